What follows belongs to an exercise in optimizing a design on an open flow for small area and a short achievable clock period; a production flow would make more cautious choices.
Where RTL was checked, it was by simulation tests only, not by an equivalence proof against the original.
Runs are listed by start time; runs that overlapped did not see each other's results, and the first one shown may already differ from the original design.
The series may have gaps, and a smaller design here may also do less where the tests do not look.
Function not checked in runs 3 to 9, 18 to 28, 31 and 35: the RTL went through the layout flow alone.
Power and IR drop assume default switching activity.

File: config.mk
export PLATFORM = sky130hd
export DESIGN_NAME = mult_top
export DESIGN_NICKNAME = mult_top
export VERILOG_FILES = /design/flow/design.v
export SDC_FILE = /design/flow/constraint.sdc
export NUM_CORES = 4
export LEC_CHECK = 0
export CAP_MARGIN = 20
export CORE_MARGIN = 2
export CORE_UTILIZATION = 40
export SLEW_MARGIN = 20
File: constraint.sdc
create_clock -name core_clock -period 7.0 [get_ports {clk}]
set_input_delay 1.4000 -clock core_clock [delete_from_list [all_inputs] [get_ports {clk}]]
set_output_delay 1.4000 -clock core_clock [all_outputs]
set_load 0.01 [all_outputs]
File: design.v
`timescale 1ns / 1ps
module ALM10_SOA(
    input [15:0] x,
    input [15:0] y,
    output [31:0] p
    );
	wire [15:0] x_abs;
	wire [15:0] y_abs;
	assign x_abs = x ^ {16{x[15]}};
	assign y_abs = y ^ {16{y[15]}};
	wire [15:0] kx;
	wire zero_x;
	wire [3:0] code_x;
	LOD16 LODx (
		.data_i(x_abs),
		.zero_o(zero_x),
		.data_o(kx)
	 ); 
	PriorityEncoder_16 PEx (
		.data_i(kx),
		.code_o(code_x)
	 ); 
	wire [15:0] ky;
	wire zero_y;
	wire [3:0] code_y;
	LOD16 LODy (
		.data_i(y_abs),
		.zero_o(zero_y),
		.data_o(ky)
	 ); 
	PriorityEncoder_16 PEy (
			.data_i(ky),
			.code_o(code_y)
		 ); 
	wire [3:0] code_x_inv;
	wire [6:0] barrel_x;
	assign code_x_inv = ~code_x;
	Barrel16L BShiftx (
		.data_i(x_abs),
		.shift_i(code_x_inv),
		.data_o(barrel_x)
 	 ); 
	wire [3:0] code_y_inv;
	wire [6:0] barrel_y;
	assign code_y_inv = ~code_y;
	Barrel16L BShifty (
		.data_i(y_abs),
		.shift_i(code_y_inv),
		.data_o(barrel_y)
 	 );
	wire [9:0] op1;
	wire [9:0] op2;
	wire [19:0] L;
	wire c_in;
	assign op1 = {1'b0,code_x,barrel_x[5:1]};
	assign op2 = {1'b0,code_y,barrel_y[5:1]};
	assign c_in = barrel_x[0] & barrel_y[0];
	assign L[19:10] = op1 + op2 + c_in;
	assign L[9:0] = {10{1'b1}};
	wire [31:0] tmp_out; 
	AntiLog anti_log(
		.data_i(L),
		.data_o(tmp_out)
	);
	wire prod_sign; 
	wire [31:0] tmp_sign;
	assign prod_sign = x[15] ^ y[15];
	assign tmp_sign = {32{prod_sign}} ^ tmp_out;
	wire not_zero;
	assign not_zero = (~zero_x | x[15] | x[0]) & (~zero_y | y[15] | y[0]);
	assign p = not_zero ? tmp_sign : 32'b0;
endmodule
module AntiLog(
	input [19:0] data_i,
	output [31:0] data_o
	);
	wire [31:0] l1_in;
	wire [31:0] l1_out;
	wire [4:0] k_enc;
	wire [4:0] k_enc_inc;
	assign l1_in = {16'b0,1'b1,data_i[14:0]};
	assign k_enc = {1'b0,data_i[18:15]};
	carry_lookahead_inc inc_inst(
     .i_add1(k_enc),
     .o_result(k_enc_inc)
     );	
	Barrel32L L1shift (
		.data_i(l1_in),
		.shift_i(k_enc_inc),
		.data_o(l1_out)
 	 );
	wire [15:0] r_in;
	wire [15:0] r_out;
	wire [3:0] enc;
	assign enc = ~data_i[18:15];
	assign r_in = {1'b1,data_i[14:0]};
	Barrel16R Rshift (
		.data_i(r_in),
		.shift_i(enc),
		.data_o(r_out)
 	 );
	wire lr;
	wire [15:0] out_msb;
	assign lr = data_i[19];
	assign out_msb = {16{lr}} & l1_out[31:16];
	wire [15:0] out_lsb;
	assign out_lsb = lr ? l1_out[15:0] : r_out;
	assign data_o = {out_msb,out_lsb};
endmodule
module PriorityEncoder_16_old(
    input [15:0] data_i,
    output reg [3:0] code_o
    );
	always @*
		case (data_i)
         16'b0000000000000001 : code_o = 4'b0000;
         16'b0000000000000010 : code_o = 4'b0001;
         16'b0000000000000100 : code_o = 4'b0010;
         16'b0000000000001000 : code_o = 4'b0011;
         16'b0000000000010000 : code_o = 4'b0100;
         16'b0000000000100000 : code_o = 4'b0101;
         16'b0000000001000000 : code_o = 4'b0110;
         16'b0000000010000000 : code_o = 4'b0111;
         16'b0000000100000000 : code_o = 4'b1000;
         16'b0000001000000000 : code_o = 4'b1001;
         16'b0000010000000000 : code_o = 4'b1010;
         16'b0000100000000000 : code_o = 4'b1011;
         16'b0001000000000000 : code_o = 4'b1100;
         16'b0010000000000000 : code_o = 4'b1101;
         16'b0100000000000000 : code_o = 4'b1110;
         16'b1000000000000000 : code_o = 4'b1111;
			default     : code_o = 4'b0000;
		endcase
endmodule
module PriorityEncoder_16(
    input [15:0] data_i,
    output [3:0] code_o
    );
    wire [7:0] tmp0;
    assign tmp0 = {data_i[15],data_i[13],data_i[11],data_i[9],data_i[7],data_i[5],data_i[3],data_i[1]};
    OR_tree code0(tmp0,code_o[0]);
    wire [7:0] tmp1;
    assign tmp1 = {data_i[15],data_i[14],data_i[11],data_i[10],data_i[7],data_i[6],data_i[3],data_i[2]};
    OR_tree code1(tmp1,code_o[1]);
    wire [7:0] tmp2;
    assign tmp2 = {data_i[15],data_i[14],data_i[13],data_i[12],data_i[7],data_i[6],data_i[5],data_i[4]};
    OR_tree code2(tmp2,code_o[2]);
    wire [7:0] tmp3;
    assign tmp3 = {data_i[15],data_i[14],data_i[13],data_i[12],data_i[11],data_i[10],data_i[9],data_i[8]};
    OR_tree code3(tmp3,code_o[3]);
endmodule
module OR_tree(
    input [7:0] data_i,
    output data_o
    );
    wire [3:0] tmp1;
    wire [1:0] tmp2;
    assign tmp1 = data_i[3:0] | data_i[7:4];
    assign tmp2 = tmp1[1:0] | tmp1[3:2];
    assign data_o = tmp2[0] | tmp2[1];
endmodule
module LOD4(
    input [3:0] data_i,
    output [3:0] data_o
    );
	 wire mux0;
	 wire mux1;
	 wire mux2;
	 assign mux2 = (data_i[3]==1) ? 1'b0 : 1'b1;
	 assign mux1 = (data_i[2]==1) ? 1'b0 : mux2;
	 assign mux0 = (data_i[1]==1) ? 1'b0 : mux1;
	 assign data_o[3] = data_i[3];
	 assign data_o[2] =(mux2 & data_i[2]);
	 assign data_o[1] =(mux1 & data_i[1]);
	 assign data_o[0] =(mux0 & data_i[0]);
endmodule
module Muxes2in1Array4(
    input [3:0] data_i,
    input select_i,
    output [3:0] data_o
    );
	assign data_o[3] = select_i ? data_i[3] : 1'b0;
	assign data_o[2] = select_i ? data_i[2] : 1'b0;
	assign data_o[1] = select_i ? data_i[1] : 1'b0;
	assign data_o[0] = select_i ? data_i[0] : 1'b0;
endmodule
module LOD16(
    input [15:0] data_i,
    output zero_o,
    output [15:0] data_o
    );
	 wire [15:0] z;
	 wire [3:0] select;
	 wire [3:0] zdet;
	 assign zdet[3] = data_i[15] | data_i[14] | data_i[13] | data_i[12];
	 assign zdet[2] = data_i[11] | data_i[10] | data_i[9] | data_i[8];
	 assign zdet[1] = data_i[7] | data_i[6] | data_i[5] | data_i[4];
	 assign zdet[0] = data_i[3] | data_i[2] | data_i[1] | data_i[0];
	 assign zero_o = ~(zdet[3] | zdet[2] | zdet[1] | zdet[0]);
	 LOD4 lod4_3 (
		.data_i(data_i[15:12]), 
		.data_o(z[15:12])
	 );
	 LOD4 lod4_2 (
		.data_i(data_i[11:8]), 
		.data_o(z[11:8])
	 );
	 LOD4 lod4_1 (
		.data_i(data_i[7:4]), 
		.data_o(z[7:4])
	 );
	 LOD4 lod4_0 (
		.data_i(data_i[3:0]), 
		.data_o(z[3:0])
	 );
	 LOD4 lod4_middle (
		.data_i(zdet), 
		.data_o(select)
	 );
	 Muxes2in1Array4 Inst_MUX214_3 (
		.data_i(z[15:12]), 
		.select_i(select[3]), 
		.data_o(data_o[15:12])
    );
	 Muxes2in1Array4 Inst_MUX214_2 (
		.data_i(z[11:8]), 
		.select_i(select[2]), 
		.data_o(data_o[11:8])
    );
	 Muxes2in1Array4 Inst_MUX214_1 (
		.data_i(z[7:4]), 
		.select_i(select[1]), 
		.data_o(data_o[7:4])
    );
	 Muxes2in1Array4 Inst_MUX214_0 (
		.data_i(z[3:0]), 
		.select_i(select[0]), 
		.data_o(data_o[3:0])
    );
endmodule
module Barrel16L(
    input [15:0] data_i,
    input [3:0] shift_i,
    output [6:0] data_o
    );
   reg [15:0] tmp;
   always @*
      case (shift_i)
         4'b0000: tmp = data_i;
         4'b0001: tmp = data_i << 1;
         4'b0010: tmp = data_i << 2;
         4'b0011: tmp = data_i << 3;
         4'b0100: tmp = data_i << 4;
         4'b0101: tmp = data_i << 5;
         4'b0110: tmp = data_i << 6;
         4'b0111: tmp = data_i << 7;
         4'b1000: tmp = data_i << 8;
         4'b1001: tmp = data_i << 9;
         4'b1010: tmp = data_i << 10;
         4'b1011: tmp = data_i << 11;
         4'b1100: tmp = data_i << 12;
         4'b1101: tmp = data_i << 13;
         4'b1110: tmp = data_i << 14;
         default: tmp = data_i << 15;
      endcase
	assign data_o = tmp[15:9];
endmodule
module Barrel16R(
    input [15:0] data_i,
    input [3:0] shift_i,
    output reg [15:0] data_o
    );
   always @*
      case (shift_i)
         4'b0000: data_o = data_i;
         4'b0001: data_o = data_i >> 1;
         4'b0010: data_o = data_i >> 2;
         4'b0011: data_o = data_i >> 3;
         4'b0100: data_o = data_i >> 4;
         4'b0101: data_o = data_i >> 5;
         4'b0110: data_o = data_i >> 6;
         4'b0111: data_o = data_i >> 7;
         4'b1000: data_o = data_i >> 8;
         4'b1001: data_o = data_i >> 9;
         4'b1010: data_o = data_i >> 10;
         4'b1011: data_o = data_i >> 11;
         4'b1100: data_o = data_i >> 12;
         4'b1101: data_o = data_i >> 13;
         4'b1110: data_o = data_i >> 14;
         default: data_o = data_i >> 15;
      endcase
endmodule
module Barrel32L(
    input [31:0] data_i,
    input [4:0] shift_i,
    output reg [31:0] data_o
    );
   always @*
      case (shift_i)
         5'b00000: data_o = data_i;
         5'b00001: data_o = data_i << 1;
         5'b00010: data_o = data_i << 2;
         5'b00011: data_o = data_i << 3;
         5'b00100: data_o = data_i << 4;
         5'b00101: data_o = data_i << 5;
         5'b00110: data_o = data_i << 6;
         5'b00111: data_o = data_i << 7;
         5'b01000: data_o = data_i << 8;
         5'b01001: data_o = data_i << 9;
         5'b01010: data_o = data_i << 10;
         5'b01011: data_o = data_i << 11;
         5'b01100: data_o = data_i << 12;
         5'b01101: data_o = data_i << 13;
         5'b01110: data_o = data_i << 14;
	     5'b01111: data_o = data_i << 15;
         default:  data_o = data_i << 16;
      endcase
endmodule
module FAd(a,b,c,cy,sm);
	input a,b,c;
	output cy,sm;
	wire x,y,z;
	xor x1(x,a,b);
	xor x2(sm,x,c);
	and a1(y,a,b);
	and a2(z,x,c);
	or o1(cy,y,z);
endmodule
module carry_lookahead_inc
  (
   input [4:0] i_add1,
   output [4:0]  o_result
   );
  wire [5:0]     w_C;
  wire [4:0]   w_SUM;
  genvar  ii;
  generate 
    for (ii=0; ii<5; ii=ii+1) 
      begin: once_told
         assign w_SUM[ii] = i_add1[ii] ^ w_C[ii];
      end
  endgenerate
  genvar jj;
  generate
    for (jj=0; jj<5; jj=jj+1) 
      begin : someone
        assign w_C[jj+1] = (i_add1[jj] & w_C[jj]);
      end
  endgenerate
  assign w_C[0] = 1'b1;  
  assign o_result = w_SUM;    
endmodule  
`timescale 1ns / 10ps
module mult_top(
    input clk,
    input  [15:0] x,
    input  [15:0] y,
    output reg [31:0] p_out
    );
    wire [31:0] P_vec;
    reg [15:0] X_vec;
    reg [15:0] Y_vec;
    ALM10_SOA mult(X_vec,Y_vec,P_vec); 
    always @(posedge clk) 
    begin
        p_out <= P_vec;
        X_vec <= x;
        Y_vec <= y;
    end
endmodule
File: run.sh
#!/bin/bash
# synth_recipe.tcl (not shown) runs the flow's synth.tcl, then flattens the netlist and writes it again
# the make line also repeats each setting of config.mk as NAME=value (left out here)
make -C /OpenROAD-flow-scripts/flow DESIGN_CONFIG=/design/flow/config.mk WORK_HOME=/design/flow/orfs CLKGATE_MAP_FILE= SYNTH_SCRIPT=/design/flow/synth_recipe.tcl finish
==> results.py, run 1 <==
metrics = {
    "timing": {
        "holdWs_ps": 978,
        "final_max_slew_viol_count": 0,
        "worst_pin_slew_ps": 923,
        "min_period_ps": 6630,
        "finalSetupTns_ps": 0,
        "finalSetupViolCount": 0,
        "clock_skew_ps": 8.70,
        "clock.fmax_mhz": 151,
        "slew_headroom_pct": 37.8,
        "grt_setup_unrepaired": "no",
        "min_period_over_period_pct": 94.7,
        "final_hold_viol_count": 0,
    },
    "final_layout": {
        "syn_to_final_growth_pct": 19.0,
        "multi_input_area_um2": 5290,
        "area.sequential_um2": 1290,
        "diodes": 0,
        "nNetsFinal": 1046,
        "stdcell_count": 1233,
        "fillers": 1679,
        "layout-drive-gt1-share_pct": 14.6,
    },
    "worst_hold_path": {
        "min_from": "X_vec[1]",
        "holdPathStages": 4,
        "min_to": "p_out[18]",
        "hold_path_class": "reg2reg",
    },
    "critical_path": {
        "worst_path_most_repeated_cell": "nor2_1",
        "crit_required_ps": 7200,
        "crit_family": "compound AO/OA/AOI/OAI gates",
        "rr_endpoint": "p_out[14]",
        "path_class": "reg2reg",
        "cp-end-kind": "register",
        "crit_arrival_ps": 6830,
        "critPathLaunchType": "register",
        "cp_slowest_cell": "or4_4",
        "cp_max_fo": 22,
        "cpPeakStageDelay_ps": 580,
        "worst-r2r-setup-slack_ps": 370,
        "r2r_start": "X_vec[15]",
        "cp_num_buf_inv": 4,
        "ff2ff_path_depth": 27,
    },
    "clock_tree": {
        "cts-htree-levels": 3,
        "clkSlewWorstSetupHoldPaths_ps": 60,
        "clk_latency_ps": 350,
        "ctsHoldBuffers": 0,
        "cts_max_path_buffers": 2,
        "cts_num_sinks": 64,
        "clock-root-buffer": "clkbuf_16",
        "cts_tree": "built",
        "cts_buffers": 9,
    },
    "place": {
        "gp_congestion": 0.961,
        "hpwl_mm": 17.2,
        "dp.cells": 1217,
        "portBuffers": 64,
    },
    "synth": {
        "synth_edf_count": 0,
        "syn_area_um2": 7030,
        "synth_area_per_cell_um2": 7.32,
        "synthArstFlopShare_pct": 0,
        "yosys_register_bits": 64,
        "synth_most_common_cell": "nor2_1",
        "synth_area_leaders": "dfxtp_1 (18%), mux2i_1 (6.7%), a21oi_1 (4.9%), nor2_1 (4.9%), nand2_1 (4.6%)",
        "synthDistinctLibCells": 97,
        "yosysSeqAreaShare_pct": 18.2,
        "ys_top_cells_by_count": "nor2_1 (91), nand2_1 (86), clkbuf_1 (70), a21oi_1 (69), dfxtp_1 (64)",
        "synth-warning-count": 4,
        "synth_flop_cell": "dfxtp_1",
        "post-synth-top-area-cell": "dfxtp_1",
        "synth_top_area_share_pct": 18.2,
        "syn_inst": 960,
    },
    "pwr": {
        "power.leakage_nw": 3.13,
        "power_density_nw_per_um2": 299,
        "ir_worst_vdd_v": 0.000211,
    },
    "detailed_routing": {
        "viasPerCell": 6.38,
        "drtPass1Iterations": 7,
        "wirelength_mm": 23.4,
        "drcViolationCount": 0,
        "drtAntennaViolNets": 0,
        "avgRoutedWirePerCell_um": 19.0,
        "drt_first_iter_violations": 859,
        "vias": 7870,
    },
    "grt": {
        "overflow": 0,
        "antenna_found_initial": 0,
        "first_global_vias": 6980,
        "grt_pass1_wl_mm": 37.6,
        "grt_max_degree": 37,
        "grt.total_usage_pct": 25.1,
    },
    "flow_run": {
        "maxCapViolCount": 0,
    },
    "die": {
        "io_pins": 65,
        "core_region_area_um2": 17200,
        "placement_rows": 48,
        "die_width_um": 137,
        "die_h_um": 137,
        "start_util_pct": 40.8,
        "die-area_um2": 18600,
    },
    "status": {
        "status": "timing/DRC/antenna clean",
    },
}
-- worst max path at each step --
stage | from | cells past startpoint | endpoint
2_1_floorplan | Y_vec[7] | 34 | p_out[14]
3_3_place_gp | X_vec[15] | 30 | p_out[14]
3_5_place_dp | X_vec[15] | 31 | p_out[14]
4_1_cts | X_vec[15] | 30 | p_out[14]
5_1_grt | Y_vec[15] | 30 | p_out[14]
6_report | X_vec[15] | 27 | p_out[14]
-- layout make-up --
class	count	share of cell area, %
clock buffer	10	2.86
clock inverter	6	0.524
inverter	23	1.06
multi-input combinational	776	63.3
sequential	64	15.4
tap	225	3.37
timing repair buffer	129	13.5
-- report_power, final --
part | internal [mW] | switching, mW
clock network | 0.250 | 0.185
registers | 0.462 | 0.0408
logic | 0.652 | 0.911
-- cells in the final DEF, fill, tap and decap left out, types with 10 or more instances in the layout --
cell type / netlist / layout
nor2_1: 91 / 90
nor2b_1: 10 / 10
o21ai_0: 59 / 57
a31oi_1: 23 / 23
nand3_1: 23 / 23
o22ai_1: 17 / 16
o221ai_1: 15 / 15
or3_1: 11 / 11
o211ai_1: 17 / 17
xor2_1: 18 / 18
clkdlybuf4s50_1: 0 / 64
mux2i_1: 47 / 47
a21oi_1: 69 / 68
a211oi_1: 17 / 15
and2_1: 10 / 10
a221oi_1: 21 / 20
xnor2_1: 12 / 12
a221o_1: 15 / 15
nor3_1: 22 / 22
dfxtp_1: 64 / 62
buf_4: 1 / 64
nand2_1: 86 / 86
inv_1: 18 / 18
nand2b_1: 11 / 11
-- kinds of logic after synthesis --
logic type	share of synthesized area (%)
DFF	18.2
buffers and inverters	7.37
muxes	7.90
and+or+nand+nor	21.9
adders and majority gates	1.99
AOI/OAI and AO/OA	38.2
xor gates and xnor gates	4.40
-- sequential cells by signal, indices dropped and copies added (netlist names) --
register,cells
p_out,32
Y_vec,16
X_vec,16
-- through the flow --
step	utilization (%)	instance area [um2]	power [mW]	setup WS [ps]
6_report	48.5	8360	2.50	368
5_1_grt	48.5	8360	2.66	39.5
4_1_cts	48.1	8300	2.47	180
3_5_place_dp	46.5	8020	2.02	199
3_3_place_gp	46.5	8020	2.03	298
2_1_floorplan	-	7030	1.53	28.7
-- tightest hold or removal path, delay by kind of cell (launching register included) --
family	cells	cell delay (ps)
flops	1	350
simple gates	1	100
compound gates	1	90
buf+inv	2	400
-- routing by layer --
| metal | track usage [%] | wire, um | share of wire [%] | vias to the layer above |
|---|---|---|---|---|
| met1 | 37.2 | 10900 | 47 | 3665 |
| met3 | 2.52 | 1700 | 7.2 | 32 |
| met2 | 37.8 | 10300 | 44 | 406 |
| met5 | 0 | 0 | 0 | - |
| met4 | 8.04 | 475 | 2.0 | 0 |
| li1 | - | - | - | 3767 |
-- timing repair --
item	in CTS	in global routing
hold endpoints to repair	0	0
buffers inserted	0	0
setup endpoints to repair	0	16
gates resized for setup	0	17
==> inputs of run 2 (changes only) <==
==> design.v (replaced) <==
`timescale 1ns / 1ps
module ALM10_SOA_log(
    input  [15:0] x,
    input  [15:0] y,
    output [9:0]  s,
    output        sgn,
    output        nz
    );
    wire [15:0] xa = x ^ {16{x[15]}};
    wire [15:0] ya = y ^ {16{y[15]}};
    wire [3:0] kx, ky;
    wire [5:0] fx, fy;
    ALM10_SOA_lod lodx(.a(xa[14:0]), .k(kx), .f(fx));
    ALM10_SOA_lod lody(.a(ya[14:0]), .k(ky), .f(fy));
    assign s   = {1'b0, kx, fx[5:1]} + {1'b0, ky, fy[5:1]} + (fx[0] & fy[0]);
    assign sgn = x[15] ^ y[15];
    assign nz  = (|x) & (|y);
endmodule
module ALM10_SOA_lod(
    input  [14:0] a,
    output reg [3:0] k,
    output [5:0] f
    );
    integer i;
    always @* begin
        k = 4'd0;
        for (i = 1; i < 15; i = i + 1)
            if (a[i]) k = i;
    end
    wire [20:0] ext = {a, 6'b0};
    wire [20:0] sh  = ext << (4'd14 - k);
    assign f = sh[19:14];
endmodule
module ALM10_SOA_antilog(
    input  [9:0]  s,
    input         sgn,
    input         nz,
    output [31:0] p
    );
    wire [15:0] m = {1'b1, s[4:0], 10'b1111111111};
    wire [46:0] sh = {31'b0, m} << s[9:5];
    wire [31:0] o = sh[46:15];
    assign p = nz ? (o ^ {32{sgn}}) : 32'b0;
endmodule
module ALM10_SOA(
    input [15:0] x,
    input [15:0] y,
    output [31:0] p
    );
    wire [9:0] s;
    wire sgn, nz;
    ALM10_SOA_log     lg(.x(x), .y(y), .s(s), .sgn(sgn), .nz(nz));
    ALM10_SOA_antilog al(.s(s), .sgn(sgn), .nz(nz), .p(p));
endmodule
`timescale 1ns / 10ps
module mult_top(
    input clk,
    input  [15:0] x,
    input  [15:0] y,
    output [31:0] p_out
    );
    wire [9:0] s;
    wire sgn, nz;
    reg  [9:0] s1, s2;
    reg  sgn1, sgn2, nz1, nz2;
    ALM10_SOA_log lg(.x(x), .y(y), .s(s), .sgn(sgn), .nz(nz));
    always @(posedge clk) begin
        s1 <= s;   sgn1 <= sgn;   nz1 <= nz;
        s2 <= s1;  sgn2 <= sgn1;  nz2 <= nz1;
    end
    ALM10_SOA_antilog al(.s(s2), .sgn(sgn2), .nz(nz2), .p(p_out));
endmodule
==> run 2 against run 1 <==
Area after synthesis decreased by 41%. Final cell count decreased by 39%. Die area decreased by 40%. Non-clock buffer count decreased by 52. Setup slack improved by 570 ps. Critical endpoint is now s1[8]. Synthesized cell count decreased by 39%. First-iteration DRC count decreased by 54%. Via count decreased by 45%. Largest cell class unchanged. Flip-flop and latch count decreased by 40.
==> results.py, run 2 <==
metrics = {
    "timing": {
        "slew_headroom_pct": 50.4,
        "worst_pin_slew_ps": 743,
        "clock.fmax_mhz": 165,
        "final_max_slew_viol_count": 0,
        "finalSetupViolCount": 0,
        "final_hold_viol_count": 0,
        "grt_setup_unrepaired": "no",
        "min_period_over_period_pct": 86.6,
        "min_period_ps": 6070,
        "clock_skew_ps": 0.952,
        "finalSetupTns_ps": 0,
    },
    "critical_path": {
        "critPathLaunchType": "input pin",
        "cp_max_fo": 23,
        "path_class": "in2reg",
        "crit_required_ps": 7190,
        "crit_arrival_ps": 6250,
        "cp-end-kind": "register",
    },
    "clock_tree": {
        "clock-root-buffer": "clkbuf_8",
        "clkSlewWorstSetupHoldPaths_ps": 70,
        "clk_latency_ps": 250,
        "cts_num_sinks": 24,
        "ctsHoldBuffers": 0,
        "cts_max_path_buffers": 2,
        "cts_tree": "built",
        "cts-resized-gates": 0,
        "cts_buffers": 3,
        "cts-htree-levels": 1,
        "cts_setup_buffers": 0,
    },
    "place": {
        "hpwl_mm": 8.79,
        "portBuffers": 64,
        "gp_congestion": 0.964,
    },
    "synth": {
        "synth_fa_ha_area_share_pct": 4.22,
        "yosysSeqAreaShare_pct": 11.6,
        "yosys_register_bits": 24,
        "synthDistinctLibCells": 74,
        "synth_area_leaders": "dfxtp_1 (12%), mux2i_1 (9.4%), xnor2_1 (8.9%), o21ai_0 (4.6%), nor2_1 (4.3%)",
        "synth_most_common_cell": "nor2_1",
        "synth-simple-area-share_pct": 24.9,
        "synth_area_per_cell_um2": 7.05,
        "synthMuxAreaShare_pct": 11.7,
        "synthXorXnorAreaFrac_pct": 12.4,
        "synth_top_area_share_pct": 11.6,
        "synthArstFlopShare_pct": 0,
        "synth_edf_count": 0,
        "synth_flop_cell": "dfxtp_1",
        "synth-warning-count": 2,
        "syn_area_um2": 4150,
        "post-synth-top-area-cell": "dfxtp_1",
        "synth_top_family_by_area": "compound AO/OA/AOI/OAI gates",
        "synth_compound_area_share_pct": 27.4,
        "syn_inst": 588,
        "ys_top_cells_by_count": "nor2_1 (48), nand2_1 (46), xnor2_1 (42), mux2i_1 (39), o21ai_0 (38)",
    },
    "die": {
        "die-area_um2": 11200,
        "io_pins": 65,
        "start_util_pct": 40.7,
        "die_h_um": 106,
        "die_width_um": 106,
        "placement_rows": 37,
        "core_region_area_um2": 10200,
    },
    "pwr": {
        "power.leakage_nw": 1.94,
        "ir_worst_vdd_v": 0.000158,
        "p_clk_share_pct": 5.5,
        "p_int_uw": 737,
        "power.switching_uw": 594,
        "p_comb_share_pct": 75.3,
        "swShare_pct": 44.6,
        "power_density_nw_per_um2": 273,
        "p_seq_share_pct": 19.3,
    },
    "final_layout": {
        "diodes": 0,
        "fillers": 1058,
        "final_common_cell": "clkdlybuf4s50_1",
        "layout_common_cells": "clkdlybuf4s50_1 (64), nor2_1 (48), nand2_1 (46)",
        "layout-drive-gt1-share_pct": 6.03,
        "area.sequential_um2": 480,
        "syn_to_final_growth_pct": 17.4,
        "nNetsFinal": 661,
        "fin_util_pct": 47.8,
        "multi_input_area_um2": 3340,
        "reg.largest.list": "s1: 10 flops, s2: 10 flops",
    },
    "grt": {
        "overflow": 0,
        "grt_pass1_wl_mm": 18.6,
        "antenna_found_initial": 0,
        "first_global_vias": 3810,
        "grt.total_usage_pct": 19.6,
        "grt_max_degree": 37,
    },
    "detailed_routing": {
        "drtPass1Iterations": 5,
        "drtAntennaViolNets": 0,
        "drcViolationCount": 0,
        "viasPerCell": 5.76,
        "drt_first_iter_violations": 398,
        "vias": 4322,
        "avgRoutedWirePerCell_um": 14.9,
        "wirelength_mm": 11.2,
    },
    "worst_hold_path": {
        "hold_path_class": "reg2reg",
    },
    "status": {
        "status": "timing/DRC/antenna clean",
    },
    "flow_run": {
        "maxCapViolCount": 0,
    },
}
[run 2: cell types whose count changed in the layout (fill, tap and decap cells not counted), moves of 19 or more]
cell	previous run	this run
nor2_1	90	48
dfxtp_1	62	24
a31oi_1	23	3
o21ai_0	57	38
nand2_1	86	46
xnor2_1	12	42
a21oi_1	68	31
buf_4	64	13
[run 2: final cells by class]
cell class                 count  share of cell area, %
timing repair buffer          77                   15.2
sequential                    24                   9.87
inverter                      25                   1.93
clock buffer                   3                  0.848
multi-input combinational    485                   68.7
tap                          136                   3.50
[run 2: logic make-up after synthesis]
| kind of cell | after synthesis |
|---|---|
| AND/OR/NAND/NOR | 208 |
| AO/OA/AOI/OAI | 162 |
| XOR/XNOR | 58 |
| buffers and inverters | 79 |
| flip-flops | 24 |
| adder cells (fa/ha/maj) | 13 |
| multiplexers | 44 |
[run 2: path summary, 6_finish.rpt]
check	depth (start not counted)	to	slack (ps)	start
min	0	s2[0]	330	s1[0]
max reg2reg	0	s2[3]	6600	s1[3]
min reg2reg	0	s2[0]	330	s1[0]
max	26	s1[8]	930	x[15]
[run 2: metrics by stage]
| step | setup slack [ps] | total power, mW | std cells | instance area, um2 | hold WS, ps |
|---|---|---|---|---|---|
| 2_1_floorplan | 1020 | 0.916 | 588 | 4150 | 310 |
| 3_3_place_gp | 736 | 1.26 | 747 | 4830 | 310 |
| 3_5_place_dp | 703 | 1.26 | 747 | 4830 | 312 |
| 4_1_cts | 955 | 1.34 | 750 | 4870 | 329 |
| 5_1_grt | 539 | 1.46 | 750 | 4870 | 332 |
| 6_report | 935 | 1.33 | 750 | 4870 | 327 |
[run 2: worst max-delay path, cell delays in order]
cell	delay, ps
clkdlybuf4s50_1	500
buf_4	280
nand2_1	110
o32ai_1	280
a21oi_1	100
o2111ai_2	250
inv_2	110
ha_1	220
xor2_2	340
buf_4	270
mux2i_1	240
xnor2_1	70
o21ai_0	240
o221ai_1	220
fa_1	440
inv_1	90
fa_1	200
a21oi_1	70
nor2_1	80
nor2_1	60
inv_1	50
a21oi_1	50
o21ai_0	70
o21ai_0	170
o21ai_1	190
xor2_1	140
[run 2: power groups by stage]
stage                     registers (mW)  logic (mW)  clock network (mW)
after detailed placement           0.259        1.00                   0
after CTS                          0.256        1.01              0.0764
final                              0.256        1.00              0.0729
after floorplan                    0.211       0.705                   0
after global placement             0.257        1.00                   0
after global routing               0.267        1.11              0.0826
[run 2: layer usage]
metal / wire length (um) / global-route usage (%) / up-vias
li1: - / - / 2160
met1: 5100 / 27.5 / 1999
met2: 5230 / 32.6 / 149
met3: 644 / 1.73 / 14
met4: 193 / 4.51 / 0
met5: 0 / 0 / -
==> inputs of run 3 (changes only) <==
==> design.v (replaced) <==
`timescale 1ns / 1ps
module ALM10_SOA_lod(
    input  [14:0] a,
    output reg [3:0] k,
    output [5:0] f
    );
    integer i;
    always @* begin
        k = 4'd0;
        for (i = 1; i < 15; i = i + 1)
            if (a[i]) k = i;
    end
    wire [20:0] ext = {a, 6'b0};
    wire [20:0] sh  = ext << (4'd14 - k);
    assign f = sh[19:14];
endmodule
module ALM10_SOA_log(
    input  [15:0] x,
    input  [15:0] y,
    output [8:0]  lx,
    output [8:0]  ly,
    output        c,
    output        sgn,
    output        nz
    );
    wire [15:0] xa = x ^ {16{x[15]}};
    wire [15:0] ya = y ^ {16{y[15]}};
    wire [3:0] kx, ky;
    wire [5:0] fx, fy;
    ALM10_SOA_lod lodx(.a(xa[14:0]), .k(kx), .f(fx));
    ALM10_SOA_lod lody(.a(ya[14:0]), .k(ky), .f(fy));
    assign lx  = {kx, fx[5:1]};
    assign ly  = {ky, fy[5:1]};
    assign c   = fx[0] & fy[0];
    assign sgn = x[15] ^ y[15];
    assign nz  = (|x) & (|y);
endmodule
module ALM10_SOA_add(
    input  [8:0] lx,
    input  [8:0] ly,
    input        c,
    output [9:0] s
    );
    assign s = lx + ly + c;
endmodule
module ALM10_SOA_antilog(
    input  [9:0]  s,
    input         sgn,
    input         nz,
    output [31:0] p
    );
    wire [15:0] m = {1'b1, s[4:0], 10'b1111111111};
    wire [46:0] sh = {31'b0, m} << s[9:5];
    wire [31:0] o = sh[46:15];
    assign p = nz ? (o ^ {32{sgn}}) : 32'b0;
endmodule
module ALM10_SOA(
    input [15:0] x,
    input [15:0] y,
    output [31:0] p
    );
    wire [8:0] lx, ly;
    wire [9:0] s;
    wire c, sgn, nz;
    ALM10_SOA_log     lg(.x(x), .y(y), .lx(lx), .ly(ly), .c(c), .sgn(sgn), .nz(nz));
    ALM10_SOA_add     ad(.lx(lx), .ly(ly), .c(c), .s(s));
    ALM10_SOA_antilog al(.s(s), .sgn(sgn), .nz(nz), .p(p));
endmodule
`timescale 1ns / 10ps
module mult_top(
    input clk,
    input  [15:0] x,
    input  [15:0] y,
    output [31:0] p_out
    );
    wire [8:0] lx, ly;
    wire [9:0] s;
    wire c, sgn, nz;
    reg  [8:0] lx1, ly1;
    reg  c1, sgn1, nz1, sgn2, nz2;
    reg  [9:0] s2;
    ALM10_SOA_log lg(.x(x), .y(y), .lx(lx), .ly(ly), .c(c), .sgn(sgn), .nz(nz));
    ALM10_SOA_add ad(.lx(lx1), .ly(ly1), .c(c1), .s(s));
    always @(posedge clk) begin
        lx1 <= lx;  ly1 <= ly;  c1 <= c;  sgn1 <= sgn;  nz1 <= nz;
        s2 <= s;    sgn2 <= sgn1;  nz2 <= nz1;
    end
    ALM10_SOA_antilog al(.s(s2), .sgn(sgn2), .nz(nz2), .p(p_out));
endmodule
--- a/config.mk
+++ b/config.mk
@@ -8,4 +8,5 @@
 export CAP_MARGIN = 20
 export CORE_MARGIN = 2
 export CORE_UTILIZATION = 40
+export SETUP_SLACK_MARGIN = 3.0
 export SLEW_MARGIN = 20
==> run 3 against run 2 <==
Die area up 11%. Global-route usage up 0.69 points. Sequential power up 17%. Clock power rose to 2.8 times the previous value. Highest routed layer unchanged.
==> results.py, run 3 <==
metrics = {
    "detailed_routing": {
        "drtPass1Iterations": 5,
        "viasPerCell": 5.82,
        "vias": 4862,
        "drt_first_iter_violations": 364,
        "drtAntennaViolNets": 0,
        "avgRoutedWirePerCell_um": 15.8,
        "wirelength_mm": 13.2,
        "drcViolationCount": 0,
    },
    "critical_path": {
        "r2r_start": "ly1[0]",
        "crit_start": "s2[6]",
        "crit_family": "compound AO/OA/AOI/OAI gates",
        "cp_slowest_cell": "clkdlybuf4s50_1",
        "critPathLaunchType": "register",
        "path_class": "reg2out",
        "crit_end": "p_out[25]",
        "cpPeakStageDelay_ps": 600,
        "worst-r2r-setup-slack_ps": 4820,
        "cp_max_fo": 13,
        "crit_chain": "nor2b_1 > a211oi_1 > a21oi_1 > mux2i_2 > or3_1 > a21boi_0 > clkdlybuf4s50_1",
        "crit_arrival_ps": 2550,
        "crit_required_ps": 5600,
        "rr_endpoint": "s2[8]",
        "cp_num_buf_inv": 1,
        "cp-end-kind": "primary output",
        "critical_path_cell_count": 7,
        "ff2ff_path_depth": 12,
    },
    "final_layout": {
        "syn_to_final_growth_pct": 24.3,
        "stdcell_count": 835,
        "largest_reg_flops": 10,
        "multi_input_area_um2": 3830,
        "layout-drive-gt1-share_pct": 13.6,
        "fin_util_pct": 50.7,
        "area.sequential_um2": 674,
        "reg.largest.list": "s2: 10 flops, lx1: 9 flops, ly1: 9 flops",
        "final_common_cell": "nand2_1",
        "fillers": 1146,
        "nNetsFinal": 736,
        "layout_common_cells": "nand2_1 (56), nor2_1 (49), clkdlybuf4s50_1 (42)",
        "diodes": 0,
        "largest_register": "s2",
    },
    "synth": {
        "synth_area_per_cell_um2": 7.04,
        "ys_top_cells_by_count": "nand2_1 (56), nor2_1 (53), a21oi_1 (40), o21ai_0 (37)",
        "yosysSeqAreaShare_pct": 14.3,
        "synth_area_leaders": "dfxtp_1 (14%), mux2i_1 (7.8%), xnor2_1 (6.8%), nand2_1 (4.6%), a21oi_1 (4.3%)",
        "synthDistinctLibCells": 78,
        "post-synth-top-area-cell": "dfxtp_1",
        "yosys_register_bits": 33,
        "synth_edf_count": 0,
        "synth_flop_cell": "dfxtp_1",
        "syn_area_um2": 4620,
        "synth_top_area_share_pct": 14.3,
        "synth_most_common_cell": "nand2_1",
        "synth-warning-count": 2,
        "syn_inst": 656,
        "synthArstFlopShare_pct": 0,
    },
    "die": {
        "io_pins": 65,
        "die_width_um": 111,
        "placement_rows": 39,
        "core_region_area_um2": 11300,
        "die-area_um2": 12400,
        "start_util_pct": 40.8,
        "die_h_um": 111,
    },
    "status": {
        "status": "timing/DRC/antenna clean",
    },
    "timing": {
        "holdWs_ps": 324,
        "final_hold_viol_count": 0,
        "finalSetupTns_ps": 0,
        "final_max_slew_viol_count": 0,
        "worst_pin_slew_ps": 714,
        "min_period_over_period_pct": 56.4,
        "grt_setup_unrepaired": "yes",
        "min_period_ps": 3950,
        "finalSetupViolCount": 0,
        "clock.fmax_mhz": 253,
        "slew_headroom_pct": 52.3,
        "clock_skew_ps": 3.96,
    },
    "grt": {
        "antenna_found_initial": 0,
        "grt_pass1_wl_mm": 21.5,
        "grt_max_degree": 39,
        "overflow": 0,
        "first_global_vias": 4426,
        "grt.total_usage_pct": 20.3,
    },
    "pwr": {
        "power.leakage_nw": 2.24,
        "power_density_nw_per_um2": 265,
        "ir_worst_vdd_v": 0.000170,
    },
    "clock_tree": {
        "cts_buffers": 5,
        "cts-htree-levels": 2,
        "cts_num_sinks": 33,
        "clkSlewWorstSetupHoldPaths_ps": 50,
        "clock-root-buffer": "clkbuf_16",
        "cts_max_path_buffers": 2,
        "clk_latency_ps": 270,
        "ctsHoldBuffers": 0,
        "cts_tree": "built",
    },
    "place": {
        "dp.cells": 808,
        "portBuffers": 64,
        "hpwl_mm": 9.91,
        "gp_congestion": 0.916,
    },
    "flow_run": {
        "maxCapViolCount": 0,
    },
    "worst_hold_path": {
        "hold_path_class": "reg2reg",
        "min_from": "nz1",
    },
}
## run 3: layout make-up
| cell class | count | area share [%] |
|---|---|---|
| Inverter | 24 | 1.77 |
| Multi-Input combinational cell | 542 | 66.8 |
| Sequential cell | 33 | 11.8 |
| Timing Repair Buffer | 85 | 14.1 |
| Clock buffer | 5 | 2.18 |
| Tap cell | 143 | 3.12 |
| Clock inverter | 3 | 0.305 |
## run 3: stage by stage
stage	setup WS (ps)	power [mW]	area, um2
after global placement	1810	1.22	5210
after global routing	2970	1.64	5740
after detailed placement	1630	1.24	5210
final	3050	1.52	5740
after CTS	2980	1.48	5490
after floorplan	3180	0.905	4620
## run 3: repair_timing
action | 4_1_cts | 5_1_grt
buffers inserted | 7 | 12
resized for setup | 40 | 55
endpoints found under the setup margin | 43 | 31
pin swaps | 2 | 11
cloned | 0 | 0
## run 3: worst min path at each step
stage,end,depth (start not counted)
finish,nz2,0
detailed placement,nz2,0
floorplan,nz2,0
global placement,sgn2,0
CTS,nz2,0
global route,sgn2,0
## run 3: metal layers
metal,wire (um),track usage (%)
met5,0,0
met4,288,6.09
met3,574,1.80
met2,6520,35.9
met1,5810,26.3
## run 3: logic make-up (layout without fill, tap and decap cells)
logic type / after synthesis / count (layout) / synth area share, %
simple gates: 239 / 239 / 25.8
fa+ha+maj: 12 / 12 / 3.58
mux: 46 / 46 / 10.2
compound gates: 194 / 194 / 28.9
xor+xnor: 51 / 51 / 10.0
flops: 33 / 33 / 14.3
buf+inv: 81 / 117 / 7.21
## run 3: power by group
| group | switching [mW] | internal [mW] |
|---|---|---|
| Sequential | 0.0614 | 0.239 |
| Combinational | 0.507 | 0.509 |
| Clock | 0.0727 | 0.130 |
| Total | 0.641 | 0.878 |
==> inputs of run 4 (changes only) <==
--- a/config.mk
+++ b/config.mk
@@ -8,5 +8,4 @@
 export CAP_MARGIN = 20
 export CORE_MARGIN = 2
 export CORE_UTILIZATION = 40
-export SETUP_SLACK_MARGIN = 3.0
 export SLEW_MARGIN = 20
==> run 4 against run 3 <==
Worst hold slack about the same. Die area did not move. Area after synthesis is the same. Maximum frequency down 23%. Combinational power is about 10% lower. Sequential share of layout area grew 0.59 points. Core utilization shrank 3.4 points. Final cell count decreased by 2.3%. Routed wire length is 3.6% lower. Synthesized cell count is the same. Critical path depth grew 3.
==> results.py, run 4 <==
metrics = {
    "detailed_routing": {
        "drcViolationCount": 0,
        "avgRoutedWirePerCell_um": 15.6,
        "wirelength_mm": 12.7,
        "drtPass1Iterations": 5,
        "viasPerCell": 5.81,
        "drtAntennaViolNets": 0,
        "vias": 4745,
        "drt_first_iter_violations": 350,
    },
    "synth": {
        "ys_top_cells_by_count": "nand2_1 (56), nor2_1 (53), a21oi_1 (40), o21ai_0 (37)",
        "synth_area_per_cell_um2": 7.04,
        "syn_area_um2": 4620,
        "synth-simple-area-share_pct": 25.8,
        "syn_inst": 656,
        "synth_flop_cell": "dfxtp_1",
        "yosysSeqAreaShare_pct": 14.3,
        "post-synth-top-area-cell": "dfxtp_1",
        "synth_most_common_cell": "nand2_1",
        "synth_edf_count": 0,
        "synth-warning-count": 2,
        "synthArstFlopShare_pct": 0,
        "synth_top_family_by_area": "compound AO/OA/AOI/OAI gates",
        "synthXorXnorAreaFrac_pct": 10.0,
        "synth_fa_ha_area_share_pct": 3.58,
        "synth_area_leaders": "dfxtp_1 (14%), mux2i_1 (7.8%), xnor2_1 (6.8%), nand2_1 (4.6%), a21oi_1 (4.3%)",
        "synthDistinctLibCells": 78,
        "yosys_register_bits": 33,
        "synth_compound_area_share_pct": 28.9,
        "synthMuxAreaShare_pct": 10.2,
        "synth_top_area_share_pct": 14.3,
    },
    "die": {
        "die-area_um2": 12400,
        "start_util_pct": 40.8,
        "io_pins": 65,
        "die_width_um": 111,
        "die_h_um": 111,
        "core_region_area_um2": 11300,
        "placement_rows": 39,
    },
    "final_layout": {
        "reg.largest.list": "s2: 10 flops, lx1: 9 flops, ly1: 9 flops",
        "syn_to_final_growth_pct": 15.9,
        "nNetsFinal": 717,
        "largest_register": "s2",
        "diodes": 0,
        "fillers": 1181,
        "final_common_cell": "clkdlybuf4s50_1",
        "largest_reg_flops": 10,
        "layout-drive-gt1-share_pct": 4.46,
        "layout_common_cells": "clkdlybuf4s50_1 (64), nand2_1 (56), nor2_1 (53)",
    },
    "timing": {
        "grt_setup_unrepaired": "no",
        "setup_slack_ps": 1850,
        "final_hold_viol_count": 0,
        "finalSetupTns_ps": 0,
        "min_period_over_period_pct": 73.5,
        "slew_headroom_pct": 35.6,
        "clock.fmax_mhz": 194,
        "clock_skew_ps": 4.04,
        "min_period_ps": 5150,
        "worst_pin_slew_ps": 940,
        "finalSetupViolCount": 0,
        "final_max_slew_viol_count": 0,
    },
    "critical_path": {
        "crit_start": "y[15]",
        "r2r_start": "ly1[0]",
        "path_class": "in2reg",
        "worst-r2r-setup-slack_ps": 4820,
        "cp-end-kind": "register",
        "cp_max_fo": 25,
        "crit_required_ps": 7200,
        "crit_end": "c1",
        "crit_arrival_ps": 5340,
        "rr_endpoint": "s2[8]",
        "ff2ff_path_depth": 12,
        "critPathLaunchType": "input pin",
    },
    "worst_hold_path": {
        "holdPathStages": 0,
        "hold_path_class": "reg2reg",
    },
    "clock_tree": {
        "cts-resized-gates": 0,
        "cts_tree": "built",
        "cts_num_sinks": 33,
        "clk_latency_ps": 270,
        "clock-root-buffer": "clkbuf_16",
        "cts-htree-levels": 2,
        "clkSlewWorstSetupHoldPaths_ps": 50,
        "cts_buffers": 5,
        "ctsHoldBuffers": 0,
        "cts_max_path_buffers": 2,
        "cts_setup_buffers": 0,
    },
    "grt": {
        "first_global_vias": 4369,
        "grt.total_usage_pct": 20.0,
        "grt.busiest_layer": "met2",
        "use_met2_pct": 35.2,
        "grt_use_met1_pct": 25.8,
        "overflow": 0,
        "grt_max_degree": 39,
        "antenna_found_initial": 0,
        "grt_pass1_wl_mm": 21.2,
        "grt_use_met3_pct": 2.07,
    },
    "place": {
        "hpwl_mm": 9.91,
        "portBuffers": 64,
        "pre_cts_slack_ps": 1630,
        "gp_congestion": 0.916,
    },
    "flow_run": {
        "maxCapViolCount": 0,
    },
    "pwr": {
        "power.leakage_nw": 2.01,
        "ir_worst_vdd_v": 0.000178,
        "power_density_nw_per_um2": 267,
    },
    "status": {
        "status": "timing/DRC/antenna clean",
    },
}
==> run 4: cell types whose count changed in the layout (fill, tap and decap cells not counted), sizes merged <==
cell           change
buf               -19
clkbuf             -4
clkdlybuf4s15      -1
clkdlybuf4s50     +22
clkinv             +2
clkinvlp           -3
dlygate4sd2        -4
dlymetal6s2s      -13
inv                +1
==> run 4: where the power goes <==
part / switching, mW / internal [mW]
Clock: 0.0725 / 0.130
Sequential: 0.0759 / 0.234
Combinational: 0.457 / 0.459
Total: 0.606 / 0.823
==> run 4: per-layer routing <==
metal / wire [um] / part of all wire (%)
met3: 683 / 5.4
met5: 0 / 0
met1: 5570 / 44
met2: 6190 / 49
met4: 275 / 2.2
==> run 4: cells by family after synthesis <==
family,Yosys count
flip-flops,33
adder cells (fa/ha/maj),12
XOR/XNOR,51
buffers and inverters,81
AO/OA/AOI/OAI,194
multiplexers,46
AND/OR/NAND/NOR,239
==> run 4: worst min-delay path by stage <==
stage | start | to | slack, ps
after floorplan | nz1 | nz2 | 310
after global placement | sgn1 | sgn2 | 310
after detailed placement | nz1 | nz2 | 310
after CTS | nz1 | nz2 | 320
after global routing | sgn1 | sgn2 | 330
final | nz1 | nz2 | 320
==> run 4: critical path, stage by stage <==
cell,delay (ps)
clkdlybuf4s50_1,1110
inv_2,400
ha_1,640
a21oi_1,290
o21ai_1,220
a31oi_1,580
a211oi_1,150
o22ai_1,250
a22oi_1,160
nor3_1,150
==> run 4: cell type report <==
class	count	area [um2]	share of cell area, %
flip-flops and latches	33	661	12.3
well taps	143	179	3.34
clock buffers	5	125	2.34
repair buffers	66	656	12.3
inverters	24	90.1	1.68
clock inverters	3	17.5	0.327
multi-input cells	542	3620	67.7
==> run 4: stage by stage <==
step	area, um2	cells	hold WS [ps]	utilization (%)	power (mW)
detailed placement	5210	808	312	46.0	1.24
CTS	5350	816	324	47.3	1.44
global placement	5210	808	311	46.0	1.22
finish	5350	816	324	47.3	1.43
global route	5350	816	330	47.3	1.55
floorplan	4620	656	310	-	0.905
==> inputs of run 5 (changes only) <==
--- a/config.mk
+++ b/config.mk
@@ -8,4 +8,5 @@
 export CAP_MARGIN = 20
 export CORE_MARGIN = 2
 export CORE_UTILIZATION = 40
+export SETUP_SLACK_MARGIN = 4.0
 export SLEW_MARGIN = 20
==> run 5 against run 4 <==
Still clean on timing, DRC and antenna. Area after synthesis unchanged. Synthesized cell count unchanged. Clock skew shrank 2.5 ps. Register-to-register slack lost 30 ps.
==> results.py, run 5 <==
metrics = {
    "status": {
        "status": "timing/DRC/antenna clean",
    },
    "clock_tree": {
        "cts_tree": "built",
        "clkSlewWorstSetupHoldPaths_ps": 50,
        "cts_max_path_buffers": 2,
        "cts-htree-levels": 2,
        "clk_latency_ps": 270,
        "clock-root-buffer": "clkbuf_16",
        "cts_num_sinks": 33,
        "cts_buffers": 5,
    },
    "timing": {
        "min_period_ps": 3710,
        "min_period_over_period_pct": 53.1,
        "final_max_slew_viol_count": 0,
        "slew_headroom_pct": 48.4,
        "finalSetupTns_ps": 0,
        "final_hold_viol_count": 0,
        "finalSetupViolCount": 0,
        "clock.fmax_mhz": 269,
        "holdWs_ps": 336,
        "grt_setup_unrepaired": "yes",
        "clock_skew_ps": 1.54,
        "worst_pin_slew_ps": 772,
    },
    "synth": {
        "post-synth-top-area-cell": "dfxtp_1",
        "synthArstFlopShare_pct": 0,
        "synth_edf_count": 0,
        "synth_area_per_cell_um2": 7.04,
        "synth_area_leaders": "dfxtp_1 (14%), mux2i_1 (7.8%), xnor2_1 (6.8%), nand2_1 (4.6%), a21oi_1 (4.3%)",
        "syn_inst": 656,
        "synth_most_common_cell": "nand2_1",
        "ys_top_cells_by_count": "nand2_1 (56), nor2_1 (53), a21oi_1 (40), o21ai_0 (37)",
        "synth_flop_cell": "dfxtp_1",
        "syn_area_um2": 4620,
        "yosysSeqAreaShare_pct": 14.3,
        "synth_top_area_share_pct": 14.3,
        "synthDistinctLibCells": 78,
        "synth-warning-count": 2,
        "yosys_register_bits": 33,
    },
    "flow_run": {
        "maxCapViolCount": 0,
    },
    "final_layout": {
        "syn_to_final_growth_pct": 60.1,
        "nNetsFinal": 826,
        "final_common_cell": "buf_4",
        "reg.largest.list": "s2: 10 flops, lx1: 9 flops, ly1: 9 flops",
        "diodes": 0,
        "fillers": 913,
        "layout-drive-gt1-share_pct": 44.8,
        "layout_common_cells": "buf_4 (75), nand2_1 (45), nor2_1 (39)",
        "largest_register": "s2",
        "largest_reg_flops": 10,
    },
    "detailed_routing": {
        "vias": 5471,
        "drtPass1Iterations": 5,
        "wirelength_mm": 16.5,
        "viasPerCell": 5.91,
        "drcViolationCount": 0,
        "avgRoutedWirePerCell_um": 17.8,
        "drtAntennaViolNets": 0,
        "drt_first_iter_violations": 477,
    },
    "grt": {
        "first_global_vias": 5090,
        "overflow": 0,
        "antenna_found_initial": 0,
        "grt_max_degree": 39,
        "grt_pass1_wl_mm": 24.5,
        "grt.total_usage_pct": 23.1,
    },
    "critical_path": {
        "crit_start": "s2[6]",
        "critPathLaunchType": "register",
        "r2r_start": "c1",
        "cp-end-kind": "primary output",
        "cp_max_fo": 6,
        "path_class": "reg2out",
        "crit_arrival_ps": 2310,
        "crit_required_ps": 5600,
    },
    "die": {
        "placement_rows": 39,
        "die_h_um": 111,
        "start_util_pct": 40.8,
        "die-area_um2": 12400,
        "io_pins": 65,
        "die_width_um": 111,
        "core_region_area_um2": 11300,
    },
    "worst_hold_path": {
        "hold_path_class": "reg2reg",
        "min_from": "nz1",
    },
    "pwr": {
        "power.leakage_nw": 2.93,
        "power_density_nw_per_um2": 298,
        "ir_worst_vdd_v": 0.000225,
    },
    "place": {
        "hpwl_mm": 9.85,
        "portBuffers": 64,
        "gp_congestion": 0.920,
    },
}
-- run 5: cell counts after synthesis --
Identical to the previous run, type by type.
-- run 5: final cells by class --
class                   instances  area [um2]  area share, %
well taps                     143         179           2.42
inverters                      24         111           1.51
multi-input cells             542        4630           62.6
clock inverters                 1        5.00         0.0677
clock buffers                   7         153           2.07
repair buffers                175        1630           22.1
flip-flops and latches         33         683           9.24
-- run 5: per-layer routing --
metal  wire (um)  GRT usage (%)  vias up  share of wire, %
met5           0              0        -                 0
met4         514           7.82        0               3.1
met3         760           3.10       44               4.6
met2        8470           42.6      210                51
met1        6730           27.6     2599                41
li1            -              -     2618                 -
-- run 5: per-stage QoR --
stage	power, mW	cell area [um2]	setup WS, ps	utilization [%]	instances
after detailed placement	1.26	5370	2070	47.5	808
after floorplan	0.949	4900	3310	-	656
final	2.20	7390	3290	65.3	925
after global routing	2.33	7390	3140	65.3	925
after CTS	1.89	6940	3410	61.3	903
after global placement	1.25	5370	2120	47.5	808
-- run 5: critical path: stages, from the launching register on --
cell	delay (ps)
dfxtp_4	390
buf_12	160
buf_12	130
buf_4	140
o41ai_1	600
o21ai_2	150
xnor2_1	210
and2_1	140
buf_2	130
-- run 5: path summary, 6_finish.rpt --
| check | slack (ps) | end | cells past startpoint |
|---|---|---|---|
| worst max-delay path | 3290 | p_out[1] | 8 |
| worst min-delay path | 340 | nz2 | 0 |
| worst min register to register | 340 | nz2 | 0 |
| worst max register to register | 4790 | s2[8] | 12 |
-- run 5: cell families after synthesis --
kind of cell             after synthesis  share of synthesized area, %
AND/OR/NAND/NOR                      239                          25.8
AO/OA/AOI/OAI                        194                          28.9
buffers and inverters                 81                          7.21
XOR/XNOR                              51                          10.0
multiplexers                          46                          10.2
flip-flops                            33                          14.3
adder cells (fa/ha/maj)               12                          3.58
-- run 5: timing repair --
| action | in CTS | in global routing |
|---|---|---|
| hold buffers | 0 | 0 |
| endpoints found under the setup margin | 51 | 43 |
| gates cloned | 3 | 1 |
| buffers inserted | 84 | 21 |
| pin swaps | 76 | 50 |
| resized for setup | 417 | 91 |
-- run 5: power breakdown --
part	leakage [nW]	switching, mW	internal, mW
Sequential	0.277	0.0756	0.242
Combinational	2.57	0.801	0.864
Clock	0.0799	0.0696	0.150
==> inputs of run 6 (changes only) <==
--- a/config.mk
+++ b/config.mk
@@ -8,5 +8,5 @@
 export CAP_MARGIN = 20
 export CORE_MARGIN = 2
 export CORE_UTILIZATION = 40
-export SETUP_SLACK_MARGIN = 4.0
+export SETUP_SLACK_MARGIN = 3.5
 export SLEW_MARGIN = 20
==> run 6 against run 5 <==
Synthesized cell count unchanged. Design area is 10% lower. Routed wire length decreased by 10%. Highest routed layer unchanged.
==> results.py, run 6 <==
metrics = {
    "final_layout": {
        "multi_input_area_um2": 4470,
        "fin_util_pct": 58.4,
        "stdcell_count": 877,
        "fin_area_um2": 6620,
        "layout_common_cells": "nand2_1 (50), buf_4 (48), nor2_1 (43)",
        "area.sequential_um2": 682,
        "syn_to_final_growth_pct": 43.3,
        "nNetsFinal": 778,
        "reg.largest.list": "s2: 10 flops, lx1: 9 flops, ly1: 9 flops",
        "largest_reg_flops": 10,
        "diodes": 0,
        "layout-drive-gt1-share_pct": 35.4,
        "final_common_cell": "nand2_1",
        "largest_register": "s2",
        "fillers": 1029,
    },
    "grt": {
        "first_global_vias": 4849,
        "antenna_found_initial": 0,
        "grt_max_degree": 39,
        "overflow": 0,
        "grt.total_usage_pct": 22.1,
        "grt_pass1_wl_mm": 23.4,
    },
    "synth": {
        "synth_top_area_share_pct": 14.3,
        "yosysSeqAreaShare_pct": 14.3,
        "synth_most_common_cell": "nand2_1",
        "synth_area_per_cell_um2": 7.04,
        "yosys_register_bits": 33,
        "syn_area_um2": 4620,
        "post-synth-top-area-cell": "dfxtp_1",
        "synth_area_leaders": "dfxtp_1 (14%), mux2i_1 (7.8%), xnor2_1 (6.8%), nand2_1 (4.6%), a21oi_1 (4.3%)",
        "synth-warning-count": 2,
        "synthArstFlopShare_pct": 0,
        "synth_edf_count": 0,
        "syn_inst": 656,
        "ys_top_cells_by_count": "nand2_1 (56), nor2_1 (53), a21oi_1 (40), o21ai_0 (37)",
        "synth_flop_cell": "dfxtp_1",
        "synthDistinctLibCells": 78,
    },
    "detailed_routing": {
        "avgRoutedWirePerCell_um": 16.9,
        "drtPass1Iterations": 4,
        "vias": 5192,
        "drtAntennaViolNets": 0,
        "drcViolationCount": 0,
        "wirelength_mm": 14.8,
        "drt_first_iter_violations": 284,
        "viasPerCell": 5.92,
    },
    "worst_hold_path": {
        "holdPathStages": 0,
        "hold_path_class": "reg2reg",
    },
    "critical_path": {
        "crit_chain": "nor2b_2 > a211oi_4 > a21oi_2 > buf_6 > mux2i_4 > buf_4 > or3_1 > a21boi_1 > dlygate4sd2_1",
        "cp_slowest_cell": "dfxtp_2",
        "ff2ff_path_depth": 12,
        "cpPeakStageDelay_ps": 380,
        "critPathLaunchType": "register",
        "path_class": "reg2out",
        "crit_arrival_ps": 2180,
        "cp_max_fo": 3,
        "cp-end-kind": "primary output",
        "crit_required_ps": 5600,
    },
    "clock_tree": {
        "cts-htree-levels": 2,
        "cts_num_sinks": 33,
        "cts_max_path_buffers": 2,
        "clk_latency_ps": 270,
        "clock-root-buffer": "clkbuf_16",
        "cts_tree": "built",
        "clkSlewWorstSetupHoldPaths_ps": 50,
        "cts_buffers": 5,
        "ctsHoldBuffers": 0,
    },
    "die": {
        "io_pins": 65,
        "placement_rows": 39,
        "start_util_pct": 40.8,
        "die-area_um2": 12400,
        "die_width_um": 111,
        "core_region_area_um2": 11300,
        "die_h_um": 111,
    },
    "timing": {
        "grt_setup_unrepaired": "yes",
        "setup_slack_ps": 3420,
        "finalSetupTns_ps": 0,
        "final_hold_viol_count": 0,
        "worst_pin_slew_ps": 732,
        "slew_headroom_pct": 51.2,
        "min_period_over_period_pct": 51.1,
        "final_max_slew_viol_count": 0,
        "finalSetupViolCount": 0,
        "clock.fmax_mhz": 279,
        "min_period_ps": 3580,
        "clock_skew_ps": 1.55,
    },
    "status": {
        "status": "timing/DRC/antenna clean",
    },
    "flow_run": {
        "maxCapViolCount": 0,
    },
    "place": {
        "gp_congestion": 0.946,
        "pre_cts_slack_ps": 1720,
        "placed_area_um2": 5260,
        "hpwl_mm": 9.79,
        "portBuffers": 64,
        "dp.cells": 808,
    },
    "pwr": {
        "power_density_nw_per_um2": 280,
        "ir_worst_vdd_v": 0.000237,
        "power.leakage_nw": 2.54,
    },
}
[run 6: cell counts after synthesis]
Identical to the previous run, type by type.
[run 6: repair_timing]
action                     CTS  global route
gates cloned                 1             0
hold endpoints to repair     0             0
resized for setup          237           164
pin swaps                   31            36
setup endpoints to repair   47            37
setup buffers               40            20
[run 6: cells by family after synthesis]
logic type      synth area share (%)
compound gates                  28.9
xor+xnor                        10.0
fa+ha+maj                       3.58
buf+inv                         7.21
flops                           14.3
mux                             10.2
simple gates                    25.8
[run 6: layout make-up]
type | count | share of cell area [%]
Clock buffer | 5 | 1.89
Clock inverter | 3 | 0.265
Tap cell | 143 | 2.70
Inverter | 24 | 1.59
Timing Repair Buffer | 126 | 15.6
Sequential cell | 33 | 10.3
Multi-Input combinational cell | 543 | 67.6
[run 6: through the flow]
| step | hold slack [ps] | power, mW |
|---|---|---|
| finish | 324 | 1.85 |
| global route | 341 | 1.97 |
| floorplan | 310 | 0.911 |
| global placement | 312 | 1.23 |
| detailed placement | 312 | 1.24 |
| CTS | 324 | 1.64 |
[run 6: worst max-delay path: cells and delay by family (launching register included)]
kind / cells / cell delay, ps
compound gates: 3 / 360
mux: 1 / 80
buf+inv: 3 / 570
flops: 1 / 380
simple gates: 2 / 520
[run 6: worst paths after layout]
path | slack (ps) | endpoint | start
worst max-delay path | 3420 | p_out[25] | s2[2]
worst min-delay path | 320 | nz2 | nz1
worst max register to register | 4810 | s2[8] | ly1[0]
worst min register to register | 320 | nz2 | nz1
[run 6: per-layer routing]
metal / wire [um] / global-route usage (%) / up-vias / part of all wire [%]
met5: 0 / 0 / - / 0
met4: 448 / 7.49 / 0 / 3.0
met2: 7530 / 40.0 / 181 / 51
li1: - / - / 2528 / -
met3: 636 / 1.91 / 40 / 4.3
met1: 6210 / 27.6 / 2443 / 42
[run 6: power breakdown]
group	switching, mW	internal [mW]	total [mW]
combinational	0.673	0.663	1.34
clock	0.0723	0.130	0.202
sequential	0.0731	0.242	0.315
total	0.819	1.03	1.85
==> inputs of run 7 (changes only) <==
--- a/design.v
+++ b/design.v
@@ -1,18 +1,74 @@
 `timescale 1ns / 1ps
+module c_xor2 (input a, input b, output y); assign y = a ^ b; endmodule
+module c_nor3 (input a, input b, input c, output y); assign y = ~(a | b | c); endmodule
+module c_nor4 (input a, input b, input c, input d, output y); assign y = ~(a | b | c | d); endmodule
+module c_mux4 (input a0, input a1, input a2, input a3, input s0, input s1, output y);
+    assign y = s1 ? (s0 ? a3 : a2) : (s0 ? a1 : a0);
+endmodule
+module c_ao4 (input a0, input a1, input a2, input a3,
+              input s0, input s1, input s2, input s3, output y);
+    assign y = (a0 & s0) | (a1 & s1) | (a2 & s2) | (a3 & s3);
+endmodule
+module c_ao3 (input a0, input a1, input a2, input s0, input s1, input s2, output y);
+    assign y = (a0 & s0) | (a1 & s1) | (a2 & s2);
+endmodule
+module c_ao2 (input a0, input a1, input s0, input s1, output y);
+    assign y = (a0 & s0) | (a1 & s1);
+endmodule
+module ALM10_SOA_lod4(input [3:0] b, output [1:0] p);
+    assign p[1] = b[3] | b[2];
+    assign p[0] = b[3] | (~b[2] & b[1]);
+endmodule
+module ALM10_SOA_grp(input z3, input z2, input z1,
+                     output s3, output s2, output s1, output s0, output [1:0] g);
+    assign s3 = ~z3;
+    assign s2 = z3 & ~z2;
+    assign s1 = z3 & z2 & ~z1;
+    assign s0 = z3 & z2 & z1;
+    assign g[1] = ~(z3 & z2);
+    assign g[0] = ~z3 | (z2 & ~z1);
+endmodule
 module ALM10_SOA_lod(
-    input  [14:0] a,
-    output reg [3:0] k,
-    output [5:0] f
+    input  [15:0] x,
+    output [3:0]  k,
+    output [5:0]  f,
+    output        xz
     );
-    integer i;
-    always @* begin
-        k = 4'd0;
-        for (i = 1; i < 15; i = i + 1)
-            if (a[i]) k = i;
-    end
-    wire [20:0] ext = {a, 6'b0};
-    wire [20:0] sh  = ext << (4'd14 - k);
-    assign f = sh[19:14];
+    wire sg = x[15];
+    wire [14:0] a;
+    genvar i;
+    generate for (i = 0; i < 15; i = i + 1) begin : abs
+        c_xor2 u(.a(x[i]), .b(sg), .y(a[i]));
+    end endgenerate
+    wire z3, z2, z1, z0;
+    c_nor3 uz3(.a(a[14]), .b(a[13]), .c(a[12]), .y(z3));
+    c_nor4 uz2(.a(a[11]), .b(a[10]), .c(a[9]), .d(a[8]), .y(z2));
+    c_nor4 uz1(.a(a[7]),  .b(a[6]),  .c(a[5]), .d(a[4]), .y(z1));
+    c_nor4 uz0(.a(a[3]),  .b(a[2]),  .c(a[1]), .d(a[0]), .y(z0));
+    wire s3, s2, s1, s0;
+    ALM10_SOA_grp ug(.z3(z3), .z2(z2), .z1(z1), .s3(s3), .s2(s2), .s1(s1), .s0(s0), .g(k[3:2]));
+    assign xz = ~sg & s0 & z0;
+    wire [10:1] w;
+    c_ao3 uw10(.a0(a[11]), .a1(a[7]), .a2(a[3]), .s0(s2), .s1(s1), .s2(s0), .y(w[10]));
+    c_ao4 uw9 (.a0(a[14]), .a1(a[10]), .a2(a[6]), .a3(a[2]), .s0(s3), .s1(s2), .s2(s1), .s3(s0), .y(w[9]));
+    c_ao4 uw8 (.a0(a[13]), .a1(a[9]),  .a2(a[5]), .a3(a[1]), .s0(s3), .s1(s2), .s2(s1), .s3(s0), .y(w[8]));
+    c_ao4 uw7 (.a0(a[12]), .a1(a[8]),  .a2(a[4]), .a3(a[0]), .s0(s3), .s1(s2), .s2(s1), .s3(s0), .y(w[7]));
+    c_ao3 uw6 (.a0(a[11]), .a1(a[7]), .a2(a[3]), .s0(s3), .s1(s2), .s2(s1), .y(w[6]));
+    c_ao3 uw5 (.a0(a[10]), .a1(a[6]), .a2(a[2]), .s0(s3), .s1(s2), .s2(s1), .y(w[5]));
+    c_ao3 uw4 (.a0(a[9]),  .a1(a[5]), .a2(a[1]), .s0(s3), .s1(s2), .s2(s1), .y(w[4]));
+    c_ao3 uw3 (.a0(a[8]),  .a1(a[4]), .a2(a[0]), .s0(s3), .s1(s2), .s2(s1), .y(w[3]));
+    c_ao2 uw2 (.a0(a[7]), .a1(a[3]), .s0(s3), .s1(s2), .y(w[2]));
+    c_ao2 uw1 (.a0(a[6]), .a1(a[2]), .s0(s3), .s1(s2), .y(w[1]));
+    wire [1:0] p3, p2, p1, p0;
+    ALM10_SOA_lod4 ul3(.b({1'b0, a[14:12]}), .p(p3));
+    ALM10_SOA_lod4 ul2(.b(a[11:8]), .p(p2));
+    ALM10_SOA_lod4 ul1(.b(a[7:4]),  .p(p1));
+    ALM10_SOA_lod4 ul0(.b(a[3:0]),  .p(p0));
+    c_ao4 up1(.a0(p3[1]), .a1(p2[1]), .a2(p1[1]), .a3(p0[1]), .s0(s3), .s1(s2), .s2(s1), .s3(s0), .y(k[1]));
+    c_ao4 up0(.a0(p3[0]), .a1(p2[0]), .a2(p1[0]), .a3(p0[0]), .s0(s3), .s1(s2), .s2(s1), .s3(s0), .y(k[0]));
+    generate for (i = 0; i < 6; i = i + 1) begin : fr
+        c_mux4 u(.a0(w[1+i]), .a1(w[2+i]), .a2(w[3+i]), .a3(w[4+i]), .s0(k[0]), .s1(k[1]), .y(f[i]));
+    end endgenerate
 endmodule
 module ALM10_SOA_log(
     input  [15:0] x,
@@ -23,17 +79,16 @@
     output        sgn,
     output        nz
     );
-    wire [15:0] xa = x ^ {16{x[15]}};
-    wire [15:0] ya = y ^ {16{y[15]}};
     wire [3:0] kx, ky;
     wire [5:0] fx, fy;
-    ALM10_SOA_lod lodx(.a(xa[14:0]), .k(kx), .f(fx));
-    ALM10_SOA_lod lody(.a(ya[14:0]), .k(ky), .f(fy));
+    wire xz, yz;
+    ALM10_SOA_lod lodx(.x(x), .k(kx), .f(fx), .xz(xz));
+    ALM10_SOA_lod lody(.x(y), .k(ky), .f(fy), .xz(yz));
     assign lx  = {kx, fx[5:1]};
     assign ly  = {ky, fy[5:1]};
     assign c   = fx[0] & fy[0];
     assign sgn = x[15] ^ y[15];
-    assign nz  = (|x) & (|y);
+    assign nz  = ~(xz | yz);
 endmodule
 module ALM10_SOA_add(
     input  [8:0] lx,
@@ -43,16 +98,51 @@
     );
     assign s = lx + ly + c;
 endmodule
+module ALM10_SOA_dec8(input [2:0] a, input en, output [7:0] h);
+    assign h = en ? (8'b1 << a) : 8'b0;
+endmodule
+module ALM10_SOA_fine(
+    input [1:0] b,
+    input [4:0] t,
+    output g00, g10, g20, g30,
+    output g01, g11, g21, g31,
+    output g32, g14, g24, g34
+    );
+    assign g00 = b == 2'd0 ? 1'b1 : b == 2'd1 ? t[4] : b == 2'd2 ? t[3] : t[2];
+    assign g10 = b == 2'd0 ? 1'b0 : b == 2'd1 ? 1'b1 : b == 2'd2 ? t[4] : t[3];
+    assign g20 = b == 2'd3 ? t[4] : (b == 2'd2);
+    assign g30 = b == 2'd3;
+    assign g01 = b == 2'd0 ? t[1] : b == 2'd1 ? t[0] : 1'b1;
+    assign g11 = b == 2'd0 ? t[2] : b == 2'd1 ? t[1] : b == 2'd2 ? t[0] : 1'b1;
+    assign g21 = b == 2'd0 ? t[3] : b == 2'd1 ? t[2] : b == 2'd2 ? t[1] : t[0];
+    assign g31 = b == 2'd0 ? t[4] : b == 2'd1 ? t[3] : b == 2'd2 ? t[2] : t[1];
+    assign g32 = b == 2'd0 ? t[0] : 1'b1;
+    assign g14 = b == 2'd0;
+    assign g24 = ~b[1];
+    assign g34 = ~(b[1] & b[0]);
+endmodule
 module ALM10_SOA_antilog(
     input  [9:0]  s,
     input         sgn,
     input         nz,
     output [31:0] p
     );
-    wire [15:0] m = {1'b1, s[4:0], 10'b1111111111};
-    wire [46:0] sh = {31'b0, m} << s[9:5];
-    wire [31:0] o = sh[46:15];
-    assign p = nz ? (o ^ {32{sgn}}) : 32'b0;
+    wire [11:0] h;                        
+    ALM10_SOA_dec8 ud(.a(s[9:7]), .en(nz), .h(h[7:0]));
+    assign h[11:8] = 4'b0;
+    wire g00, g10, g20, g30, g01, g11, g21, g31, g32, g14, g24, g34;
+    ALM10_SOA_fine uf(.b(s[6:5]), .t(s[4:0]),
+        .g00(g00), .g10(g10), .g20(g20), .g30(g30),
+        .g01(g01), .g11(g11), .g21(g21), .g31(g31),
+        .g32(g32), .g14(g14), .g24(g24), .g34(g34));
+    wire sn = sgn & nz;
+    genvar q;
+    generate for (q = 0; q < 8; q = q + 1) begin : ob
+        assign p[4*q]   = ((h[q] & g00) | (h[q+1] & g01) | h[q+2] | h[q+3]) ^ sn;
+        assign p[4*q+1] = ((h[q] & g10) | (h[q+1] & g11) | h[q+2] | h[q+3] | (h[q+4] & g14)) ^ sn;
+        assign p[4*q+2] = ((h[q] & g20) | (h[q+1] & g21) | h[q+2] | h[q+3] | (h[q+4] & g24)) ^ sn;
+        assign p[4*q+3] = ((h[q] & g30) | (h[q+1] & g31) | (h[q+2] & g32) | h[q+3] | (h[q+4] & g34)) ^ sn;
+    end endgenerate
 endmodule
 module ALM10_SOA(
     input [15:0] x,
--- a/config.mk
+++ b/config.mk
@@ -8,5 +8,6 @@
 export CAP_MARGIN = 20
 export CORE_MARGIN = 2
 export CORE_UTILIZATION = 40
-export SETUP_SLACK_MARGIN = 3.5
+export SETUP_SLACK_MARGIN = 3.0
 export SLEW_MARGIN = 20
+export SYNTH_HIERARCHICAL = 1
==> run 7 against run 6 <==
Synthesized cell count fell by 43%. Final cell count fell by 38%. Global-route usage fell by 5.1 points. Area after synthesis fell by 29%. Design area fell by 38%. Critical path type is now in2reg. Critical endpoint is now c1. Largest power group unchanged.
==> results.py, run 7 <==
metrics = {
    "status": {
        "status": "timing/DRC/antenna clean",
    },
    "timing": {
        "slew_headroom_pct": 55.7,
        "grt_setup_unrepaired": "yes",
        "clock.fmax_mhz": 256,
        "worst_pin_slew_ps": 647,
        "clock_skew_ps": 2.90,
        "final_hold_viol_count": 0,
        "min_period_over_period_pct": 55.9,
        "holdWs_ps": 329,
        "finalSetupTns_ps": 0,
        "min_period_ps": 3910,
        "finalSetupViolCount": 0,
        "final_max_slew_viol_count": 0,
    },
    "final_layout": {
        "area.sequential_um2": 663,
        "layout-drive-gt1-share_pct": 13.3,
        "layout_common_cells": "clkdlybuf4s50_1 (62), xor2_1 (48), nand2_1 (41)",
        "reg.largest.list": "s2: 10 flops, lx1: 9 flops, ly1: 9 flops",
        "multi_input_area_um2": 2440,
        "final_common_cell": "clkdlybuf4s50_1",
        "nNetsFinal": 477,
        "largest_reg_flops": 10,
        "diodes": 0,
        "syn_to_final_growth_pct": 24.2,
        "fillers": 793,
        "largest_register": "s2",
    },
    "synth": {
        "post-synth-top-area-cell": "dfxtp_1",
        "synth_area_leaders": "dfxtp_1 (20%), xor2_1 (13%), mux4_2 (8.2%), a22oi_1 (7.5%), xnor2_1 (5.9%)",
        "ys_top_cells_by_count": "xor2_1 (48), nand2_1 (43), a22oi_1 (33), dfxtp_1 (33), inv_1 (33)",
        "synth_edf_count": 0,
        "synth_area_per_cell_um2": 8.72,
        "syn_area_um2": 3290,
        "syn_inst": 377,
        "synth_top_area_share_pct": 20.1,
        "synthDistinctLibCells": 47,
        "synth_flop_cell": "dfxtp_1",
        "synthArstFlopShare_pct": 0,
        "synth_most_common_cell": "xor2_1",
        "yosys_register_bits": 33,
        "synth-warning-count": 7,
        "yosysSeqAreaShare_pct": 20.1,
    },
    "clock_tree": {
        "cts_max_path_buffers": 2,
        "cts_buffers": 5,
        "clock-root-buffer": "clkbuf_8",
        "ctsHoldBuffers": 0,
        "cts_num_sinks": 33,
        "cts_tree": "built",
        "cts_setup_buffers": 0,
        "cts-htree-levels": 2,
        "clk_latency_ps": 280,
        "clkSlewWorstSetupHoldPaths_ps": 70,
    },
    "detailed_routing": {
        "avgRoutedWirePerCell_um": 14.0,
        "wirelength_mm": 7.58,
        "drtAntennaViolNets": 0,
        "viasPerCell": 5.49,
        "drtPass1Iterations": 8,
        "drt_first_iter_violations": 237,
        "drcViolationCount": 0,
        "vias": 2963,
    },
    "flow_run": {
        "maxCapViolCount": 0,
    },
    "critical_path": {
        "cp-end-kind": "register",
        "cp_max_fo": 17,
        "crit_arrival_ps": 4090,
        "path_class": "in2reg",
        "crit_required_ps": 7180,
        "critPathLaunchType": "input pin",
    },
    "die": {
        "placement_rows": 33,
        "die_h_um": 94.6,
        "die-area_um2": 8950,
        "start_util_pct": 40.6,
        "core_region_area_um2": 8090,
        "die_width_um": 94.6,
        "io_pins": 65,
    },
    "grt": {
        "antenna_found_initial": 0,
        "first_global_vias": 2598,
        "grt_max_degree": 33,
        "overflow": 0,
        "grt.total_usage_pct": 17.0,
        "grt_pass1_wl_mm": 12.4,
    },
    "place": {
        "gp_congestion": 0.930,
        "hpwl_mm": 6.04,
        "portBuffers": 64,
    },
    "pwr": {
        "power_density_nw_per_um2": 380,
        "ir_worst_vdd_v": 0.000163,
        "power.leakage_nw": 1.67,
    },
    "worst_hold_path": {
        "hold_path_class": "reg2reg",
    },
}
[run 7: cell type report]
type | instances | share of cell area, %
clock buffer | 6 | 1.78
clock inverter | 2 | 0.245
sequential | 33 | 16.3
inverter | 33 | 3.04
timing repair buffer | 65 | 15.8
tap | 105 | 3.22
multi-input combinational | 296 | 59.7
[run 7: kinds of logic (layout without fill, tap and decap cells)]
group,after synthesis,in the layout,share of synthesized area (%)
fa+ha+maj,10,10,4.27
mux,18,18,10.1
compound gates,87,87,21.0
other cells,2,4,0.229
flops,33,33,20.1
simple gates,107,107,18.8
xor+xnor,70,70,18.7
buf+inv,50,106,6.89
[run 7: power by group]
part	switching, mW	leakage [nW]	internal (mW)
clock	0.0664	0.0450	0.0688
sequential	0.0489	0.276	0.245
combinational	0.561	1.35	0.562
[run 7: what timing repair did]
action	4_1_cts	5_1_grt
pin swaps	0	0
gates resized for setup	12	10
endpoints found under the setup margin	22	32
[run 7: per-module statistics from Yosys (local to each module, per instance), excerpt]
| module | times used | cells | flip-flops and latches |
|---|---|---|---|
| ALM10_SOA_dec8 | 1 | 8 | 0 |
| ALM10_SOA_fine | 1 | 23 | 0 |
| c_xor2 | 30 | 1 | 0 |
| c_nor3 | 2 | 1 | 0 |
| ALM10_SOA_lod | 2 | 2 | 0 |
| c_ao3 | 8 | 2 | 0 |
| ALM10_SOA_log | 1 | 3 | 0 |
| ALM10_SOA_add | 1 | 49 | 0 |
| mult_top | 1 | 33 | 33 |
| c_ao4 | 10 | 3 | 0 |
[run 7: path summary, 6_finish.rpt]
check	startpoint	to	slack (ps)	cells after the start
worst min-delay path	nz1	nz2	330	0
worst min register to register	nz1	nz2	330	0
worst max register to register	c1	s2[8]	5040	8
worst max-delay path	x[15]	c1	3090	9
[run 7: per-stage QoR]
stage | util (%) | power, mW | instances | worst slack, ps | instance area [um2]
6_report | 50.4 | 1.55 | 540 | 3090 | 4080
5_1_grt | 50.4 | 1.67 | 540 | 2840 | 4080
4_1_cts | 50.3 | 1.55 | 540 | 2970 | 4070
3_5_place_dp | 49.1 | 1.41 | 532 | 1930 | 3970
3_3_place_gp | 49.1 | 1.40 | 532 | 2020 | 3970
2_1_floorplan | - | 1.02 | 379 | 3390 | 3290
[run 7: routing by layer]
metal	track usage (%)	up-vias	share of wire (%)
met4	4.23	0	1.3
met2	31.8	136	52
li1	-	1476	-
met1	20.6	1340	40
met5	0	-	0
met3	2.08	11	6.6
[run 7: critical path, stage by stage]
cell             delay (ps)
clkdlybuf4s18_2         390
xor2_1                  300
nor4_2                  460
nand2_1                 140
nor2_2                  290
a22oi_1                 170
nand2_2                 220
mux4_2                  540
and2_1                  170
==> inputs of run 8 (changes only) <==
--- a/design.v
+++ b/design.v
@@ -18,6 +18,10 @@
 module ALM10_SOA_lod4(input [3:0] b, output [1:0] p);
     assign p[1] = b[3] | b[2];
     assign p[0] = b[3] | (~b[2] & b[1]);
+endmodule
+module ALM10_SOA_lod3(input [2:0] b, output [1:0] p);
+    assign p[1] = b[2];
+    assign p[0] = ~b[2] & b[1];
 endmodule
 module ALM10_SOA_grp(input z3, input z2, input z1,
                      output s3, output s2, output s1, output s0, output [1:0] g);
@@ -60,7 +64,7 @@
     c_ao2 uw2 (.a0(a[7]), .a1(a[3]), .s0(s3), .s1(s2), .y(w[2]));
     c_ao2 uw1 (.a0(a[6]), .a1(a[2]), .s0(s3), .s1(s2), .y(w[1]));
     wire [1:0] p3, p2, p1, p0;
-    ALM10_SOA_lod4 ul3(.b({1'b0, a[14:12]}), .p(p3));
+    ALM10_SOA_lod3 ul3(.b(a[14:12]), .p(p3));
     ALM10_SOA_lod4 ul2(.b(a[11:8]), .p(p2));
     ALM10_SOA_lod4 ul1(.b(a[7:4]),  .p(p1));
     ALM10_SOA_lod4 ul0(.b(a[3:0]),  .p(p0));
@@ -121,27 +125,37 @@
     assign g24 = ~b[1];
     assign g34 = ~(b[1] & b[0]);
 endmodule
-module ALM10_SOA_antilog(
+module ALM10_SOA_expand(
     input  [9:0]  s,
     input         sgn,
     input         nz,
+    output [7:0]  h,
+    output [11:0] g,
+    output        sn
+    );
+    ALM10_SOA_dec8 ud(.a(s[9:7]), .en(nz), .h(h));
+    ALM10_SOA_fine uf(.b(s[6:5]), .t(s[4:0]),
+        .g00(g[0]), .g10(g[1]), .g20(g[2]), .g30(g[3]),
+        .g01(g[4]), .g11(g[5]), .g21(g[6]), .g31(g[7]),
+        .g32(g[8]), .g14(g[9]), .g24(g[10]), .g34(g[11]));
+    assign sn = sgn & nz;
+endmodule
+module ALM10_SOA_out(
+    input  [7:0]  h,
+    input  [11:0] g,
+    input         sn,
     output [31:0] p
     );
-    wire [11:0] h;                        
-    ALM10_SOA_dec8 ud(.a(s[9:7]), .en(nz), .h(h[7:0]));
-    assign h[11:8] = 4'b0;
-    wire g00, g10, g20, g30, g01, g11, g21, g31, g32, g14, g24, g34;
-    ALM10_SOA_fine uf(.b(s[6:5]), .t(s[4:0]),
-        .g00(g00), .g10(g10), .g20(g20), .g30(g30),
-        .g01(g01), .g11(g11), .g21(g21), .g31(g31),
-        .g32(g32), .g14(g14), .g24(g24), .g34(g34));
-    wire sn = sgn & nz;
+    wire [11:0] hh = {4'b0, h};
+    wire g00 = g[0], g10 = g[1], g20 = g[2], g30 = g[3];
+    wire g01 = g[4], g11 = g[5], g21 = g[6], g31 = g[7];
+    wire g32 = g[8], g14 = g[9], g24 = g[10], g34 = g[11];
     genvar q;
     generate for (q = 0; q < 8; q = q + 1) begin : ob
-        assign p[4*q]   = ((h[q] & g00) | (h[q+1] & g01) | h[q+2] | h[q+3]) ^ sn;
-        assign p[4*q+1] = ((h[q] & g10) | (h[q+1] & g11) | h[q+2] | h[q+3] | (h[q+4] & g14)) ^ sn;
-        assign p[4*q+2] = ((h[q] & g20) | (h[q+1] & g21) | h[q+2] | h[q+3] | (h[q+4] & g24)) ^ sn;
-        assign p[4*q+3] = ((h[q] & g30) | (h[q+1] & g31) | (h[q+2] & g32) | h[q+3] | (h[q+4] & g34)) ^ sn;
+        assign p[4*q]   = ((hh[q] & g00) | (hh[q+1] & g01) | hh[q+2] | hh[q+3]) ^ sn;
+        assign p[4*q+1] = ((hh[q] & g10) | (hh[q+1] & g11) | hh[q+2] | hh[q+3] | (hh[q+4] & g14)) ^ sn;
+        assign p[4*q+2] = ((hh[q] & g20) | (hh[q+1] & g21) | hh[q+2] | hh[q+3] | (hh[q+4] & g24)) ^ sn;
+        assign p[4*q+3] = ((hh[q] & g30) | (hh[q+1] & g31) | (hh[q+2] & g32) | hh[q+3] | (hh[q+4] & g34)) ^ sn;
     end endgenerate
 endmodule
 module ALM10_SOA(
@@ -154,7 +168,11 @@
     wire c, sgn, nz;
     ALM10_SOA_log     lg(.x(x), .y(y), .lx(lx), .ly(ly), .c(c), .sgn(sgn), .nz(nz));
     ALM10_SOA_add     ad(.lx(lx), .ly(ly), .c(c), .s(s));
-    ALM10_SOA_antilog al(.s(s), .sgn(sgn), .nz(nz), .p(p));
+    wire [7:0] h;
+    wire [11:0] g;
+    wire sn;
+    ALM10_SOA_expand  ex(.s(s), .sgn(sgn), .nz(nz), .h(h), .g(g), .sn(sn));
+    ALM10_SOA_out     ou(.h(h), .g(g), .sn(sn), .p(p));
 endmodule
 `timescale 1ns / 10ps
 module mult_top(
@@ -164,16 +182,22 @@
     output [31:0] p_out
     );
     wire [8:0] lx, ly;
-    wire [9:0] s;
     wire c, sgn, nz;
     reg  [8:0] lx1, ly1;
-    reg  c1, sgn1, nz1, sgn2, nz2;
-    reg  [9:0] s2;
+    reg  c1, sgn1, nz1;
     ALM10_SOA_log lg(.x(x), .y(y), .lx(lx), .ly(ly), .c(c), .sgn(sgn), .nz(nz));
-    ALM10_SOA_add ad(.lx(lx1), .ly(ly1), .c(c1), .s(s));
+    wire [9:0] s;
+    wire [7:0] h;
+    wire [11:0] g;
+    wire sn;
+    reg  [7:0] h2;
+    reg  [11:0] g2;
+    reg  sn2;
+    ALM10_SOA_add    ad(.lx(lx1), .ly(ly1), .c(c1), .s(s));
+    ALM10_SOA_expand ex(.s(s), .sgn(sgn1), .nz(nz1), .h(h), .g(g), .sn(sn));
     always @(posedge clk) begin
         lx1 <= lx;  ly1 <= ly;  c1 <= c;  sgn1 <= sgn;  nz1 <= nz;
-        s2 <= s;    sgn2 <= sgn1;  nz2 <= nz1;
+        h2 <= h;    g2 <= g;    sn2 <= sn;
     end
-    ALM10_SOA_antilog al(.s(s2), .sgn(sgn2), .nz(nz2), .p(p_out));
-endmodule
+    ALM10_SOA_out ou(.h(h2), .g(g2), .sn(sn2), .p(p_out));
+endmodule
==> run 8 against run 7 <==
Global-route usage fell by 0.85 points. Final cell count is 0.56% higher. Maximum frequency up 2.6%. Largest power group unchanged. Flip-flop and latch count is 9 higher. Clock power increased by 6%.
==> results.py, run 8 <==
metrics = {
    "synth": {
        "synth_flop_cell": "dfxtp_1",
        "post-synth-top-area-cell": "dfxtp_1",
        "synth_area_leaders": "dfxtp_1 (24%), xor2_1 (13%), mux4_2 (7.7%), a22oi_1 (7.1%), xnor2_1 (5.0%)",
        "yosys_register_bits": 42,
        "yosysSeqAreaShare_pct": 24.1,
        "ys_top_cells_by_count": "xor2_1 (50), dfxtp_1 (42), nand2_1 (42), a22oi_1 (33), inv_1 (31)",
        "synth_top_area_share_pct": 24.1,
        "synth-warning-count": 7,
        "synth_area_per_cell_um2": 9.11,
        "syn_area_um2": 3490,
        "synthArstFlopShare_pct": 0,
        "synth_edf_count": 0,
        "syn_inst": 383,
        "synth_most_common_cell": "xor2_1",
        "synthDistinctLibCells": 46,
    },
    "timing": {
        "slew_headroom_pct": 35.4,
        "worst_pin_slew_ps": 962,
        "finalSetupViolCount": 0,
        "holdWs_ps": 434,
        "min_period_ps": 3810,
        "clock_skew_ps": 4.40,
        "min_period_over_period_pct": 54.5,
        "grt_setup_unrepaired": "no",
        "clock.fmax_mhz": 262,
        "finalSetupTns_ps": 0,
        "final_max_slew_viol_count": 0,
        "final_hold_viol_count": 0,
        "setup_slack_ps": 3190,
    },
    "critical_path": {
        "cp_num_buf_inv": 1,
        "worst-r2r-setup-slack_ps": 4250,
        "crit_arrival_ps": 4000,
        "path_class": "in2reg",
        "cpPeakStageDelay_ps": 520,
        "cp_slowest_cell": "mux4_2",
        "critPathLaunchType": "input pin",
        "cp_max_fo": 9,
        "crit_required_ps": 7190,
        "crit_family": "simple AND/OR/NAND/NOR gates",
        "crit_chain": "clkdlybuf4s50_1 > xor2_1 > nor4_4 > nand2_1 > nor2_2 > a22oi_1 > nand2_2 > mux4_2 > and2_1",
        "cp-end-kind": "register",
    },
    "grt": {
        "overflow": 0,
        "grt_max_degree": 33,
        "grt.total_usage_pct": 16.2,
        "antenna_found_initial": 0,
        "first_global_vias": 2716,
        "grt_pass1_wl_mm": 12.8,
    },
    "die": {
        "die-area_um2": 9490,
        "die_width_um": 97.4,
        "io_pins": 65,
        "placement_rows": 34,
        "core_region_area_um2": 8590,
        "start_util_pct": 40.6,
        "die_h_um": 97.4,
    },
    "detailed_routing": {
        "drtPass1Iterations": 6,
        "wirelength_mm": 7.81,
        "avgRoutedWirePerCell_um": 14.4,
        "drcViolationCount": 0,
        "vias": 3001,
        "drt_first_iter_violations": 183,
        "viasPerCell": 5.53,
        "drtAntennaViolNets": 0,
    },
    "place": {
        "dp.cells": 536,
        "hpwl_mm": 6.12,
        "portBuffers": 64,
        "pre_cts_slack_ps": 1920,
        "gp_congestion": 0.835,
        "placed_area_um2": 4150,
    },
    "clock_tree": {
        "cts_buffers": 5,
        "cts_num_sinks": 42,
        "cts-htree-levels": 2,
        "cts_tree": "built",
        "clkSlewWorstSetupHoldPaths_ps": 70,
        "clk_latency_ps": 290,
        "clock-root-buffer": "clkbuf_8",
        "ctsHoldBuffers": 0,
        "cts_max_path_buffers": 2,
    },
    "final_layout": {
        "fin_util_pct": 49.6,
        "largest_register": "g2",
        "fin_area_um2": 4260,
        "layout_common_cells": "clkdlybuf4s50_1 (62), xor2_1 (50), dfxtp_1 (42)",
        "fillers": 847,
        "final_common_cell": "clkdlybuf4s50_1",
        "largest_reg_flops": 12,
        "diodes": 0,
        "layout-drive-gt1-share_pct": 12.6,
        "syn_to_final_growth_pct": 22.1,
        "nNetsFinal": 478,
        "stdcell_count": 543,
        "reg.largest.list": "g2: 12 flops, lx1: 9 flops, ly1: 9 flops",
    },
    "pwr": {
        "p_comb_share_pct": 64.4,
        "p_total_mw": 1.66,
        "power.leakage_nw": 1.74,
        "power_density_nw_per_um2": 390,
        "p_int_uw": 957,
        "p_seq_share_pct": 27.0,
        "p_clk_share_pct": 8.6,
        "power.switching_uw": 705,
        "ir_worst_vdd_v": 0.000157,
        "swShare_pct": 42.4,
    },
    "status": {
        "status": "timing/DRC/antenna clean",
    },
    "flow_run": {
        "maxCapViolCount": 0,
    },
    "worst_hold_path": {
        "hold_path_class": "reg2reg",
    },
}
## run 8: cell families after synthesis
kind of cell | after synthesis | synth area share, %
XOR/XNOR | 70 | 17.6
flip-flops | 42 | 24.1
AND/OR/NAND/NOR | 107 | 18.2
multiplexers | 18 | 9.47
buffers and inverters | 51 | 6.96
AO/OA/AOI/OAI | 85 | 19.7
adder cells (fa/ha/maj) | 10 | 4.02
## run 8: timing repair
| action | in CTS | in global routing |
|---|---|---|
| endpoints found under the setup margin | 15 | 7 |
| buffers inserted | 0 | 0 |
| resized for setup | 13 | 8 |
## run 8: final cells by class
type	count	area (um2)	area share, %
Sequential cell	42	841	19.7
Clock inverter	2	10.0	0.235
Multi-Input combinational cell	290	2450	57.5
Inverter	31	116	2.73
Timing Repair Buffer	65	641	15.0
Tap cell	108	135	3.17
Clock buffer	5	68.8	1.62
## run 8: path summary, 6_finish.rpt
| check | to | start | depth (start not counted) |
|---|---|---|---|
| max reg2reg | g2[7] | c1 | 10 |
| max | c1 | x[10] | 9 |
| min | sn2 | sgn1 | 1 |
| min reg2reg | sn2 | sgn1 | 1 |
## run 8: power groups by stage
| stage | registers (mW) | logic (mW) | clock network (mW) |
|---|---|---|---|
| global route | 0.462 | 1.17 | 0.162 |
| CTS | 0.448 | 1.08 | 0.149 |
| detailed placement | 0.454 | 1.07 | 0 |
| finish | 0.449 | 1.07 | 0.143 |
| global placement | 0.452 | 1.06 | 0 |
| floorplan | 0.363 | 0.786 | 0 |
## run 8: Yosys stat by module, one instance, submodules excluded, excerpt
module / area (um2) / flops+latches
ALM10_SOA_add: 375 / 0
ALM10_SOA_lod: 8.76 / 0
ALM10_SOA_lod4: 17.5 / 0
c_ao2: 8.76 / 0
c_ao3: 13.8 / 0
c_ao4: 18.8 / 0
c_nor3: 10.0 / 0
c_nor4: 12.5 / 0
c_xor2: 8.76 / 0
## run 8: per-layer routing
layer | vias to the layer above | GRT usage [%] | wire length (um)
li1 | 1488 | - | -
met1 | 1363 | 18.7 | 3090
met2 | 133 | 29.4 | 4050
met3 | 17 | 2.45 | 456
met4 | 0 | 7.05 | 209
met5 | - | 0 | 0
==> inputs of run 9 (changes only) <==
==> flow/run.sh (new file) <==
#!/bin/bash
# The standard layout, with plain buffers (not delay cells) on the ports.
set -euo pipefail
bash standard.sh BUFFER_PORTS_ARGS="-buffer_cell sky130_fd_sc_hd__buf_2" finish > flow_make.log 2>&1
==> standard.sh (new file) <==
#!/bin/bash
# synth_recipe.tcl (not shown) runs the flow's synth.tcl, then flattens the netlist and writes it again
# the make line also repeats each setting of config.mk as NAME=value (left out here)
make -C /OpenROAD-flow-scripts/flow DESIGN_CONFIG=/design/flow/config.mk WORK_HOME=/design/flow/orfs CLKGATE_MAP_FILE= SYNTH_SCRIPT=/design/flow/synth_recipe.tcl "${@:-finish}"
removed: run.sh
==> run 9 against run 8 <==
Maximum frequency up 0.63%. Clock skew about the same. Die area did not move. Critical path depth did not move. Highest routed layer unchanged. Combinational power down 14%. Synthesized cell count unchanged. Flip-flop and latch count did not move. Sequential share of layout area is 1.3 points higher. Non-clock buffer count is the same.
==> results.py, run 9 <==
metrics = {
    "timing": {
        "min_period_ps": 3790,
        "worst_pin_slew_ps": 1010,
        "setup_slack_ps": 3210,
        "finalSetupViolCount": 0,
        "clock.fmax_mhz": 264,
        "min_period_over_period_pct": 54.1,
        "finalSetupTns_ps": 0,
        "grt_setup_unrepaired": "no",
        "final_max_slew_viol_count": 0,
        "clock_skew_ps": 4.84,
        "final_hold_viol_count": 0,
        "slew_headroom_pct": 32.4,
    },
    "synth": {
        "ys_top_cells_by_count": "xor2_1 (50), dfxtp_1 (42), nand2_1 (42), a22oi_1 (33), inv_1 (31)",
        "syn_area_um2": 3490,
        "yosys_register_bits": 42,
        "synth-warning-count": 7,
        "synth_area_leaders": "dfxtp_1 (24%), xor2_1 (13%), mux4_2 (7.7%), a22oi_1 (7.1%), xnor2_1 (5.0%)",
        "synth_edf_count": 0,
        "synthDistinctLibCells": 46,
        "synth_area_per_cell_um2": 9.11,
        "yosysSeqAreaShare_pct": 24.1,
        "syn_inst": 383,
        "post-synth-top-area-cell": "dfxtp_1",
        "synth_most_common_cell": "xor2_1",
        "synth_top_area_share_pct": 24.1,
        "synth_flop_cell": "dfxtp_1",
        "synthArstFlopShare_pct": 0,
    },
    "die": {
        "die_h_um": 97.4,
        "io_pins": 65,
        "start_util_pct": 40.6,
        "die-area_um2": 9490,
        "die_width_um": 97.4,
        "placement_rows": 34,
        "core_region_area_um2": 8590,
    },
    "critical_path": {
        "cp_max_fo": 17,
        "critPathLaunchType": "input pin",
        "ff2ff_path_depth": 10,
        "crit_required_ps": 7180,
        "crit_arrival_ps": 3970,
        "path_class": "in2reg",
        "r2r_start": "c1",
        "cp-end-kind": "register",
        "rr_endpoint": "g2[7]",
        "worst-r2r-setup-slack_ps": 4240,
    },
    "detailed_routing": {
        "drcViolationCount": 0,
        "avgRoutedWirePerCell_um": 13.8,
        "drtAntennaViolNets": 0,
        "wirelength_mm": 7.50,
        "drtPass1Iterations": 6,
        "viasPerCell": 5.49,
        "vias": 2987,
        "drt_first_iter_violations": 150,
    },
    "clock_tree": {
        "cts_max_path_buffers": 2,
        "ctsHoldBuffers": 0,
        "clkSlewWorstSetupHoldPaths_ps": 80,
        "clock-root-buffer": "clkbuf_8",
        "clk_latency_ps": 280,
        "cts_num_sinks": 42,
        "cts-htree-levels": 2,
        "cts_buffers": 5,
        "cts_tree": "built",
    },
    "final_layout": {
        "fin_area_um2": 4000,
        "layout-drive-gt1-share_pct": 27.1,
        "largest_register": "g2",
        "final_common_cell": "buf_2",
        "diodes": 0,
        "syn_to_final_growth_pct": 14.6,
        "layout_common_cells": "buf_2 (63), xor2_1 (50), dfxtp_1 (42)",
        "reg.largest.list": "g2: 12 flops, lx1: 9 flops, ly1: 9 flops",
        "largest_reg_flops": 12,
        "nNetsFinal": 478,
        "fillers": 873,
    },
    "pwr": {
        "p_int_uw": 901,
        "p_clk_share_pct": 14.4,
        "power.switching_uw": 691,
        "swShare_pct": 43.4,
        "power.leakage_nw": 1.77,
        "p_comb_share_pct": 57.8,
        "power_density_nw_per_um2": 398,
        "p_seq_share_pct": 27.8,
        "ir_worst_vdd_v": 0.000127,
    },
    "grt": {
        "grt.total_usage_pct": 15.8,
        "antenna_found_initial": 0,
        "first_global_vias": 2754,
        "grt_max_degree": 33,
        "grt_pass1_wl_mm": 12.8,
        "overflow": 0,
    },
    "place": {
        "portBuffers": 64,
        "pre_cts_slack_ps": 2640,
        "hpwl_mm": 5.92,
        "gp_congestion": 0.937,
        "placed_area_um2": 3830,
    },
    "status": {
        "status": "timing/DRC/antenna clean",
    },
    "worst_hold_path": {
        "hold_path_class": "reg2reg",
        "holdPathStages": 1,
        "min_from": "sgn1",
        "min_to": "sn2",
    },
    "flow_run": {
        "maxCapViolCount": 0,
    },
}
-- run 9: cell counts after synthesis --
No cell type changed its count.
-- run 9: timing repair --
| action | CTS | global route |
|---|---|---|
| setup endpoints to repair | 1 | 9 |
| buffers inserted | 0 | 0 |
| resized for setup | 3 | 6 |
-- run 9: per-layer routing --
layer / GRT usage, % / share of wire, % / vias to the layer above
met5: 0 / 0 / -
met4: 4.38 / 1.4 / 0
met3: 2.52 / 4.9 / 10
met2: 28.2 / 51 / 99
met1: 19.7 / 42 / 1386
li1: - / - / 1492
-- run 9: area by class of cell --
type	instances	area, um2	area share, %
Inverter	31	116	2.91
Tap cell	108	135	3.38
Timing Repair Buffer	65	330	8.26
Multi-Input combinational cell	290	2430	60.9
Clock buffer	6	82.6	2.06
Sequential cell	42	841	21.0
Clock inverter	2	60.1	1.50
-- run 9: cells by family after synthesis --
family / share of synthesized area (%)
and+or+nand+nor: 18.2
AOI/OAI and AO/OA: 19.7
xor gates and xnor gates: 17.6
buffers and inverters: 6.96
DFF: 24.1
muxes: 9.47
adders and majority gates: 4.02
-- run 9: critical path: stages --
cell and delay [ps]:
buf_2 350, xor2_1 250, nor4_4 440, nand2_1 130
nor2_2 300, a22oi_1 170, nand2_2 230, mux4_2 520
and2_1 170
-- run 9: how the worst max path moves through the flow --
stage / endpoint / from / slack, ps
floorplan: c1 / x[15] / 3360
global placement: c1 / y[15] / 2770
detailed placement: c1 / x[15] / 2640
CTS: c1 / y[15] / 3010
global route: c1 / x[15] / 3000
finish: c1 / x[15] / 3210
-- run 9: per-module statistics from Yosys (local to each module, per instance), a selection --
module / area [um2] / flip-flops and latches / times used / cells
ALM10_SOA_expand: 6.26 / 0 / 1 / 1
ALM10_SOA_dec8: 95.1 / 0 / 1 / 8
c_nor3: 10.0 / 0 / 2 / 1
ALM10_SOA_grp: 31.3 / 0 / 2 / 7
ALM10_SOA_lod: 8.76 / 0 / 2 / 1
c_ao3: 13.8 / 0 / 8 / 2
c_ao4: 18.8 / 0 / 10 / 3
c_mux4: 22.5 / 0 / 12 / 1
ALM10_SOA_fine: 155 / 0 / 1 / 23
c_xor2: 8.76 / 0 / 30 / 1
ALM10_SOA_out: 810 / 0 / 1 / 119
ALM10_SOA_log: 18.8 / 0 / 1 / 3
ALM10_SOA_lod4: 17.5 / 0 / 6 / 3
ALM10_SOA_add: 375 / 0 / 1 / 49
ALM10_SOA_lod3: 21.3 / 0 / 2 / 2
c_nor4: 12.5 / 0 / 6 / 1
-- run 9: power by group through the flow --
stage               Clock [mW]  Sequential, mW  Combinational (mW)
detailed placement           0           0.448               0.926
global placement             0           0.448               0.911
global route             0.245           0.456                1.02
finish                   0.229           0.443               0.921
CTS                      0.234           0.443               0.930
floorplan                    0           0.363               0.786
-- run 9: through the flow --
step                util [%]  cells  hold slack, ps  power, mW
floorplan                  -    383             412       1.15
global placement        44.5    536             419       1.36
detailed placement      44.5    536             424       1.37
CTS                     46.3    544             441       1.61
global route            46.5    544             467       1.73
finish                  46.5    544             438       1.59
==> inputs of run 10 (changes only) <==
==> design.v (replaced) <==
`timescale 1ns / 1ps
module c_xor2 (input a, input b, output y); assign y = a ^ b; endmodule
module c_nor2 (input a, input b, output y); assign y = ~(a | b); endmodule
module c_nand2 (input a, input b, output y); assign y = ~(a & b); endmodule
module c_nor3 (input a, input b, input c, output y); assign y = ~(a | b | c); endmodule
module c_mux4 (input a0, input a1, input a2, input a3, input s0, input s1, output y);
    assign y = s1 ? (s0 ? a3 : a2) : (s0 ? a1 : a0);
endmodule
module c_ao4 (input a0, input a1, input a2, input a3,
              input s0, input s1, input s2, input s3, output y);
    assign y = (a0 & s0) | (a1 & s1) | (a2 & s2) | (a3 & s3);
endmodule
module c_ao3 (input a0, input a1, input a2, input s0, input s1, input s2, output y);
    assign y = (a0 & s0) | (a1 & s1) | (a2 & s2);
endmodule
module c_ao2 (input a0, input a1, input s0, input s1, output y);
    assign y = (a0 & s0) | (a1 & s1);
endmodule
module ALM10_SOA_grp(input n3, input n2, input n1,
                     output s3, output s2, output s1, output s0, output [1:0] g);
    assign s3 = n3;
    assign s2 = ~n3 & n2;
    assign s1 = ~n3 & ~n2 & n1;
    assign s0 = ~n3 & ~n2 & ~n1;
    assign g[1] = n3 | n2;
    assign g[0] = n3 | (~n2 & n1);
endmodule
module ALM10_SOA_win(
    input  [15:0] x,
    output [1:0]  g,
    output [10:1] w,
    output        xz
    );
    wire sg = x[15];
    wire [14:0] a;
    genvar i;
    generate for (i = 0; i < 15; i = i + 1) begin : abs
        c_xor2 u(.a(x[i]), .b(sg), .y(a[i]));
    end endgenerate
    wire n3, n2, n1, z0;
    wire [5:0] o;
    c_nor2 uo0(.a(a[11]), .b(a[10]), .y(o[0]));
    c_nor2 uo1(.a(a[9]),  .b(a[8]),  .y(o[1]));
    c_nor2 uo2(.a(a[7]),  .b(a[6]),  .y(o[2]));
    c_nor2 uo3(.a(a[5]),  .b(a[4]),  .y(o[3]));
    c_nor2 uo4(.a(a[13]), .b(a[12]), .y(o[4]));
    c_nor2 uo5(.a(a[3]),  .b(a[2]),  .y(o[5]));
    c_nand2 un2(.a(o[0]), .b(o[1]), .y(n2));
    c_nand2 un1(.a(o[2]), .b(o[3]), .y(n1));
    wire a14n;
    c_nor2 un3a(.a(a[14]), .b(a[14]), .y(a14n));
    c_nand2 un3(.a(o[4]), .b(a14n), .y(n3));
    c_nor3 uz0(.a(a[1]), .b(a[0]), .c(~o[5]), .y(z0));
    wire s3, s2, s1, s0;
    ALM10_SOA_grp ug(.n3(n3), .n2(n2), .n1(n1), .s3(s3), .s2(s2), .s1(s1), .s0(s0), .g(g));
    assign xz = ~sg & s0 & z0;
    c_ao3 uw10(.a0(a[11]), .a1(a[7]), .a2(a[3]), .s0(s2), .s1(s1), .s2(s0), .y(w[10]));
    c_ao4 uw9 (.a0(a[14]), .a1(a[10]), .a2(a[6]), .a3(a[2]), .s0(s3), .s1(s2), .s2(s1), .s3(s0), .y(w[9]));
    c_ao4 uw8 (.a0(a[13]), .a1(a[9]),  .a2(a[5]), .a3(a[1]), .s0(s3), .s1(s2), .s2(s1), .s3(s0), .y(w[8]));
    c_ao4 uw7 (.a0(a[12]), .a1(a[8]),  .a2(a[4]), .a3(a[0]), .s0(s3), .s1(s2), .s2(s1), .s3(s0), .y(w[7]));
    c_ao3 uw6 (.a0(a[11]), .a1(a[7]), .a2(a[3]), .s0(s3), .s1(s2), .s2(s1), .y(w[6]));
    c_ao3 uw5 (.a0(a[10]), .a1(a[6]), .a2(a[2]), .s0(s3), .s1(s2), .s2(s1), .y(w[5]));
    c_ao3 uw4 (.a0(a[9]),  .a1(a[5]), .a2(a[1]), .s0(s3), .s1(s2), .s2(s1), .y(w[4]));
    c_ao3 uw3 (.a0(a[8]),  .a1(a[4]), .a2(a[0]), .s0(s3), .s1(s2), .s2(s1), .y(w[3]));
    c_ao2 uw2 (.a0(a[7]), .a1(a[3]), .s0(s3), .s1(s2), .y(w[2]));
    c_ao2 uw1 (.a0(a[6]), .a1(a[2]), .s0(s3), .s1(s2), .y(w[1]));
endmodule
module ALM10_SOA_norm(
    input  [1:0]  g,
    input  [10:1] w,
    output [3:0]  k,
    output [5:0]  f
    );
    wire [1:0] p;
    assign p[1] = w[10] | w[9];
    assign p[0] = w[10] | (~w[9] & w[8]);
    assign k = {g, p};
    genvar i;
    generate for (i = 0; i < 6; i = i + 1) begin : fr
        c_mux4 u(.a0(w[1+i]), .a1(w[2+i]), .a2(w[3+i]), .a3(w[4+i]), .s0(p[0]), .s1(p[1]), .y(f[i]));
    end endgenerate
endmodule
module ALM10_SOA_add(
    input  [8:0] lx,
    input  [8:0] ly,
    input        c,
    output [9:0] s
    );
    assign s = lx + ly + c;
endmodule
module ALM10_SOA_dec8(input [2:0] a, input en, output [7:0] h);
    assign h = en ? (8'b1 << a) : 8'b0;
endmodule
module ALM10_SOA_fine(
    input [1:0] b,
    input [4:0] t,
    output g00, g10, g20, g30,
    output g01, g11, g21, g31,
    output g32, g14, g24, g34
    );
    assign g00 = b == 2'd0 ? 1'b1 : b == 2'd1 ? t[4] : b == 2'd2 ? t[3] : t[2];
    assign g10 = b == 2'd0 ? 1'b0 : b == 2'd1 ? 1'b1 : b == 2'd2 ? t[4] : t[3];
    assign g20 = b == 2'd3 ? t[4] : (b == 2'd2);
    assign g30 = b == 2'd3;
    assign g01 = b == 2'd0 ? t[1] : b == 2'd1 ? t[0] : 1'b1;
    assign g11 = b == 2'd0 ? t[2] : b == 2'd1 ? t[1] : b == 2'd2 ? t[0] : 1'b1;
    assign g21 = b == 2'd0 ? t[3] : b == 2'd1 ? t[2] : b == 2'd2 ? t[1] : t[0];
    assign g31 = b == 2'd0 ? t[4] : b == 2'd1 ? t[3] : b == 2'd2 ? t[2] : t[1];
    assign g32 = b == 2'd0 ? t[0] : 1'b1;
    assign g14 = b == 2'd0;
    assign g24 = ~b[1];
    assign g34 = ~(b[1] & b[0]);
endmodule
module ALM10_SOA_expand(
    input  [9:0]  s,
    input         sgn,
    input         nz,
    output [7:0]  h,
    output [11:0] g,
    output        sn
    );
    ALM10_SOA_dec8 ud(.a(s[9:7]), .en(nz), .h(h));
    ALM10_SOA_fine uf(.b(s[6:5]), .t(s[4:0]),
        .g00(g[0]), .g10(g[1]), .g20(g[2]), .g30(g[3]),
        .g01(g[4]), .g11(g[5]), .g21(g[6]), .g31(g[7]),
        .g32(g[8]), .g14(g[9]), .g24(g[10]), .g34(g[11]));
    assign sn = sgn & nz;
endmodule
module ALM10_SOA_out(
    input  [7:0]  h,
    input  [11:0] g,
    input         sn,
    output [31:0] p
    );
    wire [11:0] hh = {4'b0, h};
    wire g00 = g[0], g10 = g[1], g20 = g[2], g30 = g[3];
    wire g01 = g[4], g11 = g[5], g21 = g[6], g31 = g[7];
    wire g32 = g[8], g14 = g[9], g24 = g[10], g34 = g[11];
    genvar q;
    generate for (q = 0; q < 8; q = q + 1) begin : ob
        assign p[4*q]   = ((hh[q] & g00) | (hh[q+1] & g01) | hh[q+2] | hh[q+3]) ^ sn;
        assign p[4*q+1] = ((hh[q] & g10) | (hh[q+1] & g11) | hh[q+2] | hh[q+3] | (hh[q+4] & g14)) ^ sn;
        assign p[4*q+2] = ((hh[q] & g20) | (hh[q+1] & g21) | hh[q+2] | hh[q+3] | (hh[q+4] & g24)) ^ sn;
        assign p[4*q+3] = ((hh[q] & g30) | (hh[q+1] & g31) | (hh[q+2] & g32) | hh[q+3] | (hh[q+4] & g34)) ^ sn;
    end endgenerate
endmodule
module ALM10_SOA_mid(
    input  [1:0]  gx,
    input  [10:1] wx,
    input  [1:0]  gy,
    input  [10:1] wy,
    input         sgn,
    input         nz,
    output [7:0]  h,
    output [11:0] g,
    output        sn
    );
    wire [3:0] kx, ky;
    wire [5:0] fx, fy;
    ALM10_SOA_norm nx(.g(gx), .w(wx), .k(kx), .f(fx));
    ALM10_SOA_norm ny(.g(gy), .w(wy), .k(ky), .f(fy));
    wire [9:0] s;
    ALM10_SOA_add ad(.lx({kx, fx[5:1]}), .ly({ky, fy[5:1]}), .c(fx[0] & fy[0]), .s(s));
    ALM10_SOA_expand ex(.s(s), .sgn(sgn), .nz(nz), .h(h), .g(g), .sn(sn));
endmodule
module ALM10_SOA(
    input [15:0] x,
    input [15:0] y,
    output [31:0] p
    );
    wire [1:0] gx, gy;
    wire [10:1] wx, wy;
    wire xz, yz;
    ALM10_SOA_win ux(.x(x), .g(gx), .w(wx), .xz(xz));
    ALM10_SOA_win uy(.x(y), .g(gy), .w(wy), .xz(yz));
    wire [7:0] h;
    wire [11:0] g;
    wire sn;
    ALM10_SOA_mid um(.gx(gx), .wx(wx), .gy(gy), .wy(wy), .sgn(x[15] ^ y[15]), .nz(~(xz | yz)),
                     .h(h), .g(g), .sn(sn));
    ALM10_SOA_out uo(.h(h), .g(g), .sn(sn), .p(p));
endmodule
`timescale 1ns / 10ps
module mult_top(
    input clk,
    input  [15:0] x,
    input  [15:0] y,
    output [31:0] p_out
    );
    wire [1:0] gx, gy;
    wire [10:1] wx, wy;
    wire xz, yz;
    reg  [1:0] gx1, gy1;
    reg  [10:1] wx1, wy1;
    reg  sgn1, nz1;
    ALM10_SOA_win ux(.x(x), .g(gx), .w(wx), .xz(xz));
    ALM10_SOA_win uy(.x(y), .g(gy), .w(wy), .xz(yz));
    wire [7:0] h;
    wire [11:0] g;
    wire sn;
    reg  [7:0] h2;
    reg  [11:0] g2;
    reg  sn2;
    ALM10_SOA_mid um(.gx(gx1), .wx(wx1), .gy(gy1), .wy(wy1), .sgn(sgn1), .nz(nz1),
                     .h(h), .g(g), .sn(sn));
    always @(posedge clk) begin
        gx1 <= gx;  wx1 <= wx;  gy1 <= gy;  wy1 <= wy;
        sgn1 <= x[15] ^ y[15];  nz1 <= ~(xz | yz);
        h2 <= h;    g2 <= g;    sn2 <= sn;
    end
    ALM10_SOA_out uo(.h(h2), .g(g2), .sn(sn2), .p(p_out));
endmodule
==> run.sh (new file) <==
#!/bin/bash
# synth_recipe.tcl (not shown) runs the flow's synth.tcl, then flattens the netlist and writes it again
# the make line also repeats each setting of config.mk as NAME=value (left out here)
make -C /OpenROAD-flow-scripts/flow DESIGN_CONFIG=/design/flow/config.mk WORK_HOME=/design/flow/orfs CLKGATE_MAP_FILE= SYNTH_SCRIPT=/design/flow/synth_recipe.tcl finish
removed: flow/run.sh
removed: standard.sh
==> run 10 against run 9 <==
Critical path type unchanged. Routed wire length about the same. Design area increased by 5.7%. Via count decreased by 2.0%. Non-clock buffer count unchanged. Critical endpoint is now wy1[10]. Clock power decreased by about 20%. Still clean on timing, DRC and antenna. Worst hold slack improved by 52 ps. Flip-flop and latch count increased by 5. Synthesized cell count increased by 0.78%. Clock-buffer cell count unchanged. First-iteration DRC count increased by 17%. Sequential power increased by 3%. Clock skew increased by 2.3 ps.
==> results.py, run 10 <==
metrics = {
    "final_layout": {
        "reg.largest.list": "g2: 12 flops, wx1: 10 flops, wy1: 10 flops",
        "layout-drive-gt1-share_pct": 9.68,
        "diodes": 0,
        "syn_to_final_growth_pct": 20.8,
        "fin_util_pct": 49.2,
        "final_common_cell": "clkdlybuf4s50_1",
        "largest_reg_flops": 12,
        "largest_register": "g2",
        "nNetsFinal": 477,
        "layout_common_cells": "clkdlybuf4s50_1 (64), xor2_1 (50), dfxtp_1 (47)",
    },
    "grt": {
        "antenna_found_initial": 0,
        "overflow": 0,
        "grt.total_usage_pct": 15.9,
        "grt_max_degree": 33,
        "grt_pass1_wl_mm": 12.6,
        "first_global_vias": 2733,
    },
    "critical_path": {
        "crit_chain": "clkdlybuf4s50_1 > xor2_1 > nor2_1 > nand2_1 > nor2_1 > a222oi_1 > inv_1",
        "crit_arrival_ps": 3870,
        "path_class": "in2reg",
        "cp_max_fo": 17,
        "ff2ff_path_depth": 14,
        "critPathLaunchType": "input pin",
        "cp-end-kind": "register",
        "worst_path_most_repeated_cell": "nor2_1",
        "cpPeakStageDelay_ps": 990,
        "crit_required_ps": 7240,
        "cp_slowest_cell": "clkdlybuf4s50_1",
        "worst-r2r-setup-slack_ps": 3410,
    },
    "die": {
        "core_region_area_um2": 8590,
        "io_pins": 65,
        "placement_rows": 34,
        "die_h_um": 97.5,
        "die_width_um": 97.5,
        "start_util_pct": 40.7,
        "die-area_um2": 9510,
    },
    "synth": {
        "synth_top_area_share_pct": 26.9,
        "yosys_register_bits": 47,
        "syn_inst": 386,
        "synth-warning-count": 7,
        "synthArstFlopShare_pct": 0,
        "synth_flop_cell": "dfxtp_1",
        "synthDistinctLibCells": 43,
        "synth_most_common_cell": "xor2_1",
        "synth_area_per_cell_um2": 9.07,
        "synth_area_leaders": "dfxtp_1 (27%), xor2_1 (13%), mux4_2 (7.7%), a22oi_1 (5.4%), xnor2_1 (5.0%)",
        "synth_edf_count": 0,
        "ys_top_cells_by_count": "xor2_1 (50), dfxtp_1 (47), nand2_1 (42), inv_1 (31)",
        "syn_area_um2": 3500,
        "post-synth-top-area-cell": "dfxtp_1",
        "yosysSeqAreaShare_pct": 26.9,
    },
    "clock_tree": {
        "cts_setup_buffers": 0,
        "cts_num_sinks": 47,
        "cts-resized-gates": 0,
        "ctsHoldBuffers": 0,
        "cts_tree": "built",
        "clk_latency_ps": 290,
        "cts_max_path_buffers": 2,
        "clkSlewWorstSetupHoldPaths_ps": 80,
        "clock-root-buffer": "clkbuf_8",
        "cts-htree-levels": 2,
        "cts_buffers": 5,
    },
    "detailed_routing": {
        "avgRoutedWirePerCell_um": 13.8,
        "drcViolationCount": 0,
        "viasPerCell": 5.40,
        "drt_first_iter_violations": 176,
        "drtPass1Iterations": 6,
        "wirelength_mm": 7.50,
        "vias": 2926,
        "drtAntennaViolNets": 0,
    },
    "flow_run": {
        "maxCapViolCount": 0,
    },
    "timing": {
        "finalSetupViolCount": 0,
        "grt_setup_unrepaired": "no",
        "finalSetupTns_ps": 0,
        "final_max_slew_viol_count": 0,
        "clock.fmax_mhz": 276,
        "min_period_ps": 3620,
        "slew_headroom_pct": 36.5,
        "clock_skew_ps": 7.11,
        "worst_pin_slew_ps": 946,
        "min_period_over_period_pct": 51.8,
        "final_hold_viol_count": 0,
    },
    "pwr": {
        "power.switching_uw": 641,
        "swShare_pct": 40.3,
        "p_comb_share_pct": 59.9,
        "power_density_nw_per_um2": 376,
        "p_seq_share_pct": 28.6,
        "power.leakage_nw": 1.79,
        "ir_worst_vdd_v": 0.000130,
        "p_clk_share_pct": 11.5,
        "p_int_uw": 949,
    },
    "status": {
        "status": "timing/DRC/antenna clean",
    },
    "worst_hold_path": {
        "holdPathStages": 1,
        "hold_path_class": "reg2reg",
    },
    "place": {
        "gp_congestion": 0.959,
        "hpwl_mm": 5.96,
        "portBuffers": 64,
    },
}
## run 10: cell types whose count changed after synthesis, sizes merged, moves of 4 or more
cell   previous run  this run
nor4              6         0
buf              18        22
a22oi            33        25
nor2             13        29
dfxtp            42        47
## run 10: cell type report
type | instances | area, um2
inverters | 31 | 116
clock inverters | 1 | 30.0
fillers | 830 | 4360
flip-flops and latches | 47 | 941
multi-input cells | 284 | 2290
repair buffers | 65 | 648
well taps | 108 | 135
clock buffers | 6 | 72.6
## run 10: through the flow
stage	total power, mW	worst slack [ps]	hold slack, ps	instances	instance area, um2
after floorplan	1.08	3900	412	386	3500
after global placement	1.41	3110	456	535	4130
after detailed placement	1.42	3110	475	535	4130
after CTS	1.60	3390	489	542	4230
after global routing	1.72	3130	502	542	4230
final	1.59	3380	490	542	4230
## run 10: worst max-delay path, delay by kind of cell
family	cells	cell delay (ps)
simple gates	3	970
xor+xnor	1	200
compound gates	1	230
buf+inv	2	1070
## run 10: kinds of logic (layout without fill, tap and decap cells)
kind of cell / count (synthesis) / count (layout) / synth area share [%]
simple gates: 111 / 111 / 16.6
mux: 18 / 18 / 9.44
compound gates: 75 / 75 / 17.8
fa+ha+maj: 10 / 10 / 4.00
buf+inv: 55 / 103 / 7.79
xor+xnor: 70 / 70 / 17.5
flops: 47 / 47 / 26.9
## run 10: path summary, 6_finish.rpt
kind              startpoint       to
setup / recovery       y[15]  wy1[10]
hold / removal          sgn1      sn2
setup reg to reg      wy1[9]    g2[7]
hold reg to reg         sgn1      sn2
## run 10: Yosys stat by module, one instance, submodules excluded, excerpt
module            times used  flip-flops and latches  cell area [um2]
c_xor2                    30                       0             8.76
ALM10_SOA_norm             2                       0             32.5
ALM10_SOA_out              1                       0              810
mult_top                   1                      47              953
c_ao4                      6                       0             18.8
ALM10_SOA_expand           1                       0             6.26
c_mux4                    12                       0             22.5
c_nand2                    6                       0             3.75
## run 10: per-layer routing
metal	GRT usage [%]	vias to the layer above	wire length [um]
li1	-	1460	-
met1	17.9	1316	3020
met2	29.5	131	3850
met3	2.95	19	414
met4	6.30	0	215
met5	0	-	0
## run 10: power by group through the flow
stage / Combinational, mW / Sequential, mW / Clock, mW
final: 0.951 / 0.455 / 0.183
after CTS: 0.963 / 0.451 / 0.189
after global placement: 0.951 / 0.455 / 0
after global routing: 1.05 / 0.464 / 0.201
after floorplan: 0.702 / 0.379 / 0
after detailed placement: 0.958 / 0.458 / 0
==> inputs of run 11 (changes only) <==
==> flow/run.sh (new file) <==
#!/bin/bash
# The standard layout, with plain buffers (not delay cells) on the ports.
set -euo pipefail
bash standard.sh BUFFER_PORTS_ARGS="-buffer_cell sky130_fd_sc_hd__buf_2" finish > flow_make.log 2>&1
==> standard.sh (new file) <==
#!/bin/bash
# synth_recipe.tcl (not shown) runs the flow's synth.tcl, then flattens the netlist and writes it again
# the make line also repeats each setting of config.mk as NAME=value (left out here)
make -C /OpenROAD-flow-scripts/flow DESIGN_CONFIG=/design/flow/config.mk WORK_HOME=/design/flow/orfs CLKGATE_MAP_FILE= SYNTH_SCRIPT=/design/flow/synth_recipe.tcl "${@:-finish}"
--- a/config.mk
+++ b/config.mk
@@ -8,6 +8,6 @@
 export CAP_MARGIN = 20
 export CORE_MARGIN = 2
 export CORE_UTILIZATION = 40
-export SETUP_SLACK_MARGIN = 3.0
+export SETUP_SLACK_MARGIN = 3.5
 export SLEW_MARGIN = 20
 export SYNTH_HIERARCHICAL = 1
removed: run.sh
==> run 11 against run 10 <==
Total power is 8.8% lower. Via count down 1.7%. Sequential share of layout area grew 1.6 points. Design area shrank 6.8%. Critical path depth rose by 6. Setup slack improved by 380 ps. Core utilization decreased by 3.4 points. Non-clock buffer count increased by 2. First-iteration DRC count fell by 6.8%. Clock skew is 3.1 ps lower. Critical path type is now reg2reg. Critical endpoint is now h2[1]. Largest cell class unchanged. Largest power group unchanged.
==> results.py, run 11 <==
metrics = {
    "status": {
        "status": "timing/DRC/antenna clean",
    },
    "detailed_routing": {
        "drcViolationCount": 0,
        "wirelength_mm": 7.09,
        "drtPass1Iterations": 5,
        "vias": 2876,
        "viasPerCell": 5.28,
        "drt_first_iter_violations": 164,
        "avgRoutedWirePerCell_um": 13.0,
        "drtAntennaViolNets": 0,
    },
    "clock_tree": {
        "ctsHoldBuffers": 0,
        "cts_buffers": 5,
        "cts-htree-levels": 2,
        "clkSlewWorstSetupHoldPaths_ps": 80,
        "cts_num_sinks": 47,
        "clk_latency_ps": 290,
        "cts_tree": "built",
        "clock-root-buffer": "clkbuf_8",
        "cts_max_path_buffers": 2,
    },
    "timing": {
        "min_period_over_period_pct": 46.3,
        "min_period_ps": 3240,
        "slew_headroom_pct": 54.0,
        "final_max_slew_viol_count": 0,
        "finalSetupViolCount": 0,
        "final_hold_viol_count": 0,
        "clock.fmax_mhz": 309,
        "finalSetupTns_ps": 0,
        "worst_pin_slew_ps": 683,
        "clock_skew_ps": 3.98,
        "grt_setup_unrepaired": "no",
    },
    "synth": {
        "synth-simple-area-share_pct": 16.6,
        "synth_area_leaders": "dfxtp_1 (27%), xor2_1 (13%), mux4_2 (7.7%), a22oi_1 (5.4%), xnor2_1 (5.0%)",
        "yosys_register_bits": 47,
        "post-synth-top-area-cell": "dfxtp_1",
        "ys_top_cells_by_count": "xor2_1 (50), dfxtp_1 (47), nand2_1 (42), inv_1 (31)",
        "synthDistinctLibCells": 43,
        "synth_edf_count": 0,
        "yosysSeqAreaShare_pct": 26.9,
        "synth-warning-count": 7,
        "synth_flop_cell": "dfxtp_1",
        "synth_most_common_cell": "xor2_1",
        "synthXorXnorAreaFrac_pct": 17.5,
        "syn_area_um2": 3500,
        "synthMuxAreaShare_pct": 9.44,
        "synth_top_area_share_pct": 26.9,
        "synth_compound_area_share_pct": 17.8,
        "synth_top_family_by_area": "compound AO/OA/AOI/OAI gates",
        "syn_inst": 386,
        "synthArstFlopShare_pct": 0,
        "synth_fa_ha_area_share_pct": 4.00,
        "synth_area_per_cell_um2": 9.07,
    },
    "die": {
        "placement_rows": 34,
        "core_region_area_um2": 8590,
        "start_util_pct": 40.7,
        "die_h_um": 97.5,
        "die-area_um2": 9510,
        "die_width_um": 97.5,
        "io_pins": 65,
    },
    "final_layout": {
        "reg.largest.list": "g2: 12 flops, wx1: 10 flops, wy1: 10 flops",
        "largest_reg_flops": 12,
        "nNetsFinal": 479,
        "final_common_cell": "buf_2",
        "diodes": 0,
        "layout-drive-gt1-share_pct": 25.9,
        "fin_area_um2": 3940,
        "fin_util_pct": 45.9,
        "layout_common_cells": "buf_2 (64), xor2_1 (49), dfxtp_1 (47)",
        "largest_register": "g2",
        "syn_to_final_growth_pct": 12.6,
    },
    "critical_path": {
        "worst-r2r-setup-slack_ps": 3760,
        "critPathLaunchType": "register",
        "crit_family": "adder cells",
        "worst_path_most_repeated_cell": "inv_1",
        "cp_num_buf_inv": 3,
        "rr_endpoint": "h2[1]",
        "r2r_start": "wy1[9]",
        "cp_slowest_cell": "fa_1",
        "cpPeakStageDelay_ps": 460,
        "critical_path_cell_count": 13,
        "crit_arrival_ps": 3430,
        "cp_max_fo": 8,
        "ff2ff_path_depth": 13,
        "crit_required_ps": 7190,
        "cp-end-kind": "register",
        "crit_chain": "inv_1 > a21o_1 > mux4_2 > and2_1 > inv_1 > fa_1 > fa_1 > inv_1 > a21oi_4 > o21ai_2 > o41a_1 > xor2_2 > and4bb_2",
        "path_class": "reg2reg",
    },
    "grt": {
        "overflow": 0,
        "grt_max_degree": 33,
        "first_global_vias": 2663,
        "antenna_found_initial": 0,
        "grt.total_usage_pct": 15.0,
        "grt_pass1_wl_mm": 12.2,
    },
    "pwr": {
        "power.leakage_nw": 1.81,
        "ir_worst_vdd_v": 0.000125,
        "power_density_nw_per_um2": 368,
    },
    "worst_hold_path": {
        "hold_path_class": "reg2reg",
        "holdPathStages": 1,
        "min_from": "sgn1",
        "min_to": "sn2",
    },
    "place": {
        "placed_area_um2": 3810,
        "gp_congestion": 0.911,
        "portBuffers": 64,
        "hpwl_mm": 5.58,
    },
    "flow_run": {
        "maxCapViolCount": 0,
    },
}
-- run 11: cell families (layout without fill, tap and decap cells) --
logic type,after synthesis,count (layout)
multiplexers,18,18
AO/OA/AOI/OAI,75,75
flip-flops,47,47
XOR/XNOR,70,70
AND/OR/NAND/NOR,111,111
buffers and inverters,55,106
adder cells (fa/ha/maj),10,10
-- run 11: how the worst max path moves through the flow --
stage / to / from / slack, ps
2_1_floorplan: h2[1] / wx1[9] / 3900
3_3_place_gp: g2[7] / wx1[9] / 3570
3_5_place_dp: g2[7] / wx1[9] / 3500
4_1_cts: g2[0] / wx1[9] / 3580
5_1_grt: h2[1] / wy1[9] / 3510
6_report: h2[1] / wy1[9] / 3760
-- run 11: worst reg2reg max path, stage by stage, from the launching register on --
cell and delay (ps):
dfxtp_1 340, inv_1 40, a21o_1 270, mux4_2 370, and2_1 120, inv_1 60, fa_1 470, fa_1 420
inv_1 110, a21oi_4 60, o21ai_2 150, o41a_1 180, xor2_2 280, and4bb_2 270
-- run 11: metrics by stage --
| step | std cells | hold slack, ps | setup slack, ps | power (mW) |
|---|---|---|---|---|
| floorplan | 386 | 412 | 3900 | 1.08 |
| global placement | 535 | 420 | 3570 | 1.26 |
| detailed placement | 535 | 423 | 3500 | 1.28 |
| CTS | 543 | 443 | 3580 | 1.45 |
| global route | 545 | 468 | 3510 | 1.58 |
| finish | 545 | 437 | 3760 | 1.45 |
-- run 11: layout make-up --
class                   instances  area (um2)
inverters                      31         116
fillers                       885        4650
clock inverters                 1        8.76
multi-input cells             284        2310
well taps                     108         135
clock buffers                   7        86.3
flip-flops and latches         47         941
repair buffers                 67         343
-- run 11: metal layers --
metal  GRT usage, %  share of wire [%]  vias up
li1               -                  -     1463
met1           19.1                 44     1305
met2           25.9                 50      102
met3           2.73                5.9        6
met4           4.59                1.0        0
met5              0                  0        -
-- run 11: per-module statistics from Yosys, one instance, submodules excluded, excerpt --
module,flops+latches,cell area (um2),times used
ALM10_SOA_out,0,810,1
c_ao2,0,8.76,4
ALM10_SOA_add,0,375,1
ALM10_SOA_dec8,0,95.1,1
ALM10_SOA_mid,0,6.26,1
ALM10_SOA_expand,0,6.26,1
ALM10_SOA_win,0,12.5,2
c_nor2,0,3.75,14
c_ao3,0,13.8,10
mult_top,47,953,1
c_nand2,0,3.75,6
c_ao4,0,18.8,6
c_nor3,0,10.0,2
ALM10_SOA_grp,0,47.5,2
-- run 11: where the power goes --
part / switching, mW / internal [mW] / leakage (nW)
Combinational: 0.427 / 0.403 / 1.37
Sequential: 0.123 / 0.332 / 0.392
Clock: 0.0841 / 0.0809 / 0.0484
-- run 11: timing repair --
| item | in CTS | in global routing |
|---|---|---|
| hold endpoints to repair | 0 | 0 |
| gates resized for setup | 1 | 3 |
| endpoints found under the setup margin | 2 | 15 |
| pin swaps | 0 | 1 |
| setup buffers | 0 | 2 |
==> inputs of run 12 (changes only) <==
--- a/design.v
+++ b/design.v
@@ -2,6 +2,10 @@
 module c_xor2 (input a, input b, output y); assign y = a ^ b; endmodule
 module c_nor2 (input a, input b, output y); assign y = ~(a | b); endmodule
 module c_nand2 (input a, input b, output y); assign y = ~(a & b); endmodule
+module c_inv (input a, output y); assign y = ~a; endmodule
+module c_xnor2 (input a, input b, output y); assign y = ~(a ^ b); endmodule
+module c_a21oi (input a1, input a2, input b1, output y); assign y = ~((a1 & a2) | b1); endmodule
+module c_o21ai (input a1, input a2, input b1, output y); assign y = ~((a1 | a2) & b1); endmodule
 module c_nor3 (input a, input b, input c, output y); assign y = ~(a | b | c); endmodule
 module c_mux4 (input a0, input a1, input a2, input a3, input s0, input s1, output y);
     assign y = s1 ? (s0 ? a3 : a2) : (s0 ? a1 : a0);
@@ -48,7 +52,7 @@
     c_nand2 un2(.a(o[0]), .b(o[1]), .y(n2));
     c_nand2 un1(.a(o[2]), .b(o[3]), .y(n1));
     wire a14n;
-    c_nor2 un3a(.a(a[14]), .b(a[14]), .y(a14n));
+    c_inv un3a(.a(a[14]), .y(a14n));
     c_nand2 un3(.a(o[4]), .b(a14n), .y(n3));
     c_nor3 uz0(.a(a[1]), .b(a[0]), .c(~o[5]), .y(z0));
     wire s3, s2, s1, s0;
@@ -83,13 +87,148 @@
 module ALM10_SOA_add(
     input  [8:0] lx,
     input  [8:0] ly,
-    input        c,
+    input        fx0,
+    input        fy0,
     output [9:0] s
     );
-    assign s = lx + ly + c;
+    wire g0_0;
+    c_nand2 u1(.a(fx0), .b(fy0), .y(g0_0));
+    wire g0_1;
+    c_nand2 u2(.a(lx[0]), .b(ly[0]), .y(g0_1));
+    wire t0_1;
+    c_nor2 u3(.a(lx[0]), .b(ly[0]), .y(t0_1));
+    wire p_1;
+    c_xor2 u4(.a(lx[0]), .b(ly[0]), .y(p_1));
+    wire g0_2;
+    c_nand2 u5(.a(lx[1]), .b(ly[1]), .y(g0_2));
+    wire t0_2;
+    c_nor2 u6(.a(lx[1]), .b(ly[1]), .y(t0_2));
+    wire p_2;
+    c_xor2 u7(.a(lx[1]), .b(ly[1]), .y(p_2));
+    wire g0_3;
+    c_nand2 u8(.a(lx[2]), .b(ly[2]), .y(g0_3));
+    wire t0_3;
+    c_nor2 u9(.a(lx[2]), .b(ly[2]), .y(t0_3));
+    wire p_3;
+    c_xor2 u10(.a(lx[2]), .b(ly[2]), .y(p_3));
+    wire g0_4;
+    c_nand2 u11(.a(lx[3]), .b(ly[3]), .y(g0_4));
+    wire t0_4;
+    c_nor2 u12(.a(lx[3]), .b(ly[3]), .y(t0_4));
+    wire p_4;
+    c_xor2 u13(.a(lx[3]), .b(ly[3]), .y(p_4));
+    wire g0_5;
+    c_nand2 u14(.a(lx[4]), .b(ly[4]), .y(g0_5));
+    wire t0_5;
+    c_nor2 u15(.a(lx[4]), .b(ly[4]), .y(t0_5));
+    wire p_5;
+    c_xor2 u16(.a(lx[4]), .b(ly[4]), .y(p_5));
+    wire g0_6;
+    c_nand2 u17(.a(lx[5]), .b(ly[5]), .y(g0_6));
+    wire t0_6;
+    c_nor2 u18(.a(lx[5]), .b(ly[5]), .y(t0_6));
+    wire p_6;
+    c_xor2 u19(.a(lx[5]), .b(ly[5]), .y(p_6));
+    wire g0_7;
+    c_nand2 u20(.a(lx[6]), .b(ly[6]), .y(g0_7));
+    wire t0_7;
+    c_nor2 u21(.a(lx[6]), .b(ly[6]), .y(t0_7));
+    wire p_7;
+    c_xor2 u22(.a(lx[6]), .b(ly[6]), .y(p_7));
+    wire g0_8;
+    c_nand2 u23(.a(lx[7]), .b(ly[7]), .y(g0_8));
+    wire t0_8;
+    c_nor2 u24(.a(lx[7]), .b(ly[7]), .y(t0_8));
+    wire p_8;
+    c_xor2 u25(.a(lx[7]), .b(ly[7]), .y(p_8));
+    wire g0_9;
+    c_nand2 u26(.a(lx[8]), .b(ly[8]), .y(g0_9));
+    wire t0_9;
+    c_nor2 u27(.a(lx[8]), .b(ly[8]), .y(t0_9));
+    wire p_9;
+    c_xor2 u28(.a(lx[8]), .b(ly[8]), .y(p_9));
+    wire g1_1;
+    c_o21ai u29(.a1(t0_1), .a2(g0_0), .b1(g0_1), .y(g1_1));
+    wire g1_3;
+    c_o21ai u30(.a1(t0_3), .a2(g0_2), .b1(g0_3), .y(g1_3));
+    wire t1_3;
+    c_nor2 u31(.a(t0_3), .b(t0_2), .y(t1_3));
+    wire g1_5;
+    c_o21ai u32(.a1(t0_5), .a2(g0_4), .b1(g0_5), .y(g1_5));
+    wire t1_5;
+    c_nor2 u33(.a(t0_5), .b(t0_4), .y(t1_5));
+    wire g1_7;
+    c_o21ai u34(.a1(t0_7), .a2(g0_6), .b1(g0_7), .y(g1_7));
+    wire t1_7;
+    c_nor2 u35(.a(t0_7), .b(t0_6), .y(t1_7));
+    wire g1_9;
+    c_o21ai u36(.a1(t0_9), .a2(g0_8), .b1(g0_9), .y(g1_9));
+    wire t1_9;
+    c_nor2 u37(.a(t0_9), .b(t0_8), .y(t1_9));
+    wire g1_1_i;
+    c_inv u38(.a(g1_1), .y(g1_1_i));
+    wire g2_2;
+    c_o21ai u39(.a1(t0_2), .a2(g1_1_i), .b1(g0_2), .y(g2_2));
+    wire g2_3;
+    c_a21oi u40(.a1(t1_3), .a2(g1_1), .b1(g1_3), .y(g2_3));
+    wire g1_5_i;
+    c_inv u41(.a(g1_5), .y(g1_5_i));
+    wire g2_6;
+    c_o21ai u42(.a1(t0_6), .a2(g1_5_i), .b1(g0_6), .y(g2_6));
+    wire t1_5_i;
+    c_inv u43(.a(t1_5), .y(t1_5_i));
+    wire t2_6;
+    c_nor2 u44(.a(t0_6), .b(t1_5_i), .y(t2_6));
+    wire g2_7;
+    c_a21oi u45(.a1(t1_7), .a2(g1_5), .b1(g1_7), .y(g2_7));
+    wire t2_7;
+    c_nand2 u46(.a(t1_7), .b(t1_5), .y(t2_7));
+    wire g3_4;
+    c_o21ai u47(.a1(t0_4), .a2(g2_3), .b1(g0_4), .y(g3_4));
+    wire g2_3_i;
+    c_inv u48(.a(g2_3), .y(g2_3_i));
+    wire g3_5;
+    c_a21oi u49(.a1(t1_5), .a2(g2_3_i), .b1(g1_5), .y(g3_5));
+    wire g3_6;
+    c_a21oi u50(.a1(t2_6), .a2(g2_3_i), .b1(g2_6), .y(g3_6));
+    wire g3_7;
+    c_o21ai u51(.a1(t2_7), .a2(g2_3), .b1(g2_7), .y(g3_7));
+    wire g3_7_i;
+    c_inv u52(.a(g3_7), .y(g3_7_i));
+    wire g4_8;
+    c_o21ai u53(.a1(t0_8), .a2(g3_7_i), .b1(g0_8), .y(g4_8));
+    wire g4_9;
+    c_a21oi u54(.a1(t1_9), .a2(g3_7), .b1(g1_9), .y(g4_9));
+    c_xnor2 u55(.a(p_1), .b(g0_0), .y(s[0]));
+    c_xor2 u56(.a(p_2), .b(g1_1), .y(s[1]));
+    c_xor2 u57(.a(p_3), .b(g2_2), .y(s[2]));
+    c_xnor2 u58(.a(p_4), .b(g2_3), .y(s[3]));
+    c_xor2 u59(.a(p_5), .b(g3_4), .y(s[4]));
+    c_xnor2 u60(.a(p_6), .b(g3_5), .y(s[5]));
+    c_xnor2 u61(.a(p_7), .b(g3_6), .y(s[6]));
+    c_xor2 u62(.a(p_8), .b(g3_7), .y(s[7]));
+    c_xor2 u63(.a(p_9), .b(g4_8), .y(s[8]));
+    wire g4_9_i;
+    c_inv u64(.a(g4_9), .y(g4_9_i));
+    assign s[9] = g4_9_i;
 endmodule
 module ALM10_SOA_dec8(input [2:0] a, input en, output [7:0] h);
-    assign h = en ? (8'b1 << a) : 8'b0;
+    wire [2:0] an;
+    c_inv ui0(.a(a[0]), .y(an[0]));
+    c_inv ui1(.a(a[1]), .y(an[1]));
+    c_inv ui2(.a(a[2]), .y(an[2]));
+    wire [3:0] pn;
+    wire [1:0] qn;
+    c_nand2 up0(.a(an[1]), .b(an[0]), .y(pn[0]));
+    c_nand2 up1(.a(an[1]), .b(a[0]),  .y(pn[1]));
+    c_nand2 up2(.a(a[1]),  .b(an[0]), .y(pn[2]));
+    c_nand2 up3(.a(a[1]),  .b(a[0]),  .y(pn[3]));
+    c_nand2 uq0(.a(en), .b(an[2]), .y(qn[0]));
+    c_nand2 uq1(.a(en), .b(a[2]),  .y(qn[1]));
+    genvar i;
+    generate for (i = 0; i < 8; i = i + 1) begin : o
+        c_nor2 u(.a(pn[i % 4]), .b(qn[i / 4]), .y(h[i]));
+    end endgenerate
 endmodule
 module ALM10_SOA_fine(
     input [1:0] b,
@@ -160,7 +299,7 @@
     ALM10_SOA_norm nx(.g(gx), .w(wx), .k(kx), .f(fx));
     ALM10_SOA_norm ny(.g(gy), .w(wy), .k(ky), .f(fy));
     wire [9:0] s;
-    ALM10_SOA_add ad(.lx({kx, fx[5:1]}), .ly({ky, fy[5:1]}), .c(fx[0] & fy[0]), .s(s));
+    ALM10_SOA_add ad(.lx({kx, fx[5:1]}), .ly({ky, fy[5:1]}), .fx0(fx[0]), .fy0(fy[0]), .s(s));
     ALM10_SOA_expand ex(.s(s), .sgn(sgn), .nz(nz), .h(h), .g(g), .sn(sn));
 endmodule
 module ALM10_SOA(
--- a/config.mk
+++ b/config.mk
@@ -8,6 +8,6 @@
 export CAP_MARGIN = 20
 export CORE_MARGIN = 2
 export CORE_UTILIZATION = 40
-export SETUP_SLACK_MARGIN = 3.5
+export SETUP_SLACK_MARGIN = 4.0
 export SLEW_MARGIN = 20
 export SYNTH_HIERARCHICAL = 1
==> run 12 against run 11 <==
Still clean on timing, DRC and antenna. Synthesized cell count increased by 6.2%. Worst hold slack improved by 83 ps. Combinational power increased by 4.9%. Design area decreased by 0.64%. Clock skew increased by 4.4 ps. Register-to-register slack improved by 480 ps. Routed wire length increased by 5.0%. Area after synthesis decreased by 1.1%. Highest routed layer unchanged.
==> results.py, run 12 <==
metrics = {
    "final_layout": {
        "fin_area_um2": 3920,
        "nNetsFinal": 489,
        "largest_register": "g2",
        "final_common_cell": "buf_2",
        "diodes": 0,
        "reg.largest.list": "g2: 12 flops, wx1: 10 flops, wy1: 10 flops",
        "stdcell_count": 562,
        "fillers": 849,
        "fin_util_pct": 47.2,
        "largest_reg_flops": 12,
        "syn_to_final_growth_pct": 13.1,
        "layout-drive-gt1-share_pct": 25.4,
        "layout_common_cells": "buf_2 (63), xor2_1 (62), nand2_1 (56)",
    },
    "timing": {
        "finalSetupViolCount": 0,
        "setup_slack_ps": 4080,
        "clock.fmax_mhz": 342,
        "final_hold_viol_count": 0,
        "clock_skew_ps": 8.40,
        "min_period_ps": 2920,
        "min_period_over_period_pct": 41.8,
        "holdWs_ps": 520,
        "grt_setup_unrepaired": "no",
        "slew_headroom_pct": 61.4,
        "final_max_slew_viol_count": 0,
        "worst_pin_slew_ps": 576,
        "finalSetupTns_ps": 0,
    },
    "place": {
        "gp_congestion": 0.916,
        "portBuffers": 64,
        "pre_cts_slack_ps": 3830,
        "hpwl_mm": 5.86,
        "placed_area_um2": 3750,
        "dp.cells": 554,
    },
    "status": {
        "status": "timing/DRC/antenna clean",
    },
    "detailed_routing": {
        "avgRoutedWirePerCell_um": 13.2,
        "vias": 2941,
        "viasPerCell": 5.23,
        "drcViolationCount": 0,
        "drtPass1Iterations": 5,
        "wirelength_mm": 7.44,
        "drt_first_iter_violations": 162,
        "drtAntennaViolNets": 0,
    },
    "synth": {
        "synth_area_leaders": "dfxtp_1 (27%), xor2_1 (16%), mux4_2 (7.8%), nand2_1 (6.1%), a22oi_1 (5.4%)",
        "synthXorXnorAreaFrac_pct": 20.5,
        "synthDistinctLibCells": 29,
        "yosysSeqAreaShare_pct": 27.2,
        "synth_flop_cell": "dfxtp_1",
        "synth_compound_area_share_pct": 18.4,
        "synth_top_family_by_area": "XOR/XNOR gates",
        "ys_top_cells_by_count": "xor2_1 (62), nand2_1 (56), dfxtp_1 (47), nor2_1 (42), inv_1 (33)",
        "synthMuxAreaShare_pct": 9.54,
        "post-synth-top-area-cell": "dfxtp_1",
        "synth_most_common_cell": "xor2_1",
        "syn_area_um2": 3460,
        "synth_top_area_share_pct": 27.2,
        "synthArstFlopShare_pct": 0,
        "synth_fa_ha_area_share_pct": 0,
        "synth-warning-count": 7,
        "yosys_register_bits": 47,
        "syn_inst": 410,
        "synth_area_per_cell_um2": 8.44,
        "synth-simple-area-share_pct": 16.1,
        "synth_edf_count": 0,
    },
    "grt": {
        "use_met2_pct": 27.5,
        "overflow": 0,
        "grt_pass1_wl_mm": 12.5,
        "grt.busiest_layer": "met2",
        "grt_max_degree": 33,
        "antenna_found_initial": 0,
        "grt_use_met3_pct": 2.46,
        "grt_use_met1_pct": 19.1,
        "first_global_vias": 2726,
        "grt.total_usage_pct": 15.6,
    },
    "die": {
        "die_width_um": 97.0,
        "start_util_pct": 41.7,
        "die-area_um2": 9420,
        "die_h_um": 97.0,
        "core_region_area_um2": 8300,
        "placement_rows": 33,
        "io_pins": 65,
    },
    "clock_tree": {
        "cts_buffers": 5,
        "cts_max_path_buffers": 2,
        "cts_setup_buffers": 0,
        "cts-htree-levels": 2,
        "clock-root-buffer": "clkbuf_8",
        "clk_latency_ps": 300,
        "cts_tree": "built",
        "cts_num_sinks": 47,
        "clkSlewWorstSetupHoldPaths_ps": 90,
        "ctsHoldBuffers": 0,
    },
    "critical_path": {
        "cp_num_buf_inv": 1,
        "cp_max_fo": 15,
        "path_class": "reg2out",
        "crit_family": "flip-flops",
        "critPathLaunchType": "register",
        "crit_required_ps": 5600,
        "r2r_start": "wx1[9]",
        "cp_slowest_cell": "dfxtp_4",
        "crit_arrival_ps": 1520,
        "crit_start": "h2[6]",
        "cpPeakStageDelay_ps": 410,
        "crit_chain": "a222oi_1 > nand2_1 > xor2_1 > buf_2",
        "cp-end-kind": "primary output",
    },
    "pwr": {
        "power_density_nw_per_um2": 392,
        "p_total_mw": 1.54,
        "ir_worst_vdd_v": 0.000113,
        "power.leakage_nw": 1.82,
    },
    "flow_run": {
        "maxCapViolCount": 0,
    },
    "worst_hold_path": {
        "min_from": "sgn1",
        "hold_path_class": "reg2reg",
    },
}
[run 12: worst reg2reg max path: cells and delay by family (launching register included)]
| family | cells | cell delay [ps] |
|---|---|---|
| AND/OR/NAND/NOR | 2 | 250 |
| XOR/XNOR | 1 | 270 |
| buffers and inverters | 2 | 190 |
| AO/OA/AOI/OAI | 3 | 610 |
| flip-flops | 1 | 330 |
| multiplexers | 3 | 990 |
[run 12: timing repair]
| item | 4_1_cts | 5_1_grt |
|---|---|---|
| setup endpoints to repair | 23 | 30 |
| gates resized for setup | 6 | 11 |
| cloned | 0 | 0 |
| pin swaps | 0 | 1 |
[run 12: per-module statistics from Yosys (local to each module, per instance), a selection]
module | cells inside | copies in the design | area (um2)
c_o21ai | 1 | 10 | 5.00
c_nand2 | 1 | 23 | 3.75
c_nor3 | 1 | 2 | 10.0
c_xor2 | 1 | 44 | 8.76
c_xnor2 | 1 | 4 | 8.76
c_ao4 | 3 | 6 | 18.8
ALM10_SOA_norm | 5 | 2 | 32.5
c_ao3 | 2 | 10 | 13.8
c_a21oi | 1 | 5 | 8.76
[run 12: layer usage]
metal	routed length, um	part of all wire (%)	up-vias
li1	-	-	1497
met1	3120	42	1305
met2	3750	50	122
met3	388	5.2	17
met4	176	2.4	0
met5	0	0	-
[run 12: kinds of logic (layout without fill, tap and decap cells)]
logic type,after synthesis,in the layout
DFF,47,47
muxes,18,18
buffers and inverters,58,105
AOI/OAI and AO/OA,79,79
and+or+nand+nor,127,127
xor gates and xnor gates,81,81
[run 12: path summary, 6_finish.rpt]
| path | end | slack, ps | cells after the start |
|---|---|---|---|
| worst max-delay path | p_out[11] | 4080 | 4 |
| worst min-delay path | sn2 | 520 | 1 |
| worst max register to register | g2[7] | 4240 | 11 |
| worst min register to register | sn2 | 520 | 1 |
[run 12: final cells by class]
class,count,area [um2],share of cell area [%]
Inverter,33,124,3.16
Multi-Input combinational cell,305,2270,57.9
Sequential cell,47,956,24.4
Tap cell,105,131,3.36
Clock inverter,3,43.8,1.12
Timing Repair Buffer,64,323,8.25
Clock buffer,5,68.8,1.76
[run 12: power breakdown]
part           switching (mW)  leakage, nW  internal (mW)  total [mW]
Sequential              0.133        0.394          0.341       0.474
Clock                  0.0852       0.0581          0.106       0.191
Combinational           0.469         1.37          0.402       0.871
==> inputs of run 13 (changes only) <==
==> design.v: back to that of run 10 <==
==> run 13 against run 12 <==
Still clean. Total power up 2.8%. Via count up 1.8%. Critical path depth up 9. Maximum frequency down 1.4%. Routed wire length up 1.9%. Sequential share of layout area down 1.5 points. Synthesized cell count down 5.9%. Clock power down 3%. Sequential power down 3%. Largest power group unchanged.
==> results.py, run 13 <==
metrics = {
    "clock_tree": {
        "cts_tree": "built",
        "clock-root-buffer": "clkbuf_8",
        "clk_latency_ps": 300,
        "clkSlewWorstSetupHoldPaths_ps": 80,
        "cts_num_sinks": 47,
        "cts-htree-levels": 2,
        "cts_buffers": 5,
        "cts_max_path_buffers": 2,
    },
    "critical_path": {
        "crit_start": "wx1[9]",
        "path_class": "reg2reg",
        "crit_required_ps": 7180,
        "crit_chain": "inv_2 > a21o_4 > buf_6 > mux4_2 > ha_4 > nor2b_1 > o21ai_0 > nand2b_1 > a31oi_2 > xnor2_2 > buf_4 > buf_4 > or3_1",
        "r2r_start": "wx1[9]",
        "rr_endpoint": "g2[8]",
        "critical_path_cell_count": 13,
        "ff2ff_path_depth": 13,
        "crit_family": "compound AO/OA/AOI/OAI gates",
        "critPathLaunchType": "register",
        "cp_slowest_cell": "mux4_2",
        "cp_max_fo": 6,
        "cp-end-kind": "register",
        "worst-r2r-setup-slack_ps": 4040,
        "crit_arrival_ps": 3150,
        "crit_end": "g2[8]",
        "worst_path_most_repeated_cell": "buf_4",
        "cpPeakStageDelay_ps": 470,
        "cp_num_buf_inv": 4,
    },
    "synth": {
        "yosysSeqAreaShare_pct": 26.9,
        "post-synth-top-area-cell": "dfxtp_1",
        "yosys_register_bits": 47,
        "synth_flop_cell": "dfxtp_1",
        "synthArstFlopShare_pct": 0,
        "syn_inst": 386,
        "synth_area_per_cell_um2": 9.07,
        "synth_edf_count": 0,
        "synth-warning-count": 7,
        "synthDistinctLibCells": 43,
        "ys_top_cells_by_count": "xor2_1 (50), dfxtp_1 (47), nand2_1 (42), inv_1 (31)",
        "syn_area_um2": 3500,
        "synth_top_area_share_pct": 26.9,
        "synth_area_leaders": "dfxtp_1 (27%), xor2_1 (13%), mux4_2 (7.7%), a22oi_1 (5.4%), xnor2_1 (5.0%)",
        "synth_most_common_cell": "xor2_1",
    },
    "final_layout": {
        "final_common_cell": "buf_2",
        "largest_reg_flops": 12,
        "fin_util_pct": 48.4,
        "stdcell_count": 559,
        "layout-drive-gt1-share_pct": 33.7,
        "largest_register": "g2",
        "fin_area_um2": 4160,
        "multi_input_area_um2": 2390,
        "area.sequential_um2": 953,
        "diodes": 0,
        "syn_to_final_growth_pct": 18.9,
        "layout_common_cells": "buf_2 (62), xor2_1 (49), nand2_1 (40)",
        "nNetsFinal": 494,
        "fillers": 850,
        "reg.largest.list": "g2: 12 flops, wx1: 10 flops, wy1: 10 flops",
    },
    "timing": {
        "clock.fmax_mhz": 337,
        "finalSetupTns_ps": 0,
        "finalSetupViolCount": 0,
        "holdWs_ps": 438,
        "clock_skew_ps": 2.10,
        "min_period_ps": 2960,
        "worst_pin_slew_ps": 633,
        "setup_slack_ps": 4040,
        "grt_setup_unrepaired": "yes",
        "slew_headroom_pct": 57.6,
        "final_hold_viol_count": 0,
        "min_period_over_period_pct": 42.3,
        "final_max_slew_viol_count": 0,
    },
    "grt": {
        "antenna_found_initial": 0,
        "grt_pass1_wl_mm": 12.4,
        "overflow": 0,
        "grt_max_degree": 33,
        "first_global_vias": 2666,
        "grt.total_usage_pct": 15.6,
    },
    "pwr": {
        "power_density_nw_per_um2": 379,
        "p_total_mw": 1.58,
        "ir_worst_vdd_v": 0.000115,
        "power.leakage_nw": 1.89,
    },
    "die": {
        "io_pins": 65,
        "die_width_um": 97.5,
        "placement_rows": 34,
        "start_util_pct": 40.7,
        "die-area_um2": 9510,
        "die_h_um": 97.5,
        "core_region_area_um2": 8590,
    },
    "worst_hold_path": {
        "hold_path_class": "reg2reg",
        "min_from": "sgn1",
    },
    "detailed_routing": {
        "drtAntennaViolNets": 0,
        "drtPass1Iterations": 6,
        "wirelength_mm": 7.58,
        "drcViolationCount": 0,
        "avgRoutedWirePerCell_um": 13.6,
        "vias": 2993,
        "viasPerCell": 5.35,
        "drt_first_iter_violations": 114,
    },
    "place": {
        "placed_area_um2": 3830,
        "gp_congestion": 0.887,
        "hpwl_mm": 5.82,
        "portBuffers": 64,
        "pre_cts_slack_ps": 3570,
        "dp.cells": 535,
    },
    "status": {
        "status": "timing/DRC/antenna clean",
    },
    "flow_run": {
        "maxCapViolCount": 0,
    },
}
-- run 13: final cells by class --
type,count,share of cell area [%]
multi-input cells,284,57.3
flip-flops and latches,47,22.9
repair buffers,82,11.2
well taps,108,3.25
inverters,31,2.80
clock buffers,6,1.74
clock inverters,1,0.722
-- run 13: how the worst min path moves through the flow --
stage / endpoint / slack [ps] / cells after the start
final: sn2 / 440 / 1
after global routing: sn2 / 470 / 1
after detailed placement: sn2 / 420 / 1
after floorplan: sn2 / 410 / 1
after CTS: sn2 / 440 / 1
after global placement: sn2 / 420 / 1
-- run 13: cells by family after synthesis --
kind of cell | Yosys count | share of synthesized area [%]
simple gates | 111 | 16.6
mux | 18 | 9.44
buf+inv | 55 | 7.79
flops | 47 | 26.9
xor+xnor | 70 | 17.5
compound gates | 75 | 17.8
fa+ha+maj | 10 | 4.00
-- run 13: layer usage --
layer / GRT usage (%) / part of all wire, % / up-vias
met2: 27.2 / 51 / 112
met5: 0 / 0 / -
met4: 5.88 / 2.6 / 0
li1: - / - / 1495
met1: 18.8 / 40 / 1370
met3: 3.24 / 5.7 / 16
-- run 13: power by group --
part | switching (mW) | total [mW] | internal (mW)
clock | 0.0814 | 0.186 | 0.105
combinational | 0.465 | 0.935 | 0.471
sequential | 0.122 | 0.458 | 0.336
total | 0.668 | 1.58 | 0.911
-- run 13: worst reg2reg max path: cells and delay by family, from the launching register on --
family	cells	cell delay, ps
AO/OA/AOI/OAI	3	610
XOR/XNOR	1	100
adder cells (fa/ha/maj)	1	250
buffers and inverters	4	480
flip-flops	1	350
multiplexers	1	470
AND/OR/NAND/NOR	3	590
-- run 13: what timing repair did --
action | in CTS | in global routing
setup endpoints to repair | 32 | 43
buffers inserted | 7 | 10
resized for setup | 18 | 15
hold buffers | 0 | 0
pin swaps | 9 | 10
-- run 13: Yosys stat by module, one instance, submodules excluded, a selection --
module / flip-flops and latches / cells inside
ALM10_SOA_add: 0 / 49
ALM10_SOA_dec8: 0 / 8
ALM10_SOA_expand: 0 / 1
ALM10_SOA_grp: 0 / 8
ALM10_SOA_mid: 0 / 1
ALM10_SOA_out: 0 / 119
ALM10_SOA_win: 0 / 2
c_mux4: 0 / 1
c_nor3: 0 / 1
==> inputs of run 14 (changes only) <==
==> design.v: back to that of run 12 <==
--- a/config.mk
+++ b/config.mk
@@ -8,6 +8,6 @@
 export CAP_MARGIN = 20
 export CORE_MARGIN = 2
 export CORE_UTILIZATION = 40
-export SETUP_SLACK_MARGIN = 4.0
+export SETUP_SLACK_MARGIN = 4.3
 export SLEW_MARGIN = 20
 export SYNTH_HIERARCHICAL = 1
==> run 14 against run 13 <==
Core utilization up 7.9 points. Largest cell class unchanged. Flip-flop and latch count unchanged. Maximum frequency up 3.1%. Design area up 12%. Largest power group unchanged. First-iteration DRC count up 39%. Worst hold slack better by 83 ps. Die area down 1.0%. Routed wire length up 16%. Setup slack better by 89 ps. Critical endpoint is now p_out[18]. Sequential share of layout area down 1.7 points. Via count up 8.4%.
==> results.py, run 14 <==
metrics = {
    "status": {
        "status": "timing/DRC/antenna clean",
    },
    "synth": {
        "syn_area_um2": 3460,
        "synth-warning-count": 7,
        "synth_flop_cell": "dfxtp_1",
        "synthArstFlopShare_pct": 0,
        "synth_most_common_cell": "xor2_1",
        "synth_edf_count": 0,
        "ys_top_cells_by_count": "xor2_1 (62), nand2_1 (56), dfxtp_1 (47), nor2_1 (42), inv_1 (33)",
        "synth_top_area_share_pct": 27.2,
        "yosysSeqAreaShare_pct": 27.2,
        "post-synth-top-area-cell": "dfxtp_1",
        "synth_area_per_cell_um2": 8.44,
        "synth_area_leaders": "dfxtp_1 (27%), xor2_1 (16%), mux4_2 (7.8%), nand2_1 (6.1%), a22oi_1 (5.4%)",
        "syn_inst": 410,
        "synthDistinctLibCells": 29,
        "yosys_register_bits": 47,
    },
    "timing": {
        "finalSetupTns_ps": 0,
        "slew_headroom_pct": 54.7,
        "finalSetupViolCount": 0,
        "clock_skew_ps": 7.53,
        "final_hold_viol_count": 0,
        "final_max_slew_viol_count": 0,
        "holdWs_ps": 521,
        "clock.fmax_mhz": 348,
        "min_period_ps": 2870,
        "setup_slack_ps": 4130,
        "min_period_over_period_pct": 41.1,
        "grt_setup_unrepaired": "yes",
        "worst_pin_slew_ps": 677,
    },
    "worst_hold_path": {
        "hold_path_class": "reg2reg",
        "holdPathStages": 1,
        "min_to": "sn2",
        "min_from": "sgn1",
    },
    "final_layout": {
        "fin_util_pct": 56.3,
        "syn_to_final_growth_pct": 34.9,
        "layout-drive-gt1-share_pct": 43.3,
        "reg.largest.list": "g2: 12 flops, wx1: 10 flops, wy1: 10 flops",
        "fillers": 754,
        "fin_area_um2": 4670,
        "largest_register": "g2",
        "diodes": 0,
        "nNetsFinal": 533,
        "largest_reg_flops": 12,
        "stdcell_count": 606,
        "layout_common_cells": "xor2_1 (62), buf_2 (62), nand2_1 (51)",
    },
    "die": {
        "io_pins": 65,
        "start_util_pct": 41.7,
        "core_region_area_um2": 8300,
        "die_width_um": 97.0,
        "placement_rows": 33,
        "die-area_um2": 9420,
        "die_h_um": 97.0,
    },
    "place": {
        "gp_congestion": 0.916,
        "hpwl_mm": 5.86,
        "pre_cts_slack_ps": 3830,
        "dp.cells": 554,
        "portBuffers": 64,
        "placed_area_um2": 3750,
    },
    "pwr": {
        "p_total_mw": 1.86,
        "power.leakage_nw": 2.15,
        "ir_worst_vdd_v": 0.000138,
        "power_density_nw_per_um2": 398,
    },
    "grt": {
        "grt.total_usage_pct": 17.7,
        "grt_max_degree": 18,
        "first_global_vias": 2964,
        "antenna_found_initial": 0,
        "overflow": 0,
        "grt_pass1_wl_mm": 14.1,
    },
    "flow_run": {
        "maxCapViolCount": 0,
    },
    "clock_tree": {
        "cts_num_sinks": 47,
        "cts_max_path_buffers": 2,
        "clock-root-buffer": "clkbuf_8",
        "clkSlewWorstSetupHoldPaths_ps": 90,
        "cts_buffers": 5,
        "cts_tree": "built",
        "clk_latency_ps": 300,
        "cts-htree-levels": 2,
    },
    "detailed_routing": {
        "drcViolationCount": 0,
        "wirelength_mm": 8.82,
        "drtPass1Iterations": 5,
        "drt_first_iter_violations": 158,
        "avgRoutedWirePerCell_um": 14.5,
        "vias": 3245,
        "viasPerCell": 5.35,
        "drtAntennaViolNets": 0,
    },
    "critical_path": {
        "cp-end-kind": "primary output",
        "r2r_start": "wx1[9]",
        "cp_max_fo": 5,
        "critPathLaunchType": "register",
        "crit_required_ps": 5600,
        "worst-r2r-setup-slack_ps": 4370,
        "rr_endpoint": "g2[7]",
        "path_class": "reg2out",
        "ff2ff_path_depth": 11,
        "crit_arrival_ps": 1470,
        "crit_start": "h2[7]",
    },
}
-- run 14: layer usage --
metal	up-vias	track usage [%]	wire, um
met1	1525	20.6	3470
met5	-	0	0
met2	110	33.7	4790
li1	1597	-	-
met4	0	5.31	140
met3	13	2.24	417
-- run 14: layout make-up --
type                            instances  area (um2)  share of cell area (%)
Clock inverter                          3        43.8                   0.937
Multi-Input combinational cell        306        2590                    55.5
Timing Repair Buffer                  107         717                    15.3
Clock buffer                            5        68.8                    1.47
Inverter                               33         124                    2.65
Tap cell                              105         131                    2.81
Sequential cell                        47         992                    21.2
-- run 14: worst max-delay path by stage --
stage / to / cells after the start / slack (ps)
2_1_floorplan: g2[6] / 12 / 4340
3_3_place_gp: wx1[10] / 7 / 3840
3_5_place_dp: wx1[10] / 7 / 3830
4_1_cts: p_out[17] / 4 / 4150
5_1_grt: p_out[15] / 4 / 4060
6_report: p_out[18] / 4 / 4130
-- run 14: worst max-delay path, cell delays in order, from the launching register on --
cell	delay [ps]
dfxtp_4	370
or2_4	290
a221oi_4	200
xnor2_1	160
buf_2	160
-- run 14: what timing repair did --
item,CTS,global route
gates cloned,0,1
setup endpoints to repair,73,60
hold buffers,0,0
setup buffers,28,15
gates resized for setup,73,43
pin swaps,30,28
-- run 14: cell families after synthesis --
| logic type | after synthesis | share of synthesized area [%] |
|---|---|---|
| DFF | 47 | 27.2 |
| and+or+nand+nor | 127 | 16.1 |
| muxes | 18 | 9.54 |
| buffers and inverters | 58 | 8.31 |
| xor gates and xnor gates | 81 | 20.5 |
| AOI/OAI and AO/OA | 79 | 18.4 |
-- run 14: where the power goes --
part / switching, mW / internal (mW) / leakage (nW)
clock network: 0.0865 / 0.106 / 0.0581
logic: 0.620 / 0.575 / 1.69
registers: 0.123 / 0.348 / 0.398
-- run 14: per-module statistics from Yosys, one instance, submodules excluded, a selection --
module          area [um2]  flops+latches  copies in the design  cells inside
ALM10_SOA_fine         155              0                     1            23
ALM10_SOA_grp         47.5              0                     2             8
c_ao4                 18.8              0                     6             3
ALM10_SOA_win         12.5              0                     2             2
c_nor3                10.0              0                     2             1
c_xor2                8.76              0                    44             1
c_inv                 3.75              0                    11             1
==> inputs of run 15 (changes only) <==
--- a/config.mk
+++ b/config.mk
@@ -8,6 +8,6 @@
 export CAP_MARGIN = 20
 export CORE_MARGIN = 2
 export CORE_UTILIZATION = 40
-export SETUP_SLACK_MARGIN = 4.3
+export SETUP_SLACK_MARGIN = 4.6
 export SLEW_MARGIN = 20
 export SYNTH_HIERARCHICAL = 1
==> run 15 against run 14 <==
Still clean on timing, DRC and antenna. Flip-flop and latch count unchanged. Die area did not move. Sequential power increased by 0.8%. Critical path depth unchanged. Clock-buffer cell count did not move. Sequential share of layout area shrank 3.2 points. Design area rose by 19%. Setup slack got worse by 23 ps. Final cell count is 4.3% higher. First-iteration DRC count rose by 5.7%. Non-clock buffer count up 26.
==> results.py, run 15 <==
metrics = {
    "detailed_routing": {
        "drtAntennaViolNets": 0,
        "wirelength_mm": 9.92,
        "drcViolationCount": 0,
        "vias": 3382,
        "drt_first_iter_violations": 167,
        "avgRoutedWirePerCell_um": 15.7,
        "drtPass1Iterations": 6,
        "viasPerCell": 5.35,
    },
    "timing": {
        "final_hold_viol_count": 0,
        "min_period_ps": 2900,
        "min_period_over_period_pct": 41.4,
        "finalSetupViolCount": 0,
        "worst_pin_slew_ps": 699,
        "finalSetupTns_ps": 0,
        "clock_skew_ps": 5.67,
        "final_max_slew_viol_count": 0,
        "clock.fmax_mhz": 345,
        "slew_headroom_pct": 53.3,
        "grt_setup_unrepaired": "yes",
    },
    "synth": {
        "synth_most_common_cell": "xor2_1",
        "ys_top_cells_by_count": "xor2_1 (62), nand2_1 (56), dfxtp_1 (47), nor2_1 (42), inv_1 (33)",
        "synth_edf_count": 0,
        "synth_flop_cell": "dfxtp_1",
        "synthArstFlopShare_pct": 0,
        "post-synth-top-area-cell": "dfxtp_1",
        "synth-warning-count": 7,
        "yosysSeqAreaShare_pct": 27.2,
        "yosys_register_bits": 47,
        "syn_inst": 410,
        "synthDistinctLibCells": 29,
        "synth_area_leaders": "dfxtp_1 (27%), xor2_1 (16%), mux4_2 (7.8%), nand2_1 (6.1%), a22oi_1 (5.4%)",
        "synth_top_area_share_pct": 27.2,
        "syn_area_um2": 3460,
        "synth_area_per_cell_um2": 8.44,
    },
    "final_layout": {
        "nNetsFinal": 559,
        "largest_reg_flops": 12,
        "final_common_cell": "buf_2",
        "layout-drive-gt1-share_pct": 56.7,
        "syn_to_final_growth_pct": 60.4,
        "diodes": 0,
        "layout_common_cells": "buf_2 (60), buf_4 (46), nand2_1 (44)",
        "reg.largest.list": "g2: 12 flops, wx1: 10 flops, wy1: 10 flops",
        "largest_register": "g2",
    },
    "status": {
        "status": "timing/DRC/antenna clean",
    },
    "grt": {
        "overflow": 0,
        "grt_pass1_wl_mm": 14.2,
        "grt.total_usage_pct": 18.0,
        "antenna_found_initial": 0,
        "grt_max_degree": 18,
        "first_global_vias": 3004,
    },
    "critical_path": {
        "cpPeakStageDelay_ps": 380,
        "cp_slowest_cell": "dfxtp_4",
        "cp_num_buf_inv": 1,
        "cp-end-kind": "primary output",
        "crit_required_ps": 5600,
        "crit_arrival_ps": 1500,
        "crit_chain": "or2_4 > a221oi_2 > xnor2_1 > buf_2",
        "cp_max_fo": 6,
        "crit_family": "flip-flops",
        "critPathLaunchType": "register",
        "path_class": "reg2out",
    },
    "worst_hold_path": {
        "hold_path_class": "reg2reg",
    },
    "clock_tree": {
        "cts-htree-levels": 2,
        "cts_num_sinks": 47,
        "cts_buffers": 5,
        "cts_max_path_buffers": 2,
        "clk_latency_ps": 300,
        "clkSlewWorstSetupHoldPaths_ps": 90,
        "ctsHoldBuffers": 0,
        "clock-root-buffer": "clkbuf_8",
        "cts_tree": "built",
    },
    "die": {
        "io_pins": 65,
        "die_width_um": 97.0,
        "core_region_area_um2": 8300,
        "die-area_um2": 9420,
        "die_h_um": 97.0,
        "placement_rows": 33,
        "start_util_pct": 41.7,
    },
    "place": {
        "hpwl_mm": 5.61,
        "portBuffers": 64,
        "gp_congestion": 0.824,
    },
    "pwr": {
        "ir_worst_vdd_v": 0.000146,
        "power.leakage_nw": 2.42,
        "power_density_nw_per_um2": 378,
        "p_total_mw": 2.10,
    },
    "flow_run": {
        "maxCapViolCount": 0,
    },
}
## run 15: cell counts after synthesis
Identical to the previous run, type by type.
## run 15: timing repair
action	CTS	global route
buffers inserted	35	29
pin swaps	43	77
gates cloned	3	3
endpoints found under the setup margin	75	70
gates resized for setup	104	90
## run 15: Yosys stat by module, one instance, submodules excluded, a selection
module            cells  flip-flops and latches
ALM10_SOA_win         2                       0
ALM10_SOA_norm        5                       0
c_xnor2               1                       0
c_ao4                 3                       0
c_o21ai               1                       0
c_inv                 1                       0
c_nand2               1                       0
c_ao2                 1                       0
ALM10_SOA_fine       23                       0
ALM10_SOA_out       119                       0
ALM10_SOA_expand      1                       0
## run 15: power by group
part	internal (mW)	switching (mW)	total, mW	leakage, nW
Sequential	0.351	0.125	0.475	0.399
Clock	0.108	0.0928	0.200	0.0548
Combinational	0.712	0.708	1.42	1.97
Total	1.17	0.926	2.10	2.42
## run 15: cell type report
cell class	count	area, um2
multi-input combinational	306	3070
fill	615	2750
inverter	33	124
clock buffer	5	68.8
sequential	47	1000
tap	105	131
timing repair buffer	133	1110
clock inverter	3	46.3
## run 15: per-layer routing
metal  vias up  wire length (um)  track usage (%)
li1       1638                 -                -
met1      1610              3750             21.9
met2       120              5560             33.5
met3        14               451             2.24
met4         0               157             4.23
met5         -                 0                0
## run 15: through the flow
step,setup slack [ps],instance area (um2),utilization [%],instances,hold slack (ps)
floorplan,4550,3550,-,410,412
global placement,3940,3820,46.1,554,484
detailed placement,3840,3820,46.1,554,477
CTS,4160,4790,57.7,600,502
global route,4030,5550,66.9,632,527
finish,4100,5550,66.9,632,519
## run 15: cell families (layout without fill, tap and decap cells)
family | Yosys count | in the layout | synth area share, %
AND/OR/NAND/NOR | 127 | 127 | 16.1
XOR/XNOR | 81 | 82 | 20.5
AO/OA/AOI/OAI | 79 | 79 | 18.4
buffers and inverters | 58 | 174 | 8.31
flip-flops | 47 | 47 | 27.2
multiplexers | 18 | 18 | 9.54
## run 15: path summary, 6_finish.rpt
path,start,to,slack [ps],cells past startpoint
max,h2[7],p_out[17],4100,4
min,sgn1,sn2,520,1
max reg2reg,wy1[9],g2[6],4400,11
min reg2reg,sgn1,sn2,520,1
==> inputs of run 16 (changes only) <==
--- a/config.mk
+++ b/config.mk
@@ -7,7 +7,7 @@
 export LEC_CHECK = 0
 export CAP_MARGIN = 20
 export CORE_MARGIN = 2
-export CORE_UTILIZATION = 40
-export SETUP_SLACK_MARGIN = 4.6
+export CORE_UTILIZATION = 60
+export SETUP_SLACK_MARGIN = 4.0
 export SLEW_MARGIN = 20
 export SYNTH_HIERARCHICAL = 1
==> run 16 against run 15 <==
Clock power increased by 14%. Global-route usage up 5.3 points. Non-clock buffer count shrank 68. Core utilization rose by 3.4 points.
==> results.py, run 16 <==
metrics = {
    "synth": {
        "synth_most_common_cell": "xor2_1",
        "ys_top_cells_by_count": "xor2_1 (62), nand2_1 (56), dfxtp_1 (47), nor2_1 (42), inv_1 (33)",
        "synth_edf_count": 0,
        "synthDistinctLibCells": 29,
        "syn_inst": 410,
        "synth_flop_cell": "dfxtp_1",
        "synth_area_leaders": "dfxtp_1 (27%), xor2_1 (16%), mux4_2 (7.8%), nand2_1 (6.1%), a22oi_1 (5.4%)",
        "post-synth-top-area-cell": "dfxtp_1",
        "yosysSeqAreaShare_pct": 27.2,
        "synth_top_area_share_pct": 27.2,
        "yosys_register_bits": 47,
        "synth-warning-count": 7,
        "synthArstFlopShare_pct": 0,
        "syn_area_um2": 3460,
        "synth_area_per_cell_um2": 8.44,
    },
    "critical_path": {
        "crit_start": "h2[7]",
        "path_class": "reg2out",
        "critPathLaunchType": "register",
        "r2r_start": "wy1[8]",
        "cpPeakStageDelay_ps": 420,
        "cp-end-kind": "primary output",
        "crit_family": "flip-flops",
        "crit_chain": "or2_4 > a221oi_2 > xnor2_1 > buf_2",
        "cp_max_fo": 17,
        "cp_slowest_cell": "dfxtp_2",
        "cp_num_buf_inv": 1,
        "crit_required_ps": 5600,
        "crit_arrival_ps": 1550,
    },
    "pwr": {
        "power_density_nw_per_um2": 405,
        "ir_worst_vdd_v": 0.000239,
        "power.leakage_nw": 1.83,
    },
    "timing": {
        "finalSetupTns_ps": 0,
        "grt_setup_unrepaired": "yes",
        "worst_pin_slew_ps": 589,
        "clock.fmax_mhz": 339,
        "final_max_slew_viol_count": 0,
        "finalSetupViolCount": 0,
        "clock_skew_ps": 7.42,
        "slew_headroom_pct": 60.6,
        "final_hold_viol_count": 0,
        "min_period_ps": 2950,
        "setup_slack_ps": 4050,
        "min_period_over_period_pct": 42.1,
    },
    "final_layout": {
        "final_common_cell": "buf_2",
        "largest_reg_flops": 12,
        "area.sequential_um2": 953,
        "largest_register": "g2",
        "layout-drive-gt1-share_pct": 26.0,
        "multi_input_area_um2": 2260,
        "diodes": 0,
        "fillers": 465,
        "reg.largest.list": "g2: 12 flops, wx1: 10 flops, wy1: 10 flops",
        "nNetsFinal": 490,
        "syn_to_final_growth_pct": 12.5,
        "layout_common_cells": "buf_2 (64), xor2_1 (62), nand2_1 (55)",
    },
    "detailed_routing": {
        "drtAntennaViolNets": 0,
        "drtPass1Iterations": 10,
        "drt_first_iter_violations": 163,
        "wirelength_mm": 7.18,
        "drcViolationCount": 0,
        "viasPerCell": 5.58,
        "vias": 2960,
        "avgRoutedWirePerCell_um": 13.6,
    },
    "grt": {
        "grt_pass1_wl_mm": 11.9,
        "grt.total_usage_pct": 23.2,
        "overflow": 0,
        "grt_max_degree": 33,
        "first_global_vias": 2643,
        "antenna_found_initial": 0,
    },
    "clock_tree": {
        "cts_buffers": 5,
        "clkSlewWorstSetupHoldPaths_ps": 90,
        "clock-root-buffer": "clkbuf_8",
        "cts-htree-levels": 2,
        "cts_num_sinks": 47,
        "cts_max_path_buffers": 2,
        "cts_tree": "built",
        "cts_setup_buffers": 0,
        "clk_latency_ps": 300,
    },
    "die": {
        "io_pins": 65,
        "core_region_area_um2": 5540,
        "die_h_um": 80.0,
        "die-area_um2": 6390,
        "die_width_um": 80.0,
        "placement_rows": 27,
        "start_util_pct": 62.5,
    },
    "place": {
        "gp_congestion": 0.884,
        "portBuffers": 64,
        "hpwl_mm": 5.61,
        "pre_cts_slack_ps": 3820,
    },
    "worst_hold_path": {
        "min_from": "sgn1",
        "hold_path_class": "reg2reg",
    },
    "status": {
        "status": "timing/DRC/antenna clean",
    },
    "flow_run": {
        "maxCapViolCount": 0,
    },
}
[run 16: cell count changes in the layout (fill, tap and decap cells not counted), moves of 14 or more]
cell | previous run | this run
buf_4 | 46 | 1
xor2_1 | 39 | 62
a22oi_1 | 6 | 25
a22oi_2 | 19 | 0
nor2_1 | 25 | 41
nor2_4 | 14 | 0
[run 16: final timing paths]
kind               endpoint  slack (ps)  cells past startpoint
setup / recovery  p_out[17]        4050                      4
hold / removal          sn2         490                      1
setup reg to reg      g2[6]        4190                     10
hold reg to reg         sn2         490                      1
[run 16: per-module statistics from Yosys, one instance, submodules excluded, excerpt]
module / flip-flops and latches / cells inside / cell area [um2] / copies in the design
mult_top: 47 / 49 / 953 / 1
ALM10_SOA_out: 0 / 119 / 810 / 1
ALM10_SOA_grp: 0 / 8 / 47.5 / 2
ALM10_SOA_norm: 0 / 5 / 32.5 / 2
ALM10_SOA_win: 0 / 2 / 12.5 / 2
c_nor3: 0 / 1 / 10.0 / 2
c_a21oi: 0 / 1 / 8.76 / 5
ALM10_SOA_add: 0 / 1 / 7.51 / 1
c_nor2: 0 / 1 / 3.75 / 34
[run 16: final cells by class]
type                       instances  share of cell area [%]
multi-input combinational        305                    58.1
sequential                        47                    24.5
timing repair buffer              65                    8.42
inverter                          33                    3.18
tap                               72                    2.31
clock buffer                       5                    1.77
clock inverter                     3                    1.74
[run 16: through the flow]
stage	area [um2]	total power [mW]	util, %	hold WS [ps]	instances
5_1_grt	3890	1.70	70.3	498	530
2_1_floorplan	3460	1.13	-	412	410
3_3_place_gp	3720	1.32	67.1	467	522
4_1_cts	3860	1.57	69.8	494	530
6_report	3890	1.58	70.3	490	530
3_5_place_dp	3720	1.33	67.1	473	522
[run 16: layer usage]
| layer | global-route usage, % | routed length [um] | vias up |
|---|---|---|---|
| met3 | 4.41 | 364 | 12 |
| met4 | 8.47 | 145 | 0 |
| li1 | - | - | 1494 |
| met1 | 27.3 | 2950 | 1359 |
| met5 | 0 | 0 | - |
| met2 | 41.8 | 3720 | 95 |
[run 16: logic make-up (layout without fill, tap and decap cells)]
kind of cell / Yosys count / count (layout) / share of synthesized area (%)
XOR/XNOR: 81 / 81 / 20.5
AND/OR/NAND/NOR: 127 / 127 / 16.1
AO/OA/AOI/OAI: 79 / 79 / 18.4
multiplexers: 18 / 18 / 9.54
flip-flops: 47 / 47 / 27.2
buffers and inverters: 58 / 106 / 8.31
[run 16: report_power, final]
group | total (mW) | internal (mW) | switching [mW]
logic | 0.884 | 0.401 | 0.482
registers | 0.466 | 0.341 | 0.125
clock network | 0.229 | 0.142 | 0.0864
[run 16: repair_timing]
action | 4_1_cts | 5_1_grt
setup endpoints to repair | 16 | 33
resized for setup | 5 | 11
pin swaps | 0 | 2
hold buffers | 0 | 0
==> inputs of run 17 (changes only) <==
==> flow/run.sh (replaced) <==
#!/bin/bash
# The standard layout, with plain buffers (not delay cells) on the ports.
set -euo pipefail
bash standard.sh BUFFER_PORTS_ARGS="-buffer_cell sky130_fd_sc_hd__buf_1" RECOVER_POWER=100 finish > flow_make.log 2>&1
--- a/config.mk
+++ b/config.mk
@@ -7,7 +7,7 @@
 export LEC_CHECK = 0
 export CAP_MARGIN = 20
 export CORE_MARGIN = 2
-export CORE_UTILIZATION = 60
+export CORE_UTILIZATION = 40
 export SETUP_SLACK_MARGIN = 4.0
 export SLEW_MARGIN = 20
 export SYNTH_HIERARCHICAL = 1
==> run 17 against run 16 <==
Now fails the layout checks on max-capacitance violations, max-slew violations. Non-clock buffer count is the same. Via count fell by 1.7%. Clock power is 19% lower. Clock skew about the same. Design area is 2.8% lower. First-iteration DRC count decreased by 18%. Critical path type unchanged. Largest cell class unchanged. Largest power group unchanged.
==> results.py, run 17 <==
metrics = {
    "timing": {
        "finalSetupTns_ps": 0,
        "min_period_ps": 3570,
        "clock.fmax_mhz": 280,
        "min_period_over_period_pct": 51.0,
        "finalSetupViolCount": 0,
        "final_hold_viol_count": 0,
        "worst_pin_slew_ps": 1640,
        "grt_setup_unrepaired": "no",
        "clock_skew_ps": 7.87,
        "final_max_slew_viol_count": 33,
        "slew_headroom_pct": -9.79,
    },
    "die": {
        "die_h_um": 97.0,
        "die-area_um2": 9420,
        "io_pins": 65,
        "placement_rows": 33,
        "die_width_um": 97.0,
        "start_util_pct": 41.7,
        "core_region_area_um2": 8300,
    },
    "grt": {
        "grt_pass1_wl_mm": 11.9,
        "first_global_vias": 2631,
        "antenna_found_initial": 0,
        "overflow": 0,
        "grt.total_usage_pct": 14.9,
        "grt_max_degree": 33,
    },
    "synth": {
        "synth_top_area_share_pct": 27.2,
        "ys_top_cells_by_count": "xor2_1 (62), nand2_1 (56), dfxtp_1 (47), nor2_1 (42), inv_1 (33)",
        "yosysSeqAreaShare_pct": 27.2,
        "synth_most_common_cell": "xor2_1",
        "synth_edf_count": 0,
        "synthArstFlopShare_pct": 0,
        "syn_inst": 410,
        "yosys_register_bits": 47,
        "syn_area_um2": 3460,
        "synth_flop_cell": "dfxtp_1",
        "synth_area_per_cell_um2": 8.44,
        "synth-warning-count": 7,
        "post-synth-top-area-cell": "dfxtp_1",
        "synth_area_leaders": "dfxtp_1 (27%), xor2_1 (16%), mux4_2 (7.8%), nand2_1 (6.1%), a22oi_1 (5.4%)",
        "synthDistinctLibCells": 29,
    },
    "pwr": {
        "ir_worst_vdd_v": 0.000156,
        "power_density_nw_per_um2": 392,
        "power.leakage_nw": 1.63,
    },
    "clock_tree": {
        "ctsHoldBuffers": 0,
        "cts_num_sinks": 47,
        "clk_latency_ps": 290,
        "cts_buffers": 5,
        "clock-root-buffer": "clkbuf_8",
        "clkSlewWorstSetupHoldPaths_ps": 80,
        "cts-htree-levels": 2,
        "cts_tree": "built",
        "cts_max_path_buffers": 2,
    },
    "critical_path": {
        "critPathLaunchType": "register",
        "cp_slowest_cell": "dfxtp_1",
        "path_class": "reg2out",
        "cp-end-kind": "primary output",
        "cp_max_fo": 32,
        "cpPeakStageDelay_ps": 1430,
        "worst-r2r-setup-slack_ps": 3620,
        "crit_required_ps": 5600,
        "crit_arrival_ps": 2170,
        "crit_chain": "xnor2_1 > buf_1",
    },
    "final_layout": {
        "syn_to_final_growth_pct": 9.29,
        "layout_common_cells": "xor2_1 (62), buf_1 (62), nand2_1 (56)",
        "reg.largest.list": "g2: 12 flops, wx1: 10 flops, wy1: 10 flops",
        "largest_reg_flops": 12,
        "layout-drive-gt1-share_pct": 9.19,
        "diodes": 0,
        "largest_register": "g2",
        "nNetsFinal": 490,
        "fin_util_pct": 45.6,
    },
    "detailed_routing": {
        "avgRoutedWirePerCell_um": 12.7,
        "drt_first_iter_violations": 134,
        "viasPerCell": 5.18,
        "vias": 2911,
        "wirelength_mm": 7.15,
        "drtPass1Iterations": 5,
        "route.met3.wl_um": 412,
        "drcViolationCount": 0,
        "wl_met2_mm": 3.44,
        "drtAntennaViolNets": 0,
        "wl_met1_mm": 3.21,
        "maxUsedRoutingLayer": "met4",
    },
    "status": {
        "status": "failed layout checks",
        "so.violations": "max-capacitance violations, max-slew violations",
    },
    "place": {
        "hpwl_mm": 5.59,
        "portBuffers": 64,
        "gp_congestion": 0.826,
    },
    "worst_hold_path": {
        "hold_path_class": "reg2reg",
    },
    "flow_run": {
        "maxCapViolCount": 1,
    },
}
[run 17: final timing paths]
check	startpoint	endpoint	depth (start not counted)
hold / removal	sgn1	sn2	1
hold reg to reg	sgn1	sn2	1
setup / recovery	sn2	p_out[27]	2
setup reg to reg	wy1[9]	g2[0]	11
[run 17: critical path, delay by kind of cell (launching register included)]
kind / cells / cell delay, ps
flip-flops: 1 / 1430
XOR/XNOR: 1 / 240
buffers and inverters: 1 / 200
[run 17: Yosys stat by module, one instance, submodules excluded, a selection]
module | flip-flops and latches | area, um2 | copies in the design | cells inside
ALM10_SOA_grp | 0 | 47.5 | 2 | 8
mult_top | 47 | 953 | 1 | 49
c_xnor2 | 0 | 8.76 | 4 | 1
c_o21ai | 0 | 5.00 | 10 | 1
c_inv | 0 | 3.75 | 11 | 1
c_ao3 | 0 | 13.8 | 10 | 2
ALM10_SOA_expand | 0 | 6.26 | 1 | 1
ALM10_SOA_norm | 0 | 32.5 | 2 | 5
ALM10_SOA_add | 0 | 7.51 | 1 | 1
ALM10_SOA_win | 0 | 12.5 | 2 | 2
c_nand2 | 0 | 3.75 | 23 | 1
c_nor3 | 0 | 10.0 | 2 | 1
c_xor2 | 0 | 8.76 | 44 | 1
[run 17: final cells by class]
class | count | area [um2]
clock buffer | 6 | 72.6
sequential | 47 | 953
fill | 877 | 4520
timing repair buffer | 65 | 248
multi-input combinational | 305 | 2220
clock inverter | 1 | 30.0
inverter | 33 | 124
tap | 105 | 131
[run 17: stage by stage]
| stage | area [um2] | power (mW) | hold WS [ps] | std cells | setup WS [ps] |
|---|---|---|---|---|---|
| global placement | 3670 | 1.29 | 483 | 554 | 3510 |
| finish | 3780 | 1.48 | 522 | 562 | 3430 |
| detailed placement | 3670 | 1.30 | 478 | 554 | 3440 |
| floorplan | 3460 | 1.13 | 412 | 410 | 4340 |
| CTS | 3810 | 1.49 | 506 | 561 | 4030 |
| global route | 3780 | 1.62 | 559 | 562 | 3270 |
[run 17: power breakdown]
part / total [mW] / internal, mW / switching [mW]
registers: 0.466 / 0.340 / 0.126
logic: 0.831 / 0.368 / 0.462
clock network: 0.186 / 0.105 / 0.0813
total: 1.48 / 0.813 / 0.670
[run 17: cell families (layout without fill, tap and decap cells)]
group | after synthesis | count (layout) | synth area share [%]
muxes | 18 | 18 | 9.54
AOI/OAI and AO/OA | 79 | 79 | 18.4
xor gates and xnor gates | 81 | 81 | 20.5
buffers and inverters | 58 | 105 | 8.31
and+or+nand+nor | 127 | 127 | 16.1
DFF | 47 | 47 | 27.2
[run 17: layer usage]
layer  track usage (%)  vias up
met5                 0        -
met4              4.44        0
met3              3.11        5
met2              25.1       99
met1              19.2     1311
li1                  -     1496
[run 17: what timing repair did]
action                     in CTS  in global routing
setup buffers                   0                  1
setup endpoints to repair      46                 37
pin swaps                       0                  2
resized for setup              12                 18
==> inputs of run 18 (changes only) <==
--- a/design.v
+++ b/design.v
@@ -6,6 +6,15 @@
 module c_xnor2 (input a, input b, output y); assign y = ~(a ^ b); endmodule
 module c_a21oi (input a1, input a2, input b1, output y); assign y = ~((a1 & a2) | b1); endmodule
 module c_o21ai (input a1, input a2, input b1, output y); assign y = ~((a1 | a2) & b1); endmodule
+module c_a22oi (input a1, input a2, input b1, input b2, output y);
+    assign y = ~((a1 & a2) | (b1 & b2));
+endmodule
+module c_a221oi (input a1, input a2, input b1, input b2, input c1, output y);
+    assign y = ~((a1 & a2) | (b1 & b2) | c1);
+endmodule
+module c_a222oi (input a1, input a2, input b1, input b2, input c1, input c2, output y);
+    assign y = ~((a1 & a2) | (b1 & b2) | (c1 & c2));
+endmodule
 module c_nor3 (input a, input b, input c, output y); assign y = ~(a | b | c); endmodule
 module c_mux4 (input a0, input a1, input a2, input a3, input s0, input s1, output y);
     assign y = s1 ? (s0 ? a3 : a2) : (s0 ? a1 : a0);
@@ -271,17 +280,161 @@
     input         sn,
     output [31:0] p
     );
-    wire [11:0] hh = {4'b0, h};
     wire g00 = g[0], g10 = g[1], g20 = g[2], g30 = g[3];
     wire g01 = g[4], g11 = g[5], g21 = g[6], g31 = g[7];
     wire g32 = g[8], g14 = g[9], g24 = g[10], g34 = g[11];
-    genvar q;
-    generate for (q = 0; q < 8; q = q + 1) begin : ob
-        assign p[4*q]   = ((hh[q] & g00) | (hh[q+1] & g01) | hh[q+2] | hh[q+3]) ^ sn;
-        assign p[4*q+1] = ((hh[q] & g10) | (hh[q+1] & g11) | hh[q+2] | hh[q+3] | (hh[q+4] & g14)) ^ sn;
-        assign p[4*q+2] = ((hh[q] & g20) | (hh[q+1] & g21) | hh[q+2] | hh[q+3] | (hh[q+4] & g24)) ^ sn;
-        assign p[4*q+3] = ((hh[q] & g30) | (hh[q+1] & g31) | (hh[q+2] & g32) | hh[q+3] | (hh[q+4] & g34)) ^ sn;
-    end endgenerate
+    wire hpn0;
+    c_nor2 u1(.a(h[2]), .b(h[3]), .y(hpn0));
+    wire hp0;
+    c_inv u2(.a(hpn0), .y(hp0));
+    wire on0;
+    c_a221oi u3(.a1(h[0]), .a2(g00), .b1(h[1]), .b2(g01), .c1(hp0), .y(on0));
+    c_xnor2 u4(.a(on0), .b(sn), .y(p[0]));
+    wire oa1;
+    c_a222oi u5(.a1(h[0]), .a2(g10), .b1(h[1]), .b2(g11), .c1(h[4]), .c2(g14), .y(oa1));
+    wire o1;
+    c_nand2 u6(.a(oa1), .b(hpn0), .y(o1));
+    c_xor2 u7(.a(o1), .b(sn), .y(p[1]));
+    wire oa2;
+    c_a222oi u8(.a1(h[0]), .a2(g20), .b1(h[1]), .b2(g21), .c1(h[4]), .c2(g24), .y(oa2));
+    wire o2;
+    c_nand2 u9(.a(oa2), .b(hpn0), .y(o2));
+    c_xor2 u10(.a(o2), .b(sn), .y(p[2]));
+    wire oa3;
+    c_a222oi u11(.a1(h[0]), .a2(g30), .b1(h[1]), .b2(g31), .c1(h[2]), .c2(g32), .y(oa3));
+    wire ob3;
+    c_a21oi u12(.a1(h[4]), .a2(g34), .b1(h[3]), .y(ob3));
+    wire o3;
+    c_nand2 u13(.a(oa3), .b(ob3), .y(o3));
+    c_xor2 u14(.a(o3), .b(sn), .y(p[3]));
+    wire hpn1;
+    c_nor2 u15(.a(h[3]), .b(h[4]), .y(hpn1));
+    wire hp1;
+    c_inv u16(.a(hpn1), .y(hp1));
+    wire on4;
+    c_a221oi u17(.a1(h[1]), .a2(g00), .b1(h[2]), .b2(g01), .c1(hp1), .y(on4));
+    c_xnor2 u18(.a(on4), .b(sn), .y(p[4]));
+    wire oa5;
+    c_a222oi u19(.a1(h[1]), .a2(g10), .b1(h[2]), .b2(g11), .c1(h[5]), .c2(g14), .y(oa5));
+    wire o5;
+    c_nand2 u20(.a(oa5), .b(hpn1), .y(o5));
+    c_xor2 u21(.a(o5), .b(sn), .y(p[5]));
+    wire oa6;
+    c_a222oi u22(.a1(h[1]), .a2(g20), .b1(h[2]), .b2(g21), .c1(h[5]), .c2(g24), .y(oa6));
+    wire o6;
+    c_nand2 u23(.a(oa6), .b(hpn1), .y(o6));
+    c_xor2 u24(.a(o6), .b(sn), .y(p[6]));
+    wire oa7;
+    c_a222oi u25(.a1(h[1]), .a2(g30), .b1(h[2]), .b2(g31), .c1(h[3]), .c2(g32), .y(oa7));
+    wire ob7;
+    c_a21oi u26(.a1(h[5]), .a2(g34), .b1(h[4]), .y(ob7));
+    wire o7;
+    c_nand2 u27(.a(oa7), .b(ob7), .y(o7));
+    c_xor2 u28(.a(o7), .b(sn), .y(p[7]));
+    wire hpn2;
+    c_nor2 u29(.a(h[4]), .b(h[5]), .y(hpn2));
+    wire hp2;
+    c_inv u30(.a(hpn2), .y(hp2));
+    wire on8;
+    c_a221oi u31(.a1(h[2]), .a2(g00), .b1(h[3]), .b2(g01), .c1(hp2), .y(on8));
+    c_xnor2 u32(.a(on8), .b(sn), .y(p[8]));
+    wire oa9;
+    c_a222oi u33(.a1(h[2]), .a2(g10), .b1(h[3]), .b2(g11), .c1(h[6]), .c2(g14), .y(oa9));
+    wire o9;
+    c_nand2 u34(.a(oa9), .b(hpn2), .y(o9));
+    c_xor2 u35(.a(o9), .b(sn), .y(p[9]));
+    wire oa10;
+    c_a222oi u36(.a1(h[2]), .a2(g20), .b1(h[3]), .b2(g21), .c1(h[6]), .c2(g24), .y(oa10));
+    wire o10;
+    c_nand2 u37(.a(oa10), .b(hpn2), .y(o10));
+    c_xor2 u38(.a(o10), .b(sn), .y(p[10]));
+    wire oa11;
+    c_a222oi u39(.a1(h[2]), .a2(g30), .b1(h[3]), .b2(g31), .c1(h[4]), .c2(g32), .y(oa11));
+    wire ob11;
+    c_a21oi u40(.a1(h[6]), .a2(g34), .b1(h[5]), .y(ob11));
+    wire o11;
+    c_nand2 u41(.a(oa11), .b(ob11), .y(o11));
+    c_xor2 u42(.a(o11), .b(sn), .y(p[11]));
+    wire hpn3;
+    c_nor2 u43(.a(h[5]), .b(h[6]), .y(hpn3));
+    wire hp3;
+    c_inv u44(.a(hpn3), .y(hp3));
+    wire on12;
+    c_a221oi u45(.a1(h[3]), .a2(g00), .b1(h[4]), .b2(g01), .c1(hp3), .y(on12));
+    c_xnor2 u46(.a(on12), .b(sn), .y(p[12]));
+    wire oa13;
+    c_a222oi u47(.a1(h[3]), .a2(g10), .b1(h[4]), .b2(g11), .c1(h[7]), .c2(g14), .y(oa13));
+    wire o13;
+    c_nand2 u48(.a(oa13), .b(hpn3), .y(o13));
+    c_xor2 u49(.a(o13), .b(sn), .y(p[13]));
+    wire oa14;
+    c_a222oi u50(.a1(h[3]), .a2(g20), .b1(h[4]), .b2(g21), .c1(h[7]), .c2(g24), .y(oa14));
+    wire o14;
+    c_nand2 u51(.a(oa14), .b(hpn3), .y(o14));
+    c_xor2 u52(.a(o14), .b(sn), .y(p[14]));
+    wire oa15;
+    c_a222oi u53(.a1(h[3]), .a2(g30), .b1(h[4]), .b2(g31), .c1(h[5]), .c2(g32), .y(oa15));
+    wire ob15;
+    c_a21oi u54(.a1(h[7]), .a2(g34), .b1(h[6]), .y(ob15));
+    wire o15;
+    c_nand2 u55(.a(oa15), .b(ob15), .y(o15));
+    c_xor2 u56(.a(o15), .b(sn), .y(p[15]));
+    wire hpn4;
+    c_nor2 u57(.a(h[6]), .b(h[7]), .y(hpn4));
+    wire hp4;
+    c_inv u58(.a(hpn4), .y(hp4));
+    wire on16;
+    c_a221oi u59(.a1(h[4]), .a2(g00), .b1(h[5]), .b2(g01), .c1(hp4), .y(on16));
+    c_xnor2 u60(.a(on16), .b(sn), .y(p[16]));
+    wire on17;
+    c_a221oi u61(.a1(h[4]), .a2(g10), .b1(h[5]), .b2(g11), .c1(hp4), .y(on17));
+    c_xnor2 u62(.a(on17), .b(sn), .y(p[17]));
+    wire on18;
+    c_a221oi u63(.a1(h[4]), .a2(g20), .b1(h[5]), .b2(g21), .c1(hp4), .y(on18));
+    c_xnor2 u64(.a(on18), .b(sn), .y(p[18]));
+    wire oa19;
+    c_a222oi u65(.a1(h[4]), .a2(g30), .b1(h[5]), .b2(g31), .c1(h[6]), .c2(g32), .y(oa19));
+    wire hn7;
+    c_inv u66(.a(h[7]), .y(hn7));
+    wire o19;
+    c_nand2 u67(.a(oa19), .b(hn7), .y(o19));
+    c_xor2 u68(.a(o19), .b(sn), .y(p[19]));
+    wire on20;
+    c_a221oi u69(.a1(h[5]), .a2(g00), .b1(h[6]), .b2(g01), .c1(h[7]), .y(on20));
+    c_xnor2 u70(.a(on20), .b(sn), .y(p[20]));
+    wire on21;
+    c_a221oi u71(.a1(h[5]), .a2(g10), .b1(h[6]), .b2(g11), .c1(h[7]), .y(on21));
+    c_xnor2 u72(.a(on21), .b(sn), .y(p[21]));
+    wire on22;
+    c_a221oi u73(.a1(h[5]), .a2(g20), .b1(h[6]), .b2(g21), .c1(h[7]), .y(on22));
+    c_xnor2 u74(.a(on22), .b(sn), .y(p[22]));
+    wire oa23;
+    c_a222oi u75(.a1(h[5]), .a2(g30), .b1(h[6]), .b2(g31), .c1(h[7]), .c2(g32), .y(oa23));
+    c_xnor2 u76(.a(oa23), .b(sn), .y(p[23]));
+    wire on24;
+    c_a22oi u77(.a1(h[6]), .a2(g00), .b1(h[7]), .b2(g01), .y(on24));
+    c_xnor2 u78(.a(on24), .b(sn), .y(p[24]));
+    wire on25;
+    c_a22oi u79(.a1(h[6]), .a2(g10), .b1(h[7]), .b2(g11), .y(on25));
+    c_xnor2 u80(.a(on25), .b(sn), .y(p[25]));
+    wire on26;
+    c_a22oi u81(.a1(h[6]), .a2(g20), .b1(h[7]), .b2(g21), .y(on26));
+    c_xnor2 u82(.a(on26), .b(sn), .y(p[26]));
+    wire on27;
+    c_a22oi u83(.a1(h[6]), .a2(g30), .b1(h[7]), .b2(g31), .y(on27));
+    c_xnor2 u84(.a(on27), .b(sn), .y(p[27]));
+    wire on28;
+    c_nand2 u85(.a(h[7]), .b(g00), .y(on28));
+    c_xnor2 u86(.a(on28), .b(sn), .y(p[28]));
+    wire on29;
+    c_nand2 u87(.a(h[7]), .b(g10), .y(on29));
+    c_xnor2 u88(.a(on29), .b(sn), .y(p[29]));
+    wire on30;
+    c_nand2 u89(.a(h[7]), .b(g20), .y(on30));
+    c_xnor2 u90(.a(on30), .b(sn), .y(p[30]));
+    wire on31;
+    c_nand2 u91(.a(h[7]), .b(g30), .y(on31));
+    c_xnor2 u92(.a(on31), .b(sn), .y(p[31]));
 endmodule
 module ALM10_SOA_mid(
     input  [1:0]  gx,
==> flow/run.sh (replaced) <==
#!/bin/bash
# The standard layout, with plain buffers (not delay cells) on the ports.
set -euo pipefail
bash standard.sh BUFFER_PORTS_ARGS="-buffer_cell sky130_fd_sc_hd__buf_1" ABC_LOAD_IN_FF=1 finish > flow_make.log 2>&1
==> run 18 against run 17 <==
Now clean on timing, DRC and antenna. Clock power is 9% higher. Sequential power shrank 4%. Area after synthesis down 5.5%. Worst hold slack got worse by 38 ps. Global-route usage grew 1.2 points. Non-clock buffer count rose by 1. Clock skew shrank 3.6 ps. Design area increased by 1.8%. Final cell count shrank 2.1%. Die area decreased by 5.3%. Routed wire length shrank 0.48%. Setup slack improved by 660 ps. Largest cell class unchanged.
==> results.py, run 18 <==
metrics = {
    "grt": {
        "grt.total_usage_pct": 16.1,
        "grt_max_degree": 33,
        "overflow": 0,
        "first_global_vias": 2602,
        "grt_pass1_wl_mm": 11.7,
        "antenna_found_initial": 0,
    },
    "critical_path": {
        "cp_max_fo": 15,
        "critPathLaunchType": "register",
        "crit_start": "h2[5]",
        "crit_required_ps": 5600,
        "r2r_start": "wy1[8]",
        "cp-end-kind": "primary output",
        "ff2ff_path_depth": 10,
        "path_class": "reg2out",
        "crit_arrival_ps": 1510,
    },
    "die": {
        "start_util_pct": 41.9,
        "io_pins": 65,
        "core_region_area_um2": 7810,
        "die_h_um": 94.4,
        "die_width_um": 94.4,
        "placement_rows": 32,
        "die-area_um2": 8920,
    },
    "synth": {
        "synth-warning-count": 7,
        "yosys_register_bits": 47,
        "synth_area_leaders": "dfxtp_1 (29%), xor2_1 (16%), mux4_2 (8.3%), a222oi_1 (7.3%), xnor2_1 (6.2%)",
        "synth_flop_cell": "dfxtp_1",
        "ys_top_cells_by_count": "xor2_1 (58), nand2_1 (48), dfxtp_1 (47), nor2_1 (47), inv_1 (39)",
        "synthArstFlopShare_pct": 0,
        "syn_inst": 383,
        "synth_top_area_share_pct": 28.8,
        "synth_edf_count": 0,
        "syn_area_um2": 3270,
        "synthDistinctLibCells": 24,
        "yosysSeqAreaShare_pct": 28.8,
        "synth_area_per_cell_um2": 8.54,
        "synth_most_common_cell": "xor2_1",
        "post-synth-top-area-cell": "dfxtp_1",
    },
    "final_layout": {
        "multi_input_area_um2": 2230,
        "fin_util_pct": 49.3,
        "largest_reg_flops": 12,
        "largest_register": "g2",
        "layout-drive-gt1-share_pct": 12.5,
        "nNetsFinal": 480,
        "final_common_cell": "buf_1",
        "area.sequential_um2": 960,
        "layout_common_cells": "buf_1 (60), xor2_1 (58), nand2_1 (48)",
        "reg.largest.list": "g2: 12 flops, wx1: 10 flops, wy1: 10 flops",
        "diodes": 0,
        "fillers": 786,
        "syn_to_final_growth_pct": 17.7,
    },
    "flow_run": {
        "maxCapViolCount": 0,
    },
    "timing": {
        "grt_setup_unrepaired": "yes",
        "worst_pin_slew_ps": 552,
        "min_period_over_period_pct": 41.6,
        "finalSetupTns_ps": 0,
        "clock.fmax_mhz": 344,
        "finalSetupViolCount": 0,
        "final_hold_viol_count": 0,
        "min_period_ps": 2910,
        "slew_headroom_pct": 63.0,
        "clock_skew_ps": 4.24,
        "final_max_slew_viol_count": 0,
    },
    "clock_tree": {
        "cts_buffers": 5,
        "clk_latency_ps": 290,
        "cts_max_path_buffers": 2,
        "clock-root-buffer": "clkbuf_8",
        "cts-htree-levels": 2,
        "cts_tree": "built",
        "cts_num_sinks": 47,
        "clkSlewWorstSetupHoldPaths_ps": 80,
    },
    "detailed_routing": {
        "viasPerCell": 5.36,
        "drcViolationCount": 0,
        "wirelength_mm": 7.11,
        "vias": 2946,
        "drtPass1Iterations": 8,
        "drtAntennaViolNets": 0,
        "drt_first_iter_violations": 235,
        "avgRoutedWirePerCell_um": 12.9,
    },
    "worst_hold_path": {
        "hold_path_class": "reg2reg",
        "holdPathStages": 1,
        "min_from": "sgn1",
    },
    "status": {
        "status": "timing/DRC/antenna clean",
    },
    "place": {
        "gp_congestion": 0.895,
        "hpwl_mm": 5.43,
        "portBuffers": 64,
    },
    "pwr": {
        "ir_worst_vdd_v": 0.000121,
        "power.leakage_nw": 1.67,
        "power_density_nw_per_um2": 398,
    },
}
## run 18: cell types whose count changed after synthesis, sizes merged, moves of 6 or more
cell    before  now
buf         23    9
nand3       12    0
a222oi      15   24
a22oi       25   16
nand2       56   48
inv         33   39
## run 18: area by class of cell
cell class	count	share of cell area, %
repair buffers	66	6.89
clock buffers	6	2.14
multi-input cells	288	57.9
clock inverters	2	1.01
inverters	39	3.80
flip-flops and latches	47	24.9
well taps	102	3.31
## run 18: per-module statistics from Yosys (local to each module, per instance), a selection
module          flops+latches  cells inside  cell area (um2)  times used
ALM10_SOA_norm              0             5             32.5           2
ALM10_SOA_win               0             2             12.5           2
c_a221oi                    0             1             8.76          10
c_a222oi                    0             1             10.0          14
c_a22oi                     0             1             7.51           4
c_xnor2                     0             1             8.76          23
c_xor2                      0             1             8.76          57
mult_top                   47            49              953           1
## run 18: metrics by stage
stage | setup WS, ps | power [mW] | hold WS [ps] | instance area, um2 | cells
global placement | 3290 | 1.26 | 450 | 3570 | 541
CTS | 3990 | 1.49 | 493 | 3740 | 549
detailed placement | 3260 | 1.27 | 471 | 3570 | 541
global route | 3960 | 1.67 | 527 | 3850 | 550
floorplan | 4090 | 1.08 | 413 | 3270 | 383
finish | 4090 | 1.53 | 483 | 3850 | 550
## run 18: kinds of logic (layout without fill, tap and decap cells)
kind of cell | after synthesis | count (layout) | synth area share (%)
buf+inv | 48 | 113 | 6.77
flops | 47 | 47 | 28.8
compound gates | 82 | 82 | 19.3
mux | 18 | 18 | 10.1
simple gates | 107 | 107 | 13.3
xor+xnor | 81 | 81 | 21.7
## run 18: worst paths after layout
kind	slack [ps]	end
max	4090	p_out[8]
min	480	sn2
max reg2reg	4230	g2[6]
min reg2reg	480	sn2
## run 18: power breakdown
group	internal [mW]	total, mW	switching [mW]
clock network	0.117	0.203	0.0862
logic	0.390	0.884	0.494
registers	0.338	0.447	0.109
## run 18: repair_timing
item,in CTS,in global routing
buffers inserted,0,1
pin swaps,0,4
endpoints found under the hold margin,0,0
resized for setup,23,30
hold buffers,0,0
setup endpoints to repair,39,46
## run 18: worst max-delay path, stage by stage (launching register included)
cell      delay [ps]
dfxtp_2          420
nor2_2           210
inv_1             70
a221oi_2         190
xnor2_1          150
buf_1            170
## run 18: routing by layer
metal  wire length (um)  track usage, %
met3                452            2.15
met5                  0               0
met2               3330            27.1
met1               3110            20.2
met4                219            7.97
==> inputs of run 19 (changes only) <==
--- a/config.mk
+++ b/config.mk
@@ -8,6 +8,6 @@
 export CAP_MARGIN = 20
 export CORE_MARGIN = 2
 export CORE_UTILIZATION = 40
-export SETUP_SLACK_MARGIN = 4.0
+export SETUP_SLACK_MARGIN = 4.2
 export SLEW_MARGIN = 20
 export SYNTH_HIERARCHICAL = 1
==> run 19 against run 18 <==
Still clean. Flip-flop and latch count did not move. Die area stayed put. Global-route usage increased by 0.46 points. Final cell count rose by 4.7%. Core utilization up 4.7 points. Clock skew up 1.7 ps. Total power is 9.3% higher. Synthesized cell count unchanged. Sequential share of layout area down 1.7 points. Area after synthesis unchanged. Largest cell class unchanged. Largest power group unchanged.
==> results.py, run 19 <==
metrics = {
    "critical_path": {
        "cp_slowest_cell": "dfxtp_4",
        "path_class": "reg2out",
        "rr_endpoint": "g2[8]",
        "crit_arrival_ps": 1490,
        "cp_max_fo": 8,
        "worst-r2r-setup-slack_ps": 4310,
        "cp-end-kind": "primary output",
        "crit_required_ps": 5600,
        "ff2ff_path_depth": 12,
        "crit_chain": "buf_4 > nor2_4 > inv_1 > a221oi_2 > xnor2_1 > buf_2",
        "critPathLaunchType": "register",
        "cpPeakStageDelay_ps": 390,
        "r2r_start": "wy1[9]",
    },
    "final_layout": {
        "fin_area_um2": 4220,
        "layout_common_cells": "xor2_1 (57), nand2_1 (46), inv_1 (38)",
        "stdcell_count": 576,
        "largest_register": "g2",
        "nNetsFinal": 506,
        "reg.largest.list": "g2: 12 flops, wx1: 10 flops, wy1: 10 flops",
        "syn_to_final_growth_pct": 29.0,
        "multi_input_area_um2": 2350,
        "largest_reg_flops": 12,
        "area.sequential_um2": 981,
        "final_common_cell": "xor2_1",
        "fillers": 750,
        "diodes": 0,
        "layout-drive-gt1-share_pct": 26.8,
    },
    "synth": {
        "synthXorXnorAreaFrac_pct": 21.7,
        "synth-simple-area-share_pct": 13.3,
        "synth_top_family_by_area": "XOR/XNOR gates",
        "synth-warning-count": 7,
        "ys_top_cells_by_count": "xor2_1 (58), nand2_1 (48), dfxtp_1 (47), nor2_1 (47), inv_1 (39)",
        "synth_area_leaders": "dfxtp_1 (29%), xor2_1 (16%), mux4_2 (8.3%), a222oi_1 (7.3%), xnor2_1 (6.2%)",
        "syn_area_um2": 3270,
        "yosys_register_bits": 47,
        "synth_most_common_cell": "xor2_1",
        "synth_compound_area_share_pct": 19.3,
        "syn_inst": 383,
        "synth_area_per_cell_um2": 8.54,
        "synthArstFlopShare_pct": 0,
        "synth_top_area_share_pct": 28.8,
        "synthDistinctLibCells": 24,
        "post-synth-top-area-cell": "dfxtp_1",
        "synthMuxAreaShare_pct": 10.1,
        "synth_flop_cell": "dfxtp_1",
        "yosysSeqAreaShare_pct": 28.8,
        "synth_fa_ha_area_share_pct": 0,
        "synth_edf_count": 0,
    },
    "clock_tree": {
        "clkSlewWorstSetupHoldPaths_ps": 80,
        "clock-root-buffer": "clkbuf_8",
        "clk_latency_ps": 300,
        "cts_max_path_buffers": 2,
        "cts-htree-levels": 2,
        "cts_tree": "built",
        "cts_num_sinks": 47,
        "ctsHoldBuffers": 0,
        "cts_buffers": 5,
    },
    "detailed_routing": {
        "drtPass1Iterations": 6,
        "wirelength_mm": 7.82,
        "drt_first_iter_violations": 205,
        "avgRoutedWirePerCell_um": 13.6,
        "drtAntennaViolNets": 0,
        "viasPerCell": 5.36,
        "drcViolationCount": 0,
        "vias": 3089,
    },
    "timing": {
        "worst_pin_slew_ps": 507,
        "holdWs_ps": 473,
        "slew_headroom_pct": 66.1,
        "finalSetupViolCount": 0,
        "min_period_over_period_pct": 41.3,
        "final_max_slew_viol_count": 0,
        "clock_skew_ps": 5.98,
        "finalSetupTns_ps": 0,
        "grt_setup_unrepaired": "yes",
        "final_hold_viol_count": 0,
        "clock.fmax_mhz": 346,
        "min_period_ps": 2890,
    },
    "place": {
        "hpwl_mm": 5.38,
        "gp_congestion": 0.888,
        "portBuffers": 64,
        "placed_area_um2": 3570,
        "dp.cells": 540,
    },
    "worst_hold_path": {
        "min_from": "sgn1",
        "min_to": "sn2",
        "holdPathStages": 1,
        "hold_path_class": "reg2reg",
    },
    "flow_run": {
        "maxCapViolCount": 0,
    },
    "grt": {
        "grt_pass1_wl_mm": 12.1,
        "grt_max_degree": 33,
        "overflow": 0,
        "grt.total_usage_pct": 16.6,
        "antenna_found_initial": 0,
        "first_global_vias": 2685,
    },
    "pwr": {
        "ir_worst_vdd_v": 0.000124,
        "power.leakage_nw": 1.90,
        "power_density_nw_per_um2": 397,
    },
    "die": {
        "io_pins": 65,
        "core_region_area_um2": 7810,
        "die_h_um": 94.4,
        "die_width_um": 94.4,
        "die-area_um2": 8920,
        "start_util_pct": 41.9,
        "placement_rows": 32,
    },
    "status": {
        "status": "timing/DRC/antenna clean",
    },
}
==> run 19: through the flow <==
| step | util (%) | setup slack (ps) | power [mW] |
|---|---|---|---|
| after floorplan | - | 4290 | 1.08 |
| after global placement | 45.7 | 3300 | 1.25 |
| after detailed placement | 45.7 | 3260 | 1.27 |
| after CTS | 50.2 | 4100 | 1.55 |
| after global routing | 54.1 | 4000 | 1.81 |
| final | 54.1 | 4110 | 1.68 |
==> run 19: how the worst max path moves through the flow <==
stage | from | end
4_1_cts | h2[4] | p_out[15]
2_1_floorplan | wy1[9] | g2[6]
5_1_grt | h2[4] | p_out[14]
3_3_place_gp | y[15] | wy1[8]
3_5_place_dp | y[15] | wy1[7]
6_report | h2[4] | p_out[8]
==> run 19: cell families after synthesis <==
kind of cell    Yosys count
mux                      18
flops                    47
simple gates            107
xor+xnor                 81
compound gates           82
buf+inv                  48
==> run 19: layout make-up <==
type	instances	share of cell area, %
clock buffers	5	1.63
inverters	39	3.47
well taps	102	3.02
multi-input cells	289	55.8
repair buffers	91	12.4
flip-flops and latches	47	23.2
clock inverters	3	0.445
==> run 19: per-module statistics from Yosys (local to each module, per instance), excerpt <==
module          area [um2]  cells
ALM10_SOA_add         7.51      1
c_nor2                3.75      1
mult_top               953     49
ALM10_SOA_win         12.5      2
c_a22oi               7.51      1
c_nand2               3.75      1
ALM10_SOA_fine         155     23
ALM10_SOA_grp         40.0      8
c_xor2                8.76      1
c_ao3                 13.8      2
c_ao4                 18.8      3
==> run 19: where the power goes <==
part           leakage, nW  switching, mW  internal [mW]  total, mW
logic                 1.45          0.550          0.509       1.06
clock network       0.0483         0.0847         0.0702      0.155
registers            0.398          0.119          0.344      0.464
total                 1.90          0.754          0.923       1.68
==> run 19: layer usage <==
layer / vias up / global-route usage (%) / wire (um)
li1: 1533 / - / -
met1: 1419 / 20.3 / 3210
met2: 129 / 29.2 / 3980
met3: 8 / 3.11 / 520
met4: 0 / 5.56 / 110
met5: - / 0 / 0
==> run 19: what timing repair did <==
item | in CTS | in global routing
pin swaps | 17 | 27
gates resized for setup | 82 | 34
cloned | 1 | 0
endpoints found under the setup margin | 75 | 66
setup buffers | 8 | 19
==> run 19: worst max-delay path: cells and delay by family, from the launching register on <==
family                 cells  cell delay, ps
flip-flops                 1             390
buffers and inverters      3             350
AO/OA/AOI/OAI              1             200
XOR/XNOR                   1             150
AND/OR/NAND/NOR            1             100
==> inputs of run 20 (changes only) <==
--- a/config.mk
+++ b/config.mk
@@ -8,6 +8,6 @@
 export CAP_MARGIN = 20
 export CORE_MARGIN = 2
 export CORE_UTILIZATION = 40
-export SETUP_SLACK_MARGIN = 4.2
+export SETUP_SLACK_MARGIN = 3.8
 export SLEW_MARGIN = 20
 export SYNTH_HIERARCHICAL = 1
==> run 20 against run 19 <==
Maximum frequency is 8.2% lower. Critical path depth fell by 1. Synthesized cell count unchanged. Setup slack worse by 260 ps. First-iteration DRC count rose by 4.9%. Core utilization fell by 6.0 points. Area after synthesis did not move. Largest cell class unchanged.
==> results.py, run 20 <==
metrics = {
    "synth": {
        "synthDistinctLibCells": 24,
        "synth-warning-count": 7,
        "synth_compound_area_share_pct": 19.3,
        "synth_most_common_cell": "xor2_1",
        "post-synth-top-area-cell": "dfxtp_1",
        "synth_top_area_share_pct": 28.8,
        "syn_area_um2": 3270,
        "syn_inst": 383,
        "synth_area_per_cell_um2": 8.54,
        "yosys_register_bits": 47,
        "ys_top_cells_by_count": "xor2_1 (58), nand2_1 (48), dfxtp_1 (47), nor2_1 (47), inv_1 (39)",
        "synthXorXnorAreaFrac_pct": 21.7,
        "synth_top_family_by_area": "XOR/XNOR gates",
        "synthMuxAreaShare_pct": 10.1,
        "synth_fa_ha_area_share_pct": 0,
        "synthArstFlopShare_pct": 0,
        "synth-simple-area-share_pct": 13.3,
        "yosysSeqAreaShare_pct": 28.8,
        "synth_flop_cell": "dfxtp_1",
        "synth_edf_count": 0,
        "synth_area_leaders": "dfxtp_1 (29%), xor2_1 (16%), mux4_2 (8.3%), a222oi_1 (7.3%), xnor2_1 (6.2%)",
    },
    "pwr": {
        "p_seq_share_pct": 30.0,
        "power.switching_uw": 662,
        "p_total_mw": 1.48,
        "p_int_uw": 814,
        "ir_worst_vdd_v": 0.000118,
        "power_density_nw_per_um2": 394,
        "p_comb_share_pct": 56.3,
        "power.leakage_nw": 1.63,
        "swShare_pct": 44.8,
        "p_clk_share_pct": 13.8,
    },
    "worst_hold_path": {
        "holdPathStages": 1,
        "hold_path_class": "reg2reg",
        "min_to": "sn2",
        "min_from": "sgn1",
    },
    "die": {
        "die-area_um2": 8920,
        "placement_rows": 32,
        "io_pins": 65,
        "die_h_um": 94.4,
        "core_region_area_um2": 7810,
        "die_width_um": 94.4,
        "start_util_pct": 41.9,
    },
    "timing": {
        "min_period_ps": 3150,
        "final_hold_viol_count": 0,
        "clock.fmax_mhz": 317,
        "finalSetupTns_ps": 0,
        "holdWs_ps": 483,
        "grt_setup_unrepaired": "yes",
        "finalSetupViolCount": 0,
        "min_period_over_period_pct": 45.0,
        "final_max_slew_viol_count": 0,
        "clock_skew_ps": 4.43,
        "slew_headroom_pct": 53.0,
        "worst_pin_slew_ps": 701,
    },
    "detailed_routing": {
        "viasPerCell": 5.37,
        "drtPass1Iterations": 6,
        "drcViolationCount": 0,
        "drtAntennaViolNets": 0,
        "drt_first_iter_violations": 215,
        "vias": 2948,
        "avgRoutedWirePerCell_um": 12.8,
        "wirelength_mm": 7.00,
    },
    "place": {
        "portBuffers": 64,
        "hpwl_mm": 5.43,
        "gp_congestion": 0.895,
    },
    "clock_tree": {
        "clock-root-buffer": "clkbuf_8",
        "clkSlewWorstSetupHoldPaths_ps": 80,
        "cts_max_path_buffers": 2,
        "cts_tree": "built",
        "cts_buffers": 5,
        "cts_num_sinks": 47,
        "cts-htree-levels": 2,
        "clk_latency_ps": 290,
        "cts_setup_buffers": 0,
        "ctsHoldBuffers": 0,
    },
    "critical_path": {
        "critPathLaunchType": "register",
        "cp-end-kind": "primary output",
        "r2r_start": "wx1[9]",
        "worst-r2r-setup-slack_ps": 4080,
        "rr_endpoint": "g2[6]",
        "cp_max_fo": 15,
        "path_class": "reg2out",
        "ff2ff_path_depth": 10,
        "crit_required_ps": 5600,
        "crit_arrival_ps": 1750,
    },
    "status": {
        "status": "timing/DRC/antenna clean",
    },
    "final_layout": {
        "largest_reg_flops": 12,
        "layout-drive-gt1-share_pct": 7.83,
        "largest_register": "g2",
        "reg.largest.list": "g2: 12 flops, wx1: 10 flops, wy1: 10 flops",
        "final_common_cell": "buf_1",
        "diodes": 0,
        "syn_to_final_growth_pct": 14.6,
        "layout_common_cells": "buf_1 (62), xor2_1 (58), nand2_1 (48)",
        "nNetsFinal": 479,
    },
    "grt": {
        "antenna_found_initial": 0,
        "overflow": 0,
        "first_global_vias": 2599,
        "grt.total_usage_pct": 16.1,
        "grt_pass1_wl_mm": 11.7,
        "grt_max_degree": 33,
    },
    "flow_run": {
        "maxCapViolCount": 0,
    },
}
-- run 20: timing repair --
action	in CTS	in global routing
resized for setup	6	14
endpoints found under the setup margin	23	32
endpoints found under the hold margin	0	0
cloned	0	0
-- run 20: routing by layer --
metal	track usage [%]	up-vias	part of all wire, %
met3	2.15	12	6.9
met5	0	-	0
li1	-	1480	-
met1	20.1	1318	43
met2	27.3	138	47
met4	7.85	0	2.7
-- run 20: Yosys stat by module, one instance, submodules excluded, a selection --
module	flip-flops and latches	copies in the design
c_inv	0	17
c_ao3	0	10
mult_top	47	1
ALM10_SOA_win	0	2
c_a222oi	0	14
c_mux4	0	12
c_nand2	0	40
ALM10_SOA_fine	0	1
-- run 20: cells by family (layout without fill, tap and decap cells) --
logic type / count (synthesis) / in the layout
buffers and inverters: 48 / 112
AOI/OAI and AO/OA: 82 / 82
xor gates and xnor gates: 81 / 81
DFF: 47 / 47
muxes: 18 / 18
and+or+nand+nor: 107 / 107
-- run 20: worst max-delay path by stage --
stage / startpoint / end / slack [ps] / depth (start not counted)
finish: h2[4] / p_out[4] / 3850 / 5
global route: h2[4] / p_out[4] / 3780 / 5
CTS: wx1[9] / g2[6] / 3820 / 11
detailed placement: y[15] / wy1[7] / 3260 / 8
global placement: y[15] / wy1[4] / 3290 / 8
floorplan: sn2 / p_out[10] / 4090 / 1
-- run 20: layout make-up --
| cell class | count | area (um2) |
|---|---|---|
| Sequential cell | 47 | 943 |
| Fill cell | 794 | 4060 |
| Inverter | 39 | 146 |
| Multi-Input combinational cell | 288 | 2150 |
| Clock inverter | 2 | 38.8 |
| Tap cell | 102 | 128 |
| Timing Repair Buffer | 65 | 262 |
| Clock buffer | 6 | 82.6 |
-- run 20: metrics by stage --
stage / cell area [um2] / setup WS, ps / utilization, % / instances
after floorplan: 3270 / 4090 / - / 383
after global placement: 3570 / 3290 / 45.8 / 541
after detailed placement: 3570 / 3260 / 45.8 / 541
after CTS: 3720 / 3820 / 47.6 / 549
after global routing: 3750 / 3780 / 48.0 / 549
final: 3750 / 3850 / 48.0 / 549
-- run 20: critical path, cell delays in order, from the launching register on --
cell and delay (ps):
dfxtp_1 480, nor2_1 280, inv_1 60, a221oi_1 310, xnor2_1 160, buf_1 170
-- run 20: power by group through the flow --
stage          Sequential, mW  Combinational [mW]  Clock [mW]
6_report                0.442               0.831       0.203
5_1_grt                 0.457               0.935       0.221
4_1_cts                 0.438               0.831       0.210
3_5_place_dp            0.445               0.822           0
3_3_place_gp            0.443               0.812           0
2_1_floorplan           0.419               0.662           0
==> inputs of run 21 (changes only) <==
--- a/design.v
+++ b/design.v
@@ -15,6 +15,10 @@
 module c_a222oi (input a1, input a2, input b1, input b2, input c1, input c2, output y);
     assign y = ~((a1 & a2) | (b1 & b2) | (c1 & c2));
 endmodule
+module c_a211oi (input a1, input a2, input b1, input c1, output y);
+    assign y = ~((a1 & a2) | b1 | c1);
+endmodule
+module c_or2 (input a, input b, output y); assign y = a | b; endmodule
 module c_nor3 (input a, input b, input c, output y); assign y = ~(a | b | c); endmodule
 module c_mux4 (input a0, input a1, input a2, input a3, input s0, input s1, output y);
     assign y = s1 ? (s0 ? a3 : a2) : (s0 ? a1 : a0);
@@ -29,15 +33,6 @@
 module c_ao2 (input a0, input a1, input s0, input s1, output y);
     assign y = (a0 & s0) | (a1 & s1);
 endmodule
-module ALM10_SOA_grp(input n3, input n2, input n1,
-                     output s3, output s2, output s1, output s0, output [1:0] g);
-    assign s3 = n3;
-    assign s2 = ~n3 & n2;
-    assign s1 = ~n3 & ~n2 & n1;
-    assign s0 = ~n3 & ~n2 & ~n1;
-    assign g[1] = n3 | n2;
-    assign g[0] = n3 | (~n2 & n1);
-endmodule
 module ALM10_SOA_win(
     input  [15:0] x,
     output [1:0]  g,
@@ -50,7 +45,7 @@
     generate for (i = 0; i < 15; i = i + 1) begin : abs
         c_xor2 u(.a(x[i]), .b(sg), .y(a[i]));
     end endgenerate
-    wire n3, n2, n1, z0;
+    wire n2, n1, z0;
     wire [5:0] o;
     c_nor2 uo0(.a(a[11]), .b(a[10]), .y(o[0]));
     c_nor2 uo1(.a(a[9]),  .b(a[8]),  .y(o[1]));
@@ -62,10 +57,14 @@
     c_nand2 un1(.a(o[2]), .b(o[3]), .y(n1));
     wire a14n;
     c_inv un3a(.a(a[14]), .y(a14n));
-    c_nand2 un3(.a(o[4]), .b(a14n), .y(n3));
     c_nor3 uz0(.a(a[1]), .b(a[0]), .c(~o[5]), .y(z0));
     wire s3, s2, s1, s0;
-    ALM10_SOA_grp ug(.n3(n3), .n2(n2), .n1(n1), .s3(s3), .s2(s2), .s1(s1), .s0(s0), .g(g));
+    c_nand2 us3(.a(o[4]), .b(a14n), .y(s3));
+    c_a21oi us2(.a1(o[0]), .a2(o[1]), .b1(s3), .y(s2));
+    c_a211oi us1(.a1(o[2]), .a2(o[3]), .b1(s3), .c1(n2), .y(s1));
+    c_nor3 us0(.a(s3), .b(n2), .c(n1), .y(s0));
+    c_or2 ug1(.a(s3), .b(n2), .y(g[1]));
+    c_or2 ug0(.a(s3), .b(s1), .y(g[0]));
     assign xz = ~sg & s0 & z0;
     c_ao3 uw10(.a0(a[11]), .a1(a[7]), .a2(a[3]), .s0(s2), .s1(s1), .s2(s0), .y(w[10]));
     c_ao4 uw9 (.a0(a[14]), .a1(a[10]), .a2(a[6]), .a3(a[2]), .s0(s3), .s1(s2), .s2(s1), .s3(s0), .y(w[9]));
@@ -88,11 +87,20 @@
     assign p[1] = w[10] | w[9];
     assign p[0] = w[10] | (~w[9] & w[8]);
     assign k = {g, p};
+    wire [3:0] ph;                       
+    ALM10_SOA_oh4 uo(.w(w[10:8]), .ph(ph));
     genvar i;
     generate for (i = 0; i < 6; i = i + 1) begin : fr
-        c_mux4 u(.a0(w[1+i]), .a1(w[2+i]), .a2(w[3+i]), .a3(w[4+i]), .s0(p[0]), .s1(p[1]), .y(f[i]));
+        c_ao4 u(.a0(w[1+i]), .a1(w[2+i]), .a2(w[3+i]), .a3(w[4+i]),
+                .s0(ph[0]), .s1(ph[1]), .s2(ph[2]), .s3(ph[3]), .y(f[i]));
     end endgenerate
 endmodule
+module ALM10_SOA_oh4(input [10:8] w, output [3:0] ph);
+    assign ph[3] = w[10];
+    assign ph[2] = ~w[10] & w[9];
+    assign ph[1] = ~w[10] & ~w[9] & w[8];
+    assign ph[0] = ~w[10] & ~w[9] & ~w[8];
+endmodule
 module ALM10_SOA_add(
     input  [8:0] lx,
     input  [8:0] ly,
--- a/config.mk
+++ b/config.mk
@@ -8,6 +8,6 @@
 export CAP_MARGIN = 20
 export CORE_MARGIN = 2
 export CORE_UTILIZATION = 40
-export SETUP_SLACK_MARGIN = 3.8
+export SETUP_SLACK_MARGIN = 4.2
 export SLEW_MARGIN = 20
 export SYNTH_HIERARCHICAL = 1
==> run 21 against run 20 <==
Clock-buffer cell count up 2. Die area fell by 0.36%. Flip-flop and latch count unchanged. Via count is 11% higher. Critical path depth is the same. Sequential share of layout area shrank 1.8 points. Area after synthesis fell by 0.38%. Worst hold slack got worse by 49 ps. Final cell count grew 9.8%. Core utilization grew 6.3 points. Largest power group unchanged.
==> results.py, run 21 <==
metrics = {
    "timing": {
        "grt_setup_unrepaired": "yes",
        "final_hold_viol_count": 0,
        "finalSetupViolCount": 0,
        "slew_headroom_pct": 70.9,
        "clock_skew_ps": 1.90,
        "worst_pin_slew_ps": 436,
        "finalSetupTns_ps": 0,
        "final_max_slew_viol_count": 0,
        "min_period_ps": 2920,
        "clock.fmax_mhz": 342,
        "setup_slack_ps": 4080,
        "min_period_over_period_pct": 41.7,
    },
    "die": {
        "core_region_area_um2": 7810,
        "die_h_um": 94.3,
        "die_width_um": 94.3,
        "io_pins": 65,
        "placement_rows": 32,
        "start_util_pct": 41.7,
        "die-area_um2": 8890,
    },
    "grt": {
        "grt_use_met1_pct": 20.2,
        "use_met2_pct": 30.5,
        "first_global_vias": 2868,
        "antenna_found_initial": 0,
        "grt.total_usage_pct": 17.0,
        "grt_use_met3_pct": 2.49,
        "overflow": 0,
        "grt_max_degree": 33,
        "grt.busiest_layer": "met2",
        "grt_pass1_wl_mm": 12.5,
    },
    "flow_run": {
        "maxCapViolCount": 0,
    },
    "synth": {
        "yosysSeqAreaShare_pct": 28.9,
        "post-synth-top-area-cell": "dfxtp_1",
        "synth_flop_cell": "dfxtp_1",
        "synthArstFlopShare_pct": 0,
        "ys_top_cells_by_count": "nand2_1 (60), xor2_1 (58), dfxtp_1 (47), nor2_1 (41), a22oi_1 (40)",
        "yosys_register_bits": 47,
        "synth_area_per_cell_um2": 7.97,
        "synth_edf_count": 0,
        "synth_area_leaders": "dfxtp_1 (29%), xor2_1 (16%), a22oi_1 (9.2%), a222oi_1 (7.4%), nand2_1 (6.9%)",
        "synth-warning-count": 7,
        "syn_area_um2": 3260,
        "synth_top_area_share_pct": 28.9,
        "synthDistinctLibCells": 24,
        "synth_most_common_cell": "nand2_1",
        "syn_inst": 409,
    },
    "critical_path": {
        "worst-r2r-setup-slack_ps": 4460,
        "cp-end-kind": "primary output",
        "ff2ff_path_depth": 12,
        "r2r_start": "wy1[9]",
        "critPathLaunchType": "register",
        "cp_max_fo": 6,
        "crit_arrival_ps": 1520,
        "rr_endpoint": "g2[8]",
        "crit_end": "p_out[3]",
        "path_class": "reg2out",
        "crit_required_ps": 5600,
        "crit_start": "h2[2]",
    },
    "clock_tree": {
        "ctsHoldBuffers": 0,
        "clkSlewWorstSetupHoldPaths_ps": 70,
        "cts_tree": "built",
        "clock-root-buffer": "clkbuf_8",
        "cts_max_path_buffers": 2,
        "cts_buffers": 5,
        "clk_latency_ps": 280,
        "cts-htree-levels": 2,
        "cts_num_sinks": 47,
    },
    "place": {
        "portBuffers": 64,
        "gp_congestion": 0.911,
        "hpwl_mm": 5.44,
        "pre_cts_slack_ps": 3100,
    },
    "final_layout": {
        "area.sequential_um2": 990,
        "largest_register": "g2",
        "largest_reg_flops": 12,
        "reg.largest.list": "g2: 12 flops, wx1: 10 flops, wy1: 10 flops",
        "layout-drive-gt1-share_pct": 24.0,
        "nNetsFinal": 533,
        "syn_to_final_growth_pct": 30.1,
        "diodes": 0,
        "final_common_cell": "nand2_1",
        "fillers": 733,
        "multi_input_area_um2": 2370,
        "layout_common_cells": "nand2_1 (57), xor2_1 (54), a22oi_1 (40)",
    },
    "detailed_routing": {
        "drcViolationCount": 0,
        "avgRoutedWirePerCell_um": 13.2,
        "drtPass1Iterations": 6,
        "wirelength_mm": 7.96,
        "vias": 3283,
        "drtAntennaViolNets": 0,
        "viasPerCell": 5.44,
        "drt_first_iter_violations": 228,
    },
    "pwr": {
        "ir_worst_vdd_v": 0.000100,
        "p_total_mw": 1.53,
        "power.leakage_nw": 1.92,
        "power_density_nw_per_um2": 362,
    },
    "worst_hold_path": {
        "hold_path_class": "reg2reg",
    },
    "status": {
        "status": "timing/DRC/antenna clean",
    },
}
[run 21: cell count changes in the layout (fill, tap and decap cells not counted), sizes merged, moves of 3 or more]
cell,delta
mux4,-12
buf,+22
nor3,+4
nand2,+12
nor2,-6
a22oi,+24
a211oi,+3
clkbuf,+9
inv,-5
[run 21: timing repair]
action | CTS | global route
gates resized for setup | 77 | 43
cloned | 1 | 0
pin swaps | 10 | 21
endpoints found under the setup margin | 77 | 62
setup buffers | 9 | 19
[run 21: stage by stage]
stage	hold WS [ps]	instances	util (%)	instance area [um2]
3_3_place_gp	418	566	45.5	3550
6_report	435	603	54.3	4240
4_1_cts	438	584	50.7	3960
3_5_place_dp	420	566	45.5	3550
2_1_floorplan	413	409	-	3260
5_1_grt	465	603	54.3	4240
[run 21: report_power, final]
part	switching, mW	total, mW	internal (mW)
Sequential	0.122	0.466	0.344
Combinational	0.480	0.903	0.423
Clock	0.0757	0.166	0.0899
Total	0.677	1.53	0.857
[run 21: cell type report]
type	count	share of cell area, %
Tap cell	102	3.01
Multi-Input combinational cell	319	56.0
Sequential cell	47	23.3
Clock buffer	8	2.36
Inverter	35	3.10
Timing Repair Buffer	92	12.2
[run 21: cells by family (layout without fill, tap and decap cells)]
family / count (synthesis) / in the layout / share of synthesized area, %
muxes: 6 / 6 / 1.84
buffers and inverters: 44 / 135 / 6.33
xor gates and xnor gates: 81 / 81 / 21.8
AOI/OAI and AO/OA: 108 / 109 / 25.3
DFF: 47 / 47 / 28.9
and+or+nand+nor: 123 / 123 / 15.9
[run 21: how the worst min path moves through the flow]
stage | cells after the start | startpoint | endpoint
final | 1 | sgn1 | sn2
after global routing | 1 | sgn1 | sn2
after global placement | 1 | sgn1 | sn2
after CTS | 1 | sgn1 | sn2
after detailed placement | 1 | sgn1 | sn2
after floorplan | 1 | sgn1 | sn2
[run 21: layer usage]
| layer | routed length [um] | share of wire, % |
|---|---|---|
| met5 | 0 | 0 |
| met3 | 446 | 5.6 |
| met2 | 4020 | 50 |
| met4 | 185 | 2.3 |
| met1 | 3310 | 42 |
[run 21: Yosys stat by module, one instance, submodules excluded, excerpt]
module,times used,cells inside,cell area (um2)
ALM10_SOA_add,1,1,7.51
ALM10_SOA_fine,1,23,155
c_a21oi,11,1,5.00
c_a222oi,14,1,10.0
c_ao4,18,3,18.8
c_nor2,39,1,3.75
c_o21ai,10,1,5.00
c_xor2,57,1,8.76
mult_top,1,49,953
[run 21: critical path, cell delays in order (launching register included)]
cell      delay (ps)
dfxtp_4          370
buf_6            140
a222oi_1         320
nand2_1          120
xor2_1           150
buf_2            140
==> inputs of run 22 (changes only) <==
--- a/config.mk
+++ b/config.mk
@@ -8,6 +8,6 @@
 export CAP_MARGIN = 20
 export CORE_MARGIN = 2
 export CORE_UTILIZATION = 40
-export SETUP_SLACK_MARGIN = 4.2
+export SETUP_SLACK_MARGIN = 4.0
 export SLEW_MARGIN = 20
 export SYNTH_HIERARCHICAL = 1
==> run 22 against run 21 <==
Synthesized cell count stayed put. Clock-buffer cell count fell by 3. Clock skew rose by 5.7 ps. Register-to-register slack got worse by 220 ps. Core utilization down 5.1 points. Routed wire length fell by 8.6%. Sequential share of layout area is 1.6 points higher. Design area fell by 9.3%. Worst hold slack improved by 29 ps. Critical path depth fell by 1. Final cell count down 4.5%. Largest power group unchanged. Highest routed layer unchanged.
==> results.py, run 22 <==
metrics = {
    "status": {
        "status": "timing/DRC/antenna clean",
    },
    "pwr": {
        "p_comb_share_pct": 56.2,
        "power.leakage_nw": 1.64,
        "power.switching_uw": 647,
        "p_clk_share_pct": 11.1,
        "ir_worst_vdd_v": 0.000111,
        "p_total_mw": 1.39,
        "p_int_uw": 743,
        "p_seq_share_pct": 32.7,
        "swShare_pct": 46.5,
        "power_density_nw_per_um2": 362,
    },
    "worst_hold_path": {
        "min_to": "sn2",
        "min_from": "sgn1",
        "hold_path_class": "reg2reg",
        "holdPathStages": 1,
    },
    "timing": {
        "final_hold_viol_count": 0,
        "min_period_ps": 2910,
        "final_max_slew_viol_count": 0,
        "grt_setup_unrepaired": "yes",
        "min_period_over_period_pct": 41.6,
        "worst_pin_slew_ps": 478,
        "clock_skew_ps": 7.55,
        "clock.fmax_mhz": 343,
        "slew_headroom_pct": 68.2,
        "finalSetupViolCount": 0,
        "finalSetupTns_ps": 0,
        "holdWs_ps": 464,
    },
    "grt": {
        "first_global_vias": 2757,
        "grt_pass1_wl_mm": 11.9,
        "overflow": 0,
        "antenna_found_initial": 0,
        "grt.total_usage_pct": 16.3,
        "grt_max_degree": 33,
    },
    "final_layout": {
        "diodes": 0,
        "layout_common_cells": "buf_1 (60), xor2_1 (58), nand2_1 (58)",
        "reg.largest.list": "g2: 12 flops, wx1: 10 flops, wy1: 10 flops",
        "nNetsFinal": 506,
        "final_common_cell": "buf_1",
        "syn_to_final_growth_pct": 17.9,
        "layout-drive-gt1-share_pct": 9.70,
        "largest_reg_flops": 12,
        "fin_util_pct": 49.2,
        "largest_register": "g2",
        "fillers": 807,
    },
    "place": {
        "portBuffers": 64,
        "gp_congestion": 0.848,
        "hpwl_mm": 5.43,
    },
    "synth": {
        "synth_top_area_share_pct": 28.9,
        "ys_top_cells_by_count": "nand2_1 (60), xor2_1 (58), dfxtp_1 (47), nor2_1 (41), a22oi_1 (40)",
        "syn_area_um2": 3260,
        "yosys_register_bits": 47,
        "synth_area_leaders": "dfxtp_1 (29%), xor2_1 (16%), a22oi_1 (9.2%), a222oi_1 (7.4%), nand2_1 (6.9%)",
        "synth_flop_cell": "dfxtp_1",
        "synth_area_per_cell_um2": 7.97,
        "synth-warning-count": 7,
        "synth_most_common_cell": "nand2_1",
        "synthDistinctLibCells": 24,
        "synth_edf_count": 0,
        "synthArstFlopShare_pct": 0,
        "post-synth-top-area-cell": "dfxtp_1",
        "syn_inst": 409,
        "yosysSeqAreaShare_pct": 28.9,
    },
    "die": {
        "die_width_um": 94.3,
        "io_pins": 65,
        "die_h_um": 94.3,
        "placement_rows": 32,
        "die-area_um2": 8890,
        "start_util_pct": 41.7,
        "core_region_area_um2": 7810,
    },
    "flow_run": {
        "maxCapViolCount": 0,
    },
    "detailed_routing": {
        "wirelength_mm": 7.28,
        "drt_first_iter_violations": 232,
        "viasPerCell": 5.39,
        "drtPass1Iterations": 7,
        "drcViolationCount": 0,
        "avgRoutedWirePerCell_um": 12.6,
        "drtAntennaViolNets": 0,
        "vias": 3107,
    },
    "critical_path": {
        "r2r_start": "wy1[9]",
        "cpPeakStageDelay_ps": 420,
        "crit_required_ps": 5600,
        "cp_max_fo": 8,
        "critPathLaunchType": "register",
        "cp-end-kind": "primary output",
        "critical_path_cell_count": 4,
        "path_class": "reg2out",
        "cp_num_buf_inv": 1,
        "crit_chain": "a222oi_1 > nand2_1 > xor2_1 > buf_1",
        "rr_endpoint": "g2[6]",
        "cp_slowest_cell": "dfxtp_1",
        "worst-r2r-setup-slack_ps": 4240,
        "crit_family": "flip-flops",
        "ff2ff_path_depth": 11,
        "crit_arrival_ps": 1510,
    },
    "clock_tree": {
        "cts_num_sinks": 47,
        "clk_latency_ps": 300,
        "clock-root-buffer": "clkbuf_8",
        "cts_buffers": 5,
        "cts-htree-levels": 2,
        "cts_max_path_buffers": 2,
        "cts_setup_buffers": 0,
        "clkSlewWorstSetupHoldPaths_ps": 90,
        "cts_tree": "built",
    },
}
-- run 22: changes by cell type in the layout (fill, tap and decap cells not counted), moves of 3 or more --
cell	change
nor2_4	-3
a221oi_2	-7
xor2_2	-4
buf_4	-24
dfxtp_1	+8
xor2_1	+4
clkbuf_2	-5
dfxtp_4	-8
buf_1	+23
a221oi_1	+7
buf_2	-17
-- run 22: power groups by stage --
stage	Combinational, mW	Sequential (mW)	Clock (mW)
final	0.781	0.455	0.154
after global routing	0.883	0.470	0.169
after CTS	0.761	0.444	0.158
after detailed placement	0.750	0.447	0
after global placement	0.742	0.446	0
after floorplan	0.600	0.420	0
-- run 22: final cells by class --
cell class / count / area (um2) / area share (%)
timing repair buffer: 65 / 259 / 6.74
clock inverter: 3 / 20.0 / 0.521
clock buffer: 5 / 68.8 / 1.79
inverter: 35 / 131 / 3.42
tap: 102 / 128 / 3.32
sequential: 47 / 960 / 25.0
multi-input combinational: 319 / 2280 / 59.2
-- run 22: timing repair --
item | 4_1_cts | 5_1_grt
resized for setup | 25 | 26
pin swaps | 0 | 5
hold buffers | 0 | 0
endpoints found under the setup margin | 41 | 56
gates cloned | 0 | 1
-- run 22: Yosys stat by module, one instance, submodules excluded, excerpt --
module,flip-flops and latches,area [um2],times used
c_inv,0,3.75,17
c_ao3,0,13.8,10
c_a221oi,0,8.76,10
ALM10_SOA_expand,0,6.26,1
c_a22oi,0,7.51,4
c_a222oi,0,10.0,14
c_xnor2,0,8.76,23
c_or2,0,6.26,4
ALM10_SOA_fine,0,155,1
-- run 22: layer usage --
metal	global-route usage (%)	up-vias	share of wire, %
met1	19.0	1385	43
met5	0	-	0
met3	2.97	9	6.4
met4	7.00	0	1.7
met2	29.2	131	49
li1	-	1582	-
-- run 22: logic make-up after synthesis --
group,Yosys count,synth area share [%]
AND/OR/NAND/NOR,123,15.9
AO/OA/AOI/OAI,108,25.3
flip-flops,47,28.9
multiplexers,6,1.84
buffers and inverters,44,6.33
XOR/XNOR,81,21.8
-- run 22: worst reg2reg max path, cell delays in order (launching register included) --
cell and delay (ps):
dfxtp_1 390, nor2b_2 230, a22oi_1 190, nand2_1 150, nor2_1 180, nor2_1 60
a21oi_1 330, inv_1 110, a21oi_1 330, xnor2_4 240, mux2i_1 320, mux2i_1 110
-- run 22: how the worst max path moves through the flow --
stage	start	to	slack [ps]
4_1_cts	x[15]	nz1	4000
3_3_place_gp	y[15]	wy1[8]	3220
6_report	h2[1]	p_out[5]	4090
5_1_grt	h2[7]	p_out[16]	3960
2_1_floorplan	sn2	p_out[10]	4090
3_5_place_dp	x[15]	wx1[8]	3080
-- run 22: stage by stage --
step | instance area [um2] | worst slack, ps | instances
2_1_floorplan | 3260 | 4090 | 409
3_3_place_gp | 3560 | 3220 | 567
3_5_place_dp | 3560 | 3080 | 567
4_1_cts | 3740 | 4000 | 575
5_1_grt | 3840 | 3960 | 576
6_report | 3840 | 4090 | 576
==> inputs of run 23 (changes only) <==
--- a/config.mk
+++ b/config.mk
@@ -8,6 +8,8 @@
 export CAP_MARGIN = 20
 export CORE_MARGIN = 2
 export CORE_UTILIZATION = 40
+export CTS_CLUSTER_DIAMETER = 80
+export CTS_CLUSTER_SIZE = 24
 export SETUP_SLACK_MARGIN = 4.0
 export SLEW_MARGIN = 20
 export SYNTH_HIERARCHICAL = 1
==> run 23 against run 22 <==
Routed wire length is the same. Setup slack is the same. Critical path depth is the same. Total power is the same. Area after synthesis is the same. Critical path type unchanged. Largest cell class unchanged.
==> results.py, run 23 <==
metrics = {
    "pwr": {
        "power.leakage_nw": 1.64,
        "ir_worst_vdd_v": 0.000111,
        "swShare_pct": 46.5,
        "p_seq_share_pct": 32.7,
        "power_density_nw_per_um2": 362,
        "p_clk_share_pct": 11.1,
        "p_comb_share_pct": 56.2,
        "p_int_uw": 743,
        "power.switching_uw": 647,
    },
    "final_layout": {
        "layout_common_cells": "buf_1 (60), xor2_1 (58), nand2_1 (58)",
        "largest_register": "g2",
        "fin_util_pct": 49.2,
        "syn_to_final_growth_pct": 17.9,
        "fillers": 807,
        "diodes": 0,
        "nNetsFinal": 506,
        "layout-drive-gt1-share_pct": 9.70,
        "largest_reg_flops": 12,
        "area.sequential_um2": 960,
        "reg.largest.list": "g2: 12 flops, wx1: 10 flops, wy1: 10 flops",
        "multi_input_area_um2": 2280,
        "stdcell_count": 576,
        "final_common_cell": "buf_1",
    },
    "clock_tree": {
        "cts-htree-levels": 2,
        "cts_setup_buffers": 0,
        "clk_latency_ps": 300,
        "ctsHoldBuffers": 0,
        "cts_buffers": 5,
        "cts_num_sinks": 47,
        "cts_tree": "built",
        "clkSlewWorstSetupHoldPaths_ps": 90,
        "clock-root-buffer": "clkbuf_8",
        "cts_max_path_buffers": 2,
    },
    "die": {
        "core_region_area_um2": 7810,
        "die_width_um": 94.3,
        "die_h_um": 94.3,
        "placement_rows": 32,
        "io_pins": 65,
        "start_util_pct": 41.7,
        "die-area_um2": 8890,
    },
    "timing": {
        "grt_setup_unrepaired": "yes",
        "final_hold_viol_count": 0,
        "min_period_over_period_pct": 41.6,
        "setup_slack_ps": 4090,
        "finalSetupTns_ps": 0,
        "final_max_slew_viol_count": 0,
        "worst_pin_slew_ps": 478,
        "slew_headroom_pct": 68.2,
        "clock.fmax_mhz": 343,
        "finalSetupViolCount": 0,
        "clock_skew_ps": 7.55,
        "min_period_ps": 2910,
    },
    "synth": {
        "synth_area_per_cell_um2": 7.97,
        "synth_edf_count": 0,
        "synth_top_area_share_pct": 28.9,
        "synth-warning-count": 7,
        "synth_most_common_cell": "nand2_1",
        "synthArstFlopShare_pct": 0,
        "synthDistinctLibCells": 24,
        "ys_top_cells_by_count": "nand2_1 (60), xor2_1 (58), dfxtp_1 (47), nor2_1 (41), a22oi_1 (40)",
        "synth_flop_cell": "dfxtp_1",
        "yosysSeqAreaShare_pct": 28.9,
        "syn_inst": 409,
        "post-synth-top-area-cell": "dfxtp_1",
        "synth_area_leaders": "dfxtp_1 (29%), xor2_1 (16%), a22oi_1 (9.2%), a222oi_1 (7.4%), nand2_1 (6.9%)",
        "yosys_register_bits": 47,
        "syn_area_um2": 3260,
    },
    "status": {
        "status": "timing/DRC/antenna clean",
    },
    "place": {
        "pre_cts_slack_ps": 3080,
        "gp_congestion": 0.848,
        "hpwl_mm": 5.43,
        "portBuffers": 64,
        "dp.cells": 567,
    },
    "grt": {
        "grt.total_usage_pct": 16.3,
        "overflow": 0,
        "first_global_vias": 2757,
        "antenna_found_initial": 0,
        "grt_max_degree": 33,
        "grt_pass1_wl_mm": 11.9,
    },
    "detailed_routing": {
        "drtPass1Iterations": 7,
        "wirelength_mm": 7.28,
        "avgRoutedWirePerCell_um": 12.6,
        "drt_first_iter_violations": 232,
        "viasPerCell": 5.39,
        "drcViolationCount": 0,
        "vias": 3107,
        "drtAntennaViolNets": 0,
    },
    "flow_run": {
        "maxCapViolCount": 0,
    },
    "critical_path": {
        "critPathLaunchType": "register",
        "crit_required_ps": 5600,
        "crit_arrival_ps": 1510,
        "cp_slowest_cell": "dfxtp_1",
        "crit_chain": "a222oi_1 > nand2_1 > xor2_1 > buf_1",
        "cp_max_fo": 8,
        "crit_family": "flip-flops",
        "cp-end-kind": "primary output",
        "path_class": "reg2out",
        "cp_num_buf_inv": 1,
        "cpPeakStageDelay_ps": 420,
    },
    "worst_hold_path": {
        "hold_path_class": "reg2reg",
    },
}
## run 23: cell counts after synthesis
Identical to the previous run, type by type.
## run 23: power groups by stage
| stage | logic, mW | registers, mW | clock network [mW] |
|---|---|---|---|
| after floorplan | 0.600 | 0.420 | 0 |
| after global placement | 0.742 | 0.446 | 0 |
| after detailed placement | 0.750 | 0.447 | 0 |
| after CTS | 0.761 | 0.444 | 0.158 |
| after global routing | 0.883 | 0.470 | 0.169 |
| final | 0.781 | 0.455 | 0.154 |
## run 23: final timing paths
kind               start  endpoint  slack [ps]  cells past startpoint
hold / removal      sgn1       sn2         460                      1
setup / recovery   h2[1]  p_out[5]        4090                      4
hold reg to reg     sgn1       sn2         460                      1
setup reg to reg  wy1[9]     g2[6]        4240                     11
## run 23: kinds of logic (layout without fill, tap and decap cells)
family | after synthesis | in the layout | synth area share, %
simple gates | 123 | 123 | 15.9
xor+xnor | 81 | 81 | 21.8
flops | 47 | 47 | 28.9
mux | 6 | 6 | 1.84
buf+inv | 44 | 108 | 6.33
compound gates | 108 | 109 | 25.3
## run 23: Yosys stat by module (local to each module, per instance), excerpt
module            flip-flops and latches  cell area (um2)
ALM10_SOA_expand                       0             6.26
c_a211oi                               0             7.51
c_ao2                                  0             8.76
c_ao4                                  0             18.8
c_inv                                  0             3.75
c_nor2                                 0             3.75
c_nor3                                 0             5.00
c_xnor2                                0             8.76
## run 23: cell type report
cell class	count	area share, %
multi-input combinational	319	59.2
sequential	47	25.0
timing repair buffer	65	6.74
inverter	35	3.42
tap	102	3.32
clock buffer	5	1.79
clock inverter	3	0.521
## run 23: metal layers
layer	part of all wire, %	routed length, um	global-route usage, %
met5	0	0	0
met4	1.7	125	7.00
met3	6.4	469	2.97
met2	49	3560	29.2
met1	43	3130	19.0
## run 23: what timing repair did
item | 4_1_cts | 5_1_grt
endpoints found under the setup margin | 41 | 56
hold endpoints to repair | 0 | 0
pin swaps | 0 | 5
cloned | 0 | 1
resized for setup | 25 | 26
## run 23: metrics by stage
step | cell area, um2 | total power, mW | hold slack, ps
after floorplan | 3260 | 1.02 | 413
after global placement | 3560 | 1.19 | 442
after detailed placement | 3560 | 1.20 | 444
after CTS | 3740 | 1.36 | 470
after global routing | 3840 | 1.52 | 494
final | 3840 | 1.39 | 464
==> inputs of run 24 (changes only) <==
==> design.v: back to that of run 18 <==
==> run 24 against run 23 <==
Still clean on timing, DRC and antenna. Register-to-register slack about the same. Maximum frequency rose by 0.21%. Non-clock buffer count is 1 higher. Combinational power up 13%. Global-route usage is 0.23 points lower. Final cell count shrank 4.5%. Clock-buffer cell count grew 1. Total power up 10%. Core utilization up 0.096 points. First-iteration DRC count rose by 1.3%. Sequential share of layout area hardly changed. Critical path type unchanged.
==> results.py, run 24 <==
metrics = {
    "status": {
        "status": "timing/DRC/antenna clean",
    },
    "place": {
        "dp.cells": 541,
        "hpwl_mm": 5.43,
        "placed_area_um2": 3570,
        "gp_congestion": 0.895,
        "pre_cts_slack_ps": 3260,
        "portBuffers": 64,
    },
    "synth": {
        "synth_most_common_cell": "xor2_1",
        "synth_top_family_by_area": "XOR/XNOR gates",
        "synthXorXnorAreaFrac_pct": 21.7,
        "synthMuxAreaShare_pct": 10.1,
        "yosys_register_bits": 47,
        "yosysSeqAreaShare_pct": 28.8,
        "synth_area_leaders": "dfxtp_1 (29%), xor2_1 (16%), mux4_2 (8.3%), a222oi_1 (7.3%), xnor2_1 (6.2%)",
        "synth_edf_count": 0,
        "synth_top_area_share_pct": 28.8,
        "synth-simple-area-share_pct": 13.3,
        "post-synth-top-area-cell": "dfxtp_1",
        "synth_flop_cell": "dfxtp_1",
        "synthArstFlopShare_pct": 0,
        "synth_compound_area_share_pct": 19.3,
        "synthDistinctLibCells": 24,
        "synth_area_per_cell_um2": 8.54,
        "syn_area_um2": 3270,
        "syn_inst": 383,
        "synth-warning-count": 7,
        "ys_top_cells_by_count": "xor2_1 (58), nand2_1 (48), dfxtp_1 (47), nor2_1 (47), inv_1 (39)",
        "synth_fa_ha_area_share_pct": 0,
    },
    "pwr": {
        "p_total_mw": 1.53,
        "power.leakage_nw": 1.67,
        "swShare_pct": 44.9,
        "p_int_uw": 845,
        "p_comb_share_pct": 57.6,
        "ir_worst_vdd_v": 0.000121,
        "p_seq_share_pct": 29.1,
        "p_clk_share_pct": 13.3,
        "power_density_nw_per_um2": 398,
        "power.switching_uw": 689,
    },
    "die": {
        "io_pins": 65,
        "die-area_um2": 8920,
        "placement_rows": 32,
        "die_h_um": 94.4,
        "die_width_um": 94.4,
        "start_util_pct": 41.9,
        "core_region_area_um2": 7810,
    },
    "timing": {
        "finalSetupViolCount": 0,
        "min_period_ps": 2910,
        "clock.fmax_mhz": 344,
        "worst_pin_slew_ps": 552,
        "final_max_slew_viol_count": 0,
        "setup_slack_ps": 4090,
        "min_period_over_period_pct": 41.6,
        "finalSetupTns_ps": 0,
        "final_hold_viol_count": 0,
        "holdWs_ps": 483,
        "clock_skew_ps": 4.24,
        "grt_setup_unrepaired": "yes",
        "slew_headroom_pct": 63.0,
    },
    "final_layout": {
        "layout_common_cells": "buf_1 (60), xor2_1 (58), nand2_1 (48)",
        "area.sequential_um2": 960,
        "fin_area_um2": 3850,
        "multi_input_area_um2": 2230,
        "largest_reg_flops": 12,
        "fillers": 786,
        "reg.largest.list": "g2: 12 flops, wx1: 10 flops, wy1: 10 flops",
        "fin_util_pct": 49.3,
        "final_common_cell": "buf_1",
        "layout-drive-gt1-share_pct": 12.5,
        "diodes": 0,
        "largest_register": "g2",
        "stdcell_count": 550,
        "syn_to_final_growth_pct": 17.7,
        "nNetsFinal": 480,
    },
    "clock_tree": {
        "cts_tree": "built",
        "clock-root-buffer": "clkbuf_8",
        "clk_latency_ps": 290,
        "cts-htree-levels": 2,
        "cts_num_sinks": 47,
        "clkSlewWorstSetupHoldPaths_ps": 80,
        "cts_buffers": 5,
        "cts_max_path_buffers": 2,
    },
    "grt": {
        "grt_pass1_wl_mm": 11.7,
        "grt.total_usage_pct": 16.1,
        "first_global_vias": 2602,
        "grt_max_degree": 33,
        "overflow": 0,
        "antenna_found_initial": 0,
    },
    "detailed_routing": {
        "avgRoutedWirePerCell_um": 12.9,
        "vias": 2946,
        "viasPerCell": 5.36,
        "drtPass1Iterations": 8,
        "drcViolationCount": 0,
        "drtAntennaViolNets": 0,
        "wirelength_mm": 7.11,
        "drt_first_iter_violations": 235,
    },
    "critical_path": {
        "critPathLaunchType": "register",
        "crit_required_ps": 5600,
        "cp-end-kind": "primary output",
        "worst-r2r-setup-slack_ps": 4230,
        "path_class": "reg2out",
        "crit_arrival_ps": 1510,
        "cp_max_fo": 15,
    },
    "flow_run": {
        "maxCapViolCount": 0,
    },
    "worst_hold_path": {
        "hold_path_class": "reg2reg",
    },
}
==> run 24: cell types whose count changed after synthesis, sizes merged <==
| cell | previous run | this run |
|---|---|---|
| a211oi | 2 | 0 |
| mux4 | 0 | 12 |
| nor3b | 4 | 2 |
| a21oi | 16 | 14 |
| nor2b | 2 | 0 |
| nor2 | 41 | 47 |
| nand2 | 60 | 48 |
| a22oi | 40 | 16 |
| a21o | 2 | 4 |
| or2 | 6 | 4 |
| nor3 | 6 | 2 |
| inv | 35 | 39 |
==> run 24: modules after synthesis (local to each module, per instance), a selection <==
module | flip-flops and latches | cell area [um2]
ALM10_SOA_expand | 0 | 6.26
c_nor2 | 0 | 3.75
c_a221oi | 0 | 8.76
c_nor3 | 0 | 5.00
c_ao2 | 0 | 8.76
c_xnor2 | 0 | 8.76
ALM10_SOA_add | 0 | 7.51
==> run 24: area by class of cell <==
type	instances	share of cell area, %
flip-flops and latches	47	24.9
repair buffers	66	6.89
clock inverters	2	1.01
clock buffers	6	2.14
multi-input cells	288	57.9
well taps	102	3.31
inverters	39	3.80
==> run 24: metal layers <==
layer,vias to the layer above,GRT usage [%],share of wire [%]
met5,-,0,0
met2,126,27.1,47
met4,0,7.97,3.1
li1,1486,-,-
met1,1319,20.2,44
met3,15,2.15,6.4
==> run 24: timing repair <==
| item | CTS | global route |
|---|---|---|
| hold endpoints to repair | 0 | 0 |
| endpoints found under the setup margin | 39 | 46 |
| resized for setup | 23 | 30 |
| pin swaps | 0 | 4 |
| buffers inserted | 0 | 1 |
| hold buffers | 0 | 0 |
==> run 24: kinds of logic after synthesis <==
| group | Yosys count |
|---|---|
| buffers and inverters | 48 |
| AOI/OAI and AO/OA | 82 |
| muxes | 18 |
| xor gates and xnor gates | 81 |
| DFF | 47 |
| and+or+nand+nor | 107 |
==> run 24: critical path, stage by stage, from the launching register on <==
cell and delay, ps:
dfxtp_2 420, nor2_2 210, inv_1 70, a221oi_2 190, xnor2_1 150, buf_1 170
==> run 24: worst paths after layout <==
check,endpoint,cells past startpoint,from
max,p_out[8],5,h2[5]
min,sn2,1,sgn1
max reg2reg,g2[6],10,wy1[8]
min reg2reg,sn2,1,sgn1
==> run 24: power by group through the flow <==
stage                     Combinational, mW  Clock, mW  Sequential, mW
after floorplan                       0.662          0           0.419
after global placement                0.812          0           0.443
after detailed placement              0.822          0           0.445
after CTS                             0.836      0.210           0.442
after global routing                  0.987      0.221           0.463
final                                 0.884      0.203           0.447
==> inputs of run 25 (changes only) <==
--- a/design.v
+++ b/design.v
@@ -15,6 +15,10 @@
 module c_a222oi (input a1, input a2, input b1, input b2, input c1, input c2, output y);
     assign y = ~((a1 & a2) | (b1 & b2) | (c1 & c2));
 endmodule
+module c_a211oi (input a1, input a2, input b1, input c1, output y);
+    assign y = ~((a1 & a2) | b1 | c1);
+endmodule
+module c_or2 (input a, input b, output y); assign y = a | b; endmodule
 module c_nor3 (input a, input b, input c, output y); assign y = ~(a | b | c); endmodule
 module c_mux4 (input a0, input a1, input a2, input a3, input s0, input s1, output y);
     assign y = s1 ? (s0 ? a3 : a2) : (s0 ? a1 : a0);
@@ -29,15 +33,6 @@
 module c_ao2 (input a0, input a1, input s0, input s1, output y);
     assign y = (a0 & s0) | (a1 & s1);
 endmodule
-module ALM10_SOA_grp(input n3, input n2, input n1,
-                     output s3, output s2, output s1, output s0, output [1:0] g);
-    assign s3 = n3;
-    assign s2 = ~n3 & n2;
-    assign s1 = ~n3 & ~n2 & n1;
-    assign s0 = ~n3 & ~n2 & ~n1;
-    assign g[1] = n3 | n2;
-    assign g[0] = n3 | (~n2 & n1);
-endmodule
 module ALM10_SOA_win(
     input  [15:0] x,
     output [1:0]  g,
@@ -50,7 +45,7 @@
     generate for (i = 0; i < 15; i = i + 1) begin : abs
         c_xor2 u(.a(x[i]), .b(sg), .y(a[i]));
     end endgenerate
-    wire n3, n2, n1, z0;
+    wire n2, n1, z0;
     wire [5:0] o;
     c_nor2 uo0(.a(a[11]), .b(a[10]), .y(o[0]));
     c_nor2 uo1(.a(a[9]),  .b(a[8]),  .y(o[1]));
@@ -62,10 +57,14 @@
     c_nand2 un1(.a(o[2]), .b(o[3]), .y(n1));
     wire a14n;
     c_inv un3a(.a(a[14]), .y(a14n));
-    c_nand2 un3(.a(o[4]), .b(a14n), .y(n3));
     c_nor3 uz0(.a(a[1]), .b(a[0]), .c(~o[5]), .y(z0));
     wire s3, s2, s1, s0;
-    ALM10_SOA_grp ug(.n3(n3), .n2(n2), .n1(n1), .s3(s3), .s2(s2), .s1(s1), .s0(s0), .g(g));
+    c_nand2 us3(.a(o[4]), .b(a14n), .y(s3));
+    c_a21oi us2(.a1(o[0]), .a2(o[1]), .b1(s3), .y(s2));
+    c_a211oi us1(.a1(o[2]), .a2(o[3]), .b1(s3), .c1(n2), .y(s1));
+    c_nor3 us0(.a(s3), .b(n2), .c(n1), .y(s0));
+    c_or2 ug1(.a(s3), .b(n2), .y(g[1]));
+    c_or2 ug0(.a(s3), .b(s1), .y(g[0]));
     assign xz = ~sg & s0 & z0;
     c_ao3 uw10(.a0(a[11]), .a1(a[7]), .a2(a[3]), .s0(s2), .s1(s1), .s2(s0), .y(w[10]));
     c_ao4 uw9 (.a0(a[14]), .a1(a[10]), .a2(a[6]), .a3(a[2]), .s0(s3), .s1(s2), .s2(s1), .s3(s0), .y(w[9]));
@@ -88,11 +87,20 @@
     assign p[1] = w[10] | w[9];
     assign p[0] = w[10] | (~w[9] & w[8]);
     assign k = {g, p};
+    wire [3:0] ph;                       
+    ALM10_SOA_oh4 uo(.w(w[10:8]), .ph(ph));
     genvar i;
     generate for (i = 0; i < 6; i = i + 1) begin : fr
-        c_mux4 u(.a0(w[1+i]), .a1(w[2+i]), .a2(w[3+i]), .a3(w[4+i]), .s0(p[0]), .s1(p[1]), .y(f[i]));
+        c_ao4 u(.a0(w[1+i]), .a1(w[2+i]), .a2(w[3+i]), .a3(w[4+i]),
+                .s0(ph[0]), .s1(ph[1]), .s2(ph[2]), .s3(ph[3]), .y(f[i]));
     end endgenerate
 endmodule
+module ALM10_SOA_oh4(input [10:8] w, output [3:0] ph);
+    assign ph[3] = w[10];
+    assign ph[2] = ~w[10] & w[9];
+    assign ph[1] = ~w[10] & ~w[9] & w[8];
+    assign ph[0] = ~w[10] & ~w[9] & ~w[8];
+endmodule
 module ALM10_SOA_add(
     input  [8:0] lx,
     input  [8:0] ly,
@@ -291,150 +299,170 @@
     c_a221oi u3(.a1(h[0]), .a2(g00), .b1(h[1]), .b2(g01), .c1(hp0), .y(on0));
     c_xnor2 u4(.a(on0), .b(sn), .y(p[0]));
     wire oa1;
-    c_a222oi u5(.a1(h[0]), .a2(g10), .b1(h[1]), .b2(g11), .c1(h[4]), .c2(g14), .y(oa1));
+    c_a22oi u5(.a1(h[0]), .a2(g10), .b1(h[1]), .b2(g11), .y(oa1));
+    wire ob1;
+    c_a21oi u6(.a1(h[4]), .a2(g14), .b1(hp0), .y(ob1));
     wire o1;
-    c_nand2 u6(.a(oa1), .b(hpn0), .y(o1));
-    c_xor2 u7(.a(o1), .b(sn), .y(p[1]));
+    c_nand2 u7(.a(oa1), .b(ob1), .y(o1));
+    c_xor2 u8(.a(o1), .b(sn), .y(p[1]));
     wire oa2;
-    c_a222oi u8(.a1(h[0]), .a2(g20), .b1(h[1]), .b2(g21), .c1(h[4]), .c2(g24), .y(oa2));
+    c_a22oi u9(.a1(h[0]), .a2(g20), .b1(h[1]), .b2(g21), .y(oa2));
+    wire ob2;
+    c_a21oi u10(.a1(h[4]), .a2(g24), .b1(hp0), .y(ob2));
     wire o2;
-    c_nand2 u9(.a(oa2), .b(hpn0), .y(o2));
-    c_xor2 u10(.a(o2), .b(sn), .y(p[2]));
+    c_nand2 u11(.a(oa2), .b(ob2), .y(o2));
+    c_xor2 u12(.a(o2), .b(sn), .y(p[2]));
     wire oa3;
-    c_a222oi u11(.a1(h[0]), .a2(g30), .b1(h[1]), .b2(g31), .c1(h[2]), .c2(g32), .y(oa3));
+    c_a22oi u13(.a1(h[0]), .a2(g30), .b1(h[1]), .b2(g31), .y(oa3));
     wire ob3;
-    c_a21oi u12(.a1(h[4]), .a2(g34), .b1(h[3]), .y(ob3));
+    c_a221oi u14(.a1(h[2]), .a2(g32), .b1(h[4]), .b2(g34), .c1(h[3]), .y(ob3));
     wire o3;
-    c_nand2 u13(.a(oa3), .b(ob3), .y(o3));
-    c_xor2 u14(.a(o3), .b(sn), .y(p[3]));
+    c_nand2 u15(.a(oa3), .b(ob3), .y(o3));
+    c_xor2 u16(.a(o3), .b(sn), .y(p[3]));
     wire hpn1;
-    c_nor2 u15(.a(h[3]), .b(h[4]), .y(hpn1));
+    c_nor2 u17(.a(h[3]), .b(h[4]), .y(hpn1));
     wire hp1;
-    c_inv u16(.a(hpn1), .y(hp1));
+    c_inv u18(.a(hpn1), .y(hp1));
     wire on4;
-    c_a221oi u17(.a1(h[1]), .a2(g00), .b1(h[2]), .b2(g01), .c1(hp1), .y(on4));
-    c_xnor2 u18(.a(on4), .b(sn), .y(p[4]));
+    c_a221oi u19(.a1(h[1]), .a2(g00), .b1(h[2]), .b2(g01), .c1(hp1), .y(on4));
+    c_xnor2 u20(.a(on4), .b(sn), .y(p[4]));
     wire oa5;
-    c_a222oi u19(.a1(h[1]), .a2(g10), .b1(h[2]), .b2(g11), .c1(h[5]), .c2(g14), .y(oa5));
+    c_a22oi u21(.a1(h[1]), .a2(g10), .b1(h[2]), .b2(g11), .y(oa5));
+    wire ob5;
+    c_a21oi u22(.a1(h[5]), .a2(g14), .b1(hp1), .y(ob5));
     wire o5;
-    c_nand2 u20(.a(oa5), .b(hpn1), .y(o5));
-    c_xor2 u21(.a(o5), .b(sn), .y(p[5]));
+    c_nand2 u23(.a(oa5), .b(ob5), .y(o5));
+    c_xor2 u24(.a(o5), .b(sn), .y(p[5]));
     wire oa6;
-    c_a222oi u22(.a1(h[1]), .a2(g20), .b1(h[2]), .b2(g21), .c1(h[5]), .c2(g24), .y(oa6));
+    c_a22oi u25(.a1(h[1]), .a2(g20), .b1(h[2]), .b2(g21), .y(oa6));
+    wire ob6;
+    c_a21oi u26(.a1(h[5]), .a2(g24), .b1(hp1), .y(ob6));
     wire o6;
-    c_nand2 u23(.a(oa6), .b(hpn1), .y(o6));
-    c_xor2 u24(.a(o6), .b(sn), .y(p[6]));
+    c_nand2 u27(.a(oa6), .b(ob6), .y(o6));
+    c_xor2 u28(.a(o6), .b(sn), .y(p[6]));
     wire oa7;
-    c_a222oi u25(.a1(h[1]), .a2(g30), .b1(h[2]), .b2(g31), .c1(h[3]), .c2(g32), .y(oa7));
+    c_a22oi u29(.a1(h[1]), .a2(g30), .b1(h[2]), .b2(g31), .y(oa7));
     wire ob7;
-    c_a21oi u26(.a1(h[5]), .a2(g34), .b1(h[4]), .y(ob7));
+    c_a221oi u30(.a1(h[3]), .a2(g32), .b1(h[5]), .b2(g34), .c1(h[4]), .y(ob7));
     wire o7;
-    c_nand2 u27(.a(oa7), .b(ob7), .y(o7));
-    c_xor2 u28(.a(o7), .b(sn), .y(p[7]));
+    c_nand2 u31(.a(oa7), .b(ob7), .y(o7));
+    c_xor2 u32(.a(o7), .b(sn), .y(p[7]));
     wire hpn2;
-    c_nor2 u29(.a(h[4]), .b(h[5]), .y(hpn2));
+    c_nor2 u33(.a(h[4]), .b(h[5]), .y(hpn2));
     wire hp2;
-    c_inv u30(.a(hpn2), .y(hp2));
+    c_inv u34(.a(hpn2), .y(hp2));
     wire on8;
-    c_a221oi u31(.a1(h[2]), .a2(g00), .b1(h[3]), .b2(g01), .c1(hp2), .y(on8));
-    c_xnor2 u32(.a(on8), .b(sn), .y(p[8]));
+    c_a221oi u35(.a1(h[2]), .a2(g00), .b1(h[3]), .b2(g01), .c1(hp2), .y(on8));
+    c_xnor2 u36(.a(on8), .b(sn), .y(p[8]));
     wire oa9;
-    c_a222oi u33(.a1(h[2]), .a2(g10), .b1(h[3]), .b2(g11), .c1(h[6]), .c2(g14), .y(oa9));
+    c_a22oi u37(.a1(h[2]), .a2(g10), .b1(h[3]), .b2(g11), .y(oa9));
+    wire ob9;
+    c_a21oi u38(.a1(h[6]), .a2(g14), .b1(hp2), .y(ob9));
     wire o9;
-    c_nand2 u34(.a(oa9), .b(hpn2), .y(o9));
-    c_xor2 u35(.a(o9), .b(sn), .y(p[9]));
+    c_nand2 u39(.a(oa9), .b(ob9), .y(o9));
+    c_xor2 u40(.a(o9), .b(sn), .y(p[9]));
     wire oa10;
-    c_a222oi u36(.a1(h[2]), .a2(g20), .b1(h[3]), .b2(g21), .c1(h[6]), .c2(g24), .y(oa10));
+    c_a22oi u41(.a1(h[2]), .a2(g20), .b1(h[3]), .b2(g21), .y(oa10));
+    wire ob10;
+    c_a21oi u42(.a1(h[6]), .a2(g24), .b1(hp2), .y(ob10));
     wire o10;
-    c_nand2 u37(.a(oa10), .b(hpn2), .y(o10));
-    c_xor2 u38(.a(o10), .b(sn), .y(p[10]));
+    c_nand2 u43(.a(oa10), .b(ob10), .y(o10));
+    c_xor2 u44(.a(o10), .b(sn), .y(p[10]));
     wire oa11;
-    c_a222oi u39(.a1(h[2]), .a2(g30), .b1(h[3]), .b2(g31), .c1(h[4]), .c2(g32), .y(oa11));
+    c_a22oi u45(.a1(h[2]), .a2(g30), .b1(h[3]), .b2(g31), .y(oa11));
     wire ob11;
-    c_a21oi u40(.a1(h[6]), .a2(g34), .b1(h[5]), .y(ob11));
+    c_a221oi u46(.a1(h[4]), .a2(g32), .b1(h[6]), .b2(g34), .c1(h[5]), .y(ob11));
     wire o11;
-    c_nand2 u41(.a(oa11), .b(ob11), .y(o11));
-    c_xor2 u42(.a(o11), .b(sn), .y(p[11]));
+    c_nand2 u47(.a(oa11), .b(ob11), .y(o11));
+    c_xor2 u48(.a(o11), .b(sn), .y(p[11]));
     wire hpn3;
-    c_nor2 u43(.a(h[5]), .b(h[6]), .y(hpn3));
+    c_nor2 u49(.a(h[5]), .b(h[6]), .y(hpn3));
     wire hp3;
-    c_inv u44(.a(hpn3), .y(hp3));
+    c_inv u50(.a(hpn3), .y(hp3));
     wire on12;
-    c_a221oi u45(.a1(h[3]), .a2(g00), .b1(h[4]), .b2(g01), .c1(hp3), .y(on12));
-    c_xnor2 u46(.a(on12), .b(sn), .y(p[12]));
+    c_a221oi u51(.a1(h[3]), .a2(g00), .b1(h[4]), .b2(g01), .c1(hp3), .y(on12));
+    c_xnor2 u52(.a(on12), .b(sn), .y(p[12]));
     wire oa13;
-    c_a222oi u47(.a1(h[3]), .a2(g10), .b1(h[4]), .b2(g11), .c1(h[7]), .c2(g14), .y(oa13));
+    c_a22oi u53(.a1(h[3]), .a2(g10), .b1(h[4]), .b2(g11), .y(oa13));
+    wire ob13;
+    c_a21oi u54(.a1(h[7]), .a2(g14), .b1(hp3), .y(ob13));
     wire o13;
-    c_nand2 u48(.a(oa13), .b(hpn3), .y(o13));
-    c_xor2 u49(.a(o13), .b(sn), .y(p[13]));
+    c_nand2 u55(.a(oa13), .b(ob13), .y(o13));
+    c_xor2 u56(.a(o13), .b(sn), .y(p[13]));
     wire oa14;
-    c_a222oi u50(.a1(h[3]), .a2(g20), .b1(h[4]), .b2(g21), .c1(h[7]), .c2(g24), .y(oa14));
+    c_a22oi u57(.a1(h[3]), .a2(g20), .b1(h[4]), .b2(g21), .y(oa14));
+    wire ob14;
+    c_a21oi u58(.a1(h[7]), .a2(g24), .b1(hp3), .y(ob14));
     wire o14;
-    c_nand2 u51(.a(oa14), .b(hpn3), .y(o14));
-    c_xor2 u52(.a(o14), .b(sn), .y(p[14]));
+    c_nand2 u59(.a(oa14), .b(ob14), .y(o14));
+    c_xor2 u60(.a(o14), .b(sn), .y(p[14]));
     wire oa15;
-    c_a222oi u53(.a1(h[3]), .a2(g30), .b1(h[4]), .b2(g31), .c1(h[5]), .c2(g32), .y(oa15));
+    c_a22oi u61(.a1(h[3]), .a2(g30), .b1(h[4]), .b2(g31), .y(oa15));
     wire ob15;
-    c_a21oi u54(.a1(h[7]), .a2(g34), .b1(h[6]), .y(ob15));
+    c_a221oi u62(.a1(h[5]), .a2(g32), .b1(h[7]), .b2(g34), .c1(h[6]), .y(ob15));
     wire o15;
-    c_nand2 u55(.a(oa15), .b(ob15), .y(o15));
-    c_xor2 u56(.a(o15), .b(sn), .y(p[15]));
+    c_nand2 u63(.a(oa15), .b(ob15), .y(o15));
+    c_xor2 u64(.a(o15), .b(sn), .y(p[15]));
     wire hpn4;
-    c_nor2 u57(.a(h[6]), .b(h[7]), .y(hpn4));
+    c_nor2 u65(.a(h[6]), .b(h[7]), .y(hpn4));
     wire hp4;
-    c_inv u58(.a(hpn4), .y(hp4));
+    c_inv u66(.a(hpn4), .y(hp4));
     wire on16;
-    c_a221oi u59(.a1(h[4]), .a2(g00), .b1(h[5]), .b2(g01), .c1(hp4), .y(on16));
-    c_xnor2 u60(.a(on16), .b(sn), .y(p[16]));
+    c_a221oi u67(.a1(h[4]), .a2(g00), .b1(h[5]), .b2(g01), .c1(hp4), .y(on16));
+    c_xnor2 u68(.a(on16), .b(sn), .y(p[16]));
     wire on17;
-    c_a221oi u61(.a1(h[4]), .a2(g10), .b1(h[5]), .b2(g11), .c1(hp4), .y(on17));
-    c_xnor2 u62(.a(on17), .b(sn), .y(p[17]));
+    c_a221oi u69(.a1(h[4]), .a2(g10), .b1(h[5]), .b2(g11), .c1(hp4), .y(on17));
+    c_xnor2 u70(.a(on17), .b(sn), .y(p[17]));
     wire on18;
-    c_a221oi u63(.a1(h[4]), .a2(g20), .b1(h[5]), .b2(g21), .c1(hp4), .y(on18));
-    c_xnor2 u64(.a(on18), .b(sn), .y(p[18]));
+    c_a221oi u71(.a1(h[4]), .a2(g20), .b1(h[5]), .b2(g21), .c1(hp4), .y(on18));
+    c_xnor2 u72(.a(on18), .b(sn), .y(p[18]));
     wire oa19;
-    c_a222oi u65(.a1(h[4]), .a2(g30), .b1(h[5]), .b2(g31), .c1(h[6]), .c2(g32), .y(oa19));
-    wire hn7;
-    c_inv u66(.a(h[7]), .y(hn7));
+    c_a22oi u73(.a1(h[4]), .a2(g30), .b1(h[5]), .b2(g31), .y(oa19));
+    wire ob19;
+    c_a21oi u74(.a1(h[6]), .a2(g32), .b1(h[7]), .y(ob19));
     wire o19;
-    c_nand2 u67(.a(oa19), .b(hn7), .y(o19));
-    c_xor2 u68(.a(o19), .b(sn), .y(p[19]));
+    c_nand2 u75(.a(oa19), .b(ob19), .y(o19));
+    c_xor2 u76(.a(o19), .b(sn), .y(p[19]));
     wire on20;
-    c_a221oi u69(.a1(h[5]), .a2(g00), .b1(h[6]), .b2(g01), .c1(h[7]), .y(on20));
-    c_xnor2 u70(.a(on20), .b(sn), .y(p[20]));
+    c_a221oi u77(.a1(h[5]), .a2(g00), .b1(h[6]), .b2(g01), .c1(h[7]), .y(on20));
+    c_xnor2 u78(.a(on20), .b(sn), .y(p[20]));
     wire on21;
-    c_a221oi u71(.a1(h[5]), .a2(g10), .b1(h[6]), .b2(g11), .c1(h[7]), .y(on21));
-    c_xnor2 u72(.a(on21), .b(sn), .y(p[21]));
+    c_a221oi u79(.a1(h[5]), .a2(g10), .b1(h[6]), .b2(g11), .c1(h[7]), .y(on21));
+    c_xnor2 u80(.a(on21), .b(sn), .y(p[21]));
     wire on22;
-    c_a221oi u73(.a1(h[5]), .a2(g20), .b1(h[6]), .b2(g21), .c1(h[7]), .y(on22));
-    c_xnor2 u74(.a(on22), .b(sn), .y(p[22]));
+    c_a221oi u81(.a1(h[5]), .a2(g20), .b1(h[6]), .b2(g21), .c1(h[7]), .y(on22));
+    c_xnor2 u82(.a(on22), .b(sn), .y(p[22]));
     wire oa23;
-    c_a222oi u75(.a1(h[5]), .a2(g30), .b1(h[6]), .b2(g31), .c1(h[7]), .c2(g32), .y(oa23));
-    c_xnor2 u76(.a(oa23), .b(sn), .y(p[23]));
+    c_a22oi u83(.a1(h[5]), .a2(g30), .b1(h[6]), .b2(g31), .y(oa23));
+    wire ob23;
+    c_nand2 u84(.a(h[7]), .b(g32), .y(ob23));
+    wire o23;
+    c_nand2 u85(.a(oa23), .b(ob23), .y(o23));
+    c_xor2 u86(.a(o23), .b(sn), .y(p[23]));
     wire on24;
-    c_a22oi u77(.a1(h[6]), .a2(g00), .b1(h[7]), .b2(g01), .y(on24));
-    c_xnor2 u78(.a(on24), .b(sn), .y(p[24]));
+    c_a22oi u87(.a1(h[6]), .a2(g00), .b1(h[7]), .b2(g01), .y(on24));
+    c_xnor2 u88(.a(on24), .b(sn), .y(p[24]));
     wire on25;
-    c_a22oi u79(.a1(h[6]), .a2(g10), .b1(h[7]), .b2(g11), .y(on25));
-    c_xnor2 u80(.a(on25), .b(sn), .y(p[25]));
+    c_a22oi u89(.a1(h[6]), .a2(g10), .b1(h[7]), .b2(g11), .y(on25));
+    c_xnor2 u90(.a(on25), .b(sn), .y(p[25]));
     wire on26;
-    c_a22oi u81(.a1(h[6]), .a2(g20), .b1(h[7]), .b2(g21), .y(on26));
-    c_xnor2 u82(.a(on26), .b(sn), .y(p[26]));
+    c_a22oi u91(.a1(h[6]), .a2(g20), .b1(h[7]), .b2(g21), .y(on26));
+    c_xnor2 u92(.a(on26), .b(sn), .y(p[26]));
     wire on27;
-    c_a22oi u83(.a1(h[6]), .a2(g30), .b1(h[7]), .b2(g31), .y(on27));
-    c_xnor2 u84(.a(on27), .b(sn), .y(p[27]));
+    c_a22oi u93(.a1(h[6]), .a2(g30), .b1(h[7]), .b2(g31), .y(on27));
+    c_xnor2 u94(.a(on27), .b(sn), .y(p[27]));
     wire on28;
-    c_nand2 u85(.a(h[7]), .b(g00), .y(on28));
-    c_xnor2 u86(.a(on28), .b(sn), .y(p[28]));
+    c_nand2 u95(.a(h[7]), .b(g00), .y(on28));
+    c_xnor2 u96(.a(on28), .b(sn), .y(p[28]));
     wire on29;
-    c_nand2 u87(.a(h[7]), .b(g10), .y(on29));
-    c_xnor2 u88(.a(on29), .b(sn), .y(p[29]));
+    c_nand2 u97(.a(h[7]), .b(g10), .y(on29));
+    c_xnor2 u98(.a(on29), .b(sn), .y(p[29]));
     wire on30;
-    c_nand2 u89(.a(h[7]), .b(g20), .y(on30));
-    c_xnor2 u90(.a(on30), .b(sn), .y(p[30]));
+    c_nand2 u99(.a(h[7]), .b(g20), .y(on30));
+    c_xnor2 u100(.a(on30), .b(sn), .y(p[30]));
     wire on31;
-    c_nand2 u91(.a(h[7]), .b(g30), .y(on31));
-    c_xnor2 u92(.a(on31), .b(sn), .y(p[31]));
+    c_nand2 u101(.a(h[7]), .b(g30), .y(on31));
+    c_xnor2 u102(.a(on31), .b(sn), .y(p[31]));
 endmodule
 module ALM10_SOA_mid(
     input  [1:0]  gx,
--- a/config.mk
+++ b/config.mk
@@ -8,8 +8,6 @@
 export CAP_MARGIN = 20
 export CORE_MARGIN = 2
 export CORE_UTILIZATION = 40
-export CTS_CLUSTER_DIAMETER = 80
-export CTS_CLUSTER_SIZE = 24
-export SETUP_SLACK_MARGIN = 4.0
+export SETUP_SLACK_MARGIN = 4.2
 export SLEW_MARGIN = 20
 export SYNTH_HIERARCHICAL = 1
==> run 25 against run 24 <==
Area after synthesis increased by 0.50%. Design area rose by 12%. Via count grew 12%. Clock-buffer cell count unchanged. Critical path type unchanged. Die area up 0.48%. Combinational power grew 8.0%. Core utilization grew 4.0 points. Sequential share of layout area fell by 2.2 points. First-iteration DRC count fell by 28%. Clock power shrank 22%. Worst hold slack lost 0.81 ps. Maximum frequency rose by 2.2%.
==> results.py, run 25 <==
metrics = {
    "timing": {
        "setup_slack_ps": 4150,
        "final_hold_viol_count": 0,
        "finalSetupTns_ps": 0,
        "final_max_slew_viol_count": 0,
        "finalSetupViolCount": 0,
        "min_period_over_period_pct": 40.7,
        "min_period_ps": 2850,
        "slew_headroom_pct": 72.0,
        "grt_setup_unrepaired": "yes",
        "clock_skew_ps": 5.03,
        "clock.fmax_mhz": 351,
        "worst_pin_slew_ps": 420,
    },
    "place": {
        "hpwl_mm": 5.54,
        "placed_area_um2": 3590,
        "portBuffers": 64,
        "gp_congestion": 0.855,
        "pre_cts_slack_ps": 3060,
    },
    "detailed_routing": {
        "drtAntennaViolNets": 0,
        "wirelength_mm": 8.19,
        "vias": 3293,
        "drt_first_iter_violations": 169,
        "drtPass1Iterations": 7,
        "drcViolationCount": 0,
        "viasPerCell": 5.33,
        "avgRoutedWirePerCell_um": 13.3,
    },
    "pwr": {
        "p_total_mw": 1.57,
        "ir_worst_vdd_v": 0.000125,
        "power_density_nw_per_um2": 365,
        "power.leakage_nw": 1.93,
    },
    "synth": {
        "synthDistinctLibCells": 24,
        "syn_inst": 419,
        "yosysSeqAreaShare_pct": 28.6,
        "synth_area_per_cell_um2": 7.85,
        "synth_area_leaders": "dfxtp_1 (29%), xor2_1 (16%), a22oi_1 (12%), nand2_1 (7.1%), xnor2_1 (5.9%)",
        "synthArstFlopShare_pct": 0,
        "synth_most_common_cell": "nand2_1",
        "ys_top_cells_by_count": "nand2_1 (62), xor2_1 (59), a22oi_1 (54), dfxtp_1 (47), nor2_1 (41)",
        "synth_flop_cell": "dfxtp_1",
        "syn_area_um2": 3290,
        "post-synth-top-area-cell": "dfxtp_1",
        "yosys_register_bits": 47,
        "synth_top_area_share_pct": 28.6,
        "synth-warning-count": 7,
        "synth_edf_count": 0,
    },
    "critical_path": {
        "cp_slowest_cell": "dfxtp_4",
        "cp_max_fo": 6,
        "path_class": "reg2out",
        "crit_family": "flip-flops",
        "cpPeakStageDelay_ps": 380,
        "crit_required_ps": 5600,
        "r2r_start": "wy1[8]",
        "critPathLaunchType": "register",
        "cp-end-kind": "primary output",
        "crit_start": "h2[2]",
        "crit_chain": "buf_2 > a221oi_2 > xnor2_1 > clkbuf_2",
        "crit_arrival_ps": 1450,
        "cp_num_buf_inv": 2,
    },
    "clock_tree": {
        "cts_num_sinks": 47,
        "ctsHoldBuffers": 0,
        "clock-root-buffer": "clkbuf_8",
        "clk_latency_ps": 300,
        "cts-htree-levels": 2,
        "cts_buffers": 5,
        "cts_max_path_buffers": 2,
        "clkSlewWorstSetupHoldPaths_ps": 80,
        "cts_tree": "built",
    },
    "final_layout": {
        "final_common_cell": "nand2_1",
        "syn_to_final_growth_pct": 31.2,
        "layout_common_cells": "nand2_1 (60), xor2_1 (55), a22oi_1 (45)",
        "fin_util_pct": 53.3,
        "nNetsFinal": 545,
        "largest_register": "g2",
        "reg.largest.list": "g2: 12 flops, wx1: 10 flops, wy1: 10 flops",
        "largest_reg_flops": 12,
        "diodes": 0,
        "layout-drive-gt1-share_pct": 25.1,
        "fin_area_um2": 4310,
    },
    "worst_hold_path": {
        "min_from": "sgn1",
        "hold_path_class": "reg2reg",
    },
    "die": {
        "die-area_um2": 8960,
        "die_h_um": 94.7,
        "start_util_pct": 40.6,
        "io_pins": 65,
        "core_region_area_um2": 8090,
        "placement_rows": 33,
        "die_width_um": 94.7,
    },
    "grt": {
        "grt.total_usage_pct": 16.7,
        "grt_pass1_wl_mm": 12.3,
        "first_global_vias": 2822,
        "grt_use_met3_pct": 2.31,
        "use_met2_pct": 30.9,
        "antenna_found_initial": 0,
        "grt_use_met1_pct": 19.3,
        "grt_max_degree": 33,
        "overflow": 0,
        "grt.busiest_layer": "met2",
    },
    "flow_run": {
        "maxCapViolCount": 0,
    },
    "status": {
        "status": "timing/DRC/antenna clean",
    },
}
[run 25: cell count changes after synthesis, sizes merged, moves of 2 or more]
cell / change
a21oi: +7
a222oi: -14
nor2b: +2
a221oi: +4
nor2: -6
nand2: +14
a22oi: +38
a21o: -2
or2: +2
mux4: -12
nor3b: +2
a211oi: +2
nor3: +4
inv: -5
[run 25: worst paths after layout]
| path | depth (start not counted) | slack, ps | to |
|---|---|---|---|
| max | 4 | 4150 | p_out[4] |
| min | 1 | 480 | sn2 |
| max reg2reg | 13 | 4420 | g2[8] |
| min reg2reg | 1 | 480 | sn2 |
[run 25: metal layers]
metal  wire, um  vias up
met1       3460     1469
li1           -     1659
met2       3980      146
met5          0        -
met3        488       19
met4        258        0
[run 25: what timing repair did]
item | CTS | global route
buffers inserted | 17 | 14
pin swaps | 3 | 8
resized for setup | 58 | 73
setup endpoints to repair | 76 | 64
[run 25: report_power, final]
group / switching [mW] / internal [mW] / leakage, nW / total, mW
clock: 0.0876 / 0.0716 / 0.0418 / 0.159
combinational: 0.506 / 0.449 / 1.49 / 0.955
sequential: 0.119 / 0.341 / 0.398 / 0.460
total: 0.713 / 0.862 / 1.93 / 1.57
[run 25: final cells by class]
type | count | area [um2]
Clock buffer | 6 | 72.6
Tap cell | 105 | 131
Clock inverter | 2 | 16.3
Timing Repair Buffer | 95 | 553
Inverter | 34 | 128
Fill cell | 789 | 3780
Sequential cell | 47 | 978
Multi-Input combinational cell | 329 | 2430
[run 25: metrics by stage]
stage          hold WS [ps]  std cells
2_1_floorplan           413        419
3_3_place_gp            473        579
3_5_place_dp            457        579
4_1_cts                 482        604
5_1_grt                 480        618
6_report                483        618
[run 25: worst reg2reg max path, delay by kind of cell (launching register included)]
kind                      cells  cell delay (ps)
and+or+nand+nor               4              840
AOI/OAI and AO/OA             4              620
buffers and inverters         4              540
xor gates and xnor gates      1               80
DFF                           1              380
[run 25: Yosys stat by module, one instance, submodules excluded, a selection]
module	cell area (um2)	flops+latches
ALM10_SOA_add	7.51	0
ALM10_SOA_fine	155	0
ALM10_SOA_norm	32.5	0
ALM10_SOA_oh4	26.3	0
ALM10_SOA_win	12.5	0
c_a211oi	7.51	0
c_ao4	18.8	0
c_nand2	3.75	0
c_nor2	3.75	0
c_or2	6.26	0
c_xnor2	8.76	0
[run 25: kinds of logic after synthesis]
logic type	after synthesis	synth area share (%)
compound gates	117	25.8
buf+inv	43	6.16
mux	6	1.83
xor+xnor	81	21.6
flops	47	28.6
simple gates	125	16.0
==> inputs of run 26 (changes only) <==
--- a/config.mk
+++ b/config.mk
@@ -8,6 +8,6 @@
 export CAP_MARGIN = 20
 export CORE_MARGIN = 2
 export CORE_UTILIZATION = 40
-export SETUP_SLACK_MARGIN = 4.2
+export SETUP_SLACK_MARGIN = 4.4
 export SLEW_MARGIN = 20
 export SYNTH_HIERARCHICAL = 1
==> run 26 against run 25 <==
Final cell count up 1.6%. Via count up 3.0%. Combinational power up 6%. Maximum frequency down 0.71%. Clock power about the same. Still clean. Non-clock buffer count up 10. Synthesized cell count unchanged. Design area up 7.0%.
==> results.py, run 26 <==
metrics = {
    "status": {
        "status": "timing/DRC/antenna clean",
    },
    "clock_tree": {
        "cts-htree-levels": 2,
        "clkSlewWorstSetupHoldPaths_ps": 80,
        "cts_buffers": 5,
        "cts_max_path_buffers": 2,
        "clock-root-buffer": "clkbuf_8",
        "cts_num_sinks": 47,
        "cts_tree": "built",
        "clk_latency_ps": 300,
    },
    "final_layout": {
        "diodes": 0,
        "area.sequential_um2": 991,
        "multi_input_area_um2": 2620,
        "nNetsFinal": 555,
        "fin_util_pct": 57.0,
        "reg.largest.list": "g2: 12 flops, wx1: 10 flops, wy1: 10 flops",
        "fin_area_um2": 4610,
        "final_common_cell": "nand2_1",
        "largest_register": "g2",
        "fillers": 750,
        "syn_to_final_growth_pct": 40.3,
        "layout_common_cells": "nand2_1 (54), xor2_1 (48), a22oi_1 (45)",
        "stdcell_count": 628,
        "layout-drive-gt1-share_pct": 32.9,
        "largest_reg_flops": 12,
    },
    "grt": {
        "antenna_found_initial": 0,
        "grt_pass1_wl_mm": 13.0,
        "grt.total_usage_pct": 17.6,
        "first_global_vias": 2861,
        "grt_max_degree": 18,
        "overflow": 0,
    },
    "synth": {
        "synth_most_common_cell": "nand2_1",
        "ys_top_cells_by_count": "nand2_1 (62), xor2_1 (59), a22oi_1 (54), dfxtp_1 (47), nor2_1 (41)",
        "synth_flop_cell": "dfxtp_1",
        "syn_area_um2": 3290,
        "post-synth-top-area-cell": "dfxtp_1",
        "synth-warning-count": 7,
        "yosysSeqAreaShare_pct": 28.6,
        "synth_area_per_cell_um2": 7.85,
        "synth_fa_ha_area_share_pct": 0,
        "syn_inst": 419,
        "synth_top_family_by_area": "compound AO/OA/AOI/OAI gates",
        "synth_edf_count": 0,
        "synthDistinctLibCells": 24,
        "synth_area_leaders": "dfxtp_1 (29%), xor2_1 (16%), a22oi_1 (12%), nand2_1 (7.1%), xnor2_1 (5.9%)",
        "synthArstFlopShare_pct": 0,
        "yosys_register_bits": 47,
        "synth-simple-area-share_pct": 16.0,
        "synth_top_area_share_pct": 28.6,
        "synthXorXnorAreaFrac_pct": 21.6,
        "synth_compound_area_share_pct": 25.8,
        "synthMuxAreaShare_pct": 1.83,
    },
    "place": {
        "placed_area_um2": 3600,
        "dp.cells": 579,
        "pre_cts_slack_ps": 3320,
        "hpwl_mm": 5.49,
        "gp_congestion": 0.839,
        "portBuffers": 64,
    },
    "critical_path": {
        "path_class": "reg2out",
        "cp_max_fo": 5,
        "cp-end-kind": "primary output",
        "crit_chain": "buf_6 > nor2_4 > inv_2 > a221oi_2 > xnor2_1 > buf_2",
        "crit_end": "p_out[4]",
        "crit_required_ps": 5600,
        "rr_endpoint": "g2[8]",
        "crit_start": "h2[3]",
        "r2r_start": "wy1[9]",
        "cp_slowest_cell": "dfxtp_4",
        "ff2ff_path_depth": 12,
        "crit_arrival_ps": 1470,
        "worst-r2r-setup-slack_ps": 4510,
        "critPathLaunchType": "register",
        "cpPeakStageDelay_ps": 380,
    },
    "die": {
        "die_h_um": 94.7,
        "core_region_area_um2": 8090,
        "start_util_pct": 40.6,
        "die-area_um2": 8960,
        "io_pins": 65,
        "placement_rows": 33,
        "die_width_um": 94.7,
    },
    "timing": {
        "min_period_ps": 2870,
        "final_max_slew_viol_count": 0,
        "clock.fmax_mhz": 349,
        "slew_headroom_pct": 70.9,
        "clock_skew_ps": 4.37,
        "finalSetupTns_ps": 0,
        "worst_pin_slew_ps": 436,
        "finalSetupViolCount": 0,
        "holdWs_ps": 477,
        "final_hold_viol_count": 0,
        "setup_slack_ps": 4130,
        "grt_setup_unrepaired": "yes",
        "min_period_over_period_pct": 41.0,
    },
    "pwr": {
        "p_comb_share_pct": 61.3,
        "p_int_uw": 891,
        "p_total_mw": 1.64,
        "ir_worst_vdd_v": 0.000129,
        "power.leakage_nw": 2.03,
        "swShare_pct": 45.8,
        "power.switching_uw": 751,
        "p_clk_share_pct": 9.7,
        "p_seq_share_pct": 29.0,
        "power_density_nw_per_um2": 356,
    },
    "detailed_routing": {
        "viasPerCell": 5.40,
        "wirelength_mm": 8.52,
        "vias": 3391,
        "avgRoutedWirePerCell_um": 13.6,
        "drtAntennaViolNets": 0,
        "drt_first_iter_violations": 183,
        "drtPass1Iterations": 5,
        "drcViolationCount": 0,
    },
    "worst_hold_path": {
        "hold_path_class": "reg2reg",
    },
    "flow_run": {
        "maxCapViolCount": 0,
    },
}
==> run 26: cell counts after synthesis <==
No cell type changed its count.
==> run 26: metal layers <==
layer	share of wire (%)	routed length, um	vias to the layer above	GRT usage (%)
met5	0	0	-	0
met4	2.2	185	0	4.83
met3	6.6	558	21	2.47
met2	51	4340	159	32.0
met1	40	3440	1534	21.7
li1	-	-	1677	-
==> run 26: layout make-up <==
| class | count | share of cell area [%] |
|---|---|---|
| clock buffer | 5 | 1.49 |
| clock inverter | 3 | 0.407 |
| inverter | 34 | 2.77 |
| multi-input combinational | 329 | 56.7 |
| sequential | 47 | 21.5 |
| tap | 105 | 2.85 |
| timing repair buffer | 105 | 14.3 |
==> run 26: cells by family after synthesis <==
family                 count (synthesis)
buffers and inverters                 43
multiplexers                           6
flip-flops                            47
XOR/XNOR                              81
AO/OA/AOI/OAI                        117
AND/OR/NAND/NOR                      125
==> run 26: worst min path at each step <==
stage                     endpoint  slack [ps]  start  cells after the start
after global placement         sn2         470   sgn1                      1
after floorplan                sn2         410   sgn1                      1
final                          sn2         480   sgn1                      1
after CTS                      sn2         490   sgn1                      1
after global routing           sn2         490   sgn1                      1
after detailed placement       sn2         460   sgn1                      1
==> run 26: power by group through the flow <==
| stage | Combinational [mW] | Sequential, mW | Clock [mW] |
|---|---|---|---|
| after global placement | 0.735 | 0.452 | 0 |
| after global routing | 1.11 | 0.486 | 0.177 |
| final | 1.01 | 0.477 | 0.159 |
| after CTS | 0.886 | 0.454 | 0.166 |
| after detailed placement | 0.744 | 0.454 | 0 |
| after floorplan | 0.601 | 0.421 | 0 |
==> run 26: critical path: cells and delay by family (launching register included) <==
kind,cells,cell delay (ps)
buffers and inverters,3,320
XOR/XNOR,1,140
flip-flops,1,380
AO/OA/AOI/OAI,1,230
AND/OR/NAND/NOR,1,90
==> run 26: repair_timing <==
action / in CTS / in global routing
buffers inserted: 18 / 23
pin swaps: 5 / 23
endpoints found under the setup margin: 77 / 65
hold buffers: 0 / 0
resized for setup: 100 / 75
==> run 26: modules after synthesis (local to each module, per instance), a selection <==
module / cell area (um2) / copies in the design / flip-flops and latches / cells
c_inv: 3.75 / 16 / 0 / 1
c_a221oi: 8.76 / 14 / 0 / 1
c_ao3: 13.8 / 10 / 0 / 2
ALM10_SOA_fine: 155 / 1 / 0 / 23
c_nor2: 3.75 / 39 / 0 / 1
c_nor3: 5.00 / 4 / 0 / 1
c_xor2: 8.76 / 58 / 0 / 1
mult_top: 953 / 1 / 47 / 49
c_a21oi: 5.00 / 16 / 0 / 1
==> inputs of run 27 (changes only) <==
--- a/config.mk
+++ b/config.mk
@@ -8,6 +8,6 @@
 export CAP_MARGIN = 20
 export CORE_MARGIN = 2
 export CORE_UTILIZATION = 40
-export SETUP_SLACK_MARGIN = 4.4
+export SETUP_SLACK_MARGIN = 4.0
 export SLEW_MARGIN = 20
 export SYNTH_HIERARCHICAL = 1
==> run 27 against run 26 <==
Routed wire length down 14%. Global-route usage decreased by 1.7 points. Total power down 14%. Synthesized cell count did not move. Design area is 16% lower. Critical path depth unchanged. Worst hold slack worse by 4.8 ps. Clock-buffer cell count is 1 higher. Flip-flop and latch count unchanged. Largest cell class unchanged. Register-to-register slack worse by 240 ps. Non-clock buffer count fell by 37. Core utilization decreased by 9.1 points. Critical endpoint is now p_out[1].
==> results.py, run 27 <==
metrics = {
    "critical_path": {
        "r2r_start": "wy1[8]",
        "worst-r2r-setup-slack_ps": 4270,
        "crit_arrival_ps": 1530,
        "cp_slowest_cell": "dfxtp_1",
        "ff2ff_path_depth": 12,
        "crit_end": "p_out[1]",
        "critPathLaunchType": "register",
        "cp_max_fo": 10,
        "rr_endpoint": "g2[7]",
        "crit_start": "h2[2]",
        "cp-end-kind": "primary output",
        "crit_chain": "nor2_1 > inv_1 > a21oi_1 > nand2_1 > xor2_1 > buf_1",
        "path_class": "reg2out",
        "cpPeakStageDelay_ps": 570,
        "crit_required_ps": 5600,
    },
    "clock_tree": {
        "cts_max_path_buffers": 2,
        "cts_buffers": 5,
        "ctsHoldBuffers": 0,
        "clk_latency_ps": 290,
        "clock-root-buffer": "clkbuf_8",
        "cts_tree": "built",
        "cts-htree-levels": 2,
        "cts_num_sinks": 47,
        "clkSlewWorstSetupHoldPaths_ps": 80,
    },
    "synth": {
        "syn_inst": 419,
        "synth-simple-area-share_pct": 16.0,
        "synth_edf_count": 0,
        "synth_area_per_cell_um2": 7.85,
        "synthDistinctLibCells": 24,
        "synthXorXnorAreaFrac_pct": 21.6,
        "synthMuxAreaShare_pct": 1.83,
        "synth_top_family_by_area": "compound AO/OA/AOI/OAI gates",
        "post-synth-top-area-cell": "dfxtp_1",
        "synth_most_common_cell": "nand2_1",
        "synth-warning-count": 7,
        "synth_area_leaders": "dfxtp_1 (29%), xor2_1 (16%), a22oi_1 (12%), nand2_1 (7.1%), xnor2_1 (5.9%)",
        "synthArstFlopShare_pct": 0,
        "yosys_register_bits": 47,
        "synth_fa_ha_area_share_pct": 0,
        "synth_flop_cell": "dfxtp_1",
        "yosysSeqAreaShare_pct": 28.6,
        "ys_top_cells_by_count": "nand2_1 (62), xor2_1 (59), a22oi_1 (54), dfxtp_1 (47), nor2_1 (41)",
        "syn_area_um2": 3290,
        "synth_top_area_share_pct": 28.6,
        "synth_compound_area_share_pct": 25.8,
    },
    "final_layout": {
        "syn_to_final_growth_pct": 17.9,
        "nNetsFinal": 519,
        "largest_reg_flops": 12,
        "diodes": 0,
        "layout_common_cells": "buf_1 (62), nand2_1 (60), xor2_1 (59)",
        "fin_util_pct": 47.9,
        "final_common_cell": "buf_1",
        "reg.largest.list": "g2: 12 flops, wx1: 10 flops, wy1: 10 flops",
        "stdcell_count": 592,
        "largest_register": "g2",
        "layout-drive-gt1-share_pct": 8.83,
        "fin_area_um2": 3880,
    },
    "pwr": {
        "p_clk_share_pct": 11.9,
        "swShare_pct": 46.3,
        "p_seq_share_pct": 32.1,
        "p_int_uw": 756,
        "power.leakage_nw": 1.67,
        "power_density_nw_per_um2": 363,
        "p_comb_share_pct": 56.0,
        "power.switching_uw": 651,
        "ir_worst_vdd_v": 0.000102,
    },
    "detailed_routing": {
        "viasPerCell": 5.30,
        "vias": 3136,
        "avgRoutedWirePerCell_um": 12.4,
        "wirelength_mm": 7.36,
        "drtAntennaViolNets": 0,
        "drtPass1Iterations": 5,
        "drcViolationCount": 0,
        "drt_first_iter_violations": 134,
    },
    "timing": {
        "clock.fmax_mhz": 341,
        "finalSetupTns_ps": 0,
        "slew_headroom_pct": 69.4,
        "min_period_over_period_pct": 41.9,
        "setup_slack_ps": 4070,
        "finalSetupViolCount": 0,
        "final_hold_viol_count": 0,
        "grt_setup_unrepaired": "yes",
        "min_period_ps": 2930,
        "clock_skew_ps": 2.63,
        "worst_pin_slew_ps": 459,
        "final_max_slew_viol_count": 0,
    },
    "grt": {
        "antenna_found_initial": 0,
        "grt_pass1_wl_mm": 11.8,
        "grt_max_degree": 33,
        "grt.total_usage_pct": 16.0,
        "overflow": 0,
        "first_global_vias": 2738,
    },
    "place": {
        "portBuffers": 64,
        "dp.cells": 580,
        "placed_area_um2": 3590,
        "pre_cts_slack_ps": 3060,
        "gp_congestion": 0.878,
        "hpwl_mm": 5.56,
    },
    "die": {
        "start_util_pct": 40.6,
        "core_region_area_um2": 8090,
        "die_h_um": 94.7,
        "io_pins": 65,
        "placement_rows": 33,
        "die_width_um": 94.7,
        "die-area_um2": 8960,
    },
    "worst_hold_path": {
        "hold_path_class": "reg2reg",
    },
    "flow_run": {
        "maxCapViolCount": 0,
    },
    "status": {
        "status": "timing/DRC/antenna clean",
    },
}
-- run 27: cell count changes in the layout (fill, tap and decap cells not counted), moves of 11 or more --
cell / previous run / this run
buf_1: 33 / 62
buf_2: 28 / 2
buf_4: 30 / 4
dfxtp_1: 27 / 39
xor2_1: 48 / 59
-- run 27: layout make-up --
cell class                      count  area (um2)
Fill cell                         827        4220
Multi-Input combinational cell    330        2290
Sequential cell                    47         956
Timing Repair Buffer               68         273
Tap cell                          105         131
Inverter                           34         128
Clock buffer                        6        82.6
Clock inverter                      2        13.8
-- run 27: through the flow --
stage	total power [mW]	hold slack, ps
4_1_cts	1.38	482
3_3_place_gp	1.18	473
2_1_floorplan	1.02	413
5_1_grt	1.53	499
3_5_place_dp	1.20	464
6_report	1.41	473
-- run 27: what timing repair did --
action / CTS / global route
buffers inserted: 0 / 3
setup endpoints to repair: 43 / 55
resized for setup: 19 / 25
pin swaps: 0 / 3
cloned: 0 / 1
-- run 27: cells by family (layout without fill, tap and decap cells) --
family          after synthesis  count (layout)
simple gates                125             125
compound gates              117             118
buf+inv                      43             110
mux                           6               6
flops                        47              47
xor+xnor                     81              81
-- run 27: power by group through the flow --
| stage | sequential, mW | clock, mW | combinational, mW |
|---|---|---|---|
| finish | 0.451 | 0.167 | 0.788 |
| global placement | 0.444 | 0 | 0.741 |
| global route | 0.464 | 0.181 | 0.889 |
| CTS | 0.442 | 0.171 | 0.764 |
| detailed placement | 0.447 | 0 | 0.753 |
| floorplan | 0.421 | 0 | 0.599 |
-- run 27: worst min-delay path by stage --
stage / start / endpoint / slack (ps) / depth (start not counted)
after floorplan: sgn1 / sn2 / 410 / 1
after global placement: sgn1 / sn2 / 470 / 1
after detailed placement: sgn1 / sn2 / 460 / 1
after CTS: sgn1 / sn2 / 480 / 1
after global routing: sgn1 / sn2 / 500 / 1
final: sgn1 / sn2 / 470 / 1
-- run 27: per-module statistics from Yosys (local to each module, per instance), excerpt --
| module | cells | times used |
|---|---|---|
| c_o21ai | 1 | 10 |
| c_a22oi | 1 | 18 |
| ALM10_SOA_fine | 23 | 1 |
| c_ao2 | 1 | 4 |
| ALM10_SOA_add | 1 | 1 |
| c_a211oi | 1 | 2 |
| ALM10_SOA_expand | 1 | 1 |
| c_ao4 | 3 | 18 |
| c_nand2 | 1 | 42 |
| c_nor3 | 1 | 4 |
| ALM10_SOA_win | 2 | 2 |
| ALM10_SOA_norm | 5 | 2 |
| mult_top | 49 | 1 |
-- run 27: critical path: cells and delay by family (launching register included) --
family                 cells  cell delay (ps)
AND/OR/NAND/NOR            2              170
buffers and inverters      2              290
flip-flops                 1              570
XOR/XNOR                   1              160
AO/OA/AOI/OAI              1               50
-- run 27: metal layers --
| metal | routed length [um] | GRT usage [%] |
|---|---|---|
| met1 | 3280 | 19.3 |
| met2 | 3570 | 29.0 |
| met3 | 393 | 1.92 |
| met4 | 113 | 5.56 |
| met5 | 0 | 0 |
==> inputs of run 28 (changes only) <==
--- a/design.v
+++ b/design.v
@@ -28,7 +28,10 @@
     assign y = (a0 & s0) | (a1 & s1) | (a2 & s2) | (a3 & s3);
 endmodule
 module c_ao3 (input a0, input a1, input a2, input s0, input s1, input s2, output y);
-    assign y = (a0 & s0) | (a1 & s1) | (a2 & s2);
+    wire n01, n2;
+    c_a22oi u0(.a1(a0), .a2(s0), .b1(a1), .b2(s1), .y(n01));
+    c_nand2 u1(.a(a2), .b(s2), .y(n2));
+    c_nand2 u2(.a(n01), .b(n2), .y(y));
 endmodule
 module c_ao2 (input a0, input a1, input s0, input s1, output y);
     assign y = (a0 & s0) | (a1 & s1);
==> run 28 against run 27 <==
Still clean on timing, DRC and antenna. Area after synthesis grew 0.38%. Setup slack lost 7.3 ps. Via count is essentially flat. Clock-buffer cell count shrank 1. Global-route usage grew 0.65 points. Sequential power grew 3%. Core utilization grew 0.74 points. Die area grew 0.37%. Total power grew 2.1%. Critical path type unchanged. Largest cell class unchanged.
==> results.py, run 28 <==
metrics = {
    "status": {
        "status": "timing/DRC/antenna clean",
    },
    "die": {
        "core_region_area_um2": 8090,
        "start_util_pct": 40.8,
        "io_pins": 65,
        "placement_rows": 33,
        "die_width_um": 94.8,
        "die-area_um2": 8990,
        "die_h_um": 94.8,
    },
    "synth": {
        "yosys_register_bits": 47,
        "synth_top_family_by_area": "compound AO/OA/AOI/OAI gates",
        "synth_top_area_share_pct": 28.5,
        "synthArstFlopShare_pct": 0,
        "post-synth-top-area-cell": "dfxtp_1",
        "synth_area_per_cell_um2": 7.69,
        "synthDistinctLibCells": 23,
        "synth-warning-count": 7,
        "synth_edf_count": 0,
        "syn_area_um2": 3300,
        "synthXorXnorAreaFrac_pct": 21.5,
        "syn_inst": 429,
        "synth_area_leaders": "dfxtp_1 (29%), xor2_1 (16%), a22oi_1 (15%), nand2_1 (9.3%), xnor2_1 (5.8%)",
        "synthMuxAreaShare_pct": 1.82,
        "synth-simple-area-share_pct": 18.2,
        "synth_flop_cell": "dfxtp_1",
        "synth_compound_area_share_pct": 24.9,
        "yosysSeqAreaShare_pct": 28.5,
        "synth_fa_ha_area_share_pct": 0,
        "ys_top_cells_by_count": "nand2_1 (82), a22oi_1 (64), xor2_1 (59), dfxtp_1 (47), nor2_1 (41)",
        "synth_most_common_cell": "nand2_1",
    },
    "place": {
        "portBuffers": 64,
        "placed_area_um2": 3600,
        "gp_congestion": 0.864,
        "hpwl_mm": 5.74,
        "pre_cts_slack_ps": 3110,
    },
    "clock_tree": {
        "cts_tree": "built",
        "clkSlewWorstSetupHoldPaths_ps": 90,
        "cts_max_path_buffers": 2,
        "cts_num_sinks": 47,
        "clock-root-buffer": "clkbuf_8",
        "clk_latency_ps": 300,
        "cts-htree-levels": 2,
        "cts_buffers": 5,
    },
    "detailed_routing": {
        "drcViolationCount": 0,
        "vias": 3138,
        "drt_first_iter_violations": 141,
        "drtPass1Iterations": 5,
        "drtAntennaViolNets": 0,
        "avgRoutedWirePerCell_um": 12.4,
        "viasPerCell": 5.22,
        "wirelength_mm": 7.43,
    },
    "timing": {
        "min_period_over_period_pct": 42.0,
        "finalSetupTns_ps": 0,
        "worst_pin_slew_ps": 488,
        "finalSetupViolCount": 0,
        "clock.fmax_mhz": 340,
        "holdWs_ps": 489,
        "final_hold_viol_count": 0,
        "min_period_ps": 2940,
        "slew_headroom_pct": 67.4,
        "grt_setup_unrepaired": "yes",
        "clock_skew_ps": 6.24,
        "final_max_slew_viol_count": 0,
        "setup_slack_ps": 4060,
    },
    "final_layout": {
        "layout_common_cells": "nand2_1 (80), a22oi_1 (64), buf_1 (61)",
        "fin_area_um2": 3940,
        "final_common_cell": "nand2_1",
        "largest_register": "g2",
        "diodes": 0,
        "nNetsFinal": 528,
        "fillers": 842,
        "fin_util_pct": 48.6,
        "largest_reg_flops": 12,
        "reg.largest.list": "g2: 12 flops, wx1: 10 flops, wy1: 10 flops",
        "syn_to_final_growth_pct": 19.3,
        "layout-drive-gt1-share_pct": 8.87,
    },
    "pwr": {
        "power.leakage_nw": 1.68,
        "swShare_pct": 46.0,
        "p_seq_share_pct": 32.3,
        "p_comb_share_pct": 54.2,
        "ir_worst_vdd_v": 0.000118,
        "p_int_uw": 775,
        "power_density_nw_per_um2": 365,
        "p_clk_share_pct": 13.5,
        "power.switching_uw": 662,
    },
    "worst_hold_path": {
        "min_to": "sn2",
        "min_from": "sgn1",
        "holdPathStages": 1,
        "hold_path_class": "reg2reg",
    },
    "critical_path": {
        "worst-r2r-setup-slack_ps": 4220,
        "r2r_start": "wx1[10]",
        "crit_arrival_ps": 1540,
        "cp-end-kind": "primary output",
        "rr_endpoint": "g2[7]",
        "critPathLaunchType": "register",
        "crit_required_ps": 5600,
        "ff2ff_path_depth": 11,
        "cp_max_fo": 17,
        "path_class": "reg2out",
    },
    "grt": {
        "overflow": 0,
        "grt_max_degree": 33,
        "first_global_vias": 2807,
        "grt_pass1_wl_mm": 12.4,
        "grt.total_usage_pct": 16.6,
        "antenna_found_initial": 0,
    },
    "flow_run": {
        "maxCapViolCount": 0,
    },
}
[run 28: changes by cell type after synthesis]
cell / before / now
a22oi_1: 54 / 64
nand2_1: 62 / 82
inv_1: 34 / 24
a222oi_1: 10 / 0
[run 28: worst max-delay path by stage]
stage	startpoint	slack [ps]	depth (start not counted)	to
after CTS	x[15]	4000	7	wx1[9]
after global placement	x[15]	3270	7	wx1[9]
after floorplan	sn2	4090	1	p_out[10]
after global routing	wx1[10]	3940	11	g2[6]
final	h2[7]	4060	5	p_out[18]
after detailed placement	y[15]	3110	7	wy1[9]
[run 28: kinds of logic after synthesis]
family / Yosys count
compound gates: 117
xor+xnor: 81
buf+inv: 33
flops: 47
mux: 6
simple gates: 145
[run 28: final cells by class]
class                           instances  area (um2)  share of cell area, %
Sequential cell                        47         961                   24.4
Clock buffer                            5        68.8                   1.75
Inverter                               24        90.1                   2.29
Multi-Input combinational cell        350        2370                   60.2
Clock inverter                          3        47.5                   1.21
Tap cell                              105         131                   3.34
Timing Repair Buffer                   67         267                   6.77
[run 28: power by group through the flow]
stage          Combinational [mW]  Clock, mW  Sequential, mW
2_1_floorplan               0.599          0           0.421
3_3_place_gp                0.733          0           0.456
3_5_place_dp                0.750          0           0.457
4_1_cts                     0.765      0.199           0.453
5_1_grt                     0.879      0.214           0.477
6_report                    0.778      0.194           0.465
[run 28: critical path, stage by stage, from the launching register on]
cell	delay, ps
dfxtp_4	410
nor2_1	110
inv_1	90
a221oi_1	300
xnor2_1	160
buf_1	170
[run 28: Yosys stat by module (local to each module, per instance), excerpt]
module,flops+latches,cells inside,times used
c_ao4,0,3,18
ALM10_SOA_norm,0,5,2
c_ao2,0,1,4
c_or2,0,1,4
c_o21ai,0,1,10
c_nor3,0,1,4
ALM10_SOA_oh4,0,4,2
mult_top,47,49,1
c_a211oi,0,1,2
c_nor2,0,1,39
c_a22oi,0,1,28
ALM10_SOA_add,0,1,1
ALM10_SOA_win,0,2,2
[run 28: what timing repair did]
| action | CTS | global route |
|---|---|---|
| buffers inserted | 0 | 3 |
| endpoints found under the hold margin | 0 | 0 |
| pin swaps | 0 | 3 |
| hold buffers | 0 | 0 |
| gates cloned | 0 | 1 |
| gates resized for setup | 21 | 31 |
| setup endpoints to repair | 48 | 58 |
[run 28: metrics by stage]
step | power, mW | std cells
5_1_grt | 1.57 | 601
6_report | 1.44 | 601
2_1_floorplan | 1.02 | 429
3_5_place_dp | 1.21 | 589
4_1_cts | 1.42 | 597
3_3_place_gp | 1.19 | 589
[run 28: per-layer routing]
layer / GRT usage, % / routed length (um) / part of all wire, %
met5: 0 / 0 / 0
met4: 4.83 / 48 / 0.65
met3: 2.55 / 417 / 5.6
met2: 30.1 / 3790 / 51
met1: 20.2 / 3170 / 43
==> inputs of run 29 (changes only) <==
==> design.v: back to that of run 12 <==
==> flow/run.sh (replaced) <==
#!/bin/bash
# The standard layout, with plain buffers (not delay cells) on the ports.
set -euo pipefail
bash standard.sh BUFFER_PORTS_ARGS="-buffer_cell sky130_fd_sc_hd__buf_1" finish > flow_make.log 2>&1
==> run 29 against run 28 <==
Maximum frequency increased by 1.3%. Combinational power increased by 11%. Total power increased by 5.4%. Area after synthesis increased by 4.9%. Clock power decreased by 5%. Design area decreased by 2.0%. Global-route usage decreased by 1.7 points. Via count decreased by 6.7%. Clock skew increased by 1.8 ps. Sequential power about the same. Die area increased by 4.7%. Largest power group unchanged.
==> results.py, run 29 <==
metrics = {
    "grt": {
        "grt.total_usage_pct": 14.9,
        "antenna_found_initial": 0,
        "grt_max_degree": 33,
        "grt_pass1_wl_mm": 11.9,
        "first_global_vias": 2631,
        "overflow": 0,
    },
    "critical_path": {
        "crit_family": "flip-flops",
        "cp-end-kind": "primary output",
        "crit_required_ps": 5600,
        "critPathLaunchType": "register",
        "cp_num_buf_inv": 1,
        "cp_slowest_cell": "dfxtp_2",
        "crit_chain": "or2_4 > a221oi_2 > xnor2_1 > buf_1",
        "path_class": "reg2out",
        "rr_endpoint": "g2[0]",
        "ff2ff_path_depth": 11,
        "worst-r2r-setup-slack_ps": 4240,
        "r2r_start": "wy1[9]",
        "crit_arrival_ps": 1500,
        "cpPeakStageDelay_ps": 410,
        "cp_max_fo": 17,
    },
    "worst_hold_path": {
        "min_from": "sgn1",
        "hold_path_class": "reg2reg",
        "holdPathStages": 1,
        "min_to": "sn2",
    },
    "timing": {
        "final_max_slew_viol_count": 0,
        "clock_skew_ps": 8.05,
        "grt_setup_unrepaired": "no",
        "clock.fmax_mhz": 345,
        "min_period_over_period_pct": 41.4,
        "finalSetupTns_ps": 0,
        "slew_headroom_pct": 66.2,
        "worst_pin_slew_ps": 506,
        "min_period_ps": 2900,
        "finalSetupViolCount": 0,
        "final_hold_viol_count": 0,
    },
    "synth": {
        "ys_top_cells_by_count": "xor2_1 (62), nand2_1 (56), dfxtp_1 (47), nor2_1 (42), inv_1 (33)",
        "synthArstFlopShare_pct": 0,
        "synthDistinctLibCells": 29,
        "synth_flop_cell": "dfxtp_1",
        "synth_area_per_cell_um2": 8.44,
        "syn_area_um2": 3460,
        "synth_top_area_share_pct": 27.2,
        "synth_area_leaders": "dfxtp_1 (27%), xor2_1 (16%), mux4_2 (7.8%), nand2_1 (6.1%), a22oi_1 (5.4%)",
        "syn_inst": 410,
        "synth_edf_count": 0,
        "yosys_register_bits": 47,
        "post-synth-top-area-cell": "dfxtp_1",
        "yosysSeqAreaShare_pct": 27.2,
        "synth_most_common_cell": "xor2_1",
        "synth-warning-count": 7,
    },
    "detailed_routing": {
        "drcViolationCount": 0,
        "drtAntennaViolNets": 0,
        "drtPass1Iterations": 6,
        "viasPerCell": 5.21,
        "wirelength_mm": 7.14,
        "avgRoutedWirePerCell_um": 12.7,
        "drt_first_iter_violations": 170,
        "vias": 2928,
    },
    "clock_tree": {
        "clk_latency_ps": 290,
        "cts_num_sinks": 47,
        "cts_buffers": 5,
        "clock-root-buffer": "clkbuf_8",
        "cts_tree": "built",
        "cts-htree-levels": 2,
        "ctsHoldBuffers": 0,
        "cts_max_path_buffers": 2,
        "clkSlewWorstSetupHoldPaths_ps": 80,
    },
    "die": {
        "placement_rows": 33,
        "die-area_um2": 9420,
        "io_pins": 65,
        "die_h_um": 97.0,
        "die_width_um": 97.0,
        "core_region_area_um2": 8300,
        "start_util_pct": 41.7,
    },
    "pwr": {
        "power.leakage_nw": 1.65,
        "ir_worst_vdd_v": 0.000169,
        "p_total_mw": 1.51,
        "power_density_nw_per_um2": 393,
    },
    "final_layout": {
        "diodes": 0,
        "layout_common_cells": "xor2_1 (62), buf_1 (62), nand2_1 (55)",
        "nNetsFinal": 490,
        "multi_input_area_um2": 2290,
        "syn_to_final_growth_pct": 11.4,
        "fillers": 860,
        "reg.largest.list": "g2: 12 flops, wx1: 10 flops, wy1: 10 flops",
        "largest_register": "g2",
        "layout-drive-gt1-share_pct": 12.7,
        "area.sequential_um2": 957,
        "largest_reg_flops": 12,
    },
    "place": {
        "portBuffers": 64,
        "hpwl_mm": 5.59,
        "gp_congestion": 0.826,
    },
    "status": {
        "status": "timing/DRC/antenna clean",
    },
    "flow_run": {
        "maxCapViolCount": 0,
    },
}
run 29: cell types whose count changed in the layout (fill, tap and decap cells not counted), moves of 5 or more:
cell	before	now
nand3_1	0	12
a21oi_2	0	5
or2_0	6	0
nand2_1	80	55
nor2_2	0	5
inv_1	24	33
a22oi_1	64	25
mux4_2	0	12
a222oi_1	0	15
a221oi_1	11	0
a21oi_1	19	10
run 29: repair_timing:
item	4_1_cts	5_1_grt
gates resized for setup	12	18
setup endpoints to repair	46	37
buffers inserted	0	1
pin swaps	0	2
run 29: cells by family after synthesis:
family / Yosys count / synth area share (%)
xor gates and xnor gates: 81 / 20.5
AOI/OAI and AO/OA: 79 / 18.4
and+or+nand+nor: 127 / 16.1
buffers and inverters: 58 / 8.31
DFF: 47 / 27.2
muxes: 18 / 9.54
run 29: where the power goes:
group | total (mW) | switching [mW] | internal (mW)
clock | 0.185 | 0.0807 | 0.105
combinational | 0.862 | 0.476 | 0.386
sequential | 0.467 | 0.127 | 0.340
run 29: worst max-delay path by stage:
stage | startpoint | endpoint | cells past startpoint
global placement | x[15] | wx1[8] | 8
floorplan | wy1[9] | g2[6] | 12
global route | h2[7] | p_out[17] | 4
CTS | x[15] | wx1[3] | 8
finish | h2[7] | p_out[18] | 4
detailed placement | x[15] | wx1[8] | 8
run 29: metrics by stage:
step / utilization [%] / hold slack (ps) / std cells / setup slack, ps / area, um2
6_report: 46.5 / 502 / 562 / 4100 / 3860
5_1_grt: 46.5 / 533 / 562 / 4000 / 3860
4_1_cts: 45.9 / 506 / 561 / 4030 / 3810
3_5_place_dp: 44.2 / 478 / 554 / 3440 / 3670
3_3_place_gp: 44.2 / 483 / 554 / 3510 / 3670
2_1_floorplan: - / 412 / 410 / 4340 / 3460
run 29: area by class of cell:
type | instances | area share (%)
Inverter | 33 | 3.21
Multi-Input combinational cell | 305 | 59.4
Tap cell | 105 | 3.41
Clock inverter | 1 | 0.779
Sequential cell | 47 | 24.8
Timing Repair Buffer | 65 | 6.49
Clock buffer | 6 | 1.88
run 29: metal layers:
metal  GRT usage [%]  wire length (um)  vias to the layer above
li1                -                 -                     1499
met1            19.2              3180                     1317
met2            25.1              3440                      107
met3            3.11               445                        5
met4            4.44                83                        0
met5               0                 0                        -
run 29: per-module statistics from Yosys (local to each module, per instance), excerpt:
module,times used,flip-flops and latches
ALM10_SOA_out,1,0
ALM10_SOA_grp,2,0
ALM10_SOA_win,2,0
c_xor2,44,0
c_ao2,4,0
c_xnor2,4,0
c_nand2,23,0
c_inv,11,0
c_nor2,34,0
==> inputs of run 30 (changes only) <==
==> flow/run.sh (replaced) <==
#!/bin/bash
# The standard layout, with plain buffers (not delay cells) on the ports.
set -euo pipefail
bash standard.sh BUFFER_PORTS_ARGS="-buffer_cell sky130_fd_sc_hd__buf_1" CTS_ARGS="-sink_clustering_enable -repair_clock_nets -sink_clustering_size 50 -sink_clustering_max_diameter 400 -dont_use_dummy_load" finish > flow_make.log 2>&1
==> run 30 against run 29 <==
Still clean on timing, DRC and antenna. Final cell count shrank 0.36%. Register-to-register slack is essentially flat. Synthesized cell count is the same. Clock power shrank 24%. Die area is the same. Clock skew grew 5.6 ps. Combinational power is essentially flat. Critical endpoint is now p_out[17].
==> results.py, run 30 <==
metrics = {
    "status": {
        "status": "timing/DRC/antenna clean",
    },
    "die": {
        "io_pins": 65,
        "die-area_um2": 9420,
        "core_region_area_um2": 8300,
        "die_width_um": 97.0,
        "start_util_pct": 41.7,
        "placement_rows": 33,
        "die_h_um": 97.0,
    },
    "synth": {
        "synth_most_common_cell": "xor2_1",
        "syn_area_um2": 3460,
        "synth_area_per_cell_um2": 8.44,
        "synth_area_leaders": "dfxtp_1 (27%), xor2_1 (16%), mux4_2 (7.8%), nand2_1 (6.1%), a22oi_1 (5.4%)",
        "syn_inst": 410,
        "yosys_register_bits": 47,
        "synth-warning-count": 7,
        "synth-simple-area-share_pct": 16.1,
        "synthArstFlopShare_pct": 0,
        "synth_top_family_by_area": "XOR/XNOR gates",
        "synth_flop_cell": "dfxtp_1",
        "post-synth-top-area-cell": "dfxtp_1",
        "yosysSeqAreaShare_pct": 27.2,
        "synth_top_area_share_pct": 27.2,
        "synth_edf_count": 0,
        "ys_top_cells_by_count": "xor2_1 (62), nand2_1 (56), dfxtp_1 (47), nor2_1 (42), inv_1 (33)",
        "synthMuxAreaShare_pct": 9.54,
        "synth_compound_area_share_pct": 18.4,
        "synth_fa_ha_area_share_pct": 0,
        "synthXorXnorAreaFrac_pct": 20.5,
        "synthDistinctLibCells": 29,
    },
    "critical_path": {
        "crit_required_ps": 5600,
        "crit_arrival_ps": 1500,
        "cp_max_fo": 17,
        "cp-end-kind": "primary output",
        "r2r_start": "wy1[9]",
        "critPathLaunchType": "register",
        "ff2ff_path_depth": 11,
        "crit_start": "h2[7]",
        "path_class": "reg2out",
    },
    "detailed_routing": {
        "viasPerCell": 5.21,
        "avgRoutedWirePerCell_um": 12.8,
        "vias": 2919,
        "drt_first_iter_violations": 161,
        "wirelength_mm": 7.16,
        "drtAntennaViolNets": 0,
        "drtPass1Iterations": 7,
        "drcViolationCount": 0,
    },
    "clock_tree": {
        "clkSlewWorstSetupHoldPaths_ps": 80,
        "clk_latency_ps": 290,
        "cts_num_sinks": 47,
        "cts_buffers": 5,
        "cts-htree-levels": 2,
        "cts_tree": "built",
        "clock-root-buffer": "clkbuf_8",
        "cts_max_path_buffers": 2,
    },
    "pwr": {
        "ir_worst_vdd_v": 0.000137,
        "power.leakage_nw": 1.63,
        "power_density_nw_per_um2": 385,
        "p_total_mw": 1.47,
    },
    "final_layout": {
        "stdcell_count": 560,
        "nNetsFinal": 490,
        "layout-drive-gt1-share_pct": 12.5,
        "diodes": 0,
        "largest_register": "g2",
        "fin_util_pct": 46.1,
        "reg.largest.list": "g2: 12 flops, wx1: 10 flops, wy1: 10 flops",
        "fillers": 866,
        "largest_reg_flops": 12,
        "syn_to_final_growth_pct": 10.4,
        "layout_common_cells": "xor2_1 (62), buf_1 (62), nand2_1 (55)",
    },
    "worst_hold_path": {
        "hold_path_class": "reg2reg",
        "holdPathStages": 1,
        "min_from": "sgn1",
    },
    "timing": {
        "min_period_ps": 2900,
        "final_max_slew_viol_count": 0,
        "min_period_over_period_pct": 41.4,
        "clock_skew_ps": 13.7,
        "worst_pin_slew_ps": 503,
        "finalSetupViolCount": 0,
        "final_hold_viol_count": 0,
        "finalSetupTns_ps": 0,
        "clock.fmax_mhz": 345,
        "grt_setup_unrepaired": "no",
        "slew_headroom_pct": 66.4,
    },
    "grt": {
        "first_global_vias": 2641,
        "antenna_found_initial": 0,
        "grt.total_usage_pct": 14.9,
        "overflow": 0,
        "grt_pass1_wl_mm": 11.9,
        "grt_max_degree": 33,
    },
    "place": {
        "dp.cells": 554,
        "portBuffers": 64,
        "hpwl_mm": 5.59,
        "gp_congestion": 0.826,
    },
    "flow_run": {
        "maxCapViolCount": 0,
    },
}
## run 30: cell counts after synthesis
Identical to the previous run, type by type.
## run 30: cell families (layout without fill, tap and decap cells)
group | Yosys count | in the layout
buffers and inverters | 58 | 103
flip-flops | 47 | 47
XOR/XNOR | 81 | 81
AO/OA/AOI/OAI | 79 | 79
AND/OR/NAND/NOR | 127 | 127
multiplexers | 18 | 18
## run 30: timing repair
action	4_1_cts	5_1_grt
pin swaps	0	2
resized for setup	12	18
endpoints found under the setup margin	43	37
buffers inserted	0	1
hold buffers	0	0
## run 30: metrics by stage
stage	hold WS (ps)	worst slack, ps	cell area, um2
floorplan	412	4340	3460
finish	512	4100	3820
global placement	483	3510	3670
detailed placement	478	3440	3670
CTS	517	4030	3770
global route	544	4000	3820
## run 30: report_power, final
| group | switching, mW | leakage (nW) | internal, mW | total (mW) |
|---|---|---|---|---|
| clock | 0.0767 | 0.0359 | 0.0644 | 0.141 |
| sequential | 0.126 | 0.395 | 0.340 | 0.467 |
| combinational | 0.478 | 1.20 | 0.386 | 0.864 |
| total | 0.681 | 1.63 | 0.791 | 1.47 |
## run 30: worst max-delay path: stages, from the launching register on
cell      delay, ps
dfxtp_2         420
or2_4           280
a221oi_2        200
xnor2_1         150
buf_1           170
## run 30: layer usage
layer / global-route usage (%) / up-vias / wire length, um
met5: 0 / - / 0
met4: 4.44 / 0 / 55
met3: 3.11 / 4 / 409
met2: 25.2 / 110 / 3490
met1: 19.2 / 1309 / 3210
li1: - / 1496 / -
## run 30: per-module statistics from Yosys, one instance, submodules excluded, a selection
module | cells | copies in the design | flops+latches
ALM10_SOA_norm | 5 | 2 | 0
c_mux4 | 1 | 12 | 0
c_ao3 | 2 | 10 | 0
c_nor3 | 1 | 2 | 0
c_xor2 | 1 | 44 | 0
c_o21ai | 1 | 10 | 0
## run 30: final cells by class
| class | instances | area, um2 | area share (%) |
|---|---|---|---|
| clock buffers | 5 | 68.8 | 1.80 |
| inverters | 33 | 124 | 3.24 |
| flip-flops and latches | 47 | 957 | 25.0 |
| well taps | 105 | 131 | 3.44 |
| multi-input cells | 305 | 2290 | 59.9 |
| repair buffers | 65 | 250 | 6.55 |
## run 30: path summary, 6_finish.rpt
kind                     to  slack [ps]
setup / recovery  p_out[17]        4100
hold reg to reg         sn2         510
setup reg to reg      g2[0]        4230
hold / removal          sn2         510
==> inputs of run 31 (changes only) <==
==> design.v: back to that of run 18 <==
==> flow/run.sh (replaced) <==
#!/bin/bash
# The standard layout, with plain buffers (not delay cells) on the ports.
set -euo pipefail
bash standard.sh BUFFER_PORTS_ARGS="-buffer_cell sky130_fd_sc_hd__buf_1" CTS_ARGS="-sink_clustering_enable -repair_clock_nets -dont_use_dummy_load" finish > flow_make.log 2>&1
==> run 31 against run 30 <==
First-iteration DRC count rose by 53%. Design area is 3.8% higher. Highest routed layer unchanged. Non-clock buffer count is 8 higher. Total power increased by 5.2%. Via count grew 1.7%. Largest power group unchanged. Worst hold slack lost 17 ps. Core utilization increased by 2.0 points. Combinational power up 8.4%. Global-route usage increased by 0.74 points.
==> results.py, run 31 <==
metrics = {
    "die": {
        "die_width_um": 96.4,
        "io_pins": 65,
        "die-area_um2": 9290,
        "placement_rows": 33,
        "die_h_um": 96.4,
        "start_util_pct": 41.3,
        "core_region_area_um2": 8260,
    },
    "timing": {
        "clock_skew_ps": 21.1,
        "min_period_over_period_pct": 41.7,
        "grt_setup_unrepaired": "yes",
        "final_max_slew_viol_count": 0,
        "worst_pin_slew_ps": 488,
        "finalSetupViolCount": 0,
        "slew_headroom_pct": 67.5,
        "finalSetupTns_ps": 0,
        "final_hold_viol_count": 0,
        "clock.fmax_mhz": 343,
        "min_period_ps": 2920,
    },
    "flow_run": {
        "maxCapViolCount": 0,
    },
    "clock_tree": {
        "ctsHoldBuffers": 0,
        "cts_tree": "built",
        "clock-root-buffer": "clkbuf_8",
        "cts-htree-levels": 2,
        "cts_buffers": 5,
        "cts_num_sinks": 47,
        "clk_latency_ps": 290,
        "clkSlewWorstSetupHoldPaths_ps": 80,
        "cts_max_path_buffers": 2,
    },
    "synth": {
        "syn_area_um2": 3410,
        "synthArstFlopShare_pct": 0,
        "synth_top_area_share_pct": 27.6,
        "post-synth-top-area-cell": "dfxtp_1",
        "synth_most_common_cell": "xor2_1",
        "yosys_register_bits": 47,
        "synth_flop_cell": "dfxtp_1",
        "synth_area_leaders": "dfxtp_1 (28%), xor2_1 (15%), mux4_2 (7.9%), a222oi_1 (7.0%), xnor2_1 (5.9%)",
        "syn_inst": 383,
        "synth-warning-count": 7,
        "synth_area_per_cell_um2": 8.91,
        "synth_edf_count": 0,
        "ys_top_cells_by_count": "xor2_1 (58), nand2_1 (48), dfxtp_1 (47), nor2_1 (43), inv_1 (39)",
        "synthDistinctLibCells": 27,
        "yosysSeqAreaShare_pct": 27.6,
    },
    "critical_path": {
        "crit_required_ps": 5600,
        "crit_arrival_ps": 1520,
        "rr_endpoint": "g2[6]",
        "crit_end": "p_out[5]",
        "ff2ff_path_depth": 11,
        "critPathLaunchType": "register",
        "worst-r2r-setup-slack_ps": 4210,
        "cp-end-kind": "primary output",
        "path_class": "reg2out",
        "crit_start": "h2[5]",
        "cp_max_fo": 15,
        "r2r_start": "wy1[9]",
    },
    "final_layout": {
        "fillers": 824,
        "layout-drive-gt1-share_pct": 19.5,
        "layout_common_cells": "xor2_1 (58), buf_1 (55), nand2_1 (46)",
        "multi_input_area_um2": 2320,
        "final_common_cell": "xor2_1",
        "largest_register": "g2",
        "syn_to_final_growth_pct": 16.2,
        "nNetsFinal": 487,
        "diodes": 0,
        "reg.largest.list": "g2: 12 flops, wx1: 10 flops, wy1: 10 flops",
        "largest_reg_flops": 12,
        "area.sequential_um2": 965,
    },
    "pwr": {
        "power.leakage_nw": 1.72,
        "power_density_nw_per_um2": 390,
        "ir_worst_vdd_v": 0.000117,
        "p_total_mw": 1.55,
    },
    "place": {
        "portBuffers": 64,
        "hpwl_mm": 5.50,
        "gp_congestion": 0.853,
    },
    "detailed_routing": {
        "drtPass1Iterations": 8,
        "drcViolationCount": 0,
        "drtAntennaViolNets": 0,
        "wirelength_mm": 7.10,
        "drt_first_iter_violations": 246,
        "viasPerCell": 5.33,
        "vias": 2969,
        "avgRoutedWirePerCell_um": 12.7,
    },
    "worst_hold_path": {
        "hold_path_class": "reg2reg",
        "holdPathStages": 1,
    },
    "grt": {
        "grt_max_degree": 33,
        "grt_pass1_wl_mm": 11.8,
        "antenna_found_initial": 0,
        "grt.total_usage_pct": 15.6,
        "overflow": 0,
        "first_global_vias": 2626,
    },
    "status": {
        "status": "timing/DRC/antenna clean",
    },
}
## run 31: critical path: stages (launching register included)
cell	delay [ps]
dfxtp_4	420
a222oi_1	360
nand2_1	130
xor2_1	160
clkbuf_2	160
## run 31: cell type report
type	count	share of cell area [%]
sequential	47	24.3
clock buffer	5	1.73
multi-input combinational	288	58.5
tap	105	3.31
inverter	39	3.69
timing repair buffer	73	8.42
## run 31: modules after synthesis, one instance, submodules excluded, excerpt
module | copies in the design | flops+latches | cells inside
c_o21ai | 10 | 0 | 1
c_a22oi | 4 | 0 | 1
mult_top | 1 | 47 | 49
c_inv | 17 | 0 | 1
c_ao4 | 6 | 0 | 3
c_ao3 | 10 | 0 | 2
c_a21oi | 9 | 0 | 1
c_xnor2 | 23 | 0 | 1
c_a221oi | 10 | 0 | 1
ALM10_SOA_win | 2 | 0 | 2
ALM10_SOA_grp | 2 | 0 | 8
c_nor3 | 2 | 0 | 1
ALM10_SOA_fine | 1 | 0 | 23
c_mux4 | 12 | 0 | 1
## run 31: logic make-up after synthesis
kind of cell / Yosys count / share of synthesized area, %
AND/OR/NAND/NOR: 107 / 13.5
AO/OA/AOI/OAI: 82 / 22.0
XOR/XNOR: 81 / 20.8
buffers and inverters: 48 / 6.49
flip-flops: 47 / 27.6
multiplexers: 18 / 9.68
## run 31: through the flow
| stage | setup slack [ps] | util [%] | instances | hold slack (ps) | cell area (um2) |
|---|---|---|---|---|---|
| global route | 3990 | 48.0 | 557 | 527 | 3970 |
| floorplan | 4090 | - | 383 | 412 | 3410 |
| detailed placement | 3380 | 44.9 | 543 | 478 | 3710 |
| global placement | 3400 | 44.9 | 543 | 498 | 3710 |
| CTS | 3980 | 46.2 | 548 | 505 | 3810 |
| finish | 4080 | 48.0 | 557 | 495 | 3970 |
## run 31: timing repair
item,CTS,global route
setup endpoints to repair,57,50
gates resized for setup,16,30
pin swaps,0,6
buffers inserted,0,9
## run 31: power by group
part / internal, mW / leakage [nW] / switching (mW)
clock: 0.0642 / 0.0359 / 0.0709
combinational: 0.437 / 1.29 / 0.499
sequential: 0.343 / 0.396 / 0.134
## run 31: layer usage
metal	GRT usage (%)	up-vias	part of all wire [%]
met5	0	-	0
met4	4.69	0	1.8
met3	2.72	9	7.2
met2	27.2	127	48
met1	19.8	1342	43
li1	-	1491	-
## run 31: worst min-delay path by stage
stage,from,end
3_5_place_dp,sgn1,sn2
4_1_cts,sgn1,sn2
3_3_place_gp,sgn1,sn2
2_1_floorplan,sgn1,sn2
6_report,sgn1,sn2
5_1_grt,sgn1,sn2
==> inputs of run 32 (changes only) <==
--- a/design.v
+++ b/design.v
@@ -6,15 +6,6 @@
 module c_xnor2 (input a, input b, output y); assign y = ~(a ^ b); endmodule
 module c_a21oi (input a1, input a2, input b1, output y); assign y = ~((a1 & a2) | b1); endmodule
 module c_o21ai (input a1, input a2, input b1, output y); assign y = ~((a1 | a2) & b1); endmodule
-module c_a22oi (input a1, input a2, input b1, input b2, output y);
-    assign y = ~((a1 & a2) | (b1 & b2));
-endmodule
-module c_a221oi (input a1, input a2, input b1, input b2, input c1, output y);
-    assign y = ~((a1 & a2) | (b1 & b2) | c1);
-endmodule
-module c_a222oi (input a1, input a2, input b1, input b2, input c1, input c2, output y);
-    assign y = ~((a1 & a2) | (b1 & b2) | (c1 & c2));
-endmodule
 module c_nor3 (input a, input b, input c, output y); assign y = ~(a | b | c); endmodule
 module c_mux4 (input a0, input a1, input a2, input a3, input s0, input s1, output y);
     assign y = s1 ? (s0 ? a3 : a2) : (s0 ? a1 : a0);
@@ -280,161 +271,22 @@
     input         sn,
     output [31:0] p
     );
+    wire [11:0] hh = {4'b0, h};
     wire g00 = g[0], g10 = g[1], g20 = g[2], g30 = g[3];
     wire g01 = g[4], g11 = g[5], g21 = g[6], g31 = g[7];
     wire g32 = g[8], g14 = g[9], g24 = g[10], g34 = g[11];
-    wire hpn0;
-    c_nor2 u1(.a(h[2]), .b(h[3]), .y(hpn0));
-    wire hp0;
-    c_inv u2(.a(hpn0), .y(hp0));
-    wire on0;
-    c_a221oi u3(.a1(h[0]), .a2(g00), .b1(h[1]), .b2(g01), .c1(hp0), .y(on0));
-    c_xnor2 u4(.a(on0), .b(sn), .y(p[0]));
-    wire oa1;
-    c_a222oi u5(.a1(h[0]), .a2(g10), .b1(h[1]), .b2(g11), .c1(h[4]), .c2(g14), .y(oa1));
-    wire o1;
-    c_nand2 u6(.a(oa1), .b(hpn0), .y(o1));
-    c_xor2 u7(.a(o1), .b(sn), .y(p[1]));
-    wire oa2;
-    c_a222oi u8(.a1(h[0]), .a2(g20), .b1(h[1]), .b2(g21), .c1(h[4]), .c2(g24), .y(oa2));
-    wire o2;
-    c_nand2 u9(.a(oa2), .b(hpn0), .y(o2));
-    c_xor2 u10(.a(o2), .b(sn), .y(p[2]));
-    wire oa3;
-    c_a222oi u11(.a1(h[0]), .a2(g30), .b1(h[1]), .b2(g31), .c1(h[2]), .c2(g32), .y(oa3));
-    wire ob3;
-    c_a21oi u12(.a1(h[4]), .a2(g34), .b1(h[3]), .y(ob3));
-    wire o3;
-    c_nand2 u13(.a(oa3), .b(ob3), .y(o3));
-    c_xor2 u14(.a(o3), .b(sn), .y(p[3]));
-    wire hpn1;
-    c_nor2 u15(.a(h[3]), .b(h[4]), .y(hpn1));
-    wire hp1;
-    c_inv u16(.a(hpn1), .y(hp1));
-    wire on4;
-    c_a221oi u17(.a1(h[1]), .a2(g00), .b1(h[2]), .b2(g01), .c1(hp1), .y(on4));
-    c_xnor2 u18(.a(on4), .b(sn), .y(p[4]));
-    wire oa5;
-    c_a222oi u19(.a1(h[1]), .a2(g10), .b1(h[2]), .b2(g11), .c1(h[5]), .c2(g14), .y(oa5));
-    wire o5;
-    c_nand2 u20(.a(oa5), .b(hpn1), .y(o5));
-    c_xor2 u21(.a(o5), .b(sn), .y(p[5]));
-    wire oa6;
-    c_a222oi u22(.a1(h[1]), .a2(g20), .b1(h[2]), .b2(g21), .c1(h[5]), .c2(g24), .y(oa6));
-    wire o6;
-    c_nand2 u23(.a(oa6), .b(hpn1), .y(o6));
-    c_xor2 u24(.a(o6), .b(sn), .y(p[6]));
-    wire oa7;
-    c_a222oi u25(.a1(h[1]), .a2(g30), .b1(h[2]), .b2(g31), .c1(h[3]), .c2(g32), .y(oa7));
-    wire ob7;
-    c_a21oi u26(.a1(h[5]), .a2(g34), .b1(h[4]), .y(ob7));
-    wire o7;
-    c_nand2 u27(.a(oa7), .b(ob7), .y(o7));
-    c_xor2 u28(.a(o7), .b(sn), .y(p[7]));
-    wire hpn2;
-    c_nor2 u29(.a(h[4]), .b(h[5]), .y(hpn2));
-    wire hp2;
-    c_inv u30(.a(hpn2), .y(hp2));
-    wire on8;
-    c_a221oi u31(.a1(h[2]), .a2(g00), .b1(h[3]), .b2(g01), .c1(hp2), .y(on8));
-    c_xnor2 u32(.a(on8), .b(sn), .y(p[8]));
-    wire oa9;
-    c_a222oi u33(.a1(h[2]), .a2(g10), .b1(h[3]), .b2(g11), .c1(h[6]), .c2(g14), .y(oa9));
-    wire o9;
-    c_nand2 u34(.a(oa9), .b(hpn2), .y(o9));
-    c_xor2 u35(.a(o9), .b(sn), .y(p[9]));
-    wire oa10;
-    c_a222oi u36(.a1(h[2]), .a2(g20), .b1(h[3]), .b2(g21), .c1(h[6]), .c2(g24), .y(oa10));
-    wire o10;
-    c_nand2 u37(.a(oa10), .b(hpn2), .y(o10));
-    c_xor2 u38(.a(o10), .b(sn), .y(p[10]));
-    wire oa11;
-    c_a222oi u39(.a1(h[2]), .a2(g30), .b1(h[3]), .b2(g31), .c1(h[4]), .c2(g32), .y(oa11));
-    wire ob11;
-    c_a21oi u40(.a1(h[6]), .a2(g34), .b1(h[5]), .y(ob11));
-    wire o11;
-    c_nand2 u41(.a(oa11), .b(ob11), .y(o11));
-    c_xor2 u42(.a(o11), .b(sn), .y(p[11]));
-    wire hpn3;
-    c_nor2 u43(.a(h[5]), .b(h[6]), .y(hpn3));
-    wire hp3;
-    c_inv u44(.a(hpn3), .y(hp3));
-    wire on12;
-    c_a221oi u45(.a1(h[3]), .a2(g00), .b1(h[4]), .b2(g01), .c1(hp3), .y(on12));
-    c_xnor2 u46(.a(on12), .b(sn), .y(p[12]));
-    wire oa13;
-    c_a222oi u47(.a1(h[3]), .a2(g10), .b1(h[4]), .b2(g11), .c1(h[7]), .c2(g14), .y(oa13));
-    wire o13;
-    c_nand2 u48(.a(oa13), .b(hpn3), .y(o13));
-    c_xor2 u49(.a(o13), .b(sn), .y(p[13]));
-    wire oa14;
-    c_a222oi u50(.a1(h[3]), .a2(g20), .b1(h[4]), .b2(g21), .c1(h[7]), .c2(g24), .y(oa14));
-    wire o14;
-    c_nand2 u51(.a(oa14), .b(hpn3), .y(o14));
-    c_xor2 u52(.a(o14), .b(sn), .y(p[14]));
-    wire oa15;
-    c_a222oi u53(.a1(h[3]), .a2(g30), .b1(h[4]), .b2(g31), .c1(h[5]), .c2(g32), .y(oa15));
-    wire ob15;
-    c_a21oi u54(.a1(h[7]), .a2(g34), .b1(h[6]), .y(ob15));
-    wire o15;
-    c_nand2 u55(.a(oa15), .b(ob15), .y(o15));
-    c_xor2 u56(.a(o15), .b(sn), .y(p[15]));
-    wire hpn4;
-    c_nor2 u57(.a(h[6]), .b(h[7]), .y(hpn4));
-    wire hp4;
-    c_inv u58(.a(hpn4), .y(hp4));
-    wire on16;
-    c_a221oi u59(.a1(h[4]), .a2(g00), .b1(h[5]), .b2(g01), .c1(hp4), .y(on16));
-    c_xnor2 u60(.a(on16), .b(sn), .y(p[16]));
-    wire on17;
-    c_a221oi u61(.a1(h[4]), .a2(g10), .b1(h[5]), .b2(g11), .c1(hp4), .y(on17));
-    c_xnor2 u62(.a(on17), .b(sn), .y(p[17]));
-    wire on18;
-    c_a221oi u63(.a1(h[4]), .a2(g20), .b1(h[5]), .b2(g21), .c1(hp4), .y(on18));
-    c_xnor2 u64(.a(on18), .b(sn), .y(p[18]));
-    wire oa19;
-    c_a222oi u65(.a1(h[4]), .a2(g30), .b1(h[5]), .b2(g31), .c1(h[6]), .c2(g32), .y(oa19));
-    wire hn7;
-    c_inv u66(.a(h[7]), .y(hn7));
-    wire o19;
-    c_nand2 u67(.a(oa19), .b(hn7), .y(o19));
-    c_xor2 u68(.a(o19), .b(sn), .y(p[19]));
-    wire on20;
-    c_a221oi u69(.a1(h[5]), .a2(g00), .b1(h[6]), .b2(g01), .c1(h[7]), .y(on20));
-    c_xnor2 u70(.a(on20), .b(sn), .y(p[20]));
-    wire on21;
-    c_a221oi u71(.a1(h[5]), .a2(g10), .b1(h[6]), .b2(g11), .c1(h[7]), .y(on21));
-    c_xnor2 u72(.a(on21), .b(sn), .y(p[21]));
-    wire on22;
-    c_a221oi u73(.a1(h[5]), .a2(g20), .b1(h[6]), .b2(g21), .c1(h[7]), .y(on22));
-    c_xnor2 u74(.a(on22), .b(sn), .y(p[22]));
-    wire oa23;
-    c_a222oi u75(.a1(h[5]), .a2(g30), .b1(h[6]), .b2(g31), .c1(h[7]), .c2(g32), .y(oa23));
-    c_xnor2 u76(.a(oa23), .b(sn), .y(p[23]));
-    wire on24;
-    c_a22oi u77(.a1(h[6]), .a2(g00), .b1(h[7]), .b2(g01), .y(on24));
-    c_xnor2 u78(.a(on24), .b(sn), .y(p[24]));
-    wire on25;
-    c_a22oi u79(.a1(h[6]), .a2(g10), .b1(h[7]), .b2(g11), .y(on25));
-    c_xnor2 u80(.a(on25), .b(sn), .y(p[25]));
-    wire on26;
-    c_a22oi u81(.a1(h[6]), .a2(g20), .b1(h[7]), .b2(g21), .y(on26));
-    c_xnor2 u82(.a(on26), .b(sn), .y(p[26]));
-    wire on27;
-    c_a22oi u83(.a1(h[6]), .a2(g30), .b1(h[7]), .b2(g31), .y(on27));
-    c_xnor2 u84(.a(on27), .b(sn), .y(p[27]));
-    wire on28;
-    c_nand2 u85(.a(h[7]), .b(g00), .y(on28));
-    c_xnor2 u86(.a(on28), .b(sn), .y(p[28]));
-    wire on29;
-    c_nand2 u87(.a(h[7]), .b(g10), .y(on29));
-    c_xnor2 u88(.a(on29), .b(sn), .y(p[29]));
-    wire on30;
-    c_nand2 u89(.a(h[7]), .b(g20), .y(on30));
-    c_xnor2 u90(.a(on30), .b(sn), .y(p[30]));
-    wire on31;
-    c_nand2 u91(.a(h[7]), .b(g30), .y(on31));
-    c_xnor2 u92(.a(on31), .b(sn), .y(p[31]));
+    genvar q;
+    generate for (q = 0; q < 8; q = q + 1) begin : ob
+        assign p[4*q]   = ((hh[q] & g00) | (hh[q+1] & g01) | hh[q+2] | hh[q+3]) ^ sn;
+        assign p[4*q+1] = ((hh[q] & g10) | (hh[q+1] & g11) | hh[q+2] | hh[q+3] | (hh[q+4] & g14)) ^ sn;
+        if (q < 7) begin : lo
+            assign p[4*q+2] = ((hh[q] & g20) | (hh[q+1] & g21) | hh[q+2] | hh[q+3] | (hh[q+4] & g24)) ^ sn;
+            assign p[4*q+3] = ((hh[q] & g30) | (hh[q+1] & g31) | (hh[q+2] & g32) | hh[q+3] | (hh[q+4] & g34)) ^ sn;
+        end else begin : hi
+            assign p[30] = sn;
+            assign p[31] = sn;
+        end
+    end endgenerate
 endmodule
 module ALM10_SOA_mid(
     input  [1:0]  gx,
--- a/config.mk
+++ b/config.mk
@@ -8,6 +8,6 @@
 export CAP_MARGIN = 20
 export CORE_MARGIN = 2
 export CORE_UTILIZATION = 40
-export SETUP_SLACK_MARGIN = 4.0
+export SETUP_SLACK_MARGIN = 4.1
 export SLEW_MARGIN = 20
 export SYNTH_HIERARCHICAL = 1
==> run 32 against run 31 <==
Still clean. Sequential share of layout area up 0.37 points. Core utilization decreased by 0.35 points. Register-to-register slack hardly changed. Critical path depth unchanged. Critical endpoint is now p_out[11].
==> results.py, run 32 <==
metrics = {
    "status": {
        "status": "timing/DRC/antenna clean",
    },
    "synth": {
        "syn_area_um2": 3430,
        "synth_top_area_share_pct": 27.4,
        "synth-warning-count": 7,
        "post-synth-top-area-cell": "dfxtp_1",
        "yosysSeqAreaShare_pct": 27.4,
        "synth_edf_count": 0,
        "synthArstFlopShare_pct": 0,
        "yosys_register_bits": 47,
        "synth_flop_cell": "dfxtp_1",
        "synthDistinctLibCells": 29,
        "syn_inst": 405,
        "synth_most_common_cell": "xor2_1",
        "ys_top_cells_by_count": "xor2_1 (62), nand2_1 (54), dfxtp_1 (47), nor2_1 (42), inv_1 (33)",
        "synth_area_per_cell_um2": 8.47,
        "synth_area_leaders": "dfxtp_1 (27%), xor2_1 (16%), mux4_2 (7.9%), nand2_1 (5.9%), a22oi_1 (5.5%)",
    },
    "timing": {
        "grt_setup_unrepaired": "yes",
        "final_hold_viol_count": 0,
        "finalSetupViolCount": 0,
        "min_period_ps": 2860,
        "clock.fmax_mhz": 350,
        "min_period_over_period_pct": 40.9,
        "finalSetupTns_ps": 0,
        "final_max_slew_viol_count": 0,
        "slew_headroom_pct": 60.0,
        "holdWs_ps": 499,
        "clock_skew_ps": 18.5,
        "worst_pin_slew_ps": 598,
    },
    "die": {
        "io_pins": 65,
        "die_width_um": 96.6,
        "die_h_um": 96.6,
        "start_util_pct": 41.5,
        "core_region_area_um2": 8260,
        "placement_rows": 33,
        "die-area_um2": 9330,
    },
    "critical_path": {
        "crit_arrival_ps": 1460,
        "crit_required_ps": 5600,
        "path_class": "reg2out",
        "cp-end-kind": "primary output",
        "critPathLaunchType": "register",
        "cp_max_fo": 10,
    },
    "grt": {
        "overflow": 0,
        "use_met2_pct": 26.0,
        "antenna_found_initial": 0,
        "grt.busiest_layer": "met2",
        "grt.total_usage_pct": 14.9,
        "grt_pass1_wl_mm": 11.9,
        "first_global_vias": 2654,
        "grt_use_met3_pct": 2.53,
        "grt_max_degree": 33,
        "grt_use_met1_pct": 18.9,
    },
    "clock_tree": {
        "clk_latency_ps": 300,
        "cts_max_path_buffers": 2,
        "clock-root-buffer": "clkbuf_8",
        "clkSlewWorstSetupHoldPaths_ps": 80,
        "cts-htree-levels": 2,
        "cts_tree": "built",
        "cts_buffers": 5,
        "cts_num_sinks": 47,
    },
    "detailed_routing": {
        "drt_first_iter_violations": 172,
        "wirelength_mm": 7.25,
        "drtPass1Iterations": 7,
        "viasPerCell": 5.23,
        "drtAntennaViolNets": 0,
        "vias": 2959,
        "avgRoutedWirePerCell_um": 12.8,
        "drcViolationCount": 0,
    },
    "final_layout": {
        "fin_util_pct": 47.7,
        "reg.largest.list": "g2: 12 flops, wx1: 10 flops, wy1: 10 flops",
        "largest_reg_flops": 12,
        "final_common_cell": "xor2_1",
        "syn_to_final_growth_pct": 14.8,
        "layout-drive-gt1-share_pct": 17.1,
        "layout_common_cells": "xor2_1 (62), buf_1 (54), nand2_1 (53)",
        "largest_register": "g2",
        "nNetsFinal": 496,
        "diodes": 0,
    },
    "pwr": {
        "power_density_nw_per_um2": 389,
        "power.leakage_nw": 1.70,
        "ir_worst_vdd_v": 0.000127,
    },
    "place": {
        "portBuffers": 64,
        "gp_congestion": 0.911,
        "hpwl_mm": 5.54,
    },
    "worst_hold_path": {
        "hold_path_class": "reg2reg",
    },
    "flow_run": {
        "maxCapViolCount": 0,
    },
}
run 32: changes by cell type after synthesis, moves of 5 or more:
cell / change
nand2_1: +6
a21oi_1: +5
a22oi_1: +13
nand3_1: +12
a222oi_1: -9
inv_1: -6
buf_2: +9
xnor2_1: -6
run 32: power breakdown:
part	switching (mW)	internal, mW
registers	0.103	0.343
clock network	0.0765	0.0644
logic	0.525	0.421
total	0.704	0.829
run 32: worst max-delay path, stage by stage (launching register included):
cell and delay [ps]:
dfxtp_4 390, a222oi_1 350, nand2_1 130, xor2_1 150, buf_2 160
run 32: through the flow:
step                instance area (um2)  setup slack, ps  total power, mW  instances
floorplan                          3430             4340             1.11        405
global placement                   3650             3540             1.27        550
CTS                                3780             4110             1.46        558
global route                       3940             4040             1.65        566
detailed placement                 3650             3440             1.29        550
finish                             3940             4140             1.53        566
run 32: per-module statistics from Yosys, one instance, submodules excluded, excerpt:
| module | flip-flops and latches | cells inside |
|---|---|---|
| c_nor2 | 0 | 1 |
| c_xor2 | 0 | 1 |
| ALM10_SOA_expand | 0 | 1 |
| c_nor3 | 0 | 1 |
| c_mux4 | 0 | 1 |
| ALM10_SOA_out | 0 | 114 |
| c_o21ai | 0 | 1 |
| c_xnor2 | 0 | 1 |
run 32: final timing paths:
kind / from / depth (start not counted) / to / slack, ps
worst max-delay path: h2[3] / 4 / p_out[11] / 4140
worst min-delay path: sgn1 / 1 / sn2 / 500
worst max register to register: wy1[9] / 11 / g2[0] / 4210
worst min register to register: sgn1 / 1 / sn2 / 500
run 32: final cells by class:
| cell class | count | area, um2 |
|---|---|---|
| fill | 821 | 4320 |
| inverter | 33 | 124 |
| multi-input combinational | 301 | 2290 |
| sequential | 47 | 972 |
| timing repair buffer | 75 | 350 |
| tap | 105 | 131 |
| clock buffer | 5 | 68.8 |
run 32: per-layer routing:
layer / part of all wire [%] / up-vias
met5: 0 / -
met4: 0.88 / 0
met3: 5.8 / 5
met2: 49 / 108
met1: 44 / 1345
li1: - / 1501
run 32: repair_timing:
item                                   4_1_cts  5_1_grt
endpoints found under the hold margin        0        0
resized for setup                           24       30
setup endpoints to repair                   62       42
buffers inserted                             3        8
hold buffers                                 0        0
pin swaps                                    0        9
run 32: cell families after synthesis:
group	share of synthesized area, %
simple gates	16.0
compound gates	18.6
xor+xnor	20.2
buf+inv	8.21
flops	27.4
mux	9.63
==> inputs of run 33 (changes only) <==
--- a/config.mk
+++ b/config.mk
@@ -8,6 +8,6 @@
 export CAP_MARGIN = 20
 export CORE_MARGIN = 2
 export CORE_UTILIZATION = 40
-export SETUP_SLACK_MARGIN = 4.1
+export SETUP_SLACK_MARGIN = 4.0
 export SLEW_MARGIN = 20
 export SYNTH_HIERARCHICAL = 1
==> run 33 against run 32 <==
Routed wire length shrank 3.4%. Still clean on timing, DRC and antenna. Clock skew barely moved. Setup slack worse by 69 ps. Highest routed layer unchanged. Clock power barely moved. Global-route usage down 0.11 points. Largest power group unchanged. Critical path type unchanged. Worst hold slack barely moved. Combinational power shrank 12%. First-iteration DRC count fell by 10%. Via count is 2.1% lower.
==> results.py, run 33 <==
metrics = {
    "final_layout": {
        "final_common_cell": "xor2_1",
        "syn_to_final_growth_pct": 10.0,
        "fin_util_pct": 45.7,
        "layout_common_cells": "xor2_1 (62), buf_1 (60), nand2_1 (53)",
        "reg.largest.list": "g2: 12 flops, wx1: 10 flops, wy1: 10 flops",
        "largest_register": "g2",
        "diodes": 0,
        "layout-drive-gt1-share_pct": 12.0,
        "largest_reg_flops": 12,
        "nNetsFinal": 485,
    },
    "timing": {
        "clock.fmax_mhz": 341,
        "min_period_ps": 2930,
        "slew_headroom_pct": 61.6,
        "final_hold_viol_count": 0,
        "min_period_over_period_pct": 41.8,
        "final_max_slew_viol_count": 0,
        "worst_pin_slew_ps": 573,
        "finalSetupViolCount": 0,
        "grt_setup_unrepaired": "no",
        "finalSetupTns_ps": 0,
        "clock_skew_ps": 18.5,
    },
    "synth": {
        "yosys_register_bits": 47,
        "yosysSeqAreaShare_pct": 27.4,
        "ys_top_cells_by_count": "xor2_1 (62), nand2_1 (54), dfxtp_1 (47), nor2_1 (42), inv_1 (33)",
        "synthDistinctLibCells": 29,
        "synth_area_per_cell_um2": 8.47,
        "synthArstFlopShare_pct": 0,
        "synth-warning-count": 7,
        "syn_area_um2": 3430,
        "synth_area_leaders": "dfxtp_1 (27%), xor2_1 (16%), mux4_2 (7.9%), nand2_1 (5.9%), a22oi_1 (5.5%)",
        "synth_edf_count": 0,
        "post-synth-top-area-cell": "dfxtp_1",
        "synth_flop_cell": "dfxtp_1",
        "synth_most_common_cell": "xor2_1",
        "syn_inst": 405,
        "synth_top_area_share_pct": 27.4,
    },
    "critical_path": {
        "r2r_start": "wx1[9]",
        "crit_required_ps": 5600,
        "crit_arrival_ps": 1530,
        "rr_endpoint": "g2[6]",
        "ff2ff_path_depth": 11,
        "path_class": "reg2out",
        "cp-end-kind": "primary output",
        "critPathLaunchType": "register",
        "cp_max_fo": 15,
        "worst-r2r-setup-slack_ps": 4150,
    },
    "die": {
        "core_region_area_um2": 8260,
        "die_h_um": 96.6,
        "start_util_pct": 41.5,
        "die-area_um2": 9330,
        "io_pins": 65,
        "placement_rows": 33,
        "die_width_um": 96.6,
    },
    "grt": {
        "grt.total_usage_pct": 14.8,
        "overflow": 0,
        "grt_max_degree": 33,
        "grt_pass1_wl_mm": 11.8,
        "antenna_found_initial": 0,
        "first_global_vias": 2630,
    },
    "detailed_routing": {
        "drtAntennaViolNets": 0,
        "avgRoutedWirePerCell_um": 12.6,
        "drcViolationCount": 0,
        "viasPerCell": 5.22,
        "vias": 2896,
        "drtPass1Iterations": 7,
        "drt_first_iter_violations": 154,
        "wirelength_mm": 7.01,
    },
    "place": {
        "portBuffers": 64,
        "gp_congestion": 0.911,
        "hpwl_mm": 5.54,
    },
    "clock_tree": {
        "cts_tree": "built",
        "cts_setup_buffers": 0,
        "cts_buffers": 5,
        "cts_max_path_buffers": 2,
        "clkSlewWorstSetupHoldPaths_ps": 80,
        "clock-root-buffer": "clkbuf_8",
        "cts-htree-levels": 2,
        "clk_latency_ps": 290,
        "cts_num_sinks": 47,
    },
    "worst_hold_path": {
        "min_to": "sn2",
        "min_from": "sgn1",
        "holdPathStages": 1,
        "hold_path_class": "reg2reg",
    },
    "pwr": {
        "power_density_nw_per_um2": 382,
        "ir_worst_vdd_v": 0.000123,
        "power.leakage_nw": 1.62,
    },
    "flow_run": {
        "maxCapViolCount": 0,
    },
    "status": {
        "status": "timing/DRC/antenna clean",
    },
}
[run 33: cell counts after synthesis]
No cell type changed its count.
[run 33: where the power goes]
| group | internal, mW | leakage [nW] | switching (mW) |
|---|---|---|---|
| Clock | 0.0644 | 0.0359 | 0.0753 |
| Combinational | 0.365 | 1.19 | 0.470 |
| Sequential | 0.342 | 0.395 | 0.124 |
[run 33: how the worst max path moves through the flow]
| stage | start | to | slack, ps |
|---|---|---|---|
| floorplan | wy1[9] | g2[6] | 4340 |
| global placement | y[15] | nz1 | 3540 |
| detailed placement | y[15] | wy1[10] | 3440 |
| CTS | h2[6] | p_out[17] | 4020 |
| global route | wx1[8] | g2[6] | 3980 |
| finish | h2[6] | p_out[17] | 4070 |
[run 33: cell families after synthesis]
logic type / after synthesis / synth area share [%]
mux: 18 / 9.63
simple gates: 125 / 16.0
compound gates: 79 / 18.6
xor+xnor: 79 / 20.2
flops: 47 / 27.4
buf+inv: 57 / 8.21
[run 33: layout make-up]
class / instances / area [um2]
fillers: 840 / 4480
multi-input cells: 301 / 2240
flip-flops and latches: 47 / 961
repair buffers: 64 / 245
well taps: 105 / 131
inverters: 33 / 124
clock buffers: 5 / 68.8
[run 33: critical path, stage by stage (launching register included)]
cell and delay (ps):
dfxtp_4 410, or2_4 280, a221oi_2 230, xnor2_1 160, clkbuf_2 150
[run 33: Yosys stat by module, one instance, submodules excluded, a selection]
module	flip-flops and latches	area, um2
c_mux4	0	22.5
c_a21oi	0	8.76
ALM10_SOA_out	0	778
ALM10_SOA_fine	0	155
c_xor2	0	8.76
c_o21ai	0	5.00
c_nor3	0	10.0
ALM10_SOA_grp	0	47.5
c_ao2	0	8.76
c_inv	0	3.75
ALM10_SOA_norm	0	32.5
ALM10_SOA_win	0	12.5
c_nor2	0	3.75
c_nand2	0	3.75
c_xnor2	0	8.76
ALM10_SOA_expand	0	6.26
[run 33: through the flow]
| step | setup slack, ps | area, um2 | power, mW | instances | hold slack [ps] |
|---|---|---|---|---|---|
| after floorplan | 4340 | 3430 | 1.11 | 405 | 412 |
| after global placement | 3540 | 3650 | 1.27 | 550 | 474 |
| after detailed placement | 3440 | 3650 | 1.29 | 550 | 470 |
| after CTS | 4020 | 3750 | 1.44 | 555 | 500 |
| after global routing | 3980 | 3770 | 1.56 | 555 | 531 |
| final | 4070 | 3770 | 1.44 | 555 | 499 |
[run 33: what timing repair did]
action / CTS / global route
endpoints found under the setup margin: 46 / 34
resized for setup: 12 / 17
pin swaps: 0 / 1
hold buffers: 0 / 0
[run 33: metal layers]
layer	vias to the layer above	track usage, %	routed length [um]
li1	1480	-	-
met1	1311	18.8	3140
met2	100	25.7	3400
met3	5	2.53	393
met4	0	4.12	64
met5	-	0	0
==> inputs of run 34 (changes only) <==
==> flow/run.sh (replaced) <==
#!/bin/bash
# The standard layout, with plain buffers (not delay cells) on the ports.
set -euo pipefail
bash standard.sh BUFFER_PORTS_ARGS="-buffer_cell sky130_fd_sc_hd__buf_1" ABC_LOAD_IN_FF=1 CTS_ARGS="-sink_clustering_enable -repair_clock_nets -dont_use_dummy_load" finish > flow_make.log 2>&1
==> run 34 against run 33 <==
Still clean on timing, DRC and antenna. Die area is 1.3% lower. Sequential share of layout area hardly changed. Via count is 1.5% lower. Register-to-register slack better by 80 ps. Clock power hardly changed. Global-route usage is 0.61 points higher. Synthesized cell count stayed put. Maximum frequency is 0.81% higher. Setup slack better by 24 ps. Final cell count stayed put. Critical endpoint is now p_out[18]. Largest cell class unchanged.
==> results.py, run 34 <==
metrics = {
    "die": {
        "placement_rows": 33,
        "io_pins": 65,
        "die-area_um2": 9210,
        "core_region_area_um2": 8220,
        "die_h_um": 96.0,
        "die_width_um": 96.0,
        "start_util_pct": 41.2,
    },
    "synth": {
        "synth_area_leaders": "dfxtp_1 (28%), xor2_1 (16%), mux4_2 (8.0%), nand2_1 (6.0%), a22oi_1 (5.5%)",
        "yosys_register_bits": 47,
        "synth_most_common_cell": "xor2_1",
        "synth_area_per_cell_um2": 8.35,
        "yosysSeqAreaShare_pct": 27.8,
        "synth_top_area_share_pct": 27.8,
        "syn_area_um2": 3380,
        "post-synth-top-area-cell": "dfxtp_1",
        "syn_inst": 405,
        "ys_top_cells_by_count": "xor2_1 (62), nand2_1 (54), dfxtp_1 (47), nor2_1 (46), inv_1 (33)",
        "synth_edf_count": 0,
        "synthArstFlopShare_pct": 0,
        "synth-warning-count": 7,
        "synth_flop_cell": "dfxtp_1",
        "synthDistinctLibCells": 28,
    },
    "grt": {
        "overflow": 0,
        "antenna_found_initial": 0,
        "grt_max_degree": 33,
        "first_global_vias": 2542,
        "grt.total_usage_pct": 15.4,
        "grt_pass1_wl_mm": 11.5,
    },
    "critical_path": {
        "cp-end-kind": "primary output",
        "crit_required_ps": 5600,
        "crit_start": "h2[6]",
        "cp_max_fo": 15,
        "path_class": "reg2out",
        "r2r_start": "wy1[8]",
        "critPathLaunchType": "register",
        "crit_arrival_ps": 1510,
    },
    "final_layout": {
        "layout_common_cells": "xor2_1 (62), buf_1 (59), nand2_1 (53)",
        "nNetsFinal": 485,
        "fillers": 839,
        "syn_to_final_growth_pct": 11.6,
        "fin_area_um2": 3780,
        "final_common_cell": "xor2_1",
        "layout-drive-gt1-share_pct": 10.2,
        "largest_register": "g2",
        "largest_reg_flops": 12,
        "reg.largest.list": "g2: 12 flops, wx1: 10 flops, wy1: 10 flops",
        "diodes": 0,
    },
    "timing": {
        "grt_setup_unrepaired": "yes",
        "finalSetupTns_ps": 0,
        "worst_pin_slew_ps": 623,
        "final_max_slew_viol_count": 0,
        "min_period_ps": 2910,
        "final_hold_viol_count": 0,
        "min_period_over_period_pct": 41.5,
        "clock.fmax_mhz": 344,
        "finalSetupViolCount": 0,
        "slew_headroom_pct": 58.3,
        "clock_skew_ps": 16.8,
        "holdWs_ps": 504,
    },
    "clock_tree": {
        "cts_tree": "built",
        "cts_num_sinks": 47,
        "cts_buffers": 5,
        "ctsHoldBuffers": 0,
        "clock-root-buffer": "clkbuf_8",
        "clk_latency_ps": 290,
        "cts_max_path_buffers": 2,
        "clkSlewWorstSetupHoldPaths_ps": 80,
        "cts-htree-levels": 2,
    },
    "place": {
        "gp_congestion": 0.852,
        "hpwl_mm": 5.29,
        "placed_area_um2": 3600,
        "portBuffers": 64,
    },
    "detailed_routing": {
        "drtAntennaViolNets": 0,
        "avgRoutedWirePerCell_um": 12.2,
        "wirelength_mm": 6.76,
        "drcViolationCount": 0,
        "drt_first_iter_violations": 174,
        "drtPass1Iterations": 5,
        "viasPerCell": 5.14,
        "vias": 2854,
    },
    "pwr": {
        "ir_worst_vdd_v": 0.000113,
        "power_density_nw_per_um2": 383,
        "power.leakage_nw": 1.63,
    },
    "worst_hold_path": {
        "min_from": "sgn1",
        "hold_path_class": "reg2reg",
    },
    "flow_run": {
        "maxCapViolCount": 0,
    },
    "status": {
        "status": "timing/DRC/antenna clean",
    },
}
[run 34: where the power goes]
group,switching [mW],internal [mW],leakage (nW)
sequential,0.120,0.341,0.395
clock,0.0770,0.0644,0.0359
combinational,0.469,0.376,1.20
total,0.666,0.781,1.63
[run 34: modules after synthesis (local to each module, per instance), excerpt]
module / copies in the design / area [um2] / flops+latches / cells inside
c_inv: 11 / 3.75 / 0 / 1
c_o21ai: 10 / 5.00 / 0 / 1
c_xnor2: 4 / 8.76 / 0 / 1
c_nor3: 2 / 5.00 / 0 / 1
c_ao4: 6 / 18.8 / 0 / 3
c_xor2: 44 / 8.76 / 0 / 1
ALM10_SOA_grp: 2 / 40.0 / 0 / 8
ALM10_SOA_expand: 1 / 6.26 / 0 / 1
c_a21oi: 5 / 5.00 / 0 / 1
[run 34: worst max-delay path: stages (launching register included)]
cell and delay (ps):
dfxtp_4 410, or2_4 280, a221oi_2 200, xnor2_1 150, buf_1 160
[run 34: final cells by class]
cell class                      instances  area (um2)  share of cell area, %
Clock buffer                            5        68.8                   1.82
Inverter                               33         124                   3.28
Multi-Input combinational cell        301        2240                   59.3
Sequential cell                        47         963                   25.5
Tap cell                              105         131                   3.48
Timing Repair Buffer                   64         251                   6.66
[run 34: worst paths after layout]
path               endpoint  slack [ps]  cells after the start
setup / recovery  p_out[18]        4090                      4
hold / removal          sn2         500                      1
setup reg to reg      g2[0]        4230                     10
hold reg to reg         sn2         500                      1
[run 34: logic make-up (layout without fill, tap and decap cells)]
| logic type | count (synthesis) | count (layout) | synth area share, % |
|---|---|---|---|
| AOI/OAI and AO/OA | 79 | 79 | 18.3 |
| xor gates and xnor gates | 79 | 79 | 20.5 |
| buffers and inverters | 57 | 102 | 8.21 |
| DFF | 47 | 47 | 27.8 |
| muxes | 18 | 18 | 9.76 |
| and+or+nand+nor | 125 | 125 | 15.5 |
[run 34: repair_timing]
| action | in CTS | in global routing |
|---|---|---|
| buffers inserted | 0 | 0 |
| gates cloned | 0 | 0 |
| endpoints found under the hold margin | 0 | 0 |
| pin swaps | 0 | 4 |
| resized for setup | 17 | 25 |
| endpoints found under the setup margin | 48 | 43 |
[run 34: through the flow]
stage	total power, mW	std cells	util [%]	setup WS, ps
after floorplan	1.10	405	-	4290
after global placement	1.26	550	43.8	3340
after detailed placement	1.27	550	43.8	3270
after CTS	1.42	555	45.2	3980
after global routing	1.59	555	46.0	3980
final	1.45	555	46.0	4090
[run 34: layer usage]
metal,global-route usage [%],up-vias,routed length [um]
li1,-,1485,-
met1,20.0,1268,3110
met4,2.86,0,55
met2,27.2,97,3230
met3,2.35,4,363
met5,0,-,0
==> inputs of run 35 (changes only) <==
--- a/design.v
+++ b/design.v
@@ -6,10 +6,11 @@
 module c_xnor2 (input a, input b, output y); assign y = ~(a ^ b); endmodule
 module c_a21oi (input a1, input a2, input b1, output y); assign y = ~((a1 & a2) | b1); endmodule
 module c_o21ai (input a1, input a2, input b1, output y); assign y = ~((a1 | a2) & b1); endmodule
-module c_nor3 (input a, input b, input c, output y); assign y = ~(a | b | c); endmodule
-module c_mux4 (input a0, input a1, input a2, input a3, input s0, input s1, output y);
-    assign y = s1 ? (s0 ? a3 : a2) : (s0 ? a1 : a0);
+module c_a211oi (input a1, input a2, input b1, input c1, output y);
+    assign y = ~((a1 & a2) | b1 | c1);
 endmodule
+module c_or2 (input a, input b, output y); assign y = a | b; endmodule
+module c_nor3 (input a, input b, input c, output y); assign y = ~(a | b | c); endmodule
 module c_ao4 (input a0, input a1, input a2, input a3,
               input s0, input s1, input s2, input s3, output y);
     assign y = (a0 & s0) | (a1 & s1) | (a2 & s2) | (a3 & s3);
@@ -20,15 +21,6 @@
 module c_ao2 (input a0, input a1, input s0, input s1, output y);
     assign y = (a0 & s0) | (a1 & s1);
 endmodule
-module ALM10_SOA_grp(input n3, input n2, input n1,
-                     output s3, output s2, output s1, output s0, output [1:0] g);
-    assign s3 = n3;
-    assign s2 = ~n3 & n2;
-    assign s1 = ~n3 & ~n2 & n1;
-    assign s0 = ~n3 & ~n2 & ~n1;
-    assign g[1] = n3 | n2;
-    assign g[0] = n3 | (~n2 & n1);
-endmodule
 module ALM10_SOA_win(
     input  [15:0] x,
     output [1:0]  g,
@@ -41,7 +33,7 @@
     generate for (i = 0; i < 15; i = i + 1) begin : abs
         c_xor2 u(.a(x[i]), .b(sg), .y(a[i]));
     end endgenerate
-    wire n3, n2, n1, z0;
+    wire n2, n1, z0;
     wire [5:0] o;
     c_nor2 uo0(.a(a[11]), .b(a[10]), .y(o[0]));
     c_nor2 uo1(.a(a[9]),  .b(a[8]),  .y(o[1]));
@@ -53,10 +45,14 @@
     c_nand2 un1(.a(o[2]), .b(o[3]), .y(n1));
     wire a14n;
     c_inv un3a(.a(a[14]), .y(a14n));
-    c_nand2 un3(.a(o[4]), .b(a14n), .y(n3));
     c_nor3 uz0(.a(a[1]), .b(a[0]), .c(~o[5]), .y(z0));
     wire s3, s2, s1, s0;
-    ALM10_SOA_grp ug(.n3(n3), .n2(n2), .n1(n1), .s3(s3), .s2(s2), .s1(s1), .s0(s0), .g(g));
+    c_nand2 us3(.a(o[4]), .b(a14n), .y(s3));
+    c_a21oi us2(.a1(o[0]), .a2(o[1]), .b1(s3), .y(s2));
+    c_a211oi us1(.a1(o[2]), .a2(o[3]), .b1(s3), .c1(n2), .y(s1));
+    c_nor3 us0(.a(s3), .b(n2), .c(n1), .y(s0));
+    c_or2 ug1(.a(s3), .b(n2), .y(g[1]));
+    c_or2 ug0(.a(s3), .b(s1), .y(g[0]));
     assign xz = ~sg & s0 & z0;
     c_ao3 uw10(.a0(a[11]), .a1(a[7]), .a2(a[3]), .s0(s2), .s1(s1), .s2(s0), .y(w[10]));
     c_ao4 uw9 (.a0(a[14]), .a1(a[10]), .a2(a[6]), .a3(a[2]), .s0(s3), .s1(s2), .s2(s1), .s3(s0), .y(w[9]));
@@ -79,11 +75,20 @@
     assign p[1] = w[10] | w[9];
     assign p[0] = w[10] | (~w[9] & w[8]);
     assign k = {g, p};
+    wire [3:0] ph;                       
+    ALM10_SOA_oh4 uo(.w(w[10:8]), .ph(ph));
     genvar i;
     generate for (i = 0; i < 6; i = i + 1) begin : fr
-        c_mux4 u(.a0(w[1+i]), .a1(w[2+i]), .a2(w[3+i]), .a3(w[4+i]), .s0(p[0]), .s1(p[1]), .y(f[i]));
+        c_ao4 u(.a0(w[1+i]), .a1(w[2+i]), .a2(w[3+i]), .a3(w[4+i]),
+                .s0(ph[0]), .s1(ph[1]), .s2(ph[2]), .s3(ph[3]), .y(f[i]));
     end endgenerate
 endmodule
+module ALM10_SOA_oh4(input [10:8] w, output [3:0] ph);
+    assign ph[3] = w[10];
+    assign ph[2] = ~w[10] & w[9];
+    assign ph[1] = ~w[10] & ~w[9] & w[8];
+    assign ph[0] = ~w[10] & ~w[9] & ~w[8];
+endmodule
 module ALM10_SOA_add(
     input  [8:0] lx,
     input  [8:0] ly,
==> run 35 against run 34 <==
Still clean on timing, DRC and antenna. Combinational power decreased by 8.4%. Highest routed layer unchanged. Sequential share of layout area shrank 0.59 points. Clock power about the same.
==> results.py, run 35 <==
metrics = {
    "timing": {
        "grt_setup_unrepaired": "yes",
        "slew_headroom_pct": 69.7,
        "min_period_ps": 2910,
        "final_max_slew_viol_count": 0,
        "finalSetupViolCount": 0,
        "holdWs_ps": 488,
        "min_period_over_period_pct": 41.6,
        "final_hold_viol_count": 0,
        "clock_skew_ps": 8.57,
        "clock.fmax_mhz": 344,
        "worst_pin_slew_ps": 455,
        "setup_slack_ps": 4090,
        "finalSetupTns_ps": 0,
    },
    "detailed_routing": {
        "vias": 3168,
        "wirelength_mm": 7.26,
        "viasPerCell": 5.43,
        "drtAntennaViolNets": 0,
        "drcViolationCount": 0,
        "drtPass1Iterations": 9,
        "avgRoutedWirePerCell_um": 12.5,
        "drt_first_iter_violations": 211,
    },
    "status": {
        "status": "timing/DRC/antenna clean",
    },
    "critical_path": {
        "critPathLaunchType": "input pin",
        "cp_num_buf_inv": 2,
        "crit_chain": "clkdlybuf4s18_2 > xor2_1 > nor2_1 > nand2_1 > a211oi_4 > a222oi_1 > inv_1",
        "cpPeakStageDelay_ps": 410,
        "cp_slowest_cell": "a211oi_4",
        "crit_family": "compound AO/OA/AOI/OAI gates",
        "crit_required_ps": 7230,
        "cp-end-kind": "register",
        "path_class": "in2reg",
        "cp_max_fo": 17,
        "crit_arrival_ps": 3140,
    },
    "die": {
        "die_h_um": 95.8,
        "core_region_area_um2": 8180,
        "die_width_um": 95.8,
        "die-area_um2": 9180,
        "placement_rows": 33,
        "io_pins": 65,
        "start_util_pct": 41.2,
    },
    "synth": {
        "post-synth-top-area-cell": "dfxtp_1",
        "synth-warning-count": 7,
        "synthDistinctLibCells": 28,
        "synth_area_leaders": "dfxtp_1 (28%), xor2_1 (16%), a22oi_1 (11%), nand2_1 (7.3%), a222oi_1 (4.5%)",
        "synth_area_per_cell_um2": 7.82,
        "syn_area_um2": 3370,
        "yosys_register_bits": 47,
        "ys_top_cells_by_count": "nand2_1 (66), xor2_1 (62), a22oi_1 (49), dfxtp_1 (47), nor2_1 (40)",
        "yosysSeqAreaShare_pct": 27.9,
        "syn_inst": 431,
        "synth_top_area_share_pct": 27.9,
        "synthArstFlopShare_pct": 0,
        "synth_most_common_cell": "nand2_1",
        "synth_edf_count": 0,
        "synth_flop_cell": "dfxtp_1",
    },
    "place": {
        "placed_area_um2": 3600,
        "dp.cells": 577,
        "gp_congestion": 0.847,
        "hpwl_mm": 5.66,
        "pre_cts_slack_ps": 3140,
        "portBuffers": 64,
    },
    "pwr": {
        "power.leakage_nw": 1.64,
        "swShare_pct": 46.7,
        "p_total_mw": 1.38,
        "p_clk_share_pct": 10.1,
        "ir_worst_vdd_v": 0.0000970,
        "p_comb_share_pct": 56.2,
        "p_seq_share_pct": 33.7,
        "power_density_nw_per_um2": 359,
        "p_int_uw": 733,
        "power.switching_uw": 643,
    },
    "final_layout": {
        "layout-drive-gt1-share_pct": 8.37,
        "syn_to_final_growth_pct": 13.7,
        "stdcell_count": 583,
        "final_common_cell": "nand2_1",
        "largest_register": "g2",
        "diodes": 0,
        "largest_reg_flops": 12,
        "nNetsFinal": 513,
        "fin_util_pct": 46.9,
        "reg.largest.list": "g2: 12 flops, wx1: 10 flops, wy1: 10 flops",
        "fin_area_um2": 3830,
        "layout_common_cells": "nand2_1 (64), xor2_1 (62), buf_1 (61)",
    },
    "grt": {
        "grt_pass1_wl_mm": 12.2,
        "overflow": 0,
        "antenna_found_initial": 0,
        "grt_max_degree": 33,
        "grt.total_usage_pct": 16.4,
        "first_global_vias": 2744,
    },
    "clock_tree": {
        "clk_latency_ps": 290,
        "clkSlewWorstSetupHoldPaths_ps": 80,
        "cts_num_sinks": 47,
        "cts_tree": "built",
        "ctsHoldBuffers": 0,
        "cts_max_path_buffers": 2,
        "clock-root-buffer": "clkbuf_8",
        "cts-htree-levels": 2,
        "cts_buffers": 5,
    },
    "flow_run": {
        "maxCapViolCount": 0,
    },
    "worst_hold_path": {
        "hold_path_class": "reg2reg",
    },
}
[run 35: what timing repair did]
item | 4_1_cts | 5_1_grt
setup endpoints to repair | 46 | 45
buffers inserted | 0 | 0
gates resized for setup | 17 | 24
pin swaps | 0 | 2
cloned | 0 | 1
[run 35: routing by layer]
metal  share of wire [%]  track usage [%]  wire, um  vias up
met5                   0                0         0        -
met4                 2.2             4.40       158        0
met3                 6.6             2.66       482       13
met2                  48             29.5      3500      153
met1                  43             20.1      3120     1407
li1                    -                -         -     1595
[run 35: logic make-up (layout without fill, tap and decap cells)]
| logic type | after synthesis | after routing | synth area share [%] |
|---|---|---|---|
| multiplexers | 6 | 6 | 1.78 |
| XOR/XNOR | 79 | 79 | 20.5 |
| AO/OA/AOI/OAI | 105 | 106 | 24.0 |
| buffers and inverters | 53 | 99 | 7.79 |
| AND/OR/NAND/NOR | 141 | 141 | 18.0 |
| flip-flops | 47 | 47 | 27.9 |
[run 35: area by class of cell]
| type | count | area (um2) |
|---|---|---|
| Timing Repair Buffer | 65 | 256 |
| Inverter | 29 | 109 |
| Multi-Input combinational cell | 332 | 2310 |
| Sequential cell | 47 | 955 |
| Clock buffer | 5 | 68.8 |
| Tap cell | 105 | 131 |
| Fill cell | 852 | 4340 |
[run 35: path summary, 6_finish.rpt]
check / startpoint / end / slack [ps] / depth (start not counted)
worst max-delay path: y[15] / wy1[3] / 4090 / 7
worst min-delay path: sgn1 / sn2 / 490 / 1
worst max register to register: wx1[9] / h2[1] / 4240 / 13
worst min register to register: sgn1 / sn2 / 490 / 1
[run 35: power groups by stage]
stage               clock (mW)  sequential [mW]  combinational [mW]
finish                   0.139            0.464               0.773
CTS                      0.146            0.458               0.761
floorplan                    0            0.395               0.645
global placement             0            0.461               0.736
detailed placement           0            0.463               0.747
global route             0.157            0.475               0.879
[run 35: modules after synthesis (local to each module, per instance), excerpt]
module	flip-flops and latches	cell area [um2]	cells
mult_top	47	953	49
ALM10_SOA_out	0	774	114
ALM10_SOA_oh4	0	26.3	4
ALM10_SOA_win	0	12.5	2
c_ao2	0	8.76	1
c_xor2	0	8.76	1
ALM10_SOA_add	0	7.51	1
c_or2	0	6.26	1
c_nor3	0	5.00	1
c_a21oi	0	5.00	1
c_nor2	0	3.75	1
c_inv	0	3.75	1
==> inputs of run 36 (changes only) <==
==> design.v: back to that of run 32 <==
--- a/config.mk
+++ b/config.mk
@@ -11,3 +11,4 @@
 export SETUP_SLACK_MARGIN = 4.0
 export SLEW_MARGIN = 20
 export SYNTH_HIERARCHICAL = 1
+export TNS_END_PERCENT = 5
==> run 36 against run 35 <==
Non-clock buffer count fell by 1. Critical path type is now reg2out. Worst hold slack better by 17 ps. Design area down 2.2%. Combinational power up 7.5%. Die area grew 0.36%. First-iteration DRC count fell by 20%. Critical path depth fell by 3. Area after synthesis increased by 0.37%. Clock power is essentially flat.
==> results.py, run 36 <==
metrics = {
    "grt": {
        "grt_max_degree": 33,
        "overflow": 0,
        "first_global_vias": 2539,
        "antenna_found_initial": 0,
        "grt.total_usage_pct": 15.2,
        "grt_pass1_wl_mm": 11.3,
    },
    "detailed_routing": {
        "drcViolationCount": 0,
        "drt_first_iter_violations": 169,
        "drtAntennaViolNets": 0,
        "avgRoutedWirePerCell_um": 12.1,
        "vias": 2854,
        "viasPerCell": 5.14,
        "wirelength_mm": 6.69,
        "drtPass1Iterations": 6,
    },
    "synth": {
        "synthArstFlopShare_pct": 0,
        "synth_edf_count": 0,
        "synth_top_area_share_pct": 27.8,
        "synth_most_common_cell": "xor2_1",
        "synth_flop_cell": "dfxtp_1",
        "yosys_register_bits": 47,
        "synth_area_leaders": "dfxtp_1 (28%), xor2_1 (16%), mux4_2 (8.0%), nand2_1 (6.0%), a22oi_1 (5.5%)",
        "syn_area_um2": 3380,
        "syn_inst": 405,
        "synth_area_per_cell_um2": 8.35,
        "yosysSeqAreaShare_pct": 27.8,
        "ys_top_cells_by_count": "xor2_1 (62), nand2_1 (54), dfxtp_1 (47), nor2_1 (46), inv_1 (33)",
        "post-synth-top-area-cell": "dfxtp_1",
        "synth-warning-count": 7,
        "synthDistinctLibCells": 28,
    },
    "timing": {
        "min_period_over_period_pct": 41.9,
        "clock_skew_ps": 15.8,
        "min_period_ps": 2930,
        "final_max_slew_viol_count": 0,
        "worst_pin_slew_ps": 607,
        "finalSetupTns_ps": 0,
        "slew_headroom_pct": 59.4,
        "grt_setup_unrepaired": "yes",
        "final_hold_viol_count": 0,
        "setup_slack_ps": 4070,
        "clock.fmax_mhz": 341,
        "finalSetupViolCount": 0,
    },
    "final_layout": {
        "largest_reg_flops": 12,
        "largest_register": "g2",
        "fin_util_pct": 45.6,
        "layout_common_cells": "xor2_1 (62), buf_1 (62), nand2_1 (54)",
        "reg.largest.list": "g2: 12 flops, wx1: 10 flops, wy1: 10 flops",
        "syn_to_final_growth_pct": 10.8,
        "layout-drive-gt1-share_pct": 9.33,
        "nNetsFinal": 485,
        "diodes": 0,
        "fillers": 842,
    },
    "critical_path": {
        "ff2ff_path_depth": 10,
        "path_class": "reg2out",
        "cp_num_buf_inv": 1,
        "crit_start": "h2[6]",
        "cp-end-kind": "primary output",
        "rr_endpoint": "g2[0]",
        "crit_required_ps": 5600,
        "cp_max_fo": 15,
        "crit_family": "flip-flops",
        "r2r_start": "wy1[8]",
        "crit_arrival_ps": 1530,
        "worst-r2r-setup-slack_ps": 4230,
        "crit_chain": "or2_4 > a221oi_2 > xnor2_1 > buf_1",
        "critPathLaunchType": "register",
        "cpPeakStageDelay_ps": 420,
        "cp_slowest_cell": "dfxtp_2",
    },
    "place": {
        "pre_cts_slack_ps": 3270,
        "gp_congestion": 0.852,
        "portBuffers": 64,
        "hpwl_mm": 5.29,
    },
    "clock_tree": {
        "clkSlewWorstSetupHoldPaths_ps": 80,
        "cts-htree-levels": 2,
        "ctsHoldBuffers": 0,
        "cts_max_path_buffers": 2,
        "cts_buffers": 5,
        "cts_tree": "built",
        "cts_num_sinks": 47,
        "clock-root-buffer": "clkbuf_8",
        "clk_latency_ps": 290,
    },
    "flow_run": {
        "maxCapViolCount": 0,
    },
    "die": {
        "die_width_um": 96.0,
        "die_h_um": 96.0,
        "die-area_um2": 9210,
        "core_region_area_um2": 8220,
        "start_util_pct": 41.2,
        "placement_rows": 33,
        "io_pins": 65,
    },
    "worst_hold_path": {
        "hold_path_class": "reg2reg",
        "min_to": "sn2",
        "min_from": "sgn1",
        "holdPathStages": 1,
    },
    "pwr": {
        "power_density_nw_per_um2": 382,
        "power.leakage_nw": 1.61,
        "p_total_mw": 1.43,
        "ir_worst_vdd_v": 0.000112,
    },
    "status": {
        "status": "timing/DRC/antenna clean",
    },
}
==> run 36: logic make-up after synthesis <==
group | Yosys count | synth area share, %
simple gates | 125 | 15.5
compound gates | 79 | 18.3
xor+xnor | 79 | 20.5
buf+inv | 57 | 8.21
flops | 47 | 27.8
mux | 18 | 9.76
==> run 36: per-stage QoR <==
stage,area [um2],cells,hold WS [ps]
global route,3750,555,530
detailed placement,3600,550,466
finish,3750,555,505
CTS,3700,555,526
floorplan,3380,405,413
global placement,3600,550,485
==> run 36: worst max path at each step <==
stage | end | slack [ps] | cells past startpoint
global route | p_out[11] | 3920 | 4
global placement | wx1[4] | 3340 | 8
CTS | nz1 | 3930 | 8
floorplan | g2[6] | 4290 | 12
detailed placement | wx1[8] | 3270 | 8
finish | p_out[18] | 4070 | 4
==> run 36: report_power, final <==
group	leakage [nW]	switching [mW]	internal, mW	total (mW)
registers	0.394	0.120	0.338	0.459
clock network	0.0359	0.0768	0.0644	0.141
logic	1.18	0.462	0.368	0.831
==> run 36: metal layers <==
metal  track usage, %  wire length (um)  up-vias
li1                 -                 -     1487
met1             19.7              3050     1259
met2             26.9              3220      104
met3             2.35               373        4
met4             2.86                55        0
met5                0                 0        -
==> run 36: Yosys stat by module (local to each module, per instance), a selection <==
module | flip-flops and latches | area [um2] | times used
ALM10_SOA_expand | 0 | 6.26 | 1
ALM10_SOA_win | 0 | 12.5 | 2
c_nor3 | 0 | 5.00 | 2
ALM10_SOA_add | 0 | 7.51 | 1
c_nor2 | 0 | 3.75 | 34
ALM10_SOA_norm | 0 | 32.5 | 2
c_ao4 | 0 | 18.8 | 6
mult_top | 47 | 953 | 1
c_a21oi | 0 | 5.00 | 5
ALM10_SOA_fine | 0 | 155 | 1
c_mux4 | 0 | 22.5 | 12
c_inv | 0 | 3.75 | 11
==> run 36: timing repair <==
| item | 4_1_cts | 5_1_grt |
|---|---|---|
| setup endpoints to repair | 48 | 70 |
| setup buffers | 0 | 0 |
| gates resized for setup | 10 | 21 |
| pin swaps | 0 | 3 |
| endpoints found under the hold margin | 0 | 0 |
==> run 36: final cells by class <==
| type | instances | area [um2] | area share, % |
|---|---|---|---|
| Timing Repair Buffer | 64 | 245 | 6.54 |
| Tap cell | 105 | 131 | 3.50 |
| Multi-Input combinational cell | 301 | 2230 | 59.4 |
| Inverter | 33 | 124 | 3.30 |
| Sequential cell | 47 | 951 | 25.4 |
| Clock buffer | 5 | 68.8 | 1.84 |
==> inputs of run 37 (changes only) <==
--- a/config.mk
+++ b/config.mk
@@ -8,7 +8,7 @@
 export CAP_MARGIN = 20
 export CORE_MARGIN = 2
 export CORE_UTILIZATION = 40
-export SETUP_SLACK_MARGIN = 4.0
+export SETUP_SLACK_MARGIN = 4.2
 export SLEW_MARGIN = 20
 export SYNTH_HIERARCHICAL = 1
 export TNS_END_PERCENT = 5
==> run 37 against run 36 <==
Register-to-register slack improved by 100 ps. Global-route usage grew 0.35 points. Combinational power up about 20%. Largest power group unchanged. Largest cell class unchanged. Sequential share of layout area fell by 1.1 points. Core utilization grew 2.7 points. Sequential power is 4% lower. Critical path type unchanged. Setup slack gained 72 ps. Clock-buffer cell count unchanged. Clock power barely moved.
==> results.py, run 37 <==
metrics = {
    "status": {
        "status": "timing/DRC/antenna clean",
    },
    "synth": {
        "synthMuxAreaShare_pct": 9.76,
        "synth-warning-count": 7,
        "ys_top_cells_by_count": "xor2_1 (62), nand2_1 (54), dfxtp_1 (47), nor2_1 (46), inv_1 (33)",
        "synth_area_per_cell_um2": 8.35,
        "synth_flop_cell": "dfxtp_1",
        "synth_compound_area_share_pct": 18.3,
        "synthDistinctLibCells": 28,
        "yosysSeqAreaShare_pct": 27.8,
        "synthArstFlopShare_pct": 0,
        "synth_fa_ha_area_share_pct": 0,
        "syn_area_um2": 3380,
        "synth-simple-area-share_pct": 15.5,
        "post-synth-top-area-cell": "dfxtp_1",
        "synth_most_common_cell": "xor2_1",
        "synth_edf_count": 0,
        "synthXorXnorAreaFrac_pct": 20.5,
        "yosys_register_bits": 47,
        "synth_top_area_share_pct": 27.8,
        "synth_area_leaders": "dfxtp_1 (28%), xor2_1 (16%), mux4_2 (8.0%), nand2_1 (6.0%), a22oi_1 (5.5%)",
        "syn_inst": 405,
        "synth_top_family_by_area": "XOR/XNOR gates",
    },
    "critical_path": {
        "critPathLaunchType": "register",
        "crit_chain": "a222oi_1 > nand2_1 > xor2_1 > buf_1",
        "r2r_start": "wy1[9]",
        "cp-end-kind": "primary output",
        "crit_start": "h2[2]",
        "cp_max_fo": 10,
        "path_class": "reg2out",
        "rr_endpoint": "g2[7]",
        "cp_slowest_cell": "dfxtp_1",
        "crit_arrival_ps": 1460,
        "crit_required_ps": 5600,
        "worst-r2r-setup-slack_ps": 4330,
        "crit_end": "p_out[7]",
        "ff2ff_path_depth": 12,
        "cpPeakStageDelay_ps": 410,
    },
    "timing": {
        "setup_slack_ps": 4140,
        "final_max_slew_viol_count": 0,
        "min_period_ps": 2860,
        "worst_pin_slew_ps": 626,
        "clock_skew_ps": 16.1,
        "clock.fmax_mhz": 350,
        "final_hold_viol_count": 0,
        "min_period_over_period_pct": 40.8,
        "finalSetupTns_ps": 0,
        "slew_headroom_pct": 58.1,
        "grt_setup_unrepaired": "yes",
        "finalSetupViolCount": 0,
    },
    "detailed_routing": {
        "drt_first_iter_violations": 175,
        "drcViolationCount": 0,
        "wirelength_mm": 6.93,
        "avgRoutedWirePerCell_um": 12.1,
        "viasPerCell": 5.13,
        "vias": 2947,
        "drtPass1Iterations": 6,
        "drtAntennaViolNets": 0,
    },
    "die": {
        "placement_rows": 33,
        "die_width_um": 96.0,
        "die_h_um": 96.0,
        "die-area_um2": 9210,
        "core_region_area_um2": 8220,
        "io_pins": 65,
        "start_util_pct": 41.2,
    },
    "clock_tree": {
        "clock-root-buffer": "clkbuf_8",
        "clkSlewWorstSetupHoldPaths_ps": 80,
        "cts_tree": "built",
        "cts_num_sinks": 47,
        "cts_max_path_buffers": 2,
        "cts-htree-levels": 2,
        "cts_buffers": 5,
        "ctsHoldBuffers": 0,
        "clk_latency_ps": 290,
    },
    "grt": {
        "antenna_found_initial": 0,
        "overflow": 0,
        "grt_max_degree": 33,
        "first_global_vias": 2614,
        "grt.total_usage_pct": 15.6,
        "grt_pass1_wl_mm": 11.7,
    },
    "final_layout": {
        "multi_input_area_um2": 2280,
        "area.sequential_um2": 965,
        "largest_reg_flops": 12,
        "stdcell_count": 574,
        "syn_to_final_growth_pct": 17.4,
        "fillers": 829,
        "layout_common_cells": "xor2_1 (62), buf_1 (56), nand2_1 (53)",
        "reg.largest.list": "g2: 12 flops, wx1: 10 flops, wy1: 10 flops",
        "fin_util_pct": 48.3,
        "nNetsFinal": 504,
        "largest_register": "g2",
        "diodes": 0,
        "fin_area_um2": 3970,
        "layout-drive-gt1-share_pct": 16.2,
        "final_common_cell": "xor2_1",
    },
    "place": {
        "pre_cts_slack_ps": 3270,
        "dp.cells": 550,
        "hpwl_mm": 5.29,
        "gp_congestion": 0.852,
        "portBuffers": 64,
        "placed_area_um2": 3600,
    },
    "flow_run": {
        "maxCapViolCount": 0,
    },
    "pwr": {
        "power.leakage_nw": 1.74,
        "ir_worst_vdd_v": 0.000138,
        "power_density_nw_per_um2": 397,
    },
    "worst_hold_path": {
        "holdPathStages": 1,
        "hold_path_class": "reg2reg",
    },
}
run 37: cell counts after synthesis:
Identical to the previous run, type by type.
run 37: what timing repair did:
| item | 4_1_cts | 5_1_grt |
|---|---|---|
| pin swaps | 3 | 8 |
| gates cloned | 0 | 1 |
| setup endpoints to repair | 74 | 69 |
| endpoints found under the hold margin | 0 | 0 |
| gates resized for setup | 39 | 15 |
| buffers inserted | 8 | 10 |
run 37: cell type report:
class	instances	area share (%)
well taps	105	3.31
clock buffers	5	1.73
inverters	33	3.12
multi-input cells	302	57.4
flip-flops and latches	47	24.3
repair buffers	82	10.1
run 37: worst min path at each step:
stage	end	start	slack, ps
after floorplan	sn2	sgn1	410
after global placement	sn2	sgn1	490
after detailed placement	sn2	sgn1	470
after CTS	sn2	sgn1	530
after global routing	sn2	sgn1	530
final	sn2	sgn1	500
run 37: worst max-delay path: cells and delay by family (launching register included):
family	cells	cell delay [ps]
buffers and inverters	1	160
DFF	1	410
and+or+nand+nor	1	110
AOI/OAI and AO/OA	1	350
xor gates and xnor gates	1	140
run 37: per-module statistics from Yosys, one instance, submodules excluded, excerpt:
module / times used / flops+latches / cells inside
c_nand2: 23 / 0 / 1
c_xor2: 44 / 0 / 1
c_a21oi: 5 / 0 / 1
c_ao3: 10 / 0 / 2
c_ao2: 4 / 0 / 1
c_nor2: 34 / 0 / 1
c_ao4: 6 / 0 / 3
ALM10_SOA_fine: 1 / 0 / 23
c_nor3: 2 / 0 / 1
mult_top: 1 / 47 / 49
run 37: kinds of logic after synthesis:
group           Yosys count
compound gates           79
xor+xnor                 79
buf+inv                  57
flops                    47
mux                      18
simple gates            125
run 37: where the power goes:
group / total (mW) / internal (mW) / switching [mW]
combinational: 0.994 / 0.466 / 0.528
clock: 0.142 / 0.0644 / 0.0776
sequential: 0.440 / 0.342 / 0.0983
total: 1.58 / 0.872 / 0.704
run 37: routing by layer:
layer / share of wire [%] / global-route usage [%] / vias up
met5: 0 / 0 / -
met4: 0.84 / 2.98 / 0
met3: 5.8 / 2.35 / 5
met2: 48 / 27.9 / 106
met1: 45 / 19.9 / 1311
li1: - / - / 1525
run 37: per-stage QoR:
step | total power, mW | hold slack, ps
after detailed placement | 1.27 | 466
final | 1.58 | 503
after CTS | 1.46 | 526
after floorplan | 1.10 | 413
after global routing | 1.72 | 529
after global placement | 1.26 | 485

## re-timing with driven ports
The results above use ideal ports. As a check the final layouts listed here were re-extracted and re-timed, cells and wires unchanged.
Step 1 (the two cells are an assumption about what drives the block):
set clk [get_ports {clk}]
set_driving_cell -lib_cell sky130_fd_sc_hd__clkbuf_16 $clk
set_driving_cell -lib_cell sky130_fd_sc_hd__buf_2 [delete_from_list [all_inputs] $clk]
Step 2, shift: input delay + t, output delay - t, t = (earliest + latest rising clock arrival at the registers) / 2. This alone moves slack from input paths to output paths.
Three values: no drivers, after step 1, after step 2; two values: the first two.
| run | shift t [ns] | setup slack, ns | hold slack, ns | worst setup path after step 2 | slew at the worst register clock pin (ns) |
|---|---|---|---|---|---|
| run 1 | 0.395 | 0.368 / 0.368 / 0.368 | 0.978 / 0.978 / 0.978 | register to register | 0.06 / 0.06 |
| run 2 | 0.280 | 0.935 / 0.942 / 0.663 | 0.327 / 0.327 / 0.327 | input to register | 0.07 / 0.07 |
| run 3 | 0.303 | 3.051 / 3.017 / 2.807 | 0.324 / 0.324 / 0.324 | input to register | 0.05 / 0.05 |
| run 4 | 0.303 | 1.852 / 1.865 / 1.562 | 0.324 / 0.324 / 0.324 | input to register | 0.05 / 0.05 |
| run 5 | 0.295 | 3.286 / 3.257 / 3.071 | 0.336 / 0.336 / 0.336 | input to register | 0.05 / 0.05 |
| run 6 | 0.303 | 3.422 / 3.390 / 3.179 | 0.324 / 0.324 / 0.324 | input to register | 0.05 / 0.05 |
| run 7 | 0.307 | 3.087 / 3.093 / 2.786 | 0.329 / 0.329 / 0.329 | input to register | 0.07 / 0.07 |
| run 8 | 0.317 | 3.187 / 3.191 / 2.874 | 0.434 / 0.434 / 0.434 | input to register | 0.07 / 0.07 |
| run 9 | 0.309 | 3.211 / 3.219 / 2.909 | 0.438 / 0.438 / 0.438 | input to register | 0.08 / 0.08 |
| run 10 | 0.321 | 3.376 / 3.385 / 3.064 | 0.490 / 0.490 / 0.490 | input to register | 0.08 / 0.08 |
| run 11 | 0.324 | 3.760 / 3.760 / 3.747 | 0.437 / 0.437 / 0.437 | input to register | 0.08 / 0.08 |
| run 12 | 0.324 | 4.077 / 4.046 / 3.799 | 0.520 / 0.520 / 0.520 | input to register | 0.09 / 0.09 |
| run 13 | 0.324 | 4.036 / 4.036 / 3.910 | 0.438 / 0.438 / 0.438 | input to register | 0.08 / 0.08 |
| run 14 | 0.322 | 4.125 / 4.096 / 4.085 | 0.521 / 0.521 / 0.521 | input to register | 0.09 / 0.09 |
| run 15 | 0.332 | 4.102 / 4.071 / 4.174 | 0.519 / 0.519 / 0.519 | input to register | 0.09 / 0.09 |
| run 16 | 0.324 | 4.051 / 4.021 / 3.836 | 0.490 / 0.490 / 0.490 | input to register | 0.09 / 0.09 |
| run 17 | 0.323 | 3.430 / 3.396 / 3.226 | 0.522 / 0.522 / 0.522 | input to register | 0.08 / 0.08 |
| run 18 | 0.321 | 4.091 / 4.063 / 3.832 | 0.483 / 0.483 / 0.483 | input to register | 0.08 / 0.08 |
| run 19 | 0.319 | 4.106 / 4.079 / 4.014 | 0.473 / 0.473 / 0.473 | input to register | 0.08 / 0.08 |
| run 20 | 0.321 | 3.848 / 3.819 / 3.622 | 0.483 / 0.483 / 0.483 | input to register | 0.08 / 0.08 |
| run 21 | 0.311 | 4.080 / 4.052 / 4.000 | 0.435 / 0.435 / 0.435 | input to register | 0.07 / 0.07 |
| run 22 | 0.322 | 4.085 / 4.056 / 3.788 | 0.464 / 0.464 / 0.464 | input to register | 0.09 / 0.09 |
| run 23 | 0.322 | 4.085 / 4.056 / 3.788 | 0.464 / 0.464 / 0.464 | input to register | 0.09 / 0.09 |
| run 24 | 0.321 | 4.091 / 4.063 / 3.832 | 0.483 / 0.483 / 0.483 | input to register | 0.08 / 0.08 |
| run 25 | 0.329 | 4.154 / 4.126 / 3.993 | 0.483 / 0.483 / 0.483 | input to register | 0.08 / 0.08 |
| run 26 | 0.319 | 4.133 / 4.109 / 4.162 | 0.477 / 0.477 / 0.477 | input to register | 0.09 / 0.09 |
| run 27 | 0.320 | 4.069 / 4.042 / 3.906 | 0.473 / 0.473 / 0.473 | input to register | 0.08 / 0.08 |
| run 28 | 0.322 | 4.062 / 4.034 / 3.939 | 0.489 / 0.489 / 0.489 | input to register | 0.09 / 0.09 |
| run 29 | 0.322 | 4.100 / 4.066 / 3.865 | 0.502 / 0.502 / 0.502 | input to register | 0.08 / 0.08 |
| run 30 | 0.318 | 4.101 / 4.067 / 3.861 | 0.512 / 0.512 / 0.512 | input to register | 0.08 / 0.08 |
| run 31 | 0.302 | 4.082 / 4.057 / 3.933 | 0.495 / 0.495 / 0.495 | input to register | 0.08 / 0.08 |
| run 32 | 0.315 | 4.140 / 4.111 / 3.915 | 0.499 / 0.499 / 0.499 | input to register | 0.09 / 0.09 |
| run 33 | 0.312 | 4.071 / 4.043 / 3.836 | 0.499 / 0.499 / 0.499 | input to register | 0.08 / 0.08 |
| run 34 | 0.309 | 4.095 / 4.069 / 3.889 | 0.504 / 0.504 / 0.504 | input to register | 0.08 / 0.08 |
| run 35 | 0.310 | 4.091 / 4.069 / 3.789 | 0.488 / 0.488 / 0.488 | input to register | 0.08 / 0.08 |
| run 36 | 0.310 | 4.069 / 4.043 / 3.810 | 0.505 / 0.505 / 0.505 | input to register | 0.08 / 0.08 |
| run 37 | 0.310 | 4.141 / 4.115 / 3.890 | 0.503 / 0.503 / 0.503 | input to register | 0.08 / 0.08 |
The setup slack of run 8, which loses most, moves by +0.004 ns with the drivers and by -0.313 ns with both steps.
